This design comes from an exercise in tuning for small area, a short achievable clock period and few clock cycles per item on the open sky130 flow, not from production work.
Where RTL was checked, it was by simulation tests only, not by an equivalence proof against the original.
The runs stand in the order in which they began. Some may have run side by side, so a run need not build on the results above it, and the first need not be the original design.
Not every run is shown, and edits may drop behaviour that the tests do not exercise.
For runs 4, 9 and 13, only the layout was checked, not whether the RTL still works.

==> config.mk <==
export PLATFORM = sky130hd
export DESIGN_NAME = accelerator
export DESIGN_NICKNAME = accelerator
export VERILOG_FILES = /design/flow/design.v
export SDC_FILE = /design/flow/constraint.sdc
export NUM_CORES = 4
export LEC_CHECK = 0
export CAP_MARGIN = 20
export CORE_MARGIN = 2
export CORE_UTILIZATION = 40
export SLEW_MARGIN = 20
==> run.sh <==
#!/bin/bash
# synth_recipe.tcl (not shown) runs the flow's synth.tcl, then flattens the netlist and writes it again
# the make line also repeats each setting of config.mk as NAME=value (left out here)
make -C /OpenROAD-flow-scripts/flow DESIGN_CONFIG=/design/flow/config.mk WORK_HOME=/design/flow/orfs CLKGATE_MAP_FILE= SYNTH_SCRIPT=/design/flow/synth_recipe.tcl finish
==> constraint.sdc <==
create_clock -name core_clock -period 12.0 [get_ports {clk}]
set_input_delay 2.4000 -clock core_clock [delete_from_list [all_inputs] [get_ports {clk}]]
set_output_delay 2.4000 -clock core_clock [all_outputs]
set_load 0.01 [all_outputs]
==> design.v <==
module accelerator (
    input logic clk, rst,
    input logic signed [31:0] a0,
    input logic signed [31:0] a1,
    input logic signed [31:0] a2,
    input logic signed [31:0] a3,
    input logic signed [31:0] a4,
    input logic signed [31:0] a5,
    input logic signed [31:0] a6,
    input logic signed [31:0] a7,
    input logic signed [31:0] b0,
    input logic signed [31:0] b1,
    input logic signed [31:0] b2,
    input logic signed [31:0] b3,
    input logic signed [31:0] b4,
    input logic signed [31:0] b5,
    input logic signed [31:0] b6,
    input logic signed [31:0] b7,
    input logic start,
    output logic done,
    output logic signed [63:0] result
);
    logic signed [31:0] A_v [7:0];                
    logic signed [31:0] B_v [7:0];                
    assign A_v[0] = a0; assign B_v[0] = b0;
    assign A_v[1] = a1; assign B_v[1] = b1;
    assign A_v[2] = a2; assign B_v[2] = b2;
    assign A_v[3] = a3; assign B_v[3] = b3;
    assign A_v[4] = a4; assign B_v[4] = b4;
    assign A_v[5] = a5; assign B_v[5] = b5;
    assign A_v[6] = a6; assign B_v[6] = b6;
    assign A_v[7] = a7; assign B_v[7] = b7;
    logic [7:0]  index, index_next;                  
    logic signed [63:0] acc, acc_next;               
    logic signed [63:0] prod;                        
    logic done_reg, done_next;                       
    typedef enum logic [1:0] {
        IDLE, 
        CALC, 
        DONE
    } state_type;
    state_type state, state_next;
    always_ff @(posedge clk, posedge rst) begin
        if (rst) begin
            state <= IDLE;
            index <= 0;
            acc   <= 0;
            done_reg <= 0;
        end else begin
            state <= state_next;
            index <= index_next;
            acc   <= acc_next;
            done_reg <= done_next;
        end
    end
    assign prod = A_v[index] * B_v[index];
    always_comb begin
        state_next = state;
        index_next = index;
        acc_next   = acc;
        done_next  = done_reg;
        case (state) 
            IDLE: begin
                done_next  = 0;
                if (start) begin
                    state_next = CALC;
                    index_next = 0;
                    acc_next   = 0;  
                end
            end
            CALC: begin
                acc_next   = acc + prod;
                index_next = index + 1'b1;
                if (index == 4'd7) begin
                    state_next = DONE;
                    done_next = 1;
                end
            end
            DONE: begin
                if (!start)      
                    state_next = IDLE;       
            end
            default: begin
                state_next = IDLE;
            end
        endcase
    end
    assign done = done_reg;
    assign result = acc;
endmodule
==> summary.txt, run 1 <==
- The critical register-to-register path endpoint is acc[63].
- The number of instances in the synthesized netlist is slightly above 5000.
- After global routing the overflow that remains totals 0.
- The clock root buffer is sky130_fd_sc_hd__clkbuf_16.
- The die width is around 340 um.
- The top cell types in the final layout, fill and taps aside, are 1328 x sky130_fd_sc_hd__inv_1, 1210 x sky130_fd_sc_hd__fa_1, 736 x sky130_fd_sc_hd__nand2_1.
- The level count of the clock H-tree is 3.
- Among all flip-flop cells after synthesis, the most frequent one is sky130_fd_sc_hd__dfrtp_1.
- The slowest stage of the critical path belongs to the cell sky130_fd_sc_hd__a222oi_1.
- The run finished with no timing, DRC or antenna violations.
- The origin of the critical flop-to-flop path is index[1].
- The data arrival time at the worst-slack endpoint is 11.75 ns.
- The count of clock tree sinks is 75.
- In this run, post-CTS repair resized a total of 0 instances.
- The all-layer global routing usage is a little over 30%.
- Data on the critical path is required at its endpoint by 12.24 ns.
- The die covers 118000 um2.
- The via count of the first global-routing pass is 40200.
- Relative to the synthesized area, the layout overhead comes to 19.7%.
- The final instance area is between 50000 and 60000 um2.
- During synthesis, Yosys emitted a total of 3 warnings.
- In this run, CTS created clock tree buffers numbering 9.
- The per-instance average area after synthesis is between 8 and 9 um2.
- Counting flops per register, the top entry is acc.
- The distinct cell type count after synthesis is between 70 and 80.
- The relative slew slack is 18.5%.
- The largest registers in the layout are acc x64, index x8, state x2.
- The cell depth of the worst min-delay path is 1.
- The first detailed-routing pass ran for 10 iterations.
- The share of flip-flops with an asynchronous set or reset after synthesis is 100%.
- In this run the worst hold path is classified as register to register.
- The count of buffers added on input and output ports is roughly 580.
- The number of hold violations in the final report is 0.
- The number of I/O pins is 580.
- The first global-routing pass estimated approximately 260000 um of wire.
- The first-iteration detailed-routing DRC count is 2997.
- The pin count of the biggest net entering global routing is 105.
- At the later pin of the worst-skew pair, clock insertion delay measures 0.38 ns.
- In this run, post-CTS hold repair placed 0 buffers.
- The cell with the most instances on the worst path is sky130_fd_sc_hd__fa_1.
- The end point of the most critical hold path is index[7].
- The sequential element share of the synthesized area is a little over 4%.
- Counting every net in the synthesized netlist gives 7123.
- Leaving out fill and tap cells, the most frequent cell in the layout is sky130_fd_sc_hd__inv_1.
- The count of antenna-violating nets left after detailed routing is 0.
- The aggregate routed wire length is roughly 180000 um.
- The TritonCTS clock tree is built.
- The flip-flop count of the largest register, all copies and words added is between 60 and 70.
- In this run the most critical hold path is launched from index[7].
- After detailed routing, the number of vias per cell comes to ~5.2.
- Setup violations remaining at the end of the flow were counted as 0.
- The clock skew is about 0.013 ns.
- In this run the vertical extent of the chip is around 340 um.
- The critical path is of the input port to register type.
- The routed length per placed instance is ~24 um.
- The tool flagged a number of max-cap violations equal to 0.
- The fmax is between 80 and 90 MHz.
- For the pin with the worst max-slew slack, the measured transition is 1.22 ns.
- Summing every instance area after synthesis gives about 46000 um2.
- On the worst path, the slowest cell contributes a delay of 0.86 ns.
- After clock tree synthesis, the setup repair step added 0 buffers.
- By area, the combinational part of the netlist is dominated by adder cells.
- The final-report max-slew violation count is 0.
- The critical path startpoint category is an input port.
- The number of cells on the worst reg-to-reg path is 33.
- The total number of vias is between 30000 and 40000.
- The floorplan core area is around 110000 um2.
- In the finished design, the share of the clock period the worst path needs comes to 95.9%.
- Setup repair after global routing left no endpoint under its margin.
- Of all nets on the critical path, the largest fanout is 12.
- The fraction of synthesized area in multiplexers is under 10%.
- The worst reg-to-reg setup slack is roughly 0.64 ns.
- The critical path endpoint category is a register.
- The summed negative setup slack over all endpoints is 0 ns.
- The synthesized design contains 75 register bits.
- After legalization and detailed placement, the total HPWL measured 153000 um.
- The number of antenna violations at the first check in global routing is 18.
- After filler insertion, the fill cell instance count of the layout stands at about 11000.
- The clock-pin transition on the worst setup and hold timing paths is 0.07 ns.
- Summing the areas of all compound-gate instances in the mapped netlist gives around 7.0% of the synthesized area.
- The synthesized netlist devotes approximately three fifths of its cell area to adder and majority cells.
- The synthesized design contains 0 enable-type register cells.
- The layout cell share with drive strength beyond 1 is under 10%.
- The weighted congestion at the end of routability-driven global placement is just under 1.
- The initial core utilization is between 40% and 50%.
- The xor and xnor area share after synthesis is under 10%.
- The shortest period the worst path allows is between 10 and 15 ns.
- In this run the cell area measured after placement is 54800 um2.
- The number of buffers on the longest clock path is 2.
- In the routed design, unresolved DRC markers number 0.
- The net total in the final layout is about 7700.
- The number of cell rows is 124.
- Of the total synthesized cell area, the portion taken by AND, OR, NAND and NOR gates is about 13%.
-- through the flow --
stage	util, %	setup WS, ns	std cells	hold slack [ns]
finish	48.3	0.491	7247	0.506
global route	48.2	0.0614	7245	0.536
CTS	48.2	0.658	7239	0.499
detailed placement	48.0	0.278	7223	0.487
global placement	48.0	0.322	7223	0.485
floorplan	-	0.968	5174	0.457
-- critical path: cells and delay by family --
family | cells | cell delay (ns)
and+or+nand+nor | 4 | 0.91
xor gates and xnor gates | 1 | 0.15
buffers and inverters | 6 | 0.67
AOI/OAI and AO/OA | 10 | 3.15
adders and majority gates | 9 | 4.45
-- layout make-up --
cell class,count,area [um2],area share (%)
repair buffers,803,7560,13.7
clock buffers,11,243,0.441
well taps,1512,1890,3.43
multi-input cells,3503,38400,69.8
clock inverters,5,60.1,0.109
flip-flops and latches,75,1880,3.41
inverters,1331,5000,9.07
diodes,7,17.5,0.0318
-- worst max-delay path by stage --
stage	startpoint	to	slack, ns	cells after the start
2_1_floorplan	b5[0]	acc[61]	0.97	30
3_3_place_gp	b3[2]	acc[63]	0.32	30
3_5_place_dp	b3[2]	acc[63]	0.28	30
4_1_cts	b3[2]	acc[63]	0.66	30
5_1_grt	a3[22]	acc[62]	0.06	30
6_report	a3[22]	acc[62]	0.49	30
-- cells by family after synthesis --
group | Yosys count
flops | 75
compound gates | 453
mux | 118
xor+xnor | 78
simple gates | 1420
buf+inv | 1596
fa+ha+maj | 1434
-- metal layers --
layer	share of wire, %	wire length, um	global-route usage (%)
met3	9.6	16900	7.49
met4	6.1	10800	15.9
met5	0.070	124	0
met2	46	80600	48.2
met1	39	67900	39.3
-- cells in the mapped netlist, types with 3 or more instances --
| cell type | number | area (um2) |
|---|---|---|
| sky130_fd_sc_hd__o31ai_1 | 3 | 22.5 |
| sky130_fd_sc_hd__a21oi_1 | 69 | 345 |
| sky130_fd_sc_hd__and4_1 | 3 | 26.3 |
| sky130_fd_sc_hd__and3_1 | 4 | 25.0 |
| sky130_fd_sc_hd__o21bai_1 | 9 | 67.6 |
| sky130_fd_sc_hd__or2_2 | 7 | 43.8 |
| sky130_fd_sc_hd__nand3_1 | 22 | 110 |
| sky130_fd_sc_hd__and3_2 | 4 | 30.0 |
| sky130_fd_sc_hd__nand2b_1 | 40 | 250 |
| sky130_fd_sc_hd__nand2_1 | 738 | 2770 |
| sky130_fd_sc_hd__o21ai_1 | 44 | 220 |
| sky130_fd_sc_hd__a22o_1 | 10 | 87.6 |
| sky130_fd_sc_hd__nor2_1 | 452 | 1700 |
| sky130_fd_sc_hd__clkbuf_8 | 3 | 41.3 |
| sky130_fd_sc_hd__ha_1 | 224 | 2800 |
| sky130_fd_sc_hd__nand4_1 | 67 | 419 |
| sky130_fd_sc_hd__buf_2 | 6 | 30.0 |
| sky130_fd_sc_hd__a221oi_1 | 3 | 26.3 |
| sky130_fd_sc_hd__a21o_1 | 30 | 225 |
| sky130_fd_sc_hd__nor2b_1 | 23 | 144 |
| sky130_fd_sc_hd__and2_1 | 45 | 282 |
| sky130_fd_sc_hd__xor2_1 | 23 | 201 |
| sky130_fd_sc_hd__mux2_2 | 118 | 1330 |
| sky130_fd_sc_hd__buf_1 | 15 | 56.3 |
| sky130_fd_sc_hd__o21ai_2 | 3 | 26.3 |
| sky130_fd_sc_hd__o211ai_1 | 4 | 30.0 |
| sky130_fd_sc_hd__o21ai_0 | 108 | 541 |
| sky130_fd_sc_hd__a31oi_2 | 3 | 37.5 |
| sky130_fd_sc_hd__a211oi_1 | 3 | 22.5 |
| sky130_fd_sc_hd__a41oi_1 | 12 | 105 |
| sky130_fd_sc_hd__o21a_1 | 48 | 360 |
| sky130_fd_sc_hd__xnor2_1 | 55 | 482 |
| sky130_fd_sc_hd__clkbuf_1 | 240 | 901 |
| sky130_fd_sc_hd__inv_1 | 1331 | 5000 |
| sky130_fd_sc_hd__a31oi_1 | 4 | 25.0 |
| sky130_fd_sc_hd__nor3_1 | 8 | 40.0 |
| sky130_fd_sc_hd__a222oi_1 | 66 | 661 |
| sky130_fd_sc_hd__fa_1 | 1210 | 24200 |
| sky130_fd_sc_hd__dfrtp_1 | 75 | 1880 |
Testbench counts, summed over its fixed seeds: cycles 10,544, items 960.
Power of run 1 is left out: the tool's default activity adds up to more than one toggle a clock period on the data nets, which glitch-free logic cannot reach.
==> inputs of run 2 (changes only) <==
==> design.v (replaced) <==
module accelerator (
    input  logic clk, rst,
    input  logic signed [31:0] a0,
    input  logic signed [31:0] a1,
    input  logic signed [31:0] a2,
    input  logic signed [31:0] a3,
    input  logic signed [31:0] a4,
    input  logic signed [31:0] a5,
    input  logic signed [31:0] a6,
    input  logic signed [31:0] a7,
    input  logic signed [31:0] b0,
    input  logic signed [31:0] b1,
    input  logic signed [31:0] b2,
    input  logic signed [31:0] b3,
    input  logic signed [31:0] b4,
    input  logic signed [31:0] b5,
    input  logic signed [31:0] b6,
    input  logic signed [31:0] b7,
    input  logic start,
    output logic done,
    output logic signed [63:0] result
);
    logic [3:0] c;
    logic       run, first, done_reg;
    logic       ld;
    assign ld = run ? ~c[3] : start & ~done_reg;
    always_ff @(posedge clk, posedge rst) begin
        if (rst) begin
            c        <= 4'd0;
            run      <= 1'b0;
            first    <= 1'b0;
            done_reg <= 1'b0;
        end else begin
            first <= ~run & ~done_reg & start;
            if (run) begin
                if (c[3]) begin
                    run      <= 1'b0;
                    done_reg <= 1'b1;
                    c        <= 4'd0;
                end else begin
                    c <= c + 4'd1;
                end
            end else if (done_reg) begin
                if (!start) done_reg <= 1'b0;
            end else if (start) begin
                run <= 1'b1;
                c   <= 4'd1;
            end
        end
    end
    assign done = done_reg;
    logic [31:0] amux, bmux;
    always_comb begin
        case (c[2:0])
            3'd0: begin amux = a0; bmux = b0; end
            3'd1: begin amux = a1; bmux = b1; end
            3'd2: begin amux = a2; bmux = b2; end
            3'd3: begin amux = a3; bmux = b3; end
            3'd4: begin amux = a4; bmux = b4; end
            3'd5: begin amux = a5; bmux = b5; end
            3'd6: begin amux = a6; bmux = b6; end
            default: begin amux = a7; bmux = b7; end
        endcase
    end
    logic [31:0] bg;
    assign bg = ld ? bmux : 32'd0;
    logic [15:0] neg_d, one_d, two_d;
    always_comb begin
        for (int i = 0; i < 16; i++) begin
            logic lo, mid, hi;
            lo  = (i == 0) ? 1'b0 : bg[2*i-1];
            mid = bg[2*i];
            hi  = bg[2*i+1];
            neg_d[i] = hi;
            one_d[i] = mid ^ lo;
            two_d[i] = (hi & ~mid & ~lo) | (~hi & mid & lo);
        end
    end
    logic [31:0] opA;
    logic [15:0] neg, one, two;
    always_ff @(posedge clk) begin
        opA <= amux;
        neg <= neg_d;
        one <= one_d;
        two <= two_d;
    end
    logic [32:0] ax;
    assign ax = {opA[31], opA};
    logic [31:0] pp0;
    logic ppn0, neg0;
    logic [31:0] pp1;
    logic ppn1, neg1;
    logic [31:0] pp2;
    logic ppn2, neg2;
    logic [31:0] pp3;
    logic ppn3, neg3;
    logic [31:0] pp4;
    logic ppn4, neg4;
    logic [31:0] pp5;
    logic ppn5, neg5;
    logic [31:0] pp6;
    logic ppn6, neg6;
    logic [31:0] pp7;
    logic ppn7, neg7;
    logic [31:0] pp8;
    logic ppn8, neg8;
    logic [31:0] pp9;
    logic ppn9, neg9;
    logic [31:0] pp10;
    logic ppn10, neg10;
    logic [31:0] pp11;
    logic ppn11, neg11;
    logic [31:0] pp12;
    logic ppn12, neg12;
    logic [31:0] pp13;
    logic ppn13, neg13;
    logic [31:0] pp14;
    logic ppn14, neg14;
    logic [31:0] pp15;
    logic ppn15, neg15;
    always_comb begin
        for (int j = 0; j < 32; j++)
            pp0[j] = ((one[0] & ax[j]) | (two[0] & (j == 0 ? 1'b0 : ax[j-1]))) ^ neg[0];
        ppn0 = ~(((one[0] & ax[32]) | (two[0] & ax[31])) ^ neg[0]);
        neg0 = neg[0];
        for (int j = 0; j < 32; j++)
            pp1[j] = ((one[1] & ax[j]) | (two[1] & (j == 0 ? 1'b0 : ax[j-1]))) ^ neg[1];
        ppn1 = ~(((one[1] & ax[32]) | (two[1] & ax[31])) ^ neg[1]);
        neg1 = neg[1];
        for (int j = 0; j < 32; j++)
            pp2[j] = ((one[2] & ax[j]) | (two[2] & (j == 0 ? 1'b0 : ax[j-1]))) ^ neg[2];
        ppn2 = ~(((one[2] & ax[32]) | (two[2] & ax[31])) ^ neg[2]);
        neg2 = neg[2];
        for (int j = 0; j < 32; j++)
            pp3[j] = ((one[3] & ax[j]) | (two[3] & (j == 0 ? 1'b0 : ax[j-1]))) ^ neg[3];
        ppn3 = ~(((one[3] & ax[32]) | (two[3] & ax[31])) ^ neg[3]);
        neg3 = neg[3];
        for (int j = 0; j < 32; j++)
            pp4[j] = ((one[4] & ax[j]) | (two[4] & (j == 0 ? 1'b0 : ax[j-1]))) ^ neg[4];
        ppn4 = ~(((one[4] & ax[32]) | (two[4] & ax[31])) ^ neg[4]);
        neg4 = neg[4];
        for (int j = 0; j < 32; j++)
            pp5[j] = ((one[5] & ax[j]) | (two[5] & (j == 0 ? 1'b0 : ax[j-1]))) ^ neg[5];
        ppn5 = ~(((one[5] & ax[32]) | (two[5] & ax[31])) ^ neg[5]);
        neg5 = neg[5];
        for (int j = 0; j < 32; j++)
            pp6[j] = ((one[6] & ax[j]) | (two[6] & (j == 0 ? 1'b0 : ax[j-1]))) ^ neg[6];
        ppn6 = ~(((one[6] & ax[32]) | (two[6] & ax[31])) ^ neg[6]);
        neg6 = neg[6];
        for (int j = 0; j < 32; j++)
            pp7[j] = ((one[7] & ax[j]) | (two[7] & (j == 0 ? 1'b0 : ax[j-1]))) ^ neg[7];
        ppn7 = ~(((one[7] & ax[32]) | (two[7] & ax[31])) ^ neg[7]);
        neg7 = neg[7];
        for (int j = 0; j < 32; j++)
            pp8[j] = ((one[8] & ax[j]) | (two[8] & (j == 0 ? 1'b0 : ax[j-1]))) ^ neg[8];
        ppn8 = ~(((one[8] & ax[32]) | (two[8] & ax[31])) ^ neg[8]);
        neg8 = neg[8];
        for (int j = 0; j < 32; j++)
            pp9[j] = ((one[9] & ax[j]) | (two[9] & (j == 0 ? 1'b0 : ax[j-1]))) ^ neg[9];
        ppn9 = ~(((one[9] & ax[32]) | (two[9] & ax[31])) ^ neg[9]);
        neg9 = neg[9];
        for (int j = 0; j < 32; j++)
            pp10[j] = ((one[10] & ax[j]) | (two[10] & (j == 0 ? 1'b0 : ax[j-1]))) ^ neg[10];
        ppn10 = ~(((one[10] & ax[32]) | (two[10] & ax[31])) ^ neg[10]);
        neg10 = neg[10];
        for (int j = 0; j < 32; j++)
            pp11[j] = ((one[11] & ax[j]) | (two[11] & (j == 0 ? 1'b0 : ax[j-1]))) ^ neg[11];
        ppn11 = ~(((one[11] & ax[32]) | (two[11] & ax[31])) ^ neg[11]);
        neg11 = neg[11];
        for (int j = 0; j < 32; j++)
            pp12[j] = ((one[12] & ax[j]) | (two[12] & (j == 0 ? 1'b0 : ax[j-1]))) ^ neg[12];
        ppn12 = ~(((one[12] & ax[32]) | (two[12] & ax[31])) ^ neg[12]);
        neg12 = neg[12];
        for (int j = 0; j < 32; j++)
            pp13[j] = ((one[13] & ax[j]) | (two[13] & (j == 0 ? 1'b0 : ax[j-1]))) ^ neg[13];
        ppn13 = ~(((one[13] & ax[32]) | (two[13] & ax[31])) ^ neg[13]);
        neg13 = neg[13];
        for (int j = 0; j < 32; j++)
            pp14[j] = ((one[14] & ax[j]) | (two[14] & (j == 0 ? 1'b0 : ax[j-1]))) ^ neg[14];
        ppn14 = ~(((one[14] & ax[32]) | (two[14] & ax[31])) ^ neg[14]);
        neg14 = neg[14];
        for (int j = 0; j < 32; j++)
            pp15[j] = ((one[15] & ax[j]) | (two[15] & (j == 0 ? 1'b0 : ax[j-1]))) ^ neg[15];
        ppn15 = ~(((one[15] & ax[32]) | (two[15] & ax[31])) ^ neg[15]);
        neg15 = neg[15];
    end
    logic [63:0] S, C;
    logic [63:0] si, ci;
    assign si = first ? 64'd0 : S;
    assign ci = first ? 64'd0 : C;
    logic t1, t2, t3, t4, t5, t6, t7, t8, t9, t10, t11, t12, t13, t14, t15, t16, t17, t18, t19, t20, t21, t22, t23, t24, t25, t26, t27, t28, t29, t30, t31, t32, t33, t34, t35, t36, t37, t38, t39, t40, t41, t42, t43, t44, t45, t46, t47, t48, t49, t50, t51, t52, t53, t54, t55, t56, t57, t58, t59, t60, t61, t62, t63, t64, t65, t66, t67, t68, t69, t70, t71, t72, t73, t74, t75, t76, t77, t78, t79, t80, t81, t82, t83, t84, t85, t86, t87, t88, t89, t90, t91, t92, t93, t94, t95, t96, t97, t98, t99, t100, t101, t102, t103, t104, t105, t106, t107, t108, t109, t110, t111, t112, t113, t114, t115, t116, t117, t118, t119, t120, t121, t122, t123, t124, t125, t126, t127, t128, t129, t130, t131, t132, t133, t134, t135, t136, t137, t138, t139, t140, t141, t142, t143, t144, t145, t146, t147, t148, t149, t150, t151, t152, t153, t154, t155, t156, t157, t158, t159, t160, t161, t162, t163, t164, t165, t166, t167, t168, t169, t170, t171, t172, t173, t174, t175, t176, t177, t178, t179, t180, t181, t182, t183, t184, t185, t186, t187, t188, t189, t190, t191, t192, t193, t194, t195, t196, t197, t198, t199, t200, t201, t202, t203, t204, t205, t206, t207, t208, t209, t210, t211, t212, t213, t214, t215, t216, t217, t218, t219, t220, t221, t222, t223, t224, t225, t226, t227, t228, t229, t230, t231, t232, t233, t234, t235, t236, t237, t238, t239, t240, t241, t242, t243, t244, t245, t246, t247, t248, t249, t250, t251, t252, t253, t254, t255, t256, t257, t258, t259, t260, t261, t262, t263, t264, t265, t266, t267, t268, t269, t270, t271, t272, t273, t274, t275, t276, t277, t278, t279, t280, t281, t282, t283, t284, t285, t286, t287, t288, t289, t290, t291, t292, t293, t294, t295, t296, t297, t298, t299, t300, t301, t302, t303, t304, t305, t306, t307, t308, t309, t310, t311, t312, t313, t314, t315, t316, t317, t318, t319, t320, t321, t322, t323, t324, t325, t326, t327, t328, t329, t330, t331, t332, t333, t334, t335, t336, t337, t338, t339, t340, t341, t342, t343, t344, t345, t346, t347, t348, t349, t350, t351, t352, t353, t354, t355, t356, t357, t358, t359, t360, t361, t362, t363, t364, t365, t366, t367, t368, t369, t370, t371, t372, t373, t374, t375, t376, t377, t378, t379, t380, t381, t382, t383, t384, t385, t386, t387, t388, t389, t390, t391, t392, t393, t394, t395, t396, t397, t398, t399, t400, t401, t402, t403, t404, t405, t406, t407, t408, t409, t410, t411, t412, t413, t414, t415, t416, t417, t418, t419, t420, t421, t422, t423, t424, t425, t426, t427, t428, t429, t430, t431, t432, t433, t434, t435, t436, t437, t438, t439, t440, t441, t442, t443, t444, t445, t446, t447, t448, t449, t450, t451, t452, t453, t454, t455, t456, t457, t458, t459, t460, t461, t462, t463, t464, t465, t466, t467, t468, t469, t470, t471, t472, t473, t474, t475, t476, t477, t478, t479, t480, t481, t482, t483, t484, t485, t486, t487, t488, t489, t490, t491, t492, t493, t494, t495, t496, t497, t498, t499, t500, t501, t502, t503, t504, t505, t506, t507, t508, t509, t510, t511, t512, t513, t514, t515, t516, t517, t518, t519, t520, t521, t522, t523, t524, t525, t526, t527, t528, t529, t530, t531, t532, t533, t534, t535, t536, t537, t538, t539, t540, t541, t542, t543, t544, t545, t546, t547, t548, t549, t550, t551, t552, t553, t554, t555, t556, t557, t558, t559, t560, t561, t562, t563, t564, t565, t566, t567, t568, t569, t570, t571, t572, t573, t574, t575, t576, t577, t578, t579, t580, t581, t582, t583, t584, t585, t586, t587, t588, t589, t590, t591, t592, t593, t594, t595, t596, t597, t598, t599, t600, t601, t602, t603, t604, t605, t606, t607, t608, t609, t610, t611, t612, t613, t614, t615, t616, t617, t618, t619, t620, t621, t622, t623, t624, t625, t626, t627, t628, t629, t630, t631, t632, t633, t634, t635, t636, t637, t638, t639, t640, t641, t642, t643, t644, t645, t646, t647, t648, t649, t650, t651, t652, t653, t654, t655, t656, t657, t658, t659, t660, t661, t662, t663, t664, t665, t666, t667, t668, t669, t670, t671, t672, t673, t674, t675, t676, t677, t678, t679, t680, t681, t682, t683, t684, t685, t686, t687, t688, t689, t690, t691, t692, t693, t694, t695, t696, t697, t698, t699, t700, t701, t702, t703, t704, t705, t706, t707, t708, t709, t710, t711, t712, t713, t714, t715, t716, t717, t718, t719, t720, t721, t722, t723, t724, t725, t726, t727, t728, t729, t730, t731, t732, t733, t734, t735, t736, t737, t738, t739, t740, t741, t742, t743, t744, t745, t746, t747, t748, t749, t750, t751, t752, t753, t754, t755, t756, t757, t758, t759, t760, t761, t762, t763, t764, t765, t766, t767, t768, t769, t770, t771, t772, t773, t774, t775, t776, t777, t778, t779, t780, t781, t782, t783, t784, t785, t786, t787, t788, t789, t790, t791, t792, t793, t794, t795, t796, t797, t798, t799, t800, t801, t802, t803, t804, t805, t806, t807, t808, t809, t810, t811, t812, t813, t814, t815, t816, t817, t818, t819, t820, t821, t822, t823, t824, t825, t826, t827, t828, t829, t830, t831, t832, t833, t834, t835, t836, t837, t838, t839, t840, t841, t842, t843, t844, t845, t846, t847, t848, t849, t850, t851, t852, t853, t854, t855, t856, t857, t858, t859, t860, t861, t862, t863, t864, t865, t866, t867, t868, t869, t870, t871, t872, t873, t874, t875, t876, t877, t878, t879, t880, t881, t882, t883, t884, t885, t886, t887, t888, t889, t890, t891, t892, t893, t894, t895, t896, t897, t898, t899, t900, t901, t902, t903, t904, t905, t906, t907, t908, t909, t910, t911, t912, t913, t914, t915, t916, t917, t918, t919, t920, t921, t922, t923, t924, t925, t926, t927, t928, t929, t930, t931, t932, t933, t934, t935, t936, t937, t938, t939, t940, t941, t942, t943, t944, t945, t946, t947, t948, t949, t950, t951, t952, t953, t954, t955, t956, t957, t958, t959, t960, t961, t962, t963, t964, t965, t966, t967, t968, t969, t970, t971, t972, t973, t974, t975, t976, t977, t978, t979, t980, t981, t982, t983, t984, t985, t986, t987, t988, t989, t990, t991, t992, t993, t994, t995, t996, t997, t998, t999, t1000, t1001, t1002, t1003, t1004, t1005, t1006, t1007, t1008, t1009, t1010, t1011, t1012, t1013, t1014, t1015, t1016, t1017, t1018, t1019, t1020, t1021, t1022, t1023, t1024, t1025, t1026, t1027, t1028, t1029, t1030, t1031, t1032, t1033, t1034, t1035, t1036, t1037, t1038, t1039, t1040, t1041, t1042, t1043, t1044, t1045, t1046, t1047, t1048, t1049, t1050, t1051, t1052, t1053, t1054, t1055, t1056, t1057, t1058, t1059, t1060, t1061, t1062, t1063, t1064, t1065, t1066, t1067, t1068, t1069, t1070, t1071, t1072, t1073, t1074, t1075, t1076, t1077, t1078, t1079, t1080, t1081, t1082, t1083, t1084, t1085, t1086, t1087, t1088, t1089, t1090, t1091, t1092, t1093, t1094, t1095, t1096, t1097, t1098, t1099, t1100, t1101, t1102, t1103, t1104, t1105, t1106, t1107, t1108, t1109, t1110, t1111, t1112, t1113, t1114, t1115, t1116, t1117, t1118, t1119, t1120, t1121, t1122, t1123, t1124, t1125, t1126, t1127, t1128, t1129, t1130, t1131, t1132, t1133, t1134;
  assign t1 = si[0] ^ neg0 ^ pp0[0];
  assign t2 = (si[0] & neg0) | (si[0] & pp0[0]) | (neg0 & pp0[0]);
  assign t3 = ci[1] ^ si[1] ^ pp0[1];
  assign t4 = (ci[1] & si[1]) | (ci[1] & pp0[1]) | (si[1] & pp0[1]);
  assign t5 = ci[2] ^ si[2] ^ neg1;
  assign t6 = (ci[2] & si[2]) | (ci[2] & neg1) | (si[2] & neg1);
  assign t7 = pp0[2] ^ pp1[0] ^ t5;
  assign t8 = (pp0[2] & pp1[0]) | (pp0[2] & t5) | (pp1[0] & t5);
  assign t9 = ci[3] ^ si[3] ^ pp0[3];
  assign t10 = (ci[3] & si[3]) | (ci[3] & pp0[3]) | (si[3] & pp0[3]);
  assign t11 = pp1[1] ^ t6 ^ t9;
  assign t12 = (pp1[1] & t6) | (pp1[1] & t9) | (t6 & t9);
  assign t13 = ci[4] ^ si[4] ^ neg2;
  assign t14 = (ci[4] & si[4]) | (ci[4] & neg2) | (si[4] & neg2);
  assign t15 = pp0[4] ^ pp1[2] ^ pp2[0];
  assign t16 = (pp0[4] & pp1[2]) | (pp0[4] & pp2[0]) | (pp1[2] & pp2[0]);
  assign t17 = t13 ^ t10 ^ t15;
  assign t18 = (t13 & t10) | (t13 & t15) | (t10 & t15);
  assign t19 = ci[5] ^ si[5] ^ pp0[5];
  assign t20 = (ci[5] & si[5]) | (ci[5] & pp0[5]) | (si[5] & pp0[5]);
  assign t21 = pp1[3] ^ pp2[1] ^ t14;
  assign t22 = (pp1[3] & pp2[1]) | (pp1[3] & t14) | (pp2[1] & t14);
  assign t23 = t16 ^ t19 ^ t21;
  assign t24 = (t16 & t19) | (t16 & t21) | (t19 & t21);
  assign t25 = ci[6] ^ si[6] ^ neg3;
  assign t26 = (ci[6] & si[6]) | (ci[6] & neg3) | (si[6] & neg3);
  assign t27 = pp0[6] ^ pp1[4] ^ pp2[2];
  assign t28 = (pp0[6] & pp1[4]) | (pp0[6] & pp2[2]) | (pp1[4] & pp2[2]);
  assign t29 = pp3[0] ^ t25 ^ t20;
  assign t30 = (pp3[0] & t25) | (pp3[0] & t20) | (t25 & t20);
  assign t31 = t27 ^ t22 ^ t29;
  assign t32 = (t27 & t22) | (t27 & t29) | (t22 & t29);
  assign t33 = ci[7] ^ si[7] ^ pp0[7];
  assign t34 = (ci[7] & si[7]) | (ci[7] & pp0[7]) | (si[7] & pp0[7]);
  assign t35 = pp1[5] ^ pp2[3] ^ pp3[1];
  assign t36 = (pp1[5] & pp2[3]) | (pp1[5] & pp3[1]) | (pp2[3] & pp3[1]);
  assign t37 = t26 ^ t28 ^ t33;
  assign t38 = (t26 & t28) | (t26 & t33) | (t28 & t33);
  assign t39 = t35 ^ t30 ^ t37;
  assign t40 = (t35 & t30) | (t35 & t37) | (t30 & t37);
  assign t41 = ci[8] ^ si[8] ^ neg4;
  assign t42 = (ci[8] & si[8]) | (ci[8] & neg4) | (si[8] & neg4);
  assign t43 = pp0[8] ^ pp1[6] ^ pp2[4];
  assign t44 = (pp0[8] & pp1[6]) | (pp0[8] & pp2[4]) | (pp1[6] & pp2[4]);
  assign t45 = pp3[2] ^ pp4[0] ^ t41;
  assign t46 = (pp3[2] & pp4[0]) | (pp3[2] & t41) | (pp4[0] & t41);
  assign t47 = t34 ^ t36 ^ t43;
  assign t48 = (t34 & t36) | (t34 & t43) | (t36 & t43);
  assign t49 = t45 ^ t38 ^ t47;
  assign t50 = (t45 & t38) | (t45 & t47) | (t38 & t47);
  assign t51 = ci[9] ^ si[9] ^ pp0[9];
  assign t52 = (ci[9] & si[9]) | (ci[9] & pp0[9]) | (si[9] & pp0[9]);
  assign t53 = pp1[7] ^ pp2[5] ^ pp3[3];
  assign t54 = (pp1[7] & pp2[5]) | (pp1[7] & pp3[3]) | (pp2[5] & pp3[3]);
  assign t55 = pp4[1] ^ t42 ^ t44;
  assign t56 = (pp4[1] & t42) | (pp4[1] & t44) | (t42 & t44);
  assign t57 = t51 ^ t53 ^ t46;
  assign t58 = (t51 & t53) | (t51 & t46) | (t53 & t46);
  assign t59 = t55 ^ t48 ^ t57;
  assign t60 = (t55 & t48) | (t55 & t57) | (t48 & t57);
  assign t61 = ci[10] ^ si[10] ^ neg5;
  assign t62 = (ci[10] & si[10]) | (ci[10] & neg5) | (si[10] & neg5);
  assign t63 = pp0[10] ^ pp1[8] ^ pp2[6];
  assign t64 = (pp0[10] & pp1[8]) | (pp0[10] & pp2[6]) | (pp1[8] & pp2[6]);
  assign t65 = pp3[4] ^ pp4[2] ^ pp5[0];
  assign t66 = (pp3[4] & pp4[2]) | (pp3[4] & pp5[0]) | (pp4[2] & pp5[0]);
  assign t67 = t61 ^ t52 ^ t54;
  assign t68 = (t61 & t52) | (t61 & t54) | (t52 & t54);
  assign t69 = t63 ^ t65 ^ t56;
  assign t70 = (t63 & t65) | (t63 & t56) | (t65 & t56);
  assign t71 = t67 ^ t58 ^ t69;
  assign t72 = (t67 & t58) | (t67 & t69) | (t58 & t69);
  assign t73 = ci[11] ^ si[11] ^ pp0[11];
  assign t74 = (ci[11] & si[11]) | (ci[11] & pp0[11]) | (si[11] & pp0[11]);
  assign t75 = pp1[9] ^ pp2[7] ^ pp3[5];
  assign t76 = (pp1[9] & pp2[7]) | (pp1[9] & pp3[5]) | (pp2[7] & pp3[5]);
  assign t77 = pp4[3] ^ pp5[1] ^ t62;
  assign t78 = (pp4[3] & pp5[1]) | (pp4[3] & t62) | (pp5[1] & t62);
  assign t79 = t64 ^ t66 ^ t73;
  assign t80 = (t64 & t66) | (t64 & t73) | (t66 & t73);
  assign t81 = t75 ^ t77 ^ t68;
  assign t82 = (t75 & t77) | (t75 & t68) | (t77 & t68);
  assign t83 = t79 ^ t70 ^ t81;
  assign t84 = (t79 & t70) | (t79 & t81) | (t70 & t81);
  assign t85 = ci[12] ^ si[12] ^ neg6;
  assign t86 = (ci[12] & si[12]) | (ci[12] & neg6) | (si[12] & neg6);
  assign t87 = pp0[12] ^ pp1[10] ^ pp2[8];
  assign t88 = (pp0[12] & pp1[10]) | (pp0[12] & pp2[8]) | (pp1[10] & pp2[8]);
  assign t89 = pp3[6] ^ pp4[4] ^ pp5[2];
  assign t90 = (pp3[6] & pp4[4]) | (pp3[6] & pp5[2]) | (pp4[4] & pp5[2]);
  assign t91 = pp6[0] ^ t85 ^ t74;
  assign t92 = (pp6[0] & t85) | (pp6[0] & t74) | (t85 & t74);
  assign t93 = t76 ^ t87 ^ t89;
  assign t94 = (t76 & t87) | (t76 & t89) | (t87 & t89);
  assign t95 = t78 ^ t91 ^ t80;
  assign t96 = (t78 & t91) | (t78 & t80) | (t91 & t80);
  assign t97 = t93 ^ t82 ^ t95;
  assign t98 = (t93 & t82) | (t93 & t95) | (t82 & t95);
  assign t99 = ci[13] ^ si[13] ^ pp0[13];
  assign t100 = (ci[13] & si[13]) | (ci[13] & pp0[13]) | (si[13] & pp0[13]);
  assign t101 = pp1[11] ^ pp2[9] ^ pp3[7];
  assign t102 = (pp1[11] & pp2[9]) | (pp1[11] & pp3[7]) | (pp2[9] & pp3[7]);
  assign t103 = pp4[5] ^ pp5[3] ^ pp6[1];
  assign t104 = (pp4[5] & pp5[3]) | (pp4[5] & pp6[1]) | (pp5[3] & pp6[1]);
  assign t105 = t86 ^ t88 ^ t90;
  assign t106 = (t86 & t88) | (t86 & t90) | (t88 & t90);
  assign t107 = t101 ^ t103 ^ t99;
  assign t108 = (t101 & t103) | (t101 & t99) | (t103 & t99);
  assign t109 = t92 ^ t105 ^ t94;
  assign t110 = (t92 & t105) | (t92 & t94) | (t105 & t94);
  assign t111 = t107 ^ t96 ^ t109;
  assign t112 = (t107 & t96) | (t107 & t109) | (t96 & t109);
  assign t113 = ci[14] ^ si[14] ^ neg7;
  assign t114 = (ci[14] & si[14]) | (ci[14] & neg7) | (si[14] & neg7);
  assign t115 = pp0[14] ^ pp1[12] ^ pp2[10];
  assign t116 = (pp0[14] & pp1[12]) | (pp0[14] & pp2[10]) | (pp1[12] & pp2[10]);
  assign t117 = pp3[8] ^ pp4[6] ^ pp5[4];
  assign t118 = (pp3[8] & pp4[6]) | (pp3[8] & pp5[4]) | (pp4[6] & pp5[4]);
  assign t119 = pp6[2] ^ pp7[0] ^ t113;
  assign t120 = (pp6[2] & pp7[0]) | (pp6[2] & t113) | (pp7[0] & t113);
  assign t121 = t100 ^ t102 ^ t104;
  assign t122 = (t100 & t102) | (t100 & t104) | (t102 & t104);
  assign t123 = t115 ^ t117 ^ t119;
  assign t124 = (t115 & t117) | (t115 & t119) | (t117 & t119);
  assign t125 = t106 ^ t121 ^ t108;
  assign t126 = (t106 & t121) | (t106 & t108) | (t121 & t108);
  assign t127 = t123 ^ t110 ^ t125;
  assign t128 = (t123 & t110) | (t123 & t125) | (t110 & t125);
  assign t129 = ci[15] ^ si[15] ^ pp0[15];
  assign t130 = (ci[15] & si[15]) | (ci[15] & pp0[15]) | (si[15] & pp0[15]);
  assign t131 = pp1[13] ^ pp2[11] ^ pp3[9];
  assign t132 = (pp1[13] & pp2[11]) | (pp1[13] & pp3[9]) | (pp2[11] & pp3[9]);
  assign t133 = pp4[7] ^ pp5[5] ^ pp6[3];
  assign t134 = (pp4[7] & pp5[5]) | (pp4[7] & pp6[3]) | (pp5[5] & pp6[3]);
  assign t135 = pp7[1] ^ t114 ^ t116;
  assign t136 = (pp7[1] & t114) | (pp7[1] & t116) | (t114 & t116);
  assign t137 = t118 ^ t129 ^ t131;
  assign t138 = (t118 & t129) | (t118 & t131) | (t129 & t131);
  assign t139 = t133 ^ t120 ^ t122;
  assign t140 = (t133 & t120) | (t133 & t122) | (t120 & t122);
  assign t141 = t135 ^ t137 ^ t124;
  assign t142 = (t135 & t137) | (t135 & t124) | (t137 & t124);
  assign t143 = t126 ^ t139 ^ t141;
  assign t144 = (t126 & t139) | (t126 & t141) | (t139 & t141);
  assign t145 = ci[16] ^ si[16] ^ neg8;
  assign t146 = (ci[16] & si[16]) | (ci[16] & neg8) | (si[16] & neg8);
  assign t147 = pp0[16] ^ pp1[14] ^ pp2[12];
  assign t148 = (pp0[16] & pp1[14]) | (pp0[16] & pp2[12]) | (pp1[14] & pp2[12]);
  assign t149 = pp3[10] ^ pp4[8] ^ pp5[6];
  assign t150 = (pp3[10] & pp4[8]) | (pp3[10] & pp5[6]) | (pp4[8] & pp5[6]);
  assign t151 = pp6[4] ^ pp7[2] ^ pp8[0];
  assign t152 = (pp6[4] & pp7[2]) | (pp6[4] & pp8[0]) | (pp7[2] & pp8[0]);
  assign t153 = t145 ^ t130 ^ t132;
  assign t154 = (t145 & t130) | (t145 & t132) | (t130 & t132);
  assign t155 = t134 ^ t147 ^ t149;
  assign t156 = (t134 & t147) | (t134 & t149) | (t147 & t149);
  assign t157 = t151 ^ t136 ^ t153;
  assign t158 = (t151 & t136) | (t151 & t153) | (t136 & t153);
  assign t159 = t138 ^ t155 ^ t140;
  assign t160 = (t138 & t155) | (t138 & t140) | (t155 & t140);
  assign t161 = t157 ^ t142 ^ t159;
  assign t162 = (t157 & t142) | (t157 & t159) | (t142 & t159);
  assign t163 = ci[17] ^ si[17] ^ pp0[17];
  assign t164 = (ci[17] & si[17]) | (ci[17] & pp0[17]) | (si[17] & pp0[17]);
  assign t165 = pp1[15] ^ pp2[13] ^ pp3[11];
  assign t166 = (pp1[15] & pp2[13]) | (pp1[15] & pp3[11]) | (pp2[13] & pp3[11]);
  assign t167 = pp4[9] ^ pp5[7] ^ pp6[5];
  assign t168 = (pp4[9] & pp5[7]) | (pp4[9] & pp6[5]) | (pp5[7] & pp6[5]);
  assign t169 = pp7[3] ^ pp8[1] ^ t146;
  assign t170 = (pp7[3] & pp8[1]) | (pp7[3] & t146) | (pp8[1] & t146);
  assign t171 = t148 ^ t150 ^ t152;
  assign t172 = (t148 & t150) | (t148 & t152) | (t150 & t152);
  assign t173 = t163 ^ t165 ^ t167;
  assign t174 = (t163 & t165) | (t163 & t167) | (t165 & t167);
  assign t175 = t169 ^ t154 ^ t171;
  assign t176 = (t169 & t154) | (t169 & t171) | (t154 & t171);
  assign t177 = t156 ^ t173 ^ t158;
  assign t178 = (t156 & t173) | (t156 & t158) | (t173 & t158);
  assign t179 = t175 ^ t160 ^ t177;
  assign t180 = (t175 & t160) | (t175 & t177) | (t160 & t177);
  assign t181 = ci[18] ^ si[18] ^ neg9;
  assign t182 = (ci[18] & si[18]) | (ci[18] & neg9) | (si[18] & neg9);
  assign t183 = pp0[18] ^ pp1[16] ^ pp2[14];
  assign t184 = (pp0[18] & pp1[16]) | (pp0[18] & pp2[14]) | (pp1[16] & pp2[14]);
  assign t185 = pp3[12] ^ pp4[10] ^ pp5[8];
  assign t186 = (pp3[12] & pp4[10]) | (pp3[12] & pp5[8]) | (pp4[10] & pp5[8]);
  assign t187 = pp6[6] ^ pp7[4] ^ pp8[2];
  assign t188 = (pp6[6] & pp7[4]) | (pp6[6] & pp8[2]) | (pp7[4] & pp8[2]);
  assign t189 = pp9[0] ^ t181 ^ t164;
  assign t190 = (pp9[0] & t181) | (pp9[0] & t164) | (t181 & t164);
  assign t191 = t166 ^ t168 ^ t183;
  assign t192 = (t166 & t168) | (t166 & t183) | (t168 & t183);
  assign t193 = t185 ^ t187 ^ t170;
  assign t194 = (t185 & t187) | (t185 & t170) | (t187 & t170);
  assign t195 = t172 ^ t189 ^ t174;
  assign t196 = (t172 & t189) | (t172 & t174) | (t189 & t174);
  assign t197 = t191 ^ t193 ^ t176;
  assign t198 = (t191 & t193) | (t191 & t176) | (t193 & t176);
  assign t199 = t195 ^ t178 ^ t197;
  assign t200 = (t195 & t178) | (t195 & t197) | (t178 & t197);
  assign t201 = ci[19] ^ si[19] ^ pp0[19];
  assign t202 = (ci[19] & si[19]) | (ci[19] & pp0[19]) | (si[19] & pp0[19]);
  assign t203 = pp1[17] ^ pp2[15] ^ pp3[13];
  assign t204 = (pp1[17] & pp2[15]) | (pp1[17] & pp3[13]) | (pp2[15] & pp3[13]);
  assign t205 = pp4[11] ^ pp5[9] ^ pp6[7];
  assign t206 = (pp4[11] & pp5[9]) | (pp4[11] & pp6[7]) | (pp5[9] & pp6[7]);
  assign t207 = pp7[5] ^ pp8[3] ^ pp9[1];
  assign t208 = (pp7[5] & pp8[3]) | (pp7[5] & pp9[1]) | (pp8[3] & pp9[1]);
  assign t209 = t182 ^ t184 ^ t186;
  assign t210 = (t182 & t184) | (t182 & t186) | (t184 & t186);
  assign t211 = t188 ^ t201 ^ t203;
  assign t212 = (t188 & t201) | (t188 & t203) | (t201 & t203);
  assign t213 = t205 ^ t207 ^ t190;
  assign t214 = (t205 & t207) | (t205 & t190) | (t207 & t190);
  assign t215 = t209 ^ t192 ^ t194;
  assign t216 = (t209 & t192) | (t209 & t194) | (t192 & t194);
  assign t217 = t211 ^ t196 ^ t213;
  assign t218 = (t211 & t196) | (t211 & t213) | (t196 & t213);
  assign t219 = t215 ^ t198 ^ t217;
  assign t220 = (t215 & t198) | (t215 & t217) | (t198 & t217);
  assign t221 = ci[20] ^ si[20] ^ neg10;
  assign t222 = (ci[20] & si[20]) | (ci[20] & neg10) | (si[20] & neg10);
  assign t223 = pp0[20] ^ pp10[0] ^ pp1[18];
  assign t224 = (pp0[20] & pp10[0]) | (pp0[20] & pp1[18]) | (pp10[0] & pp1[18]);
  assign t225 = pp2[16] ^ pp3[14] ^ pp4[12];
  assign t226 = (pp2[16] & pp3[14]) | (pp2[16] & pp4[12]) | (pp3[14] & pp4[12]);
  assign t227 = pp5[10] ^ pp6[8] ^ pp7[6];
  assign t228 = (pp5[10] & pp6[8]) | (pp5[10] & pp7[6]) | (pp6[8] & pp7[6]);
  assign t229 = pp8[4] ^ pp9[2] ^ t221;
  assign t230 = (pp8[4] & pp9[2]) | (pp8[4] & t221) | (pp9[2] & t221);
  assign t231 = t202 ^ t204 ^ t206;
  assign t232 = (t202 & t204) | (t202 & t206) | (t204 & t206);
  assign t233 = t208 ^ t223 ^ t225;
  assign t234 = (t208 & t223) | (t208 & t225) | (t223 & t225);
  assign t235 = t227 ^ t229 ^ t210;
  assign t236 = (t227 & t229) | (t227 & t210) | (t229 & t210);
  assign t237 = t231 ^ t212 ^ t233;
  assign t238 = (t231 & t212) | (t231 & t233) | (t212 & t233);
  assign t239 = t214 ^ t235 ^ t216;
  assign t240 = (t214 & t235) | (t214 & t216) | (t235 & t216);
  assign t241 = t237 ^ t218 ^ t239;
  assign t242 = (t237 & t218) | (t237 & t239) | (t218 & t239);
  assign t243 = ci[21] ^ si[21] ^ pp0[21];
  assign t244 = (ci[21] & si[21]) | (ci[21] & pp0[21]) | (si[21] & pp0[21]);
  assign t245 = pp10[1] ^ pp1[19] ^ pp2[17];
  assign t246 = (pp10[1] & pp1[19]) | (pp10[1] & pp2[17]) | (pp1[19] & pp2[17]);
  assign t247 = pp3[15] ^ pp4[13] ^ pp5[11];
  assign t248 = (pp3[15] & pp4[13]) | (pp3[15] & pp5[11]) | (pp4[13] & pp5[11]);
  assign t249 = pp6[9] ^ pp7[7] ^ pp8[5];
  assign t250 = (pp6[9] & pp7[7]) | (pp6[9] & pp8[5]) | (pp7[7] & pp8[5]);
  assign t251 = pp9[3] ^ t222 ^ t224;
  assign t252 = (pp9[3] & t222) | (pp9[3] & t224) | (t222 & t224);
  assign t253 = t226 ^ t228 ^ t243;
  assign t254 = (t226 & t228) | (t226 & t243) | (t228 & t243);
  assign t255 = t245 ^ t247 ^ t249;
  assign t256 = (t245 & t247) | (t245 & t249) | (t247 & t249);
  assign t257 = t230 ^ t232 ^ t251;
  assign t258 = (t230 & t232) | (t230 & t251) | (t232 & t251);
  assign t259 = t234 ^ t253 ^ t255;
  assign t260 = (t234 & t253) | (t234 & t255) | (t253 & t255);
  assign t261 = t236 ^ t238 ^ t257;
  assign t262 = (t236 & t238) | (t236 & t257) | (t238 & t257);
  assign t263 = t259 ^ t240 ^ t261;
  assign t264 = (t259 & t240) | (t259 & t261) | (t240 & t261);
  assign t265 = ci[22] ^ si[22] ^ neg11;
  assign t266 = (ci[22] & si[22]) | (ci[22] & neg11) | (si[22] & neg11);
  assign t267 = pp0[22] ^ pp10[2] ^ pp11[0];
  assign t268 = (pp0[22] & pp10[2]) | (pp0[22] & pp11[0]) | (pp10[2] & pp11[0]);
  assign t269 = pp1[20] ^ pp2[18] ^ pp3[16];
  assign t270 = (pp1[20] & pp2[18]) | (pp1[20] & pp3[16]) | (pp2[18] & pp3[16]);
  assign t271 = pp4[14] ^ pp5[12] ^ pp6[10];
  assign t272 = (pp4[14] & pp5[12]) | (pp4[14] & pp6[10]) | (pp5[12] & pp6[10]);
  assign t273 = pp7[8] ^ pp8[6] ^ pp9[4];
  assign t274 = (pp7[8] & pp8[6]) | (pp7[8] & pp9[4]) | (pp8[6] & pp9[4]);
  assign t275 = t265 ^ t244 ^ t246;
  assign t276 = (t265 & t244) | (t265 & t246) | (t244 & t246);
  assign t277 = t248 ^ t250 ^ t267;
  assign t278 = (t248 & t250) | (t248 & t267) | (t250 & t267);
  assign t279 = t269 ^ t271 ^ t273;
  assign t280 = (t269 & t271) | (t269 & t273) | (t271 & t273);
  assign t281 = t252 ^ t275 ^ t254;
  assign t282 = (t252 & t275) | (t252 & t254) | (t275 & t254);
  assign t283 = t256 ^ t277 ^ t279;
  assign t284 = (t256 & t277) | (t256 & t279) | (t277 & t279);
  assign t285 = t258 ^ t260 ^ t281;
  assign t286 = (t258 & t260) | (t258 & t281) | (t260 & t281);
  assign t287 = t283 ^ t262 ^ t285;
  assign t288 = (t283 & t262) | (t283 & t285) | (t262 & t285);
  assign t289 = ci[23] ^ si[23] ^ pp0[23];
  assign t290 = (ci[23] & si[23]) | (ci[23] & pp0[23]) | (si[23] & pp0[23]);
  assign t291 = pp10[3] ^ pp11[1] ^ pp1[21];
  assign t292 = (pp10[3] & pp11[1]) | (pp10[3] & pp1[21]) | (pp11[1] & pp1[21]);
  assign t293 = pp2[19] ^ pp3[17] ^ pp4[15];
  assign t294 = (pp2[19] & pp3[17]) | (pp2[19] & pp4[15]) | (pp3[17] & pp4[15]);
  assign t295 = pp5[13] ^ pp6[11] ^ pp7[9];
  assign t296 = (pp5[13] & pp6[11]) | (pp5[13] & pp7[9]) | (pp6[11] & pp7[9]);
  assign t297 = pp8[7] ^ pp9[5] ^ t266;
  assign t298 = (pp8[7] & pp9[5]) | (pp8[7] & t266) | (pp9[5] & t266);
  assign t299 = t268 ^ t270 ^ t272;
  assign t300 = (t268 & t270) | (t268 & t272) | (t270 & t272);
  assign t301 = t274 ^ t289 ^ t291;
  assign t302 = (t274 & t289) | (t274 & t291) | (t289 & t291);
  assign t303 = t293 ^ t295 ^ t297;
  assign t304 = (t293 & t295) | (t293 & t297) | (t295 & t297);
  assign t305 = t276 ^ t299 ^ t278;
  assign t306 = (t276 & t299) | (t276 & t278) | (t299 & t278);
  assign t307 = t280 ^ t301 ^ t303;
  assign t308 = (t280 & t301) | (t280 & t303) | (t301 & t303);
  assign t309 = t282 ^ t284 ^ t305;
  assign t310 = (t282 & t284) | (t282 & t305) | (t284 & t305);
  assign t311 = t307 ^ t286 ^ t309;
  assign t312 = (t307 & t286) | (t307 & t309) | (t286 & t309);
  assign t313 = ci[24] ^ si[24] ^ neg12;
  assign t314 = (ci[24] & si[24]) | (ci[24] & neg12) | (si[24] & neg12);
  assign t315 = pp0[24] ^ pp10[4] ^ pp11[2];
  assign t316 = (pp0[24] & pp10[4]) | (pp0[24] & pp11[2]) | (pp10[4] & pp11[2]);
  assign t317 = pp12[0] ^ pp1[22] ^ pp2[20];
  assign t318 = (pp12[0] & pp1[22]) | (pp12[0] & pp2[20]) | (pp1[22] & pp2[20]);
  assign t319 = pp3[18] ^ pp4[16] ^ pp5[14];
  assign t320 = (pp3[18] & pp4[16]) | (pp3[18] & pp5[14]) | (pp4[16] & pp5[14]);
  assign t321 = pp6[12] ^ pp7[10] ^ pp8[8];
  assign t322 = (pp6[12] & pp7[10]) | (pp6[12] & pp8[8]) | (pp7[10] & pp8[8]);
  assign t323 = pp9[6] ^ t313 ^ t290;
  assign t324 = (pp9[6] & t313) | (pp9[6] & t290) | (t313 & t290);
  assign t325 = t292 ^ t294 ^ t296;
  assign t326 = (t292 & t294) | (t292 & t296) | (t294 & t296);
  assign t327 = t315 ^ t317 ^ t319;
  assign t328 = (t315 & t317) | (t315 & t319) | (t317 & t319);
  assign t329 = t321 ^ t298 ^ t300;
  assign t330 = (t321 & t298) | (t321 & t300) | (t298 & t300);
  assign t331 = t323 ^ t325 ^ t302;
  assign t332 = (t323 & t325) | (t323 & t302) | (t325 & t302);
  assign t333 = t327 ^ t304 ^ t306;
  assign t334 = (t327 & t304) | (t327 & t306) | (t304 & t306);
  assign t335 = t329 ^ t331 ^ t308;
  assign t336 = (t329 & t331) | (t329 & t308) | (t331 & t308);
  assign t337 = t310 ^ t333 ^ t335;
  assign t338 = (t310 & t333) | (t310 & t335) | (t333 & t335);
  assign t339 = ci[25] ^ si[25] ^ pp0[25];
  assign t340 = (ci[25] & si[25]) | (ci[25] & pp0[25]) | (si[25] & pp0[25]);
  assign t341 = pp10[5] ^ pp11[3] ^ pp12[1];
  assign t342 = (pp10[5] & pp11[3]) | (pp10[5] & pp12[1]) | (pp11[3] & pp12[1]);
  assign t343 = pp1[23] ^ pp2[21] ^ pp3[19];
  assign t344 = (pp1[23] & pp2[21]) | (pp1[23] & pp3[19]) | (pp2[21] & pp3[19]);
  assign t345 = pp4[17] ^ pp5[15] ^ pp6[13];
  assign t346 = (pp4[17] & pp5[15]) | (pp4[17] & pp6[13]) | (pp5[15] & pp6[13]);
  assign t347 = pp7[11] ^ pp8[9] ^ pp9[7];
  assign t348 = (pp7[11] & pp8[9]) | (pp7[11] & pp9[7]) | (pp8[9] & pp9[7]);
  assign t349 = t314 ^ t316 ^ t318;
  assign t350 = (t314 & t316) | (t314 & t318) | (t316 & t318);
  assign t351 = t320 ^ t322 ^ t339;
  assign t352 = (t320 & t322) | (t320 & t339) | (t322 & t339);
  assign t353 = t341 ^ t343 ^ t345;
  assign t354 = (t341 & t343) | (t341 & t345) | (t343 & t345);
  assign t355 = t347 ^ t324 ^ t326;
  assign t356 = (t347 & t324) | (t347 & t326) | (t324 & t326);
  assign t357 = t349 ^ t328 ^ t351;
  assign t358 = (t349 & t328) | (t349 & t351) | (t328 & t351);
  assign t359 = t353 ^ t330 ^ t332;
  assign t360 = (t353 & t330) | (t353 & t332) | (t330 & t332);
  assign t361 = t355 ^ t357 ^ t334;
  assign t362 = (t355 & t357) | (t355 & t334) | (t357 & t334);
  assign t363 = t359 ^ t336 ^ t361;
  assign t364 = (t359 & t336) | (t359 & t361) | (t336 & t361);
  assign t365 = ci[26] ^ si[26] ^ neg13;
  assign t366 = (ci[26] & si[26]) | (ci[26] & neg13) | (si[26] & neg13);
  assign t367 = pp0[26] ^ pp10[6] ^ pp11[4];
  assign t368 = (pp0[26] & pp10[6]) | (pp0[26] & pp11[4]) | (pp10[6] & pp11[4]);
  assign t369 = pp12[2] ^ pp13[0] ^ pp1[24];
  assign t370 = (pp12[2] & pp13[0]) | (pp12[2] & pp1[24]) | (pp13[0] & pp1[24]);
  assign t371 = pp2[22] ^ pp3[20] ^ pp4[18];
  assign t372 = (pp2[22] & pp3[20]) | (pp2[22] & pp4[18]) | (pp3[20] & pp4[18]);
  assign t373 = pp5[16] ^ pp6[14] ^ pp7[12];
  assign t374 = (pp5[16] & pp6[14]) | (pp5[16] & pp7[12]) | (pp6[14] & pp7[12]);
  assign t375 = pp8[10] ^ pp9[8] ^ t365;
  assign t376 = (pp8[10] & pp9[8]) | (pp8[10] & t365) | (pp9[8] & t365);
  assign t377 = t340 ^ t342 ^ t344;
  assign t378 = (t340 & t342) | (t340 & t344) | (t342 & t344);
  assign t379 = t346 ^ t348 ^ t367;
  assign t380 = (t346 & t348) | (t346 & t367) | (t348 & t367);
  assign t381 = t369 ^ t371 ^ t373;
  assign t382 = (t369 & t371) | (t369 & t373) | (t371 & t373);
  assign t383 = t375 ^ t350 ^ t377;
  assign t384 = (t375 & t350) | (t375 & t377) | (t350 & t377);
  assign t385 = t352 ^ t354 ^ t379;
  assign t386 = (t352 & t354) | (t352 & t379) | (t354 & t379);
  assign t387 = t381 ^ t356 ^ t358;
  assign t388 = (t381 & t356) | (t381 & t358) | (t356 & t358);
  assign t389 = t383 ^ t385 ^ t360;
  assign t390 = (t383 & t385) | (t383 & t360) | (t385 & t360);
  assign t391 = t387 ^ t362 ^ t389;
  assign t392 = (t387 & t362) | (t387 & t389) | (t362 & t389);
  assign t393 = ci[27] ^ si[27] ^ pp0[27];
  assign t394 = (ci[27] & si[27]) | (ci[27] & pp0[27]) | (si[27] & pp0[27]);
  assign t395 = pp10[7] ^ pp11[5] ^ pp12[3];
  assign t396 = (pp10[7] & pp11[5]) | (pp10[7] & pp12[3]) | (pp11[5] & pp12[3]);
  assign t397 = pp13[1] ^ pp1[25] ^ pp2[23];
  assign t398 = (pp13[1] & pp1[25]) | (pp13[1] & pp2[23]) | (pp1[25] & pp2[23]);
  assign t399 = pp3[21] ^ pp4[19] ^ pp5[17];
  assign t400 = (pp3[21] & pp4[19]) | (pp3[21] & pp5[17]) | (pp4[19] & pp5[17]);
  assign t401 = pp6[15] ^ pp7[13] ^ pp8[11];
  assign t402 = (pp6[15] & pp7[13]) | (pp6[15] & pp8[11]) | (pp7[13] & pp8[11]);
  assign t403 = pp9[9] ^ t366 ^ t368;
  assign t404 = (pp9[9] & t366) | (pp9[9] & t368) | (t366 & t368);
  assign t405 = t370 ^ t372 ^ t374;
  assign t406 = (t370 & t372) | (t370 & t374) | (t372 & t374);
  assign t407 = t393 ^ t395 ^ t397;
  assign t408 = (t393 & t395) | (t393 & t397) | (t395 & t397);
  assign t409 = t399 ^ t401 ^ t376;
  assign t410 = (t399 & t401) | (t399 & t376) | (t401 & t376);
  assign t411 = t378 ^ t403 ^ t405;
  assign t412 = (t378 & t403) | (t378 & t405) | (t403 & t405);
  assign t413 = t380 ^ t382 ^ t407;
  assign t414 = (t380 & t382) | (t380 & t407) | (t382 & t407);
  assign t415 = t409 ^ t384 ^ t386;
  assign t416 = (t409 & t384) | (t409 & t386) | (t384 & t386);
  assign t417 = t411 ^ t413 ^ t388;
  assign t418 = (t411 & t413) | (t411 & t388) | (t413 & t388);
  assign t419 = t415 ^ t390 ^ t417;
  assign t420 = (t415 & t390) | (t415 & t417) | (t390 & t417);
  assign t421 = ci[28] ^ si[28] ^ neg14;
  assign t422 = (ci[28] & si[28]) | (ci[28] & neg14) | (si[28] & neg14);
  assign t423 = pp0[28] ^ pp10[8] ^ pp11[6];
  assign t424 = (pp0[28] & pp10[8]) | (pp0[28] & pp11[6]) | (pp10[8] & pp11[6]);
  assign t425 = pp12[4] ^ pp13[2] ^ pp14[0];
  assign t426 = (pp12[4] & pp13[2]) | (pp12[4] & pp14[0]) | (pp13[2] & pp14[0]);
  assign t427 = pp1[26] ^ pp2[24] ^ pp3[22];
  assign t428 = (pp1[26] & pp2[24]) | (pp1[26] & pp3[22]) | (pp2[24] & pp3[22]);
  assign t429 = pp4[20] ^ pp5[18] ^ pp6[16];
  assign t430 = (pp4[20] & pp5[18]) | (pp4[20] & pp6[16]) | (pp5[18] & pp6[16]);
  assign t431 = pp7[14] ^ pp8[12] ^ pp9[10];
  assign t432 = (pp7[14] & pp8[12]) | (pp7[14] & pp9[10]) | (pp8[12] & pp9[10]);
  assign t433 = t421 ^ t394 ^ t396;
  assign t434 = (t421 & t394) | (t421 & t396) | (t394 & t396);
  assign t435 = t398 ^ t400 ^ t402;
  assign t436 = (t398 & t400) | (t398 & t402) | (t400 & t402);
  assign t437 = t423 ^ t425 ^ t427;
  assign t438 = (t423 & t425) | (t423 & t427) | (t425 & t427);
  assign t439 = t429 ^ t431 ^ t404;
  assign t440 = (t429 & t431) | (t429 & t404) | (t431 & t404);
  assign t441 = t406 ^ t433 ^ t435;
  assign t442 = (t406 & t433) | (t406 & t435) | (t433 & t435);
  assign t443 = t408 ^ t437 ^ t410;
  assign t444 = (t408 & t437) | (t408 & t410) | (t437 & t410);
  assign t445 = t412 ^ t439 ^ t414;
  assign t446 = (t412 & t439) | (t412 & t414) | (t439 & t414);
  assign t447 = t441 ^ t443 ^ t416;
  assign t448 = (t441 & t443) | (t441 & t416) | (t443 & t416);
  assign t449 = t445 ^ t418 ^ t447;
  assign t450 = (t445 & t418) | (t445 & t447) | (t418 & t447);
  assign t451 = ci[29] ^ si[29] ^ pp0[29];
  assign t452 = (ci[29] & si[29]) | (ci[29] & pp0[29]) | (si[29] & pp0[29]);
  assign t453 = pp10[9] ^ pp11[7] ^ pp12[5];
  assign t454 = (pp10[9] & pp11[7]) | (pp10[9] & pp12[5]) | (pp11[7] & pp12[5]);
  assign t455 = pp13[3] ^ pp14[1] ^ pp1[27];
  assign t456 = (pp13[3] & pp14[1]) | (pp13[3] & pp1[27]) | (pp14[1] & pp1[27]);
  assign t457 = pp2[25] ^ pp3[23] ^ pp4[21];
  assign t458 = (pp2[25] & pp3[23]) | (pp2[25] & pp4[21]) | (pp3[23] & pp4[21]);
  assign t459 = pp5[19] ^ pp6[17] ^ pp7[15];
  assign t460 = (pp5[19] & pp6[17]) | (pp5[19] & pp7[15]) | (pp6[17] & pp7[15]);
  assign t461 = pp8[13] ^ pp9[11] ^ t422;
  assign t462 = (pp8[13] & pp9[11]) | (pp8[13] & t422) | (pp9[11] & t422);
  assign t463 = t424 ^ t426 ^ t428;
  assign t464 = (t424 & t426) | (t424 & t428) | (t426 & t428);
  assign t465 = t430 ^ t432 ^ t451;
  assign t466 = (t430 & t432) | (t430 & t451) | (t432 & t451);
  assign t467 = t453 ^ t455 ^ t457;
  assign t468 = (t453 & t455) | (t453 & t457) | (t455 & t457);
  assign t469 = t459 ^ t461 ^ t434;
  assign t470 = (t459 & t461) | (t459 & t434) | (t461 & t434);
  assign t471 = t436 ^ t463 ^ t438;
  assign t472 = (t436 & t463) | (t436 & t438) | (t463 & t438);
  assign t473 = t465 ^ t467 ^ t440;
  assign t474 = (t465 & t467) | (t465 & t440) | (t467 & t440);
  assign t475 = t442 ^ t469 ^ t471;
  assign t476 = (t442 & t469) | (t442 & t471) | (t469 & t471);
  assign t477 = t444 ^ t473 ^ t446;
  assign t478 = (t444 & t473) | (t444 & t446) | (t473 & t446);
  assign t479 = t475 ^ t448 ^ t477;
  assign t480 = (t475 & t448) | (t475 & t477) | (t448 & t477);
  assign t481 = ci[30] ^ si[30] ^ neg15;
  assign t482 = (ci[30] & si[30]) | (ci[30] & neg15) | (si[30] & neg15);
  assign t483 = pp0[30] ^ pp10[10] ^ pp11[8];
  assign t484 = (pp0[30] & pp10[10]) | (pp0[30] & pp11[8]) | (pp10[10] & pp11[8]);
  assign t485 = pp12[6] ^ pp13[4] ^ pp14[2];
  assign t486 = (pp12[6] & pp13[4]) | (pp12[6] & pp14[2]) | (pp13[4] & pp14[2]);
  assign t487 = pp15[0] ^ pp1[28] ^ pp2[26];
  assign t488 = (pp15[0] & pp1[28]) | (pp15[0] & pp2[26]) | (pp1[28] & pp2[26]);
  assign t489 = pp3[24] ^ pp4[22] ^ pp5[20];
  assign t490 = (pp3[24] & pp4[22]) | (pp3[24] & pp5[20]) | (pp4[22] & pp5[20]);
  assign t491 = pp6[18] ^ pp7[16] ^ pp8[14];
  assign t492 = (pp6[18] & pp7[16]) | (pp6[18] & pp8[14]) | (pp7[16] & pp8[14]);
  assign t493 = pp9[12] ^ t481 ^ t452;
  assign t494 = (pp9[12] & t481) | (pp9[12] & t452) | (t481 & t452);
  assign t495 = t454 ^ t456 ^ t458;
  assign t496 = (t454 & t456) | (t454 & t458) | (t456 & t458);
  assign t497 = t460 ^ t483 ^ t485;
  assign t498 = (t460 & t483) | (t460 & t485) | (t483 & t485);
  assign t499 = t487 ^ t489 ^ t491;
  assign t500 = (t487 & t489) | (t487 & t491) | (t489 & t491);
  assign t501 = t462 ^ t464 ^ t493;
  assign t502 = (t462 & t464) | (t462 & t493) | (t464 & t493);
  assign t503 = t495 ^ t466 ^ t468;
  assign t504 = (t495 & t466) | (t495 & t468) | (t466 & t468);
  assign t505 = t497 ^ t499 ^ t470;
  assign t506 = (t497 & t499) | (t497 & t470) | (t499 & t470);
  assign t507 = t472 ^ t501 ^ t503;
  assign t508 = (t472 & t501) | (t472 & t503) | (t501 & t503);
  assign t509 = t474 ^ t505 ^ t476;
  assign t510 = (t474 & t505) | (t474 & t476) | (t505 & t476);
  assign t511 = t507 ^ t478 ^ t509;
  assign t512 = (t507 & t478) | (t507 & t509) | (t478 & t509);
  assign t513 = ci[31] ^ si[31] ^ pp0[31];
  assign t514 = (ci[31] & si[31]) | (ci[31] & pp0[31]) | (si[31] & pp0[31]);
  assign t515 = pp10[11] ^ pp11[9] ^ pp12[7];
  assign t516 = (pp10[11] & pp11[9]) | (pp10[11] & pp12[7]) | (pp11[9] & pp12[7]);
  assign t517 = pp13[5] ^ pp14[3] ^ pp15[1];
  assign t518 = (pp13[5] & pp14[3]) | (pp13[5] & pp15[1]) | (pp14[3] & pp15[1]);
  assign t519 = pp1[29] ^ pp2[27] ^ pp3[25];
  assign t520 = (pp1[29] & pp2[27]) | (pp1[29] & pp3[25]) | (pp2[27] & pp3[25]);
  assign t521 = pp4[23] ^ pp5[21] ^ pp6[19];
  assign t522 = (pp4[23] & pp5[21]) | (pp4[23] & pp6[19]) | (pp5[21] & pp6[19]);
  assign t523 = pp7[17] ^ pp8[15] ^ pp9[13];
  assign t524 = (pp7[17] & pp8[15]) | (pp7[17] & pp9[13]) | (pp8[15] & pp9[13]);
  assign t525 = t482 ^ t484 ^ t486;
  assign t526 = (t482 & t484) | (t482 & t486) | (t484 & t486);
  assign t527 = t488 ^ t490 ^ t492;
  assign t528 = (t488 & t490) | (t488 & t492) | (t490 & t492);
  assign t529 = t513 ^ t515 ^ t517;
  assign t530 = (t513 & t515) | (t513 & t517) | (t515 & t517);
  assign t531 = t519 ^ t521 ^ t523;
  assign t532 = (t519 & t521) | (t519 & t523) | (t521 & t523);
  assign t533 = t494 ^ t496 ^ t525;
  assign t534 = (t494 & t496) | (t494 & t525) | (t496 & t525);
  assign t535 = t527 ^ t498 ^ t500;
  assign t536 = (t527 & t498) | (t527 & t500) | (t498 & t500);
  assign t537 = t529 ^ t531 ^ t502;
  assign t538 = (t529 & t531) | (t529 & t502) | (t531 & t502);
  assign t539 = t504 ^ t533 ^ t535;
  assign t540 = (t504 & t533) | (t504 & t535) | (t533 & t535);
  assign t541 = t506 ^ t508 ^ t537;
  assign t542 = (t506 & t508) | (t506 & t537) | (t508 & t537);
  assign t543 = t539 ^ t510 ^ t541;
  assign t544 = (t539 & t510) | (t539 & t541) | (t510 & t541);
  assign t545 = ~ci[32];
  assign t546 = si[32] ^ t545 ^ pp10[12];
  assign t547 = (si[32] & t545) | (si[32] & pp10[12]) | (t545 & pp10[12]);
  assign t548 = pp11[10] ^ pp12[8] ^ pp13[6];
  assign t549 = (pp11[10] & pp12[8]) | (pp11[10] & pp13[6]) | (pp12[8] & pp13[6]);
  assign t550 = pp14[4] ^ pp15[2] ^ pp1[30];
  assign t551 = (pp14[4] & pp15[2]) | (pp14[4] & pp1[30]) | (pp15[2] & pp1[30]);
  assign t552 = pp2[28] ^ pp3[26] ^ pp4[24];
  assign t553 = (pp2[28] & pp3[26]) | (pp2[28] & pp4[24]) | (pp3[26] & pp4[24]);
  assign t554 = pp5[22] ^ pp6[20] ^ pp7[18];
  assign t555 = (pp5[22] & pp6[20]) | (pp5[22] & pp7[18]) | (pp6[20] & pp7[18]);
  assign t556 = pp8[16] ^ pp9[14] ^ ppn0;
  assign t557 = (pp8[16] & pp9[14]) | (pp8[16] & ppn0) | (pp9[14] & ppn0);
  assign t558 = t514 ^ t516 ^ t518;
  assign t559 = (t514 & t516) | (t514 & t518) | (t516 & t518);
  assign t560 = t520 ^ t522 ^ t524;
  assign t561 = (t520 & t522) | (t520 & t524) | (t522 & t524);
  assign t562 = t546 ^ t548 ^ t550;
  assign t563 = (t546 & t548) | (t546 & t550) | (t548 & t550);
  assign t564 = t552 ^ t554 ^ t556;
  assign t565 = (t552 & t554) | (t552 & t556) | (t554 & t556);
  assign t566 = t526 ^ t528 ^ t558;
  assign t567 = (t526 & t528) | (t526 & t558) | (t528 & t558);
  assign t568 = t560 ^ t530 ^ t532;
  assign t569 = (t560 & t530) | (t560 & t532) | (t530 & t532);
  assign t570 = t562 ^ t564 ^ t534;
  assign t571 = (t562 & t564) | (t562 & t534) | (t564 & t534);
  assign t572 = t536 ^ t566 ^ t568;
  assign t573 = (t536 & t566) | (t536 & t568) | (t566 & t568);
  assign t574 = t538 ^ t540 ^ t570;
  assign t575 = (t538 & t540) | (t538 & t570) | (t540 & t570);
  assign t576 = t572 ^ t542 ^ t574;
  assign t577 = (t572 & t542) | (t572 & t574) | (t542 & t574);
  assign t578 = ~ci[33];
  assign t579 = si[33] ^ ci[32] ^ t578;
  assign t580 = (si[33] & ci[32]) | (si[33] & t578) | (ci[32] & t578);
  assign t581 = t579 ^ pp10[13] ^ pp11[11];
  assign t582 = (t579 & pp10[13]) | (t579 & pp11[11]) | (pp10[13] & pp11[11]);
  assign t583 = pp12[9] ^ pp13[7] ^ pp14[5];
  assign t584 = (pp12[9] & pp13[7]) | (pp12[9] & pp14[5]) | (pp13[7] & pp14[5]);
  assign t585 = pp15[3] ^ pp1[31] ^ pp2[29];
  assign t586 = (pp15[3] & pp1[31]) | (pp15[3] & pp2[29]) | (pp1[31] & pp2[29]);
  assign t587 = pp3[27] ^ pp4[25] ^ pp5[23];
  assign t588 = (pp3[27] & pp4[25]) | (pp3[27] & pp5[23]) | (pp4[25] & pp5[23]);
  assign t589 = pp6[21] ^ pp7[19] ^ pp8[17];
  assign t590 = (pp6[21] & pp7[19]) | (pp6[21] & pp8[17]) | (pp7[19] & pp8[17]);
  assign t591 = pp9[15] ^ t547 ^ t549;
  assign t592 = (pp9[15] & t547) | (pp9[15] & t549) | (t547 & t549);
  assign t593 = t551 ^ t553 ^ t555;
  assign t594 = (t551 & t553) | (t551 & t555) | (t553 & t555);
  assign t595 = t557 ^ t581 ^ t583;
  assign t596 = (t557 & t581) | (t557 & t583) | (t581 & t583);
  assign t597 = t585 ^ t587 ^ t589;
  assign t598 = (t585 & t587) | (t585 & t589) | (t587 & t589);
  assign t599 = t559 ^ t561 ^ t591;
  assign t600 = (t559 & t561) | (t559 & t591) | (t561 & t591);
  assign t601 = t593 ^ t563 ^ t565;
  assign t602 = (t593 & t563) | (t593 & t565) | (t563 & t565);
  assign t603 = t595 ^ t597 ^ t567;
  assign t604 = (t595 & t597) | (t595 & t567) | (t597 & t567);
  assign t605 = t569 ^ t599 ^ t601;
  assign t606 = (t569 & t599) | (t569 & t601) | (t599 & t601);
  assign t607 = t571 ^ t573 ^ t603;
  assign t608 = (t571 & t573) | (t571 & t603) | (t573 & t603);
  assign t609 = t605 ^ t575 ^ t607;
  assign t610 = (t605 & t575) | (t605 & t607) | (t575 & t607);
  assign t611 = ci[34] ^ si[34] ^ ci[33];
  assign t612 = (ci[34] & si[34]) | (ci[34] & ci[33]) | (si[34] & ci[33]);
  assign t613 = t580 ^ t611 ^ pp10[14];
  assign t614 = (t580 & t611) | (t580 & pp10[14]) | (t611 & pp10[14]);
  assign t615 = pp11[12] ^ pp12[10] ^ pp13[8];
  assign t616 = (pp11[12] & pp12[10]) | (pp11[12] & pp13[8]) | (pp12[10] & pp13[8]);
  assign t617 = pp14[6] ^ pp15[4] ^ pp2[30];
  assign t618 = (pp14[6] & pp15[4]) | (pp14[6] & pp2[30]) | (pp15[4] & pp2[30]);
  assign t619 = pp3[28] ^ pp4[26] ^ pp5[24];
  assign t620 = (pp3[28] & pp4[26]) | (pp3[28] & pp5[24]) | (pp4[26] & pp5[24]);
  assign t621 = pp6[22] ^ pp7[20] ^ pp8[18];
  assign t622 = (pp6[22] & pp7[20]) | (pp6[22] & pp8[18]) | (pp7[20] & pp8[18]);
  assign t623 = pp9[16] ^ ppn1 ^ t582;
  assign t624 = (pp9[16] & ppn1) | (pp9[16] & t582) | (ppn1 & t582);
  assign t625 = t584 ^ t586 ^ t588;
  assign t626 = (t584 & t586) | (t584 & t588) | (t586 & t588);
  assign t627 = t590 ^ t613 ^ t615;
  assign t628 = (t590 & t613) | (t590 & t615) | (t613 & t615);
  assign t629 = t617 ^ t619 ^ t621;
  assign t630 = (t617 & t619) | (t617 & t621) | (t619 & t621);
  assign t631 = t592 ^ t594 ^ t623;
  assign t632 = (t592 & t594) | (t592 & t623) | (t594 & t623);
  assign t633 = t625 ^ t596 ^ t598;
  assign t634 = (t625 & t596) | (t625 & t598) | (t596 & t598);
  assign t635 = t627 ^ t629 ^ t600;
  assign t636 = (t627 & t629) | (t627 & t600) | (t629 & t600);
  assign t637 = t602 ^ t631 ^ t633;
  assign t638 = (t602 & t631) | (t602 & t633) | (t631 & t633);
  assign t639 = t604 ^ t606 ^ t635;
  assign t640 = (t604 & t606) | (t604 & t635) | (t606 & t635);
  assign t641 = t637 ^ t608 ^ t639;
  assign t642 = (t637 & t608) | (t637 & t639) | (t608 & t639);
  assign t643 = ~ci[35];
  assign t644 = si[35] ^ t643 ^ t612;
  assign t645 = (si[35] & t643) | (si[35] & t612) | (t643 & t612);
  assign t646 = pp10[15] ^ pp11[13] ^ pp12[11];
  assign t647 = (pp10[15] & pp11[13]) | (pp10[15] & pp12[11]) | (pp11[13] & pp12[11]);
  assign t648 = pp13[9] ^ pp14[7] ^ pp15[5];
  assign t649 = (pp13[9] & pp14[7]) | (pp13[9] & pp15[5]) | (pp14[7] & pp15[5]);
  assign t650 = pp2[31] ^ pp3[29] ^ pp4[27];
  assign t651 = (pp2[31] & pp3[29]) | (pp2[31] & pp4[27]) | (pp3[29] & pp4[27]);
  assign t652 = pp5[25] ^ pp6[23] ^ pp7[21];
  assign t653 = (pp5[25] & pp6[23]) | (pp5[25] & pp7[21]) | (pp6[23] & pp7[21]);
  assign t654 = pp8[19] ^ pp9[17] ^ t644;
  assign t655 = (pp8[19] & pp9[17]) | (pp8[19] & t644) | (pp9[17] & t644);
  assign t656 = t614 ^ t616 ^ t618;
  assign t657 = (t614 & t616) | (t614 & t618) | (t616 & t618);
  assign t658 = t620 ^ t622 ^ t646;
  assign t659 = (t620 & t622) | (t620 & t646) | (t622 & t646);
  assign t660 = t648 ^ t650 ^ t652;
  assign t661 = (t648 & t650) | (t648 & t652) | (t650 & t652);
  assign t662 = t654 ^ t624 ^ t626;
  assign t663 = (t654 & t624) | (t654 & t626) | (t624 & t626);
  assign t664 = t656 ^ t628 ^ t630;
  assign t665 = (t656 & t628) | (t656 & t630) | (t628 & t630);
  assign t666 = t658 ^ t660 ^ t632;
  assign t667 = (t658 & t660) | (t658 & t632) | (t660 & t632);
  assign t668 = t634 ^ t662 ^ t664;
  assign t669 = (t634 & t662) | (t634 & t664) | (t662 & t664);
  assign t670 = t636 ^ t638 ^ t666;
  assign t671 = (t636 & t638) | (t636 & t666) | (t638 & t666);
  assign t672 = t668 ^ t640 ^ t670;
  assign t673 = (t668 & t640) | (t668 & t670) | (t640 & t670);
  assign t674 = ci[36] ^ si[36] ^ ci[35];
  assign t675 = (ci[36] & si[36]) | (ci[36] & ci[35]) | (si[36] & ci[35]);
  assign t676 = t674 ^ pp10[16] ^ pp11[14];
  assign t677 = (t674 & pp10[16]) | (t674 & pp11[14]) | (pp10[16] & pp11[14]);
  assign t678 = pp12[12] ^ pp13[10] ^ pp14[8];
  assign t679 = (pp12[12] & pp13[10]) | (pp12[12] & pp14[8]) | (pp13[10] & pp14[8]);
  assign t680 = pp15[6] ^ pp3[30] ^ pp4[28];
  assign t681 = (pp15[6] & pp3[30]) | (pp15[6] & pp4[28]) | (pp3[30] & pp4[28]);
  assign t682 = pp5[26] ^ pp6[24] ^ pp7[22];
  assign t683 = (pp5[26] & pp6[24]) | (pp5[26] & pp7[22]) | (pp6[24] & pp7[22]);
  assign t684 = pp8[20] ^ pp9[18] ^ ppn2;
  assign t685 = (pp8[20] & pp9[18]) | (pp8[20] & ppn2) | (pp9[18] & ppn2);
  assign t686 = t645 ^ t647 ^ t649;
  assign t687 = (t645 & t647) | (t645 & t649) | (t647 & t649);
  assign t688 = t651 ^ t653 ^ t676;
  assign t689 = (t651 & t653) | (t651 & t676) | (t653 & t676);
  assign t690 = t678 ^ t680 ^ t682;
  assign t691 = (t678 & t680) | (t678 & t682) | (t680 & t682);
  assign t692 = t684 ^ t655 ^ t657;
  assign t693 = (t684 & t655) | (t684 & t657) | (t655 & t657);
  assign t694 = t686 ^ t659 ^ t661;
  assign t695 = (t686 & t659) | (t686 & t661) | (t659 & t661);
  assign t696 = t688 ^ t690 ^ t663;
  assign t697 = (t688 & t690) | (t688 & t663) | (t690 & t663);
  assign t698 = t665 ^ t692 ^ t694;
  assign t699 = (t665 & t692) | (t665 & t694) | (t692 & t694);
  assign t700 = t667 ^ t696 ^ t669;
  assign t701 = (t667 & t696) | (t667 & t669) | (t696 & t669);
  assign t702 = t698 ^ t671 ^ t700;
  assign t703 = (t698 & t671) | (t698 & t700) | (t671 & t700);
  assign t704 = ~ci[37];
  assign t705 = si[37] ^ t704 ^ t675;
  assign t706 = (si[37] & t704) | (si[37] & t675) | (t704 & t675);
  assign t707 = pp10[17] ^ pp11[15] ^ pp12[13];
  assign t708 = (pp10[17] & pp11[15]) | (pp10[17] & pp12[13]) | (pp11[15] & pp12[13]);
  assign t709 = pp13[11] ^ pp14[9] ^ pp15[7];
  assign t710 = (pp13[11] & pp14[9]) | (pp13[11] & pp15[7]) | (pp14[9] & pp15[7]);
  assign t711 = pp3[31] ^ pp4[29] ^ pp5[27];
  assign t712 = (pp3[31] & pp4[29]) | (pp3[31] & pp5[27]) | (pp4[29] & pp5[27]);
  assign t713 = pp6[25] ^ pp7[23] ^ pp8[21];
  assign t714 = (pp6[25] & pp7[23]) | (pp6[25] & pp8[21]) | (pp7[23] & pp8[21]);
  assign t715 = pp9[19] ^ t705 ^ t677;
  assign t716 = (pp9[19] & t705) | (pp9[19] & t677) | (t705 & t677);
  assign t717 = t679 ^ t681 ^ t683;
  assign t718 = (t679 & t681) | (t679 & t683) | (t681 & t683);
  assign t719 = t685 ^ t707 ^ t709;
  assign t720 = (t685 & t707) | (t685 & t709) | (t707 & t709);
  assign t721 = t711 ^ t713 ^ t687;
  assign t722 = (t711 & t713) | (t711 & t687) | (t713 & t687);
  assign t723 = t715 ^ t717 ^ t689;
  assign t724 = (t715 & t717) | (t715 & t689) | (t717 & t689);
  assign t725 = t691 ^ t719 ^ t693;
  assign t726 = (t691 & t719) | (t691 & t693) | (t719 & t693);
  assign t727 = t695 ^ t721 ^ t723;
  assign t728 = (t695 & t721) | (t695 & t723) | (t721 & t723);
  assign t729 = t697 ^ t725 ^ t699;
  assign t730 = (t697 & t725) | (t697 & t699) | (t725 & t699);
  assign t731 = t727 ^ t701 ^ t729;
  assign t732 = (t727 & t701) | (t727 & t729) | (t701 & t729);
  assign t733 = ci[38] ^ si[38] ^ ci[37];
  assign t734 = (ci[38] & si[38]) | (ci[38] & ci[37]) | (si[38] & ci[37]);
  assign t735 = t733 ^ pp10[18] ^ pp11[16];
  assign t736 = (t733 & pp10[18]) | (t733 & pp11[16]) | (pp10[18] & pp11[16]);
  assign t737 = pp12[14] ^ pp13[12] ^ pp14[10];
  assign t738 = (pp12[14] & pp13[12]) | (pp12[14] & pp14[10]) | (pp13[12] & pp14[10]);
  assign t739 = pp15[8] ^ pp4[30] ^ pp5[28];
  assign t740 = (pp15[8] & pp4[30]) | (pp15[8] & pp5[28]) | (pp4[30] & pp5[28]);
  assign t741 = pp6[26] ^ pp7[24] ^ pp8[22];
  assign t742 = (pp6[26] & pp7[24]) | (pp6[26] & pp8[22]) | (pp7[24] & pp8[22]);
  assign t743 = pp9[20] ^ ppn3 ^ t706;
  assign t744 = (pp9[20] & ppn3) | (pp9[20] & t706) | (ppn3 & t706);
  assign t745 = t708 ^ t710 ^ t712;
  assign t746 = (t708 & t710) | (t708 & t712) | (t710 & t712);
  assign t747 = t714 ^ t735 ^ t737;
  assign t748 = (t714 & t735) | (t714 & t737) | (t735 & t737);
  assign t749 = t739 ^ t741 ^ t743;
  assign t750 = (t739 & t741) | (t739 & t743) | (t741 & t743);
  assign t751 = t716 ^ t718 ^ t745;
  assign t752 = (t716 & t718) | (t716 & t745) | (t718 & t745);
  assign t753 = t720 ^ t747 ^ t749;
  assign t754 = (t720 & t747) | (t720 & t749) | (t747 & t749);
  assign t755 = t722 ^ t724 ^ t751;
  assign t756 = (t722 & t724) | (t722 & t751) | (t724 & t751);
  assign t757 = t726 ^ t753 ^ t728;
  assign t758 = (t726 & t753) | (t726 & t728) | (t753 & t728);
  assign t759 = t755 ^ t730 ^ t757;
  assign t760 = (t755 & t730) | (t755 & t757) | (t730 & t757);
  assign t761 = ~ci[39];
  assign t762 = si[39] ^ t761 ^ t734;
  assign t763 = (si[39] & t761) | (si[39] & t734) | (t761 & t734);
  assign t764 = pp10[19] ^ pp11[17] ^ pp12[15];
  assign t765 = (pp10[19] & pp11[17]) | (pp10[19] & pp12[15]) | (pp11[17] & pp12[15]);
  assign t766 = pp13[13] ^ pp14[11] ^ pp15[9];
  assign t767 = (pp13[13] & pp14[11]) | (pp13[13] & pp15[9]) | (pp14[11] & pp15[9]);
  assign t768 = pp4[31] ^ pp5[29] ^ pp6[27];
  assign t769 = (pp4[31] & pp5[29]) | (pp4[31] & pp6[27]) | (pp5[29] & pp6[27]);
  assign t770 = pp7[25] ^ pp8[23] ^ pp9[21];
  assign t771 = (pp7[25] & pp8[23]) | (pp7[25] & pp9[21]) | (pp8[23] & pp9[21]);
  assign t772 = t762 ^ t736 ^ t738;
  assign t773 = (t762 & t736) | (t762 & t738) | (t736 & t738);
  assign t774 = t740 ^ t742 ^ t764;
  assign t775 = (t740 & t742) | (t740 & t764) | (t742 & t764);
  assign t776 = t766 ^ t768 ^ t770;
  assign t777 = (t766 & t768) | (t766 & t770) | (t768 & t770);
  assign t778 = t744 ^ t746 ^ t772;
  assign t779 = (t744 & t746) | (t744 & t772) | (t746 & t772);
  assign t780 = t748 ^ t774 ^ t776;
  assign t781 = (t748 & t774) | (t748 & t776) | (t774 & t776);
  assign t782 = t750 ^ t752 ^ t778;
  assign t783 = (t750 & t752) | (t750 & t778) | (t752 & t778);
  assign t784 = t780 ^ t754 ^ t756;
  assign t785 = (t780 & t754) | (t780 & t756) | (t754 & t756);
  assign t786 = t782 ^ t758 ^ t784;
  assign t787 = (t782 & t758) | (t782 & t784) | (t758 & t784);
  assign t788 = ci[40] ^ si[40] ^ ci[39];
  assign t789 = (ci[40] & si[40]) | (ci[40] & ci[39]) | (si[40] & ci[39]);
  assign t790 = t788 ^ pp10[20] ^ pp11[18];
  assign t791 = (t788 & pp10[20]) | (t788 & pp11[18]) | (pp10[20] & pp11[18]);
  assign t792 = pp12[16] ^ pp13[14] ^ pp14[12];
  assign t793 = (pp12[16] & pp13[14]) | (pp12[16] & pp14[12]) | (pp13[14] & pp14[12]);
  assign t794 = pp15[10] ^ pp5[30] ^ pp6[28];
  assign t795 = (pp15[10] & pp5[30]) | (pp15[10] & pp6[28]) | (pp5[30] & pp6[28]);
  assign t796 = pp7[26] ^ pp8[24] ^ pp9[22];
  assign t797 = (pp7[26] & pp8[24]) | (pp7[26] & pp9[22]) | (pp8[24] & pp9[22]);
  assign t798 = ppn4 ^ t763 ^ t765;
  assign t799 = (ppn4 & t763) | (ppn4 & t765) | (t763 & t765);
  assign t800 = t767 ^ t769 ^ t771;
  assign t801 = (t767 & t769) | (t767 & t771) | (t769 & t771);
  assign t802 = t790 ^ t792 ^ t794;
  assign t803 = (t790 & t792) | (t790 & t794) | (t792 & t794);
  assign t804 = t796 ^ t773 ^ t798;
  assign t805 = (t796 & t773) | (t796 & t798) | (t773 & t798);
  assign t806 = t800 ^ t775 ^ t777;
  assign t807 = (t800 & t775) | (t800 & t777) | (t775 & t777);
  assign t808 = t802 ^ t779 ^ t781;
  assign t809 = (t802 & t779) | (t802 & t781) | (t779 & t781);
  assign t810 = t804 ^ t806 ^ t783;
  assign t811 = (t804 & t806) | (t804 & t783) | (t806 & t783);
  assign t812 = t808 ^ t785 ^ t810;
  assign t813 = (t808 & t785) | (t808 & t810) | (t785 & t810);
  assign t814 = ~ci[41];
  assign t815 = si[41] ^ t814 ^ t789;
  assign t816 = (si[41] & t814) | (si[41] & t789) | (t814 & t789);
  assign t817 = pp10[21] ^ pp11[19] ^ pp12[17];
  assign t818 = (pp10[21] & pp11[19]) | (pp10[21] & pp12[17]) | (pp11[19] & pp12[17]);
  assign t819 = pp13[15] ^ pp14[13] ^ pp15[11];
  assign t820 = (pp13[15] & pp14[13]) | (pp13[15] & pp15[11]) | (pp14[13] & pp15[11]);
  assign t821 = pp5[31] ^ pp6[29] ^ pp7[27];
  assign t822 = (pp5[31] & pp6[29]) | (pp5[31] & pp7[27]) | (pp6[29] & pp7[27]);
  assign t823 = pp8[25] ^ pp9[23] ^ t815;
  assign t824 = (pp8[25] & pp9[23]) | (pp8[25] & t815) | (pp9[23] & t815);
  assign t825 = t791 ^ t793 ^ t795;
  assign t826 = (t791 & t793) | (t791 & t795) | (t793 & t795);
  assign t827 = t797 ^ t817 ^ t819;
  assign t828 = (t797 & t817) | (t797 & t819) | (t817 & t819);
  assign t829 = t821 ^ t823 ^ t799;
  assign t830 = (t821 & t823) | (t821 & t799) | (t823 & t799);
  assign t831 = t801 ^ t825 ^ t803;
  assign t832 = (t801 & t825) | (t801 & t803) | (t825 & t803);
  assign t833 = t827 ^ t805 ^ t807;
  assign t834 = (t827 & t805) | (t827 & t807) | (t805 & t807);
  assign t835 = t829 ^ t831 ^ t809;
  assign t836 = (t829 & t831) | (t829 & t809) | (t831 & t809);
  assign t837 = t833 ^ t811 ^ t835;
  assign t838 = (t833 & t811) | (t833 & t835) | (t811 & t835);
  assign t839 = ci[42] ^ si[42] ^ ci[41];
  assign t840 = (ci[42] & si[42]) | (ci[42] & ci[41]) | (si[42] & ci[41]);
  assign t841 = t839 ^ pp10[22] ^ pp11[20];
  assign t842 = (t839 & pp10[22]) | (t839 & pp11[20]) | (pp10[22] & pp11[20]);
  assign t843 = pp12[18] ^ pp13[16] ^ pp14[14];
  assign t844 = (pp12[18] & pp13[16]) | (pp12[18] & pp14[14]) | (pp13[16] & pp14[14]);
  assign t845 = pp15[12] ^ pp6[30] ^ pp7[28];
  assign t846 = (pp15[12] & pp6[30]) | (pp15[12] & pp7[28]) | (pp6[30] & pp7[28]);
  assign t847 = pp8[26] ^ pp9[24] ^ ppn5;
  assign t848 = (pp8[26] & pp9[24]) | (pp8[26] & ppn5) | (pp9[24] & ppn5);
  assign t849 = t816 ^ t818 ^ t820;
  assign t850 = (t816 & t818) | (t816 & t820) | (t818 & t820);
  assign t851 = t822 ^ t841 ^ t843;
  assign t852 = (t822 & t841) | (t822 & t843) | (t841 & t843);
  assign t853 = t845 ^ t847 ^ t824;
  assign t854 = (t845 & t847) | (t845 & t824) | (t847 & t824);
  assign t855 = t826 ^ t849 ^ t828;
  assign t856 = (t826 & t849) | (t826 & t828) | (t849 & t828);
  assign t857 = t851 ^ t853 ^ t830;
  assign t858 = (t851 & t853) | (t851 & t830) | (t853 & t830);
  assign t859 = t832 ^ t855 ^ t834;
  assign t860 = (t832 & t855) | (t832 & t834) | (t855 & t834);
  assign t861 = t857 ^ t836 ^ t859;
  assign t862 = (t857 & t836) | (t857 & t859) | (t836 & t859);
  assign t863 = ~ci[43];
  assign t864 = si[43] ^ t863 ^ t840;
  assign t865 = (si[43] & t863) | (si[43] & t840) | (t863 & t840);
  assign t866 = pp10[23] ^ pp11[21] ^ pp12[19];
  assign t867 = (pp10[23] & pp11[21]) | (pp10[23] & pp12[19]) | (pp11[21] & pp12[19]);
  assign t868 = pp13[17] ^ pp14[15] ^ pp15[13];
  assign t869 = (pp13[17] & pp14[15]) | (pp13[17] & pp15[13]) | (pp14[15] & pp15[13]);
  assign t870 = pp6[31] ^ pp7[29] ^ pp8[27];
  assign t871 = (pp6[31] & pp7[29]) | (pp6[31] & pp8[27]) | (pp7[29] & pp8[27]);
  assign t872 = pp9[25] ^ t864 ^ t842;
  assign t873 = (pp9[25] & t864) | (pp9[25] & t842) | (t864 & t842);
  assign t874 = t844 ^ t846 ^ t848;
  assign t875 = (t844 & t846) | (t844 & t848) | (t846 & t848);
  assign t876 = t866 ^ t868 ^ t870;
  assign t877 = (t866 & t868) | (t866 & t870) | (t868 & t870);
  assign t878 = t850 ^ t872 ^ t874;
  assign t879 = (t850 & t872) | (t850 & t874) | (t872 & t874);
  assign t880 = t852 ^ t876 ^ t854;
  assign t881 = (t852 & t876) | (t852 & t854) | (t876 & t854);
  assign t882 = t856 ^ t878 ^ t880;
  assign t883 = (t856 & t878) | (t856 & t880) | (t878 & t880);
  assign t884 = t858 ^ t882 ^ t860;
  assign t885 = (t858 & t882) | (t858 & t860) | (t882 & t860);
  assign t886 = ci[44] ^ si[44] ^ ci[43];
  assign t887 = (ci[44] & si[44]) | (ci[44] & ci[43]) | (si[44] & ci[43]);
  assign t888 = t886 ^ pp10[24] ^ pp11[22];
  assign t889 = (t886 & pp10[24]) | (t886 & pp11[22]) | (pp10[24] & pp11[22]);
  assign t890 = pp12[20] ^ pp13[18] ^ pp14[16];
  assign t891 = (pp12[20] & pp13[18]) | (pp12[20] & pp14[16]) | (pp13[18] & pp14[16]);
  assign t892 = pp15[14] ^ pp7[30] ^ pp8[28];
  assign t893 = (pp15[14] & pp7[30]) | (pp15[14] & pp8[28]) | (pp7[30] & pp8[28]);
  assign t894 = pp9[26] ^ ppn6 ^ t865;
  assign t895 = (pp9[26] & ppn6) | (pp9[26] & t865) | (ppn6 & t865);
  assign t896 = t867 ^ t869 ^ t871;
  assign t897 = (t867 & t869) | (t867 & t871) | (t869 & t871);
  assign t898 = t888 ^ t890 ^ t892;
  assign t899 = (t888 & t890) | (t888 & t892) | (t890 & t892);
  assign t900 = t894 ^ t873 ^ t875;
  assign t901 = (t894 & t873) | (t894 & t875) | (t873 & t875);
  assign t902 = t896 ^ t877 ^ t898;
  assign t903 = (t896 & t877) | (t896 & t898) | (t877 & t898);
  assign t904 = t879 ^ t900 ^ t902;
  assign t905 = (t879 & t900) | (t879 & t902) | (t900 & t902);
  assign t906 = t881 ^ t904 ^ t883;
  assign t907 = (t881 & t904) | (t881 & t883) | (t904 & t883);
  assign t908 = ~ci[45];
  assign t909 = si[45] ^ t908 ^ t887;
  assign t910 = (si[45] & t908) | (si[45] & t887) | (t908 & t887);
  assign t911 = pp10[25] ^ pp11[23] ^ pp12[21];
  assign t912 = (pp10[25] & pp11[23]) | (pp10[25] & pp12[21]) | (pp11[23] & pp12[21]);
  assign t913 = pp13[19] ^ pp14[17] ^ pp15[15];
  assign t914 = (pp13[19] & pp14[17]) | (pp13[19] & pp15[15]) | (pp14[17] & pp15[15]);
  assign t915 = pp7[31] ^ pp8[29] ^ pp9[27];
  assign t916 = (pp7[31] & pp8[29]) | (pp7[31] & pp9[27]) | (pp8[29] & pp9[27]);
  assign t917 = t909 ^ t889 ^ t891;
  assign t918 = (t909 & t889) | (t909 & t891) | (t889 & t891);
  assign t919 = t893 ^ t911 ^ t913;
  assign t920 = (t893 & t911) | (t893 & t913) | (t911 & t913);
  assign t921 = t915 ^ t895 ^ t897;
  assign t922 = (t915 & t895) | (t915 & t897) | (t895 & t897);
  assign t923 = t917 ^ t899 ^ t919;
  assign t924 = (t917 & t899) | (t917 & t919) | (t899 & t919);
  assign t925 = t901 ^ t921 ^ t903;
  assign t926 = (t901 & t921) | (t901 & t903) | (t921 & t903);
  assign t927 = t923 ^ t905 ^ t925;
  assign t928 = (t923 & t905) | (t923 & t925) | (t905 & t925);
  assign t929 = ci[46] ^ si[46] ^ ci[45];
  assign t930 = (ci[46] & si[46]) | (ci[46] & ci[45]) | (si[46] & ci[45]);
  assign t931 = t929 ^ pp10[26] ^ pp11[24];
  assign t932 = (t929 & pp10[26]) | (t929 & pp11[24]) | (pp10[26] & pp11[24]);
  assign t933 = pp12[22] ^ pp13[20] ^ pp14[18];
  assign t934 = (pp12[22] & pp13[20]) | (pp12[22] & pp14[18]) | (pp13[20] & pp14[18]);
  assign t935 = pp15[16] ^ pp8[30] ^ pp9[28];
  assign t936 = (pp15[16] & pp8[30]) | (pp15[16] & pp9[28]) | (pp8[30] & pp9[28]);
  assign t937 = ppn7 ^ t910 ^ t912;
  assign t938 = (ppn7 & t910) | (ppn7 & t912) | (t910 & t912);
  assign t939 = t914 ^ t916 ^ t931;
  assign t940 = (t914 & t916) | (t914 & t931) | (t916 & t931);
  assign t941 = t933 ^ t935 ^ t918;
  assign t942 = (t933 & t935) | (t933 & t918) | (t935 & t918);
  assign t943 = t937 ^ t920 ^ t939;
  assign t944 = (t937 & t920) | (t937 & t939) | (t920 & t939);
  assign t945 = t922 ^ t941 ^ t924;
  assign t946 = (t922 & t941) | (t922 & t924) | (t941 & t924);
  assign t947 = t943 ^ t926 ^ t945;
  assign t948 = (t943 & t926) | (t943 & t945) | (t926 & t945);
  assign t949 = ~ci[47];
  assign t950 = si[47] ^ t949 ^ t930;
  assign t951 = (si[47] & t949) | (si[47] & t930) | (t949 & t930);
  assign t952 = pp10[27] ^ pp11[25] ^ pp12[23];
  assign t953 = (pp10[27] & pp11[25]) | (pp10[27] & pp12[23]) | (pp11[25] & pp12[23]);
  assign t954 = pp13[21] ^ pp14[19] ^ pp15[17];
  assign t955 = (pp13[21] & pp14[19]) | (pp13[21] & pp15[17]) | (pp14[19] & pp15[17]);
  assign t956 = pp8[31] ^ pp9[29] ^ t950;
  assign t957 = (pp8[31] & pp9[29]) | (pp8[31] & t950) | (pp9[29] & t950);
  assign t958 = t932 ^ t934 ^ t936;
  assign t959 = (t932 & t934) | (t932 & t936) | (t934 & t936);
  assign t960 = t952 ^ t954 ^ t956;
  assign t961 = (t952 & t954) | (t952 & t956) | (t954 & t956);
  assign t962 = t938 ^ t958 ^ t940;
  assign t963 = (t938 & t958) | (t938 & t940) | (t958 & t940);
  assign t964 = t942 ^ t960 ^ t944;
  assign t965 = (t942 & t960) | (t942 & t944) | (t960 & t944);
  assign t966 = t962 ^ t946 ^ t964;
  assign t967 = (t962 & t946) | (t962 & t964) | (t946 & t964);
  assign t968 = ci[48] ^ si[48] ^ ci[47];
  assign t969 = (ci[48] & si[48]) | (ci[48] & ci[47]) | (si[48] & ci[47]);
  assign t970 = t968 ^ pp10[28] ^ pp11[26];
  assign t971 = (t968 & pp10[28]) | (t968 & pp11[26]) | (pp10[28] & pp11[26]);
  assign t972 = pp12[24] ^ pp13[22] ^ pp14[20];
  assign t973 = (pp12[24] & pp13[22]) | (pp12[24] & pp14[20]) | (pp13[22] & pp14[20]);
  assign t974 = pp15[18] ^ pp9[30] ^ ppn8;
  assign t975 = (pp15[18] & pp9[30]) | (pp15[18] & ppn8) | (pp9[30] & ppn8);
  assign t976 = t951 ^ t953 ^ t955;
  assign t977 = (t951 & t953) | (t951 & t955) | (t953 & t955);
  assign t978 = t970 ^ t972 ^ t974;
  assign t979 = (t970 & t972) | (t970 & t974) | (t972 & t974);
  assign t980 = t957 ^ t959 ^ t976;
  assign t981 = (t957 & t959) | (t957 & t976) | (t959 & t976);
  assign t982 = t978 ^ t961 ^ t963;
  assign t983 = (t978 & t961) | (t978 & t963) | (t961 & t963);
  assign t984 = t980 ^ t965 ^ t982;
  assign t985 = (t980 & t965) | (t980 & t982) | (t965 & t982);
  assign t986 = ~ci[49];
  assign t987 = si[49] ^ t986 ^ t969;
  assign t988 = (si[49] & t986) | (si[49] & t969) | (t986 & t969);
  assign t989 = pp10[29] ^ pp11[27] ^ pp12[25];
  assign t990 = (pp10[29] & pp11[27]) | (pp10[29] & pp12[25]) | (pp11[27] & pp12[25]);
  assign t991 = pp13[23] ^ pp14[21] ^ pp15[19];
  assign t992 = (pp13[23] & pp14[21]) | (pp13[23] & pp15[19]) | (pp14[21] & pp15[19]);
  assign t993 = pp9[31] ^ t987 ^ t971;
  assign t994 = (pp9[31] & t987) | (pp9[31] & t971) | (t987 & t971);
  assign t995 = t973 ^ t975 ^ t989;
  assign t996 = (t973 & t975) | (t973 & t989) | (t975 & t989);
  assign t997 = t991 ^ t977 ^ t993;
  assign t998 = (t991 & t977) | (t991 & t993) | (t977 & t993);
  assign t999 = t979 ^ t995 ^ t981;
  assign t1000 = (t979 & t995) | (t979 & t981) | (t995 & t981);
  assign t1001 = t997 ^ t983 ^ t999;
  assign t1002 = (t997 & t983) | (t997 & t999) | (t983 & t999);
  assign t1003 = ci[50] ^ si[50] ^ ci[49];
  assign t1004 = (ci[50] & si[50]) | (ci[50] & ci[49]) | (si[50] & ci[49]);
  assign t1005 = t1003 ^ pp10[30] ^ pp11[28];
  assign t1006 = (t1003 & pp10[30]) | (t1003 & pp11[28]) | (pp10[30] & pp11[28]);
  assign t1007 = pp12[26] ^ pp13[24] ^ pp14[22];
  assign t1008 = (pp12[26] & pp13[24]) | (pp12[26] & pp14[22]) | (pp13[24] & pp14[22]);
  assign t1009 = pp15[20] ^ ppn9 ^ t988;
  assign t1010 = (pp15[20] & ppn9) | (pp15[20] & t988) | (ppn9 & t988);
  assign t1011 = t990 ^ t992 ^ t1005;
  assign t1012 = (t990 & t992) | (t990 & t1005) | (t992 & t1005);
  assign t1013 = t1007 ^ t1009 ^ t994;
  assign t1014 = (t1007 & t1009) | (t1007 & t994) | (t1009 & t994);
  assign t1015 = t996 ^ t1011 ^ t1013;
  assign t1016 = (t996 & t1011) | (t996 & t1013) | (t1011 & t1013);
  assign t1017 = t998 ^ t1000 ^ t1015;
  assign t1018 = (t998 & t1000) | (t998 & t1015) | (t1000 & t1015);
  assign t1019 = ~ci[51];
  assign t1020 = si[51] ^ t1019 ^ t1004;
  assign t1021 = (si[51] & t1019) | (si[51] & t1004) | (t1019 & t1004);
  assign t1022 = pp10[31] ^ pp11[29] ^ pp12[27];
  assign t1023 = (pp10[31] & pp11[29]) | (pp10[31] & pp12[27]) | (pp11[29] & pp12[27]);
  assign t1024 = pp13[25] ^ pp14[23] ^ pp15[21];
  assign t1025 = (pp13[25] & pp14[23]) | (pp13[25] & pp15[21]) | (pp14[23] & pp15[21]);
  assign t1026 = t1020 ^ t1006 ^ t1008;
  assign t1027 = (t1020 & t1006) | (t1020 & t1008) | (t1006 & t1008);
  assign t1028 = t1022 ^ t1024 ^ t1010;
  assign t1029 = (t1022 & t1024) | (t1022 & t1010) | (t1024 & t1010);
  assign t1030 = t1026 ^ t1012 ^ t1028;
  assign t1031 = (t1026 & t1012) | (t1026 & t1028) | (t1012 & t1028);
  assign t1032 = t1014 ^ t1030 ^ t1016;
  assign t1033 = (t1014 & t1030) | (t1014 & t1016) | (t1030 & t1016);
  assign t1034 = ci[52] ^ si[52] ^ ci[51];
  assign t1035 = (ci[52] & si[52]) | (ci[52] & ci[51]) | (si[52] & ci[51]);
  assign t1036 = t1034 ^ pp11[30] ^ pp12[28];
  assign t1037 = (t1034 & pp11[30]) | (t1034 & pp12[28]) | (pp11[30] & pp12[28]);
  assign t1038 = pp13[26] ^ pp14[24] ^ pp15[22];
  assign t1039 = (pp13[26] & pp14[24]) | (pp13[26] & pp15[22]) | (pp14[24] & pp15[22]);
  assign t1040 = ppn10 ^ t1021 ^ t1023;
  assign t1041 = (ppn10 & t1021) | (ppn10 & t1023) | (t1021 & t1023);
  assign t1042 = t1025 ^ t1036 ^ t1038;
  assign t1043 = (t1025 & t1036) | (t1025 & t1038) | (t1036 & t1038);
  assign t1044 = t1027 ^ t1040 ^ t1042;
  assign t1045 = (t1027 & t1040) | (t1027 & t1042) | (t1040 & t1042);
  assign t1046 = t1029 ^ t1044 ^ t1031;
  assign t1047 = (t1029 & t1044) | (t1029 & t1031) | (t1044 & t1031);
  assign t1048 = ~ci[53];
  assign t1049 = si[53] ^ t1048 ^ t1035;
  assign t1050 = (si[53] & t1048) | (si[53] & t1035) | (t1048 & t1035);
  assign t1051 = pp11[31] ^ pp12[29] ^ pp13[27];
  assign t1052 = (pp11[31] & pp12[29]) | (pp11[31] & pp13[27]) | (pp12[29] & pp13[27]);
  assign t1053 = pp14[25] ^ pp15[23] ^ t1049;
  assign t1054 = (pp14[25] & pp15[23]) | (pp14[25] & t1049) | (pp15[23] & t1049);
  assign t1055 = t1037 ^ t1039 ^ t1051;
  assign t1056 = (t1037 & t1039) | (t1037 & t1051) | (t1039 & t1051);
  assign t1057 = t1053 ^ t1041 ^ t1043;
  assign t1058 = (t1053 & t1041) | (t1053 & t1043) | (t1041 & t1043);
  assign t1059 = t1055 ^ t1045 ^ t1057;
  assign t1060 = (t1055 & t1045) | (t1055 & t1057) | (t1045 & t1057);
  assign t1061 = ci[54] ^ si[54] ^ ci[53];
  assign t1062 = (ci[54] & si[54]) | (ci[54] & ci[53]) | (si[54] & ci[53]);
  assign t1063 = t1061 ^ pp12[30] ^ pp13[28];
  assign t1064 = (t1061 & pp12[30]) | (t1061 & pp13[28]) | (pp12[30] & pp13[28]);
  assign t1065 = pp14[26] ^ pp15[24] ^ ppn11;
  assign t1066 = (pp14[26] & pp15[24]) | (pp14[26] & ppn11) | (pp15[24] & ppn11);
  assign t1067 = t1050 ^ t1052 ^ t1063;
  assign t1068 = (t1050 & t1052) | (t1050 & t1063) | (t1052 & t1063);
  assign t1069 = t1065 ^ t1054 ^ t1056;
  assign t1070 = (t1065 & t1054) | (t1065 & t1056) | (t1054 & t1056);
  assign t1071 = t1067 ^ t1058 ^ t1069;
  assign t1072 = (t1067 & t1058) | (t1067 & t1069) | (t1058 & t1069);
  assign t1073 = ~ci[55];
  assign t1074 = si[55] ^ t1073 ^ t1062;
  assign t1075 = (si[55] & t1073) | (si[55] & t1062) | (t1073 & t1062);
  assign t1076 = pp12[31] ^ pp13[29] ^ pp14[27];
  assign t1077 = (pp12[31] & pp13[29]) | (pp12[31] & pp14[27]) | (pp13[29] & pp14[27]);
  assign t1078 = pp15[25] ^ t1074 ^ t1064;
  assign t1079 = (pp15[25] & t1074) | (pp15[25] & t1064) | (t1074 & t1064);
  assign t1080 = t1066 ^ t1076 ^ t1078;
  assign t1081 = (t1066 & t1076) | (t1066 & t1078) | (t1076 & t1078);
  assign t1082 = t1068 ^ t1070 ^ t1080;
  assign t1083 = (t1068 & t1070) | (t1068 & t1080) | (t1070 & t1080);
  assign t1084 = ci[56] ^ si[56] ^ ci[55];
  assign t1085 = (ci[56] & si[56]) | (ci[56] & ci[55]) | (si[56] & ci[55]);
  assign t1086 = t1084 ^ pp13[30] ^ pp14[28];
  assign t1087 = (t1084 & pp13[30]) | (t1084 & pp14[28]) | (pp13[30] & pp14[28]);
  assign t1088 = pp15[26] ^ ppn12 ^ t1075;
  assign t1089 = (pp15[26] & ppn12) | (pp15[26] & t1075) | (ppn12 & t1075);
  assign t1090 = t1077 ^ t1086 ^ t1088;
  assign t1091 = (t1077 & t1086) | (t1077 & t1088) | (t1086 & t1088);
  assign t1092 = t1079 ^ t1090 ^ t1081;
  assign t1093 = (t1079 & t1090) | (t1079 & t1081) | (t1090 & t1081);
  assign t1094 = ~ci[57];
  assign t1095 = si[57] ^ t1094 ^ t1085;
  assign t1096 = (si[57] & t1094) | (si[57] & t1085) | (t1094 & t1085);
  assign t1097 = pp13[31] ^ pp14[29] ^ pp15[27];
  assign t1098 = (pp13[31] & pp14[29]) | (pp13[31] & pp15[27]) | (pp14[29] & pp15[27]);
  assign t1099 = t1095 ^ t1087 ^ t1097;
  assign t1100 = (t1095 & t1087) | (t1095 & t1097) | (t1087 & t1097);
  assign t1101 = t1089 ^ t1099 ^ t1091;
  assign t1102 = (t1089 & t1099) | (t1089 & t1091) | (t1099 & t1091);
  assign t1103 = ci[58] ^ si[58] ^ ci[57];
  assign t1104 = (ci[58] & si[58]) | (ci[58] & ci[57]) | (si[58] & ci[57]);
  assign t1105 = t1103 ^ pp14[30] ^ pp15[28];
  assign t1106 = (t1103 & pp14[30]) | (t1103 & pp15[28]) | (pp14[30] & pp15[28]);
  assign t1107 = ppn13 ^ t1096 ^ t1098;
  assign t1108 = (ppn13 & t1096) | (ppn13 & t1098) | (t1096 & t1098);
  assign t1109 = t1105 ^ t1107 ^ t1100;
  assign t1110 = (t1105 & t1107) | (t1105 & t1100) | (t1107 & t1100);
  assign t1111 = ~ci[59];
  assign t1112 = si[59] ^ t1111 ^ t1104;
  assign t1113 = (si[59] & t1111) | (si[59] & t1104) | (t1111 & t1104);
  assign t1114 = pp14[31] ^ pp15[29] ^ t1112;
  assign t1115 = (pp14[31] & pp15[29]) | (pp14[31] & t1112) | (pp15[29] & t1112);
  assign t1116 = t1106 ^ t1114 ^ t1108;
  assign t1117 = (t1106 & t1114) | (t1106 & t1108) | (t1114 & t1108);
  assign t1118 = ci[60] ^ si[60] ^ ci[59];
  assign t1119 = (ci[60] & si[60]) | (ci[60] & ci[59]) | (si[60] & ci[59]);
  assign t1120 = t1118 ^ pp15[30] ^ ppn14;
  assign t1121 = (t1118 & pp15[30]) | (t1118 & ppn14) | (pp15[30] & ppn14);
  assign t1122 = t1113 ^ t1120 ^ t1115;
  assign t1123 = (t1113 & t1120) | (t1113 & t1115) | (t1120 & t1115);
  assign t1124 = ~ci[61];
  assign t1125 = si[61] ^ t1124 ^ t1119;
  assign t1126 = (si[61] & t1124) | (si[61] & t1119) | (t1124 & t1119);
  assign t1127 = pp15[31] ^ t1125 ^ t1121;
  assign t1128 = (pp15[31] & t1125) | (pp15[31] & t1121) | (t1125 & t1121);
  assign t1129 = ci[62] ^ si[62] ^ ci[61];
  assign t1130 = (ci[62] & si[62]) | (ci[62] & ci[61]) | (si[62] & ci[61]);
  assign t1131 = t1129 ^ ppn15 ^ t1126;
  assign t1132 = (t1129 & ppn15) | (t1129 & t1126) | (ppn15 & t1126);
  assign t1133 = ~ci[63];
  assign t1134 = si[63] ^ t1133 ^ t1130;
    logic [63:0] s_n, c_n;
    assign s_n = {t1134, t1131, t1127, t1122, t1110, t1109, t1101, t1083, t1072, t1060, t1059, t1046, t1018, t1002, t985, t967, t948, t928, t927, t906, t862, t838, t813, t787, t760, t732, t703, t673, t642, t610, t577, t544, t512, t480, t450, t420, t392, t364, t338, t312, t288, t264, t242, t220, t200, t180, t162, t144, t128, t112, t98, t84, t72, t60, t50, t40, t32, t24, t18, t12, t8, t4, t2, t1};
    assign c_n = {t1132, t1128, t1123, t1117, t1116, t1102, t1093, t1092, t1082, t1071, t1047, t1033, t1032, t1017, t1001, t984, t966, t947, t907, t885, t884, t861, t837, t812, t786, t759, t731, t702, t672, t641, t609, t576, t543, t511, t479, t449, t419, t391, t363, t337, t311, t287, t263, t241, t219, t199, t179, t161, t143, t127, t111, t97, t83, t71, t59, t49, t39, t31, t23, t17, t11, t7, t3, 1'b0};
    always_ff @(posedge clk) begin
        S <= s_n;
        C <= c_n;
    end
    assign result = S + C;
endmodule
==> run 2 against run 1 <==
Effect of this change:
- hold slack better by 0.045 ns
- still clean on timing, DRC and antenna
- clock skew up 0.015 ns
- highest routed layer unchanged
- cell count down 26%
==> summary.txt, run 2 <==
- The library cell contributing the largest single delay on the critical path is sky130_fd_sc_hd__clkdlybuf4s50_1 (was sky130_fd_sc_hd__a222oi_1).
- The area share of the largest cell type after synthesis came to 31.5% (was 52.6%).
- The total number of vias is 32500 (was 38000).
- The relative slew slack is 18.2% (was 18.5%).
- The count of flip-flops with a built-in enable after synthesis is 0 (unchanged).
- The mapped cell area is 35400 um2 (was 46100 um2).
- The count of antenna-violating nets left after detailed routing was 0 (unchanged).
- The path type of the worst setup path is register to primary output (was input port to register).
- The flip-flop count of the largest register, all copies and words added is 64 (unchanged).
- The transition time at the pin with the least slew margin was 1.23 ns (was 1.22 ns).
- The sequential element share of the synthesized area is 12.2% (was 4.08%).
- The worst hold path class is register to register (unchanged).
- The max-cap violation count came to 0 (unchanged).
- The number of instances in the synthesized netlist is 3895 (was 5174).
- The Yosys warning count is 1 (was 3).
- The cell type with the highest aggregate area in the netlist is sky130_fd_sc_hd__fa_1 (unchanged).
- The floorplan die area is 90900 um2 (was 118000 um2).
- The number of nets produced by synthesis came to 5035 (was 7123).
- Registers with the most flip-flops: S x64, C x63, opA x32 (was acc x64, index x8, state x2).
- The level count of the clock H-tree is 1 (was 3).
- Ranking of synthesized cells by area: sky130_fd_sc_hd__fa_1 31%, sky130_fd_sc_hd__dfxtp_1 12%, sky130_fd_sc_hd__a22oi_1 11%, sky130_fd_sc_hd__xnor2_1 8.1%, sky130_fd_sc_hd__xor2_1 6.8% (was sky130_fd_sc_hd__fa_1 53%, sky130_fd_sc_hd__inv_1 11%, sky130_fd_sc_hd__ha_1 6.1%, sky130_fd_sc_hd__nand2_1 6.0%, sky130_fd_sc_hd__dfrtp_1 4.1%).
- The critical path endpoint category is a primary output (was register).
- The critical path startpoint category is a register (was input port).
- The routed length per placed instance was 31.6 um (was 24.3 um).
- The weighted congestion at the end of routability-driven global placement was 0.945 (was 0.966).
- The most common cell after layout, fill and taps aside is sky130_fd_sc_hd__clkdlybuf4s50_1 (was sky130_fd_sc_hd__inv_1).
- The number of buffers on the longest clock path is 3 (was 2).
- The height of the chip is 302 um (was 343 um).
- The number of buffer cells added on primary ports was 579 (unchanged).
- The layout cell share with drive strength beyond 1 is 5.03% (was 7.68%).
- The floorplan core area is 88100 um2 (was 114000 um2).
- The flip-flop and latch count after synthesis is 214 (was 75).
- The data required time of the critical path is 9.60 ns (was 12.24 ns).
- The final global-route overflow total is 0 (unchanged).
- The worst min-delay path startpoint is c[3] (was index[7]).
- RSZ-0062 raised after global routing: false (unchanged).
- The shortest period the worst path allows is 7.06 ns (was 11.51 ns).
- The post-DP HPWL is 124000 um (was 153000 um).
- The cts-stage hold buffer count is 0 (unchanged).
- The worst hold slack across all endpoints is 0.551 ns (was 0.506 ns).
- The number of gates given a new drive strength after cts is 0 (unchanged).
- The final critical-path share of the clock period is 58.9% (was 95.9%).
- Outcome: no timing/DRC/antenna violations (unchanged).
- The launch point of the worst path was S[1] (was a3[22]).
- Walking the worst path, the cells encountered are ha_1 -> inv_1 -> fa_1 -> nor2b_1 -> o31ai_2 -> a211oi_1 -> a211oi_2 -> o22ai_1 -> o31ai_1 -> o21ai_1 -> a21oi_1 -> xnor2_1 -> clkdlybuf4s50_1.
- The number of DRC violations after detailed routing was 0 (unchanged).
- The die width is 302 um (was 343 um).
- The count of clock tree sinks is 214 (was 75).
- The clock-pin transition on the worst setup and hold timing paths is 0.07 ns (about the same).
- The insertion delay to the later sink of the worst-skew pair came to 0.60 ns (was 0.38 ns).
- The final number of setup-violating endpoints came to 0 (unchanged).
- The global-route wire length before repair is 244000 um (was 264000 um).
- The TritonCTS clock tree is built (unchanged).
- The number of buffers added for setup after CTS is 0 (unchanged).
- Cell types with the highest counts after synthesis: 557 x sky130_fd_sc_hd__fa_1, 557 x sky130_fd_sc_hd__inv_1, 522 x sky130_fd_sc_hd__a22oi_1 (was 1331 x sky130_fd_sc_hd__inv_1, 1210 x sky130_fd_sc_hd__fa_1, 738 x sky130_fd_sc_hd__nand2_1).
- The fmax is 142 MHz (was 86.9 MHz).
- The summed negative setup slack over all endpoints came to 0 ns (unchanged).
- The all-layer global routing usage is 37.3% (was 30.6%).
- The count of TritonRoute iterations in the first routing pass is 10 (unchanged).
- The clock skew came to 0.0275 ns (was 0.0125 ns).
- The net total in the final layout is 5334 (was 7672).
- The number of I/O pins is 580 (unchanged).
- The aggregate routed wire length came to 170000 um (was 176000 um).
- The maximum cell stage delay along the critical path was 0.59 ns (was 0.86 ns).
- The data arrival time at the worst-slack endpoint is 4.66 ns (was 11.75 ns).
- The final-report max-slew violation count is 0 (unchanged).
- The initial core utilization was 40.2% (was 40.3%).
- The most frequently used flop master after synthesis is sky130_fd_sc_hd__dfxtp_1 (was sky130_fd_sc_hd__dfrtp_1).
- Highest-count cells in the layout ignoring fill and taps: 579 x sky130_fd_sc_hd__clkdlybuf4s50_1, 557 x sky130_fd_sc_hd__inv_1, 557 x sky130_fd_sc_hd__fa_1 (was 1328 x sky130_fd_sc_hd__inv_1, 1210 x sky130_fd_sc_hd__fa_1, 736 x sky130_fd_sc_hd__nand2_1).
- The origin of the critical flop-to-flop path was neg[6] (was index[1]).
- The number of hold violations in the final report is 0 (unchanged).
- The clock root buffer was sky130_fd_sc_hd__clkbuf_16 (unchanged).
- The largest fanout on the critical path is 4 (was 12).
- The via count normalized by instance count is 6.02 (was 5.24).
- The number of cell rows was 109 (was 124).
- The number of antenna violations at the first check in global routing was 17 (was 18).
- The share of flip-flops with an asynchronous set or reset after synthesis was 3.27% (was 100%).
- The via count of the first global-routing pass is 34000 (was 40200).
- The distinct cell type count after synthesis is 74 (was 71).
- The pin count of the biggest net entering global routing is 77 (was 105).
- The most flop-heavy register is S (was acc).
- The per-instance average area after synthesis is 9.09 um2 (was 8.90 um2).
- The clock buffer count from CTS was 28 (was 9).
- The first-iteration detailed-routing DRC count is 4345 (was 2997).
- The synthesis-to-layout area growth came to 21.2% (was 19.7%).
-- run 2: through the flow --
stage / instances / setup slack (ns) / util (%) / area (um2)
6_report: 5397 / 4.94 / 48.7 / 42900
5_1_grt: 5388 / 4.60 / 48.7 / 42900
4_1_cts: 5380 / 4.92 / 48.7 / 42900
3_5_place_dp: 5329 / 5.59 / 47.5 / 41800
3_3_place_gp: 5329 / 5.61 / 47.5 / 41800
2_1_floorplan: 3895 / 7.02 / - / 35400
-- run 2: cell families after synthesis --
kind of cell             count (synthesis)  synth area share, %
flip-flops                             214                 12.2
AND/OR/NAND/NOR                        408                 5.98
adder cells (fa/ha/maj)                625                 33.9
AO/OA/AOI/OAI                         1056                 21.6
buffers and inverters                  947                 10.1
XOR/XNOR                               602                 14.9
multiplexers                            43                 1.28
-- run 2: critical path, delay by kind of cell (launching register included) --
kind	cells	cell delay (ns)
xor gates and xnor gates	1	0.18
buffers and inverters	2	0.66
adders and majority gates	2	0.61
AOI/OAI and AO/OA	7	2.10
and+or+nand+nor	1	0.19
DFF	1	0.34
-- run 2: area by class of cell --
cell class,count,area [um2]
diodes,17,42.5
clock buffers,34,763
clock inverters,17,268
fillers,8433,45200
inverters,564,2120
multi-input cells,2734,27600
flip-flops and latches,214,4370
well taps,1165,1460
repair buffers,652,6340
-- run 2: worst paths after layout --
check                      slack [ns]    endpoint  cells after the start
min in group asynchronous        2.06    done_reg                      2
setup / recovery                 4.94  result[57]                     13
setup reg to reg                 6.82       C[33]                     11
max in group asynchronous        9.68        c[2]                      2
hold reg to reg                  0.55    done_reg                      2
hold / removal                   0.55    done_reg                      2
-- run 2: per-layer routing --
layer | track usage [%] | part of all wire, %
met2 | 58.6 | 45
met5 | 0 | 0.0076
met4 | 22.2 | 6.9
met1 | 45.4 | 36
met3 | 10.9 | 12
Testbench counts for the RTL of run 2, summed over its fixed seeds: cycles 9,592, items 960.
Power of run 2 is left out for the same reason.
==> inputs of run 3 (changes only) <==
--- a/design.v
+++ b/design.v
@@ -22,7 +22,7 @@
 );
     logic [3:0] c;
-    logic       run, first, done_reg;
+    logic       run, first, done_reg, fin;
     logic       ld;
-    assign ld = run ? ~c[3] : start & ~done_reg;
+    assign ld = run ? ~c[3] : start & ~done_reg & ~fin;
     always_ff @(posedge clk, posedge rst) begin
         if (rst) begin
@@ -31,14 +31,18 @@
             first    <= 1'b0;
             done_reg <= 1'b0;
+            fin      <= 1'b0;
         end else begin
-            first <= ~run & ~done_reg & start;
+            first <= ~run & ~done_reg & ~fin & start;
+            fin   <= 1'b0;
             if (run) begin
                 if (c[3]) begin
-                    run      <= 1'b0;
-                    done_reg <= 1'b1;
-                    c        <= 4'd0;
+                    run <= 1'b0;
+                    c   <= 4'd0;
+                    if (1'b1) fin <= 1'b1; else done_reg <= 1'b1;
                 end else begin
                     c <= c + 4'd1;
                 end
+            end else if (fin) begin
+                done_reg <= 1'b1;
             end else if (done_reg) begin
                 if (!start) done_reg <= 1'b0;
@@ -1331,4 +1335,6 @@
         C <= c_n;
     end
-    assign result = S + C;
+    logic [63:0] R;
+    always_ff @(posedge clk) R <= S + C;
+    assign result = R;
 endmodule
==> flow/run.sh (new file) <==
#!/bin/bash
set -euo pipefail
MARGIN=7.5
bash standard.sh synth > synth.log 2>&1
bash standard.sh "BUFFER_PORTS_ARGS=-buffer_cell sky130_fd_sc_hd__buf_1" \
    SETUP_SLACK_MARGIN=$MARGIN finish > layout.log 2>&1
==> standard.sh (new file) <==
#!/bin/bash
# synth_recipe.tcl (not shown) runs the flow's synth.tcl, then flattens the netlist and writes it again
# the make line also repeats each setting of config.mk as NAME=value (left out here)
make -C /OpenROAD-flow-scripts/flow DESIGN_CONFIG=/design/flow/config.mk WORK_HOME=/design/flow/orfs CLKGATE_MAP_FILE= SYNTH_SCRIPT=/design/flow/synth_recipe.tcl "${@:-finish}"
removed: run.sh
==> run 3 against run 2 <==
Effect of this change:
- fmax grew 59%
- via count grew 2.3%
- hold slack got worse by 0.17 ns
- cell count grew 2.6%
- non-clock buffer count up 22
- flip-flop and latch count up 65
- cell area fell by 3.6%
- setup slack improved by 2.6 ns
- first-iteration DRC count fell by 4.8%
- die area increased by 3.6%
- core utilization down 3.4 points
- critical path type is now register to register
- critical endpoint is now C[31]
- largest cell class unchanged
==> summary.txt, run 3 <==
- The total number of vias was 33200 (was 32500).
- The clock skew is 0.0498 ns (was 0.0275 ns).
- The TritonCTS clock tree is built (unchanged).
- The insertion delay to the later sink of the worst-skew pair came to 0.61 ns (was 0.60 ns).
- The distinct cell type count after synthesis is 71 (was 74).
- The number of buffer cells added on primary ports is 579 (unchanged).
- The most common cell after layout, fill and taps aside is sky130_fd_sc_hd__buf_1 (was sky130_fd_sc_hd__clkdlybuf4s50_1).
- The number of instances in the synthesized netlist came to 3966 (was 3895).
- The number of I/O pins is 580 (unchanged).
- The worst hold path class is register to register (unchanged).
- The count of antenna-violating nets left after detailed routing is 0 (unchanged).
- The count of flip-flops with a built-in enable after synthesis came to 0 (unchanged).
- The share of flip-flops with an asynchronous set or reset after synthesis was 2.87% (was 3.27%).
- The global-route wire length before repair was 245000 um (was 244000 um).
- Cell types with the highest counts after synthesis: 557 x sky130_fd_sc_hd__fa_1, 553 x sky130_fd_sc_hd__inv_1, 531 x sky130_fd_sc_hd__a22oi_1 (was 557 x sky130_fd_sc_hd__fa_1, 557 x sky130_fd_sc_hd__inv_1, 522 x sky130_fd_sc_hd__a22oi_1).
- The data required time of the critical path was 12.47 ns (was 9.60 ns).
- The cts-stage hold buffer count came to 0 (unchanged).
- Registers with the most flip-flops: R x64, S x64, C x63 (was S x64, C x63, opA x32).
- The via count normalized by instance count was 6.00 (was 6.02).
- The sequential element share of the synthesized area is 15.3% (was 12.2%).
- The shortest period the worst path allows came to 4.45 ns (was 7.06 ns).
- The number of hold violations in the final report is 0 (unchanged).
- The first-iteration detailed-routing DRC count is 4135 (was 4345).
- The number of buffers on the longest clock path came to 3 (unchanged).
- The final-report max-slew violation count came to 0 (unchanged).
- The mapped cell area is 36700 um2 (was 35400 um2).
- The number of nets produced by synthesis is 5106 (was 5035).
- The number of DRC violations after detailed routing was 0 (unchanged).
- The xor and xnor area share after synthesis is 14.4% (was 14.9%).
- The simple-gate share of the synthesized area came to 6.30% (was 5.98%).
- The data arrival time at the worst-slack endpoint is 4.91 ns (was 4.66 ns).
- The layout cell share with drive strength beyond 1 is 5.79% (was 5.03%).
- The initial core utilization is 40.2% (about the same).
- The floorplan die area is 94200 um2 (was 90900 um2).
- The clock root buffer is sky130_fd_sc_hd__clkbuf_16 (unchanged).
- Outcome: no timing/DRC/antenna violations (unchanged).
- The final instance area is 41400 um2 (was 42900 um2).
- The height of the chip was 307 um (was 302 um).
- The all-layer global routing usage is 36.0% (was 37.3%).
- The clock buffer count from CTS is 39 (was 28).
- The aggregate routed wire length was 171000 um (was 170000 um).
- The transition time at the pin with the least slew margin is 1.12 ns (was 1.23 ns).
- The synthesized-area fraction occupied by ao, oa, aoi and oai cells is 20.4% (was 21.6%).
- The post-DP HPWL is 126000 um (was 124000 um).
- The routed length per placed instance is 30.9 um (was 31.6 um).
- The standard cell area after detailed placement was 39600 um2 (was 41800 um2).
- The number of cell rows was 111 (was 109).
- The die width is 307 um (was 302 um).
- The floorplan core area is 91200 um2 (was 88100 um2).
- The adder-cell share of the synthesized area came to 32.7% (was 33.9%).
- The level count of the clock H-tree is 2 (was 1).
- The largest fanout on the critical path came to 93 (was 4).
- The combinational family with the most area after synthesis is adder cells (unchanged).
- The path type of the worst setup path is register to register (was register to primary output).
- The per-instance average area after synthesis is 9.25 um2 (was 9.09 um2).
- The fraction of synthesized area in multiplexers was 1.06% (was 1.28%).
- The fmax came to 225 MHz (was 142 MHz).
- The max-cap violation count is 0 (unchanged).
- The via count of the first global-routing pass came to 34100 (was 34000).
- RSZ-0062 raised after global routing: true (was false).
- Highest-count cells in the layout ignoring fill and taps: 579 x sky130_fd_sc_hd__buf_1, 551 x sky130_fd_sc_hd__inv_1, 551 x sky130_fd_sc_hd__fa_1 (was 579 x sky130_fd_sc_hd__clkdlybuf4s50_1, 557 x sky130_fd_sc_hd__inv_1, 557 x sky130_fd_sc_hd__fa_1).
- The final critical-path share of the clock period is 37.1% (was 58.9%).
- The synthesis-to-layout area growth was 12.7% (was 21.2%).
- The Yosys warning count is 1 (unchanged).
- The most frequently used flop master after synthesis is sky130_fd_sc_hd__dfxtp_1 (unchanged).
- The number of antenna violations at the first check in global routing is 21 (was 17).
- The final number of setup-violating endpoints is 0 (unchanged).
- The critical path endpoint category was a register (was primary output).
- The weighted congestion at the end of routability-driven global placement came to 0.993 (was 0.945).
- The final global-route overflow total is 0 (unchanged).
- The critical path startpoint category is a register (unchanged).
- The count of clock tree sinks is 279 (was 214).
- The net total in the final layout is 5442 (was 5334).
- The count of TritonRoute iterations in the first routing pass is 10 (unchanged).
- The clock-pin transition on the worst setup and hold timing paths is 0.07 ns (about the same).
- The cell type with the highest aggregate area in the netlist is sky130_fd_sc_hd__fa_1 (unchanged).
- The relative slew slack is 25.0% (was 18.2%).
- The area share of the largest cell type after synthesis is 30.4% (was 31.5%).
- The dominant cell by count in the synthesized netlist is sky130_fd_sc_hd__fa_1.
- The summed negative setup slack over all endpoints is 0 ns (unchanged).
- The pin count of the biggest net entering global routing is 94 (was 77).
- Ranking of synthesized cells by area: sky130_fd_sc_hd__fa_1 30%, sky130_fd_sc_hd__dfxtp_1 15%, sky130_fd_sc_hd__a22oi_1 11%, sky130_fd_sc_hd__xnor2_1 7.7%, sky130_fd_sc_hd__xor2_1 6.8% (was sky130_fd_sc_hd__fa_1 31%, sky130_fd_sc_hd__dfxtp_1 12%, sky130_fd_sc_hd__a22oi_1 11%, sky130_fd_sc_hd__xnor2_1 8.1%, sky130_fd_sc_hd__xor2_1 6.8%).
- The flip-flop and latch count after synthesis came to 279 (was 214).
==> run 3: changes by cell type after synthesis, moves of 10 or more <==
cell                      change
sky130_fd_sc_hd__dfxtp_1     +64
sky130_fd_sc_hd__o21ai_1     -10
sky130_fd_sc_hd__a21oi_1     -17
sky130_fd_sc_hd__o21ai_0     +15
==> run 3: through the flow <==
step | setup WS, ns | util, % | std cells | hold WS, ns
after floorplan | 7.51 | - | 3966 | 0.324
after global placement | 7.14 | 43.4 | 5437 | 0.396
after detailed placement | 6.99 | 43.4 | 5437 | 0.387
after CTS | 7.51 | 45.0 | 5515 | 0.397
after global routing | 7.45 | 45.3 | 5531 | 0.400
final | 7.55 | 45.3 | 5538 | 0.385
==> run 3: timing repair <==
| item | CTS | global route |
|---|---|---|
| gates resized for setup | 20 | 52 |
| pin swaps | 0 | 10 |
| gates cloned | 0 | 0 |
| setup endpoints to repair | 51 | 28 |
| setup buffers | 6 | 4 |
==> run 3: per-layer routing <==
metal	GRT usage [%]	up-vias	routed length (um)
met3	9.55	473	18300
met4	22.9	10	13900
met5	0	-	57
met1	44.0	16500	62200
li1	-	14000	-
met2	56.3	2258	76600
==> run 3: worst paths after layout <==
kind | from | end | slack [ns] | depth (start not counted)
setup / recovery | first | C[31] | 7.55 | 11
hold / removal | S[0] | R[0] | 0.39 | 0
setup reg to reg | first | C[31] | 7.55 | 11
hold reg to reg | S[0] | R[0] | 0.39 | 0
max in group asynchronous | rst | first | 9.63 | 2
min in group asynchronous | rst | first | 1.89 | 2
==> run 3: cell families (layout without fill, tap and decap cells) <==
group                      after synthesis  count (layout)
AOI/OAI and AO/OA                     1037            1037
buffers and inverters                  937            1304
adders and majority gates              625             625
xor gates and xnor gates               605             605
and+or+nand+nor                        446             446
DFF                                    279             279
muxes                                   37              37
other                                    0              19
==> run 3: cell type report <==
class	instances	area, um2
sequential	279	5680
fill	8895	49900
multi-input combinational	2750	27600
tap	1186	1480
inverter	558	2100
antenna	19	47.5
timing repair buffer	674	3060
clock buffer	53	1110
clock inverter	19	254
==> run 3: worst max-delay path, stage by stage, from the launching register on <==
cell and delay, ns:
sky130_fd_sc_hd__dfrtp_4 0.53, sky130_fd_sc_hd__buf_4 0.16, sky130_fd_sc_hd__buf_12 0.12, sky130_fd_sc_hd__buf_12 0.17, sky130_fd_sc_hd__nand2b_4 0.22, sky130_fd_sc_hd__fa_1 0.49
sky130_fd_sc_hd__fa_1 0.54, sky130_fd_sc_hd__fa_2 0.41, sky130_fd_sc_hd__fa_1 0.51, sky130_fd_sc_hd__fa_1 0.55, sky130_fd_sc_hd__inv_1 0.06, sky130_fd_sc_hd__fa_1 0.46
Testbench counts for the RTL of run 3, summed over its fixed seeds: cycles 10,552, items 960.
Power of run 3 is left out for the same reason.
==> run 4: too many edits to list; what changed since run 3 <==
design.v: 1340 -> 1340 lines; modules unchanged: 0
  accelerator: edited, 1340 -> 1340 lines, shown in part
==> module accelerator as of run 4, first 56 of 1340 lines <==
module accelerator (
    input  logic clk, rst,
    input  logic signed [31:0] a0,
    input  logic signed [31:0] a1,
    input  logic signed [31:0] a2,
    input  logic signed [31:0] a3,
    input  logic signed [31:0] a4,
    input  logic signed [31:0] a5,
    input  logic signed [31:0] a6,
    input  logic signed [31:0] a7,
    input  logic signed [31:0] b0,
    input  logic signed [31:0] b1,
    input  logic signed [31:0] b2,
    input  logic signed [31:0] b3,
    input  logic signed [31:0] b4,
    input  logic signed [31:0] b5,
    input  logic signed [31:0] b6,
    input  logic signed [31:0] b7,
    input  logic start,
    output logic done,
    output logic signed [63:0] result
);
    logic [3:0] c;
    logic       run, first, done_reg, fin;
    logic       ld;
    assign ld = run ? ~c[3] : start & ~done_reg & ~fin;
    always_ff @(posedge clk, posedge rst) begin
        if (rst) begin
            c        <= 4'd0;
            run      <= 1'b0;
            first    <= 1'b0;
            done_reg <= 1'b0;
            fin      <= 1'b0;
        end else begin
            first <= ~run & ~done_reg & ~fin & start;
            fin   <= 1'b0;
            if (run) begin
                if (c[3]) begin
                    run <= 1'b0;
                    c   <= 4'd0;
                    if (1'b1) fin <= 1'b1; else done_reg <= 1'b1;
                end else begin
                    c <= c + 4'd1;
                end
            end else if (fin) begin
                done_reg <= 1'b1;
            end else if (done_reg) begin
                if (!start) done_reg <= 1'b0;
            end else if (start) begin
                run <= 1'b1;
                c   <= 4'd1;
            end
        end
    end
    assign done = done_reg;
    logic [31:0] amux, bmux;
==> flow/run.sh (replaced) <==
#!/bin/bash
set -euo pipefail
MARGIN=${MARGIN:-7.8}
R=orfs/results/sky130hd/accelerator/base
bash standard.sh synth > synth.log 2>&1
cp $R/1_2_yosys.v polfix_in.v
python3 flow/polfix.py polfix_in.v $R/1_2_yosys.v > polfix.log 2>&1
bash standard.sh synth > synth2.log 2>&1
bash standard.sh "BUFFER_PORTS_ARGS=-buffer_cell sky130_fd_sc_hd__buf_1" \
    SETUP_SLACK_MARGIN=$MARGIN finish > layout.log 2>&1
==> flow/polfix.py (new file) <==
#!/usr/bin/env python3
"""Remove inverters between full adders in a flat Yosys netlist.

A full adder is self-dual: with all three inputs complemented it gives both
outputs complemented. Yosys's adder extraction leaves inverters between many
sky130 fa cells; this pass chooses, for each fa cell, whether it works on
complemented signals, so that as few inverters as possible are needed, and
rewires the netlist to match. Registers, ports and all other cells are left
as they are.

usage: polfix.py IN.v OUT.v
"""
import re
import sys
import random
from collections import defaultdict

OUT_PINS = {"X", "Y", "Q", "Q_N", "SUM", "COUT", "HI", "LO"}

src = open(sys.argv[1]).read()
mod_start = src.index("module ")
body_start = None
cell_re = re.compile(r"^  (sky130_fd_sc_hd__\w+) (\S+)\s+\((.*?)\n  \);\n", re.S | re.M)
pin_re = re.compile(r"\.(\w+)\(([^()]*)\)")

cells = []
first = None
last = None
for m in cell_re.finditer(src):
    if first is None:
        first = m.start()
    last = m.end()
    typ, name, body = m.group(1), m.group(2), m.group(3)
    pins = [(p, n.strip()) for p, n in pin_re.findall(body)]
    cells.append({"type": typ, "name": name, "pins": pins})
head = src[:first]
tail = src[last:]
# anything between cells other than whitespace would be lost: check
between = cell_re.sub("", src[first:last])
assert between.strip() == "", "unexpected text between cells"
assert tail.strip() == "endmodule", "unexpected text after cells"
assert "assign" not in tail and "assign" not in head.split(");", 1)[1], "assign statements present"

# output ports
outs = set()
for m in re.finditer(r"^\s*output\s+(\[(\d+):(\d+)\]\s+)?(\S+);", head, re.M):
    nm = m.group(4)
    if m.group(1):
        hi, lo = int(m.group(2)), int(m.group(3))
        for i in range(min(hi, lo), max(hi, lo) + 1):
            outs.add(f"{nm}[{i}]")
    else:
        outs.add(nm)

drv = {}
loads = defaultdict(list)  # net -> [(cell index, pin)]
for ci, c in enumerate(cells):
    for p, n in c["pins"]:
        if p in OUT_PINS:
            drv[n] = (ci, p)
        else:
            loads[n].append((ci, p))


def is_inv(ci):
    return cells[ci]["type"].startswith("sky130_fd_sc_hd__inv_")


def is_fa(ci):
    return cells[ci]["type"].startswith("sky130_fd_sc_hd__fa_")


XSWAP = {"sky130_fd_sc_hd__xor2_1": "sky130_fd_sc_hd__xnor2_1",
         "sky130_fd_sc_hd__xnor2_1": "sky130_fd_sc_hd__xor2_1"}


def is_xs(ci):
    return cells[ci]["type"] in XSWAP


def pin(ci, p):
    for q, n in cells[ci]["pins"]:
        if q == p:
            return n
    raise KeyError(p)


# roots: nets not driven by an inverter; chains of inverters hang off them
uses = defaultdict(list)     # root -> [(ci, pin, parity)]
chain_invs = defaultdict(list)
fixed = set()


def walk(root, net, par):
    if net in outs:
        fixed.add(root)
    for ci, p in loads[net]:
        if is_inv(ci):
            chain_invs[root].append(ci)
            walk(root, pin(ci, "Y"), par ^ 1)
        else:
            uses[root].append((ci, p, par))


roots = [n for n in set(list(drv) + list(loads)) if not (n in drv and is_inv(drv[n][0]))]
for r in roots:
    walk(r, r, 0)

# the roots this pass rewires: those touching an fa cell, not feeding a port
fa_cells = [ci for ci in range(len(cells)) if is_fa(ci)]
touch = set()
for r in roots:
    if r in fixed:
        continue
    d = drv.get(r)
    if (d and is_fa(d[0])) or any(is_fa(ci) for ci, _, _ in uses[r]):
        if chain_invs[r] or (d and is_fa(d[0])) or True:
            touch.add(r)
frozen = set()
for r in roots:
    if r in fixed:
        d = drv.get(r)
        if d and is_fa(d[0]):
            frozen.add(d[0])
        for ci, _, _ in uses[r]:
            if is_fa(ci):
                frozen.add(ci)
# an inverter chain may also feed fa pins of a root that we touch; all good.

x = defaultdict(int)
fa_roots = defaultdict(set)
for r in touch:
    d = drv.get(r)
    if d and (is_fa(d[0]) or is_xs(d[0])):
        fa_roots[d[0]].add(r)
    for ci, _, _ in uses[r]:
        if is_fa(ci):
            fa_roots[ci].add(r)


def cost(r):
    d = drv.get(r)
    pol = x[d[0]] if d and (is_fa(d[0]) or is_xs(d[0])) else 0
    need1 = False
    for ci, p, par in uses[r]:
        need = par ^ pol ^ (x[ci] if is_fa(ci) else 0)
        if need:
            need1 = True
            break
    return 1 if need1 else 0


before = sum(len(set(chain_invs[r])) for r in touch)
total = sum(cost(r) for r in touch)
rng = random.Random(1)
def outnet(ci):
    for q, n in cells[ci]["pins"]:
        if q in OUT_PINS:
            return n


xs_cells = [ci for ci in range(len(cells)) if is_xs(ci) and outnet(ci) in touch]
order = [f for f in fa_cells if f not in frozen] + xs_cells
import math
best = dict(x)
best_total = total
T = 2.0
steps = 1500000
for it in range(steps):
    T = 2.0 * (1 - it / steps) + 0.01
    f = order[rng.randrange(len(order))]
    rs = fa_roots[f]
    old = sum(cost(r) for r in rs)
    x[f] ^= 1
    new = sum(cost(r) for r in rs)
    dlt = new - old
    if dlt <= 0 or rng.random() < math.exp(-dlt / T):
        total += dlt
        if total < best_total:
            best_total = total
            best = dict(x)
    else:
        x[f] ^= 1
x = defaultdict(int, best)
total = best_total

# rewrite
dead = set()
for r in touch:
    dead.update(chain_invs[r])
newcells = []
newnets = []
k = 0
for r in sorted(touch):
    d = drv.get(r)
    pol = x[d[0]] if d and (is_fa(d[0]) or is_xs(d[0])) else 0
    if d and is_xs(d[0]) and pol:
        cells[d[0]]["type"] = XSWAP[cells[d[0]]["type"]]
        cells[d[0]]["pins"] = [({"X": "Y", "Y": "X"}.get(q, q), n) for q, n in cells[d[0]]["pins"]]
    inv_net = None
    for ci, p, par in uses[r]:
        need = par ^ pol ^ (x[ci] if is_fa(ci) else 0)
        net = r
        if need:
            if inv_net is None:
                k += 1
                inv_net = f"_polfix_n{k}_"
                newnets.append(inv_net)
                newcells.append({"type": "sky130_fd_sc_hd__inv_1", "name": f"_polfix_i{k}_",
                                 "pins": [("A", r), ("Y", inv_net)]})
            net = inv_net
        c = cells[ci]
        c["pins"] = [(q, net if q == p else n) for q, n in c["pins"]]
        # a cell may use the same root on two pins with different needs;
        # replace one pin at a time
for ci in sorted(dead):
    pass

out = [head]
for nn in newnets:
    out.append(f"  wire {nn};\n")
for ci, c in enumerate(cells + newcells):
    if ci < len(cells) and ci in dead:
        continue
    pins = ",\n".join(f"    .{p}({n + ' ' if n.startswith(chr(92)) else n})" for p, n in c["pins"])
    out.append(f"  {c['type']} {c['name']}{' ' if c['name'].startswith(chr(92)) else ''} (\n{pins}\n  );\n")
out.append(tail)
open(sys.argv[2], "w").write("".join(out))
flipped = sum(1 for f in fa_cells if x[f])
print(f"polfix: {len(fa_cells)} fa cells, {flipped} flipped, {len(frozen)} frozen; "
      f"inverters on touched nets {before} -> {k}", file=sys.stderr)
==> run 4 against run 3 <==
Effect of this change:
- largest cell class unchanged
- synthesized cell count is 11% lower
- cell count is 7.0% lower
- critical path depth is 2 lower
- hold slack hardly changed
- routed wire length is 2.4% lower
- still clean on timing, DRC and antenna
- highest routed layer unchanged
- sequential share of layout area is 0.24 points higher
- die area is 4.5% lower
- setup slack better by 0.23 ns
- first-iteration DRC count is 20% higher
==> summary.txt, run 4 <==
- The number of instances in the synthesized netlist came to 3521 (was 3966).
- The TritonCTS clock tree is built (unchanged).
- The net total in the final layout was 5093 (was 5442).
- The cts-stage hold buffer count is 0 (unchanged).
- The total number of vias is 32800 (was 33200).
- The most common cell after layout, fill and taps aside is sky130_fd_sc_hd__buf_1 (unchanged).
- The via count of the first global-routing pass is 33000 (was 34100).
- The data arrival time at the worst-slack endpoint is 4.69 ns (was 4.91 ns).
- The largest fanout on the critical path is 7 (was 93).
- The layout cell share with drive strength beyond 1 is 10.5% (was 5.79%).
- The number of antenna violations at the first check in global routing is 16 (was 21).
- The cell total after placement was 4931 (was 5437).
- The number of hold violations in the final report is 0 (unchanged).
- The floorplan die area is 89900 um2 (was 94200 um2).
- The final global-route overflow total was 0 (unchanged).
- The relative slew slack is 18.9% (was 25.0%).
- The final critical-path share of the clock period is 35.1% (was 37.1%).
- The total area of multi-input combinational cells is 27700 um2 (was 27600 um2).
- The weighted congestion at the end of routability-driven global placement was 1.01 (was 0.993).
- The initial core utilization is 40.4% (was 40.2%).
- The final core utilization is 48.2% (was 45.3%).
- The final-report max-slew violation count is 0 (unchanged).
- The summed negative setup slack over all endpoints came to 0 ns (unchanged).
- The height of the chip is 300 um (was 307 um).
- The data required time of the critical path is 12.47 ns (about the same).
- The per-instance average area after synthesis is 9.94 um2 (was 9.25 um2).
- The transition time at the pin with the least slew margin is 1.22 ns (was 1.12 ns).
- The level count of the clock H-tree is 2 (unchanged).
- The path type of the worst setup path is register to register (unchanged).
- The number of nets produced by synthesis is 4659 (was 5106).
- The count of TritonRoute iterations in the first routing pass is 10 (unchanged).
- Highest-count cells in the layout ignoring fill and taps: 579 x sky130_fd_sc_hd__buf_1, 547 x sky130_fd_sc_hd__fa_1, 533 x sky130_fd_sc_hd__a22oi_1 (was 579 x sky130_fd_sc_hd__buf_1, 551 x sky130_fd_sc_hd__inv_1, 551 x sky130_fd_sc_hd__fa_1).
- The number of buffers on the longest clock path is 3 (unchanged).
- The via count normalized by instance count was 6.37 (was 6.00).
- The routed length per placed instance is 32.4 um (was 30.9 um).
- The worst hold path class is register to register (unchanged).
- The Yosys warning count came to 1 (unchanged).
- The worst-case setup margin in the final layout is 7.78 ns (was 7.55 ns).
- The die width was 300 um (was 307 um).
- The critical path startpoint category is a register (unchanged).
- The fmax is 237 MHz (was 225 MHz).
- The clock skew is 0.0287 ns (was 0.0498 ns).
- The number of DRC violations after detailed routing came to 0 (unchanged).
- The max-cap violation count is 0 (unchanged).
- The total of fill cells in the finished design came to 8088 (was 8895).
- RSZ-0062 raised after global routing: true (unchanged).
- Registers with the most flip-flops: R x64, S x64, C x63 (unchanged).
- The post-DP HPWL is 110000 um (was 126000 um).
- The pin count of the biggest net entering global routing is 76 (was 94).
- The worst reg-to-reg setup slack came to 7.78 ns (was 7.55 ns).
- The clock root buffer is sky130_fd_sc_hd__clkbuf_16 (unchanged).
- The shortest period the worst path allows was 4.22 ns (was 4.45 ns).
- The pre-CTS setup slack is 6.96 ns (was 6.99 ns).
- The clock-pin transition on the worst setup and hold timing paths is 0.07 ns (about the same).
- The clock buffer count from CTS is 35 (was 39).
- The global-route wire length before repair is 234000 um (was 245000 um).
- The number of cell rows came to 108 (was 111).
- The first-iteration detailed-routing DRC count came to 4978 (was 4135).
- The mapped cell area is 35000 um2 (was 36700 um2).
- Outcome: no timing/DRC/antenna violations (unchanged).
- The number of buffer cells added on primary ports was 579 (unchanged).
- The final number of setup-violating endpoints is 0 (unchanged).
- The insertion delay to the later sink of the worst-skew pair is 0.59 ns (was 0.61 ns).
- The floorplan core area is 86800 um2 (was 91200 um2).
- The number of I/O pins came to 580 (unchanged).
- The critical path endpoint category is a register (unchanged).
- The post-route non-filler standard cell count is 5148 (was 5538).
- The sequential cell area is 5850 um2 (was 5680 um2).
- The aggregate routed wire length is 167000 um (was 171000 um).
- The synthesis-to-layout area growth came to 19.5% (was 12.7%).
- The count of clock tree sinks is 279 (unchanged).
- The all-layer global routing usage is 35.7% (was 36.0%).
- The count of antenna-violating nets left after detailed routing came to 0 (unchanged).
==> run 4: routing by layer <==
layer | global-route usage [%] | vias up | share of wire [%]
li1 | - | 13200 | -
met1 | 43.3 | 16100 | 36
met2 | 53.9 | 2756 | 43
met3 | 12.4 | 685 | 13
met4 | 23.3 | 6 | 8.4
met5 | 0 | - | 0.095
==> run 4: area by class of cell <==
type                       count  area share [%]
sequential                   279            14.0
clock inverter                10           0.284
antenna                       13          0.0778
inverter                     124            1.18
multi-input combinational   2738            66.1
tap                         1155            3.46
timing repair buffer         777            12.4
clock buffer                  52            2.51
==> run 4: stage by stage <==
| stage | hold WS [ns] | instance area [um2] |
|---|---|---|
| 3_5_place_dp | 0.376 | 37800 |
| 2_1_floorplan | 0.324 | 35000 |
| 3_3_place_gp | 0.374 | 37800 |
| 6_report | 0.385 | 41800 |
| 4_1_cts | 0.392 | 40100 |
| 5_1_grt | 0.388 | 41800 |
==> run 4: critical path: stages (launching register included) <==
cell                      delay [ns]
sky130_fd_sc_hd__dfxtp_4        0.47
sky130_fd_sc_hd__buf_6          0.20
sky130_fd_sc_hd__a22oi_1        0.12
sky130_fd_sc_hd__xnor2_1        0.27
sky130_fd_sc_hd__fa_1           0.53
sky130_fd_sc_hd__fa_1           0.47
sky130_fd_sc_hd__fa_1           0.56
sky130_fd_sc_hd__fa_1           0.49
sky130_fd_sc_hd__fa_1           0.53
sky130_fd_sc_hd__fa_1           0.48
==> run 4: timing repair <==
item	CTS	global route
resized for setup	101	93
pin swaps	1	13
setup endpoints to repair	79	50
gates cloned	0	2
buffers inserted	43	97
==> run 4: path summary, 6_finish.rpt <==
check	startpoint	end	depth (start not counted)
min in group asynchronous	rst	done_reg	2
hold reg to reg	S[0]	R[0]	0
setup reg to reg	one[12]	C[28]	9
hold / removal	S[0]	R[0]	0
setup / recovery	one[12]	C[28]	9
max in group asynchronous	rst	c[2]	2
Power of run 4 is left out for the same reason.
==> inputs of run 5 (changes only) <==
--- a/design.v
+++ b/design.v
@@ -54,19 +54,18 @@
     end
     assign done = done_reg;
-    logic [31:0] amux, bmux;
-    always_comb begin
-        case (c[2:0])
-            3'd0: begin amux = a0; bmux = b0; end
-            3'd1: begin amux = a1; bmux = b1; end
-            3'd2: begin amux = a2; bmux = b2; end
-            3'd3: begin amux = a3; bmux = b3; end
-            3'd4: begin amux = a4; bmux = b4; end
-            3'd5: begin amux = a5; bmux = b5; end
-            3'd6: begin amux = a6; bmux = b6; end
-            default: begin amux = a7; bmux = b7; end
-        endcase
+    logic [7:0] sel, selb;
+    always_ff @(posedge clk, posedge rst) begin
+        if (rst) sel <= 8'd1;
+        else if (run) sel <= c[3] ? 8'd1 : {sel[6:0], sel[7]};
+        else if (!done_reg && !fin && start) sel <= 8'd2;
     end
+    assign selb = sel & {8{ld}};
+    logic [31:0] amux, bmux;
+    assign amux = ({32{sel[0]}} & a0) | ({32{sel[1]}} & a1) | ({32{sel[2]}} & a2) | ({32{sel[3]}} & a3)
+                | ({32{sel[4]}} & a4) | ({32{sel[5]}} & a5) | ({32{sel[6]}} & a6) | ({32{sel[7]}} & a7);
+    assign bmux = ({32{selb[0]}} & b0) | ({32{selb[1]}} & b1) | ({32{selb[2]}} & b2) | ({32{selb[3]}} & b3)
+                | ({32{selb[4]}} & b4) | ({32{selb[5]}} & b5) | ({32{selb[6]}} & b6) | ({32{selb[7]}} & b7);
     logic [31:0] bg;
-    assign bg = ld ? bmux : 32'd0;
+    assign bg = bmux;
     logic [15:0] neg_d, one_d, two_d;
     always_comb begin
@@ -1336,5 +1335,27 @@
     end
     logic [63:0] R;
-    always_ff @(posedge clk) R <= S + C;
+    logic [63:0] ap, ag, lc, lp, sum;
+    logic [15:0] bgn, bpr;
+    logic [16:0] bc;
+    always_comb begin
+        ap = S ^ C;
+        ag = S & C;
+        for (int i = 0; i < 16; i++) begin
+            lc[4*i] = 1'b0;
+            lp[4*i] = 1'b1;
+            for (int j = 1; j < 4; j++) begin
+                lc[4*i+j] = ag[4*i+j-1] | (ap[4*i+j-1] & lc[4*i+j-1]);
+                lp[4*i+j] = lp[4*i+j-1] & ap[4*i+j-1];
+            end
+            bgn[i] = ag[4*i+3] | (ap[4*i+3] & lc[4*i+3]);
+            bpr[i] = lp[4*i+3] & ap[4*i+3];
+        end
+        bc[0] = 1'b0;
+        for (int i = 0; i < 16; i++)
+            bc[i+1] = bgn[i] | (bpr[i] & bc[i]);
+        for (int i = 0; i < 64; i++)
+            sum[i] = ap[i] ^ (lc[i] | (lp[i] & bc[i/4]));
+    end
+    always_ff @(posedge clk) R <= sum;
     assign result = R;
 endmodule
--- a/flow/run.sh
+++ b/flow/run.sh
@@ -1,5 +1,5 @@
 #!/bin/bash
 set -euo pipefail
-MARGIN=${MARGIN:-7.8}
+MARGIN=${MARGIN:-7.5}
 R=orfs/results/sky130hd/accelerator/base
 bash standard.sh synth > synth.log 2>&1
==> run 5 against run 4 <==
Effect of this change:
- critical path type unchanged
- hold slack worse by 0.013 ns
- synthesized cell count shrank 8.1%
- count of clock-buffer cells in the layout up 2
- largest cell class unchanged
- flip-flop and latch count up 8
==> summary.txt, run 5 <==
- Outcome: no timing/DRC/antenna violations (unchanged).
- The pre-CTS setup slack is 6.96 ns (about the same).
- The net total in the final layout is 4703 (was 5093).
- The weighted congestion at the end of routability-driven global placement was 1.01 (about the same).
- The met1 wire length is 52500 um (was 59400 um).
- The global-route wire length before repair is 224000 um (was 234000 um).
- The end point of the most critical hold path is R[0] (unchanged).
- The wire length on met3 came to 17600 um (was 21300 um).
- The length in cells of the worst reg-to-reg path is 9 (unchanged).
- The via count normalized by instance count was 6.30 (was 6.37).
- The final global-route overflow total was 0 (unchanged).
- The data required time of the critical path is 12.47 ns (about the same).
- The total number of vias is 29600 (was 32800).
- Registers with the most flip-flops: R x64, S x64, C x63 (unchanged).
- The worst min-delay path startpoint is S[0] (unchanged).
- The relative slew slack is 37.3% (was 18.9%).
- The critical path startpoint category was a register (unchanged).
- The number of hold violations in the final report came to 0 (unchanged).
- The aggregate routed wire length came to 157000 um (was 167000 um).
- The number of nets produced by synthesis is 4383 (was 4659).
- The total of fill cells in the finished design is 8053 (was 8088).
- The critical register-to-register path endpoint is C[29] (was C[28]).
- The origin of the critical flop-to-flop path is one[5] (was one[12]).
- The initial core utilization is 40.3% (was 40.4%).
- The all-layer global routing usage is 36.4% (was 35.7%).
- The clock root buffer is sky130_fd_sc_hd__clkbuf_16 (unchanged).
- The cell depth of the worst min-delay path is 0 (unchanged).
- The per-instance average area after synthesis is 10.4 um2 (was 9.94 um2).
- The number of buffer cells added on primary ports is 579 (unchanged).
- The pin count of the biggest net entering global routing is 71 (was 76).
- The shortest period the worst path allows is 4.42 ns (was 4.22 ns).
- The count of antenna-violating nets left after detailed routing is 0 (unchanged).
- The critical path endpoint category is a register (unchanged).
- The first-iteration detailed-routing DRC count is 3892 (was 4978).
- The number of DRC violations after detailed routing was 0 (unchanged).
- The cell total after placement is 4590 (was 4931).
- The routed length per placed instance is 33.3 um (was 32.4 um).
- The Yosys warning count is 1 (unchanged).
- The level count of the clock H-tree is 2 (unchanged).
- The post-route non-filler standard cell count came to 4701 (was 5148).
- The floorplan die area was 86400 um2 (was 89900 um2).
- The count of TritonRoute iterations in the first routing pass is 9 (was 10).
- RSZ-0062 raised after global routing: false (was true).
- The number of cell rows is 106 (was 108).
- The max-cap violation count is 0 (unchanged).
- The final critical-path share of the clock period is 36.9% (was 35.1%).
- The clock-pin transition on the worst setup and hold timing paths is 0.06 ns (was 0.07 ns).
- The post-DP HPWL came to 111000 um (was 110000 um).
- The transition time at the pin with the least slew margin came to 0.939 ns (was 1.22 ns).
- Highest-count cells in the layout ignoring fill and taps: 742 x sky130_fd_sc_hd__a22oi_1, 579 x sky130_fd_sc_hd__buf_1, 572 x sky130_fd_sc_hd__fa_1 (was 579 x sky130_fd_sc_hd__buf_1, 547 x sky130_fd_sc_hd__fa_1, 533 x sky130_fd_sc_hd__a22oi_1).
- The mapped cell area came to 33600 um2 (was 35000 um2).
- The largest fanout on the critical path is 33 (was 7).
- The path type of the worst setup path is register to register (unchanged).
- The number of antenna violations at the first check in global routing was 61 (was 16).
- The TritonCTS clock tree is built (unchanged).
- The clock skew is 0.0377 ns (was 0.0287 ns).
- The via count of the first global-routing pass is 30300 (was 33000).
- The data arrival time at the worst-slack endpoint is 4.89 ns (was 4.69 ns).
- The number of I/O pins is 580 (unchanged).
- The final-report max-slew violation count is 0 (unchanged).
- The number of buffers on the longest clock path came to 3 (unchanged).
- The insertion delay to the later sink of the worst-skew pair is 0.59 ns (about the same).
- The layout cell share with drive strength beyond 1 came to 6.33% (was 10.5%).
- The number of instances in the synthesized netlist is 3235 (was 3521).
- The summed negative setup slack over all endpoints is 0 ns (unchanged).
- The count of clock tree sinks is 287 (was 279).
- The floorplan core area was 83400 um2 (was 86800 um2).
- The met2 wire length was 69600 um (was 72000 um).
- The fmax was 226 MHz (was 237 MHz).
- The highest metal layer used by the detailed router is met5 (unchanged).
- The clock buffer count from CTS is 39 (was 35).
- The worst reg-to-reg setup slack was 7.58 ns (was 7.78 ns).
- The die width came to 294 um (was 300 um).
- The final number of setup-violating endpoints came to 0 (unchanged).
- The synthesis-to-layout area growth is 12.9% (was 19.5%).
- The worst-case setup margin in the final layout came to 7.58 ns (was 7.78 ns).
- The height of the chip is 294 um (was 300 um).
- The most common cell after layout, fill and taps aside is sky130_fd_sc_hd__a22oi_1 (was sky130_fd_sc_hd__buf_1).
- The worst hold path class was register to register (unchanged).
==> run 5: worst max-delay path: stages (launching register included) <==
cell and delay, ns:
sky130_fd_sc_hd__dfxtp_2 0.31, sky130_fd_sc_hd__buf_4 0.44, sky130_fd_sc_hd__a22oi_1 0.20, sky130_fd_sc_hd__xor2_1 0.20
sky130_fd_sc_hd__fa_1 0.54, sky130_fd_sc_hd__fa_1 0.55, sky130_fd_sc_hd__fa_1 0.53, sky130_fd_sc_hd__fa_1 0.47
sky130_fd_sc_hd__fa_1 0.51, sky130_fd_sc_hd__fa_1 0.47
==> run 5: worst max-delay path by stage <==
stage	depth (start not counted)	end	from	slack [ns]
2_1_floorplan	9	C[30]	neg[6]	7.68
3_3_place_gp	8	two[6]	start	7.02
3_5_place_dp	8	two[1]	start	6.96
4_1_cts	8	C[30]	two[10]	7.47
5_1_grt	9	C[30]	opA[3]	7.50
6_report	9	C[29]	one[5]	7.58
==> run 5: layout make-up <==
class	instances	area [um2]	share of cell area [%]
inverters	145	549	1.45
diodes	36	90.1	0.237
repair buffers	627	2600	6.84
well taps	1080	1350	3.56
multi-input cells	2455	26000	68.6
flip-flops and latches	287	6050	15.9
clock inverters	17	175	0.461
clock buffers	54	1110	2.94
==> run 5: repair_timing <==
action / CTS / global route
setup endpoints to repair: 45 / 49
hold buffers: 0 / 0
buffers inserted: 0 / 3
pin swaps: 0 / 1
hold endpoints to repair: 0 / 0
gates resized for setup: 54 / 18
==> run 5: through the flow <==
step                hold WS, ns  utilization, %  instance area [um2]
finish                    0.372            45.5                38000
global route              0.407            45.5                37900
CTS                       0.392            45.3                37800
detailed placement        0.373            43.6                36300
global placement          0.373            43.6                36300
floorplan                 0.324               -                33600
==> run 5: metal layers <==
layer	GRT usage (%)	vias up
met1	41.4	14700
met3	11.6	641
met4	31.3	24
li1	-	11900
met5	0	-
met2	55.3	2316
Testbench counts for the RTL of run 5, summed over its fixed seeds: cycles 10,552, items 960.
Power of run 5 is left out for the same reason.
==> inputs of run 6 (changes only) <==
--- a/flow/run.sh
+++ b/flow/run.sh
@@ -1,5 +1,5 @@
 #!/bin/bash
 set -euo pipefail
-MARGIN=${MARGIN:-7.5}
+MARGIN=${MARGIN:-7.0}
 R=orfs/results/sky130hd/accelerator/base
 bash standard.sh synth > synth.log 2>&1
--- a/flow/polfix.py
+++ b/flow/polfix.py
@@ -71,6 +71,21 @@
 
 
-XSWAP = {"sky130_fd_sc_hd__xor2_1": "sky130_fd_sc_hd__xnor2_1",
-         "sky130_fd_sc_hd__xnor2_1": "sky130_fd_sc_hd__xor2_1"}
+# cells whose output can be complemented by a swap to another cell type:
+# type -> (other type, its output pin, area change)
+PAIRS = [("xor2_1", "X", "xnor2_1", "Y", 8.7584, 8.7584),
+         ("nand2b_1", "Y", "and2b_1", "X", 6.256, 7.5072),
+         ("nor2b_1", "Y", "or2b_1", "X", 6.256, 7.5072),
+         ("nand2_1", "Y", "and2_1", "X", 3.7536, 6.256),
+         ("nor2_1", "Y", "or2_1", "X", 3.7536, 6.256),
+         ("a21oi_1", "Y", "a21o_1", "X", 5.0048, 7.5072),
+         ("o21ai_0", "Y", "o21a_1", "X", 5.0048, 7.5072),
+         ("a22oi_1", "Y", "a22o_1", "X", 7.5072, 8.7584),
+         ("nand3_1", "Y", "and3_1", "X", 5.0048, 6.256),
+         ("clkbuf_1", "X", "clkinv_1", "Y", 3.7536, 3.7536)]
+XSWAP = {}
+for t1, p1, t2, p2, a1, a2 in PAIRS:
+    XSWAP["sky130_fd_sc_hd__" + t1] = ("sky130_fd_sc_hd__" + t2, p1, p2, a2 - a1)
+    XSWAP["sky130_fd_sc_hd__" + t2] = ("sky130_fd_sc_hd__" + t1, p2, p1, a1 - a2)
+INV_AREA = 3.7536
 
 
@@ -114,7 +129,6 @@
         continue
     d = drv.get(r)
-    if (d and is_fa(d[0])) or any(is_fa(ci) for ci, _, _ in uses[r]):
-        if chain_invs[r] or (d and is_fa(d[0])) or True:
-            touch.add(r)
+    if (d and (is_fa(d[0]) or is_xs(d[0]))) or any(is_fa(ci) for ci, _, _ in uses[r]) or chain_invs[r]:
+        touch.add(r)
 frozen = set()
 for r in roots:
@@ -142,11 +156,10 @@
     d = drv.get(r)
     pol = x[d[0]] if d and (is_fa(d[0]) or is_xs(d[0])) else 0
-    need1 = False
+    c0 = XSWAP[cells[d[0]]["type"]][3] if pol and d and is_xs(d[0]) else 0.0
     for ci, p, par in uses[r]:
         need = par ^ pol ^ (x[ci] if is_fa(ci) else 0)
         if need:
-            need1 = True
-            break
-    return 1 if need1 else 0
+            return INV_AREA + c0
+    return c0
 
 
@@ -160,5 +173,6 @@
 
 
-xs_cells = [ci for ci in range(len(cells)) if is_xs(ci) and outnet(ci) in touch]
+xs_cells = [ci for ci in range(len(cells)) if is_xs(ci) and outnet(ci) in touch
+            and drv.get(outnet(ci), (None,))[0] == ci]
 order = [f for f in fa_cells if f not in frozen] + xs_cells
 import math
@@ -168,5 +182,5 @@
 steps = 1500000
 for it in range(steps):
-    T = 2.0 * (1 - it / steps) + 0.01
+    T = 8.0 * (1 - it / steps) + 0.04
     f = order[rng.randrange(len(order))]
     rs = fa_roots[f]
@@ -196,6 +210,7 @@
     pol = x[d[0]] if d and (is_fa(d[0]) or is_xs(d[0])) else 0
     if d and is_xs(d[0]) and pol:
-        cells[d[0]]["type"] = XSWAP[cells[d[0]]["type"]]
-        cells[d[0]]["pins"] = [({"X": "Y", "Y": "X"}.get(q, q), n) for q, n in cells[d[0]]["pins"]]
+        nt, po, pn, _ = XSWAP[cells[d[0]]["type"]]
+        cells[d[0]]["type"] = nt
+        cells[d[0]]["pins"] = [(pn if q == po else q, n) for q, n in cells[d[0]]["pins"]]
     inv_net = None
     for ci, p, par in uses[r]:
@@ -228,4 +243,6 @@
 open(sys.argv[2], "w").write("".join(out))
 flipped = sum(1 for f in fa_cells if x[f])
-print(f"polfix: {len(fa_cells)} fa cells, {flipped} flipped, {len(frozen)} frozen; "
+nsw = sum(1 for f in xs_cells if x[f])
+print(f"polfix: cost (inverter + swap area) {before * INV_AREA:.1f} -> {total:.1f} um2", file=sys.stderr)
+print(f"polfix: {len(fa_cells)} fa cells, {flipped} flipped, {nsw} cells swapped, {len(frozen)} frozen; "
       f"inverters on touched nets {before} -> {k}", file=sys.stderr)
==> run 6 against run 5 <==
Effect of this change:
- still clean
- non-clock buffer count decreased by 5
- cell area decreased by 1.4%
- first-iteration DRC count decreased by 10%
- flip-flop and latch count unchanged
- critical path depth decreased by 1
- synthesized cell count decreased by 2.2%
==> summary.txt, run 6 <==
- The number of buffers added for setup after CTS is 0 (unchanged).
- The clock-pin transition on the worst setup and hold timing paths is 0.06 ns (about the same).
- The die width came to 293 um (was 294 um).
- The number of DRC violations after detailed routing is 0 (unchanged).
- The first-iteration detailed-routing DRC count came to 3503 (was 3892).
- The via count of the first global-routing pass is 29900 (was 30300).
- The cell type group with the largest total delay on the critical path is adder cells (unchanged).
- RSZ-0062 raised after global routing: false (unchanged).
- The clock buffer count from CTS is 39 (unchanged).
- The floorplan die area is 86000 um2 (was 86400 um2).
- The fraction of met2 tracks used by global routing was 51.3% (was 55.3%).
- The final global-route overflow total is 0 (unchanged).
- The cell with the most instances on the worst path was sky130_fd_sc_hd__fa_1 (unchanged).
- The total number of vias is 28500 (was 29600).
- The number of I/O pins came to 580 (unchanged).
- The origin of the critical flop-to-flop path was one[5] (unchanged).
- The aggregate routed wire length is 142000 um (was 157000 um).
- The path type of the worst setup path was register to register (unchanged).
- The total buffers and inverters traversed by the critical path is 0 (was 1).
- Outcome: no timing/DRC/antenna violations (unchanged).
- The routing usage on met1 is 39.2% (was 41.4%).
- The number of antenna violations at the first check in global routing came to 9 (was 61).
- The number of buffer cells added on primary ports is 579 (unchanged).
- The post-DP HPWL is 98900 um (was 111000 um).
- The number of gates on the worst path with buffers counted is 8 (was 9).
- The shortest period the worst path allows is 4.84 ns (was 4.42 ns).
- The worst hold slack across all endpoints is 0.380 ns (was 0.372 ns).
- The Yosys warning count came to 1 (unchanged).
- The critical path startpoint category is a register (unchanged).
- The weighted congestion at the end of routability-driven global placement is 0.999 (was 1.01).
- The worst reg-to-reg setup slack was 7.16 ns (was 7.58 ns).
- The summed negative setup slack over all endpoints came to 0 ns (unchanged).
- The end point of the most critical hold path is R[0] (unchanged).
- The level count of the clock H-tree is 2 (unchanged).
- The floorplan core area is 83300 um2 (was 83400 um2).
- The worst min-delay path startpoint is S[0] (unchanged).
- Highest-count cells in the layout ignoring fill and taps: 744 x sky130_fd_sc_hd__a22oi_1, 579 x sky130_fd_sc_hd__buf_1, 572 x sky130_fd_sc_hd__fa_1 (was 742 x sky130_fd_sc_hd__a22oi_1, 579 x sky130_fd_sc_hd__buf_1, 572 x sky130_fd_sc_hd__fa_1).
- The global-route wire length before repair was 206000 um (was 224000 um).
- The global routing met3 resource utilization is 8.78% (was 11.6%).
- The largest fanout on the critical path is 33 (unchanged).
- The all-layer global routing usage is 32.8% (was 36.4%).
- The transition time at the pin with the least slew margin was 1.25 ns (was 0.939 ns).
- The cell total after placement is 4517 (was 4590).
- The insertion delay to the later sink of the worst-skew pair was 0.60 ns (was 0.59 ns).
- The relative slew slack was 16.9% (was 37.3%).
- The mapped cell area is 33500 um2 (was 33600 um2).
- The layout cell share with drive strength beyond 1 is 6.16% (was 6.33%).
- The count of clock tree sinks is 287 (unchanged).
- The total of fill cells in the finished design is 8020 (was 8053).
- The clock root buffer is sky130_fd_sc_hd__clkbuf_16 (unchanged).
- Registers with the most flip-flops: R x64, S x64, C x63 (unchanged).
- The fmax is 207 MHz (was 226 MHz).
- The height of the chip is 293 um (was 294 um).
- The count of TritonRoute iterations in the first routing pass is 6 (was 9).
- The cell depth of the worst min-delay path is 0 (unchanged).
- The final number of setup-violating endpoints was 0 (unchanged).
- The via count normalized by instance count is 6.21 (was 6.30).
- The pin count of the biggest net entering global routing is 72 (was 71).
- The length in cells of the worst reg-to-reg path is 8 (was 9).
- The maximum cell stage delay along the critical path came to 1.14 ns (was 0.55 ns).
- The library cell contributing the largest single delay on the critical path is sky130_fd_sc_hd__dfxtp_2 (was sky130_fd_sc_hd__fa_1).
- The count of antenna-violating nets left after detailed routing is 0 (unchanged).
- The number of nets produced by synthesis is 4311 (was 4383).
- The critical path endpoint category is a register (unchanged).
- The most congested layer reported by global routing is met2 (unchanged).
- The most common cell after layout, fill and taps aside is sky130_fd_sc_hd__a22oi_1 (unchanged).
- The final critical-path share of the clock period was 40.3% (was 36.9%).
- The data required time of the critical path is 12.46 ns (was 12.47 ns).
- The routed length per placed instance was 30.9 um (was 33.3 um).
- The number of cell rows is 106 (unchanged).
- The post-route non-filler standard cell count is 4595 (was 4701).
- The final-report max-slew violation count is 0 (unchanged).
- The number of buffers on the longest clock path is 3 (unchanged).
- The number of hold violations in the final report was 0 (unchanged).
- The TritonCTS clock tree is built (unchanged).
- The final core utilization came to 45.0% (was 45.5%).
- The number of instances in the synthesized netlist was 3163 (was 3235).
- The critical register-to-register path endpoint is C[29] (unchanged).
- The max-cap violation count is 0 (unchanged).
- The sequential cell area came to 5920 um2 (was 6050 um2).
- The clock skew is 0.0369 ns (was 0.0377 ns).
- The total area of multi-input combinational cells is 26100 um2 (was 26000 um2).
- The initial core utilization came to 40.2% (was 40.3%).
- The cts-stage hold buffer count is 0 (unchanged).
- The worst hold path class is register to register (unchanged).
- The net total in the final layout is 4626 (was 4703).
- The per-instance average area after synthesis is 10.6 um2 (was 10.4 um2).
- Worst path cell trace: a22oi_1 -> xor2_1 -> fa_1 -> fa_1 -> fa_1 -> fa_1 -> fa_1 -> fa_1 (was buf_4 -> a22oi_1 -> xor2_1 -> fa_1 -> fa_1 -> fa_1 -> fa_1 -> fa_1 -> fa_1).
- The synthesis-to-layout area growth is 11.9% (was 12.9%).
- The number of gates given a new drive strength after cts was 1 (was 54).
- The data arrival time at the worst-slack endpoint came to 5.30 ns (was 4.89 ns).
[run 6: worst max path at each step]
stage                       from    end  slack [ns]
after floorplan           neg[6]  C[30]        7.68
after global placement    neg[8]  C[32]        6.98
after detailed placement  neg[8]  C[32]        6.90
after CTS                   C[1]  R[56]        7.27
after global routing      one[5]  C[32]        7.09
final                     one[5]  C[29]        7.16
[run 6: per-stage QoR]
step	area [um2]	setup slack [ns]
2_1_floorplan	33500	7.68
6_report	37400	7.16
3_3_place_gp	36100	6.98
3_5_place_dp	36100	6.90
4_1_cts	37400	7.27
5_1_grt	37400	7.09
[run 6: final cells by class]
| type | count | share of cell area (%) |
|---|---|---|
| Clock inverter | 17 | 0.508 |
| Antenna cell | 9 | 0.0601 |
| Sequential cell | 287 | 15.8 |
| Tap cell | 1080 | 3.61 |
| Multi-Input combinational cell | 2455 | 69.7 |
| Clock buffer | 52 | 2.96 |
| Inverter | 73 | 0.732 |
| Timing Repair Buffer | 622 | 6.67 |
[run 6: routing by layer]
metal | routed length, um | part of all wire [%]
met1 | 50200 | 35
met4 | 11400 | 8.0
met3 | 15800 | 11
met2 | 64600 | 45
met5 | 33 | 0.023
Power of run 6 is left out for the same reason.
==> inputs of run 7 (changes only) <==
==> flow/run.sh (replaced) <==
#!/bin/bash
set -euo pipefail
MARGIN=${MARGIN:-7.5}
R=orfs/results/sky130hd/accelerator/base
bash standard.sh synth > synth.log 2>&1
cp $R/1_2_yosys.v polfix_in.v
python3 flow/polfix.py polfix_in.v $R/1_2_yosys.v > polfix.log 2>&1
bash standard.sh synth > synth2.log 2>&1
bash standard.sh "BUFFER_PORTS_ARGS=-buffer_cell sky130_fd_sc_hd__buf_1" \
    "CTS_BUF_LIST=sky130_fd_sc_hd__clkbuf_4 sky130_fd_sc_hd__clkbuf_8" \
    SETUP_SLACK_MARGIN=$MARGIN finish > layout.log 2>&1
==> run 7 against run 6 <==
Effect of this change:
- cell count is 1.0% higher
- core utilization grew 0.38 points
- cell area up 0.85%
- critical path type unchanged
- still clean on timing, DRC and antenna
- largest cell class unchanged
- non-clock buffer count grew 7
- first-iteration DRC count up 2.7%
- clock skew increased by 0.020 ns
- synthesized area did not move
==> summary.txt, run 7 <==
- Outcome: no timing/DRC/antenna violations (unchanged).
- Worst path cell trace: buf_4 -> a22oi_1 -> xnor2_1 -> fa_1 -> fa_1 -> fa_1 -> fa_1 -> fa_1 -> fa_1 (was a22oi_1 -> xor2_1 -> fa_1 -> fa_1 -> fa_1 -> fa_1 -> fa_1 -> fa_1).
- The via count of the first global-routing pass was 30200 (was 29900).
- The clock skew was 0.0573 ns (was 0.0369 ns).
- The relative slew slack came to 34.3% (was 16.9%).
- The library cell contributing the largest single delay on the critical path is sky130_fd_sc_hd__fa_1 (was sky130_fd_sc_hd__dfxtp_2).
- The mapped cell area is 33500 um2 (unchanged).
- The clock buffer count from CTS is 58 (was 39).
- The post-DP HPWL came to 98900 um (unchanged).
- The worst reg-to-reg setup slack is 7.52 ns (was 7.16 ns).
- Registers with the most flip-flops: R x64, S x64, C x63 (unchanged).
- Highest-count cells in the layout ignoring fill and taps: 744 x sky130_fd_sc_hd__a22oi_1, 579 x sky130_fd_sc_hd__buf_1, 572 x sky130_fd_sc_hd__fa_1 (unchanged).
- The total area of multi-input combinational cells is 26100 um2 (unchanged).
- The critical path endpoint category is a register (unchanged).
- The floorplan core area is 83300 um2 (unchanged).
- The maximum cell stage delay along the critical path was 0.60 ns (was 1.14 ns).
- The die width was 293 um (unchanged).
- The number of I/O pins is 580 (unchanged).
- The number of buffer cells added on primary ports is 579 (unchanged).
- The largest fanout on the critical path was 32 (was 33).
- The final-report max-slew violation count is 0 (unchanged).
- The count of TritonRoute iterations in the first routing pass is 7 (was 6).
- The insertion delay to the later sink of the worst-skew pair was 0.70 ns (was 0.60 ns).
- The count of clock tree sinks came to 287 (unchanged).
- The net total in the final layout is 4652 (was 4626).
- The clock-pin transition on the worst setup and hold timing paths is 0.06 ns (about the same).
- The synthesis-to-layout area growth came to 12.9% (was 11.9%).
- The final global-route overflow total is 0 (unchanged).
- The fmax is 223 MHz (was 207 MHz).
- The routed length per placed instance is 30.9 um (about the same).
- The total number of vias is 28800 (was 28500).
- The via count normalized by instance count is 6.20 (was 6.21).
- The Yosys warning count is 1 (unchanged).
- The number of antenna violations at the first check in global routing is 11 (was 9).
- The total of fill cells in the finished design is 7999 (was 8020).
- The all-layer global routing usage came to 33.0% (was 32.8%).
- The floorplan die area came to 86000 um2 (unchanged).
- The post-route non-filler standard cell count was 4643 (was 4595).
- The final critical-path share of the clock period is 37.4% (was 40.3%).
- The sequential cell area came to 6060 um2 (was 5920 um2).
- The weighted congestion at the end of routability-driven global placement is 0.999 (unchanged).
- The cell type group with the largest total delay on the critical path is adder cells (unchanged).
- The launch point of the worst path is opA[29] (was one[5]).
- The level count of the clock H-tree is 2 (unchanged).
- The summed negative setup slack over all endpoints came to 0 ns (unchanged).
- The number of DRC violations after detailed routing was 0 (unchanged).
- The global-route wire length before repair is 207000 um (was 206000 um).
- The data required time of the critical path is 12.56 ns (was 12.46 ns).
- The most common cell after layout, fill and taps aside was sky130_fd_sc_hd__a22oi_1 (unchanged).
- The number of nets produced by synthesis is 4311 (unchanged).
- The number of hold violations in the final report is 0 (unchanged).
- The cell total after placement is 4517 (unchanged).
- The aggregate routed wire length is 143000 um (was 142000 um).
- The per-instance average area after synthesis is 10.6 um2 (unchanged).
- The number of buffers on the longest clock path was 3 (unchanged).
- The final number of setup-violating endpoints came to 0 (unchanged).
- The height of the chip is 293 um (unchanged).
- The number of instances in the synthesized netlist was 3163 (unchanged).
- The origin of the critical flop-to-flop path is opA[29] (was one[5]).
- The cts-stage hold buffer count came to 0 (unchanged).
- The clock root buffer is sky130_fd_sc_hd__clkbuf_8 (was sky130_fd_sc_hd__clkbuf_16).
- The critical path startpoint category is a register (unchanged).
- The pre-CTS setup slack is 6.90 ns (unchanged).
- The path type of the worst setup path is register to register (unchanged).
- The layout cell share with drive strength beyond 1 is 7.68% (was 6.16%).
- The transition time at the pin with the least slew margin came to 0.978 ns (was 1.25 ns).
- The count of antenna-violating nets left after detailed routing was 0 (unchanged).
- The cell with the most instances on the worst path was sky130_fd_sc_hd__fa_1 (unchanged).
- The pin count of the biggest net entering global routing was 72 (unchanged).
- The worst-case setup margin in the final layout is 7.52 ns (was 7.16 ns).
- The first-iteration detailed-routing DRC count came to 3596 (was 3503).
- The max-cap violation count is 0 (unchanged).
- The worst hold path class is register to register (unchanged).
- The initial core utilization is 40.2% (unchanged).
- The met1 wire length was 50300 um (was 50200 um).
- The total buffers and inverters traversed by the critical path is 1 (was 0).
- The TritonCTS clock tree is built (unchanged).
- The highest metal layer used by the detailed router is met4 (was met5).
- RSZ-0062 raised after global routing: true (was false).
- The data arrival time at the worst-slack endpoint was 5.05 ns (was 5.30 ns).
- The worst min-delay path startpoint is S[0] (unchanged).
- The shortest period the worst path allows is 4.48 ns (was 4.84 ns).
- The number of cell rows is 106 (unchanged).
- The wire length on met3 is 16400 um (was 15800 um).
- The met2 wire length is 64800 um (was 64600 um).
## run 7: cell count changes in the layout (fill, tap and decap cells not counted), sizes merged
cell	change
bufinv	+1
clkbuf	+32
clkinv	+9
diode	+1
clkinvlp	+3
buf	+6
inv	-4
## run 7: final timing paths
check | to | depth (start not counted)
setup reg to reg | C[32] | 9
max in group asynchronous | first | 2
hold reg to reg | R[0] | 0
min in group asynchronous | sel[4] | 2
hold / removal | R[0] | 0
setup / recovery | C[32] | 9
## run 7: cell type report
cell class | count | area share [%]
sequential | 287 | 16.0
inverter | 73 | 0.745
tap | 1080 | 3.58
multi-input combinational | 2455 | 69.1
clock buffer | 83 | 2.79
antenna | 10 | 0.0663
timing repair buffer | 629 | 7.06
clock inverter | 26 | 0.649
## run 7: worst reg2reg max path, stage by stage (launching register included)
cell	delay, ns
sky130_fd_sc_hd__dfxtp_2	0.32
sky130_fd_sc_hd__buf_4	0.53
sky130_fd_sc_hd__a22oi_1	0.26
sky130_fd_sc_hd__xnor2_1	0.25
sky130_fd_sc_hd__fa_1	0.48
sky130_fd_sc_hd__fa_1	0.60
sky130_fd_sc_hd__fa_1	0.48
sky130_fd_sc_hd__fa_1	0.47
sky130_fd_sc_hd__fa_1	0.51
sky130_fd_sc_hd__fa_1	0.49
## run 7: repair_timing
item | in CTS | in global routing
resized for setup | 56 | 10
cloned | 0 | 0
pin swaps | 0 | 1
endpoints found under the setup margin | 60 | 29
buffers inserted | 1 | 6
## run 7: layer usage
metal | track usage, % | vias to the layer above
met4 | 23.3 | 0
met1 | 39.4 | 14300
met5 | 0 | -
li1 | - | 11800
met3 | 8.96 | 542
met2 | 51.6 | 2182
## run 7: metrics by stage
| step | util (%) | instance area [um2] | hold slack [ns] |
|---|---|---|---|
| 2_1_floorplan | - | 33500 | 0.324 |
| 3_3_place_gp | 43.4 | 36100 | 0.369 |
| 3_5_place_dp | 43.4 | 36100 | 0.369 |
| 4_1_cts | 45.1 | 37600 | 0.383 |
| 5_1_grt | 45.3 | 37800 | 0.384 |
| 6_report | 45.3 | 37800 | 0.381 |
Power of run 7 is left out for the same reason.
==> inputs of run 8 (changes only) <==
==> flow/run.sh (replaced) <==
#!/bin/bash
set -euo pipefail
MARGIN=${MARGIN:-7.7}
R=orfs/results/sky130hd/accelerator/base
bash standard.sh synth > synth.log 2>&1
cp $R/1_2_yosys.v polfix_in.v
python3 flow/polfix.py polfix_in.v $R/1_2_yosys.v > polfix.log 2>&1
bash standard.sh synth > synth2.log 2>&1
bash standard.sh "BUFFER_PORTS_ARGS=-buffer_cell sky130_fd_sc_hd__buf_1" \
    SETUP_SLACK_MARGIN=$MARGIN finish > layout.log 2>&1
==> run 8 against run 7 <==
Effect of this change:
- still clean on timing, DRC and antenna
- sequential share of layout area is 0.82 points lower
- fmax is 3.2% higher
- flip-flop and latch count stayed put
- routed wire length is 7.7% higher
- first-iteration DRC count is 15% higher
- count of clock-buffer cells in the layout is 33 lower
- critical path depth stayed put
- cell area is 5.2% higher
- synthesized area stayed put
- via count is 3.4% higher
- hold slack hardly changed
- critical path type unchanged
- critical endpoint is now C[27]
- highest routed layer is now met5
==> summary.txt, run 8 <==
- The total area of multi-input combinational cells is 26200 um2 (was 26100 um2).
- The clock-pin transition on the worst setup and hold timing paths is 0.06 ns (about the same).
- The relative slew slack was 40.5% (was 34.3%).
- The number of antenna violations at the first check in global routing is 9 (was 11).
- The worst reg-to-reg setup slack came to 7.65 ns (was 7.52 ns).
- The mapped cell area was 33500 um2 (unchanged).
- The worst hold path class is register to register (unchanged).
- The length in cells of the worst reg-to-reg path is 9 (unchanged).
- The final global-route overflow total was 0 (unchanged).
- The shortest period the worst path allows is 4.35 ns (was 4.48 ns).
- The first-iteration detailed-routing DRC count is 4141 (was 3596).
- The aggregate routed wire length came to 155000 um (was 143000 um).
- The clock root buffer is sky130_fd_sc_hd__clkbuf_16 (was sky130_fd_sc_hd__clkbuf_8).
- The critical path startpoint category is a register (unchanged).
- The count of antenna-violating nets left after detailed routing is 0 (unchanged).
- The weighted congestion at the end of routability-driven global placement is 0.959 (was 0.999).
- The number of hold violations in the final report is 0 (unchanged).
- The insertion delay to the later sink of the worst-skew pair is 0.59 ns (was 0.70 ns).
- The standard cell area after detailed placement is 36200 um2 (was 36100 um2).
- The total buffers and inverters traversed by the critical path is 1 (unchanged).
- The per-instance average area after synthesis was 10.6 um2 (unchanged).
- The data required time of the critical path is 12.47 ns (was 12.56 ns).
- The floorplan core area is 83300 um2 (unchanged).
- The largest fanout on the critical path is 17 (was 32).
- The TritonCTS clock tree was built (unchanged).
- The clock skew is 0.0265 ns (was 0.0573 ns).
- The number of instances in the synthesized netlist is 3163 (unchanged).
- The path type of the worst setup path is register to register (unchanged).
- Worst path cell trace: buf_12 -> a22oi_1 -> xor2_1 -> fa_1 -> fa_1 -> fa_1 -> fa_1 -> fa_1 -> fa_1 (was buf_4 -> a22oi_1 -> xnor2_1 -> fa_1 -> fa_1 -> fa_1 -> fa_1 -> fa_1 -> fa_1).
- RSZ-0062 raised after global routing: true (unchanged).
- The clock buffer count from CTS is 38 (was 58).
- The number of gates on the worst path with buffers counted is 9 (unchanged).
- The net total in the final layout is 4719 (was 4652).
- The layout cell share with drive strength beyond 1 is 9.11% (was 7.68%).
- The max-cap violation count is 0 (unchanged).
- The transition time at the pin with the least slew margin is 0.892 ns (was 0.978 ns).
- The summed negative setup slack over all endpoints came to 0 ns (unchanged).
- The cell type group with the largest total delay on the critical path is adder cells (unchanged).
- The cell with the most instances on the worst path is sky130_fd_sc_hd__fa_1 (unchanged).
- The number of cell rows is 106 (unchanged).
- Outcome: no timing/DRC/antenna violations (unchanged).
- The number of DRC violations after detailed routing is 0 (unchanged).
- The global-route wire length before repair was 210000 um (was 207000 um).
- The via count of the first global-routing pass is 30400 (was 30200).
- The via count normalized by instance count is 6.35 (was 6.20).
- The cell depth of the worst min-delay path is 0 (unchanged).
- The final number of setup-violating endpoints was 0 (unchanged).
- Highest-count cells in the layout ignoring fill and taps: 741 x sky130_fd_sc_hd__a22oi_1, 579 x sky130_fd_sc_hd__buf_1, 571 x sky130_fd_sc_hd__fa_1 (was 744 x sky130_fd_sc_hd__a22oi_1, 579 x sky130_fd_sc_hd__buf_1, 572 x sky130_fd_sc_hd__fa_1).
- The data arrival time at the worst-slack endpoint came to 4.81 ns (was 5.05 ns).
- The worst hold slack across all endpoints is 0.381 ns (about the same).
- The floorplan die area is 86000 um2 (unchanged).
- The post-DP HPWL is 99300 um (was 98900 um).
- The count of clock tree sinks is 287 (unchanged).
- The Yosys warning count is 1 (unchanged).
- The final instance area is 39700 um2 (was 37800 um2).
- The sequential cell area is 6050 um2 (was 6060 um2).
- The cts-stage hold buffer count is 0 (unchanged).
- The synthesis-to-layout area growth came to 18.8% (was 12.9%).
- The fmax is 230 MHz (was 223 MHz).
- The all-layer global routing usage is 33.6% (was 33.0%).
- The number of buffer cells added on primary ports is 579 (unchanged).
- The number of buffers on the longest clock path was 3 (unchanged).
- The maximum cell stage delay along the critical path is 0.67 ns (was 0.60 ns).
- The library cell contributing the largest single delay on the critical path is sky130_fd_sc_hd__dfxtp_4 (was sky130_fd_sc_hd__fa_1).
- The final critical-path share of the clock period is 36.2% (was 37.4%).
- The count of TritonRoute iterations in the first routing pass is 9 (was 7).
- The initial core utilization came to 40.2% (unchanged).
- The total number of vias came to 29800 (was 28800).
- The pin count of the biggest net entering global routing is 75 (was 72).
- The number of nets produced by synthesis is 4311 (unchanged).
- The level count of the clock H-tree is 2 (unchanged).
- The height of the chip is 293 um (unchanged).
- Registers with the most flip-flops: R x64, S x64, C x63 (unchanged).
- The critical path endpoint category is a register (unchanged).
- The total of fill cells in the finished design is 7796 (was 7999).
- The final-report max-slew violation count is 0 (unchanged).
- The routed length per placed instance was 33.0 um (was 30.9 um).
- The number of I/O pins was 580 (unchanged).
- The most common cell after layout, fill and taps aside was sky130_fd_sc_hd__a22oi_1 (unchanged).
- The die width was 293 um (unchanged).
run 8: repair_timing:
item,in CTS,in global routing
pin swaps,1,8
setup endpoints to repair,86,51
buffers inserted,19,67
gates resized for setup,77,55
cloned,1,1
run 8: stage by stage:
step | instances | utilization [%] | setup WS [ns]
finish | 4687 | 47.7 | 7.65
global route | 4686 | 47.7 | 7.64
CTS | 4611 | 45.9 | 7.68
detailed placement | 4523 | 43.4 | 6.89
global placement | 4522 | 43.4 | 6.99
floorplan | 3163 | - | 7.71
run 8: cell type report:
cell class                 count  area share, %
antenna                        8         0.0504
tap                         1080           3.40
timing repair buffer         716           11.4
sequential                   287           15.2
clock inverter                18          0.589
multi-input combinational   2455           65.8
clock buffer                  50           2.87
inverter                      73          0.708
run 8: per-layer routing:
| metal | track usage, % | routed length (um) | share of wire, % | up-vias |
|---|---|---|---|---|
| li1 | - | - | - | 11900 |
| met1 | 40.0 | 52600 | 34 | 14700 |
| met2 | 52.8 | 68200 | 44 | 2475 |
| met3 | 9.30 | 19700 | 13 | 662 |
| met4 | 23.6 | 14000 | 9.1 | 6 |
| met5 | 0.340 | 79 | 0.051 | - |
run 8: final timing paths:
check | from | to
worst max-delay path | opA[20] | C[27]
worst min-delay path | S[0] | R[0]
worst max register to register | opA[20] | C[27]
worst min register to register | S[0] | R[0]
max in group asynchronous | rst | first
min in group asynchronous | rst | done_reg
Power of run 8 is left out for the same reason.
==> inputs of run 9 (changes only) <==
--- a/design.v
+++ b/design.v
@@ -88,4 +88,12 @@
         two <= two_d;
     end
+    logic [31:0] opAn;
+    logic [15:0] negn, onen, twon;
+    always_ff @(posedge clk) begin
+        opAn <= ~amux;
+        negn <= ~neg_d;
+        onen <= ~one_d;
+        twon <= ~two_d;
+    end
     logic [32:0] ax;
     assign ax = {opA[31], opA};
@@ -122,69 +130,551 @@
     logic [31:0] pp15;
     logic ppn15, neg15;
+    logic [32:0] axn;
+    assign axn = {opAn[31], opAn};
     always_comb begin
-        for (int j = 0; j < 32; j++)
-            pp0[j] = ((one[0] & ax[j]) | (two[0] & (j == 0 ? 1'b0 : ax[j-1]))) ^ neg[0];
-        ppn0 = ~(((one[0] & ax[32]) | (two[0] & ax[31])) ^ neg[0]);
+        pp0[0] = ((one[0] & ax[0]) | 1'b0) ^ neg[0];
+        pp0[1] = ((one[0] & ax[1]) | (two[0] & ax[0])) ^ neg[0];
+        pp0[2] = ((one[0] & ax[2]) | (two[0] & ax[1])) ^ neg[0];
+        pp0[3] = ((one[0] & ax[3]) | (two[0] & ax[2])) ^ neg[0];
+        pp0[4] = ((one[0] & ax[4]) | (two[0] & ax[3])) ^ neg[0];
+        pp0[5] = ((one[0] & ax[5]) | (two[0] & ax[4])) ^ neg[0];
+        pp0[6] = ((one[0] & ax[6]) | (two[0] & ax[5])) ^ neg[0];
+        pp0[7] = ((one[0] & ax[7]) | (two[0] & ax[6])) ^ neg[0];
+        pp0[8] = ((one[0] & ax[8]) | (two[0] & ax[7])) ^ neg[0];
+        pp0[9] = ((one[0] & ax[9]) | (two[0] & ax[8])) ^ neg[0];
+        pp0[10] = ((one[0] & ax[10]) | (two[0] & ax[9])) ^ neg[0];
+        pp0[11] = ((one[0] & ax[11]) | (two[0] & ax[10])) ^ neg[0];
+        pp0[12] = ((one[0] & ax[12]) | (two[0] & ax[11])) ^ neg[0];
+        pp0[13] = ((one[0] & ax[13]) | (two[0] & ax[12])) ^ neg[0];
+        pp0[14] = ((one[0] & ax[14]) | (two[0] & ax[13])) ^ neg[0];
+        pp0[15] = ((one[0] & ax[15]) | (two[0] & ax[14])) ^ neg[0];
+        pp0[16] = ((one[0] & ax[16]) | (two[0] & ax[15])) ^ neg[0];
+        pp0[17] = ((onen[0] | axn[17]) & (twon[0] | axn[16])) ^ negn[0];
+        pp0[18] = ((onen[0] | axn[18]) & (twon[0] | axn[17])) ^ negn[0];
+        pp0[19] = ((onen[0] | axn[19]) & (twon[0] | axn[18])) ^ negn[0];
+        pp0[20] = ((onen[0] | axn[20]) & (twon[0] | axn[19])) ^ negn[0];
+        pp0[21] = ((onen[0] | axn[21]) & (twon[0] | axn[20])) ^ negn[0];
+        pp0[22] = ((onen[0] | axn[22]) & (twon[0] | axn[21])) ^ negn[0];
+        pp0[23] = ((onen[0] | axn[23]) & (twon[0] | axn[22])) ^ negn[0];
+        pp0[24] = ((onen[0] | axn[24]) & (twon[0] | axn[23])) ^ negn[0];
+        pp0[25] = ((onen[0] | axn[25]) & (twon[0] | axn[24])) ^ negn[0];
+        pp0[26] = ((onen[0] | axn[26]) & (twon[0] | axn[25])) ^ negn[0];
+        pp0[27] = ((onen[0] | axn[27]) & (twon[0] | axn[26])) ^ negn[0];
+        pp0[28] = ((onen[0] | axn[28]) & (twon[0] | axn[27])) ^ negn[0];
+        pp0[29] = ((onen[0] | axn[29]) & (twon[0] | axn[28])) ^ negn[0];
+        pp0[30] = ((onen[0] | axn[30]) & (twon[0] | axn[29])) ^ negn[0];
+        pp0[31] = ((onen[0] | axn[31]) & (twon[0] | axn[30])) ^ negn[0];
+        ppn0 = ~(((onen[0] | axn[32]) & (twon[0] | axn[31])) ^ negn[0]);
         neg0 = neg[0];
-        for (int j = 0; j < 32; j++)
-            pp1[j] = ((one[1] & ax[j]) | (two[1] & (j == 0 ? 1'b0 : ax[j-1]))) ^ neg[1];
-        ppn1 = ~(((one[1] & ax[32]) | (two[1] & ax[31])) ^ neg[1]);
+        pp1[0] = ((one[1] & ax[0]) | 1'b0) ^ neg[1];
+        pp1[1] = ((one[1] & ax[1]) | (two[1] & ax[0])) ^ neg[1];
+        pp1[2] = ((one[1] & ax[2]) | (two[1] & ax[1])) ^ neg[1];
+        pp1[3] = ((one[1] & ax[3]) | (two[1] & ax[2])) ^ neg[1];
+        pp1[4] = ((one[1] & ax[4]) | (two[1] & ax[3])) ^ neg[1];
+        pp1[5] = ((one[1] & ax[5]) | (two[1] & ax[4])) ^ neg[1];
+        pp1[6] = ((one[1] & ax[6]) | (two[1] & ax[5])) ^ neg[1];
+        pp1[7] = ((one[1] & ax[7]) | (two[1] & ax[6])) ^ neg[1];
+        pp1[8] = ((one[1] & ax[8]) | (two[1] & ax[7])) ^ neg[1];
+        pp1[9] = ((one[1] & ax[9]) | (two[1] & ax[8])) ^ neg[1];
+        pp1[10] = ((one[1] & ax[10]) | (two[1] & ax[9])) ^ neg[1];
+        pp1[11] = ((one[1] & ax[11]) | (two[1] & ax[10])) ^ neg[1];
+        pp1[12] = ((one[1] & ax[12]) | (two[1] & ax[11])) ^ neg[1];
+        pp1[13] = ((one[1] & ax[13]) | (two[1] & ax[12])) ^ neg[1];
+        pp1[14] = ((one[1] & ax[14]) | (two[1] & ax[13])) ^ neg[1];
+        pp1[15] = ((one[1] & ax[15]) | (two[1] & ax[14])) ^ neg[1];
+        pp1[16] = ((one[1] & ax[16]) | (two[1] & ax[15])) ^ neg[1];
+        pp1[17] = ((onen[1] | axn[17]) & (twon[1] | axn[16])) ^ negn[1];
+        pp1[18] = ((onen[1] | axn[18]) & (twon[1] | axn[17])) ^ negn[1];
+        pp1[19] = ((onen[1] | axn[19]) & (twon[1] | axn[18])) ^ negn[1];
+        pp1[20] = ((onen[1] | axn[20]) & (twon[1] | axn[19])) ^ negn[1];
+        pp1[21] = ((onen[1] | axn[21]) & (twon[1] | axn[20])) ^ negn[1];
+        pp1[22] = ((onen[1] | axn[22]) & (twon[1] | axn[21])) ^ negn[1];
+        pp1[23] = ((onen[1] | axn[23]) & (twon[1] | axn[22])) ^ negn[1];
+        pp1[24] = ((onen[1] | axn[24]) & (twon[1] | axn[23])) ^ negn[1];
+        pp1[25] = ((onen[1] | axn[25]) & (twon[1] | axn[24])) ^ negn[1];
+        pp1[26] = ((onen[1] | axn[26]) & (twon[1] | axn[25])) ^ negn[1];
+        pp1[27] = ((onen[1] | axn[27]) & (twon[1] | axn[26])) ^ negn[1];
+        pp1[28] = ((onen[1] | axn[28]) & (twon[1] | axn[27])) ^ negn[1];
+        pp1[29] = ((onen[1] | axn[29]) & (twon[1] | axn[28])) ^ negn[1];
+        pp1[30] = ((onen[1] | axn[30]) & (twon[1] | axn[29])) ^ negn[1];
+        pp1[31] = ((onen[1] | axn[31]) & (twon[1] | axn[30])) ^ negn[1];
+        ppn1 = ~(((onen[1] | axn[32]) & (twon[1] | axn[31])) ^ negn[1]);
         neg1 = neg[1];
-        for (int j = 0; j < 32; j++)
-            pp2[j] = ((one[2] & ax[j]) | (two[2] & (j == 0 ? 1'b0 : ax[j-1]))) ^ neg[2];
-        ppn2 = ~(((one[2] & ax[32]) | (two[2] & ax[31])) ^ neg[2]);
+        pp2[0] = ((one[2] & ax[0]) | 1'b0) ^ neg[2];
+        pp2[1] = ((one[2] & ax[1]) | (two[2] & ax[0])) ^ neg[2];
+        pp2[2] = ((one[2] & ax[2]) | (two[2] & ax[1])) ^ neg[2];
+        pp2[3] = ((one[2] & ax[3]) | (two[2] & ax[2])) ^ neg[2];
+        pp2[4] = ((one[2] & ax[4]) | (two[2] & ax[3])) ^ neg[2];
+        pp2[5] = ((one[2] & ax[5]) | (two[2] & ax[4])) ^ neg[2];
+        pp2[6] = ((one[2] & ax[6]) | (two[2] & ax[5])) ^ neg[2];
+        pp2[7] = ((one[2] & ax[7]) | (two[2] & ax[6])) ^ neg[2];
+        pp2[8] = ((one[2] & ax[8]) | (two[2] & ax[7])) ^ neg[2];
+        pp2[9] = ((one[2] & ax[9]) | (two[2] & ax[8])) ^ neg[2];
+        pp2[10] = ((one[2] & ax[10]) | (two[2] & ax[9])) ^ neg[2];
+        pp2[11] = ((one[2] & ax[11]) | (two[2] & ax[10])) ^ neg[2];
+        pp2[12] = ((one[2] & ax[12]) | (two[2] & ax[11])) ^ neg[2];
+        pp2[13] = ((one[2] & ax[13]) | (two[2] & ax[12])) ^ neg[2];
+        pp2[14] = ((one[2] & ax[14]) | (two[2] & ax[13])) ^ neg[2];
+        pp2[15] = ((one[2] & ax[15]) | (two[2] & ax[14])) ^ neg[2];
+        pp2[16] = ((one[2] & ax[16]) | (two[2] & ax[15])) ^ neg[2];
+        pp2[17] = ((onen[2] | axn[17]) & (twon[2] | axn[16])) ^ negn[2];
+        pp2[18] = ((onen[2] | axn[18]) & (twon[2] | axn[17])) ^ negn[2];
+        pp2[19] = ((onen[2] | axn[19]) & (twon[2] | axn[18])) ^ negn[2];
+        pp2[20] = ((onen[2] | axn[20]) & (twon[2] | axn[19])) ^ negn[2];
+        pp2[21] = ((onen[2] | axn[21]) & (twon[2] | axn[20])) ^ negn[2];
+        pp2[22] = ((onen[2] | axn[22]) & (twon[2] | axn[21])) ^ negn[2];
+        pp2[23] = ((onen[2] | axn[23]) & (twon[2] | axn[22])) ^ negn[2];
+        pp2[24] = ((onen[2] | axn[24]) & (twon[2] | axn[23])) ^ negn[2];
+        pp2[25] = ((onen[2] | axn[25]) & (twon[2] | axn[24])) ^ negn[2];
+        pp2[26] = ((onen[2] | axn[26]) & (twon[2] | axn[25])) ^ negn[2];
+        pp2[27] = ((onen[2] | axn[27]) & (twon[2] | axn[26])) ^ negn[2];
+        pp2[28] = ((onen[2] | axn[28]) & (twon[2] | axn[27])) ^ negn[2];
+        pp2[29] = ((onen[2] | axn[29]) & (twon[2] | axn[28])) ^ negn[2];
+        pp2[30] = ((onen[2] | axn[30]) & (twon[2] | axn[29])) ^ negn[2];
+        pp2[31] = ((onen[2] | axn[31]) & (twon[2] | axn[30])) ^ negn[2];
+        ppn2 = ~(((onen[2] | axn[32]) & (twon[2] | axn[31])) ^ negn[2]);
         neg2 = neg[2];
-        for (int j = 0; j < 32; j++)
-            pp3[j] = ((one[3] & ax[j]) | (two[3] & (j == 0 ? 1'b0 : ax[j-1]))) ^ neg[3];
-        ppn3 = ~(((one[3] & ax[32]) | (two[3] & ax[31])) ^ neg[3]);
+        pp3[0] = ((one[3] & ax[0]) | 1'b0) ^ neg[3];
+        pp3[1] = ((one[3] & ax[1]) | (two[3] & ax[0])) ^ neg[3];
+        pp3[2] = ((one[3] & ax[2]) | (two[3] & ax[1])) ^ neg[3];
+        pp3[3] = ((one[3] & ax[3]) | (two[3] & ax[2])) ^ neg[3];
+        pp3[4] = ((one[3] & ax[4]) | (two[3] & ax[3])) ^ neg[3];
+        pp3[5] = ((one[3] & ax[5]) | (two[3] & ax[4])) ^ neg[3];
+        pp3[6] = ((one[3] & ax[6]) | (two[3] & ax[5])) ^ neg[3];
+        pp3[7] = ((one[3] & ax[7]) | (two[3] & ax[6])) ^ neg[3];
+        pp3[8] = ((one[3] & ax[8]) | (two[3] & ax[7])) ^ neg[3];
+        pp3[9] = ((one[3] & ax[9]) | (two[3] & ax[8])) ^ neg[3];
+        pp3[10] = ((one[3] & ax[10]) | (two[3] & ax[9])) ^ neg[3];
+        pp3[11] = ((one[3] & ax[11]) | (two[3] & ax[10])) ^ neg[3];
+        pp3[12] = ((one[3] & ax[12]) | (two[3] & ax[11])) ^ neg[3];
+        pp3[13] = ((one[3] & ax[13]) | (two[3] & ax[12])) ^ neg[3];
+        pp3[14] = ((one[3] & ax[14]) | (two[3] & ax[13])) ^ neg[3];
+        pp3[15] = ((one[3] & ax[15]) | (two[3] & ax[14])) ^ neg[3];
+        pp3[16] = ((one[3] & ax[16]) | (two[3] & ax[15])) ^ neg[3];
+        pp3[17] = ((onen[3] | axn[17]) & (twon[3] | axn[16])) ^ negn[3];
+        pp3[18] = ((onen[3] | axn[18]) & (twon[3] | axn[17])) ^ negn[3];
+        pp3[19] = ((onen[3] | axn[19]) & (twon[3] | axn[18])) ^ negn[3];
+        pp3[20] = ((onen[3] | axn[20]) & (twon[3] | axn[19])) ^ negn[3];
+        pp3[21] = ((onen[3] | axn[21]) & (twon[3] | axn[20])) ^ negn[3];
+        pp3[22] = ((onen[3] | axn[22]) & (twon[3] | axn[21])) ^ negn[3];
+        pp3[23] = ((onen[3] | axn[23]) & (twon[3] | axn[22])) ^ negn[3];
+        pp3[24] = ((onen[3] | axn[24]) & (twon[3] | axn[23])) ^ negn[3];
+        pp3[25] = ((onen[3] | axn[25]) & (twon[3] | axn[24])) ^ negn[3];
+        pp3[26] = ((onen[3] | axn[26]) & (twon[3] | axn[25])) ^ negn[3];
+        pp3[27] = ((onen[3] | axn[27]) & (twon[3] | axn[26])) ^ negn[3];
+        pp3[28] = ((onen[3] | axn[28]) & (twon[3] | axn[27])) ^ negn[3];
+        pp3[29] = ((onen[3] | axn[29]) & (twon[3] | axn[28])) ^ negn[3];
+        pp3[30] = ((onen[3] | axn[30]) & (twon[3] | axn[29])) ^ negn[3];
+        pp3[31] = ((onen[3] | axn[31]) & (twon[3] | axn[30])) ^ negn[3];
+        ppn3 = ~(((onen[3] | axn[32]) & (twon[3] | axn[31])) ^ negn[3]);
         neg3 = neg[3];
-        for (int j = 0; j < 32; j++)
-            pp4[j] = ((one[4] & ax[j]) | (two[4] & (j == 0 ? 1'b0 : ax[j-1]))) ^ neg[4];
-        ppn4 = ~(((one[4] & ax[32]) | (two[4] & ax[31])) ^ neg[4]);
+        pp4[0] = ((one[4] & ax[0]) | 1'b0) ^ neg[4];
+        pp4[1] = ((one[4] & ax[1]) | (two[4] & ax[0])) ^ neg[4];
+        pp4[2] = ((one[4] & ax[2]) | (two[4] & ax[1])) ^ neg[4];
+        pp4[3] = ((one[4] & ax[3]) | (two[4] & ax[2])) ^ neg[4];
+        pp4[4] = ((one[4] & ax[4]) | (two[4] & ax[3])) ^ neg[4];
+        pp4[5] = ((one[4] & ax[5]) | (two[4] & ax[4])) ^ neg[4];
+        pp4[6] = ((one[4] & ax[6]) | (two[4] & ax[5])) ^ neg[4];
+        pp4[7] = ((one[4] & ax[7]) | (two[4] & ax[6])) ^ neg[4];
+        pp4[8] = ((one[4] & ax[8]) | (two[4] & ax[7])) ^ neg[4];
+        pp4[9] = ((one[4] & ax[9]) | (two[4] & ax[8])) ^ neg[4];
+        pp4[10] = ((one[4] & ax[10]) | (two[4] & ax[9])) ^ neg[4];
+        pp4[11] = ((one[4] & ax[11]) | (two[4] & ax[10])) ^ neg[4];
+        pp4[12] = ((one[4] & ax[12]) | (two[4] & ax[11])) ^ neg[4];
+        pp4[13] = ((one[4] & ax[13]) | (two[4] & ax[12])) ^ neg[4];
+        pp4[14] = ((one[4] & ax[14]) | (two[4] & ax[13])) ^ neg[4];
+        pp4[15] = ((one[4] & ax[15]) | (two[4] & ax[14])) ^ neg[4];
+        pp4[16] = ((one[4] & ax[16]) | (two[4] & ax[15])) ^ neg[4];
+        pp4[17] = ((onen[4] | axn[17]) & (twon[4] | axn[16])) ^ negn[4];
+        pp4[18] = ((onen[4] | axn[18]) & (twon[4] | axn[17])) ^ negn[4];
+        pp4[19] = ((onen[4] | axn[19]) & (twon[4] | axn[18])) ^ negn[4];
+        pp4[20] = ((onen[4] | axn[20]) & (twon[4] | axn[19])) ^ negn[4];
+        pp4[21] = ((onen[4] | axn[21]) & (twon[4] | axn[20])) ^ negn[4];
+        pp4[22] = ((onen[4] | axn[22]) & (twon[4] | axn[21])) ^ negn[4];
+        pp4[23] = ((onen[4] | axn[23]) & (twon[4] | axn[22])) ^ negn[4];
+        pp4[24] = ((onen[4] | axn[24]) & (twon[4] | axn[23])) ^ negn[4];
+        pp4[25] = ((onen[4] | axn[25]) & (twon[4] | axn[24])) ^ negn[4];
+        pp4[26] = ((onen[4] | axn[26]) & (twon[4] | axn[25])) ^ negn[4];
+        pp4[27] = ((onen[4] | axn[27]) & (twon[4] | axn[26])) ^ negn[4];
+        pp4[28] = ((onen[4] | axn[28]) & (twon[4] | axn[27])) ^ negn[4];
+        pp4[29] = ((onen[4] | axn[29]) & (twon[4] | axn[28])) ^ negn[4];
+        pp4[30] = ((onen[4] | axn[30]) & (twon[4] | axn[29])) ^ negn[4];
+        pp4[31] = ((onen[4] | axn[31]) & (twon[4] | axn[30])) ^ negn[4];
+        ppn4 = ~(((onen[4] | axn[32]) & (twon[4] | axn[31])) ^ negn[4]);
         neg4 = neg[4];
-        for (int j = 0; j < 32; j++)
-            pp5[j] = ((one[5] & ax[j]) | (two[5] & (j == 0 ? 1'b0 : ax[j-1]))) ^ neg[5];
-        ppn5 = ~(((one[5] & ax[32]) | (two[5] & ax[31])) ^ neg[5]);
+        pp5[0] = ((one[5] & ax[0]) | 1'b0) ^ neg[5];
+        pp5[1] = ((one[5] & ax[1]) | (two[5] & ax[0])) ^ neg[5];
+        pp5[2] = ((one[5] & ax[2]) | (two[5] & ax[1])) ^ neg[5];
+        pp5[3] = ((one[5] & ax[3]) | (two[5] & ax[2])) ^ neg[5];
+        pp5[4] = ((one[5] & ax[4]) | (two[5] & ax[3])) ^ neg[5];
+        pp5[5] = ((one[5] & ax[5]) | (two[5] & ax[4])) ^ neg[5];
+        pp5[6] = ((one[5] & ax[6]) | (two[5] & ax[5])) ^ neg[5];
+        pp5[7] = ((one[5] & ax[7]) | (two[5] & ax[6])) ^ neg[5];
+        pp5[8] = ((one[5] & ax[8]) | (two[5] & ax[7])) ^ neg[5];
+        pp5[9] = ((one[5] & ax[9]) | (two[5] & ax[8])) ^ neg[5];
+        pp5[10] = ((one[5] & ax[10]) | (two[5] & ax[9])) ^ neg[5];
+        pp5[11] = ((one[5] & ax[11]) | (two[5] & ax[10])) ^ neg[5];
+        pp5[12] = ((one[5] & ax[12]) | (two[5] & ax[11])) ^ neg[5];
+        pp5[13] = ((one[5] & ax[13]) | (two[5] & ax[12])) ^ neg[5];
+        pp5[14] = ((one[5] & ax[14]) | (two[5] & ax[13])) ^ neg[5];
+        pp5[15] = ((one[5] & ax[15]) | (two[5] & ax[14])) ^ neg[5];
+        pp5[16] = ((one[5] & ax[16]) | (two[5] & ax[15])) ^ neg[5];
+        pp5[17] = ((onen[5] | axn[17]) & (twon[5] | axn[16])) ^ negn[5];
+        pp5[18] = ((onen[5] | axn[18]) & (twon[5] | axn[17])) ^ negn[5];
+        pp5[19] = ((onen[5] | axn[19]) & (twon[5] | axn[18])) ^ negn[5];
+        pp5[20] = ((onen[5] | axn[20]) & (twon[5] | axn[19])) ^ negn[5];
+        pp5[21] = ((onen[5] | axn[21]) & (twon[5] | axn[20])) ^ negn[5];
+        pp5[22] = ((onen[5] | axn[22]) & (twon[5] | axn[21])) ^ negn[5];
+        pp5[23] = ((onen[5] | axn[23]) & (twon[5] | axn[22])) ^ negn[5];
+        pp5[24] = ((onen[5] | axn[24]) & (twon[5] | axn[23])) ^ negn[5];
+        pp5[25] = ((onen[5] | axn[25]) & (twon[5] | axn[24])) ^ negn[5];
+        pp5[26] = ((onen[5] | axn[26]) & (twon[5] | axn[25])) ^ negn[5];
+        pp5[27] = ((onen[5] | axn[27]) & (twon[5] | axn[26])) ^ negn[5];
+        pp5[28] = ((onen[5] | axn[28]) & (twon[5] | axn[27])) ^ negn[5];
+        pp5[29] = ((onen[5] | axn[29]) & (twon[5] | axn[28])) ^ negn[5];
+        pp5[30] = ((onen[5] | axn[30]) & (twon[5] | axn[29])) ^ negn[5];
+        pp5[31] = ((onen[5] | axn[31]) & (twon[5] | axn[30])) ^ negn[5];
+        ppn5 = ~(((onen[5] | axn[32]) & (twon[5] | axn[31])) ^ negn[5]);
         neg5 = neg[5];
-        for (int j = 0; j < 32; j++)
-            pp6[j] = ((one[6] & ax[j]) | (two[6] & (j == 0 ? 1'b0 : ax[j-1]))) ^ neg[6];
-        ppn6 = ~(((one[6] & ax[32]) | (two[6] & ax[31])) ^ neg[6]);
+        pp6[0] = ((one[6] & ax[0]) | 1'b0) ^ neg[6];
+        pp6[1] = ((one[6] & ax[1]) | (two[6] & ax[0])) ^ neg[6];
+        pp6[2] = ((one[6] & ax[2]) | (two[6] & ax[1])) ^ neg[6];
+        pp6[3] = ((one[6] & ax[3]) | (two[6] & ax[2])) ^ neg[6];
+        pp6[4] = ((one[6] & ax[4]) | (two[6] & ax[3])) ^ neg[6];
+        pp6[5] = ((one[6] & ax[5]) | (two[6] & ax[4])) ^ neg[6];
+        pp6[6] = ((one[6] & ax[6]) | (two[6] & ax[5])) ^ neg[6];
+        pp6[7] = ((one[6] & ax[7]) | (two[6] & ax[6])) ^ neg[6];
+        pp6[8] = ((one[6] & ax[8]) | (two[6] & ax[7])) ^ neg[6];
+        pp6[9] = ((one[6] & ax[9]) | (two[6] & ax[8])) ^ neg[6];
+        pp6[10] = ((one[6] & ax[10]) | (two[6] & ax[9])) ^ neg[6];
+        pp6[11] = ((one[6] & ax[11]) | (two[6] & ax[10])) ^ neg[6];
+        pp6[12] = ((one[6] & ax[12]) | (two[6] & ax[11])) ^ neg[6];
+        pp6[13] = ((one[6] & ax[13]) | (two[6] & ax[12])) ^ neg[6];
+        pp6[14] = ((one[6] & ax[14]) | (two[6] & ax[13])) ^ neg[6];
+        pp6[15] = ((one[6] & ax[15]) | (two[6] & ax[14])) ^ neg[6];
+        pp6[16] = ((one[6] & ax[16]) | (two[6] & ax[15])) ^ neg[6];
+        pp6[17] = ((onen[6] | axn[17]) & (twon[6] | axn[16])) ^ negn[6];
+        pp6[18] = ((onen[6] | axn[18]) & (twon[6] | axn[17])) ^ negn[6];
+        pp6[19] = ((onen[6] | axn[19]) & (twon[6] | axn[18])) ^ negn[6];
+        pp6[20] = ((onen[6] | axn[20]) & (twon[6] | axn[19])) ^ negn[6];
+        pp6[21] = ((onen[6] | axn[21]) & (twon[6] | axn[20])) ^ negn[6];
+        pp6[22] = ((onen[6] | axn[22]) & (twon[6] | axn[21])) ^ negn[6];
+        pp6[23] = ((onen[6] | axn[23]) & (twon[6] | axn[22])) ^ negn[6];
+        pp6[24] = ((onen[6] | axn[24]) & (twon[6] | axn[23])) ^ negn[6];
+        pp6[25] = ((onen[6] | axn[25]) & (twon[6] | axn[24])) ^ negn[6];
+        pp6[26] = ((onen[6] | axn[26]) & (twon[6] | axn[25])) ^ negn[6];
+        pp6[27] = ((onen[6] | axn[27]) & (twon[6] | axn[26])) ^ negn[6];
+        pp6[28] = ((onen[6] | axn[28]) & (twon[6] | axn[27])) ^ negn[6];
+        pp6[29] = ((onen[6] | axn[29]) & (twon[6] | axn[28])) ^ negn[6];
+        pp6[30] = ((onen[6] | axn[30]) & (twon[6] | axn[29])) ^ negn[6];
+        pp6[31] = ((onen[6] | axn[31]) & (twon[6] | axn[30])) ^ negn[6];
+        ppn6 = ~(((onen[6] | axn[32]) & (twon[6] | axn[31])) ^ negn[6]);
         neg6 = neg[6];
-        for (int j = 0; j < 32; j++)
-            pp7[j] = ((one[7] & ax[j]) | (two[7] & (j == 0 ? 1'b0 : ax[j-1]))) ^ neg[7];
-        ppn7 = ~(((one[7] & ax[32]) | (two[7] & ax[31])) ^ neg[7]);
+        pp7[0] = ((one[7] & ax[0]) | 1'b0) ^ neg[7];
+        pp7[1] = ((one[7] & ax[1]) | (two[7] & ax[0])) ^ neg[7];
+        pp7[2] = ((one[7] & ax[2]) | (two[7] & ax[1])) ^ neg[7];
+        pp7[3] = ((one[7] & ax[3]) | (two[7] & ax[2])) ^ neg[7];
+        pp7[4] = ((one[7] & ax[4]) | (two[7] & ax[3])) ^ neg[7];
+        pp7[5] = ((one[7] & ax[5]) | (two[7] & ax[4])) ^ neg[7];
+        pp7[6] = ((one[7] & ax[6]) | (two[7] & ax[5])) ^ neg[7];
+        pp7[7] = ((one[7] & ax[7]) | (two[7] & ax[6])) ^ neg[7];
+        pp7[8] = ((one[7] & ax[8]) | (two[7] & ax[7])) ^ neg[7];
+        pp7[9] = ((one[7] & ax[9]) | (two[7] & ax[8])) ^ neg[7];
+        pp7[10] = ((one[7] & ax[10]) | (two[7] & ax[9])) ^ neg[7];
+        pp7[11] = ((one[7] & ax[11]) | (two[7] & ax[10])) ^ neg[7];
+        pp7[12] = ((one[7] & ax[12]) | (two[7] & ax[11])) ^ neg[7];
+        pp7[13] = ((one[7] & ax[13]) | (two[7] & ax[12])) ^ neg[7];
+        pp7[14] = ((one[7] & ax[14]) | (two[7] & ax[13])) ^ neg[7];
+        pp7[15] = ((one[7] & ax[15]) | (two[7] & ax[14])) ^ neg[7];
+        pp7[16] = ((one[7] & ax[16]) | (two[7] & ax[15])) ^ neg[7];
+        pp7[17] = ((onen[7] | axn[17]) & (twon[7] | axn[16])) ^ negn[7];
+        pp7[18] = ((onen[7] | axn[18]) & (twon[7] | axn[17])) ^ negn[7];
+        pp7[19] = ((onen[7] | axn[19]) & (twon[7] | axn[18])) ^ negn[7];
+        pp7[20] = ((onen[7] | axn[20]) & (twon[7] | axn[19])) ^ negn[7];
+        pp7[21] = ((onen[7] | axn[21]) & (twon[7] | axn[20])) ^ negn[7];
+        pp7[22] = ((onen[7] | axn[22]) & (twon[7] | axn[21])) ^ negn[7];
+        pp7[23] = ((onen[7] | axn[23]) & (twon[7] | axn[22])) ^ negn[7];
+        pp7[24] = ((onen[7] | axn[24]) & (twon[7] | axn[23])) ^ negn[7];
+        pp7[25] = ((onen[7] | axn[25]) & (twon[7] | axn[24])) ^ negn[7];
+        pp7[26] = ((onen[7] | axn[26]) & (twon[7] | axn[25])) ^ negn[7];
+        pp7[27] = ((onen[7] | axn[27]) & (twon[7] | axn[26])) ^ negn[7];
+        pp7[28] = ((onen[7] | axn[28]) & (twon[7] | axn[27])) ^ negn[7];
+        pp7[29] = ((onen[7] | axn[29]) & (twon[7] | axn[28])) ^ negn[7];
+        pp7[30] = ((onen[7] | axn[30]) & (twon[7] | axn[29])) ^ negn[7];
+        pp7[31] = ((onen[7] | axn[31]) & (twon[7] | axn[30])) ^ negn[7];
+        ppn7 = ~(((onen[7] | axn[32]) & (twon[7] | axn[31])) ^ negn[7]);
         neg7 = neg[7];
-        for (int j = 0; j < 32; j++)
-            pp8[j] = ((one[8] & ax[j]) | (two[8] & (j == 0 ? 1'b0 : ax[j-1]))) ^ neg[8];
+        pp8[0] = ((onen[8] | axn[0]) & 1'b1) ^ negn[8];
+        pp8[1] = ((onen[8] | axn[1]) & (twon[8] | axn[0])) ^ negn[8];
+        pp8[2] = ((onen[8] | axn[2]) & (twon[8] | axn[1])) ^ negn[8];
+        pp8[3] = ((onen[8] | axn[3]) & (twon[8] | axn[2])) ^ negn[8];
+        pp8[4] = ((onen[8] | axn[4]) & (twon[8] | axn[3])) ^ negn[8];
+        pp8[5] = ((onen[8] | axn[5]) & (twon[8] | axn[4])) ^ negn[8];
+        pp8[6] = ((onen[8] | axn[6]) & (twon[8] | axn[5])) ^ negn[8];
+        pp8[7] = ((onen[8] | axn[7]) & (twon[8] | axn[6])) ^ negn[8];
+        pp8[8] = ((onen[8] | axn[8]) & (twon[8] | axn[7])) ^ negn[8];
+        pp8[9] = ((onen[8] | axn[9]) & (twon[8] | axn[8])) ^ negn[8];
+        pp8[10] = ((onen[8] | axn[10]) & (twon[8] | axn[9])) ^ negn[8];
+        pp8[11] = ((onen[8] | axn[11]) & (twon[8] | axn[10])) ^ negn[8];
+        pp8[12] = ((onen[8] | axn[12]) & (twon[8] | axn[11])) ^ negn[8];
+        pp8[13] = ((onen[8] | axn[13]) & (twon[8] | axn[12])) ^ negn[8];
+        pp8[14] = ((onen[8] | axn[14]) & (twon[8] | axn[13])) ^ negn[8];
+        pp8[15] = ((onen[8] | axn[15]) & (twon[8] | axn[14])) ^ negn[8];
+        pp8[16] = ((onen[8] | axn[16]) & (twon[8] | axn[15])) ^ negn[8];
+        pp8[17] = ((one[8] & ax[17]) | (two[8] & ax[16])) ^ neg[8];
+        pp8[18] = ((one[8] & ax[18]) | (two[8] & ax[17])) ^ neg[8];
+        pp8[19] = ((one[8] & ax[19]) | (two[8] & ax[18])) ^ neg[8];
+        pp8[20] = ((one[8] & ax[20]) | (two[8] & ax[19])) ^ neg[8];
+        pp8[21] = ((one[8] & ax[21]) | (two[8] & ax[20])) ^ neg[8];
+        pp8[22] = ((one[8] & ax[22]) | (two[8] & ax[21])) ^ neg[8];
+        pp8[23] = ((one[8] & ax[23]) | (two[8] & ax[22])) ^ neg[8];
+        pp8[24] = ((one[8] & ax[24]) | (two[8] & ax[23])) ^ neg[8];
+        pp8[25] = ((one[8] & ax[25]) | (two[8] & ax[24])) ^ neg[8];
+        pp8[26] = ((one[8] & ax[26]) | (two[8] & ax[25])) ^ neg[8];
+        pp8[27] = ((one[8] & ax[27]) | (two[8] & ax[26])) ^ neg[8];
+        pp8[28] = ((one[8] & ax[28]) | (two[8] & ax[27])) ^ neg[8];
+        pp8[29] = ((one[8] & ax[29]) | (two[8] & ax[28])) ^ neg[8];
+        pp8[30] = ((one[8] & ax[30]) | (two[8] & ax[29])) ^ neg[8];
+        pp8[31] = ((one[8] & ax[31]) | (two[8] & ax[30])) ^ neg[8];
         ppn8 = ~(((one[8] & ax[32]) | (two[8] & ax[31])) ^ neg[8]);
-        neg8 = neg[8];
-        for (int j = 0; j < 32; j++)
-            pp9[j] = ((one[9] & ax[j]) | (two[9] & (j == 0 ? 1'b0 : ax[j-1]))) ^ neg[9];
+        neg8 = ~negn[8];
+        pp9[0] = ((onen[9] | axn[0]) & 1'b1) ^ negn[9];
+        pp9[1] = ((onen[9] | axn[1]) & (twon[9] | axn[0])) ^ negn[9];
+        pp9[2] = ((onen[9] | axn[2]) & (twon[9] | axn[1])) ^ negn[9];
+        pp9[3] = ((onen[9] | axn[3]) & (twon[9] | axn[2])) ^ negn[9];
+        pp9[4] = ((onen[9] | axn[4]) & (twon[9] | axn[3])) ^ negn[9];
+        pp9[5] = ((onen[9] | axn[5]) & (twon[9] | axn[4])) ^ negn[9];
+        pp9[6] = ((onen[9] | axn[6]) & (twon[9] | axn[5])) ^ negn[9];
+        pp9[7] = ((onen[9] | axn[7]) & (twon[9] | axn[6])) ^ negn[9];
+        pp9[8] = ((onen[9] | axn[8]) & (twon[9] | axn[7])) ^ negn[9];
+        pp9[9] = ((onen[9] | axn[9]) & (twon[9] | axn[8])) ^ negn[9];
+        pp9[10] = ((onen[9] | axn[10]) & (twon[9] | axn[9])) ^ negn[9];
+        pp9[11] = ((onen[9] | axn[11]) & (twon[9] | axn[10])) ^ negn[9];
+        pp9[12] = ((onen[9] | axn[12]) & (twon[9] | axn[11])) ^ negn[9];
+        pp9[13] = ((onen[9] | axn[13]) & (twon[9] | axn[12])) ^ negn[9];
+        pp9[14] = ((onen[9] | axn[14]) & (twon[9] | axn[13])) ^ negn[9];
+        pp9[15] = ((onen[9] | axn[15]) & (twon[9] | axn[14])) ^ negn[9];
+        pp9[16] = ((onen[9] | axn[16]) & (twon[9] | axn[15])) ^ negn[9];
+        pp9[17] = ((one[9] & ax[17]) | (two[9] & ax[16])) ^ neg[9];
+        pp9[18] = ((one[9] & ax[18]) | (two[9] & ax[17])) ^ neg[9];
+        pp9[19] = ((one[9] & ax[19]) | (two[9] & ax[18])) ^ neg[9];
+        pp9[20] = ((one[9] & ax[20]) | (two[9] & ax[19])) ^ neg[9];
+        pp9[21] = ((one[9] & ax[21]) | (two[9] & ax[20])) ^ neg[9];
+        pp9[22] = ((one[9] & ax[22]) | (two[9] & ax[21])) ^ neg[9];
+        pp9[23] = ((one[9] & ax[23]) | (two[9] & ax[22])) ^ neg[9];
+        pp9[24] = ((one[9] & ax[24]) | (two[9] & ax[23])) ^ neg[9];
+        pp9[25] = ((one[9] & ax[25]) | (two[9] & ax[24])) ^ neg[9];
+        pp9[26] = ((one[9] & ax[26]) | (two[9] & ax[25])) ^ neg[9];
+        pp9[27] = ((one[9] & ax[27]) | (two[9] & ax[26])) ^ neg[9];
+        pp9[28] = ((one[9] & ax[28]) | (two[9] & ax[27])) ^ neg[9];
+        pp9[29] = ((one[9] & ax[29]) | (two[9] & ax[28])) ^ neg[9];
+        pp9[30] = ((one[9] & ax[30]) | (two[9] & ax[29])) ^ neg[9];
+        pp9[31] = ((one[9] & ax[31]) | (two[9] & ax[30])) ^ neg[9];
         ppn9 = ~(((one[9] & ax[32]) | (two[9] & ax[31])) ^ neg[9]);
-        neg9 = neg[9];
-        for (int j = 0; j < 32; j++)
-            pp10[j] = ((one[10] & ax[j]) | (two[10] & (j == 0 ? 1'b0 : ax[j-1]))) ^ neg[10];
+        neg9 = ~negn[9];
+        pp10[0] = ((onen[10] | axn[0]) & 1'b1) ^ negn[10];
+        pp10[1] = ((onen[10] | axn[1]) & (twon[10] | axn[0])) ^ negn[10];
+        pp10[2] = ((onen[10] | axn[2]) & (twon[10] | axn[1])) ^ negn[10];
+        pp10[3] = ((onen[10] | axn[3]) & (twon[10] | axn[2])) ^ negn[10];
+        pp10[4] = ((onen[10] | axn[4]) & (twon[10] | axn[3])) ^ negn[10];
+        pp10[5] = ((onen[10] | axn[5]) & (twon[10] | axn[4])) ^ negn[10];
+        pp10[6] = ((onen[10] | axn[6]) & (twon[10] | axn[5])) ^ negn[10];
+        pp10[7] = ((onen[10] | axn[7]) & (twon[10] | axn[6])) ^ negn[10];
+        pp10[8] = ((onen[10] | axn[8]) & (twon[10] | axn[7])) ^ negn[10];
+        pp10[9] = ((onen[10] | axn[9]) & (twon[10] | axn[8])) ^ negn[10];
+        pp10[10] = ((onen[10] | axn[10]) & (twon[10] | axn[9])) ^ negn[10];
+        pp10[11] = ((onen[10] | axn[11]) & (twon[10] | axn[10])) ^ negn[10];
+        pp10[12] = ((onen[10] | axn[12]) & (twon[10] | axn[11])) ^ negn[10];
+        pp10[13] = ((onen[10] | axn[13]) & (twon[10] | axn[12])) ^ negn[10];
+        pp10[14] = ((onen[10] | axn[14]) & (twon[10] | axn[13])) ^ negn[10];
+        pp10[15] = ((onen[10] | axn[15]) & (twon[10] | axn[14])) ^ negn[10];
+        pp10[16] = ((onen[10] | axn[16]) & (twon[10] | axn[15])) ^ negn[10];
+        pp10[17] = ((one[10] & ax[17]) | (two[10] & ax[16])) ^ neg[10];
+        pp10[18] = ((one[10] & ax[18]) | (two[10] & ax[17])) ^ neg[10];
+        pp10[19] = ((one[10] & ax[19]) | (two[10] & ax[18])) ^ neg[10];
+        pp10[20] = ((one[10] & ax[20]) | (two[10] & ax[19])) ^ neg[10];
+        pp10[21] = ((one[10] & ax[21]) | (two[10] & ax[20])) ^ neg[10];
+        pp10[22] = ((one[10] & ax[22]) | (two[10] & ax[21])) ^ neg[10];
+        pp10[23] = ((one[10] & ax[23]) | (two[10] & ax[22])) ^ neg[10];
+        pp10[24] = ((one[10] & ax[24]) | (two[10] & ax[23])) ^ neg[10];
+        pp10[25] = ((one[10] & ax[25]) | (two[10] & ax[24])) ^ neg[10];
+        pp10[26] = ((one[10] & ax[26]) | (two[10] & ax[25])) ^ neg[10];
+        pp10[27] = ((one[10] & ax[27]) | (two[10] & ax[26])) ^ neg[10];
+        pp10[28] = ((one[10] & ax[28]) | (two[10] & ax[27])) ^ neg[10];
+        pp10[29] = ((one[10] & ax[29]) | (two[10] & ax[28])) ^ neg[10];
+        pp10[30] = ((one[10] & ax[30]) | (two[10] & ax[29])) ^ neg[10];
+        pp10[31] = ((one[10] & ax[31]) | (two[10] & ax[30])) ^ neg[10];
         ppn10 = ~(((one[10] & ax[32]) | (two[10] & ax[31])) ^ neg[10]);
-        neg10 = neg[10];
-        for (int j = 0; j < 32; j++)
-            pp11[j] = ((one[11] & ax[j]) | (two[11] & (j == 0 ? 1'b0 : ax[j-1]))) ^ neg[11];
+        neg10 = ~negn[10];
+        pp11[0] = ((onen[11] | axn[0]) & 1'b1) ^ negn[11];
+        pp11[1] = ((onen[11] | axn[1]) & (twon[11] | axn[0])) ^ negn[11];
+        pp11[2] = ((onen[11] | axn[2]) & (twon[11] | axn[1])) ^ negn[11];
+        pp11[3] = ((onen[11] | axn[3]) & (twon[11] | axn[2])) ^ negn[11];
+        pp11[4] = ((onen[11] | axn[4]) & (twon[11] | axn[3])) ^ negn[11];
+        pp11[5] = ((onen[11] | axn[5]) & (twon[11] | axn[4])) ^ negn[11];
+        pp11[6] = ((onen[11] | axn[6]) & (twon[11] | axn[5])) ^ negn[11];
+        pp11[7] = ((onen[11] | axn[7]) & (twon[11] | axn[6])) ^ negn[11];
+        pp11[8] = ((onen[11] | axn[8]) & (twon[11] | axn[7])) ^ negn[11];
+        pp11[9] = ((onen[11] | axn[9]) & (twon[11] | axn[8])) ^ negn[11];
+        pp11[10] = ((onen[11] | axn[10]) & (twon[11] | axn[9])) ^ negn[11];
+        pp11[11] = ((onen[11] | axn[11]) & (twon[11] | axn[10])) ^ negn[11];
+        pp11[12] = ((onen[11] | axn[12]) & (twon[11] | axn[11])) ^ negn[11];
+        pp11[13] = ((onen[11] | axn[13]) & (twon[11] | axn[12])) ^ negn[11];
+        pp11[14] = ((onen[11] | axn[14]) & (twon[11] | axn[13])) ^ negn[11];
+        pp11[15] = ((onen[11] | axn[15]) & (twon[11] | axn[14])) ^ negn[11];
+        pp11[16] = ((onen[11] | axn[16]) & (twon[11] | axn[15])) ^ negn[11];
+        pp11[17] = ((one[11] & ax[17]) | (two[11] & ax[16])) ^ neg[11];
+        pp11[18] = ((one[11] & ax[18]) | (two[11] & ax[17])) ^ neg[11];
+        pp11[19] = ((one[11] & ax[19]) | (two[11] & ax[18])) ^ neg[11];
+        pp11[20] = ((one[11] & ax[20]) | (two[11] & ax[19])) ^ neg[11];
+        pp11[21] = ((one[11] & ax[21]) | (two[11] & ax[20])) ^ neg[11];
+        pp11[22] = ((one[11] & ax[22]) | (two[11] & ax[21])) ^ neg[11];
+        pp11[23] = ((one[11] & ax[23]) | (two[11] & ax[22])) ^ neg[11];
+        pp11[24] = ((one[11] & ax[24]) | (two[11] & ax[23])) ^ neg[11];
+        pp11[25] = ((one[11] & ax[25]) | (two[11] & ax[24])) ^ neg[11];
+        pp11[26] = ((one[11] & ax[26]) | (two[11] & ax[25])) ^ neg[11];
+        pp11[27] = ((one[11] & ax[27]) | (two[11] & ax[26])) ^ neg[11];
+        pp11[28] = ((one[11] & ax[28]) | (two[11] & ax[27])) ^ neg[11];
+        pp11[29] = ((one[11] & ax[29]) | (two[11] & ax[28])) ^ neg[11];
+        pp11[30] = ((one[11] & ax[30]) | (two[11] & ax[29])) ^ neg[11];
+        pp11[31] = ((one[11] & ax[31]) | (two[11] & ax[30])) ^ neg[11];
         ppn11 = ~(((one[11] & ax[32]) | (two[11] & ax[31])) ^ neg[11]);
-        neg11 = neg[11];
-        for (int j = 0; j < 32; j++)
-            pp12[j] = ((one[12] & ax[j]) | (two[12] & (j == 0 ? 1'b0 : ax[j-1]))) ^ neg[12];
+        neg11 = ~negn[11];
+        pp12[0] = ((onen[12] | axn[0]) & 1'b1) ^ negn[12];
+        pp12[1] = ((onen[12] | axn[1]) & (twon[12] | axn[0])) ^ negn[12];
+        pp12[2] = ((onen[12] | axn[2]) & (twon[12] | axn[1])) ^ negn[12];
+        pp12[3] = ((onen[12] | axn[3]) & (twon[12] | axn[2])) ^ negn[12];
+        pp12[4] = ((onen[12] | axn[4]) & (twon[12] | axn[3])) ^ negn[12];
+        pp12[5] = ((onen[12] | axn[5]) & (twon[12] | axn[4])) ^ negn[12];
+        pp12[6] = ((onen[12] | axn[6]) & (twon[12] | axn[5])) ^ negn[12];
+        pp12[7] = ((onen[12] | axn[7]) & (twon[12] | axn[6])) ^ negn[12];
+        pp12[8] = ((onen[12] | axn[8]) & (twon[12] | axn[7])) ^ negn[12];
+        pp12[9] = ((onen[12] | axn[9]) & (twon[12] | axn[8])) ^ negn[12];
+        pp12[10] = ((onen[12] | axn[10]) & (twon[12] | axn[9])) ^ negn[12];
+        pp12[11] = ((onen[12] | axn[11]) & (twon[12] | axn[10])) ^ negn[12];
+        pp12[12] = ((onen[12] | axn[12]) & (twon[12] | axn[11])) ^ negn[12];
+        pp12[13] = ((onen[12] | axn[13]) & (twon[12] | axn[12])) ^ negn[12];
+        pp12[14] = ((onen[12] | axn[14]) & (twon[12] | axn[13])) ^ negn[12];
+        pp12[15] = ((onen[12] | axn[15]) & (twon[12] | axn[14])) ^ negn[12];
+        pp12[16] = ((onen[12] | axn[16]) & (twon[12] | axn[15])) ^ negn[12];
+        pp12[17] = ((one[12] & ax[17]) | (two[12] & ax[16])) ^ neg[12];
+        pp12[18] = ((one[12] & ax[18]) | (two[12] & ax[17])) ^ neg[12];
+        pp12[19] = ((one[12] & ax[19]) | (two[12] & ax[18])) ^ neg[12];
+        pp12[20] = ((one[12] & ax[20]) | (two[12] & ax[19])) ^ neg[12];
+        pp12[21] = ((one[12] & ax[21]) | (two[12] & ax[20])) ^ neg[12];
+        pp12[22] = ((one[12] & ax[22]) | (two[12] & ax[21])) ^ neg[12];
+        pp12[23] = ((one[12] & ax[23]) | (two[12] & ax[22])) ^ neg[12];
+        pp12[24] = ((one[12] & ax[24]) | (two[12] & ax[23])) ^ neg[12];
+        pp12[25] = ((one[12] & ax[25]) | (two[12] & ax[24])) ^ neg[12];
+        pp12[26] = ((one[12] & ax[26]) | (two[12] & ax[25])) ^ neg[12];
+        pp12[27] = ((one[12] & ax[27]) | (two[12] & ax[26])) ^ neg[12];
+        pp12[28] = ((one[12] & ax[28]) | (two[12] & ax[27])) ^ neg[12];
+        pp12[29] = ((one[12] & ax[29]) | (two[12] & ax[28])) ^ neg[12];
+        pp12[30] = ((one[12] & ax[30]) | (two[12] & ax[29])) ^ neg[12];
+        pp12[31] = ((one[12] & ax[31]) | (two[12] & ax[30])) ^ neg[12];
         ppn12 = ~(((one[12] & ax[32]) | (two[12] & ax[31])) ^ neg[12]);
-        neg12 = neg[12];
-        for (int j = 0; j < 32; j++)
-            pp13[j] = ((one[13] & ax[j]) | (two[13] & (j == 0 ? 1'b0 : ax[j-1]))) ^ neg[13];
+        neg12 = ~negn[12];
+        pp13[0] = ((onen[13] | axn[0]) & 1'b1) ^ negn[13];
+        pp13[1] = ((onen[13] | axn[1]) & (twon[13] | axn[0])) ^ negn[13];
+        pp13[2] = ((onen[13] | axn[2]) & (twon[13] | axn[1])) ^ negn[13];
+        pp13[3] = ((onen[13] | axn[3]) & (twon[13] | axn[2])) ^ negn[13];
+        pp13[4] = ((onen[13] | axn[4]) & (twon[13] | axn[3])) ^ negn[13];
+        pp13[5] = ((onen[13] | axn[5]) & (twon[13] | axn[4])) ^ negn[13];
+        pp13[6] = ((onen[13] | axn[6]) & (twon[13] | axn[5])) ^ negn[13];
+        pp13[7] = ((onen[13] | axn[7]) & (twon[13] | axn[6])) ^ negn[13];
+        pp13[8] = ((onen[13] | axn[8]) & (twon[13] | axn[7])) ^ negn[13];
+        pp13[9] = ((onen[13] | axn[9]) & (twon[13] | axn[8])) ^ negn[13];
+        pp13[10] = ((onen[13] | axn[10]) & (twon[13] | axn[9])) ^ negn[13];
+        pp13[11] = ((onen[13] | axn[11]) & (twon[13] | axn[10])) ^ negn[13];
+        pp13[12] = ((onen[13] | axn[12]) & (twon[13] | axn[11])) ^ negn[13];
+        pp13[13] = ((onen[13] | axn[13]) & (twon[13] | axn[12])) ^ negn[13];
+        pp13[14] = ((onen[13] | axn[14]) & (twon[13] | axn[13])) ^ negn[13];
+        pp13[15] = ((onen[13] | axn[15]) & (twon[13] | axn[14])) ^ negn[13];
+        pp13[16] = ((onen[13] | axn[16]) & (twon[13] | axn[15])) ^ negn[13];
+        pp13[17] = ((one[13] & ax[17]) | (two[13] & ax[16])) ^ neg[13];
+        pp13[18] = ((one[13] & ax[18]) | (two[13] & ax[17])) ^ neg[13];
+        pp13[19] = ((one[13] & ax[19]) | (two[13] & ax[18])) ^ neg[13];
+        pp13[20] = ((one[13] & ax[20]) | (two[13] & ax[19])) ^ neg[13];
+        pp13[21] = ((one[13] & ax[21]) | (two[13] & ax[20])) ^ neg[13];
+        pp13[22] = ((one[13] & ax[22]) | (two[13] & ax[21])) ^ neg[13];
+        pp13[23] = ((one[13] & ax[23]) | (two[13] & ax[22])) ^ neg[13];
+        pp13[24] = ((one[13] & ax[24]) | (two[13] & ax[23])) ^ neg[13];
+        pp13[25] = ((one[13] & ax[25]) | (two[13] & ax[24])) ^ neg[13];
+        pp13[26] = ((one[13] & ax[26]) | (two[13] & ax[25])) ^ neg[13];
+        pp13[27] = ((one[13] & ax[27]) | (two[13] & ax[26])) ^ neg[13];
+        pp13[28] = ((one[13] & ax[28]) | (two[13] & ax[27])) ^ neg[13];
+        pp13[29] = ((one[13] & ax[29]) | (two[13] & ax[28])) ^ neg[13];
+        pp13[30] = ((one[13] & ax[30]) | (two[13] & ax[29])) ^ neg[13];
+        pp13[31] = ((one[13] & ax[31]) | (two[13] & ax[30])) ^ neg[13];
         ppn13 = ~(((one[13] & ax[32]) | (two[13] & ax[31])) ^ neg[13]);
-        neg13 = neg[13];
-        for (int j = 0; j < 32; j++)
-            pp14[j] = ((one[14] & ax[j]) | (two[14] & (j == 0 ? 1'b0 : ax[j-1]))) ^ neg[14];
+        neg13 = ~negn[13];
+        pp14[0] = ((onen[14] | axn[0]) & 1'b1) ^ negn[14];
+        pp14[1] = ((onen[14] | axn[1]) & (twon[14] | axn[0])) ^ negn[14];
+        pp14[2] = ((onen[14] | axn[2]) & (twon[14] | axn[1])) ^ negn[14];
+        pp14[3] = ((onen[14] | axn[3]) & (twon[14] | axn[2])) ^ negn[14];
+        pp14[4] = ((onen[14] | axn[4]) & (twon[14] | axn[3])) ^ negn[14];
+        pp14[5] = ((onen[14] | axn[5]) & (twon[14] | axn[4])) ^ negn[14];
+        pp14[6] = ((onen[14] | axn[6]) & (twon[14] | axn[5])) ^ negn[14];
+        pp14[7] = ((onen[14] | axn[7]) & (twon[14] | axn[6])) ^ negn[14];
+        pp14[8] = ((onen[14] | axn[8]) & (twon[14] | axn[7])) ^ negn[14];
+        pp14[9] = ((onen[14] | axn[9]) & (twon[14] | axn[8])) ^ negn[14];
+        pp14[10] = ((onen[14] | axn[10]) & (twon[14] | axn[9])) ^ negn[14];
+        pp14[11] = ((onen[14] | axn[11]) & (twon[14] | axn[10])) ^ negn[14];
+        pp14[12] = ((onen[14] | axn[12]) & (twon[14] | axn[11])) ^ negn[14];
+        pp14[13] = ((onen[14] | axn[13]) & (twon[14] | axn[12])) ^ negn[14];
+        pp14[14] = ((onen[14] | axn[14]) & (twon[14] | axn[13])) ^ negn[14];
+        pp14[15] = ((onen[14] | axn[15]) & (twon[14] | axn[14])) ^ negn[14];
+        pp14[16] = ((onen[14] | axn[16]) & (twon[14] | axn[15])) ^ negn[14];
+        pp14[17] = ((one[14] & ax[17]) | (two[14] & ax[16])) ^ neg[14];
+        pp14[18] = ((one[14] & ax[18]) | (two[14] & ax[17])) ^ neg[14];
+        pp14[19] = ((one[14] & ax[19]) | (two[14] & ax[18])) ^ neg[14];
+        pp14[20] = ((one[14] & ax[20]) | (two[14] & ax[19])) ^ neg[14];
+        pp14[21] = ((one[14] & ax[21]) | (two[14] & ax[20])) ^ neg[14];
+        pp14[22] = ((one[14] & ax[22]) | (two[14] & ax[21])) ^ neg[14];
+        pp14[23] = ((one[14] & ax[23]) | (two[14] & ax[22])) ^ neg[14];
+        pp14[24] = ((one[14] & ax[24]) | (two[14] & ax[23])) ^ neg[14];
+        pp14[25] = ((one[14] & ax[25]) | (two[14] & ax[24])) ^ neg[14];
+        pp14[26] = ((one[14] & ax[26]) | (two[14] & ax[25])) ^ neg[14];
+        pp14[27] = ((one[14] & ax[27]) | (two[14] & ax[26])) ^ neg[14];
+        pp14[28] = ((one[14] & ax[28]) | (two[14] & ax[27])) ^ neg[14];
+        pp14[29] = ((one[14] & ax[29]) | (two[14] & ax[28])) ^ neg[14];
+        pp14[30] = ((one[14] & ax[30]) | (two[14] & ax[29])) ^ neg[14];
+        pp14[31] = ((one[14] & ax[31]) | (two[14] & ax[30])) ^ neg[14];
         ppn14 = ~(((one[14] & ax[32]) | (two[14] & ax[31])) ^ neg[14]);
-        neg14 = neg[14];
-        for (int j = 0; j < 32; j++)
-            pp15[j] = ((one[15] & ax[j]) | (two[15] & (j == 0 ? 1'b0 : ax[j-1]))) ^ neg[15];
+        neg14 = ~negn[14];
+        pp15[0] = ((onen[15] | axn[0]) & 1'b1) ^ negn[15];
+        pp15[1] = ((onen[15] | axn[1]) & (twon[15] | axn[0])) ^ negn[15];
+        pp15[2] = ((onen[15] | axn[2]) & (twon[15] | axn[1])) ^ negn[15];
+        pp15[3] = ((onen[15] | axn[3]) & (twon[15] | axn[2])) ^ negn[15];
+        pp15[4] = ((onen[15] | axn[4]) & (twon[15] | axn[3])) ^ negn[15];
+        pp15[5] = ((onen[15] | axn[5]) & (twon[15] | axn[4])) ^ negn[15];
+        pp15[6] = ((onen[15] | axn[6]) & (twon[15] | axn[5])) ^ negn[15];
+        pp15[7] = ((onen[15] | axn[7]) & (twon[15] | axn[6])) ^ negn[15];
+        pp15[8] = ((onen[15] | axn[8]) & (twon[15] | axn[7])) ^ negn[15];
+        pp15[9] = ((onen[15] | axn[9]) & (twon[15] | axn[8])) ^ negn[15];
+        pp15[10] = ((onen[15] | axn[10]) & (twon[15] | axn[9])) ^ negn[15];
+        pp15[11] = ((onen[15] | axn[11]) & (twon[15] | axn[10])) ^ negn[15];
+        pp15[12] = ((onen[15] | axn[12]) & (twon[15] | axn[11])) ^ negn[15];
+        pp15[13] = ((onen[15] | axn[13]) & (twon[15] | axn[12])) ^ negn[15];
+        pp15[14] = ((onen[15] | axn[14]) & (twon[15] | axn[13])) ^ negn[15];
+        pp15[15] = ((onen[15] | axn[15]) & (twon[15] | axn[14])) ^ negn[15];
+        pp15[16] = ((onen[15] | axn[16]) & (twon[15] | axn[15])) ^ negn[15];
+        pp15[17] = ((one[15] & ax[17]) | (two[15] & ax[16])) ^ neg[15];
+        pp15[18] = ((one[15] & ax[18]) | (two[15] & ax[17])) ^ neg[15];
+        pp15[19] = ((one[15] & ax[19]) | (two[15] & ax[18])) ^ neg[15];
+        pp15[20] = ((one[15] & ax[20]) | (two[15] & ax[19])) ^ neg[15];
+        pp15[21] = ((one[15] & ax[21]) | (two[15] & ax[20])) ^ neg[15];
+        pp15[22] = ((one[15] & ax[22]) | (two[15] & ax[21])) ^ neg[15];
+        pp15[23] = ((one[15] & ax[23]) | (two[15] & ax[22])) ^ neg[15];
+        pp15[24] = ((one[15] & ax[24]) | (two[15] & ax[23])) ^ neg[15];
+        pp15[25] = ((one[15] & ax[25]) | (two[15] & ax[24])) ^ neg[15];
+        pp15[26] = ((one[15] & ax[26]) | (two[15] & ax[25])) ^ neg[15];
+        pp15[27] = ((one[15] & ax[27]) | (two[15] & ax[26])) ^ neg[15];
+        pp15[28] = ((one[15] & ax[28]) | (two[15] & ax[27])) ^ neg[15];
+        pp15[29] = ((one[15] & ax[29]) | (two[15] & ax[28])) ^ neg[15];
+        pp15[30] = ((one[15] & ax[30]) | (two[15] & ax[29])) ^ neg[15];
+        pp15[31] = ((one[15] & ax[31]) | (two[15] & ax[30])) ^ neg[15];
         ppn15 = ~(((one[15] & ax[32]) | (two[15] & ax[31])) ^ neg[15]);
-        neg15 = neg[15];
+        neg15 = ~negn[15];
     end
     logic [63:0] S, C;
--- a/flow/run.sh
+++ b/flow/run.sh
@@ -1,5 +1,5 @@
 #!/bin/bash
 set -euo pipefail
-MARGIN=${MARGIN:-7.7}
+MARGIN=${MARGIN:-7.5}
 R=orfs/results/sky130hd/accelerator/base
 bash standard.sh synth > synth.log 2>&1
==> run 9 against run 8 <==
Effect of this change:
- cell area is 0.15% higher
- critical path depth is 1 lower
- hold slack got worse by 0.011 ns
- routed wire length up 1.9%
- register-to-register slack worse by 0.07 ns
- core utilization down 2.5 points
- count of clock-buffer cells in the layout up 8
- critical endpoint is now C[24]
==> summary.txt, run 9 <==
- The per-instance average area after synthesis was 10.4 um2 (was 10.6 um2).
- The final-report max-slew violation count is 0 (unchanged).
- The aggregate routed wire length is 158000 um (was 155000 um).
- The net total in the final layout is 4834 (was 4719).
- The cell depth of the worst min-delay path is 0 (unchanged).
- The via count of the first global-routing pass is 30600 (was 30400).
- The initial core utilization was 40.2% (about the same).
- The TritonCTS clock tree is built (unchanged).
- The clock-pin transition on the worst setup and hold timing paths is 0.07 ns (was 0.06 ns).
- The library cell contributing the largest single delay on the critical path is sky130_fd_sc_hd__dfxtp_1 (was sky130_fd_sc_hd__dfxtp_4).
- The floorplan die area came to 90900 um2 (was 86000 um2).
- The count of TritonRoute iterations in the first routing pass is 9 (unchanged).
- The total number of vias is 30100 (was 29800).
- Worst path cell trace: a22oi_1 -> xnor2_1 -> fa_1 -> fa_1 -> fa_1 -> fa_1 -> fa_1 -> fa_1 (was buf_12 -> a22oi_1 -> xor2_1 -> fa_1 -> fa_1 -> fa_1 -> fa_1 -> fa_1 -> fa_1).
- The number of nets produced by synthesis is 4539 (was 4311).
- The origin of the critical flop-to-flop path is one[3] (was opA[20]).
- The count of clock tree sinks is 367 (was 287).
- The die width is 302 um (was 293 um).
- The all-layer global routing usage is 34.3% (was 33.6%).
- The critical path endpoint category is a register (unchanged).
- The data required time of the critical path was 12.48 ns (was 12.47 ns).
- The cts-stage hold buffer count is 0 (unchanged).
- The relative slew slack is 26.1% (was 40.5%).
- The final global-route overflow total is 0 (unchanged).
- The most congested layer reported by global routing is met2 (unchanged).
- The clock root buffer is sky130_fd_sc_hd__clkbuf_16 (unchanged).
- The Yosys warning count was 1 (unchanged).
- The max-cap violation count is 0 (unchanged).
- The number of I/O pins came to 580 (unchanged).
- The count of antenna-violating nets left after detailed routing was 0 (unchanged).
- Outcome: no timing/DRC/antenna violations (unchanged).
- The global routing met3 resource utilization is 9.59% (was 9.30%).
- The worst min-delay path startpoint is S[0] (unchanged).
- The worst reg-to-reg setup slack is 7.58 ns (was 7.65 ns).
- The clock skew is 0.0371 ns (was 0.0265 ns).
- The number of cell rows is 109 (was 106).
- The launch point of the worst path was one[3] (was opA[20]).
- The routed length per placed instance is 31.9 um (was 33.0 um).
- The insertion delay to the later sink of the worst-skew pair is 0.61 ns (was 0.59 ns).
- The maximum cell stage delay along the critical path was 0.91 ns (was 0.67 ns).
- The critical register-to-register path endpoint is C[24] (was C[27]).
- The cell with the most instances on the worst path is sky130_fd_sc_hd__fa_1 (unchanged).
- The number of buffers on the longest clock path is 3 (unchanged).
- The synthesis-to-layout area growth was 12.4% (was 18.8%).
- The number of hold violations in the final report is 0 (unchanged).
- The number of instances in the synthesized netlist is 3391 (was 3163).
- The level count of the clock H-tree is 2 (unchanged).
- Registers with the most flip-flops: R x64, S x64, C x63 (unchanged).
- The via count normalized by instance count was 6.10 (was 6.35).
- The global-route wire length before repair is 223000 um (was 210000 um).
- RSZ-0062 raised after global routing: false (was true).
- The most common cell after layout, fill and taps aside was sky130_fd_sc_hd__buf_1 (was sky130_fd_sc_hd__a22oi_1).
- The first-iteration detailed-routing DRC count is 3850 (was 4141).
- The routing usage on met1 came to 42.4% (was 40.0%).
- The data arrival time at the worst-slack endpoint is 4.90 ns (was 4.81 ns).
- The largest fanout on the critical path is 17 (unchanged).
- The clock buffer count from CTS is 43 (was 38).
- The worst hold path class is register to register (unchanged).
- The shortest period the worst path allows came to 4.42 ns (was 4.35 ns).
- The number of buffer cells added on primary ports was 579 (unchanged).
- The transition time at the pin with the least slew margin came to 1.11 ns (was 0.892 ns).
- Highest-count cells in the layout ignoring fill and taps: 579 x sky130_fd_sc_hd__buf_1, 572 x sky130_fd_sc_hd__fa_1, 482 x sky130_fd_sc_hd__xnor2_1 (was 741 x sky130_fd_sc_hd__a22oi_1, 579 x sky130_fd_sc_hd__buf_1, 571 x sky130_fd_sc_hd__fa_1).
- The fmax is 226 MHz (was 230 MHz).
- The number of DRC violations after detailed routing is 0 (unchanged).
- The post-DP HPWL is 124000 um (was 99300 um).
- The final number of setup-violating endpoints was 0 (unchanged).
- The critical path startpoint category is a register (unchanged).
- The number of antenna violations at the first check in global routing came to 55 (was 9).
- The weighted congestion at the end of routability-driven global placement is 1.02 (was 0.959).
- The end point of the most critical hold path is R[0] (unchanged).
- The fraction of met2 tracks used by global routing is 52.2% (was 52.8%).
- The summed negative setup slack over all endpoints is 0 ns (unchanged).
- The final critical-path share of the clock period is 36.8% (was 36.2%).
- The height of the chip was 302 um (was 293 um).
- The pin count of the biggest net entering global routing came to 56 (was 75).
- The layout cell share with drive strength beyond 1 is 6.96% (was 9.11%).
- The path type of the worst setup path is register to register (unchanged).
- The total of fill cells in the finished design was 8622 (was 7796).
- The floorplan core area is 88100 um2 (was 83300 um2).
- The length in cells of the worst reg-to-reg path came to 8 (was 9).
- The mapped cell area was 35400 um2 (was 33500 um2).
run 9: how the worst max path moves through the flow:
stage	to	slack, ns	cells past startpoint
final	C[24]	7.58	8
after global routing	twon[14]	7.49	12
after CTS	C[28]	7.50	8
after detailed placement	twon[7]	7.02	12
after global placement	twon[7]	7.07	12
after floorplan	twon[15]	7.54	11
run 9: final cells by class:
type                       count  area [um2]  area share (%)
multi-input combinational   2486       26000            65.3
sequential                   367        7560            19.0
timing repair buffer         633        2590            6.51
tap                         1165        1460            3.66
clock buffer                  58        1200            3.02
inverter                     155         592            1.49
clock inverter                20         300           0.754
antenna                       47         118           0.295
run 9: what timing repair did:
item | 4_1_cts | 5_1_grt
buffers inserted | 6 | 0
gates resized for setup | 53 | 54
gates cloned | 0 | 1
setup endpoints to repair | 46 | 75
run 9: worst max-delay path: cells and delay by family, from the launching register on:
family,cells,cell delay (ns)
fa+ha+maj,6,2.95
flops,1,0.91
compound gates,1,0.18
xor+xnor,1,0.26
run 9: metal layers:
metal / vias to the layer above / wire length (um)
met5: - / 62
met4: 8 / 12600
met3: 452 / 17400
met2: 2154 / 69800
met1: 15100 / 57700
li1: 12400 / -
run 9: stage by stage:
step,setup slack (ns),cells,instance area [um2],hold slack (ns),util (%)
after floorplan,7.54,3391,35400,0.324,-
after global placement,7.07,4798,37900,0.362,43.1
after detailed placement,7.02,4798,37900,0.363,43.1
after CTS,7.50,4882,39600,0.373,44.9
after global routing,7.49,4927,39800,0.379,45.2
final,7.58,4931,39800,0.370,45.2
Power of run 9 is left out for the same reason.
==> inputs of run 10 (changes only) <==
--- a/design.v
+++ b/design.v
@@ -80,12 +80,4 @@
         end
     end
-    logic [31:0] opA;
-    logic [15:0] neg, one, two;
-    always_ff @(posedge clk) begin
-        opA <= amux;
-        neg <= neg_d;
-        one <= one_d;
-        two <= two_d;
-    end
     logic [31:0] opAn;
     logic [15:0] negn, onen, twon;
@@ -96,6 +88,4 @@
         twon <= ~two_d;
     end
-    logic [32:0] ax;
-    assign ax = {opA[31], opA};
     logic [31:0] pp0;
     logic ppn0, neg0;
@@ -133,21 +123,21 @@
     assign axn = {opAn[31], opAn};
     always_comb begin
-        pp0[0] = ((one[0] & ax[0]) | 1'b0) ^ neg[0];
-        pp0[1] = ((one[0] & ax[1]) | (two[0] & ax[0])) ^ neg[0];
-        pp0[2] = ((one[0] & ax[2]) | (two[0] & ax[1])) ^ neg[0];
-        pp0[3] = ((one[0] & ax[3]) | (two[0] & ax[2])) ^ neg[0];
-        pp0[4] = ((one[0] & ax[4]) | (two[0] & ax[3])) ^ neg[0];
-        pp0[5] = ((one[0] & ax[5]) | (two[0] & ax[4])) ^ neg[0];
-        pp0[6] = ((one[0] & ax[6]) | (two[0] & ax[5])) ^ neg[0];
-        pp0[7] = ((one[0] & ax[7]) | (two[0] & ax[6])) ^ neg[0];
-        pp0[8] = ((one[0] & ax[8]) | (two[0] & ax[7])) ^ neg[0];
-        pp0[9] = ((one[0] & ax[9]) | (two[0] & ax[8])) ^ neg[0];
-        pp0[10] = ((one[0] & ax[10]) | (two[0] & ax[9])) ^ neg[0];
-        pp0[11] = ((one[0] & ax[11]) | (two[0] & ax[10])) ^ neg[0];
-        pp0[12] = ((one[0] & ax[12]) | (two[0] & ax[11])) ^ neg[0];
-        pp0[13] = ((one[0] & ax[13]) | (two[0] & ax[12])) ^ neg[0];
-        pp0[14] = ((one[0] & ax[14]) | (two[0] & ax[13])) ^ neg[0];
-        pp0[15] = ((one[0] & ax[15]) | (two[0] & ax[14])) ^ neg[0];
-        pp0[16] = ((one[0] & ax[16]) | (two[0] & ax[15])) ^ neg[0];
+        pp0[0] = ((onen[0] | axn[0]) & 1'b1) ^ negn[0];
+        pp0[1] = ((onen[0] | axn[1]) & (twon[0] | axn[0])) ^ negn[0];
+        pp0[2] = ((onen[0] | axn[2]) & (twon[0] | axn[1])) ^ negn[0];
+        pp0[3] = ((onen[0] | axn[3]) & (twon[0] | axn[2])) ^ negn[0];
+        pp0[4] = ((onen[0] | axn[4]) & (twon[0] | axn[3])) ^ negn[0];
+        pp0[5] = ((onen[0] | axn[5]) & (twon[0] | axn[4])) ^ negn[0];
+        pp0[6] = ((onen[0] | axn[6]) & (twon[0] | axn[5])) ^ negn[0];
+        pp0[7] = ((onen[0] | axn[7]) & (twon[0] | axn[6])) ^ negn[0];
+        pp0[8] = ((onen[0] | axn[8]) & (twon[0] | axn[7])) ^ negn[0];
+        pp0[9] = ((onen[0] | axn[9]) & (twon[0] | axn[8])) ^ negn[0];
+        pp0[10] = ((onen[0] | axn[10]) & (twon[0] | axn[9])) ^ negn[0];
+        pp0[11] = ((onen[0] | axn[11]) & (twon[0] | axn[10])) ^ negn[0];
+        pp0[12] = ((onen[0] | axn[12]) & (twon[0] | axn[11])) ^ negn[0];
+        pp0[13] = ((onen[0] | axn[13]) & (twon[0] | axn[12])) ^ negn[0];
+        pp0[14] = ((onen[0] | axn[14]) & (twon[0] | axn[13])) ^ negn[0];
+        pp0[15] = ((onen[0] | axn[15]) & (twon[0] | axn[14])) ^ negn[0];
+        pp0[16] = ((onen[0] | axn[16]) & (twon[0] | axn[15])) ^ negn[0];
         pp0[17] = ((onen[0] | axn[17]) & (twon[0] | axn[16])) ^ negn[0];
         pp0[18] = ((onen[0] | axn[18]) & (twon[0] | axn[17])) ^ negn[0];
@@ -166,22 +156,22 @@
         pp0[31] = ((onen[0] | axn[31]) & (twon[0] | axn[30])) ^ negn[0];
         ppn0 = ~(((onen[0] | axn[32]) & (twon[0] | axn[31])) ^ negn[0]);
-        neg0 = neg[0];
-        pp1[0] = ((one[1] & ax[0]) | 1'b0) ^ neg[1];
-        pp1[1] = ((one[1] & ax[1]) | (two[1] & ax[0])) ^ neg[1];
-        pp1[2] = ((one[1] & ax[2]) | (two[1] & ax[1])) ^ neg[1];
-        pp1[3] = ((one[1] & ax[3]) | (two[1] & ax[2])) ^ neg[1];
-        pp1[4] = ((one[1] & ax[4]) | (two[1] & ax[3])) ^ neg[1];
-        pp1[5] = ((one[1] & ax[5]) | (two[1] & ax[4])) ^ neg[1];
-        pp1[6] = ((one[1] & ax[6]) | (two[1] & ax[5])) ^ neg[1];
-        pp1[7] = ((one[1] & ax[7]) | (two[1] & ax[6])) ^ neg[1];
-        pp1[8] = ((one[1] & ax[8]) | (two[1] & ax[7])) ^ neg[1];
-        pp1[9] = ((one[1] & ax[9]) | (two[1] & ax[8])) ^ neg[1];
-        pp1[10] = ((one[1] & ax[10]) | (two[1] & ax[9])) ^ neg[1];
-        pp1[11] = ((one[1] & ax[11]) | (two[1] & ax[10])) ^ neg[1];
-        pp1[12] = ((one[1] & ax[12]) | (two[1] & ax[11])) ^ neg[1];
-        pp1[13] = ((one[1] & ax[13]) | (two[1] & ax[12])) ^ neg[1];
-        pp1[14] = ((one[1] & ax[14]) | (two[1] & ax[13])) ^ neg[1];
-        pp1[15] = ((one[1] & ax[15]) | (two[1] & ax[14])) ^ neg[1];
-        pp1[16] = ((one[1] & ax[16]) | (two[1] & ax[15])) ^ neg[1];
+        neg0 = ~negn[0];
+        pp1[0] = ((onen[1] | axn[0]) & 1'b1) ^ negn[1];
+        pp1[1] = ((onen[1] | axn[1]) & (twon[1] | axn[0])) ^ negn[1];
+        pp1[2] = ((onen[1] | axn[2]) & (twon[1] | axn[1])) ^ negn[1];
+        pp1[3] = ((onen[1] | axn[3]) & (twon[1] | axn[2])) ^ negn[1];
+        pp1[4] = ((onen[1] | axn[4]) & (twon[1] | axn[3])) ^ negn[1];
+        pp1[5] = ((onen[1] | axn[5]) & (twon[1] | axn[4])) ^ negn[1];
+        pp1[6] = ((onen[1] | axn[6]) & (twon[1] | axn[5])) ^ negn[1];
+        pp1[7] = ((onen[1] | axn[7]) & (twon[1] | axn[6])) ^ negn[1];
+        pp1[8] = ((onen[1] | axn[8]) & (twon[1] | axn[7])) ^ negn[1];
+        pp1[9] = ((onen[1] | axn[9]) & (twon[1] | axn[8])) ^ negn[1];
+        pp1[10] = ((onen[1] | axn[10]) & (twon[1] | axn[9])) ^ negn[1];
+        pp1[11] = ((onen[1] | axn[11]) & (twon[1] | axn[10])) ^ negn[1];
+        pp1[12] = ((onen[1] | axn[12]) & (twon[1] | axn[11])) ^ negn[1];
+        pp1[13] = ((onen[1] | axn[13]) & (twon[1] | axn[12])) ^ negn[1];
+        pp1[14] = ((onen[1] | axn[14]) & (twon[1] | axn[13])) ^ negn[1];
+        pp1[15] = ((onen[1] | axn[15]) & (twon[1] | axn[14])) ^ negn[1];
+        pp1[16] = ((onen[1] | axn[16]) & (twon[1] | axn[15])) ^ negn[1];
         pp1[17] = ((onen[1] | axn[17]) & (twon[1] | axn[16])) ^ negn[1];
         pp1[18] = ((onen[1] | axn[18]) & (twon[1] | axn[17])) ^ negn[1];
@@ -200,22 +190,22 @@
         pp1[31] = ((onen[1] | axn[31]) & (twon[1] | axn[30])) ^ negn[1];
         ppn1 = ~(((onen[1] | axn[32]) & (twon[1] | axn[31])) ^ negn[1]);
-        neg1 = neg[1];
-        pp2[0] = ((one[2] & ax[0]) | 1'b0) ^ neg[2];
-        pp2[1] = ((one[2] & ax[1]) | (two[2] & ax[0])) ^ neg[2];
-        pp2[2] = ((one[2] & ax[2]) | (two[2] & ax[1])) ^ neg[2];
-        pp2[3] = ((one[2] & ax[3]) | (two[2] & ax[2])) ^ neg[2];
-        pp2[4] = ((one[2] & ax[4]) | (two[2] & ax[3])) ^ neg[2];
-        pp2[5] = ((one[2] & ax[5]) | (two[2] & ax[4])) ^ neg[2];
-        pp2[6] = ((one[2] & ax[6]) | (two[2] & ax[5])) ^ neg[2];
-        pp2[7] = ((one[2] & ax[7]) | (two[2] & ax[6])) ^ neg[2];
-        pp2[8] = ((one[2] & ax[8]) | (two[2] & ax[7])) ^ neg[2];
-        pp2[9] = ((one[2] & ax[9]) | (two[2] & ax[8])) ^ neg[2];
-        pp2[10] = ((one[2] & ax[10]) | (two[2] & ax[9])) ^ neg[2];
-        pp2[11] = ((one[2] & ax[11]) | (two[2] & ax[10])) ^ neg[2];
-        pp2[12] = ((one[2] & ax[12]) | (two[2] & ax[11])) ^ neg[2];
-        pp2[13] = ((one[2] & ax[13]) | (two[2] & ax[12])) ^ neg[2];
-        pp2[14] = ((one[2] & ax[14]) | (two[2] & ax[13])) ^ neg[2];
-        pp2[15] = ((one[2] & ax[15]) | (two[2] & ax[14])) ^ neg[2];
-        pp2[16] = ((one[2] & ax[16]) | (two[2] & ax[15])) ^ neg[2];
+        neg1 = ~negn[1];
+        pp2[0] = ((onen[2] | axn[0]) & 1'b1) ^ negn[2];
+        pp2[1] = ((onen[2] | axn[1]) & (twon[2] | axn[0])) ^ negn[2];
+        pp2[2] = ((onen[2] | axn[2]) & (twon[2] | axn[1])) ^ negn[2];
+        pp2[3] = ((onen[2] | axn[3]) & (twon[2] | axn[2])) ^ negn[2];
+        pp2[4] = ((onen[2] | axn[4]) & (twon[2] | axn[3])) ^ negn[2];
+        pp2[5] = ((onen[2] | axn[5]) & (twon[2] | axn[4])) ^ negn[2];
+        pp2[6] = ((onen[2] | axn[6]) & (twon[2] | axn[5])) ^ negn[2];
+        pp2[7] = ((onen[2] | axn[7]) & (twon[2] | axn[6])) ^ negn[2];
+        pp2[8] = ((onen[2] | axn[8]) & (twon[2] | axn[7])) ^ negn[2];
+        pp2[9] = ((onen[2] | axn[9]) & (twon[2] | axn[8])) ^ negn[2];
+        pp2[10] = ((onen[2] | axn[10]) & (twon[2] | axn[9])) ^ negn[2];
+        pp2[11] = ((onen[2] | axn[11]) & (twon[2] | axn[10])) ^ negn[2];
+        pp2[12] = ((onen[2] | axn[12]) & (twon[2] | axn[11])) ^ negn[2];
+        pp2[13] = ((onen[2] | axn[13]) & (twon[2] | axn[12])) ^ negn[2];
+        pp2[14] = ((onen[2] | axn[14]) & (twon[2] | axn[13])) ^ negn[2];
+        pp2[15] = ((onen[2] | axn[15]) & (twon[2] | axn[14])) ^ negn[2];
+        pp2[16] = ((onen[2] | axn[16]) & (twon[2] | axn[15])) ^ negn[2];
         pp2[17] = ((onen[2] | axn[17]) & (twon[2] | axn[16])) ^ negn[2];
         pp2[18] = ((onen[2] | axn[18]) & (twon[2] | axn[17])) ^ negn[2];
@@ -234,22 +224,22 @@
         pp2[31] = ((onen[2] | axn[31]) & (twon[2] | axn[30])) ^ negn[2];
         ppn2 = ~(((onen[2] | axn[32]) & (twon[2] | axn[31])) ^ negn[2]);
-        neg2 = neg[2];
-        pp3[0] = ((one[3] & ax[0]) | 1'b0) ^ neg[3];
-        pp3[1] = ((one[3] & ax[1]) | (two[3] & ax[0])) ^ neg[3];
-        pp3[2] = ((one[3] & ax[2]) | (two[3] & ax[1])) ^ neg[3];
-        pp3[3] = ((one[3] & ax[3]) | (two[3] & ax[2])) ^ neg[3];
-        pp3[4] = ((one[3] & ax[4]) | (two[3] & ax[3])) ^ neg[3];
-        pp3[5] = ((one[3] & ax[5]) | (two[3] & ax[4])) ^ neg[3];
-        pp3[6] = ((one[3] & ax[6]) | (two[3] & ax[5])) ^ neg[3];
-        pp3[7] = ((one[3] & ax[7]) | (two[3] & ax[6])) ^ neg[3];
-        pp3[8] = ((one[3] & ax[8]) | (two[3] & ax[7])) ^ neg[3];
-        pp3[9] = ((one[3] & ax[9]) | (two[3] & ax[8])) ^ neg[3];
-        pp3[10] = ((one[3] & ax[10]) | (two[3] & ax[9])) ^ neg[3];
-        pp3[11] = ((one[3] & ax[11]) | (two[3] & ax[10])) ^ neg[3];
-        pp3[12] = ((one[3] & ax[12]) | (two[3] & ax[11])) ^ neg[3];
-        pp3[13] = ((one[3] & ax[13]) | (two[3] & ax[12])) ^ neg[3];
-        pp3[14] = ((one[3] & ax[14]) | (two[3] & ax[13])) ^ neg[3];
-        pp3[15] = ((one[3] & ax[15]) | (two[3] & ax[14])) ^ neg[3];
-        pp3[16] = ((one[3] & ax[16]) | (two[3] & ax[15])) ^ neg[3];
+        neg2 = ~negn[2];
+        pp3[0] = ((onen[3] | axn[0]) & 1'b1) ^ negn[3];
+        pp3[1] = ((onen[3] | axn[1]) & (twon[3] | axn[0])) ^ negn[3];
+        pp3[2] = ((onen[3] | axn[2]) & (twon[3] | axn[1])) ^ negn[3];
+        pp3[3] = ((onen[3] | axn[3]) & (twon[3] | axn[2])) ^ negn[3];
+        pp3[4] = ((onen[3] | axn[4]) & (twon[3] | axn[3])) ^ negn[3];
+        pp3[5] = ((onen[3] | axn[5]) & (twon[3] | axn[4])) ^ negn[3];
+        pp3[6] = ((onen[3] | axn[6]) & (twon[3] | axn[5])) ^ negn[3];
+        pp3[7] = ((onen[3] | axn[7]) & (twon[3] | axn[6])) ^ negn[3];
+        pp3[8] = ((onen[3] | axn[8]) & (twon[3] | axn[7])) ^ negn[3];
+        pp3[9] = ((onen[3] | axn[9]) & (twon[3] | axn[8])) ^ negn[3];
+        pp3[10] = ((onen[3] | axn[10]) & (twon[3] | axn[9])) ^ negn[3];
+        pp3[11] = ((onen[3] | axn[11]) & (twon[3] | axn[10])) ^ negn[3];
+        pp3[12] = ((onen[3] | axn[12]) & (twon[3] | axn[11])) ^ negn[3];
+        pp3[13] = ((onen[3] | axn[13]) & (twon[3] | axn[12])) ^ negn[3];
+        pp3[14] = ((onen[3] | axn[14]) & (twon[3] | axn[13])) ^ negn[3];
+        pp3[15] = ((onen[3] | axn[15]) & (twon[3] | axn[14])) ^ negn[3];
+        pp3[16] = ((onen[3] | axn[16]) & (twon[3] | axn[15])) ^ negn[3];
         pp3[17] = ((onen[3] | axn[17]) & (twon[3] | axn[16])) ^ negn[3];
         pp3[18] = ((onen[3] | axn[18]) & (twon[3] | axn[17])) ^ negn[3];
@@ -268,22 +258,22 @@
         pp3[31] = ((onen[3] | axn[31]) & (twon[3] | axn[30])) ^ negn[3];
         ppn3 = ~(((onen[3] | axn[32]) & (twon[3] | axn[31])) ^ negn[3]);
-        neg3 = neg[3];
-        pp4[0] = ((one[4] & ax[0]) | 1'b0) ^ neg[4];
-        pp4[1] = ((one[4] & ax[1]) | (two[4] & ax[0])) ^ neg[4];
-        pp4[2] = ((one[4] & ax[2]) | (two[4] & ax[1])) ^ neg[4];
-        pp4[3] = ((one[4] & ax[3]) | (two[4] & ax[2])) ^ neg[4];
-        pp4[4] = ((one[4] & ax[4]) | (two[4] & ax[3])) ^ neg[4];
-        pp4[5] = ((one[4] & ax[5]) | (two[4] & ax[4])) ^ neg[4];
-        pp4[6] = ((one[4] & ax[6]) | (two[4] & ax[5])) ^ neg[4];
-        pp4[7] = ((one[4] & ax[7]) | (two[4] & ax[6])) ^ neg[4];
-        pp4[8] = ((one[4] & ax[8]) | (two[4] & ax[7])) ^ neg[4];
-        pp4[9] = ((one[4] & ax[9]) | (two[4] & ax[8])) ^ neg[4];
-        pp4[10] = ((one[4] & ax[10]) | (two[4] & ax[9])) ^ neg[4];
-        pp4[11] = ((one[4] & ax[11]) | (two[4] & ax[10])) ^ neg[4];
-        pp4[12] = ((one[4] & ax[12]) | (two[4] & ax[11])) ^ neg[4];
-        pp4[13] = ((one[4] & ax[13]) | (two[4] & ax[12])) ^ neg[4];
-        pp4[14] = ((one[4] & ax[14]) | (two[4] & ax[13])) ^ neg[4];
-        pp4[15] = ((one[4] & ax[15]) | (two[4] & ax[14])) ^ neg[4];
-        pp4[16] = ((one[4] & ax[16]) | (two[4] & ax[15])) ^ neg[4];
+        neg3 = ~negn[3];
+        pp4[0] = ((onen[4] | axn[0]) & 1'b1) ^ negn[4];
+        pp4[1] = ((onen[4] | axn[1]) & (twon[4] | axn[0])) ^ negn[4];
+        pp4[2] = ((onen[4] | axn[2]) & (twon[4] | axn[1])) ^ negn[4];
+        pp4[3] = ((onen[4] | axn[3]) & (twon[4] | axn[2])) ^ negn[4];
+        pp4[4] = ((onen[4] | axn[4]) & (twon[4] | axn[3])) ^ negn[4];
+        pp4[5] = ((onen[4] | axn[5]) & (twon[4] | axn[4])) ^ negn[4];
+        pp4[6] = ((onen[4] | axn[6]) & (twon[4] | axn[5])) ^ negn[4];
+        pp4[7] = ((onen[4] | axn[7]) & (twon[4] | axn[6])) ^ negn[4];
+        pp4[8] = ((onen[4] | axn[8]) & (twon[4] | axn[7])) ^ negn[4];
+        pp4[9] = ((onen[4] | axn[9]) & (twon[4] | axn[8])) ^ negn[4];
+        pp4[10] = ((onen[4] | axn[10]) & (twon[4] | axn[9])) ^ negn[4];
+        pp4[11] = ((onen[4] | axn[11]) & (twon[4] | axn[10])) ^ negn[4];
+        pp4[12] = ((onen[4] | axn[12]) & (twon[4] | axn[11])) ^ negn[4];
+        pp4[13] = ((onen[4] | axn[13]) & (twon[4] | axn[12])) ^ negn[4];
+        pp4[14] = ((onen[4] | axn[14]) & (twon[4] | axn[13])) ^ negn[4];
+        pp4[15] = ((onen[4] | axn[15]) & (twon[4] | axn[14])) ^ negn[4];
+        pp4[16] = ((onen[4] | axn[16]) & (twon[4] | axn[15])) ^ negn[4];
         pp4[17] = ((onen[4] | axn[17]) & (twon[4] | axn[16])) ^ negn[4];
         pp4[18] = ((onen[4] | axn[18]) & (twon[4] | axn[17])) ^ negn[4];
@@ -302,22 +292,22 @@
         pp4[31] = ((onen[4] | axn[31]) & (twon[4] | axn[30])) ^ negn[4];
         ppn4 = ~(((onen[4] | axn[32]) & (twon[4] | axn[31])) ^ negn[4]);
-        neg4 = neg[4];
-        pp5[0] = ((one[5] & ax[0]) | 1'b0) ^ neg[5];
-        pp5[1] = ((one[5] & ax[1]) | (two[5] & ax[0])) ^ neg[5];
-        pp5[2] = ((one[5] & ax[2]) | (two[5] & ax[1])) ^ neg[5];
-        pp5[3] = ((one[5] & ax[3]) | (two[5] & ax[2])) ^ neg[5];
-        pp5[4] = ((one[5] & ax[4]) | (two[5] & ax[3])) ^ neg[5];
-        pp5[5] = ((one[5] & ax[5]) | (two[5] & ax[4])) ^ neg[5];
-        pp5[6] = ((one[5] & ax[6]) | (two[5] & ax[5])) ^ neg[5];
-        pp5[7] = ((one[5] & ax[7]) | (two[5] & ax[6])) ^ neg[5];
-        pp5[8] = ((one[5] & ax[8]) | (two[5] & ax[7])) ^ neg[5];
-        pp5[9] = ((one[5] & ax[9]) | (two[5] & ax[8])) ^ neg[5];
-        pp5[10] = ((one[5] & ax[10]) | (two[5] & ax[9])) ^ neg[5];
-        pp5[11] = ((one[5] & ax[11]) | (two[5] & ax[10])) ^ neg[5];
-        pp5[12] = ((one[5] & ax[12]) | (two[5] & ax[11])) ^ neg[5];
-        pp5[13] = ((one[5] & ax[13]) | (two[5] & ax[12])) ^ neg[5];
-        pp5[14] = ((one[5] & ax[14]) | (two[5] & ax[13])) ^ neg[5];
-        pp5[15] = ((one[5] & ax[15]) | (two[5] & ax[14])) ^ neg[5];
-        pp5[16] = ((one[5] & ax[16]) | (two[5] & ax[15])) ^ neg[5];
+        neg4 = ~negn[4];
+        pp5[0] = ((onen[5] | axn[0]) & 1'b1) ^ negn[5];
+        pp5[1] = ((onen[5] | axn[1]) & (twon[5] | axn[0])) ^ negn[5];
+        pp5[2] = ((onen[5] | axn[2]) & (twon[5] | axn[1])) ^ negn[5];
+        pp5[3] = ((onen[5] | axn[3]) & (twon[5] | axn[2])) ^ negn[5];
+        pp5[4] = ((onen[5] | axn[4]) & (twon[5] | axn[3])) ^ negn[5];
+        pp5[5] = ((onen[5] | axn[5]) & (twon[5] | axn[4])) ^ negn[5];
+        pp5[6] = ((onen[5] | axn[6]) & (twon[5] | axn[5])) ^ negn[5];
+        pp5[7] = ((onen[5] | axn[7]) & (twon[5] | axn[6])) ^ negn[5];
+        pp5[8] = ((onen[5] | axn[8]) & (twon[5] | axn[7])) ^ negn[5];
+        pp5[9] = ((onen[5] | axn[9]) & (twon[5] | axn[8])) ^ negn[5];
+        pp5[10] = ((onen[5] | axn[10]) & (twon[5] | axn[9])) ^ negn[5];
+        pp5[11] = ((onen[5] | axn[11]) & (twon[5] | axn[10])) ^ negn[5];
+        pp5[12] = ((onen[5] | axn[12]) & (twon[5] | axn[11])) ^ negn[5];
+        pp5[13] = ((onen[5] | axn[13]) & (twon[5] | axn[12])) ^ negn[5];
+        pp5[14] = ((onen[5] | axn[14]) & (twon[5] | axn[13])) ^ negn[5];
+        pp5[15] = ((onen[5] | axn[15]) & (twon[5] | axn[14])) ^ negn[5];
+        pp5[16] = ((onen[5] | axn[16]) & (twon[5] | axn[15])) ^ negn[5];
         pp5[17] = ((onen[5] | axn[17]) & (twon[5] | axn[16])) ^ negn[5];
         pp5[18] = ((onen[5] | axn[18]) & (twon[5] | axn[17])) ^ negn[5];
@@ -336,22 +326,22 @@
         pp5[31] = ((onen[5] | axn[31]) & (twon[5] | axn[30])) ^ negn[5];
         ppn5 = ~(((onen[5] | axn[32]) & (twon[5] | axn[31])) ^ negn[5]);
-        neg5 = neg[5];
-        pp6[0] = ((one[6] & ax[0]) | 1'b0) ^ neg[6];
-        pp6[1] = ((one[6] & ax[1]) | (two[6] & ax[0])) ^ neg[6];
-        pp6[2] = ((one[6] & ax[2]) | (two[6] & ax[1])) ^ neg[6];
-        pp6[3] = ((one[6] & ax[3]) | (two[6] & ax[2])) ^ neg[6];
-        pp6[4] = ((one[6] & ax[4]) | (two[6] & ax[3])) ^ neg[6];
-        pp6[5] = ((one[6] & ax[5]) | (two[6] & ax[4])) ^ neg[6];
-        pp6[6] = ((one[6] & ax[6]) | (two[6] & ax[5])) ^ neg[6];
-        pp6[7] = ((one[6] & ax[7]) | (two[6] & ax[6])) ^ neg[6];
-        pp6[8] = ((one[6] & ax[8]) | (two[6] & ax[7])) ^ neg[6];
-        pp6[9] = ((one[6] & ax[9]) | (two[6] & ax[8])) ^ neg[6];
-        pp6[10] = ((one[6] & ax[10]) | (two[6] & ax[9])) ^ neg[6];
-        pp6[11] = ((one[6] & ax[11]) | (two[6] & ax[10])) ^ neg[6];
-        pp6[12] = ((one[6] & ax[12]) | (two[6] & ax[11])) ^ neg[6];
-        pp6[13] = ((one[6] & ax[13]) | (two[6] & ax[12])) ^ neg[6];
-        pp6[14] = ((one[6] & ax[14]) | (two[6] & ax[13])) ^ neg[6];
-        pp6[15] = ((one[6] & ax[15]) | (two[6] & ax[14])) ^ neg[6];
-        pp6[16] = ((one[6] & ax[16]) | (two[6] & ax[15])) ^ neg[6];
+        neg5 = ~negn[5];
+        pp6[0] = ((onen[6] | axn[0]) & 1'b1) ^ negn[6];
+        pp6[1] = ((onen[6] | axn[1]) & (twon[6] | axn[0])) ^ negn[6];
+        pp6[2] = ((onen[6] | axn[2]) & (twon[6] | axn[1])) ^ negn[6];
+        pp6[3] = ((onen[6] | axn[3]) & (twon[6] | axn[2])) ^ negn[6];
+        pp6[4] = ((onen[6] | axn[4]) & (twon[6] | axn[3])) ^ negn[6];
+        pp6[5] = ((onen[6] | axn[5]) & (twon[6] | axn[4])) ^ negn[6];
+        pp6[6] = ((onen[6] | axn[6]) & (twon[6] | axn[5])) ^ negn[6];
+        pp6[7] = ((onen[6] | axn[7]) & (twon[6] | axn[6])) ^ negn[6];
+        pp6[8] = ((onen[6] | axn[8]) & (twon[6] | axn[7])) ^ negn[6];
+        pp6[9] = ((onen[6] | axn[9]) & (twon[6] | axn[8])) ^ negn[6];
+        pp6[10] = ((onen[6] | axn[10]) & (twon[6] | axn[9])) ^ negn[6];
+        pp6[11] = ((onen[6] | axn[11]) & (twon[6] | axn[10])) ^ negn[6];
+        pp6[12] = ((onen[6] | axn[12]) & (twon[6] | axn[11])) ^ negn[6];
+        pp6[13] = ((onen[6] | axn[13]) & (twon[6] | axn[12])) ^ negn[6];
+        pp6[14] = ((onen[6] | axn[14]) & (twon[6] | axn[13])) ^ negn[6];
+        pp6[15] = ((onen[6] | axn[15]) & (twon[6] | axn[14])) ^ negn[6];
+        pp6[16] = ((onen[6] | axn[16]) & (twon[6] | axn[15])) ^ negn[6];
         pp6[17] = ((onen[6] | axn[17]) & (twon[6] | axn[16])) ^ negn[6];
         pp6[18] = ((onen[6] | axn[18]) & (twon[6] | axn[17])) ^ negn[6];
@@ -370,22 +360,22 @@
         pp6[31] = ((onen[6] | axn[31]) & (twon[6] | axn[30])) ^ negn[6];
         ppn6 = ~(((onen[6] | axn[32]) & (twon[6] | axn[31])) ^ negn[6]);
-        neg6 = neg[6];
-        pp7[0] = ((one[7] & ax[0]) | 1'b0) ^ neg[7];
-        pp7[1] = ((one[7] & ax[1]) | (two[7] & ax[0])) ^ neg[7];
-        pp7[2] = ((one[7] & ax[2]) | (two[7] & ax[1])) ^ neg[7];
-        pp7[3] = ((one[7] & ax[3]) | (two[7] & ax[2])) ^ neg[7];
-        pp7[4] = ((one[7] & ax[4]) | (two[7] & ax[3])) ^ neg[7];
-        pp7[5] = ((one[7] & ax[5]) | (two[7] & ax[4])) ^ neg[7];
-        pp7[6] = ((one[7] & ax[6]) | (two[7] & ax[5])) ^ neg[7];
-        pp7[7] = ((one[7] & ax[7]) | (two[7] & ax[6])) ^ neg[7];
-        pp7[8] = ((one[7] & ax[8]) | (two[7] & ax[7])) ^ neg[7];
-        pp7[9] = ((one[7] & ax[9]) | (two[7] & ax[8])) ^ neg[7];
-        pp7[10] = ((one[7] & ax[10]) | (two[7] & ax[9])) ^ neg[7];
-        pp7[11] = ((one[7] & ax[11]) | (two[7] & ax[10])) ^ neg[7];
-        pp7[12] = ((one[7] & ax[12]) | (two[7] & ax[11])) ^ neg[7];
-        pp7[13] = ((one[7] & ax[13]) | (two[7] & ax[12])) ^ neg[7];
-        pp7[14] = ((one[7] & ax[14]) | (two[7] & ax[13])) ^ neg[7];
-        pp7[15] = ((one[7] & ax[15]) | (two[7] & ax[14])) ^ neg[7];
-        pp7[16] = ((one[7] & ax[16]) | (two[7] & ax[15])) ^ neg[7];
+        neg6 = ~negn[6];
+        pp7[0] = ((onen[7] | axn[0]) & 1'b1) ^ negn[7];
+        pp7[1] = ((onen[7] | axn[1]) & (twon[7] | axn[0])) ^ negn[7];
+        pp7[2] = ((onen[7] | axn[2]) & (twon[7] | axn[1])) ^ negn[7];
+        pp7[3] = ((onen[7] | axn[3]) & (twon[7] | axn[2])) ^ negn[7];
+        pp7[4] = ((onen[7] | axn[4]) & (twon[7] | axn[3])) ^ negn[7];
+        pp7[5] = ((onen[7] | axn[5]) & (twon[7] | axn[4])) ^ negn[7];
+        pp7[6] = ((onen[7] | axn[6]) & (twon[7] | axn[5])) ^ negn[7];
+        pp7[7] = ((onen[7] | axn[7]) & (twon[7] | axn[6])) ^ negn[7];
+        pp7[8] = ((onen[7] | axn[8]) & (twon[7] | axn[7])) ^ negn[7];
+        pp7[9] = ((onen[7] | axn[9]) & (twon[7] | axn[8])) ^ negn[7];
+        pp7[10] = ((onen[7] | axn[10]) & (twon[7] | axn[9])) ^ negn[7];
+        pp7[11] = ((onen[7] | axn[11]) & (twon[7] | axn[10])) ^ negn[7];
+        pp7[12] = ((onen[7] | axn[12]) & (twon[7] | axn[11])) ^ negn[7];
+        pp7[13] = ((onen[7] | axn[13]) & (twon[7] | axn[12])) ^ negn[7];
+        pp7[14] = ((onen[7] | axn[14]) & (twon[7] | axn[13])) ^ negn[7];
+        pp7[15] = ((onen[7] | axn[15]) & (twon[7] | axn[14])) ^ negn[7];
+        pp7[16] = ((onen[7] | axn[16]) & (twon[7] | axn[15])) ^ negn[7];
         pp7[17] = ((onen[7] | axn[17]) & (twon[7] | axn[16])) ^ negn[7];
         pp7[18] = ((onen[7] | axn[18]) & (twon[7] | axn[17])) ^ negn[7];
@@ -404,5 +394,5 @@
         pp7[31] = ((onen[7] | axn[31]) & (twon[7] | axn[30])) ^ negn[7];
         ppn7 = ~(((onen[7] | axn[32]) & (twon[7] | axn[31])) ^ negn[7]);
-        neg7 = neg[7];
+        neg7 = ~negn[7];
         pp8[0] = ((onen[8] | axn[0]) & 1'b1) ^ negn[8];
         pp8[1] = ((onen[8] | axn[1]) & (twon[8] | axn[0])) ^ negn[8];
@@ -422,20 +412,20 @@
         pp8[15] = ((onen[8] | axn[15]) & (twon[8] | axn[14])) ^ negn[8];
         pp8[16] = ((onen[8] | axn[16]) & (twon[8] | axn[15])) ^ negn[8];
-        pp8[17] = ((one[8] & ax[17]) | (two[8] & ax[16])) ^ neg[8];
-        pp8[18] = ((one[8] & ax[18]) | (two[8] & ax[17])) ^ neg[8];
-        pp8[19] = ((one[8] & ax[19]) | (two[8] & ax[18])) ^ neg[8];
-        pp8[20] = ((one[8] & ax[20]) | (two[8] & ax[19])) ^ neg[8];
-        pp8[21] = ((one[8] & ax[21]) | (two[8] & ax[20])) ^ neg[8];
-        pp8[22] = ((one[8] & ax[22]) | (two[8] & ax[21])) ^ neg[8];
-        pp8[23] = ((one[8] & ax[23]) | (two[8] & ax[22])) ^ neg[8];
-        pp8[24] = ((one[8] & ax[24]) | (two[8] & ax[23])) ^ neg[8];
-        pp8[25] = ((one[8] & ax[25]) | (two[8] & ax[24])) ^ neg[8];
-        pp8[26] = ((one[8] & ax[26]) | (two[8] & ax[25])) ^ neg[8];
-        pp8[27] = ((one[8] & ax[27]) | (two[8] & ax[26])) ^ neg[8];
-        pp8[28] = ((one[8] & ax[28]) | (two[8] & ax[27])) ^ neg[8];
-        pp8[29] = ((one[8] & ax[29]) | (two[8] & ax[28])) ^ neg[8];
-        pp8[30] = ((one[8] & ax[30]) | (two[8] & ax[29])) ^ neg[8];
-        pp8[31] = ((one[8] & ax[31]) | (two[8] & ax[30])) ^ neg[8];
-        ppn8 = ~(((one[8] & ax[32]) | (two[8] & ax[31])) ^ neg[8]);
+        pp8[17] = ((onen[8] | axn[17]) & (twon[8] | axn[16])) ^ negn[8];
+        pp8[18] = ((onen[8] | axn[18]) & (twon[8] | axn[17])) ^ negn[8];
+        pp8[19] = ((onen[8] | axn[19]) & (twon[8] | axn[18])) ^ negn[8];
+        pp8[20] = ((onen[8] | axn[20]) & (twon[8] | axn[19])) ^ negn[8];
+        pp8[21] = ((onen[8] | axn[21]) & (twon[8] | axn[20])) ^ negn[8];
+        pp8[22] = ((onen[8] | axn[22]) & (twon[8] | axn[21])) ^ negn[8];
+        pp8[23] = ((onen[8] | axn[23]) & (twon[8] | axn[22])) ^ negn[8];
+        pp8[24] = ((onen[8] | axn[24]) & (twon[8] | axn[23])) ^ negn[8];
+        pp8[25] = ((onen[8] | axn[25]) & (twon[8] | axn[24])) ^ negn[8];
+        pp8[26] = ((onen[8] | axn[26]) & (twon[8] | axn[25])) ^ negn[8];
+        pp8[27] = ((onen[8] | axn[27]) & (twon[8] | axn[26])) ^ negn[8];
+        pp8[28] = ((onen[8] | axn[28]) & (twon[8] | axn[27])) ^ negn[8];
+        pp8[29] = ((onen[8] | axn[29]) & (twon[8] | axn[28])) ^ negn[8];
+        pp8[30] = ((onen[8] | axn[30]) & (twon[8] | axn[29])) ^ negn[8];
+        pp8[31] = ((onen[8] | axn[31]) & (twon[8] | axn[30])) ^ negn[8];
+        ppn8 = ~(((onen[8] | axn[32]) & (twon[8] | axn[31])) ^ negn[8]);
         neg8 = ~negn[8];
         pp9[0] = ((onen[9] | axn[0]) & 1'b1) ^ negn[9];
@@ -456,20 +446,20 @@
         pp9[15] = ((onen[9] | axn[15]) & (twon[9] | axn[14])) ^ negn[9];
         pp9[16] = ((onen[9] | axn[16]) & (twon[9] | axn[15])) ^ negn[9];
-        pp9[17] = ((one[9] & ax[17]) | (two[9] & ax[16])) ^ neg[9];
-        pp9[18] = ((one[9] & ax[18]) | (two[9] & ax[17])) ^ neg[9];
-        pp9[19] = ((one[9] & ax[19]) | (two[9] & ax[18])) ^ neg[9];
-        pp9[20] = ((one[9] & ax[20]) | (two[9] & ax[19])) ^ neg[9];
-        pp9[21] = ((one[9] & ax[21]) | (two[9] & ax[20])) ^ neg[9];
-        pp9[22] = ((one[9] & ax[22]) | (two[9] & ax[21])) ^ neg[9];
-        pp9[23] = ((one[9] & ax[23]) | (two[9] & ax[22])) ^ neg[9];
-        pp9[24] = ((one[9] & ax[24]) | (two[9] & ax[23])) ^ neg[9];
-        pp9[25] = ((one[9] & ax[25]) | (two[9] & ax[24])) ^ neg[9];
-        pp9[26] = ((one[9] & ax[26]) | (two[9] & ax[25])) ^ neg[9];
-        pp9[27] = ((one[9] & ax[27]) | (two[9] & ax[26])) ^ neg[9];
-        pp9[28] = ((one[9] & ax[28]) | (two[9] & ax[27])) ^ neg[9];
-        pp9[29] = ((one[9] & ax[29]) | (two[9] & ax[28])) ^ neg[9];
-        pp9[30] = ((one[9] & ax[30]) | (two[9] & ax[29])) ^ neg[9];
-        pp9[31] = ((one[9] & ax[31]) | (two[9] & ax[30])) ^ neg[9];
-        ppn9 = ~(((one[9] & ax[32]) | (two[9] & ax[31])) ^ neg[9]);
+        pp9[17] = ((onen[9] | axn[17]) & (twon[9] | axn[16])) ^ negn[9];
+        pp9[18] = ((onen[9] | axn[18]) & (twon[9] | axn[17])) ^ negn[9];
+        pp9[19] = ((onen[9] | axn[19]) & (twon[9] | axn[18])) ^ negn[9];
+        pp9[20] = ((onen[9] | axn[20]) & (twon[9] | axn[19])) ^ negn[9];
+        pp9[21] = ((onen[9] | axn[21]) & (twon[9] | axn[20])) ^ negn[9];
+        pp9[22] = ((onen[9] | axn[22]) & (twon[9] | axn[21])) ^ negn[9];
+        pp9[23] = ((onen[9] | axn[23]) & (twon[9] | axn[22])) ^ negn[9];
+        pp9[24] = ((onen[9] | axn[24]) & (twon[9] | axn[23])) ^ negn[9];
+        pp9[25] = ((onen[9] | axn[25]) & (twon[9] | axn[24])) ^ negn[9];
+        pp9[26] = ((onen[9] | axn[26]) & (twon[9] | axn[25])) ^ negn[9];
+        pp9[27] = ((onen[9] | axn[27]) & (twon[9] | axn[26])) ^ negn[9];
+        pp9[28] = ((onen[9] | axn[28]) & (twon[9] | axn[27])) ^ negn[9];
+        pp9[29] = ((onen[9] | axn[29]) & (twon[9] | axn[28])) ^ negn[9];
+        pp9[30] = ((onen[9] | axn[30]) & (twon[9] | axn[29])) ^ negn[9];
+        pp9[31] = ((onen[9] | axn[31]) & (twon[9] | axn[30])) ^ negn[9];
+        ppn9 = ~(((onen[9] | axn[32]) & (twon[9] | axn[31])) ^ negn[9]);
         neg9 = ~negn[9];
         pp10[0] = ((onen[10] | axn[0]) & 1'b1) ^ negn[10];
@@ -490,20 +480,20 @@
         pp10[15] = ((onen[10] | axn[15]) & (twon[10] | axn[14])) ^ negn[10];
         pp10[16] = ((onen[10] | axn[16]) & (twon[10] | axn[15])) ^ negn[10];
-        pp10[17] = ((one[10] & ax[17]) | (two[10] & ax[16])) ^ neg[10];
-        pp10[18] = ((one[10] & ax[18]) | (two[10] & ax[17])) ^ neg[10];
-        pp10[19] = ((one[10] & ax[19]) | (two[10] & ax[18])) ^ neg[10];
-        pp10[20] = ((one[10] & ax[20]) | (two[10] & ax[19])) ^ neg[10];
-        pp10[21] = ((one[10] & ax[21]) | (two[10] & ax[20])) ^ neg[10];
-        pp10[22] = ((one[10] & ax[22]) | (two[10] & ax[21])) ^ neg[10];
-        pp10[23] = ((one[10] & ax[23]) | (two[10] & ax[22])) ^ neg[10];
-        pp10[24] = ((one[10] & ax[24]) | (two[10] & ax[23])) ^ neg[10];
-        pp10[25] = ((one[10] & ax[25]) | (two[10] & ax[24])) ^ neg[10];
-        pp10[26] = ((one[10] & ax[26]) | (two[10] & ax[25])) ^ neg[10];
-        pp10[27] = ((one[10] & ax[27]) | (two[10] & ax[26])) ^ neg[10];
-        pp10[28] = ((one[10] & ax[28]) | (two[10] & ax[27])) ^ neg[10];
-        pp10[29] = ((one[10] & ax[29]) | (two[10] & ax[28])) ^ neg[10];
-        pp10[30] = ((one[10] & ax[30]) | (two[10] & ax[29])) ^ neg[10];
-        pp10[31] = ((one[10] & ax[31]) | (two[10] & ax[30])) ^ neg[10];
-        ppn10 = ~(((one[10] & ax[32]) | (two[10] & ax[31])) ^ neg[10]);
+        pp10[17] = ((onen[10] | axn[17]) & (twon[10] | axn[16])) ^ negn[10];
+        pp10[18] = ((onen[10] | axn[18]) & (twon[10] | axn[17])) ^ negn[10];
+        pp10[19] = ((onen[10] | axn[19]) & (twon[10] | axn[18])) ^ negn[10];
+        pp10[20] = ((onen[10] | axn[20]) & (twon[10] | axn[19])) ^ negn[10];
+        pp10[21] = ((onen[10] | axn[21]) & (twon[10] | axn[20])) ^ negn[10];
+        pp10[22] = ((onen[10] | axn[22]) & (twon[10] | axn[21])) ^ negn[10];
+        pp10[23] = ((onen[10] | axn[23]) & (twon[10] | axn[22])) ^ negn[10];
+        pp10[24] = ((onen[10] | axn[24]) & (twon[10] | axn[23])) ^ negn[10];
+        pp10[25] = ((onen[10] | axn[25]) & (twon[10] | axn[24])) ^ negn[10];
+        pp10[26] = ((onen[10] | axn[26]) & (twon[10] | axn[25])) ^ negn[10];
+        pp10[27] = ((onen[10] | axn[27]) & (twon[10] | axn[26])) ^ negn[10];
+        pp10[28] = ((onen[10] | axn[28]) & (twon[10] | axn[27])) ^ negn[10];
+        pp10[29] = ((onen[10] | axn[29]) & (twon[10] | axn[28])) ^ negn[10];
+        pp10[30] = ((onen[10] | axn[30]) & (twon[10] | axn[29])) ^ negn[10];
+        pp10[31] = ((onen[10] | axn[31]) & (twon[10] | axn[30])) ^ negn[10];
+        ppn10 = ~(((onen[10] | axn[32]) & (twon[10] | axn[31])) ^ negn[10]);
         neg10 = ~negn[10];
         pp11[0] = ((onen[11] | axn[0]) & 1'b1) ^ negn[11];
@@ -524,20 +514,20 @@
         pp11[15] = ((onen[11] | axn[15]) & (twon[11] | axn[14])) ^ negn[11];
         pp11[16] = ((onen[11] | axn[16]) & (twon[11] | axn[15])) ^ negn[11];
-        pp11[17] = ((one[11] & ax[17]) | (two[11] & ax[16])) ^ neg[11];
-        pp11[18] = ((one[11] & ax[18]) | (two[11] & ax[17])) ^ neg[11];
-        pp11[19] = ((one[11] & ax[19]) | (two[11] & ax[18])) ^ neg[11];
-        pp11[20] = ((one[11] & ax[20]) | (two[11] & ax[19])) ^ neg[11];
-        pp11[21] = ((one[11] & ax[21]) | (two[11] & ax[20])) ^ neg[11];
-        pp11[22] = ((one[11] & ax[22]) | (two[11] & ax[21])) ^ neg[11];
-        pp11[23] = ((one[11] & ax[23]) | (two[11] & ax[22])) ^ neg[11];
-        pp11[24] = ((one[11] & ax[24]) | (two[11] & ax[23])) ^ neg[11];
-        pp11[25] = ((one[11] & ax[25]) | (two[11] & ax[24])) ^ neg[11];
-        pp11[26] = ((one[11] & ax[26]) | (two[11] & ax[25])) ^ neg[11];
-        pp11[27] = ((one[11] & ax[27]) | (two[11] & ax[26])) ^ neg[11];
-        pp11[28] = ((one[11] & ax[28]) | (two[11] & ax[27])) ^ neg[11];
-        pp11[29] = ((one[11] & ax[29]) | (two[11] & ax[28])) ^ neg[11];
-        pp11[30] = ((one[11] & ax[30]) | (two[11] & ax[29])) ^ neg[11];
-        pp11[31] = ((one[11] & ax[31]) | (two[11] & ax[30])) ^ neg[11];
-        ppn11 = ~(((one[11] & ax[32]) | (two[11] & ax[31])) ^ neg[11]);
+        pp11[17] = ((onen[11] | axn[17]) & (twon[11] | axn[16])) ^ negn[11];
+        pp11[18] = ((onen[11] | axn[18]) & (twon[11] | axn[17])) ^ negn[11];
+        pp11[19] = ((onen[11] | axn[19]) & (twon[11] | axn[18])) ^ negn[11];
+        pp11[20] = ((onen[11] | axn[20]) & (twon[11] | axn[19])) ^ negn[11];
+        pp11[21] = ((onen[11] | axn[21]) & (twon[11] | axn[20])) ^ negn[11];
+        pp11[22] = ((onen[11] | axn[22]) & (twon[11] | axn[21])) ^ negn[11];
+        pp11[23] = ((onen[11] | axn[23]) & (twon[11] | axn[22])) ^ negn[11];
+        pp11[24] = ((onen[11] | axn[24]) & (twon[11] | axn[23])) ^ negn[11];
+        pp11[25] = ((onen[11] | axn[25]) & (twon[11] | axn[24])) ^ negn[11];
+        pp11[26] = ((onen[11] | axn[26]) & (twon[11] | axn[25])) ^ negn[11];
+        pp11[27] = ((onen[11] | axn[27]) & (twon[11] | axn[26])) ^ negn[11];
+        pp11[28] = ((onen[11] | axn[28]) & (twon[11] | axn[27])) ^ negn[11];
+        pp11[29] = ((onen[11] | axn[29]) & (twon[11] | axn[28])) ^ negn[11];
+        pp11[30] = ((onen[11] | axn[30]) & (twon[11] | axn[29])) ^ negn[11];
+        pp11[31] = ((onen[11] | axn[31]) & (twon[11] | axn[30])) ^ negn[11];
+        ppn11 = ~(((onen[11] | axn[32]) & (twon[11] | axn[31])) ^ negn[11]);
         neg11 = ~negn[11];
         pp12[0] = ((onen[12] | axn[0]) & 1'b1) ^ negn[12];
@@ -558,20 +548,20 @@
         pp12[15] = ((onen[12] | axn[15]) & (twon[12] | axn[14])) ^ negn[12];
         pp12[16] = ((onen[12] | axn[16]) & (twon[12] | axn[15])) ^ negn[12];
-        pp12[17] = ((one[12] & ax[17]) | (two[12] & ax[16])) ^ neg[12];
-        pp12[18] = ((one[12] & ax[18]) | (two[12] & ax[17])) ^ neg[12];
-        pp12[19] = ((one[12] & ax[19]) | (two[12] & ax[18])) ^ neg[12];
-        pp12[20] = ((one[12] & ax[20]) | (two[12] & ax[19])) ^ neg[12];
-        pp12[21] = ((one[12] & ax[21]) | (two[12] & ax[20])) ^ neg[12];
-        pp12[22] = ((one[12] & ax[22]) | (two[12] & ax[21])) ^ neg[12];
-        pp12[23] = ((one[12] & ax[23]) | (two[12] & ax[22])) ^ neg[12];
-        pp12[24] = ((one[12] & ax[24]) | (two[12] & ax[23])) ^ neg[12];
-        pp12[25] = ((one[12] & ax[25]) | (two[12] & ax[24])) ^ neg[12];
-        pp12[26] = ((one[12] & ax[26]) | (two[12] & ax[25])) ^ neg[12];
-        pp12[27] = ((one[12] & ax[27]) | (two[12] & ax[26])) ^ neg[12];
-        pp12[28] = ((one[12] & ax[28]) | (two[12] & ax[27])) ^ neg[12];
-        pp12[29] = ((one[12] & ax[29]) | (two[12] & ax[28])) ^ neg[12];
-        pp12[30] = ((one[12] & ax[30]) | (two[12] & ax[29])) ^ neg[12];
-        pp12[31] = ((one[12] & ax[31]) | (two[12] & ax[30])) ^ neg[12];
-        ppn12 = ~(((one[12] & ax[32]) | (two[12] & ax[31])) ^ neg[12]);
+        pp12[17] = ((onen[12] | axn[17]) & (twon[12] | axn[16])) ^ negn[12];
+        pp12[18] = ((onen[12] | axn[18]) & (twon[12] | axn[17])) ^ negn[12];
+        pp12[19] = ((onen[12] | axn[19]) & (twon[12] | axn[18])) ^ negn[12];
+        pp12[20] = ((onen[12] | axn[20]) & (twon[12] | axn[19])) ^ negn[12];
+        pp12[21] = ((onen[12] | axn[21]) & (twon[12] | axn[20])) ^ negn[12];
+        pp12[22] = ((onen[12] | axn[22]) & (twon[12] | axn[21])) ^ negn[12];
+        pp12[23] = ((onen[12] | axn[23]) & (twon[12] | axn[22])) ^ negn[12];
+        pp12[24] = ((onen[12] | axn[24]) & (twon[12] | axn[23])) ^ negn[12];
+        pp12[25] = ((onen[12] | axn[25]) & (twon[12] | axn[24])) ^ negn[12];
+        pp12[26] = ((onen[12] | axn[26]) & (twon[12] | axn[25])) ^ negn[12];
+        pp12[27] = ((onen[12] | axn[27]) & (twon[12] | axn[26])) ^ negn[12];
+        pp12[28] = ((onen[12] | axn[28]) & (twon[12] | axn[27])) ^ negn[12];
+        pp12[29] = ((onen[12] | axn[29]) & (twon[12] | axn[28])) ^ negn[12];
+        pp12[30] = ((onen[12] | axn[30]) & (twon[12] | axn[29])) ^ negn[12];
+        pp12[31] = ((onen[12] | axn[31]) & (twon[12] | axn[30])) ^ negn[12];
+        ppn12 = ~(((onen[12] | axn[32]) & (twon[12] | axn[31])) ^ negn[12]);
         neg12 = ~negn[12];
         pp13[0] = ((onen[13] | axn[0]) & 1'b1) ^ negn[13];
@@ -592,20 +582,20 @@
         pp13[15] = ((onen[13] | axn[15]) & (twon[13] | axn[14])) ^ negn[13];
         pp13[16] = ((onen[13] | axn[16]) & (twon[13] | axn[15])) ^ negn[13];
-        pp13[17] = ((one[13] & ax[17]) | (two[13] & ax[16])) ^ neg[13];
-        pp13[18] = ((one[13] & ax[18]) | (two[13] & ax[17])) ^ neg[13];
-        pp13[19] = ((one[13] & ax[19]) | (two[13] & ax[18])) ^ neg[13];
-        pp13[20] = ((one[13] & ax[20]) | (two[13] & ax[19])) ^ neg[13];
-        pp13[21] = ((one[13] & ax[21]) | (two[13] & ax[20])) ^ neg[13];
-        pp13[22] = ((one[13] & ax[22]) | (two[13] & ax[21])) ^ neg[13];
-        pp13[23] = ((one[13] & ax[23]) | (two[13] & ax[22])) ^ neg[13];
-        pp13[24] = ((one[13] & ax[24]) | (two[13] & ax[23])) ^ neg[13];
-        pp13[25] = ((one[13] & ax[25]) | (two[13] & ax[24])) ^ neg[13];
-        pp13[26] = ((one[13] & ax[26]) | (two[13] & ax[25])) ^ neg[13];
-        pp13[27] = ((one[13] & ax[27]) | (two[13] & ax[26])) ^ neg[13];
-        pp13[28] = ((one[13] & ax[28]) | (two[13] & ax[27])) ^ neg[13];
-        pp13[29] = ((one[13] & ax[29]) | (two[13] & ax[28])) ^ neg[13];
-        pp13[30] = ((one[13] & ax[30]) | (two[13] & ax[29])) ^ neg[13];
-        pp13[31] = ((one[13] & ax[31]) | (two[13] & ax[30])) ^ neg[13];
-        ppn13 = ~(((one[13] & ax[32]) | (two[13] & ax[31])) ^ neg[13]);
+        pp13[17] = ((onen[13] | axn[17]) & (twon[13] | axn[16])) ^ negn[13];
+        pp13[18] = ((onen[13] | axn[18]) & (twon[13] | axn[17])) ^ negn[13];
+        pp13[19] = ((onen[13] | axn[19]) & (twon[13] | axn[18])) ^ negn[13];
+        pp13[20] = ((onen[13] | axn[20]) & (twon[13] | axn[19])) ^ negn[13];
+        pp13[21] = ((onen[13] | axn[21]) & (twon[13] | axn[20])) ^ negn[13];
+        pp13[22] = ((onen[13] | axn[22]) & (twon[13] | axn[21])) ^ negn[13];
+        pp13[23] = ((onen[13] | axn[23]) & (twon[13] | axn[22])) ^ negn[13];
+        pp13[24] = ((onen[13] | axn[24]) & (twon[13] | axn[23])) ^ negn[13];
+        pp13[25] = ((onen[13] | axn[25]) & (twon[13] | axn[24])) ^ negn[13];
+        pp13[26] = ((onen[13] | axn[26]) & (twon[13] | axn[25])) ^ negn[13];
+        pp13[27] = ((onen[13] | axn[27]) & (twon[13] | axn[26])) ^ negn[13];
+        pp13[28] = ((onen[13] | axn[28]) & (twon[13] | axn[27])) ^ negn[13];
+        pp13[29] = ((onen[13] | axn[29]) & (twon[13] | axn[28])) ^ negn[13];
+        pp13[30] = ((onen[13] | axn[30]) & (twon[13] | axn[29])) ^ negn[13];
+        pp13[31] = ((onen[13] | axn[31]) & (twon[13] | axn[30])) ^ negn[13];
+        ppn13 = ~(((onen[13] | axn[32]) & (twon[13] | axn[31])) ^ negn[13]);
         neg13 = ~negn[13];
         pp14[0] = ((onen[14] | axn[0]) & 1'b1) ^ negn[14];
@@ -626,20 +616,20 @@
         pp14[15] = ((onen[14] | axn[15]) & (twon[14] | axn[14])) ^ negn[14];
         pp14[16] = ((onen[14] | axn[16]) & (twon[14] | axn[15])) ^ negn[14];
-        pp14[17] = ((one[14] & ax[17]) | (two[14] & ax[16])) ^ neg[14];
-        pp14[18] = ((one[14] & ax[18]) | (two[14] & ax[17])) ^ neg[14];
-        pp14[19] = ((one[14] & ax[19]) | (two[14] & ax[18])) ^ neg[14];
-        pp14[20] = ((one[14] & ax[20]) | (two[14] & ax[19])) ^ neg[14];
-        pp14[21] = ((one[14] & ax[21]) | (two[14] & ax[20])) ^ neg[14];
-        pp14[22] = ((one[14] & ax[22]) | (two[14] & ax[21])) ^ neg[14];
-        pp14[23] = ((one[14] & ax[23]) | (two[14] & ax[22])) ^ neg[14];
-        pp14[24] = ((one[14] & ax[24]) | (two[14] & ax[23])) ^ neg[14];
-        pp14[25] = ((one[14] & ax[25]) | (two[14] & ax[24])) ^ neg[14];
-        pp14[26] = ((one[14] & ax[26]) | (two[14] & ax[25])) ^ neg[14];
-        pp14[27] = ((one[14] & ax[27]) | (two[14] & ax[26])) ^ neg[14];
-        pp14[28] = ((one[14] & ax[28]) | (two[14] & ax[27])) ^ neg[14];
-        pp14[29] = ((one[14] & ax[29]) | (two[14] & ax[28])) ^ neg[14];
-        pp14[30] = ((one[14] & ax[30]) | (two[14] & ax[29])) ^ neg[14];
-        pp14[31] = ((one[14] & ax[31]) | (two[14] & ax[30])) ^ neg[14];
-        ppn14 = ~(((one[14] & ax[32]) | (two[14] & ax[31])) ^ neg[14]);
+        pp14[17] = ((onen[14] | axn[17]) & (twon[14] | axn[16])) ^ negn[14];
+        pp14[18] = ((onen[14] | axn[18]) & (twon[14] | axn[17])) ^ negn[14];
+        pp14[19] = ((onen[14] | axn[19]) & (twon[14] | axn[18])) ^ negn[14];
+        pp14[20] = ((onen[14] | axn[20]) & (twon[14] | axn[19])) ^ negn[14];
+        pp14[21] = ((onen[14] | axn[21]) & (twon[14] | axn[20])) ^ negn[14];
+        pp14[22] = ((onen[14] | axn[22]) & (twon[14] | axn[21])) ^ negn[14];
+        pp14[23] = ((onen[14] | axn[23]) & (twon[14] | axn[22])) ^ negn[14];
+        pp14[24] = ((onen[14] | axn[24]) & (twon[14] | axn[23])) ^ negn[14];
+        pp14[25] = ((onen[14] | axn[25]) & (twon[14] | axn[24])) ^ negn[14];
+        pp14[26] = ((onen[14] | axn[26]) & (twon[14] | axn[25])) ^ negn[14];
+        pp14[27] = ((onen[14] | axn[27]) & (twon[14] | axn[26])) ^ negn[14];
+        pp14[28] = ((onen[14] | axn[28]) & (twon[14] | axn[27])) ^ negn[14];
+        pp14[29] = ((onen[14] | axn[29]) & (twon[14] | axn[28])) ^ negn[14];
+        pp14[30] = ((onen[14] | axn[30]) & (twon[14] | axn[29])) ^ negn[14];
+        pp14[31] = ((onen[14] | axn[31]) & (twon[14] | axn[30])) ^ negn[14];
+        ppn14 = ~(((onen[14] | axn[32]) & (twon[14] | axn[31])) ^ negn[14]);
         neg14 = ~negn[14];
         pp15[0] = ((onen[15] | axn[0]) & 1'b1) ^ negn[15];
@@ -660,20 +650,20 @@
         pp15[15] = ((onen[15] | axn[15]) & (twon[15] | axn[14])) ^ negn[15];
         pp15[16] = ((onen[15] | axn[16]) & (twon[15] | axn[15])) ^ negn[15];
-        pp15[17] = ((one[15] & ax[17]) | (two[15] & ax[16])) ^ neg[15];
-        pp15[18] = ((one[15] & ax[18]) | (two[15] & ax[17])) ^ neg[15];
-        pp15[19] = ((one[15] & ax[19]) | (two[15] & ax[18])) ^ neg[15];
-        pp15[20] = ((one[15] & ax[20]) | (two[15] & ax[19])) ^ neg[15];
-        pp15[21] = ((one[15] & ax[21]) | (two[15] & ax[20])) ^ neg[15];
-        pp15[22] = ((one[15] & ax[22]) | (two[15] & ax[21])) ^ neg[15];
-        pp15[23] = ((one[15] & ax[23]) | (two[15] & ax[22])) ^ neg[15];
-        pp15[24] = ((one[15] & ax[24]) | (two[15] & ax[23])) ^ neg[15];
-        pp15[25] = ((one[15] & ax[25]) | (two[15] & ax[24])) ^ neg[15];
-        pp15[26] = ((one[15] & ax[26]) | (two[15] & ax[25])) ^ neg[15];
-        pp15[27] = ((one[15] & ax[27]) | (two[15] & ax[26])) ^ neg[15];
-        pp15[28] = ((one[15] & ax[28]) | (two[15] & ax[27])) ^ neg[15];
-        pp15[29] = ((one[15] & ax[29]) | (two[15] & ax[28])) ^ neg[15];
-        pp15[30] = ((one[15] & ax[30]) | (two[15] & ax[29])) ^ neg[15];
-        pp15[31] = ((one[15] & ax[31]) | (two[15] & ax[30])) ^ neg[15];
-        ppn15 = ~(((one[15] & ax[32]) | (two[15] & ax[31])) ^ neg[15]);
+        pp15[17] = ((onen[15] | axn[17]) & (twon[15] | axn[16])) ^ negn[15];
+        pp15[18] = ((onen[15] | axn[18]) & (twon[15] | axn[17])) ^ negn[15];
+        pp15[19] = ((onen[15] | axn[19]) & (twon[15] | axn[18])) ^ negn[15];
+        pp15[20] = ((onen[15] | axn[20]) & (twon[15] | axn[19])) ^ negn[15];
+        pp15[21] = ((onen[15] | axn[21]) & (twon[15] | axn[20])) ^ negn[15];
+        pp15[22] = ((onen[15] | axn[22]) & (twon[15] | axn[21])) ^ negn[15];
+        pp15[23] = ((onen[15] | axn[23]) & (twon[15] | axn[22])) ^ negn[15];
+        pp15[24] = ((onen[15] | axn[24]) & (twon[15] | axn[23])) ^ negn[15];
+        pp15[25] = ((onen[15] | axn[25]) & (twon[15] | axn[24])) ^ negn[15];
+        pp15[26] = ((onen[15] | axn[26]) & (twon[15] | axn[25])) ^ negn[15];
+        pp15[27] = ((onen[15] | axn[27]) & (twon[15] | axn[26])) ^ negn[15];
+        pp15[28] = ((onen[15] | axn[28]) & (twon[15] | axn[27])) ^ negn[15];
+        pp15[29] = ((onen[15] | axn[29]) & (twon[15] | axn[28])) ^ negn[15];
+        pp15[30] = ((onen[15] | axn[30]) & (twon[15] | axn[29])) ^ negn[15];
+        pp15[31] = ((onen[15] | axn[31]) & (twon[15] | axn[30])) ^ negn[15];
+        ppn15 = ~(((onen[15] | axn[32]) & (twon[15] | axn[31])) ^ negn[15]);
         neg15 = ~negn[15];
     end
==> run 10 against run 9 <==
Effect of this change:
- synthesized area down 6.2%
- fmax down 1.1%
- global-route usage about the same
- largest cell class unchanged
==> summary.txt, run 10 <==
- Outcome: no timing/DRC/antenna violations (unchanged).
- The largest fanout on the critical path is 33 (was 17).
- The max-cap violation count is 0 (unchanged).
- The Yosys warning count came to 1 (unchanged).
- The data required time of the critical path came to 12.43 ns (was 12.48 ns).
- Highest-count cells in the layout ignoring fill and taps: 579 x sky130_fd_sc_hd__buf_1, 571 x sky130_fd_sc_hd__fa_1, 499 x sky130_fd_sc_hd__o22ai_1 (was 579 x sky130_fd_sc_hd__buf_1, 572 x sky130_fd_sc_hd__fa_1, 482 x sky130_fd_sc_hd__xnor2_1).
- The first-iteration detailed-routing DRC count is 3630 (was 3850).
- The number of instances in the synthesized netlist is 3196 (was 3391).
- The critical path endpoint category was a register (unchanged).
- The level count of the clock H-tree is 2 (unchanged).
- The transition time at the pin with the least slew margin is 0.998 ns (was 1.11 ns).
- The total number of vias is 29500 (was 30100).
- The post-route non-filler standard cell count is 4647 (was 4931).
- The global-route wire length before repair is 213000 um (was 223000 um).
- The worst hold slack across all endpoints came to 0.398 ns (was 0.370 ns).
- The pin count of the biggest net entering global routing is 58 (was 56).
- The number of buffers on the longest clock path is 3 (unchanged).
- The number of DRC violations after detailed routing was 0 (unchanged).
- The clock root buffer is sky130_fd_sc_hd__clkbuf_16 (unchanged).
- The number of nets produced by synthesis was 4344 (was 4539).
- The standard cell area after detailed placement was 36000 um2 (was 37900 um2).
- The final critical-path share of the clock period is 37.2% (was 36.8%).
- The layout cell share with drive strength beyond 1 is 6.97% (was 6.96%).
- The number of antenna violations at the first check in global routing came to 16 (was 55).
- The synthesis-to-layout area growth is 13.6% (was 12.4%).
- The worst hold path class was register to register (unchanged).
- The via count normalized by instance count is 6.35 (was 6.10).
- The final global-route overflow total is 0 (unchanged).
- The number of I/O pins is 580 (unchanged).
- The weighted congestion at the end of routability-driven global placement was 1.00 (was 1.02).
- The via count of the first global-routing pass is 30500 (was 30600).
- The critical path startpoint category is a register (unchanged).
- The count of clock tree sinks is 287 (was 367).
- The clock-pin transition on the worst setup and hold timing paths is 0.05 ns (was 0.07 ns).
- The clock skew came to 0.0474 ns (was 0.0371 ns).
- The number of hold violations in the final report came to 0 (unchanged).
- The final-report max-slew violation count was 0 (unchanged).
- The mapped cell area is 33200 um2 (was 35400 um2).
- The number of cell rows is 105 (was 109).
- The insertion delay to the later sink of the worst-skew pair came to 0.60 ns (was 0.61 ns).
- The per-instance average area after synthesis came to 10.4 um2 (about the same).
- The net total in the final layout is 4690 (was 4834).
- The die width is 292 um (was 302 um).
- The data arrival time at the worst-slack endpoint was 4.90 ns (about the same).
- The cell total after placement is 4561 (was 4798).
- The all-layer global routing usage was 34.2% (was 34.3%).
- The shortest period the worst path allows is 4.47 ns (was 4.42 ns).
- The final instance area is 37700 um2 (was 39800 um2).
- The post-DP HPWL was 104000 um (was 124000 um).
- The fmax is 224 MHz (was 226 MHz).
- The count of TritonRoute iterations in the first routing pass is 8 (was 9).
- The height of the chip is 292 um (was 302 um).
- RSZ-0062 raised after global routing: true (was false).
- The routed length per placed instance is 31.9 um (about the same).
- The clock buffer count from CTS was 38 (was 43).
- The floorplan die area is 85300 um2 (was 90900 um2).
- The initial core utilization is 40.4% (was 40.2%).
- The count of antenna-violating nets left after detailed routing is 0 (unchanged).
- The path type of the worst setup path is register to register (unchanged).
- The aggregate routed wire length came to 148000 um (was 158000 um).
- The relative slew slack was 33.4% (was 26.1%).
- The most common cell after layout, fill and taps aside is sky130_fd_sc_hd__buf_1 (unchanged).
- The TritonCTS clock tree is built (unchanged).
- The cts-stage hold buffer count is 0 (unchanged).
- The floorplan core area came to 82100 um2 (was 88100 um2).
- Registers with the most flip-flops: R x64, S x64, C x63 (unchanged).
- The number of buffer cells added on primary ports came to 579 (unchanged).
- The final number of setup-violating endpoints came to 0 (unchanged).
- The summed negative setup slack over all endpoints came to 0 ns (unchanged).
## run 10: cell types whose count changed in the layout (fill, tap and decap cells not counted), moves of 35 or more
cell | previous run | this run
sky130_fd_sc_hd__dfxtp_1 | 256 | 207
sky130_fd_sc_hd__diode_2 | 47 | 7
sky130_fd_sc_hd__nand4_1 | 42 | 7
sky130_fd_sc_hd__a22o_1 | 47 | 7
sky130_fd_sc_hd__xnor2_1 | 482 | 430
sky130_fd_sc_hd__and4_1 | 21 | 65
sky130_fd_sc_hd__xor2_1 | 98 | 145
sky130_fd_sc_hd__inv_1 | 146 | 78
sky130_fd_sc_hd__a22oi_1 | 465 | 268
sky130_fd_sc_hd__dfxtp_2 | 94 | 35
sky130_fd_sc_hd__o22ai_1 | 252 | 499
## run 10: metrics by stage
stage               setup slack [ns]  util, %
floorplan                       7.50        -
global placement                7.20     43.8
detailed placement              7.15     43.8
CTS                             7.51     45.6
global route                    7.45     45.9
finish                          7.53     45.9
## run 10: metal layers
metal  up-vias  wire, um  track usage, %
met1     14600     55100            43.3
li1      11900         -               -
met3       610     17000            8.82
met2      2373     63800            51.7
met5         -        62               0
met4         4     12300            22.6
## run 10: timing repair
| action | in CTS | in global routing |
|---|---|---|
| endpoints found under the setup margin | 46 | 33 |
| buffers inserted | 4 | 7 |
| pin swaps | 2 | 3 |
| gates resized for setup | 36 | 33 |
## run 10: final timing paths
kind	from	cells past startpoint	to	slack (ns)
min in group asynchronous	rst	2	done_reg	1.85
max in group asynchronous	rst	2	first	9.70
min	S[0]	0	R[0]	0.40
max reg2reg	onen[9]	9	C[28]	7.53
min reg2reg	S[0]	0	R[0]	0.40
max	onen[9]	9	C[28]	7.53
## run 10: critical path, cell delays in order (launching register included)
cell,delay [ns]
sky130_fd_sc_hd__dfxtp_2,0.31
sky130_fd_sc_hd__buf_4,0.46
sky130_fd_sc_hd__o22ai_1,0.21
sky130_fd_sc_hd__xnor2_1,0.19
sky130_fd_sc_hd__fa_1,0.55
sky130_fd_sc_hd__fa_1,0.47
sky130_fd_sc_hd__fa_1,0.54
sky130_fd_sc_hd__fa_1,0.52
sky130_fd_sc_hd__fa_1,0.54
sky130_fd_sc_hd__fa_1,0.47
## run 10: layout make-up
type / count / area (um2)
diodes: 7 / 17.5
clock buffers: 51 / 1060
clock inverters: 17 / 258
fillers: 7799 / 44400
inverters: 83 / 315
multi-input cells: 2472 / 25700
flip-flops and latches: 287 / 5980
well taps: 1070 / 1340
repair buffers: 660 / 3000
Testbench counts for the RTL of run 10, summed over its fixed seeds: cycles 10,552, items 960.
Power of run 10 is left out for the same reason.
==> inputs of run 11 (changes only) <==
==> design.v: back to that of run 5 <==
==> flow/run.sh (replaced) <==
#!/bin/bash
set -euo pipefail
MARGIN=${MARGIN:-7.7}
R=orfs/results/sky130hd/accelerator/base
bash standard.sh synth > synth.log 2>&1
cp $R/1_2_yosys.v polfix_in.v
python3 flow/polfix.py polfix_in.v $R/1_2_yosys.v > polfix.log 2>&1
bash standard.sh synth > synth2.log 2>&1
bash standard.sh "BUFFER_PORTS_ARGS=-buffer_cell sky130_fd_sc_hd__buf_1" \
    TNS_END_PERCENT=20 SETUP_SLACK_MARGIN=$MARGIN finish > layout.log 2>&1
==> run 11 against run 10 <==
Effect of this change:
- still clean
- sequential share of layout area shrank 0.57 points
- hold slack got worse by 0.017 ns
- fmax increased by 3.1%
- global-route usage fell by 1.1 points
- synthesized cell count shrank 1.0%
- via count rose by 1.3%
- first-iteration DRC count grew 18%
- critical endpoint is now two[7]
- largest cell class unchanged
- highest routed layer unchanged
==> summary.txt, run 11 <==
- The synthesis-to-layout area growth is 18.8% (was 13.6%).
- The number of buffers on the longest clock path came to 3 (unchanged).
- The critical register-to-register path endpoint was C[41] (was C[28]).
- The global routing met3 resource utilization was 8.66% (was 8.82%).
- The shortest period the worst path allows is 4.33 ns (was 4.47 ns).
- The post-route non-filler standard cell count is 4692 (was 4647).
- The most common cell after layout, fill and taps aside is sky130_fd_sc_hd__a22oi_1 (was sky130_fd_sc_hd__buf_1).
- The clock buffer count from CTS was 39 (was 38).
- The mapped cell area is 33500 um2 (was 33200 um2).
- Registers with the most flip-flops: R x64, S x64, C x63 (unchanged).
- The via count of the first global-routing pass was 30000 (was 30500).
- The number of DRC violations after detailed routing is 0 (unchanged).
- The via count normalized by instance count is 6.37 (was 6.35).
- The number of cell rows is 106 (was 105).
- The Yosys warning count is 1 (unchanged).
- The final global-route overflow total is 0 (unchanged).
- The data required time of the critical path came to 12.47 ns (was 12.43 ns).
- RSZ-0062 raised after global routing: true (unchanged).
- The relative slew slack is 23.1% (was 33.4%).
- The first-iteration detailed-routing DRC count is 4296 (was 3630).
- The total number of vias came to 29900 (was 29500).
- The weighted congestion at the end of routability-driven global placement is 0.980 (was 1.00).
- The worst reg-to-reg setup slack is 7.71 ns (was 7.53 ns).
- The number of hold violations in the final report is 0 (unchanged).
- The largest fanout on the critical path is 32 (was 33).
- The routed length per placed instance is 33.3 um (was 31.9 um).
- The final critical-path share of the clock period was 36.1% (was 37.2%).
- The post-DP HPWL is 99700 um (was 104000 um).
- The worst min-delay path startpoint is S[0] (unchanged).
- The clock skew is 0.0468 ns (was 0.0474 ns).
- The cell depth of the worst min-delay path came to 0 (unchanged).
- The all-layer global routing usage is 33.1% (was 34.2%).
- The transition time at the pin with the least slew margin came to 1.14 ns (was 0.998 ns).
- The layout cell share with drive strength beyond 1 came to 9.23% (was 6.97%).
- The number of buffer cells added on primary ports is 579 (unchanged).
- The TritonCTS clock tree is built (unchanged).
- The pin count of the biggest net entering global routing was 74 (was 58).
- The critical path startpoint category is an input port (was register).
- The final instance area is 39800 um2 (was 37700 um2).
- The number of antenna violations at the first check in global routing is 5 (was 16).
- The floorplan core area came to 83300 um2 (was 82100 um2).
- The path type of the worst setup path is input port to register (was register to register).
- The aggregate routed wire length is 156000 um (was 148000 um).
- Outcome: no timing/DRC/antenna violations (unchanged).
- The final-report max-slew violation count came to 0 (unchanged).
- The routing usage on met1 was 39.6% (was 43.3%).
- The height of the chip is 293 um (was 292 um).
- The global-route wire length before repair was 207000 um (was 213000 um).
- The standard cell area after detailed placement is 36100 um2 (was 36000 um2).
- The most congested layer reported by global routing is met2 (unchanged).
- Highest-count cells in the layout ignoring fill and taps: 742 x sky130_fd_sc_hd__a22oi_1, 579 x sky130_fd_sc_hd__buf_1, 572 x sky130_fd_sc_hd__fa_1 (was 579 x sky130_fd_sc_hd__buf_1, 571 x sky130_fd_sc_hd__fa_1, 499 x sky130_fd_sc_hd__o22ai_1).
- The level count of the clock H-tree came to 2 (unchanged).
- The per-instance average area after synthesis came to 10.6 um2 (was 10.4 um2).
- The initial core utilization is 40.2% (was 40.4%).
- Worst path cell trace: buf_1 -> and3_1 -> nor2_4 -> nor2b_2 -> buf_4 -> a22oi_1 -> nand4_1 -> o31ai_1 (was buf_4 -> o22ai_1 -> xnor2_1 -> fa_1 -> fa_1 -> fa_1 -> fa_1 -> fa_1 -> fa_1).
- The count of antenna-violating nets left after detailed routing is 0 (unchanged).
- The max-cap violation count was 0 (unchanged).
- The fraction of met2 tracks used by global routing is 51.7% (about the same).
- The number of instances in the synthesized netlist is 3163 (was 3196).
- The count of clock tree sinks is 287 (unchanged).
- The floorplan die area is 86000 um2 (was 85300 um2).
- The worst-case setup margin in the final layout came to 7.67 ns (was 7.53 ns).
- The die width is 293 um (was 292 um).
- The insertion delay to the later sink of the worst-skew pair came to 0.61 ns (was 0.60 ns).
- The summed negative setup slack over all endpoints is 0 ns (unchanged).
- The worst hold path class is register to register (unchanged).
- The cell type group with the largest total delay on the critical path is simple AND/OR/NAND/NOR gates (was adder cells).
- The cell total after placement is 4510 (was 4561).
- The count of TritonRoute iterations in the first routing pass came to 8 (unchanged).
- The fmax is 231 MHz (was 224 MHz).
- The net total in the final layout is 4726 (was 4690).
- The cts-stage hold buffer count was 0 (unchanged).
- The data arrival time at the worst-slack endpoint came to 4.81 ns (was 4.90 ns).
- The final number of setup-violating endpoints came to 0 (unchanged).
- The number of nets produced by synthesis was 4311 (was 4344).
- The length in cells of the worst reg-to-reg path is 9 (unchanged).
- The critical path endpoint category is a register (unchanged).
- The clock-pin transition on the worst setup and hold timing paths was 0.06 ns (was 0.05 ns).
- The pre-CTS setup slack came to 6.96 ns (was 7.15 ns).
- The clock root buffer is sky130_fd_sc_hd__clkbuf_16 (unchanged).
- The library cell contributing the largest single delay on the critical path is sky130_fd_sc_hd__a22oi_1 (was sky130_fd_sc_hd__fa_1).
- The maximum cell stage delay along the critical path is 0.49 ns (was 0.55 ns).
- The origin of the critical flop-to-flop path is two[6] (was onen[9]).
- The end point of the most critical hold path is R[0] (unchanged).
- The number of I/O pins is 580 (unchanged).
- The total buffers and inverters traversed by the critical path is 2 (was 1).
==> run 11: layout make-up <==
class,instances,area [um2]
Fill cell,7715,43500
Sequential cell,287,6080
Tap cell,1080,1350
Multi-Input combinational cell,2456,26100
Inverter,73,285
Clock inverter,22,210
Clock buffer,50,1120
Antenna cell,3,7.51
Timing Repair Buffer,721,4560
==> run 11: worst reg2reg max path, cell delays in order, from the launching register on <==
cell,delay [ns]
sky130_fd_sc_hd__dfxtp_4,0.68
sky130_fd_sc_hd__buf_12,0.28
sky130_fd_sc_hd__a22oi_1,0.13
sky130_fd_sc_hd__xnor2_1,0.16
sky130_fd_sc_hd__fa_1,0.46
sky130_fd_sc_hd__fa_1,0.48
sky130_fd_sc_hd__fa_1,0.52
sky130_fd_sc_hd__fa_1,0.46
sky130_fd_sc_hd__fa_1,0.51
sky130_fd_sc_hd__fa_1,0.47
==> run 11: worst max path at each step <==
stage               cells after the start  slack, ns       to     from
floorplan                               9       7.70    C[41]  neg[12]
global placement                        9       7.00  two[15]    start
detailed placement                      9       6.96  two[15]    start
global route                           18       7.64    R[56]     C[1]
CTS                                    16       7.57    R[56]     C[1]
finish                                  8       7.67   two[7]    start
==> run 11: repair_timing <==
item | CTS | global route
gates resized for setup | 82 | 26
buffers inserted | 10 | 95
cloned | 0 | 2
setup endpoints to repair | 79 | 59
pin swaps | 1 | 4
==> run 11: stage by stage <==
stage / utilization (%) / hold WS, ns
finish: 47.7 / 0.381
global route: 47.7 / 0.382
CTS: 45.4 / 0.381
detailed placement: 43.3 / 0.372
global placement: 43.3 / 0.365
floorplan: - / 0.324
==> run 11: layer usage <==
metal | part of all wire (%) | vias to the layer above | routed length, um
met2 | 44 | 2548 | 68000
li1 | - | 12000 | -
met3 | 13 | 688 | 19800
met5 | 0.14 | - | 218
met4 | 9.8 | 6 | 15300
met1 | 34 | 14700 | 52900
Testbench counts for the RTL of run 11, summed over its fixed seeds: cycles 10,552, items 960.
Power of run 11 is left out for the same reason.
==> inputs of run 12 (changes only) <==
==> flow/run.sh (replaced) <==
#!/bin/bash
set -euo pipefail
MARGIN=${MARGIN:-7.5}
R=orfs/results/sky130hd/accelerator/base
bash standard.sh synth > synth.log 2>&1
cp $R/1_2_yosys.v polfix_in.v
python3 flow/polfix.py polfix_in.v $R/1_2_yosys.v > polfix.log 2>&1
bash standard.sh synth > synth2.log 2>&1
bash standard.sh "BUFFER_PORTS_ARGS=-buffer_cell sky130_fd_sc_hd__buf_1" \
    SETUP_SLACK_MARGIN=$MARGIN finish > layout.log 2>&1
--- a/config.mk
+++ b/config.mk
@@ -6,4 +6,5 @@
 export NUM_CORES = 4
 export LEC_CHECK = 0
+export ABC_AREA = 1
 export CAP_MARGIN = 20
 export CORE_MARGIN = 2
==> run 12 against run 11 <==
Effect of this change:
- fmax shrank 2.9%
- routed wire length grew 1.2%
- synthesized area shrank 0.52%
- first-iteration DRC count shrank 16%
- critical path type unchanged
- synthesized cell count grew 11%
- cell count grew 8.5%
==> summary.txt, run 12 <==
- The worst reg-to-reg setup slack is 7.54 ns (was 7.71 ns).
- The fmax is 224 MHz (was 231 MHz).
- The synthesis-to-layout area growth is 16.1% (was 18.8%).
- The critical path endpoint category is a register (unchanged).
- The cell total after placement is 4941 (was 4510).
- The TritonCTS clock tree is built (unchanged).
- The count of antenna-violating nets left after detailed routing is 0 (unchanged).
- The height of the chip is 292 um (was 293 um).
- The post-DP HPWL is 118000 um (was 99700 um).
- The clock buffer count from CTS is 39 (unchanged).
- The mapped cell area came to 33300 um2 (was 33500 um2).
- The shortest period the worst path allows came to 4.46 ns (was 4.33 ns).
- The via count of the first global-routing pass is 31400 (was 30000).
- The pin count of the biggest net entering global routing was 69 (was 74).
- The routed length per placed instance is 31.1 um (was 33.3 um).
- The path type of the worst setup path is input port to register (unchanged).
- The final global-route overflow total is 0 (unchanged).
- The total number of vias came to 30700 (was 29900).
- The clock skew was 0.0267 ns (was 0.0468 ns).
- The length in cells of the worst reg-to-reg path came to 10 (was 9).
- Highest-count cells in the layout ignoring fill and taps: 579 x sky130_fd_sc_hd__buf_1, 568 x sky130_fd_sc_hd__fa_1, 499 x sky130_fd_sc_hd__o22ai_1 (was 742 x sky130_fd_sc_hd__a22oi_1, 579 x sky130_fd_sc_hd__buf_1, 572 x sky130_fd_sc_hd__fa_1).
- The net total in the final layout is 5108 (was 4726).
- The worst hold path class is register to register (unchanged).
- The number of antenna violations at the first check in global routing is 56 (was 5).
- The number of I/O pins is 580 (unchanged).
- The aggregate routed wire length is 158000 um (was 156000 um).
- The initial core utilization is 40.5% (was 40.2%).
- The floorplan core area came to 82200 um2 (was 83300 um2).
- The cts-stage hold buffer count is 0 (unchanged).
- The standard cell area after detailed placement came to 36400 um2 (was 36100 um2).
- The met2 wire length is 72400 um (was 68000 um).
- The origin of the critical flop-to-flop path is neg[6] (was two[6]).
- The insertion delay to the later sink of the worst-skew pair is 0.59 ns (was 0.61 ns).
- The cell type group with the largest total delay on the critical path is simple AND/OR/NAND/NOR gates (unchanged).
- The critical register-to-register path endpoint is C[45] (was C[41]).
- The critical path startpoint category is an input port (unchanged).
- The largest fanout on the critical path is 45 (was 32).
- The worst min-delay path startpoint is S[0] (unchanged).
- The level count of the clock H-tree is 2 (unchanged).
- The library cell contributing the largest single delay on the critical path is sky130_fd_sc_hd__a221oi_1 (was sky130_fd_sc_hd__a22oi_1).
- The total buffers and inverters traversed by the critical path is 3 (was 2).
- The count of clock tree sinks is 287 (unchanged).
- The final number of setup-violating endpoints is 0 (unchanged).
- Registers with the most flip-flops: R x64, S x64, C x63 (unchanged).
- The clock root buffer was sky130_fd_sc_hd__clkbuf_16 (unchanged).
- The per-instance average area after synthesis is 9.50 um2 (was 10.6 um2).
- The floorplan die area was 85500 um2 (was 86000 um2).
- The max-cap violation count came to 0 (unchanged).
- The relative slew slack is 17.9% (was 23.1%).
- RSZ-0062 raised after global routing: true (unchanged).
- The final critical-path share of the clock period was 37.2% (was 36.1%).
- The via count normalized by instance count is 6.03 (was 6.37).
- The number of gates on the worst path with buffers counted is 11 (was 8).
- The post-route non-filler standard cell count is 5090 (was 4692).
- The number of buffers on the longest clock path is 3 (unchanged).
- The end point of the most critical hold path is R[0] (unchanged).
- The clock-pin transition on the worst setup and hold timing paths is 0.06 ns (about the same).
- The all-layer global routing usage came to 36.3% (was 33.1%).
- The final instance area is 38600 um2 (was 39800 um2).
- The weighted congestion at the end of routability-driven global placement is 1.01 (was 0.980).
- The final-report max-slew violation count is 0 (unchanged).
- The data required time of the critical path is 12.52 ns (was 12.47 ns).
- The Yosys warning count was 1 (unchanged).
- The die width was 292 um (was 293 um).
- The first-iteration detailed-routing DRC count is 3627 (was 4296).
- The count of TritonRoute iterations in the first routing pass came to 7 (was 8).
- The global-route wire length before repair is 224000 um (was 207000 um).
- The number of hold violations in the final report was 0 (unchanged).
- The layout cell share with drive strength beyond 1 is 7.88% (was 9.23%).
- The number of instances in the synthesized netlist came to 3505 (was 3163).
- The highest metal layer used by the detailed router is met5 (unchanged).
- The most common cell after layout, fill and taps aside is sky130_fd_sc_hd__buf_1 (was sky130_fd_sc_hd__a22oi_1).
- The maximum cell stage delay along the critical path is 0.49 ns (about the same).
- The number of nets produced by synthesis is 4653 (was 4311).
- The wire length on met3 is 16500 um (was 19800 um).
- Worst path cell trace: buf_1 -> nand2_1 -> nand2_1 -> nand2_4 -> inv_2 -> buf_6 -> nand3_1 -> nand3_1 -> a221oi_1 -> nand4_1 -> nor2_1 (was buf_1 -> and3_1 -> nor2_4 -> nor2b_2 -> buf_4 -> a22oi_1 -> nand4_1 -> o31ai_1).
- The transition time at the pin with the least slew margin is 1.23 ns (was 1.14 ns).
- The met1 wire length was 52200 um (was 52900 um).
- Outcome: no timing/DRC/antenna violations (unchanged).
- The data arrival time at the worst-slack endpoint was 4.98 ns (was 4.81 ns).
- The summed negative setup slack over all endpoints is 0 ns (unchanged).
- The number of cell rows is 105 (was 106).
- The number of DRC violations after detailed routing is 0 (unchanged).
- The number of buffer cells added on primary ports was 579 (unchanged).
- The cell depth of the worst min-delay path is 0 (unchanged).
-- run 12: cell type report --
class	instances	area, um2
clock buffers	51	1120
repair buffers	717	3440
flip-flops and latches	287	5860
inverters	252	1060
repair inverters	3	18.8
multi-input cells	2660	25600
diodes	36	90.1
well taps	1070	1340
fillers	8062	43600
clock inverters	14	104
-- run 12: how the worst max path moves through the flow --
| stage | start | end | slack, ns |
|---|---|---|---|
| finish | start | two[0] | 7.54 |
| global route | C[1] | R[61] | 7.40 |
| CTS | one[1] | C[26] | 7.51 |
| detailed placement | start | two[6] | 6.40 |
| global placement | start | two[1] | 6.43 |
| floorplan | neg[11] | C[30] | 7.51 |
-- run 12: through the flow --
stage	util [%]	hold slack [ns]	setup WS, ns
6_report	47.0	0.380	7.54
5_1_grt	47.0	0.397	7.40
4_1_cts	46.3	0.380	7.51
3_5_place_dp	44.3	0.369	6.40
3_3_place_gp	44.3	0.368	6.43
2_1_floorplan	-	0.331	7.51
-- run 12: repair_timing --
item	in CTS	in global routing
buffers inserted	31	12
pin swaps	0	10
gates resized for setup	59	93
setup endpoints to repair	110	68
gates cloned	2	3
-- run 12: worst register-to-register path, delay by kind of cell (launching register included) --
family     cells  cell delay (ns)
xor+xnor       1             0.72
fa+ha+maj      5             2.57
flops          1             0.38
buf+inv        4             0.65
-- run 12: metal layers --
metal | GRT usage, % | vias to the layer above
li1 | - | 12700
met1 | 41.0 | 15000
met2 | 57.8 | 2337
met3 | 8.70 | 649
met4 | 31.5 | 6
met5 | 0 | -
Power of run 12 is left out for the same reason.
==> run 13: too many edits to list; what changed since run 12 <==
design.v: 1361 -> 1838 lines; modules unchanged: 0
  accelerator: edited, 1361 -> 1838 lines, shown in part
==> module accelerator, changes in run 13, first 53 of 692 lines <==
@@ -21,25 +21,28 @@
     output logic signed [63:0] result
 );
-    logic [3:0] c;
-    logic       run, first, done_reg, fin;
+    logic [7:0] sel, selb;
+    logic       run, first, done_reg, fin, last;
     logic       ld;
-    assign ld = run ? ~c[3] : start & ~done_reg & ~fin;
+    assign ld = run ? ~last : start & ~done_reg & ~fin;
     always_ff @(posedge clk, posedge rst) begin
         if (rst) begin
-            c        <= 4'd0;
+            sel      <= 8'd1;
             run      <= 1'b0;
             first    <= 1'b0;
             done_reg <= 1'b0;
             fin      <= 1'b0;
+            last     <= 1'b0;
         end else begin
             first <= ~run & ~done_reg & ~fin & start;
             fin   <= 1'b0;
             if (run) begin
-                if (c[3]) begin
-                    run <= 1'b0;
-                    c   <= 4'd0;
-                    if (1'b1) fin <= 1'b1; else done_reg <= 1'b1;
+                if (last) begin
+                    run  <= 1'b0;
+                    last <= 1'b0;
+                    fin  <= 1'b1;
+                    sel  <= 8'd1;
                 end else begin
-                    c <= c + 4'd1;
+                    sel  <= {sel[6:0], sel[7]};
+                    last <= sel[7];
                 end
             end else if (fin) begin
@@ -49,15 +52,9 @@
             end else if (start) begin
                 run <= 1'b1;
-                c   <= 4'd1;
+                sel <= 8'd2;
             end
         end
     end
     assign done = done_reg;
-    logic [7:0] sel, selb;
-    always_ff @(posedge clk, posedge rst) begin
-        if (rst) sel <= 8'd1;
-        else if (run) sel <= c[3] ? 8'd1 : {sel[6:0], sel[7]};
-        else if (!done_reg && !fin && start) sel <= 8'd2;
-    end
--- a/flow/run.sh
+++ b/flow/run.sh
@@ -1,5 +1,5 @@
 #!/bin/bash
 set -euo pipefail
-MARGIN=${MARGIN:-7.5}
+MARGIN=${MARGIN:-7.7}
 R=orfs/results/sky130hd/accelerator/base
 bash standard.sh synth > synth.log 2>&1
--- a/config.mk
+++ b/config.mk
@@ -6,5 +6,4 @@
 export NUM_CORES = 4
 export LEC_CHECK = 0
-export ABC_AREA = 1
 export CAP_MARGIN = 20
 export CORE_MARGIN = 2
==> run 13 against run 12 <==
Effect of this change:
- synthesized cell count down 8.8%
- critical path type is now register to register
- non-clock buffer count is 6 higher
- core utilization grew 0.99 points
- fmax rose by 4.4%
- highest routed layer unchanged
- register-to-register slack improved by 0.19 ns
- still clean on timing, DRC and antenna
- flip-flop and latch count fell by 3
- critical path depth fell by 3
- cell count is 6.8% lower
- hold slack better by 0.031 ns
- routed wire length up 6.4%
- clock skew grew 0.031 ns
==> summary.txt, run 13 <==
- The number of I/O pins is 580 (unchanged).
- The global routing met3 resource utilization was 12.6% (was 8.70%).
- The floorplan core area is 81800 um2 (was 82200 um2).
- The routed length per placed instance is 35.5 um (was 31.1 um).
- The net total in the final layout is 4752 (was 5108).
- The clock skew is 0.0576 ns (was 0.0267 ns).
- The cell depth of the worst min-delay path is 0 (unchanged).
- The count of clock tree sinks was 284 (was 287).
- The insertion delay to the later sink of the worst-skew pair is 0.62 ns (was 0.59 ns).
- The number of nets produced by synthesis came to 4342 (was 4653).
- The final critical-path share of the clock period is 35.6% (was 37.2%).
- The total area of multi-input combinational cells is 25800 um2 (was 25600 um2).
- The worst min-delay path startpoint is S[0] (unchanged).
- RSZ-0062 raised after global routing: true (unchanged).
- The number of instances in the synthesized netlist is 3195 (was 3505).
- The relative slew slack is 20.0% (was 17.9%).
- The all-layer global routing usage is 37.9% (was 36.3%).
- The via count normalized by instance count is 6.48 (was 6.03).
- The number of cell rows was 105 (unchanged).
- The clock buffer count from CTS is 39 (unchanged).
- Worst path cell trace: o22ai_1 -> xnor2_1 -> fa_1 -> fa_1 -> fa_1 -> fa_1 -> fa_1 -> fa_1 (was buf_1 -> nand2_1 -> nand2_1 -> nand2_4 -> inv_2 -> buf_6 -> nand3_1 -> nand3_1 -> a221oi_1 -> nand4_1 -> nor2_1).
- The mapped cell area is 33000 um2 (was 33300 um2).
- The library cell contributing the largest single delay on the critical path is sky130_fd_sc_hd__dfxtp_4 (was sky130_fd_sc_hd__a221oi_1).
- The critical path endpoint category is a register (unchanged).
- The final core utilization came to 48.0% (was 47.0%).
- The total of fill cells in the finished design came to 7739 (was 8062).
- The sequential cell area is 5960 um2 (was 5860 um2).
- The height of the chip is 291 um (was 292 um).
- The cell with the most instances on the worst path is sky130_fd_sc_hd__fa_1.
- The layout cell share with drive strength beyond 1 came to 9.52% (was 7.88%).
- The count of TritonRoute iterations in the first routing pass is 7 (unchanged).
- The worst-case setup margin in the final layout came to 7.73 ns (was 7.54 ns).
- The fraction of met2 tracks used by global routing is 56.8% (was 57.8%).
- The weighted congestion at the end of routability-driven global placement is 1.02 (was 1.01).
- The data required time of the critical path is 12.45 ns (was 12.52 ns).
- The post-DP HPWL is 111000 um (was 118000 um).
- The level count of the clock H-tree came to 2 (unchanged).
- The per-instance average area after synthesis is 10.3 um2 (was 9.50 um2).
- The largest fanout on the critical path is 17 (was 45).
- Highest-count cells in the layout ignoring fill and taps: 579 x sky130_fd_sc_hd__buf_1, 571 x sky130_fd_sc_hd__fa_1, 502 x sky130_fd_sc_hd__o22ai_1 (was 579 x sky130_fd_sc_hd__buf_1, 568 x sky130_fd_sc_hd__fa_1, 499 x sky130_fd_sc_hd__o22ai_1).
- The via count of the first global-routing pass came to 30300 (was 31400).
- The max-cap violation count came to 0 (unchanged).
- The global-route wire length before repair is 228000 um (was 224000 um).
- The clock-pin transition on the worst setup and hold timing paths was 0.06 ns (about the same).
- The origin of the critical flop-to-flop path was opAn[14] (was neg[6]).
- The pin count of the biggest net entering global routing was 71 (was 69).
- The data arrival time at the worst-slack endpoint is 4.72 ns (was 4.98 ns).
- The most common cell after layout, fill and taps aside is sky130_fd_sc_hd__buf_1 (unchanged).
- The critical register-to-register path endpoint is C[39] (was C[45]).
- The initial core utilization was 40.3% (was 40.5%).
- The worst reg-to-reg setup slack is 7.73 ns (was 7.54 ns).
- The cts-stage hold buffer count is 0 (unchanged).
- The final global-route overflow total was 0 (unchanged).
- The critical path startpoint category is a register (was input port).
- The first-iteration detailed-routing DRC count is 4075 (was 3627).
- The fmax came to 234 MHz (was 224 MHz).
- The aggregate routed wire length is 168000 um (was 158000 um).
- The shortest period the worst path allows is 4.27 ns (was 4.46 ns).
- The number of DRC violations after detailed routing came to 0 (unchanged).
- The worst hold path class is register to register (unchanged).
- The synthesis-to-layout area growth is 19.1% (was 16.1%).
- The pre-CTS setup slack came to 6.34 ns (was 6.40 ns).
- The most congested layer reported by global routing is met2 (unchanged).
- The floorplan die area is 84700 um2 (was 85500 um2).
- The path type of the worst setup path is register to register (was input port to register).
- The routing usage on met1 is 42.5% (was 41.0%).
- The transition time at the pin with the least slew margin is 1.19 ns (was 1.23 ns).
- The summed negative setup slack over all endpoints is 0 ns (unchanged).
- The final number of setup-violating endpoints was 0 (unchanged).
- The number of hold violations in the final report is 0 (unchanged).
- Outcome: no timing/DRC/antenna violations (unchanged).
- The clock root buffer is sky130_fd_sc_hd__clkbuf_16 (unchanged).
- The total number of vias came to 30700 (about the same).
- Registers with the most flip-flops: R x64, S x64, C x63 (unchanged).
- The number of buffers on the longest clock path is 3 (unchanged).
- The count of antenna-violating nets left after detailed routing is 0 (unchanged).
- The final-report max-slew violation count came to 0 (unchanged).
- The end point of the most critical hold path is R[0] (unchanged).
- The Yosys warning count came to 1 (unchanged).
- The length in cells of the worst reg-to-reg path was 8 (was 10).
- The die width is 291 um (was 292 um).
- The number of antenna violations at the first check in global routing came to 40 (was 56).
- The TritonCTS clock tree is built (unchanged).
- The maximum cell stage delay along the critical path is 0.67 ns (was 0.49 ns).
- The number of buffer cells added on primary ports is 579 (unchanged).
run 13: area by class of cell:
type                       count  share of cell area [%]
multi-input combinational   2479                    65.7
sequential                   284                    15.2
timing repair buffer         723                    11.2
tap                         1070                    3.41
clock buffer                  59                    3.01
inverter                      78                   0.797
clock inverter                13                   0.497
antenna                       37                   0.236
run 13: repair_timing:
| item | CTS | global route |
|---|---|---|
| cloned | 3 | 0 |
| endpoints found under the setup margin | 129 | 75 |
| pin swaps | 1 | 11 |
| buffers inserted | 27 | 69 |
| resized for setup | 92 | 74 |
run 13: per-layer routing:
layer / routed length, um / up-vias
met5: 235 / -
met1: 54600 / 15000
met2: 71800 / 2680
met4: 20500 / 10
li1: - / 12100
met3: 21100 / 919
run 13: critical path, delay by kind of cell (launching register included):
kind	cells	cell delay [ns]
AOI/OAI and AO/OA	1	0.15
xor gates and xnor gates	1	0.18
adders and majority gates	6	3.07
DFF	1	0.67
run 13: worst max-delay path by stage:
stage | to | from | slack, ns | cells past startpoint
2_1_floorplan | C[30] | negn[11] | 7.71 | 10
3_3_place_gp | twon[6] | start | 6.46 | 10
3_5_place_dp | twon[6] | start | 6.34 | 10
4_1_cts | twon[6] | start | 7.68 | 11
5_1_grt | C[35] | opAn[14] | 7.66 | 8
6_report | C[39] | opAn[14] | 7.73 | 8
run 13: through the flow:
stage	cell area [um2]	std cells	hold slack [ns]
final	39300	4743	0.411
after global routing	39200	4728	0.440
after CTS	37700	4637	0.448
after detailed placement	35600	4535	0.438
after global placement	35600	4534	0.447
after floorplan	33000	3195	0.332
Power of run 13 is left out for the same reason.
==> inputs of run 14 (changes only) <==
--- a/design.v
+++ b/design.v
@@ -21,28 +21,25 @@
     output logic signed [63:0] result
 );
-    logic [7:0] sel, selb;
-    logic       run, first, done_reg, fin, last;
+    logic [3:0] c;
+    logic       run, first, done_reg, fin;
     logic       ld;
-    assign ld = run ? ~last : start & ~done_reg & ~fin;
+    assign ld = run ? ~c[3] : start & ~done_reg & ~fin;
     always_ff @(posedge clk, posedge rst) begin
         if (rst) begin
-            sel      <= 8'd1;
+            c        <= 4'd0;
             run      <= 1'b0;
             first    <= 1'b0;
             done_reg <= 1'b0;
             fin      <= 1'b0;
-            last     <= 1'b0;
         end else begin
             first <= ~run & ~done_reg & ~fin & start;
             fin   <= 1'b0;
             if (run) begin
-                if (last) begin
-                    run  <= 1'b0;
-                    last <= 1'b0;
-                    fin  <= 1'b1;
-                    sel  <= 8'd1;
+                if (c[3]) begin
+                    run <= 1'b0;
+                    c   <= 4'd0;
+                    if (1'b1) fin <= 1'b1; else done_reg <= 1'b1;
                 end else begin
-                    sel  <= {sel[6:0], sel[7]};
-                    last <= sel[7];
+                    c <= c + 4'd1;
                 end
             end else if (fin) begin
@@ -52,9 +49,15 @@
             end else if (start) begin
                 run <= 1'b1;
-                sel <= 8'd2;
+                c   <= 4'd1;
             end
         end
     end
     assign done = done_reg;
+    logic [7:0] sel, selb;
+    always_ff @(posedge clk, posedge rst) begin
+        if (rst) sel <= 8'd1;
+        else if (run) sel <= c[3] ? 8'd1 : {sel[6:0], sel[7]};
+        else if (!done_reg && !fin && start) sel <= 8'd2;
+    end
     assign selb = sel & {8{ld}};
     logic [31:0] amux, bmux;
==> run 14 against run 13 <==
Effect of this change:
- non-clock buffer count is 6 lower
- flip-flop and latch count up 3
- cell area shrank 0.45%
- cell count fell by 0.74%
- highest routed layer unchanged
==> summary.txt, run 14 <==
- Outcome: no timing/DRC/antenna violations (unchanged).
- The clock-pin transition on the worst setup and hold timing paths is 0.06 ns (about the same).
- The floorplan core area came to 82100 um2 (was 81800 um2).
- The number of instances in the synthesized netlist is 3196 (was 3195).
- The max-cap violation count is 0 (unchanged).
- The number of buffer cells added on primary ports is 579 (unchanged).
- The die width is 292 um (was 291 um).
- The worst hold path class is register to register (unchanged).
- The clock root buffer is sky130_fd_sc_hd__clkbuf_16 (unchanged).
- The first-iteration detailed-routing DRC count is 3805 (was 4075).
- RSZ-0062 raised after global routing: true (unchanged).
- The Yosys warning count is 1 (unchanged).
- The summed negative setup slack over all endpoints is 0 ns (unchanged).
- The final number of setup-violating endpoints is 0 (unchanged).
- The count of TritonRoute iterations in the first routing pass was 7 (unchanged).
- The total buffers and inverters traversed by the critical path is 0 (unchanged).
- The per-instance average area after synthesis was 10.4 um2 (was 10.3 um2).
- Worst path cell trace: o22ai_1 -> xor2_1 -> fa_1 -> fa_1 -> fa_1 -> fa_1 -> fa_1 -> fa_1 (was o22ai_1 -> xnor2_1 -> fa_1 -> fa_1 -> fa_1 -> fa_1 -> fa_1 -> fa_1).
- The library cell contributing the largest single delay on the critical path is sky130_fd_sc_hd__dfxtp_4 (unchanged).
- The level count of the clock H-tree is 2 (unchanged).
- The via count normalized by instance count is 6.37 (was 6.48).
- The relative slew slack is 42.6% (was 20.0%).
- The number of DRC violations after detailed routing came to 0 (unchanged).
- The all-layer global routing usage is 34.8% (was 37.9%).
- The data arrival time at the worst-slack endpoint is 4.72 ns (about the same).
- The synthesis-to-layout area growth is 17.7% (was 19.1%).
- The cell with the most instances on the worst path is sky130_fd_sc_hd__fa_1 (unchanged).
- The number of nets produced by synthesis is 4344 (was 4342).
- The mapped cell area is 33200 um2 (was 33000 um2).
- The routing usage on met1 is 43.8% (was 42.5%).
- The clock skew is 0.0202 ns (was 0.0576 ns).
- The shortest period the worst path allows was 4.26 ns (was 4.27 ns).
- The maximum cell stage delay along the critical path is 0.64 ns (was 0.67 ns).
- The count of clock tree sinks is 287 (was 284).
- The fraction of met2 tracks used by global routing came to 54.3% (was 56.8%).
- The most congested layer reported by global routing is met2 (unchanged).
- The global-route wire length before repair is 216000 um (was 228000 um).
- The initial core utilization is 40.4% (was 40.3%).
- The height of the chip was 292 um (was 291 um).
- The cts-stage hold buffer count was 0 (unchanged).
- The total of fill cells in the finished design is 7651 (was 7739).
- The final critical-path share of the clock period is 35.5% (was 35.6%).
- The via count of the first global-routing pass is 30100 (was 30300).
- The weighted congestion at the end of routability-driven global placement is 0.985 (was 1.02).
- The number of antenna violations at the first check in global routing is 20 (was 40).
- The number of buffers on the longest clock path is 3 (unchanged).
- The pin count of the biggest net entering global routing is 67 (was 71).
- Registers with the most flip-flops: R x64, S x64, C x63 (unchanged).
- The aggregate routed wire length came to 158000 um (was 168000 um).
- The post-DP HPWL came to 106000 um (was 111000 um).
- The critical path startpoint category is a register (unchanged).
- The count of antenna-violating nets left after detailed routing is 0 (unchanged).
- The final-report max-slew violation count came to 0 (unchanged).
- The routed length per placed instance is 33.6 um (was 35.5 um).
- The transition time at the pin with the least slew margin is 0.861 ns (was 1.19 ns).
- The number of I/O pins is 580 (unchanged).
- The number of cell rows was 105 (unchanged).
- The clock buffer count from CTS was 37 (was 39).
- The global routing met3 resource utilization was 8.41% (was 12.6%).
- The layout cell share with drive strength beyond 1 is 8.85% (was 9.52%).
- The net total in the final layout came to 4746 (was 4752).
- The floorplan die area is 85300 um2 (was 84700 um2).
- The critical path endpoint category is a register (unchanged).
- Highest-count cells in the layout ignoring fill and taps: 579 x sky130_fd_sc_hd__buf_1, 565 x sky130_fd_sc_hd__fa_1, 498 x sky130_fd_sc_hd__o22ai_1 (was 579 x sky130_fd_sc_hd__buf_1, 571 x sky130_fd_sc_hd__fa_1, 502 x sky130_fd_sc_hd__o22ai_1).
- The most common cell after layout, fill and taps aside was sky130_fd_sc_hd__buf_1 (unchanged).
- The TritonCTS clock tree is built (unchanged).
- The final global-route overflow total is 0 (unchanged).
- The insertion delay to the later sink of the worst-skew pair was 0.58 ns (was 0.62 ns).
- The fmax is 235 MHz (was 234 MHz).
- The number of hold violations in the final report is 0 (unchanged).
- The path type of the worst setup path is register to register (unchanged).
- The cell type group with the largest total delay on the critical path is adder cells (unchanged).
- The data required time of the critical path is 12.46 ns (was 12.45 ns).
- The total number of vias is 30000 (was 30700).
- The largest fanout on the critical path is 17 (unchanged).
## run 14: what timing repair did
action,4_1_cts,5_1_grt
setup endpoints to repair,59,57
gates resized for setup,74,96
pin swaps,3,12
buffers inserted,14,58
gates cloned,1,1
## run 14: path summary, 6_finish.rpt
check                         from        to  slack (ns)  cells after the start
max                        twon[8]     C[37]        7.74                      8
min                           S[0]      R[0]        0.42                      0
max reg2reg                twon[8]     C[37]        7.74                      8
min reg2reg                   S[0]      R[0]        0.42                      0
max in group asynchronous      rst     first        9.68                      2
min in group asynchronous      rst  done_reg        1.86                      2
## run 14: worst reg2reg max path, stage by stage (launching register included)
cell and delay (ns):
sky130_fd_sc_hd__dfxtp_4 0.64, sky130_fd_sc_hd__o22ai_1 0.20, sky130_fd_sc_hd__xor2_1 0.33, sky130_fd_sc_hd__fa_1 0.48, sky130_fd_sc_hd__fa_1 0.51, sky130_fd_sc_hd__fa_1 0.52
sky130_fd_sc_hd__fa_1 0.48, sky130_fd_sc_hd__fa_1 0.53, sky130_fd_sc_hd__fa_1 0.47
## run 14: final cells by class
type | instances | area (um2) | area share, %
clock buffer | 51 | 1080 | 2.76
timing repair buffer | 717 | 4280 | 10.9
clock inverter | 17 | 218 | 0.557
sequential | 287 | 6000 | 15.3
tap | 1070 | 1340 | 3.43
multi-input combinational | 2472 | 25800 | 66.1
inverter | 83 | 328 | 0.839
antenna | 11 | 27.5 | 0.0704
## run 14: per-layer routing
layer  up-vias  wire length, um  part of all wire (%)
li1      12100                -                     -
met1     14800            56200                    35
met2      2477            68100                    43
met3       697            19500                    12
met4        10            14300                   9.1
met5         -               95                 0.060
## run 14: through the flow
step                std cells  setup slack (ns)  utilization, %  instance area (um2)  hold slack, ns
floorplan                3196              7.70               -                33200           0.332
global placement         4555              7.08            43.8                35900           0.420
detailed placement       4555              7.05            43.8                35900           0.412
CTS                      4638              7.67            45.9                37600           0.432
global route             4702              7.64            47.6                39100           0.428
finish                   4708              7.74            47.6                39100           0.422
Testbench counts for the RTL of run 14, summed over its fixed seeds: cycles 10,552, items 960.
Power of run 14 is left out for the same reason.
==> inputs of run 15 (changes only) <==
--- a/flow/run.sh
+++ b/flow/run.sh
@@ -1,5 +1,5 @@
 #!/bin/bash
 set -euo pipefail
-MARGIN=${MARGIN:-7.7}
+MARGIN=${MARGIN:-7.9}
 R=orfs/results/sky130hd/accelerator/base
 bash standard.sh synth > synth.log 2>&1
==> run 15 against run 14 <==
Effect of this change:
- via count is 5.4% higher
- non-clock buffer count up 149
- still clean
- global-route usage grew 3.6 points
- count of clock-buffer cells in the layout decreased by 2
- critical endpoint is now C[32]
- largest cell class unchanged
- routed wire length grew 6.6%
- core utilization increased by 3.5 points
- sequential share of layout area down 0.92 points
- cell area increased by 7.4%
- synthesized cell count stayed put
- hold slack worse by 0.024 ns
- die area unchanged
==> summary.txt, run 15 <==
- The path type of the worst setup path is register to register (unchanged).
- The worst reg-to-reg setup slack is 7.85 ns (was 7.74 ns).
- The largest fanout on the critical path is 6 (was 17).
- The data arrival time at the worst-slack endpoint is 4.59 ns (was 4.72 ns).
- The total of fill cells in the finished design is 7366 (was 7651).
- The critical path endpoint category is a register (unchanged).
- The origin of the critical flop-to-flop path is opAn[27] (was twon[8]).
- The count of clock tree sinks is 287 (unchanged).
- The final-report max-slew violation count is 0 (unchanged).
- The initial core utilization is 40.4% (unchanged).
- Worst path cell trace: buf_4 -> o22ai_2 -> xor2_4 -> fa_2 -> fa_2 -> fa_1 -> fa_2 -> fa_1 -> fa_1 (was o22ai_1 -> xor2_1 -> fa_1 -> fa_1 -> fa_1 -> fa_1 -> fa_1 -> fa_1).
- The clock root buffer is sky130_fd_sc_hd__clkbuf_16 (unchanged).
- The end point of the most critical hold path is R[0] (unchanged).
- The max-cap violation count was 0 (unchanged).
- The clock-pin transition on the worst setup and hold timing paths came to 0.06 ns (about the same).
- The weighted congestion at the end of routability-driven global placement is 1.01 (was 0.985).
- The Yosys warning count is 1 (unchanged).
- The fmax came to 241 MHz (was 235 MHz).
- The final number of setup-violating endpoints is 0 (unchanged).
- The number of buffer cells added on primary ports is 579 (unchanged).
- The floorplan die area is 85300 um2 (unchanged).
- The via count of the first global-routing pass is 32400 (was 30100).
- The worst min-delay path startpoint is S[0] (unchanged).
- The library cell contributing the largest single delay on the critical path is sky130_fd_sc_hd__fa_2 (was sky130_fd_sc_hd__dfxtp_4).
- The first-iteration detailed-routing DRC count is 4386 (was 3805).
- The synthesis-to-layout area growth is 26.5% (was 17.7%).
- The relative slew slack is 40.7% (was 42.6%).
- The mapped cell area is 33200 um2 (unchanged).
- The net total in the final layout is 4898 (was 4746).
- The number of buffers on the longest clock path is 3 (unchanged).
- The most common cell after layout, fill and taps aside is sky130_fd_sc_hd__buf_1 (unchanged).
- The transition time at the pin with the least slew margin came to 0.890 ns (was 0.861 ns).
- The total buffers and inverters traversed by the critical path was 1 (was 0).
- The number of DRC violations after detailed routing was 0 (unchanged).
- The number of nets produced by synthesis was 4344 (unchanged).
- The number of hold violations in the final report is 0 (unchanged).
- The aggregate routed wire length was 169000 um (was 158000 um).
- The all-layer global routing usage came to 38.4% (was 34.8%).
- The count of TritonRoute iterations in the first routing pass is 9 (was 7).
- The pin count of the biggest net entering global routing is 75 (was 67).
- The number of I/O pins is 580 (unchanged).
- The routed length per placed instance was 34.7 um (was 33.6 um).
- The per-instance average area after synthesis is 10.4 um2 (unchanged).
- The length in cells of the worst reg-to-reg path was 9 (was 8).
- The critical register-to-register path endpoint is C[32] (was C[37]).
- The level count of the clock H-tree was 2 (unchanged).
- Highest-count cells in the layout ignoring fill and taps: 579 x sky130_fd_sc_hd__buf_1, 497 x sky130_fd_sc_hd__fa_1, 468 x sky130_fd_sc_hd__o22ai_1 (was 579 x sky130_fd_sc_hd__buf_1, 565 x sky130_fd_sc_hd__fa_1, 498 x sky130_fd_sc_hd__o22ai_1).
- RSZ-0062 raised after global routing: true (unchanged).
- The cts-stage hold buffer count is 0 (unchanged).
- The number of instances in the synthesized netlist is 3196 (unchanged).
- The data required time of the critical path is 12.44 ns (was 12.46 ns).
- The final critical-path share of the clock period came to 34.6% (was 35.5%).
- The clock buffer count from CTS is 39 (was 37).
- The height of the chip came to 292 um (unchanged).
- The summed negative setup slack over all endpoints was 0 ns (unchanged).
- Outcome: no timing/DRC/antenna violations (unchanged).
- The cell depth of the worst min-delay path is 0 (unchanged).
- The count of antenna-violating nets left after detailed routing is 0 (unchanged).
- The number of antenna violations at the first check in global routing is 23 (was 20).
- The global-route wire length before repair is 235000 um (was 216000 um).
- The worst hold path class is register to register (unchanged).
- The die width was 292 um (unchanged).
- The TritonCTS clock tree is built (unchanged).
- The floorplan core area is 82100 um2 (unchanged).
- The clock skew was 0.0631 ns (was 0.0202 ns).
- The total number of vias was 31600 (was 30000).
- The number of cell rows is 105 (unchanged).
- Registers with the most flip-flops: R x64, S x64, C x63 (unchanged).
- The cell type group with the largest total delay on the critical path is adder cells (unchanged).
- The post-DP HPWL is 105000 um (was 106000 um).
- The maximum cell stage delay along the critical path was 0.64 ns (about the same).
- The final global-route overflow total came to 0 (unchanged).
- The critical path startpoint category is a register (unchanged).
- The shortest period the worst path allows came to 4.15 ns (was 4.26 ns).
- The via count normalized by instance count is 6.51 (was 6.37).
- The layout cell share with drive strength beyond 1 was 16.7% (was 8.85%).
- The insertion delay to the later sink of the worst-skew pair was 0.62 ns (was 0.58 ns).
==> run 15: worst max path at each step <==
stage	start	end	slack [ns]	cells past startpoint
after floorplan	negn[2]	C[29]	7.89	11
after global placement	start	twon[5]	6.88	9
after detailed placement	start	twon[5]	6.88	9
after CTS	C[1]	R[52]	7.84	17
after global routing	opAn[27]	C[33]	7.82	9
final	opAn[27]	C[32]	7.85	9
==> run 15: worst reg2reg max path, stage by stage, from the launching register on <==
cell,delay (ns)
sky130_fd_sc_hd__dfxtp_4,0.45
sky130_fd_sc_hd__buf_4,0.25
sky130_fd_sc_hd__o22ai_2,0.15
sky130_fd_sc_hd__xor2_4,0.22
sky130_fd_sc_hd__fa_2,0.64
sky130_fd_sc_hd__fa_2,0.47
sky130_fd_sc_hd__fa_1,0.51
sky130_fd_sc_hd__fa_2,0.36
sky130_fd_sc_hd__fa_1,0.53
sky130_fd_sc_hd__fa_1,0.40
==> run 15: per-layer routing <==
layer | vias up | routed length, um | GRT usage [%]
met5 | - | 174 | 0.510
met4 | 20 | 16200 | 25.7
met3 | 974 | 24600 | 15.8
met2 | 2860 | 70100 | 56.9
met1 | 15400 | 57600 | 45.7
li1 | 12400 | - | -
==> run 15: per-stage QoR <==
stage | utilization (%) | cells | hold WS (ns) | instance area, um2 | setup slack (ns)
global route | 51.1 | 4853 | 0.402 | 42000 | 7.82
CTS | 49.3 | 4761 | 0.411 | 40500 | 7.84
global placement | 43.7 | 4554 | 0.398 | 35900 | 6.88
floorplan | - | 3196 | 0.332 | 33300 | 7.89
detailed placement | 43.7 | 4554 | 0.400 | 35900 | 6.88
finish | 51.1 | 4860 | 0.398 | 42000 | 7.85
==> run 15: area by class of cell <==
class                           count  area, um2  area share (%)
Multi-Input combinational cell   2473      26500            63.0
Timing Repair Buffer              866       6420            15.3
Sequential cell                   287       6060            14.4
Tap cell                         1070       1340            3.19
Clock buffer                       49       1060            2.53
Inverter                           83        332           0.790
Clock inverter                     20        273           0.650
Antenna cell                       12       30.0          0.0715
==> run 15: timing repair <==
action                     4_1_cts  5_1_grt
buffers inserted               123       76
hold endpoints to repair         0        0
setup endpoints to repair      106       79
cloned                          15       11
gates resized for setup        258      129
pin swaps                       49      125
Power of run 15 is left out for the same reason.
==> inputs of run 16 (changes only) <==
==> flow/run.sh (replaced) <==
#!/bin/bash
set -euo pipefail
MARGIN=${MARGIN:-7.7}
R=orfs/results/sky130hd/accelerator/base
bash standard.sh synth > synth.log 2>&1
cp $R/1_2_yosys.v polfix_in.v
python3 flow/polfix.py polfix_in.v $R/1_2_yosys.v > polfix.log 2>&1
bash standard.sh synth > synth2.log 2>&1
bash standard.sh "BUFFER_PORTS_ARGS=-buffer_cell sky130_fd_sc_hd__buf_1" \
    MATCH_CELL_FOOTPRINT=0 SETUP_SLACK_MARGIN=$MARGIN finish > layout.log 2>&1
==> run 16 against run 15 <==
Effect of this change:
- hold slack hardly changed
- first-iteration DRC count down 7.3%
- core utilization fell by 2.9 points
- setup slack worse by 0.15 ns
- still clean on timing, DRC and antenna
- critical path depth stayed put
- cell count down 2.3%
- routed wire length fell by 5.5%
- sequential share of layout area grew 0.78 points
- register-to-register slack got worse by 0.15 ns
- fmax is 3.6% lower
- flip-flop and latch count unchanged
- via count shrank 4.1%
- largest cell class unchanged
==> summary.txt, run 16 <==
- Outcome: no timing/DRC/antenna violations (unchanged).
- The number of antenna violations at the first check in global routing is 18 (was 23).
- The critical register-to-register path endpoint is C[30] (was C[32]).
- The relative slew slack is 46.6% (was 40.7%).
- The final number of setup-violating endpoints came to 0 (unchanged).
- The number of gates on the worst path with buffers counted is 9 (unchanged).
- The mapped cell area is 33200 um2 (unchanged).
- The count of antenna-violating nets left after detailed routing is 0 (unchanged).
- The routed length per placed instance is 33.6 um (was 34.7 um).
- The number of DRC violations after detailed routing is 0 (unchanged).
- Highest-count cells in the layout ignoring fill and taps: 579 x sky130_fd_sc_hd__buf_1, 567 x sky130_fd_sc_hd__fa_1, 498 x sky130_fd_sc_hd__o22ai_1 (was 579 x sky130_fd_sc_hd__buf_1, 497 x sky130_fd_sc_hd__fa_1, 468 x sky130_fd_sc_hd__o22ai_1).
- The all-layer global routing usage came to 35.8% (was 38.4%).
- The number of I/O pins is 580 (unchanged).
- The critical path endpoint category was a register (unchanged).
- The global-route wire length before repair came to 221000 um (was 235000 um).
- The first-iteration detailed-routing DRC count is 4067 (was 4386).
- The insertion delay to the later sink of the worst-skew pair is 0.60 ns (was 0.62 ns).
- The count of TritonRoute iterations in the first routing pass came to 8 (was 9).
- The path type of the worst setup path is register to register (unchanged).
- The total number of vias is 30300 (was 31600).
- The total of fill cells in the finished design is 7599 (was 7366).
- The TritonCTS clock tree is built (unchanged).
- The summed negative setup slack over all endpoints is 0 ns (unchanged).
- The clock-pin transition on the worst setup and hold timing paths is 0.06 ns (about the same).
- The aggregate routed wire length is 159000 um (was 169000 um).
- The launch point of the worst path is onen[12] (was opAn[27]).
- The post-DP HPWL is 104000 um (was 105000 um).
- The floorplan core area was 82100 um2 (unchanged).
- The net total in the final layout is 4781 (was 4898).
- The count of clock tree sinks was 287 (unchanged).
- The via count of the first global-routing pass was 31100 (was 32400).
- The origin of the critical flop-to-flop path was onen[12] (was opAn[27]).
- The final-report max-slew violation count is 0 (unchanged).
- The total buffers and inverters traversed by the critical path is 1 (unchanged).
- The weighted congestion at the end of routability-driven global placement is 1.02 (was 1.01).
- RSZ-0062 raised after global routing: true (unchanged).
- The library cell contributing the largest single delay on the critical path is sky130_fd_sc_hd__dfxtp_4 (was sky130_fd_sc_hd__fa_2).
- The number of cell rows is 105 (unchanged).
- The most common cell after layout, fill and taps aside is sky130_fd_sc_hd__buf_1 (unchanged).
- The data required time of the critical path was 12.45 ns (was 12.44 ns).
- The synthesis-to-layout area growth is 19.3% (was 26.5%).
- The data arrival time at the worst-slack endpoint is 4.75 ns (was 4.59 ns).
- The termination of the worst setup path is C[30] (was C[32]).
- The final critical-path share of the clock period is 35.9% (was 34.6%).
- Worst path cell trace: buf_16 -> o22ai_1 -> xnor2_1 -> fa_1 -> fa_1 -> fa_1 -> fa_1 -> fa_1 -> fa_1 (was buf_4 -> o22ai_2 -> xor2_4 -> fa_2 -> fa_2 -> fa_1 -> fa_2 -> fa_1 -> fa_1).
- The per-instance average area after synthesis came to 10.4 um2 (unchanged).
- The number of buffer cells added on primary ports is 579 (unchanged).
- The worst min-delay path startpoint is S[0] (unchanged).
- The number of buffers on the longest clock path is 3 (unchanged).
- The Yosys warning count is 1 (unchanged).
- The via count normalized by instance count is 6.39 (was 6.51).
- The fmax is 232 MHz (was 241 MHz).
- The worst reg-to-reg setup slack was 7.70 ns (was 7.85 ns).
- The height of the chip is 292 um (unchanged).
- The clock buffer count from CTS is 40 (was 39).
- The critical path startpoint category is a register (unchanged).
- The number of nets produced by synthesis was 4344 (unchanged).
- The final global-route overflow total is 0 (unchanged).
- The worst hold path class was register to register (unchanged).
- The die width was 292 um (unchanged).
- The layout cell share with drive strength beyond 1 is 9.91% (was 16.7%).
- The largest fanout on the critical path was 18 (was 6).
- The initial core utilization was 40.4% (unchanged).
- The level count of the clock H-tree came to 2 (unchanged).
- The pin count of the biggest net entering global routing is 74 (was 75).
- The cell that appears most often on the critical path is sky130_fd_sc_hd__fa_1.
- The clock skew is 0.0325 ns (was 0.0631 ns).
- The number of hold violations in the final report is 0 (unchanged).
- The clock root buffer is sky130_fd_sc_hd__clkbuf_16 (unchanged).
- The cell type group with the largest total delay on the critical path is adder cells (unchanged).
- The shortest period the worst path allows is 4.30 ns (was 4.15 ns).
- The floorplan die area is 85300 um2 (unchanged).
- The number of instances in the synthesized netlist was 3196 (unchanged).
- The max-cap violation count is 0 (unchanged).
- The length in cells of the worst reg-to-reg path is 9 (unchanged).
- The transition time at the pin with the least slew margin is 0.801 ns (was 0.890 ns).
- The maximum cell stage delay along the critical path is 0.60 ns (was 0.64 ns).
- Registers with the most flip-flops: R x64, S x64, C x63 (unchanged).
==> run 16: metal layers <==
layer  track usage [%]  up-vias  wire length [um]
met4              23.9        4             15600
met2              52.7     2565             65400
met1              43.7    14900             56100
met3              13.5      792             22200
li1                  -    12100                 -
met5             0.510        -                55
==> run 16: worst register-to-register path, cell delays in order, from the launching register on <==
cell and delay, ns:
sky130_fd_sc_hd__dfxtp_4 0.60, sky130_fd_sc_hd__buf_16 0.23, sky130_fd_sc_hd__o22ai_1 0.14, sky130_fd_sc_hd__xnor2_1 0.21, sky130_fd_sc_hd__fa_1 0.49, sky130_fd_sc_hd__fa_1 0.51
sky130_fd_sc_hd__fa_1 0.54, sky130_fd_sc_hd__fa_1 0.47, sky130_fd_sc_hd__fa_1 0.51, sky130_fd_sc_hd__fa_1 0.47
==> run 16: worst min-delay path by stage <==
stage / endpoint / slack, ns / cells after the start
after floorplan: R[0] / 0.33 / 0
after global placement: R[0] / 0.40 / 0
after detailed placement: R[0] / 0.39 / 0
after CTS: R[0] / 0.41 / 0
after global routing: R[0] / 0.41 / 0
final: R[0] / 0.40 / 0
==> run 16: cell type report <==
class	count	area, um2	share of cell area (%)
Timing Repair Buffer	747	4700	11.9
Multi-Input combinational cell	2474	25900	65.3
Inverter	83	322	0.812
Antenna cell	14	35.0	0.0884
Tap cell	1070	1340	3.38
Clock buffer	53	1130	2.85
Sequential cell	287	6020	15.2
Clock inverter	20	198	0.499
==> run 16: metrics by stage <==
stage | utilization (%) | area (um2) | setup WS, ns | hold slack, ns | cells
2_1_floorplan | - | 33200 | 7.72 | 0.332 | 3196
3_3_place_gp | 43.7 | 35900 | 6.89 | 0.403 | 4547
3_5_place_dp | 43.7 | 35900 | 6.88 | 0.391 | 4547
4_1_cts | 46.3 | 38000 | 7.67 | 0.412 | 4652
5_1_grt | 48.2 | 39600 | 7.65 | 0.411 | 4743
6_report | 48.2 | 39600 | 7.70 | 0.398 | 4748
==> run 16: timing repair <==
item                                    CTS  global route
buffers inserted                         30            79
cloned                                    2             3
resized for setup                        90            89
endpoints found under the setup margin   73            63
hold buffers                              0             0
pin swaps                                 6             5
Power of run 16 is left out for the same reason.
==> inputs of run 17 (changes only) <==
--- a/flow/run.sh
+++ b/flow/run.sh
@@ -8,3 +8,4 @@
 bash standard.sh synth > synth2.log 2>&1
 bash standard.sh "BUFFER_PORTS_ARGS=-buffer_cell sky130_fd_sc_hd__buf_1" \
-    MATCH_CELL_FOOTPRINT=0 SETUP_SLACK_MARGIN=$MARGIN finish > layout.log 2>&1
+    "CTS_BUF_LIST=sky130_fd_sc_hd__clkbuf_8" \
+    SETUP_SLACK_MARGIN=$MARGIN finish > layout.log 2>&1
==> run 17 against run 16 <==
Effect of this change:
- sequential share of layout area is 0.070 points higher
- cell count is 0.19% higher
- die area stayed put
- still clean
==> summary.txt, run 17 <==
- The aggregate routed wire length is 159000 um (about the same).
- The total area of multi-input combinational cells is 25800 um2 (was 25900 um2).
- The floorplan die area is 85300 um2 (unchanged).
- The transition time at the pin with the least slew margin is 0.872 ns (was 0.801 ns).
- The fraction of met2 tracks used by global routing is 54.8% (was 52.7%).
- The via count normalized by instance count is 6.36 (was 6.39).
- The final number of setup-violating endpoints is 0 (unchanged).
- The post-DP HPWL came to 106000 um (was 104000 um).
- The floorplan core area came to 82100 um2 (unchanged).
- The number of buffers on the longest clock path is 3 (unchanged).
- The number of antenna violations at the first check in global routing is 19 (was 18).
- The insertion delay to the later sink of the worst-skew pair is 0.68 ns (was 0.60 ns).
- The clock-pin transition on the worst setup and hold timing paths was 0.06 ns (about the same).
- The total of fill cells in the finished design was 7678 (was 7599).
- The global-route wire length before repair was 219000 um (was 221000 um).
- The number of instances in the synthesized netlist is 3196 (unchanged).
- The total number of vias is 30300 (about the same).
- The shortest period the worst path allows is 4.24 ns (was 4.30 ns).
- The first-iteration detailed-routing DRC count is 3878 (was 4067).
- The relative slew slack is 41.9% (was 46.6%).
- The layout cell share with drive strength beyond 1 was 9.76% (was 9.91%).
- The cell with the most instances on the worst path was sky130_fd_sc_hd__fa_1 (unchanged).
- The routed length per placed instance is 33.5 um (was 33.6 um).
- The largest fanout on the critical path was 17 (was 18).
- The Yosys warning count was 1 (unchanged).
- The critical path endpoint category is a register (unchanged).
- The TritonCTS clock tree is built (unchanged).
- The maximum cell stage delay along the critical path is 0.58 ns (was 0.60 ns).
- The number of DRC violations after detailed routing came to 0 (unchanged).
- The die width was 292 um (unchanged).
- The number of buffer cells added on primary ports is 579 (unchanged).
- The net total in the final layout is 4784 (was 4781).
- The critical path startpoint category is a register (unchanged).
- The fmax was 236 MHz (was 232 MHz).
- RSZ-0062 raised after global routing: true (unchanged).
- The final-report max-slew violation count is 0 (unchanged).
- The count of clock tree sinks is 287 (unchanged).
- The total buffers and inverters traversed by the critical path was 1 (unchanged).
- The weighted congestion at the end of routability-driven global placement is 0.985 (was 1.02).
- The clock skew is 0.0478 ns (was 0.0325 ns).
- The worst hold path class is register to register (unchanged).
- The all-layer global routing usage came to 35.4% (was 35.8%).
- The sequential cell area was 6000 um2 (was 6020 um2).
- Highest-count cells in the layout ignoring fill and taps: 579 x sky130_fd_sc_hd__buf_1, 564 x sky130_fd_sc_hd__fa_1, 499 x sky130_fd_sc_hd__o22ai_1 (was 579 x sky130_fd_sc_hd__buf_1, 567 x sky130_fd_sc_hd__fa_1, 498 x sky130_fd_sc_hd__o22ai_1).
- The synthesis-to-layout area growth is 18.3% (was 19.3%).
- The clock buffer count from CTS is 54 (was 40).
- The number of I/O pins was 580 (unchanged).
- The level count of the clock H-tree is 2 (unchanged).
- The cell type group with the largest total delay on the critical path was adder cells (unchanged).
- The number of nets produced by synthesis is 4344 (unchanged).
- The clock root buffer is sky130_fd_sc_hd__clkbuf_8 (was sky130_fd_sc_hd__clkbuf_16).
- The path type of the worst setup path is register to register (unchanged).
- Registers with the most flip-flops: R x64, S x64, C x63 (unchanged).
- The max-cap violation count is 0 (unchanged).
- The routing usage on met1 is 43.7% (about the same).
- The summed negative setup slack over all endpoints was 0 ns (unchanged).
- The library cell contributing the largest single delay on the critical path is sky130_fd_sc_hd__fa_1 (was sky130_fd_sc_hd__dfxtp_4).
- Outcome: no timing/DRC/antenna violations (unchanged).
- The height of the chip is 292 um (unchanged).
- The via count of the first global-routing pass came to 30700 (was 31100).
- The mapped cell area was 33200 um2 (unchanged).
- The data arrival time at the worst-slack endpoint is 4.76 ns (was 4.75 ns).
- The final global-route overflow total is 0 (unchanged).
- Worst path cell trace: buf_16 -> o22ai_1 -> xnor2_1 -> fa_1 -> fa_1 -> fa_1 -> fa_1 -> fa_1 -> fa_1 (unchanged).
- The number of cell rows is 105 (unchanged).
- The most common cell after layout, fill and taps aside was sky130_fd_sc_hd__buf_1 (unchanged).
- The count of antenna-violating nets left after detailed routing is 0 (unchanged).
- The count of TritonRoute iterations in the first routing pass was 9 (was 8).
- The data required time of the critical path is 12.52 ns (was 12.45 ns).
- The final critical-path share of the clock period is 35.3% (was 35.9%).
- The global routing met3 resource utilization is 9.48% (was 13.5%).
- The number of hold violations in the final report is 0 (unchanged).
- The per-instance average area after synthesis is 10.4 um2 (unchanged).
- The pin count of the biggest net entering global routing is 67 (was 74).
- The initial core utilization is 40.4% (unchanged).
- The most congested layer reported by global routing is met2 (unchanged).
## run 17: final timing paths
check                         to  depth (start not counted)  slack (ns)  startpoint
setup / recovery           C[27]                          9        7.76    twon[12]
hold / removal              R[0]                          0        0.41        S[0]
setup reg to reg           C[27]                          9        7.76    twon[12]
hold reg to reg             R[0]                          0        0.41        S[0]
max in group asynchronous  first                          2        9.76         rst
min in group asynchronous    fin                          2        1.78         rst
## run 17: final cells by class
cell class | instances | area share (%)
diodes | 9 | 0.0573
clock buffers | 69 | 2.42
clock inverters | 29 | 0.414
inverters | 83 | 0.834
multi-input cells | 2472 | 65.7
flip-flops and latches | 287 | 15.3
well taps | 1070 | 3.41
repair buffers | 738 | 11.9
## run 17: stage by stage
| step | utilization (%) | instances | hold slack, ns | setup slack, ns | area (um2) |
|---|---|---|---|---|---|
| floorplan | - | 3196 | 0.332 | 7.70 | 33200 |
| global route | 47.8 | 4755 | 0.429 | 7.65 | 39300 |
| detailed placement | 43.8 | 4555 | 0.412 | 7.05 | 35900 |
| global placement | 43.8 | 4555 | 0.420 | 7.08 | 35900 |
| CTS | 46.0 | 4677 | 0.429 | 7.69 | 37800 |
| finish | 47.8 | 4757 | 0.413 | 7.76 | 39300 |
## run 17: worst reg2reg max path, stage by stage (launching register included)
cell                      delay [ns]
sky130_fd_sc_hd__dfxtp_4        0.56
sky130_fd_sc_hd__buf_16         0.22
sky130_fd_sc_hd__o22ai_1        0.11
sky130_fd_sc_hd__xnor2_1        0.22
sky130_fd_sc_hd__fa_1           0.48
sky130_fd_sc_hd__fa_1           0.43
sky130_fd_sc_hd__fa_1           0.58
sky130_fd_sc_hd__fa_1           0.48
sky130_fd_sc_hd__fa_1           0.51
sky130_fd_sc_hd__fa_1           0.48
## run 17: layer usage
metal | part of all wire, % | routed length [um] | vias up
met5 | 0.12 | 187 | -
met4 | 9.2 | 14700 | 8
met3 | 12 | 19900 | 706
met2 | 43 | 68200 | 2488
met1 | 35 | 56400 | 14900
li1 | - | - | 12100
## run 17: what timing repair did
item                       CTS  global route
pin swaps                    4            16
gates cloned                 1             2
buffers inserted            23            69
resized for setup           92           100
hold buffers                 0             0
setup endpoints to repair   57            52
Power of run 17 is left out for the same reason.

[afterwards: timing with drivers on the ports]
How much do the figures lean on ideal ports? The routed layouts below were timed once more, with nothing changed but the port constraints. Step 1: set_driving_cell puts a clkbuf_16 on clk and a buf_2 on each other input, an assumption about the parent block. Step 2, shift: input delay + t, output delay - t, t = (earliest + latest rising clock arrival at the registers) / 2. This alone moves slack from input paths to output paths. Slacks: ideal ports / drivers / drivers and shift; pairs: ideal ports / drivers.
run | t (ns) | setup slack, ns | slew at the worst register clock pin (ns) | worst data-port slew with drivers (ns)
run 1 | 0.431 | 0.491 / 0.495 / 0.063 | 0.07 / 0.07 | 0.31
run 2 | 0.643 | 4.937 / 4.884 / 5.528 | 0.07 / 0.07 | 0.24
run 3 | 0.643 | 7.551 / 7.551 / 7.427 | 0.07 / 0.07 | 0.27
run 4 | 0.635 | 7.784 / 7.784 / 7.355 | 0.07 / 0.07 | 0.22
run 5 | 0.645 | 7.578 / 7.578 / 7.175 | 0.06 / 0.06 | 0.27
run 6 | 0.645 | 7.159 / 7.159 / 6.859 | 0.07 / 0.07 | 0.20
run 7 | 0.734 | 7.517 / 7.517 / 6.945 | 0.07 / 0.07 | 0.20
run 8 | 0.645 | 7.655 / 7.655 / 7.222 | 0.07 / 0.07 | 0.23
run 9 | 0.661 | 7.581 / 7.581 / 6.941 | 0.07 / 0.07 | 0.25
run 10 | 0.645 | 7.533 / 7.533 / 6.981 | 0.06 / 0.06 | 0.16
run 11 | 0.649 | 7.667 / 7.663 / 7.015 | 0.06 / 0.06 | 0.12
run 12 | 0.629 | 7.536 / 7.502 / 6.872 | 0.07 / 0.07 | 0.20
run 13 | 0.664 | 7.726 / 7.726 / 7.149 | 0.06 / 0.06 | 0.24
run 14 | 0.645 | 7.736 / 7.736 / 7.263 | 0.07 / 0.07 | 0.14
run 15 | 0.661 | 7.851 / 7.851 / 7.324 | 0.07 / 0.07 | 0.17
run 16 | 0.652 | 7.698 / 7.698 / 7.167 | 0.06 / 0.06 | 0.22
run 17 | 0.727 | 7.764 / 7.764 / 7.105 | 0.07 / 0.07 | 0.15
After both steps every run listed still meets setup and hold. The setup slack of run 12, which loses most, moves by -0.034 ns with the drivers and by -0.664 ns with both steps.
